Background: an optimization exercise with open tools, aiming at small area, a short achievable clock period and few clock cycles. Do not read the settings as production practice. Where RTL was checked, it was by simulation tests only, not by an equivalence proof against the original. Order is by start time. A run may have started before the one above it ended, and the first run may already hold edits. Some runs may be left out. An edit can pass the tests and still lose a function that they never use. Only the layout flow was run in runs 4 to 8, 11 to 13, 17, 20, 21 and 26; the RTL was not checked for function there. Power figures rest on the tool's default switching activity, not on a simulated workload.

`design.v`:
```
module full_adder_1bit(
    input a,
    input b,
    input carry_in,
    output sum,
    output carry_out
);
assign sum = a ^ b ^ carry_in;
assign carry_out = ((a ^ b) & carry_in) | (a & b);
endmodule
module add_n_bit_signed #(parameter n = 4)(
    input signed [n - 1:0] a,
    input signed [n - 1:0] b,
    input enable,
    output reg valid,
    output signed [n:0] result
);
    wire [n - 1:0] carry_out;
    wire [n:0] pre_result;
    genvar i;
    generate
        for (i = 0; i <= n - 1; i = i +1) begin : FA_T1
            if (i == 0) begin
                full_adder_1bit u1(
                .a(a[i]),
                .b(b[i]),
                .carry_in(1'b0),
                .sum(pre_result[i]),
                .carry_out(carry_out[i])
            );
            end
            else begin
            full_adder_1bit u2(
                .a(a[i]),
                .b(b[i]),
                .carry_in(carry_out[i - 1]),
                .sum(pre_result[i]),
                .carry_out(carry_out[i])
            );
            end
        end
    endgenerate
    assign pre_result[n] = ((a[n-1] ^ b[n-1]) ? ~carry_out[n-1] : carry_out[n-1]);
    always @(*) begin
        if (enable) begin
            valid = 1'b1;
        end else begin
            valid = 1'b0;
        end
    end
    assign result = pre_result;
endmodule
module sub_n_bit_signed #(parameter n = 4)(
    input signed [n-1:0] a,
    input signed [n-1:0] b,
    input enable,
    output reg valid,
    output signed [n:0] result
);
    wire [n-1:0] b1;
    assign b1 = ~b + 1'b1;
    wire [n:0] pre_result;
    wire add_valid;
    add_n_bit_signed #(n) u1 (
        .a(a),
        .b(b1),
        .enable(enable),
        .valid(add_valid),
        .result(pre_result)
    );
    always @(*) begin
        if (enable && add_valid) begin
            valid = 1'b1;
        end else begin
            valid = 1'b0;
        end
    end
    assign result = (b1 == {1'b1, {(n-1){1'b0}}}) ? {~pre_result[n], pre_result[n-1:0]} : pre_result;
endmodule
module multiplier_n_bit_signed #(parameter n = 4)(
    input signed [n-1:0] a,    
    input signed [n-1:0] b,     
    input clk,                  
    input rst,
    input enable,                
    output reg valid,             
    output reg signed [2*n-1:0] result 
);
    reg signed [n:0] b_temp;      
    reg signed [2*n-1:0] A;  
    reg signed [2*n-1:0] a_temp;    
    reg internal_done;            
    integer i;                     
    always @(posedge clk or posedge rst) begin
        if (rst) begin  
            a_temp <= 0;
            b_temp <= 0;
            A <= 0;
            result <= 0;
            i <= 0;
            internal_done <= 1'b0;
            valid <= 1'b0;
        end 
        else if (enable) begin   
            if (i == 0) begin
                a_temp <= {{n{a[n-1]}}, a};   
                b_temp <= {b, 1'b0}; 
                A <= 0;
                i <= 1;
                valid <= 1'b0;
                internal_done <= 1'b0;
            end 
            else if (i < n) begin
                case ({b_temp[i+1], b_temp[i], b_temp[i-1]})
                    3'b001, 3'b010: A <= A + a_temp;
                    3'b011: A <= A + (a_temp << 1);
                    3'b100: A <= A - (a_temp << 1);
                    3'b101, 3'b110: A <= A - a_temp;
                    default: ;  
                endcase
                a_temp <= a_temp << 2;
                i <= i + 2;
            end 
            else begin
                result <= A;   
                i <= 0;
                valid <= 1'b1;
                internal_done <= 1'b1;
            end
        end
        else begin
            valid <= 1'b0;
            internal_done <= 1'b0;
        end
    end
endmodule
module divide_n_bit_signed #(parameter n = 4)(
    input signed [n - 1:0] f_num,    
    input signed [n - 1:0] s_num,    
    input clk,
    input rst,
    input enable,                
    output reg valid,             
    output reg signed [n : 0]  result,
    output reg signed [n - 1: 0] remainder
);
    reg [n  : 0] f_num1;
    reg [n  : 0] s_num1; 
    reg [n - 1 : 0] pre_result;
    reg [n  : 0] pre_remainder;
    reg [$clog2(n+2)-1:0] count;    
    always @(posedge clk or posedge rst) begin
        if (rst) begin 
            f_num1 <= 0;
            s_num1 <= 0;
            result <= 0;
            remainder <= 0;
            pre_result <= 0;
            pre_remainder <= 0;
            count <= 0;
            valid <= 1'b0;
        end
        else if (enable) begin
            if (count == 0) begin
                s_num1 <= (s_num[n-1] == 1) ? {1'b0, -s_num} : {1'b0, s_num};
                f_num1 <= (f_num[n-1] == 1) ? {1'b0, -f_num} : {1'b0, f_num};
                pre_result <= 0;
                pre_remainder <= 0;
                count <= n + 1;   
                valid <= 1'b0;
            end
            else begin 
                if (s_num == 0) begin
                    count <= 1;
                    valid <= 1'b0;
                end 
                else begin
                    if ({pre_remainder[n - 2 : 0], f_num1[n-1]} >= s_num1) begin
                        pre_remainder <= {pre_remainder[n - 2 : 0], f_num1[n-1]} - s_num1;
                        pre_result <= {pre_result[n - 2 : 0], 1'b1}; 
                    end 
                    else begin
                        pre_remainder <= {pre_remainder[n - 2 : 0], f_num1[n-1]};
                        pre_result <= {pre_result[n - 2 : 0], 1'b0};
                    end 
                    f_num1 <= f_num1 << 1;
                    count <= count - 1; 
                    if (count == 1) begin
                        result <= (f_num[n-1] ^ s_num[n-1]) ? -pre_result : pre_result;
                        remainder <= (f_num[n-1]) ? -pre_remainder[n-1:0] : pre_remainder[n-1:0];
                        valid <= 1'b1;
                    end
                end
            end
        end
        else begin
            valid <= 1'b0;
        end
    end
endmodule
module ALU_standard_calculator_n_bit #(parameter n = 32)(
    input clk,
    input rst,
    input [2:0] op,
    input signed [n-1:0] a,
    input signed [n-1:0] b,
    output reg signed [2*n-1:0] result,
    output reg valid_result
);
    reg enable_add, enable_sub, enable_mul, enable_div;
    wire valid_add, valid_sub, valid_mul, valid_div;
    wire signed [n:0] result_add;
    wire signed [n:0] result_sub;
    wire signed [2*n-1:0] result_mul;
    wire signed [n:0] result_div;
    wire signed [n-1:0] remainder;
    always @(*) begin
        enable_add = 1'b0;
        enable_sub = 1'b0;
        enable_mul = 1'b0;
        enable_div = 1'b0;
        case (op)
            3'b000: enable_add = 1'b1;
            3'b001: enable_sub = 1'b1;
            3'b010: enable_mul = 1'b1;
            3'b011: enable_div = 1'b1;
            3'b100: ;
            3'b101: ;
            3'b110: ;
            3'b111: ;
            default: ;
        endcase
    end
    add_n_bit_signed #(n) add(
        .a(a),
        .b(b),
        .enable(enable_add),
        .valid(valid_add),
        .result(result_add)
    );
    sub_n_bit_signed #(n) sub(
        .a(a),
        .b(b),
        .enable(enable_sub),
        .valid(valid_sub),
        .result(result_sub)
    );
    multiplier_n_bit_signed #(n) mul(
        .a(a),
        .b(b),
        .clk(clk),
        .rst(rst),
        .enable(enable_mul),
        .valid(valid_mul),
        .result(result_mul)
    );
    divide_n_bit_signed #(n) div(
        .f_num(a),
        .s_num(b),
        .clk(clk),
        .rst(rst),
        .enable(enable_div),
        .valid(valid_div),
        .result(result_div),
        .remainder(remainder)
    );
    always @(posedge clk or posedge rst) begin
        if (rst) begin
            result <= 0;
            valid_result <= 1'b0;
        end else begin
            case (op)
                3'b000: if (valid_add) begin result <= result_add; valid_result <= 1'b1; end
                3'b001: if (valid_sub) begin result <= result_sub; valid_result <= 1'b1; end
                3'b010: if (valid_mul) begin result <= result_mul; valid_result <= 1'b1; end
                3'b011: if (valid_div) begin result <= result_div; valid_result <= 1'b1; end
                3'b100: begin result <= a & b; valid_result <= 1'b1; end
                3'b101: begin result <= a | b; valid_result <= 1'b1; end
                3'b110: begin result <= a ^ b; valid_result <= 1'b1; end
                3'b111: begin result <= ~a; valid_result <= 1'b1; end
                default: begin result <= 0; valid_result <= 1'b1; end
            endcase
        end
    end
endmodule
```
`run.sh`:
```
#!/bin/bash
# synth_recipe.tcl (not shown) runs the flow's synth.tcl, then flattens the netlist and writes it again
# the make line also repeats each setting of config.mk as NAME=value (left out here)
make -C /OpenROAD-flow-scripts/flow DESIGN_CONFIG=/design/flow/config.mk WORK_HOME=/design/flow/orfs CLKGATE_MAP_FILE= SYNTH_SCRIPT=/design/flow/synth_recipe.tcl finish
```
`config.mk`:
```
export PLATFORM = sky130hd
export DESIGN_NAME = ALU_standard_calculator_n_bit
export DESIGN_NICKNAME = ALU_standard_calculator_n_bit
export VERILOG_FILES = /design/flow/design.v
export SDC_FILE = /design/flow/constraint.sdc
export NUM_CORES = 4
export LEC_CHECK = 0
export CAP_MARGIN = 20
export CORE_MARGIN = 2
export CORE_UTILIZATION = 40
export SLEW_MARGIN = 20
```
`constraint.sdc`:
```
create_clock -name core_clock -period 18.0 [get_ports {clk}]
set_input_delay 3.6000 -clock core_clock [delete_from_list [all_inputs] [get_ports {clk}]]
set_output_delay 3.6000 -clock core_clock [all_outputs]
set_load 0.01 [all_outputs]
```
==> metrics.md, run 1 <==
| Metric | Value |
|---|---|
| CTS tree | built |
| Max Root-Sink Buffers | 3 |
| Global Route Usage Sum | between 20 and 30% |
| # fillers | about 9400 |
| Maxcap violations | 0 |
| Nets@finish | between 4000 and 5000 |
| Cell taking the most area after synthesis | dfrtp_1 |
| Final min period | 17410 ps |
| Sequential area share after synthesis | approximately a third |
| Final-report hold violation count | 0 |
| CP max stage cell | clkdlybuf4s50_1 |
| Post-CTS Hold Buffers | 0 |
| Maximum vdd drop | roughly 0.00023 V |
| Worst min path class | reg -> reg |
| Crit path largest cell delay | between 600 and 700 ps |
| Area Overhead vs Synth | 11.39% |
| Drt total wl | 131300 µm |
| DIE AREA | approximately 100000 µm² |
| Worst skew pair latency | just under 700 ps |
| Site row count | roughly 110 |
| Critical path endpoint | result[45] |
| Top FF cell, synth | dfrtp_1 |
| Crit end category | register |
| Clk sinks | roughly 490 |
| Avg Inst Size Synth | 8.515 µm² |
| Part of the power in registers | roughly 18% |
| H-tree levels | 2 |
| Final Setup Violations | 0 |
| Critical Path Most Common Cell | fa_1 |
| Drt first pass iters | 6 |
| GR Overflow Total | 0 |
| CTS root buf | clkbuf_16 |
| DR vias | roughly 34000 |
| IO Port Bufs | 133 |
| Leak | ~20 nW |
| CP Max Fanout | 32 |
| DR vias/cell | ~5.8 |
| Critical Path RT | approximately 19000 ps |
| Most frequent cells in the layout | 574 x nand2_1, 489 x dfrtp_1, 433 x o21ai_0 |
| Crit. Startpoint | b[0] |
| Crit share post-route | 96.75% |
| Initial antenna violation count | 12 |
| Drt wl/cell | 22.45 µm |
| Net Sw Power | between 5 and 6 mW |
| Die Width | approximately 320 µm |
| Combinational power share | between 60% and 70% |
| Asr flop ratio synth | 100.0% |
| Top-area cell type share of the netlist area | approximately a third |
| Vias in the first global route | roughly 33000 |
| Global-route wire length before repair | ~200000 µm |
| Routability congestion estimate | 0.9606 |
| Initial core utilization | 40.31% |
| Synth Instances | roughly 4600 |
| Crit start category | input port |
| Worst R2R Path Depth | 25 |
| Max Freq | ~57 MHz |
| Post-Route Utilization | roughly 45% |
| Netlist cell types | 93 |
| Worst R2R End | mul.A[63] |
| Chip height | between 300 and 400 µm |
| Flop-to-flop setup slack | ~8700 ps |
| Yosys reg bits | 489 |
| Post-CTS sizing | 0 |
| Core area | slightly below 100000 µm² |
| Outcome | finished clean |
| PD cells | between 200 and 250 nW/µm² |
| Placed cells | approximately 5700 |
| Reg clk slew, reported paths | about 60 ps |
| Synth area leaders | dfrtp_1 31%, ha_1 7.6%, o21ai_0 5.6% |
| Commonest non-fill, non-tap cell in the layout | nand2_1 |
| I/O Pins | around 130 |
| Sw frac | roughly half |
| R2r startpoint | mul.i[0] |
| Area of the mapped netlist | between 30000 and 40000 µm² |
| Clock power share | 13.2% |
| RSZ-0062 raised after global routing | false |
| DRC | 0 |
| Share of cells above drive strength 1 | under 10% |
| Antenna viol nets, final | 0 |
| P_int | 4.923 mW |
| Slew Limit Headroom | around 25% |
| Worst Tran Pin Value | ~1100 ps |
| Setup bufs post-CTS | 0 |
| CP Data Arrival Time | roughly 18000 ps |
| Dpl ws | -43.17 ps |
| CTS Buf Count | 60 |
| HPWL after detailed placement | 96990 µm |
| Slew Viols, Final | 0 |
| Critical path type | in -> reg |
| Hold path startpoint | result[5] |
| WHS | 477.0 ps |
| Non-filler cells, final | ~5800 |
| Ys Warns | 5 |
| Post-synth EDFFs | 0 |
| Initial detailed-routing violation count | ~3500 |
| Largest net degree at the start of global routing | 157 |
| Total chip power | 10.03 mW |
| Worst Slack Setup Final | 585.3 ps |
| Clock Skew | between 20 and 30 ps |
==> flip-flops by register name (all words and copies together) (netlist names) <==
signal	cells
mul.result	64
mul.valid	1
div.count	6
div.valid	1
div.f_num1	32
mul.i	32
mul.A	64
result	64
div.s_num1	32
div.result	33
div.pre_result	32
div.pre_remainder	31
valid_result	1
mul.a_temp	64
mul.b_temp	32
==> Yosys cell counts, drive strengths merged (24+ instances only) <==
| cell | instances |
|---|---|
| nor2 | 357 |
| xnor2 | 206 |
| o31ai | 74 |
| mux2 | 102 |
| nand4 | 50 |
| a31oi | 35 |
| or3 | 49 |
| xor2 | 197 |
| ha | 235 |
| nor3 | 65 |
| mux2i | 48 |
| dfrtp | 489 |
| a221o | 25 |
| nand2 | 577 |
| o21ai | 439 |
| fa | 66 |
| nand2b | 34 |
| nor4 | 28 |
| a21o | 87 |
| inv | 184 |
| and3 | 38 |
| o21bai | 25 |
| nand3 | 68 |
| a22o | 33 |
| buf | 36 |
| a21oi | 382 |
| a211oi | 34 |
| nor2b | 25 |
| mux4 | 36 |
| or4 | 24 |
| clkbuf | 264 |
==> how the worst min path moves through the flow <==
| stage | endpoint | slack, ps | depth (start not counted) |
|---|---|---|---|
| after CTS | valid_result | 470 | 1 |
| after detailed placement | valid_result | 460 | 1 |
| after global routing | div.f_num1[14] | 510 | 2 |
| after global placement | valid_result | 450 | 1 |
| final | result[5] | 480 | 2 |
| after floorplan | div.s_num1[10] | 450 | 2 |
==> worst max-delay path: cells and delay by family <==
family,cells,cell delay [ps]
buffers and inverters,4,1100
adder cells (fa/ha/maj),32,12570
AO/OA/AOI/OAI,2,530
XOR/XNOR,1,100
==> stage by stage <==
| stage | cell area [µm²] | TNS (ps) |
|---|---|---|
| detailed placement | 41180 | -196.3 |
| global route | 43340 | 0 |
| global placement | 41180 | 0 |
| floorplan | 38920 | 0 |
| CTS | 43330 | 0 |
| finish | 43360 | 0 |
==> power by group through the flow <==
stage	sequential [mW]	clock, mW	combinational [mW]
6_report	1.81	1.32	6.90
5_1_grt	1.85	1.39	7.62
4_1_cts	1.80	1.35	6.81
3_5_place_dp	1.81	0	6.77
3_3_place_gp	1.81	0	6.73
2_1_floorplan	1.62	0	5.30
==> kinds of logic (layout without fill, tap and decap cells) <==
logic type | count (synthesis) | count (layout) | share of synthesized area [%]
other | 0 | 9 | 0
flip-flops | 489 | 489 | 31.44
adder cells (fa/ha/maj) | 301 | 301 | 10.95
AO/OA/AOI/OAI | 1332 | 1332 | 21.33
multiplexers | 186 | 186 | 6.269
XOR/XNOR | 403 | 403 | 9.107
AND/OR/NAND/NOR | 1375 | 1375 | 16.11
buffers and inverters | 485 | 478 | 4.790
==> layer usage <==
layer | vias up | track usage, % | part of all wire, %
li1 | 16086 | - | -
met1 | 16771 | 37.14 | 46
met2 | 1120 | 39.83 | 44
met3 | 221 | 4.113 | 6.8
met4 | 8 | 8.628 | 3.3
met5 | - | 0 | 0.036
==> layout make-up <==
cell class	count	area (µm²)	area share, %
clock buffer	77	1655	3.818
inverter	185	701.9	1.619
multi-input combinational	3597	24940	57.53
tap	1276	1597	3.682
sequential	489	12240	28.22
timing repair buffer	182	1713	3.951
antenna	9	22.52	0.05195
clock inverter	34	486.7	1.123
Testbench counts, summed over its fixed seeds: cycles 41,086.
==> inputs of run 2 (changes only) <==
==> design.v (replaced) <==
module ALU_standard_calculator_n_bit #(parameter n = 32)(
    input clk,
    input rst,
    input [2:0] op,
    input signed [n-1:0] a,
    input signed [n-1:0] b,
    output signed [2*n-1:0] result,
    output reg valid_result
);
    localparam W = 36;                
    reg [31:0] H, L;                  
    reg [31:0] A;                     
    reg        busy;                  
    reg        mmul, mdiv;            
    reg        bc;                    
    reg        sq;                    
    reg        dz;                    
    reg        dfirst;                
    reg        dneg;                  
    reg [4:0]  cnt;
    reg [7:0]  msel;                  
    assign result = {H, L};
    wire op_add = (op == 3'b000);
    wire op_sub = (op == 3'b001);
    wire op_mul = (op == 3'b010);
    wire op_div = (op == 3'b011);
    wire op_log = op[2];
    wire sa = a[31];
    wire sb = b[31];
    wire [31:0] xa = a ^ {32{sa}};
    wire [31:0] xb = b ^ {32{sb}};
    function [5:0] bitlen;            
        input [31:0] x;
        reg [4:0] z;
        reg [31:0] v;
        begin
            v = x;
            z[4] = (v[31:16] == 0); v = z[4] ? {v[15:0], 16'b0} : v;
            z[3] = (v[31:24] == 0); v = z[3] ? {v[23:0],  8'b0} : v;
            z[2] = (v[31:28] == 0); v = z[2] ? {v[27:0],  4'b0} : v;
            z[1] = (v[31:30] == 0); v = z[1] ? {v[29:0],  2'b0} : v;
            z[0] = (v[31] == 0);
            bitlen = (x == 0) ? 6'd0 : 6'd32 - {1'b0, z};
        end
    endfunction
    wire [5:0] lenA = bitlen(xa) + {5'b0, sa};    
    wire [5:0] lenB = bitlen(xb);                 
    wire [6:0] mq   = {1'b0, lenA} - {1'b0, lenB} + 7'd1;   
    wire early = mq[6] || (mq == 0);              
    wire [7:0] msel_n;
    assign msel_n[0] = (mq == 1);
    assign msel_n[1] = (mq == 2);
    assign msel_n[2] = (mq == 3);
    assign msel_n[3] = (mq == 4);
    assign msel_n[4] = (mq == 5) || (mq == 6);
    assign msel_n[5] = (mq >= 7) && (mq <= 9);
    assign msel_n[6] = (mq >= 10) && (mq <= 12);
    assign msel_n[7] = (mq >= 13);
    wire [4:0] dcnt = msel_n[0] ? 5'd0 : msel_n[1] ? 5'd1 : msel_n[2] ? 5'd2 :
                      msel_n[3] ? 5'd3 : msel_n[4] ? 5'd5 : msel_n[5] ? 5'd8 :
                      msel_n[6] ? 5'd11 : 5'd31;
    wire [31:0] lg = op[1] ? (op[0] ? ~a : a ^ b) : (op[0] ? a | b : a & b);
    function [33:0] bpp;              
        input [2:0] x;
        input [31:0] m;
        reg one, two, neg;
        reg [33:0] mag;
        begin
            one = x[1] ^ x[0];
            two = (x[2] & ~x[1] & ~x[0]) | (~x[2] & x[1] & x[0]);
            neg = x[2] & ~(x[1] & x[0]);
            mag = one ? {m[31], m[31], m} : two ? {m[31], m, 1'b0} : 34'b0;
            bpp = mag ^ {34{neg}};
        end
    endfunction
    wire [2:0] dg0 = {L[1], L[0], bc};
    wire [2:0] dg1 = {L[3], L[2], L[1]};
    wire neg0 = dg0[2] & ~(dg0[1] & dg0[0]);
    wire neg1 = dg1[2] & ~(dg1[1] & dg1[0]);
    wire [33:0] pp0 = bpp(dg0, A);
    wire [33:0] pp1 = bpp(dg1, A);
    wire [W-1:0] r0 = {{4{H[31]}}, H};
    wire [W-1:0] r1 = {{2{pp0[33]}}, pp0};
    wire [W-1:0] r2 = {pp1, neg1, neg0};
    wire [W-1:0] cs_s = r0 ^ r1 ^ r2;
    wire [W-1:0] cs_c = {((r0 & r1) | (r0 & r2) | (r1 & r2)), neg1} ;
    wire [31:0] rinit = msel[0] ? {1'b0,  L[31:1]} :
                        msel[1] ? {2'b0,  L[31:2]} :
                        msel[2] ? {3'b0,  L[31:3]} :
                        msel[3] ? {4'b0,  L[31:4]} :
                        msel[4] ? {6'b0,  L[31:6]} :
                        msel[5] ? {9'b0,  L[31:9]} :
                        msel[6] ? {12'b0, L[31:12]} : 32'b0;
    wire dbit = |(msel & {L[31], L[11], L[8], L[5], L[3], L[2], L[1], L[0]});
    wire [31:0] mask = {{20{msel[7]}}, {3{msel[7] | msel[6]}}, {3{|msel[7:5]}},
                        {2{|msel[7:4]}}, |msel[7:3], |msel[7:2], |msel[7:1], 1'b1};
    wire [31:0] rsrc = dfirst ? rinit : H;
    wire [31:0] dx = {rsrc[30:0], dbit};
    reg [W-1:0] ax, ay;
    reg         acin;
    always @(*) begin
        if (!busy) begin
            ax   = {{4{a[31] & ~op_div}}, a ^ {32{op_div & sa}}};
            ay   = op_div ? {W{1'b0}} : {{4{b[31] ^ op_sub}}, b ^ {32{op_sub}}};
            acin = op_sub | (op_div & sa);
        end else if (mmul) begin
            ax   = cs_s;
            ay   = cs_c;
            acin = neg1;
        end else if (dneg) begin
            ax   = {W{1'b0}};
            ay   = {4'b1111, ~L};
            acin = 1'b1;
        end else begin
            ax   = {4'b0, dx};
            ay   = {4'b1111, A ^ {32{~A[31]}}};
            acin = ~A[31];
        end
    end
    wire [W-1:0] sum = ax + ay + {{(W-1){1'b0}}, acin};
    wire ge = ~sum[W-1];
    always @(posedge clk) begin
        A <= b;
        if (!busy) begin
            mmul <= op_mul;
            mdiv <= op_div;
            bc <= 1'b0;
            sq <= sa ^ sb;
            dz <= (b == 0);
            dfirst <= 1'b1;
            msel <= msel_n;
            cnt <= op_mul ? 5'd7 : dcnt;
            if (op_log) begin
                H <= {32{lg[31]}};
                L <= lg;
            end else if (op_mul) begin
                H <= 32'b0;
                L <= a;
            end else if (op_div) begin
                H <= 32'b0;
                L <= early ? 32'b0 : sum[31:0];
            end else begin
                H <= {32{sum[32]}};
                L <= sum[31:0];
            end
        end else if (!valid_result) begin
            if (mmul) begin
                H <= sum[W-1:4];
                L <= {sum[3:0], L[31:4]};
                bc <= L[3];
                cnt <= cnt - 5'd1;
            end else if (dneg) begin
                H <= {32{sum[W-1]}};
                L <= sum[31:0];
            end else begin
                dfirst <= 1'b0;
                H <= (cnt == 0) ? 32'b0 : (ge ? sum[31:0] : dx);
                L <= {L[30:0], ge} & mask;
                cnt <= cnt - 5'd1;
            end
        end
    end
    always @(posedge clk or posedge rst) begin
        if (rst) begin
            busy <= 1'b0;
            valid_result <= 1'b0;
            dneg <= 1'b0;
        end else begin
            busy <= 1'b1;
            if (!busy) begin
                valid_result <= !(op_mul || (op_div && !early));
            end else if (!valid_result) begin
                if (mmul) begin
                    if (cnt == 0) valid_result <= 1'b1;
                end else if (dneg) begin
                    valid_result <= 1'b1;
                end else if (cnt == 0 && !dz) begin
                    if (sq) dneg <= 1'b1;
                    else valid_result <= 1'b1;
                end
            end
        end
    end
endmodule
==> metrics.md, run 2 <==
| Metric | Value |
|---|---|
| Drt total wl | 87530 µm (-33%) |
| Post-synth EDFFs | 80 (+80) |
| Area Overhead vs Synth | 11.84% |
| Worst Slack Setup Final | 6994 ps (+6408 ps) |
| CTS root buf | clkbuf_16 |
| Worst min path class | reg -> reg |
| Most frequent cells in the layout | 232 x a21oi_1, 196 x nand2_1, 186 x nor2_1 |
| Critical Path Most Common Cell | ha_1 |
| Core area | 46560 µm² (-52%) |
| Largest net degree at the start of global routing | 67 (-57%) |
| End of the worst hold path | bc |
| Drt wl/cell | 28.94 µm (+29%) |
| Final min period | 11010 ps (-6408 ps) |
| RSZ-0062 raised after global routing | false |
| Slew Viols, Final | 0 (unchanged) |
| Slew Limit Headroom | 18.22% (-7.0 points) |
| Final-report hold violation count | 0 (unchanged) |
| DRC | 0 (unchanged) |
| Crit start category | input port |
| CTS Buf Count | 17 (-72%) |
| Top-area cell type share of the netlist area | 12.74% (-19 points) |
| Initial core utilization | 40.51% (+0.20 points) |
| Final Setup Violations | 0 (unchanged) |
| # fillers | 4649 (-51%) |
| Dpl ws | 6736 ps (+6779 ps) |
| PD cells | 106.8 nW/µm² (-54%) |
| Crit end category | register |
| H-tree levels | 4 (+2) |
| Chip height | 221.1 µm (-30%) |
| Commonest cells in the netlist | 232 x a21oi_1, 198 x nand2_1, 187 x nor2_1 |
| DIE AREA | 48900 µm² (-51%) |
| Area of the mapped netlist | 18860 µm² (-52%) |
| Cell depth of the worst hold path | 2 (unchanged) |
| Global-route wire length before repair | 128200 µm (-36%) |
| Post-CTS sizing | 0 (unchanged) |
| Initial detailed-routing violation count | 2615 (-24%) |
| CTS tree | built |
| Ys Warns | 1 (-4) |
| CP Data Arrival Time | 11180 ps (-6780 ps) |
| Worst R2R Path Depth | 19 (-24%) |
| Top FF cell, synth | edfxtp_1 |
| Vias in the first global route | 18925 (-42%) |
| Yosys reg bits | 117 (-76%) |
| WP buf/inv | 5 (+1) |
| Worst R2R End | H[26] |
| Maxcap violations | 0 (unchanged) |
| Synth Instances | 2427 (-47%) |
| DR vias | 20167 (-41%) |
| Cell taking the most area after synthesis | edfxtp_1 |
| Leak | 8.275 nW (-58%) |
| Avg Inst Size Synth | 7.770 µm² (-8.7%) |
| Top Registers | A x32, H x32, L x32 |
| Global Route Usage Sum | 34.58% (+8.6 points) |
| Nets@finish | 2625 (-46%) |
| Max Root-Sink Buffers | 2 (-1) |
| Crit path max-delay family | compound AO/OA/AOI/OAI gates |
| Netlist cell types | 91 (-2.2%) |
| Crit path largest cell delay | 860 ps (+240 ps) |
| GR Overflow Total | 0 (unchanged) |
| Asr flop ratio synth | 2.564% (-97 points) |
| Critical path type | in -> reg |
| Sequential area share after synthesis | 16.75% (-15 points) |
| Setup bufs post-CTS | 0 (unchanged) |
| DR vias/cell | 6.667 (+14%) |
| Total chip power | 2.252 mW (-78%) |
| Worst Tran Pin Value | 1208 ps (+97.70 ps) |
| Max Freq | 90.86 MHz (+58%) |
| Drt first pass iters | 6 (unchanged) |
| Worst skew pair latency | 460 ps (-230 ps) |
| Synth area leaders | edfxtp_1 13%, ha_1 7.6%, mux2i_1 6.6% |
| Site row count | 79 (-31%) |
| IO Port Bufs | 133 (unchanged) |
| Clock Skew | 12.56 ps (-15.12 ps) |
| Critical Path RT | 18180 ps (-360 ps) |
| Setup TNS | 0 ps (unchanged) |
| Outcome | finished clean |
| CP max stage cell | o41ai_1 |
| Hold path startpoint | bc |
| HPWL after detailed placement | 66570 µm (-31%) |
| Antenna viol nets, final | 0 (unchanged) |
| Commonest non-fill, non-tap cell in the layout | a21oi_1 |
| Most instantiated library cell after synthesis | a21oi_1 |
| I/O Pins | 134 (unchanged) |
| R2r startpoint | L[1] |
| Die Width | 221.1 µm (-30%) |
| CP Max Fanout | 35 (+9.4%) |
| Initial antenna violation count | 0 (-12) |
| Flop-to-flop setup slack | 10240 ps (+1520 ps) |
| Clk sinks | 117 (-76%) |
| Maximum vdd drop | 0.00008156 V (-65%) |
| Routability congestion estimate | 1.001 (+4.2%) |
| Crit share post-route | 61.15% (-36 points) |
| Post-CTS Hold Buffers | 0 (unchanged) |
| Share of cells above drive strength 1 | 7.944% (-0.47 points) |
| Reg clk slew, reported paths | 70 ps (about the same) |
[run 2: changes by cell type in the layout (fill, tap and decap cells not counted), moves of 74 or more]
cell,delta
edfxtp_1,+80
dfrtp_1,-488
mux2i_1,+75
nor2_1,-165
xnor2_1,-80
a21oi_1,-118
mux2_2,-74
xor2_1,-141
ha_1,-122
nand2_1,-378
o21ai_0,-264
[run 2: cell type report]
cell class	count	area (µm²)	area share, %
Timing Repair Buffer	181	1688	8.003
Sequential cell	117	3166	15.01
Tap cell	607	759.5	3.601
Antenna cell	1	2.502	0.01187
Inverter	129	484.2	2.296
Clock buffer	17	425.4	2.017
Multi-Input combinational cell	1958	14400	68.30
Clock inverter	15	161.4	0.7653
[run 2: per-stage QoR]
step | cell area (µm²) | utilization (%) | hold slack [ps] | std cells
2_1_floorplan | 18860 | - | 484.0 | 2428
3_3_place_gp | 20490 | 44.01 | 502.1 | 2991
3_5_place_dp | 20500 | 44.04 | 507.7 | 2992
4_1_cts | 21090 | 45.30 | 518.7 | 3024
5_1_grt | 21090 | 45.30 | 550.7 | 3024
6_report | 21090 | 45.30 | 512.8 | 3025
[run 2: cell families after synthesis]
kind of cell	count (synthesis)	synth area share (%)
other	1	0.01989
and+or+nand+nor	611	14.97
adders and majority gates	152	11.56
muxes	184	12.08
buffers and inverters	353	7.292
DFF	117	16.75
AOI/OAI and AO/OA	828	28.93
xor gates and xnor gates	181	8.406
[run 2: report_power, final]
group	total, mW	leakage (nW)	switching [mW]	internal, mW
clock	0.356	0.287	0.160	0.196
sequential	0.485	1.16	0.131	0.353
combinational	1.41	6.82	0.870	0.541
total	2.25	8.28	1.16	1.09
[run 2: how the worst max path moves through the flow]
stage | slack, ps | end | from | cells after the start
CTS | 7210 | L[22] | b[31] | 25
global route | 6410 | L[6] | b[31] | 25
finish | 6990 | L[23] | b[31] | 25
detailed placement | 6740 | L[22] | b[31] | 25
global placement | 6780 | L[31] | b[31] | 24
floorplan | 8700 | L[18] | b[31] | 25
[run 2: routing by layer]
layer | vias to the layer above | share of wire [%] | global-route usage, %
li1 | 8896 | - | -
met1 | 9798 | 42 | 48.24
met2 | 1279 | 43 | 52.14
met3 | 194 | 11 | 6.653
met4 | 0 | 4.2 | 14.38
met5 | - | 0 | 0
[run 2: worst min-delay path: cells and delay by family, from the launching register on]
family / cells / cell delay (ps)
flops: 1 / 330
compound gates: 2 / 130
Testbench counts for the RTL of run 2, summed over its fixed seeds: cycles 15,928.
==> inputs of run 3 (changes only) <==
==> flow/run.sh (new file) <==
#!/bin/bash
set -euo pipefail
bash standard.sh SETUP_SLACK_MARGIN=12 finish > standard_flow.log 2>&1
==> standard.sh (new file) <==
#!/bin/bash
# synth_recipe.tcl (not shown) runs the flow's synth.tcl, then flattens the netlist and writes it again
# the make line also repeats each setting of config.mk as NAME=value (left out here)
make -C /OpenROAD-flow-scripts/flow DESIGN_CONFIG=/design/flow/config.mk WORK_HOME=/design/flow/orfs CLKGATE_MAP_FILE= SYNTH_SCRIPT=/design/flow/synth_recipe.tcl "${@:-finish}"
removed: run.sh
==> metrics.md, run 3 <==
| Metric | Value |
|---|---|
| Worst Tran Pin Value | 1020 ps (-188.0 ps) |
| Ys Warns | 1 (unchanged) |
| CP Max Fanout | 7 (-80%) |
| Worst skew pair latency | 460 ps (about the same) |
| Crit. Startpoint | a[31] |
| Global-route wire length before repair | 138900 µm (+8.3%) |
| Sequential area share after synthesis | 16.75% (unchanged) |
| Core area | 46560 µm² (unchanged) |
| Maxcap violations | 0 (unchanged) |
| Critical Path RT | 18210 ps (+30 ps) |
| DR vias | 21723 (+7.7%) |
| H-tree levels | 4 (unchanged) |
| Routability congestion estimate | 1.005 (+0.42%) |
| Netlist cell types | 91 (unchanged) |
| Max Freq | 114.7 MHz (+26%) |
| Crit share post-route | 48.45% (-13 points) |
| I/O Pins | 134 (unchanged) |
| Crit path max-delay family | compound AO/OA/AOI/OAI gates |
| Post-synth EDFFs | 80 (unchanged) |
| Site row count | 79 (unchanged) |
| Drt total wl | 96300 µm (+10%) |
| Nets@finish | 2774 (+5.7%) |
| HPWL after detailed placement | 67220 µm (+0.98%) |
| Clock Skew | 9.888 ps (-2.673 ps) |
| Drt wl/cell | 30.34 µm (+4.9%) |
| Dpl ws | 7598 ps (+862.0 ps) |
| CP Data Arrival Time | 8930 ps (-2250 ps) |
| Share of cells above drive strength 1 | 24.71% (+17 points) |
| Largest net degree at the start of global routing | 66 (-1.5%) |
| DIE AREA | 48900 µm² (unchanged) |
| Final instance area | 24590 µm² (+17%) |
| DR vias/cell | 6.844 (+2.7%) |
| Most frequent cells in the layout | 188 x nand2_1, 187 x a21oi_1, 176 x nor2_1 |
| Area of the mapped netlist | 18860 µm² (unchanged) |
| Hold path startpoint | bc |
| Crit end category | register |
| Vias in the first global route | 20648 (+9.1%) |
| Area Overhead vs Synth | 30.39% |
| Initial core utilization | 40.51% (unchanged) |
| Maximum vdd drop | 0.00007999 V (-1.9%) |
| CTS root buf | clkbuf_16 |
| Crit path largest cell delay | 550 ps (-310 ps) |
| Final Setup Violations | 0 (unchanged) |
| Top Registers | A x32, H x32, L x32 |
| Global Route Usage Sum | 37.87% (+3.3 points) |
| CP max stage cell | or4_4 |
| Outcome | finished clean |
| Placed cells | 2990 (-0.067%) |
| Crit start category | input port |
| Initial detailed-routing violation count | 3274 (+25%) |
| Drt first pass iters | 6 (unchanged) |
| Antenna viol nets, final | 0 (unchanged) |
| Most instantiated library cell after synthesis | a21oi_1 |
| Synth area leaders | edfxtp_1 13%, ha_1 7.6%, mux2i_1 6.6% |
| Asr flop ratio synth | 2.564% (unchanged) |
| Die Width | 221.1 µm (unchanged) |
| Slew Viols, Final | 0 (unchanged) |
| Max Root-Sink Buffers | 2 (unchanged) |
| IO Port Bufs | 133 (unchanged) |
| Post-CTS Hold Buffers | 0 (unchanged) |
| Final min period | 8722 ps (-2284 ps) |
| Initial antenna violation count | 1 (+1) |
| Non-filler cells, final | 3174 (+4.9%) |
| Reg clk slew, reported paths | 60 ps (about the same) |
| Commonest cells in the netlist | 232 x a21oi_1, 198 x nand2_1, 187 x nor2_1 |
| Synth Instances | 2427 (unchanged) |
| Cell taking the most area after synthesis | edfxtp_1 |
| Chip height | 221.1 µm (unchanged) |
| Critical path type | in -> reg |
| Yosys reg bits | 117 (unchanged) |
| Avg Inst Size Synth | 7.770 µm² (unchanged) |
| Worst Slack Setup Final | 9278 ps (+2284 ps) |
| WP buf/inv | 5 (unchanged) |
| Top FF cell, synth | edfxtp_1 |
| R2r startpoint | L[3] |
| Worst min path class | reg -> reg |
| Top-area cell type share of the netlist area | 12.74% (unchanged) |
| Setup TNS | 0 ps (unchanged) |
| Leak | 9.754 nW (+18%) |
| GR Overflow Total | 0 (unchanged) |
| CTS Buf Count | 17 (unchanged) |
| # fillers | 4394 (-5.5%) |
| Slew Limit Headroom | 32.02% (+14 points) |
| Placed Instance Area | 20840 µm² (+1.7%) |
| CTS tree | built |
| DRC | 0 (unchanged) |
| Final-report hold violation count | 0 (unchanged) |
| PD cells | 106.4 nW/µm² (-0.34%) |
| Commonest non-fill, non-tap cell in the layout | nand2_1 |
| Clk sinks | 117 (unchanged) |
| RSZ-0062 raised after global routing | true |
run 3: cell counts after synthesis:
No cell type changed its count.
run 3: final cells by class:
type                    count  area, µm²  share of cell area (%)
diodes                      1      2.502                 0.01018
clock buffers              17      425.4                   1.730
clock inverters            15      195.2                  0.7938
inverters                 129      496.7                   2.020
multi-input cells        1961      16070                   65.36
flip-flops and latches    117       3166                   12.87
well taps                 607      759.5                   3.089
repair buffers            327       3472                   14.12
run 3: repair_timing:
item / in CTS / in global routing
endpoints found under the setup margin: 78 / 78
cloned: 19 / 1
buffers inserted: 109 / 22
pin swaps: 79 / 65
resized for setup: 417 / 95
hold endpoints to repair: 0 / 0
run 3: cells by family (layout without fill, tap and decap cells):
group,Yosys count,count (layout),synth area share (%)
xor+xnor,181,181,8.406
compound gates,828,828,28.93
fa+ha+maj,152,152,11.56
flops,117,117,16.75
mux,184,185,12.08
buf+inv,353,488,7.292
other cells,1,3,0.01989
simple gates,611,613,14.97
run 3: worst paths after layout:
| check | end | slack (ps) | cells after the start |
|---|---|---|---|
| max reg2reg | H[27] | 11030 | 23 |
| min reg2reg | bc | 530 | 2 |
| max in group asynchronous | busy | 14510 | 2 |
| min in group asynchronous | busy | 3330 | 2 |
| min | bc | 530 | 2 |
| max | L[9] | 9280 | 26 |
run 3: report_power, final:
| group | internal (mW) | switching, mW |
|---|---|---|
| clock network | 0.221 | 0.157 |
| logic | 0.734 | 1.02 |
| registers | 0.353 | 0.131 |
| total | 1.31 | 1.31 |
run 3: worst register-to-register path, stage by stage (launching register included):
cell	delay, ps
edfxtp_1	810
nor2b_1	860
clkinv_1	260
buf_4	370
xnor2_1	310
fa_1	440
a221oi_1	710
a21oi_1	180
ha_4	330
buf_6	130
buf_4	160
nand2_1	90
a21oi_1	70
a21o_1	200
a221o_1	330
a41oi_4	220
buf_6	150
buf_4	110
mux2i_4	290
buf_12	150
buf_6	90
nor3_1	40
a311oi_1	230
o221ai_1	170
run 3: per-stage QoR:
step / total power, mW / hold slack [ps] / util, %
after CTS: 2.481 / 534.8 / 51.66
after global placement: 1.870 / 500.7 / 44.75
after floorplan: 1.368 / 484.0 / -
after global routing: 2.716 / 558.7 / 52.82
after detailed placement: 1.880 / 526.3 / 44.77
final: 2.616 / 534.0 / 52.82
run 3: layer usage:
layer  GRT usage, %  vias to the layer above  part of all wire (%)
met5              0                        -                     0
met4          22.08                        0                   6.6
met3          9.335                      365                    13
met2          56.13                     1644                    42
met1          49.95                    10502                    38
li1               -                     9212                     -
==> inputs of run 4 (changes only) <==
--- a/design.v
+++ b/design.v
@@ -19,5 +19,4 @@
     reg        dneg;                  
     reg [4:0]  cnt;
-    reg [7:0]  msel;                  
     assign result = {H, L};
     wire op_add = (op == 3'b000);
@@ -30,34 +29,52 @@
     wire [31:0] xa = a ^ {32{sa}};
     wire [31:0] xb = b ^ {32{sb}};
-    function [5:0] bitlen;            
+    function [31:0] smear;
         input [31:0] x;
-        reg [4:0] z;
         reg [31:0] v;
         begin
             v = x;
-            z[4] = (v[31:16] == 0); v = z[4] ? {v[15:0], 16'b0} : v;
-            z[3] = (v[31:24] == 0); v = z[3] ? {v[23:0],  8'b0} : v;
-            z[2] = (v[31:28] == 0); v = z[2] ? {v[27:0],  4'b0} : v;
-            z[1] = (v[31:30] == 0); v = z[1] ? {v[29:0],  2'b0} : v;
-            z[0] = (v[31] == 0);
-            bitlen = (x == 0) ? 6'd0 : 6'd32 - {1'b0, z};
+            v = v | {1'b0, v[31:1]};
+            v = v | {2'b0, v[31:2]};
+            v = v | {4'b0, v[31:4]};
+            v = v | {8'b0, v[31:8]};
+            v = v | {16'b0, v[31:16]};
+            smear = v;
         end
     endfunction
-    wire [5:0] lenA = bitlen(xa) + {5'b0, sa};    
-    wire [5:0] lenB = bitlen(xb);                 
-    wire [6:0] mq   = {1'b0, lenA} - {1'b0, lenB} + 7'd1;   
-    wire early = mq[6] || (mq == 0);              
-    wire [7:0] msel_n;
-    assign msel_n[0] = (mq == 1);
-    assign msel_n[1] = (mq == 2);
-    assign msel_n[2] = (mq == 3);
-    assign msel_n[3] = (mq == 4);
-    assign msel_n[4] = (mq == 5) || (mq == 6);
-    assign msel_n[5] = (mq >= 7) && (mq <= 9);
-    assign msel_n[6] = (mq >= 10) && (mq <= 12);
-    assign msel_n[7] = (mq >= 13);
-    wire [4:0] dcnt = msel_n[0] ? 5'd0 : msel_n[1] ? 5'd1 : msel_n[2] ? 5'd2 :
-                      msel_n[3] ? 5'd3 : msel_n[4] ? 5'd5 : msel_n[5] ? 5'd8 :
-                      msel_n[6] ? 5'd11 : 5'd31;
+    function [5:0] smlen;
+        input [31:0] m;
+        reg [31:0] h;
+        reg [4:0] k;
+        integer i;
+        begin
+            h = m & ~{1'b0, m[31:1]};
+            k = 5'd0;
+            for (i = 0; i < 32; i = i + 1)
+                k = k | (h[i] ? i[4:0] : 5'd0);
+            smlen = m[0] ? {1'b0, k} + 6'd1 : 6'd0;
+        end
+    endfunction
+    wire [31:0] smA = smear(xa);
+    wire [31:0] smB = smear(xb);
+    wire [31:0] smA1 = sa ? {smA[30:0], 1'b1} : smA;    
+    wire early = |(smB & ~smA1);                        
+    wire [5:0] lenA_n = smlen(smA1);                    
+    wire [5:0] lenB_n = smlen(smB);                     
+    reg  [5:0] lenA, lenB;
+    wire [6:0] mq   = {1'b0, lenA} - {1'b0, lenB} + 7'd1;
+    wire [7:0] mone;
+    assign mone[0] = (mq == 1);
+    assign mone[1] = (mq == 2);
+    assign mone[2] = (mq == 3);
+    assign mone[3] = (mq == 4);
+    assign mone[4] = (mq == 5) || (mq == 6);
+    assign mone[5] = (mq >= 7) && (mq <= 9);
+    assign mone[6] = (mq >= 10) && (mq <= 12);
+    assign mone[7] = (mq >= 13);
+    wire [4:0] dcnt = mone[0] ? 5'd0 : mone[1] ? 5'd1 : mone[2] ? 5'd2 :
+                      mone[3] ? 5'd3 : mone[4] ? 5'd5 : mone[5] ? 5'd8 :
+                      mone[6] ? 5'd11 : 5'd31;
+    reg  [7:0] mlast;
+    wire [7:0] msel = dfirst ? mone : mlast;
     wire [31:0] lg = op[1] ? (op[0] ? ~a : a ^ b) : (op[0] ? a | b : a & b);
     function [33:0] bpp;              
@@ -102,5 +119,5 @@
         if (!busy) begin
             ax   = {{4{a[31] & ~op_div}}, a ^ {32{op_div & sa}}};
-            ay   = op_div ? {W{1'b0}} : {{4{b[31] ^ op_sub}}, b ^ {32{op_sub}}};
+            ay   = op[1] ? {W{1'b0}} : {{4{b[31] ^ op_sub}}, b ^ {32{op_sub}}};
             acin = op_sub | (op_div & sa);
         end else if (mmul) begin
@@ -118,6 +135,8 @@
         end
     end
-    wire [W-1:0] sum = ax + ay + {{(W-1){1'b0}}, acin};
+    wire [W:0] sum1 = {ax, acin} + {ay, acin};    
+    wire [W-1:0] sum = sum1[W:1];
     wire ge = ~sum[W-1];
+    wire dlast = dfirst ? mone[0] : (cnt == 0);    
     always @(posedge clk) begin
         A <= b;
@@ -129,19 +148,9 @@
             dz <= (b == 0);
             dfirst <= 1'b1;
-            msel <= msel_n;
-            cnt <= op_mul ? 5'd7 : dcnt;
-            if (op_log) begin
-                H <= {32{lg[31]}};
-                L <= lg;
-            end else if (op_mul) begin
-                H <= 32'b0;
-                L <= a;
-            end else if (op_div) begin
-                H <= 32'b0;
-                L <= early ? 32'b0 : sum[31:0];
-            end else begin
-                H <= {32{sum[32]}};
-                L <= sum[31:0];
-            end
+            lenA <= lenA_n;
+            lenB <= lenB_n;
+            cnt <= 5'd7;
+            H <= {32{op_log ? lg[31] : sum[32] & ~op[1]}};
+            L <= op_log ? lg : sum[31:0] & {32{~(op_div & early)}};
         end else if (!valid_result) begin
             if (mmul) begin
@@ -155,7 +164,8 @@
             end else begin
                 dfirst <= 1'b0;
-                H <= (cnt == 0) ? 32'b0 : (ge ? sum[31:0] : dx);
+                mlast <= mone;
+                H <= dlast ? 32'b0 : (ge ? sum[31:0] : dx);
                 L <= {L[30:0], ge} & mask;
-                cnt <= cnt - 5'd1;
+                cnt <= (dfirst ? dcnt : cnt) - 5'd1;
             end
         end
@@ -175,5 +185,5 @@
                 end else if (dneg) begin
                     valid_result <= 1'b1;
-                end else if (cnt == 0 && !dz) begin
+                end else if (dlast && !dz) begin
                     if (sq) dneg <= 1'b1;
                     else valid_result <= 1'b1;
==> metrics.md, run 4 <==
| Metric | Value |
|---|---|
| Outcome | finished clean |
| Final instance area | 27090 µm² (+10%) |
| Global-route wire length before repair | 148000 µm (+6.6%) |
| Worst min path class | reg -> reg |
| Final Setup Violations | 0 (unchanged) |
| Share of cells above drive strength 1 | 26.34% (+1.6 points) |
| Most instantiated library cell after synthesis | nand2_1 |
| Maxcap violations | 0 (unchanged) |
| Cell taking the most area after synthesis | edfxtp_1 |
| Core area | 49970 µm² (+7.3%) |
| Antenna viol nets, final | 0 (unchanged) |
| Largest net degree at the start of global routing | 71 (+7.6%) |
| GR Overflow Total | 0 (unchanged) |
| Flop-to-flop setup slack | 10760 ps (-270 ps) |
| Top-area cell type share of the netlist area | 12.96% (+0.22 points) |
| Vias in the first global route | 22124 (+7.1%) |
| PD cells | 108.4 nW/µm² (+1.9%) |
| WP buf/inv | 6 (+1) |
| DIE AREA | 52210 µm² (+6.8%) |
| Setup TNS | 0 ps (unchanged) |
| Drt wl/cell | 29.46 µm (-2.9%) |
| Top Registers | A x32, H x32, L x32 |
| Crit path largest cell delay | 420 ps (-130 ps) |
| R2r startpoint | lenB[1] |
| Post-Route Utilization | 54.22% (+1.4 points) |
| Global Route Usage Sum | 37.50% (-0.37 points) |
| Final min period | 7352 ps (-1369 ps) |
| Sequential area share after synthesis | 17.21% (+0.46 points) |
| CTS Buf Count | 17 (unchanged) |
| Avg Inst Size Synth | 7.673 µm² (-1.2%) |
| Clock Skew | 11.68 ps (+1.791 ps) |
| CP Data Arrival Time | 7630 ps (-1300 ps) |
| Max Root-Sink Buffers | 2 (unchanged) |
| DR vias/cell | 6.852 (+0.12%) |
| Non-filler cells, final | 3489 (+9.9%) |
| CP max stage cell | ha_2 |
| Placed Instance Area | 22210 µm² (+6.6%) |
| Post-synth EDFFs | 87 (+8.8%) |
| End of the worst hold path | cnt[2] |
| Chip height | 228.5 µm (+3.3%) |
| H-tree levels | 4 (unchanged) |
| Leak | 10.60 nW (+8.7%) |
| Hold path startpoint | cnt[2] |
| I/O Pins | 134 (unchanged) |
| Critical Path RT | 18280 ps (+70 ps) |
| Number of antenna repair diodes | 0 (-1) |
| Initial detailed-routing violation count | 3788 (+16%) |
| Ys Warns | 1 (unchanged) |
| Max Freq | 136.0 MHz (+19%) |
| Placed cells | 3248 (+8.6%) |
| Commonest non-fill, non-tap cell in the layout | nor2_1 |
| Initial antenna violation count | 1 (unchanged) |
| Cell depth of the worst hold path | 2 (unchanged) |
| DR vias | 23908 (+10%) |
| Commonest cells in the netlist | 228 x nand2_1, 227 x nor2_1, 196 x clkbuf_1 |
| Die Width | 228.5 µm (+3.3%) |
| HPWL after detailed placement | 68740 µm (+2.3%) |
| DRC | 0 (unchanged) |
| Crit end category | register |
| Worst R2R Path Depth | 29 (+26%) |
| IO Port Bufs | 133 (unchanged) |
| Synth area leaders | edfxtp_1 13%, ha_1 7.3%, xnor2_1 6.7% |
| Site row count | 82 (+3.8%) |
| Slew Viols, Final | 0 (unchanged) |
| Drt total wl | 102800 µm (+6.7%) |
| Worst R2R End | H[10] |
| Area of the mapped netlist | 20160 µm² (+6.9%) |
| Worst skew pair latency | 470 ps (about the same) |
| Cells along the critical path | buf_12, buf_12, nand3b_1, buf_6, or2_4, xnor2_1, nand2_1, o21ai_0, ha_2, o21ai_0, o21ai_0, a211oi_1, o31ai_2, a21oi_4, o31ai_4, buf_6, xor2_4, buf_12, buf_4, a21oi_1, o221a_2, nor4_2 |
| Nets@finish | 3026 (+9.1%) |
| Yosys reg bits | 129 (+10%) |
| Area Overhead vs Synth | 34.39% |
| Worst Tran Pin Value | 1394 ps (+373.9 ps) |
| Crit share post-route | 40.85% (-7.6 points) |
| Routability congestion estimate | 1.018 (+1.2%) |
| RSZ-0062 raised after global routing | true |
| Initial core utilization | 40.34% (-0.16 points) |
| Maximum vdd drop | 0.00008823 V (+10%) |
| CTS root buf | clkbuf_16 |
| Drt first pass iters | 8 (+2) |
| CTS tree | built |
| Top FF cell, synth | edfxtp_1 |
| Reg clk slew, reported paths | 60 ps (about the same) |
| Synth Instances | 2627 (+8.2%) |
| Critical path type | in -> reg |
| Crit path max-delay family | compound AO/OA/AOI/OAI gates |
| Clk sinks | 129 (+10%) |
| Asr flop ratio synth | 2.326% (-0.24 points) |
| Most frequent cells in the layout | 215 x nor2_1, 212 x nand2_1, 169 x buf_4 |
| Slew Limit Headroom | 6.427% (-26 points) |
| Crit start category | input port |
| Final-report hold violation count | 0 (unchanged) |
| CP Max Fanout | 8 (+1) |
| Netlist cell types | 96 (+5.5%) |
| Post-CTS Hold Buffers | 0 (unchanged) |
## run 4: worst reg2reg max path, delay by kind of cell, from the launching register on
kind                     cells  cell delay, ps
AO/OA/AOI/OAI               11            2070
XOR/XNOR                     1             220
adder cells (fa/ha/maj)      4            1500
buffers and inverters        5             770
flip-flops                   1             370
AND/OR/NAND/NOR              8            2120
## run 4: layout make-up
class | instances | area [µm²]
Sequential cell | 129 | 3475
Fill cell | 4659 | 22870
Clock inverter | 15 | 191.4
Timing Repair Buffer | 385 | 3935
Multi-Input combinational cell | 2137 | 17700
Clock buffer | 17 | 425.4
Inverter | 134 | 523.0
Tap cell | 672 | 840.8
## run 4: logic make-up after synthesis
kind of cell | synth area share [%]
compound gates | 29.72
fa+ha+maj | 10.84
mux | 7.740
buf+inv | 7.088
xor+xnor | 8.994
other cells | 0.03726
simple gates | 18.38
flops | 17.21
## run 4: worst max path at each step
stage | slack (ps) | depth (start not counted) | to | start
detailed placement | 8690 | 19 | H[25] | op[2]
finish | 10650 | 22 | H[10] | op[2]
CTS | 10760 | 22 | H[25] | op[2]
global route | 10460 | 21 | H[10] | op[2]
global placement | 8540 | 19 | H[20] | op[2]
floorplan | 10420 | 24 | H[25] | a[31]
## run 4: layer usage
metal | track usage (%) | part of all wire [%] | up-vias
met5 | 0 | 0.011 | -
met3 | 9.581 | 13 | 385
li1 | - | - | 10119
met1 | 50.21 | 39 | 11540
met4 | 18.16 | 5.9 | 2
met2 | 56.10 | 43 | 1862
## run 4: per-stage QoR
stage          total power, mW  setup WS [ps]  hold slack [ps]
2_1_floorplan            1.497          10420            476.6
3_5_place_dp             2.019           8687            508.1
5_1_grt                  3.053          10460            531.3
3_3_place_gp             2.004           8539            498.4
4_1_cts                  2.679          10760            519.9
6_report                 2.937          10650            512.8
## run 4: what timing repair did
| item | 4_1_cts | 5_1_grt |
|---|---|---|
| pin swaps | 97 | 75 |
| gates cloned | 24 | 3 |
| gates resized for setup | 454 | 186 |
| setup endpoints to repair | 76 | 75 |
| setup buffers | 136 | 46 |
## run 4: power breakdown
group          switching, mW  internal, mW
Sequential             0.160         0.392
Combinational           1.14         0.868
Clock                  0.152         0.230
==> inputs of run 5 (changes only) <==
==> run.sh (new file) <==
#!/bin/bash
# synth_recipe.tcl (not shown) runs the flow's synth.tcl, then flattens the netlist and writes it again
# the make line also repeats each setting of config.mk as NAME=value (left out here)
make -C /OpenROAD-flow-scripts/flow DESIGN_CONFIG=/design/flow/config.mk WORK_HOME=/design/flow/orfs CLKGATE_MAP_FILE= SYNTH_SCRIPT=/design/flow/synth_recipe.tcl finish
removed: flow/run.sh
removed: standard.sh
==> metrics.md, run 5 <==
| Metric | Value |
|---|---|
| Worst R2R Path Depth | 28 (-3.4%) |
| Post-synth EDFFs | 87 (unchanged) |
| CTS tree | built |
| Cells along the critical path | clkdlybuf4s50_1, buf_4, nand3b_1, or2_2, buf_4, xnor2_1, nor2_1, a21oi_1, fa_1, nand2b_1, a21oi_1, o311ai_1, a21oi_1, a21oi_1, o31ai_1, xor2_2, buf_4, o221ai_1, o21bai_1, o21ai_0 |
| Worst skew pair latency | 470 ps (about the same) |
| Nets@finish | 2818 (-6.9%) |
| WHS | 509.4 ps (-3.321 ps) |
| Final min period | 9526 ps (+2174 ps) |
| WP buf/inv | 4 (-2) |
| Crit share post-route | 52.92% (+12 points) |
| Clock Skew | 10.22 ps (-1.458 ps) |
| I/O Pins | 134 (unchanged) |
| Leak | 8.635 nW (-19%) |
| DIE AREA | 52210 µm² (unchanged) |
| Drt wl/cell | 27.76 µm (-5.8%) |
| DR vias/cell | 6.671 (-2.6%) |
| Global Route Usage Sum | 33.87% (-3.6 points) |
| RSZ-0062 raised after global routing | false |
| End of the worst hold path | cnt[1] |
| Global-route wire length before repair | 135700 µm (-8.3%) |
| GRT busiest layer | met2 |
| Maximum vdd drop | 0.00007630 V (-14%) |
| Avg Inst Size Synth | 7.673 µm² (unchanged) |
| Crit end category | register |
| CP Max Fanout | 41 (+33) |
| Hold path startpoint | cnt[1] |
| Slew Limit Headroom | 22.70% (+16 points) |
| Critical path type | in -> reg |
| Critical Path Most Common Cell | a21oi_1 |
| Number of antenna repair diodes | 0 (unchanged) |
| Top-area cell type share of the netlist area | 12.96% (unchanged) |
| Share of cells above drive strength 1 | 7.896% (-18 points) |
| Met1 usage | 47.49% (-2.7 points) |
| Max Freq | 105.0 MHz (-23%) |
| Synth Instances | 2627 (unchanged) |
| Most frequent cells in the layout | 227 x nand2_1, 226 x nor2_1, 190 x o21ai_0 |
| Flop-to-flop setup slack | 8510 ps (-2250 ps) |
| GR Layer Usage met3 | 7.947% (-1.6 points) |
| Asr flop ratio synth | 2.326% (unchanged) |
| Crit start category | input port |
| Worst min path class | reg -> reg |
| Outcome | finished clean |
| Setup bufs post-CTS | 0 (-100%) |
| Vias in the first global route | 20573 (-7.0%) |
| Slew Viols, Final | 0 (unchanged) |
| CTS root buf | clkbuf_16 |
| Sequential area share after synthesis | 17.21% (unchanged) |
| Setup TNS | 0 ps (unchanged) |
| Routability congestion estimate | 0.9905 (-2.7%) |
| Post-CTS sizing | 0 (-100%) |
| Initial detailed-routing violation count | 3520 (-7.1%) |
| Max Root-Sink Buffers | 2 (unchanged) |
| Non-filler cells, final | 3281 (-6.0%) |
| Antenna viol nets, final | 0 (unchanged) |
| Cell taking the most area after synthesis | edfxtp_1 |
| Placed cells | 3249 (+0.031%) |
| Commonest cells in the netlist | 228 x nand2_1, 227 x nor2_1, 196 x clkbuf_1 |
| Drt first pass iters | 8 (unchanged) |
| PD cells | 107.1 nW/µm² (-1.2%) |
| Clk sinks | 129 (unchanged) |
| CP max stage cell | o221ai_1 |
| Yosys reg bits | 129 (unchanged) |
| Netlist cell types | 96 (unchanged) |
| HPWL after detailed placement | 67720 µm (-1.5%) |
| Drt total wl | 91100 µm (-11%) |
| Maxcap violations | 0 (unchanged) |
| Core area | 49970 µm² (unchanged) |
| H-tree levels | 4 (unchanged) |
| DRC | 0 (unchanged) |
| Top Registers | A x32, H x32, L x32 |
| Crit path max-delay family | compound AO/OA/AOI/OAI gates |
| R2r startpoint | lenB[1] |
| Post-CTS Hold Buffers | 0 (unchanged) |
| Chip height | 228.5 µm (unchanged) |
| Critical Path RT | 18160 ps (-120 ps) |
| Cell depth of the worst hold path | 2 (unchanged) |
| Worst R2R End | H[6] |
| GR Overflow Total | 0 (unchanged) |
| Initial core utilization | 40.34% (unchanged) |
| Initial antenna violation count | 0 (-1) |
| CP Data Arrival Time | 9690 ps (+2060 ps) |
| Area Overhead vs Synth | 11.48% |
| Ys Warns | 1 (unchanged) |
| CTS Buf Count | 17 (unchanged) |
| Synth area leaders | edfxtp_1 13%, ha_1 7.3%, xnor2_1 6.7% |
| Crit path largest cell delay | 860 ps (+440 ps) |
| Reg clk slew, reported paths | 60 ps (about the same) |
| Area of the mapped netlist | 20160 µm² (unchanged) |
| Largest net degree at the start of global routing | 71 (unchanged) |
| Site row count | 82 (unchanged) |
| Final Setup Violations | 0 (unchanged) |
| Commonest non-fill, non-tap cell in the layout | nand2_1 |
| Top FF cell, synth | edfxtp_1 |
| Worst Tran Pin Value | 1145 ps (-248.5 ps) |
| IO Port Bufs | 133 (unchanged) |
| Die Width | 228.5 µm (unchanged) |
| DR vias | 21889 (-8.4%) |
| Final-report hold violation count | 0 (unchanged) |
| Most instantiated library cell after synthesis | nand2_1 |
| Met2 usage | 50.39% (-5.7 points) |
[run 5: cell counts after synthesis]
No cell type changed its count.
[run 5: cell families after synthesis]
group	Yosys count	synth area share [%]
other	2	0.03726
flip-flops	129	17.21
AND/OR/NAND/NOR	786	18.38
adder cells (fa/ha/maj)	153	10.84
buffers and inverters	371	7.088
XOR/XNOR	207	8.994
AO/OA/AOI/OAI	864	29.72
multiplexers	115	7.740
[run 5: worst max-delay path by stage]
stage,from,cells after the start,slack [ps],end
6_report,op[2],20,8470,H[6]
3_3_place_gp,op[2],20,7990,H[18]
5_1_grt,op[2],20,8140,H[6]
3_5_place_dp,op[2],20,8080,H[6]
4_1_cts,op[2],20,8580,H[6]
2_1_floorplan,a[31],24,9350,H[22]
[run 5: per-stage QoR]
| stage | setup WS (ps) | total power [mW] | utilization [%] | cell area, µm² |
|---|---|---|---|---|
| detailed placement | 8075 | 1.989 | 43.82 | 21900 |
| floorplan | 9348 | 1.443 | - | 20160 |
| global placement | 7993 | 1.974 | 43.81 | 21890 |
| finish | 8474 | 2.406 | 44.97 | 22470 |
| global route | 8135 | 2.527 | 44.97 | 22470 |
| CTS | 8580 | 2.350 | 44.96 | 22460 |
[run 5: power breakdown]
part           total, mW  switching (mW)  internal (mW)
Clock              0.358           0.156          0.202
Combinational       1.50           0.922          0.577
Sequential         0.549           0.156          0.392
Total               2.41            1.23           1.17
[run 5: layout make-up]
cell class	count	area, µm²
Fill cell	5063	27490
Multi-Input combinational cell	2127	15370
Sequential cell	129	3475
Timing Repair Buffer	187	1717
Tap cell	672	840.8
Inverter	134	503.0
Clock buffer	17	425.4
Clock inverter	15	142.6
[run 5: layer usage]
| metal | wire length, µm | share of wire (%) | up-vias |
|---|---|---|---|
| met2 | 38430 | 42 | 1461 |
| met3 | 11480 | 13 | 190 |
| li1 | - | - | 9657 |
| met4 | 3453 | 3.8 | 0 |
| met1 | 37730 | 41 | 10581 |
| met5 | 0 | 0 | - |
[run 5: worst min-delay path: stages (launching register included)]
cell and delay (ps):
dfxtp_1 320, nand2_1 60, o211ai_1 70
==> inputs of run 6 (changes only) <==
==> design.v (replaced) <==
module ALU_standard_calculator_n_bit #(parameter n = 32)(
    input clk,
    input rst,
    input [2:0] op,
    input signed [n-1:0] a,
    input signed [n-1:0] b,
    output signed [2*n-1:0] result,
    output reg valid_result
);
    localparam W = 40;                
    reg [31:0] H, L;                  
    reg [31:0] A;                     
    reg        busy;                  
    reg        mmul;                  
    reg        bc;                    
    reg        sq;                    
    reg        dz;                    
    reg        dfirst;                
    reg        dneg;                  
    reg [4:0]  cnt;
    reg [6:0]  mq;                    
    reg [7:0]  mlast;
    assign result = {H, L};
    wire op_sub = (op == 3'b001);
    wire op_mul = (op == 3'b010);
    wire op_div = (op == 3'b011);
    wire op_and = (op == 3'b100);
    wire op_not = (op == 3'b111);
    wire op_log = op[2];
    wire sa = a[31];
    wire sb = b[31];
    wire [31:0] xa = a ^ {32{sa}};
    wire [31:0] xb = b ^ {32{sb}};
    wire [31:0] x1 = a ^ {32{op_div & sa}};
    wire [31:0] y1 = (op_mul | op_div) ? 32'b0 : op_not ? 32'hffffffff : b ^ {32{op_sub}};
    wire        c1 = op_sub | (op_div & sa);
    wire [31:0] pg = x1 ^ y1;
    wire [31:0] gg = x1 & y1;
    wire [31:0] lg = (pg & {32{~op_and}}) | (gg & {32{~op[1]}});
    function [31:0] smear;
        input [31:0] x;
        reg [31:0] v;
        begin
            v = x;
            v = v | {1'b0, v[31:1]};
            v = v | {2'b0, v[31:2]};
            v = v | {4'b0, v[31:4]};
            v = v | {8'b0, v[31:8]};
            v = v | {16'b0, v[31:16]};
            smear = v;
        end
    endfunction
    function [5:0] smlen;
        input [31:0] m;
        reg [31:0] h;
        reg [4:0] k;
        integer i;
        begin
            h = m & ~{1'b0, m[31:1]};
            k = 5'd0;
            for (i = 0; i < 32; i = i + 1)
                k = k | (h[i] ? i[4:0] : 5'd0);
            smlen = m[0] ? {1'b0, k} + 6'd1 : 6'd0;
        end
    endfunction
    wire [31:0] smA = smear(xa);
    wire [31:0] smB = smear(xb);
    wire [31:0] smA1 = sa ? {smA[30:0], 1'b1} : smA;    
    wire early = |(smB & ~smA1);                        
    wire [6:0] mq_n = {1'b0, smlen(smA1)} - {1'b0, smlen(smB)} + 7'd1;
    wire [7:0] mone;
    assign mone[0] = (mq == 1);
    assign mone[1] = (mq == 2);
    assign mone[2] = (mq == 3);
    assign mone[3] = (mq == 4);
    assign mone[4] = (mq == 5) || (mq == 6);
    assign mone[5] = (mq >= 7) && (mq <= 9);
    assign mone[6] = (mq >= 10) && (mq <= 12);
    assign mone[7] = (mq >= 13);
    wire [4:0] dcnt = {mone[7], mone[5] | mone[6] | mone[7], mone[4] | mone[7],      
                       mone[2] | mone[3] | mone[6] | mone[7],
                       mone[1] | mone[3] | mone[4] | mone[6] | mone[7]};
    wire [7:0] msel = dfirst ? mone : mlast;
    wire dlast = dfirst ? mone[0] : (cnt == 0);         
    wire [31:0] rinit = msel[0] ? {1'b0,  L[31:1]} :
                        msel[1] ? {2'b0,  L[31:2]} :
                        msel[2] ? {3'b0,  L[31:3]} :
                        msel[3] ? {4'b0,  L[31:4]} :
                        msel[4] ? {6'b0,  L[31:6]} :
                        msel[5] ? {9'b0,  L[31:9]} :
                        msel[6] ? {12'b0, L[31:12]} : 32'b0;
    wire dbit = |(msel & {L[31], L[11], L[8], L[5], L[3], L[2], L[1], L[0]});
    wire [31:0] mask = {{20{msel[7]}}, {3{msel[7] | msel[6]}}, {3{|msel[7:5]}},
                        {2{|msel[7:4]}}, |msel[7:3], |msel[7:2], |msel[7:1], 1'b1};
    wire [31:0] rsrc = dfirst ? rinit : H;
    wire [31:0] dx = {rsrc[30:0], dbit};                
    wire dstep = ~mmul & ~dneg;
    wire [8:0] mb = {L[7:0], bc};
    reg  [3:0] rone, rtwo, rneg;
    integer j;
    always @(*) begin
        for (j = 0; j < 4; j = j + 1) begin
            rone[j] = mmul & (mb[2*j+1] ^ mb[2*j]);
            rtwo[j] = mmul & ((mb[2*j+2] & ~mb[2*j+1] & ~mb[2*j]) | (~mb[2*j+2] & mb[2*j+1] & mb[2*j]));
            rneg[j] = mmul & mb[2*j+2] & ~(mb[2*j+1] & mb[2*j]);
        end
        rone[0] = rone[0] | dstep;
        rneg[0] = rneg[0] | (dstep & ~A[31]);
    end
    function [33:0] bpp;              
        input one, two, neg;
        input [31:0] m;
        begin
            bpp = (one ? {m[31], m[31], m} : two ? {m[31], m, 1'b0} : 34'b0) ^ {34{neg}};
        end
    endfunction
    wire [33:0] pp0 = bpp(rone[0], rtwo[0], rneg[0], A);
    wire [33:0] pp1 = bpp(rone[1], rtwo[1], rneg[1], A);
    wire [33:0] pp2 = bpp(rone[2], rtwo[2], rneg[2], A);
    wire [33:0] pp3 = bpp(rone[3], rtwo[3], rneg[3], A);
    wire n3 = rneg[3];
    wire [33:0] hrow = dstep ? {2'b10, dx} : {~H[31], H[31], H};
    wire [W-1:0] hr = {6'b0, hrow};
    wire [W-1:0] r0 = {6'b010101, ~pp0[33], pp0[32:0]};
    wire [W-1:0] r1 = {4'b0, ~pp1[33], pp1[32:0], n3, rneg[0]};
    wire [W-1:0] r2 = {2'b0, ~pp2[33], pp2[32:0], n3, rneg[1], n3, n3};
    wire [W-1:0] r3 = {~pp3[33], pp3[32:0], n3, rneg[2], n3, n3, n3, n3};
    wire [W-1:0] s1 = hr ^ r0 ^ r1;
    wire [W-1:0] k1 = {((hr & r0) | (hr & r1) | (r0 & r1)), n3};
    wire [W-1:0] s2 = s1 ^ k1 ^ r2;
    wire [W-1:0] k2 = {((s1 & k1) | (s1 & r2) | (k1 & r2)), n3};
    wire [W-1:0] s3 = s2 ^ k2 ^ r3;
    wire [W-1:0] k3 = {((s2 & k2) | (s2 & r3) | (k2 & r3)), n3};
    wire [W-1:0] ax = busy ? s3 : {{8{x1[31] & ~op_div}}, x1};
    wire [W-1:0] ay = busy ? k3 : {{8{y1[31]}}, y1};
    wire         ac = busy ? (n3 | dneg) : c1;
    wire [W:0] sum1 = {ax, ac} + {ay, ac};              
    wire [W-1:0] sum = sum1[W:1];
    wire ge = ~sum[W-1];
    wire [31:0] qn = {L[30:0], ge} & mask;              
    always @(posedge clk) begin
        A <= b;
        if (!busy) begin
            mmul <= op_mul;
            bc <= 1'b0;
            sq <= sa ^ sb;
            dz <= (b == 0);
            dfirst <= 1'b1;
            mq <= mq_n;
            cnt <= 5'd3;
            H <= {32{op_log ? lg[31] : sum[32] & ~op[1]}};
            L <= op_log ? lg : sum[31:0] & {32{~(op_div & early)}};
        end else if (!valid_result) begin
            if (mmul) begin
                H <= sum[W-1:8];
                L <= {sum[7:0], L[31:8]};
                bc <= L[7];
                cnt <= cnt - 5'd1;
            end else if (dneg) begin
                H <= {32{sum[31]}};
                L <= sum[31:0];
            end else begin
                dfirst <= 1'b0;
                mlast <= mone;
                H <= dlast ? (sq ? ~qn : 32'b0) : (ge ? sum[31:0] : dx);
                L <= qn;
                cnt <= (dfirst ? dcnt : cnt) - 5'd1;
            end
        end
    end
    always @(posedge clk or posedge rst) begin
        if (rst) begin
            busy <= 1'b0;
            valid_result <= 1'b0;
            dneg <= 1'b0;
        end else begin
            busy <= 1'b1;
            if (!busy) begin
                valid_result <= !(op_mul || (op_div && !early));
            end else if (!valid_result) begin
                if (mmul) begin
                    if (cnt == 0) valid_result <= 1'b1;
                end else if (dneg) begin
                    valid_result <= 1'b1;
                end else if (dlast && !dz) begin
                    if (sq) dneg <= 1'b1;
                    else valid_result <= 1'b1;
                end
            end
        end
    end
endmodule
==> flow/run.sh (new file) <==
#!/bin/bash
set -euo pipefail
bash standard.sh SETUP_SLACK_MARGIN=12 TNS_END_PERCENT=10 finish > standard_flow.log 2>&1
==> standard.sh (new file) <==
#!/bin/bash
# synth_recipe.tcl (not shown) runs the flow's synth.tcl, then flattens the netlist and writes it again
# the make line also repeats each setting of config.mk as NAME=value (left out here)
make -C /OpenROAD-flow-scripts/flow DESIGN_CONFIG=/design/flow/config.mk WORK_HOME=/design/flow/orfs CLKGATE_MAP_FILE= SYNTH_SCRIPT=/design/flow/synth_recipe.tcl "${@:-finish}"
removed: run.sh
==> metrics.md, run 6 <==
| Metric | Value |
|---|---|
| HPWL after detailed placement | 72400 µm (+6.9%) |
| Commonest cells in the netlist | 255 x nand2_1, 249 x a21oi_1, 237 x clkbuf_1 |
| PD cells | 152.5 nW/µm² (+42%) |
| Slew Limit Headroom | 31.14% (+8.4 points) |
| DR vias/cell | 6.831 (+2.4%) |
| H-tree levels | 4 (unchanged) |
| Most frequent cells in the layout | 250 x nand2_1, 240 x a21oi_1, 207 x nor2_1 |
| Post-CTS Hold Buffers | 0 (unchanged) |
| M1 WL | 40190 µm (+6.5%) |
| Final min period | 7933 ps (-1593 ps) |
| DIE AREA | 55660 µm² (+6.6%) |
| Chip height | 235.9 µm (+3.3%) |
| CP Data Arrival Time | 8180 ps (-1510 ps) |
| Slew Viols, Final | 0 (unchanged) |
| Most instantiated library cell after synthesis | nand2_1 |
| IO Port Bufs | 133 (unchanged) |
| # fillers | 5270 (+4.1%) |
| Ys Warns | 1 (unchanged) |
| Initial detailed-routing violation count | 3552 (+0.91%) |
| Leak | 9.993 nW (+16%) |
| Crit end category | register |
| Maximum vdd drop | 0.00009068 V (+19%) |
| Worst R2R Path Depth | 26 (-7.1%) |
| GR Overflow Total | 0 (unchanged) |
| Critical Path RT | 18240 ps (+80 ps) |
| Antenna viol nets, final | 0 (unchanged) |
| DR vias | 24388 (+11%) |
| Global Route Usage Sum | 35.24% (+1.4 points) |
| DRC | 0 (unchanged) |
| Area Overhead vs Synth | 19.17% |
| CP Max Fanout | 8 (-80%) |
| Global-route wire length before repair | 148500 µm (+9.5%) |
| Max Freq | 126.1 MHz (+20%) |
| Max Root-Sink Buffers | 2 (unchanged) |
| Asr flop ratio synth | 2.419% (+0.094 points) |
| Area of the mapped netlist | 21510 µm² (+6.7%) |
| Crit start category | input port |
| CTS root buf | clkbuf_16 |
| Largest net degree at the start of global routing | 98 (+38%) |
| Site row count | 85 (+3.7%) |
| Highest routed metal layer | met4 |
| I/O Pins | 134 (unchanged) |
| Dpl ws | 8371 ps (+296.4 ps) |
| Critical path type | in -> reg |
| Synth Instances | 2854 (+8.6%) |
| Post-Route Utilization | 47.93% (+3.0 points) |
| Final-report hold violation count | 0 (unchanged) |
| Post-synth EDFFs | 82 (-5.7%) |
| Top Registers | A x32, H x32, L x32 |
| Yosys reg bits | 124 (-3.9%) |
| CTS Buf Count | 17 (unchanged) |
| Reg clk slew, reported paths | 60 ps (about the same) |
| Initial antenna violation count | 1 (+1) |
| Die Width | 235.9 µm (+3.3%) |
| Maxcap violations | 0 (unchanged) |
| DR WL met3 | 11720 µm (+2.1%) |
| Final instance area | 25640 µm² (+14%) |
| Setup TNS | 0 ps (unchanged) |
| Worst Slack Setup Final | 10070 ps (+1593 ps) |
| Outcome | finished clean |
| Avg Inst Size Synth | 7.538 µm² (-1.8%) |
| Placed Instance Area | 23150 µm² (+5.7%) |
| CTS tree | built |
| Netlist cell types | 96 (unchanged) |
| Cell depth of the worst hold path | 2 (unchanged) |
| Commonest non-fill, non-tap cell in the layout | nand2_1 |
| RSZ-0062 raised after global routing | true |
| Clk sinks | 124 (-3.9%) |
| Worst Tran Pin Value | 1033 ps (-112.1 ps) |
| Share of cells above drive strength 1 | 13.51% (+5.6 points) |
| Initial core utilization | 40.22% (-0.13 points) |
| Worst min path class | reg -> reg |
| Vias in the first global route | 22730 (+10%) |
| Worst skew pair latency | 500 ps (+30 ps) |
| Top-area cell type share of the netlist area | 11.45% (-1.5 points) |
| Clock Skew | 9.523 ps (-0.6983 ps) |
| Met2 WL | 42730 µm (+11%) |
| Drt first pass iters | 6 (-2) |
| Final Setup Violations | 0 (unchanged) |
| Crit share post-route | 44.07% (-8.9 points) |
| Synth area leaders | edfxtp_1 11%, fa_1 9.5%, xnor2_1 7.0% |
| Drt total wl | 101000 µm (+11%) |
| Cell taking the most area after synthesis | edfxtp_1 |
| Core area | 53500 µm² (+7.1%) |
| Sequential area share after synthesis | 15.42% (-1.8 points) |
| Routability congestion estimate | 1.043 (+5.3%) |
| Top FF cell, synth | edfxtp_1 |
| Drt wl/cell | 28.28 µm (+1.9%) |
| Nets@finish | 3123 (+11%) |
run 6: critical path, cell delays in order:
cell and delay (ps):
buf_2 210, inv_1 110, ha_4 260, buf_4 140, buf_4 130, nand3_2 200, o21ai_0 130, a2111oi_0 820
nand4_1 390, nor4b_4 370, inv_1 130, buf_4 150, buf_4 130, a31oi_1 150, nor3_1 80, ha_1 310
ha_1 340, a21oi_2 190, o21bai_1 80, a21oi_1 160, xor2_1 100
run 6: kinds of logic (layout without fill, tap and decap cells):
kind of cell | count (synthesis) | in the layout | synth area share [%]
fa+ha+maj | 195 | 195 | 14.90
simple gates | 808 | 810 | 17.93
other cells | 1 | 4 | 0.01743
mux | 64 | 64 | 3.111
buf+inv | 449 | 464 | 8.119
flops | 124 | 124 | 15.42
xor+xnor | 218 | 218 | 8.875
compound gates | 995 | 995 | 31.63
run 6: power by group:
group / total [mW] / internal [mW] / leakage, nW / switching (mW)
Clock: 0.363 / 0.194 / 0.284 / 0.169
Sequential: 0.703 / 0.433 / 1.20 / 0.270
Combinational: 2.84 / 1.12 / 8.51 / 1.72
Total: 3.91 / 1.75 / 9.99 / 2.16
run 6: timing repair:
item                       CTS  global route
buffers inserted            55            19
setup endpoints to repair   72            72
pin swaps                   33            22
gates cloned                12             2
resized for setup          191            64
run 6: final timing paths:
kind / slack [ps] / endpoint / start
setup / recovery: 10070 / mq[6] / a[30]
hold / removal: 510 / cnt[0] / cnt[0]
setup reg to reg: 10380 / H[23] / dneg
hold reg to reg: 510 / cnt[0] / cnt[0]
max in group asynchronous: 14520 / busy / rst
min in group asynchronous: 3290 / dneg / rst
run 6: routing by layer:
layer | vias to the layer above | track usage [%]
met2 | 1728 | 51.92
met4 | 0 | 20.71
met5 | - | 0
li1 | 10515 | -
met3 | 333 | 7.607
met1 | 11812 | 47.32
run 6: layout make-up:
class	count	area [µm²]	share of cell area [%]
Clock buffer	17	425.4	1.659
Tap cell	696	870.8	3.397
Antenna cell	2	5.005	0.01952
Multi-Input combinational cell	2284	17430	67.99
Sequential cell	124	3326	12.97
Clock inverter	15	155.1	0.6051
Timing Repair Buffer	270	2799	10.92
Timing Repair inverter	1	7.507	0.02928
Inverter	161	619.3	2.416
run 6: stage by stage:
stage	total power [mW]	instances	hold WS, ps
6_report	3.909	3570	511.7
2_1_floorplan	2.228	2855	437.5
3_3_place_gp	3.191	3448	500.3
3_5_place_dp	3.215	3448	500.7
4_1_cts	3.734	3547	511.3
5_1_grt	4.092	3568	517.8
==> inputs of run 7 (changes only) <==
==> flow/run.sh (replaced) <==
#!/bin/bash
set -euo pipefail
bash standard.sh SETUP_SLACK_MARGIN=11 TNS_END_PERCENT=10 finish > standard_flow.log 2>&1
==> metrics.md, run 7 <==
| Metric | Value |
|---|---|
| Yosys reg bits | 124 (unchanged) |
| Final-report hold violation count | 0 (unchanged) |
| Site row count | 85 (unchanged) |
| Crit start category | input port |
| # fillers | 5270 (unchanged) |
| Sequential area share after synthesis | 15.42% (unchanged) |
| Top FF cell, synth | edfxtp_1 |
| Core area | 53500 µm² (unchanged) |
| Final min period | 7933 ps (unchanged) |
| Crit path max-delay family | compound AO/OA/AOI/OAI gates |
| Final Setup Violations | 0 (unchanged) |
| Drt total wl | 101000 µm (unchanged) |
| Chip height | 235.9 µm (unchanged) |
| RSZ-0062 raised after global routing | true |
| Leak | 9.993 nW (unchanged) |
| Final instance area | 25640 µm² (unchanged) |
| Netlist cell types | 96 (unchanged) |
| Maxcap violations | 0 (unchanged) |
| Area of the multi-input gates | 17430 µm² (unchanged) |
| Top Registers | A x32, H x32, L x32 |
| Drt wl/cell | 28.28 µm (unchanged) |
| Cells along the critical path | buf_2, inv_1, ha_4, buf_4, buf_4, nand3_2, o21ai_0, a2111oi_0, nand4_1, nor4b_4, inv_1, buf_4, buf_4, a31oi_1, nor3_1, ha_1, ha_1, a21oi_2, o21bai_1, a21oi_1, xor2_1 |
| Ys Warns | 1 (unchanged) |
| Share of cells above drive strength 1 | 13.51% (unchanged) |
| Die Width | 235.9 µm (unchanged) |
| Cell taking the most area after synthesis | edfxtp_1 |
| Initial detailed-routing violation count | 3552 (unchanged) |
| Global Route Usage Sum | 35.24% (unchanged) |
| Largest net degree at the start of global routing | 98 (unchanged) |
| Placed Instance Area | 23150 µm² (unchanged) |
| Synth area leaders | edfxtp_1 11%, fa_1 9.5%, xnor2_1 7.0% |
| Max Root-Sink Buffers | 2 (unchanged) |
| Area Overhead vs Synth | 19.17% (unchanged) |
| DRC | 0 (unchanged) |
| Crit end category | register |
| PD cells | 152.5 nW/µm² (unchanged) |
| Asr flop ratio synth | 2.419% (unchanged) |
| Routability congestion estimate | 1.043 (unchanged) |
| CTS root buf | clkbuf_16 |
| Synth Instances | 2854 (unchanged) |
| Max Freq | 126.1 MHz (unchanged) |
| GR Overflow Total | 0 (unchanged) |
| CTS Buf Count | 17 (unchanged) |
| Commonest non-fill, non-tap cell in the layout | nand2_1 |
| Crit path largest cell delay | 820 ps (about the same) |
| Antenna viol nets, final | 0 (unchanged) |
| Reg clk slew, reported paths | 60 ps (about the same) |
| Crit share post-route | 44.07% (unchanged) |
| DIE AREA | 55660 µm² (unchanged) |
| Most frequent cells in the layout | 250 x nand2_1, 240 x a21oi_1, 207 x nor2_1 |
| DR vias | 24388 (unchanged) |
| Maximum vdd drop | 0.00009068 V (unchanged) |
| Slew Limit Headroom | 31.14% (unchanged) |
| WP buf/inv | 7 (unchanged) |
| Setup TNS | 0 ps (unchanged) |
| Global-route wire length before repair | 148500 µm (unchanged) |
| Initial core utilization | 40.22% (unchanged) |
| I/O Pins | 134 (unchanged) |
| Initial antenna violation count | 1 (unchanged) |
| Drt first pass iters | 6 (unchanged) |
| IO Port Bufs | 133 (unchanged) |
| Clock Skew | 9.523 ps (unchanged) |
| Worst skew pair latency | 500 ps (about the same) |
| Worst min path class | reg -> reg |
| Sequential standard cell area | 3326 µm² (unchanged) |
| Area of the mapped netlist | 21510 µm² (unchanged) |
| Commonest cells in the netlist | 255 x nand2_1, 249 x a21oi_1, 237 x clkbuf_1 |
| Critical Path Most Common Cell | buf_4 |
| Worst Tran Pin Value | 1033 ps (unchanged) |
| CP Data Arrival Time | 8180 ps (about the same) |
| Most instantiated library cell after synthesis | nand2_1 |
| Slew Viols, Final | 0 (unchanged) |
| Post-synth EDFFs | 82 (unchanged) |
| H-tree levels | 4 (unchanged) |
| CP max stage cell | a2111oi_0 |
| CTS tree | built |
| Avg Inst Size Synth | 7.538 µm² (unchanged) |
| DR vias/cell | 6.831 (unchanged) |
| Top-area cell type share of the netlist area | 11.45% (unchanged) |
| Outcome | finished clean |
| HPWL after detailed placement | 72400 µm (unchanged) |
| Critical Path RT | 18240 ps (about the same) |
| Nets@finish | 3123 (unchanged) |
| CP Max Fanout | 8 (unchanged) |
| Critical path type | in -> reg |
| Clk sinks | 124 (unchanged) |
| Vias in the first global route | 22730 (unchanged) |
-- run 7: area by class of cell --
type | instances | area share (%)
Clock buffer | 17 | 1.659
Sequential cell | 124 | 12.97
Antenna cell | 2 | 0.01952
Timing Repair inverter | 1 | 0.02928
Clock inverter | 15 | 0.6051
Multi-Input combinational cell | 2284 | 67.99
Tap cell | 696 | 3.397
Timing Repair Buffer | 270 | 10.92
Inverter | 161 | 2.416
-- run 7: through the flow --
stage	total power, mW	hold slack, ps	setup slack [ps]	cells	util [%]
floorplan	2.228	437.5	9911	2855	-
global placement	3.191	500.3	8432	3448	43.28
detailed placement	3.215	500.7	8371	3448	43.28
CTS	3.734	511.3	10200	3547	47.02
global route	4.092	517.8	9956	3568	47.92
finish	3.909	511.7	10070	3570	47.93
-- run 7: final timing paths --
kind	from	end	slack, ps	cells after the start
worst max register to register	dneg	H[23]	10380	26
min in group asynchronous	rst	dneg	3290	2
worst min register to register	cnt[0]	cnt[0]	510	2
max in group asynchronous	rst	busy	14520	2
worst max-delay path	a[30]	mq[6]	10070	21
worst min-delay path	cnt[0]	cnt[0]	510	2
-- run 7: kinds of logic (layout without fill, tap and decap cells) --
family	count (synthesis)	in the layout	share of synthesized area, %
buffers and inverters	449	464	8.119
other	1	4	0.01743
AND/OR/NAND/NOR	808	810	17.93
flip-flops	124	124	15.42
multiplexers	64	64	3.111
AO/OA/AOI/OAI	995	995	31.63
adder cells (fa/ha/maj)	195	195	14.90
XOR/XNOR	218	218	8.875
-- run 7: worst reg2reg max path, stage by stage (launching register included) --
cell and delay (ps):
dfrtp_1 730, clkinvlp_4 460, nand2_1 240, buf_4 430, o21a_2 200, buf_6 360, xnor2_1 290, inv_1 100
fa_1 430, inv_1 100, fa_1 440, fa_1 510, mux2_2 290, ha_1 350, o211ai_1 250, o211ai_1 140
buf_4 180, a211oi_4 260, a211oi_2 100, buf_4 160, o31ai_4 250, xnor2_4 140, bufbuf_16 320, nand2_1 60
o21ai_0 110, a211oi_1 300, o21ai_0 150
-- run 7: report_power, final --
| group | switching (mW) | leakage (nW) | internal (mW) | total [mW] |
|---|---|---|---|---|
| clock | 0.169 | 0.284 | 0.194 | 0.363 |
| combinational | 1.72 | 8.51 | 1.12 | 2.84 |
| sequential | 0.270 | 1.20 | 0.433 | 0.703 |
| total | 2.16 | 9.99 | 1.75 | 3.91 |
-- run 7: routing by layer --
metal  share of wire [%]  global-route usage, %  vias to the layer above
met5                   0                      0                        -
met4                 6.3                  20.71                        0
met3                  12                  7.607                      333
met2                  42                  51.92                     1728
met1                  40                  47.32                    11812
li1                    -                      -                    10515
-- run 7: what timing repair did --
action                                  CTS  global route
setup buffers                            55            19
endpoints found under the setup margin   72            70
resized for setup                       191            64
hold buffers                              0             0
pin swaps                                33            22
cloned                                   12             2
==> inputs of run 8 (changes only) <==
--- a/design.v
+++ b/design.v
@@ -10,4 +10,5 @@
     localparam W = 40;                
     reg [31:0] H, L;                  
+    reg        hs;                    
     reg [31:0] A;                     
     reg        busy;                  
@@ -21,5 +22,5 @@
     reg [6:0]  mq;                    
     reg [7:0]  mlast;
-    assign result = {H, L};
+    assign result = {H | {32{hs}}, L};
     wire op_sub = (op == 3'b001);
     wire op_mul = (op == 3'b010);
@@ -93,6 +94,6 @@
     wire [31:0] mask = {{20{msel[7]}}, {3{msel[7] | msel[6]}}, {3{|msel[7:5]}},
                         {2{|msel[7:4]}}, |msel[7:3], |msel[7:2], |msel[7:1], 1'b1};
-    wire [31:0] rsrc = dfirst ? rinit : H;
-    wire [31:0] dx = {rsrc[30:0], dbit};                
+    wire [31:0] rsrc = dfirst ? rinit : H;             
+    wire        rneg_ = rsrc[31];                        
     wire dstep = ~mmul & ~dneg;
     wire [8:0] mb = {L[7:0], bc};
@@ -106,5 +107,5 @@
         end
         rone[0] = rone[0] | dstep;
-        rneg[0] = rneg[0] | (dstep & ~A[31]);
+        rneg[0] = rneg[0] | (dstep & (~A[31] ^ rneg_));
     end
     function [33:0] bpp;              
@@ -120,5 +121,5 @@
     wire [33:0] pp3 = bpp(rone[3], rtwo[3], rneg[3], A);
     wire n3 = rneg[3];
-    wire [33:0] hrow = dstep ? {2'b10, dx} : {~H[31], H[31], H};
+    wire [33:0] hrow = dstep ? {~rsrc[31], rsrc, dbit} : {~H[31], H[31], H};
     wire [W-1:0] hr = {6'b0, hrow};
     wire [W-1:0] r0 = {6'b010101, ~pp0[33], pp0[32:0]};
@@ -126,10 +127,10 @@
     wire [W-1:0] r2 = {2'b0, ~pp2[33], pp2[32:0], n3, rneg[1], n3, n3};
     wire [W-1:0] r3 = {~pp3[33], pp3[32:0], n3, rneg[2], n3, n3, n3, n3};
-    wire [W-1:0] s1 = hr ^ r0 ^ r1;
-    wire [W-1:0] k1 = {((hr & r0) | (hr & r1) | (r0 & r1)), n3};
-    wire [W-1:0] s2 = s1 ^ k1 ^ r2;
-    wire [W-1:0] k2 = {((s1 & k1) | (s1 & r2) | (k1 & r2)), n3};
-    wire [W-1:0] s3 = s2 ^ k2 ^ r3;
-    wire [W-1:0] k3 = {((s2 & k2) | (s2 & r3) | (k2 & r3)), n3};
+    wire [W-1:0] s1 = r1 ^ r2 ^ r3;
+    wire [W-1:0] k1 = {((r1 & r2) | (r1 & r3) | (r2 & r3)), n3};
+    wire [W-1:0] s2 = s1 ^ k1 ^ r0;
+    wire [W-1:0] k2 = {((s1 & k1) | (s1 & r0) | (k1 & r0)), n3};
+    wire [W-1:0] s3 = s2 ^ k2 ^ hr;
+    wire [W-1:0] k3 = {((s2 & k2) | (s2 & hr) | (k2 & hr)), n3};
     wire [W-1:0] ax = busy ? s3 : {{8{x1[31] & ~op_div}}, x1};
     wire [W-1:0] ay = busy ? k3 : {{8{y1[31]}}, y1};
@@ -149,5 +150,6 @@
             mq <= mq_n;
             cnt <= 5'd3;
-            H <= {32{op_log ? lg[31] : sum[32] & ~op[1]}};
+            H <= 32'b0;
+            hs <= op_log ? lg[31] : sum[32] & ~op[1];
             L <= op_log ? lg : sum[31:0] & {32{~(op_div & early)}};
         end else if (!valid_result) begin
@@ -158,10 +160,11 @@
                 cnt <= cnt - 5'd1;
             end else if (dneg) begin
-                H <= {32{sum[31]}};
+                H <= 32'b0;
+                hs <= sum[31];
                 L <= sum[31:0];
             end else begin
                 dfirst <= 1'b0;
                 mlast <= mone;
-                H <= dlast ? (sq ? ~qn : 32'b0) : (ge ? sum[31:0] : dx);
+                H <= dlast ? (sq ? ~qn : 32'b0) : sum[31:0];
                 L <= qn;
                 cnt <= (dfirst ? dcnt : cnt) - 5'd1;
==> flow/run.sh (replaced) <==
#!/bin/bash
set -euo pipefail
bash standard.sh SETUP_SLACK_MARGIN=12 TNS_END_PERCENT=10 finish > standard_flow.log 2>&1
==> metrics.md, run 8 <==
| Metric | Value |
|---|---|
| Outcome | finished clean |
| Crit share post-route | 41.19% (-2.9 points) |
| Post-Synth Adder-Cell Area | 15.48% (+0.58 points) |
| Commonest cells in the netlist | 281 x a21oi_1, 249 x clkbuf_1, 199 x nand2_1 |
| CP Data Arrival Time | 7620 ps (-560 ps) |
| CTS tree | built |
| Crit end category | register |
| Area of the multi-input gates | 17750 µm² (+1.8%) |
| Global-route wire length before repair | 141800 µm (-4.5%) |
| Sequential standard cell area | 3032 µm² (-8.8%) |
| Drt first pass iters | 6 (unchanged) |
| Clock Skew | 22.78 ps (+13.25 ps) |
| Most instantiated library cell after synthesis | a21oi_1 |
| Initial core utilization | 40.28% (+0.063 points) |
| Post-Synth XOR/XNOR Area | 8.973% (+0.099 points) |
| Yosys reg bits | 125 (+0.81%) |
| Worst Slack Setup Final | 10590 ps (+519.2 ps) |
| Worst Tran Pin Value | 1029 ps (-4.177 ps) |
| Initial antenna violation count | 0 (-1) |
| Commonest non-fill, non-tap cell in the layout | a21oi_1 |
| Dpl ws | 8841 ps (+469.7 ps) |
| Leak | 10.23 nW (+2.4%) |
| Avg Inst Size Synth | 7.535 µm² (about the same) |
| CTS Buf Count | 17 (unchanged) |
| Top-area cell type share of the netlist area | 9.306% (-2.1 points) |
| Antenna viol nets, final | 0 (unchanged) |
| Synth Instances | 2798 (-2.0%) |
| Area of the mapped netlist | 21080 µm² (-2.0%) |
| Area Overhead vs Synth | 22.12% |
| Max Freq | 134.9 MHz (+7.0%) |
| Nets@finish | 3131 (+0.26%) |
| Top FF cell, synth | dfxtp_1 |
| Worst skew pair latency | 490 ps (about the same) |
| Number of antenna repair diodes | 0 (-2) |
| Final min period | 7414 ps (-519.2 ps) |
| Max Root-Sink Buffers | 2 (unchanged) |
| Share of cells above drive strength 1 | 18.83% (+5.3 points) |
| Drt total wl | 96730 µm (-4.2%) |
| H-tree levels | 4 (unchanged) |
| Crit start category | input port |
| Core area | 52340 µm² (-2.2%) |
| Site row count | 84 (-1.2%) |
| HPWL after detailed placement | 69780 µm (-3.6%) |
| Cell taking the most area after synthesis | fa_1 |
| I/O Pins | 134 (unchanged) |
| Top Registers | A x32, H x32, L x32 |
| Setup TNS | 0 ps (unchanged) |
| CP Max Fanout | 8 (unchanged) |
| Final-report hold violation count | 0 (unchanged) |
| Chip height | 233.6 µm (-0.99%) |
| Vias in the first global route | 21783 (-4.2%) |
| Netlist cell types | 97 (+1.0%) |
| DRC | 0 (unchanged) |
| Synth Area in Compound Gates | 31.37% (-0.25 points) |
| Die Width | 233.6 µm (-0.99%) |
| Drt wl/cell | 27.16 µm (-3.9%) |
| Asr flop ratio synth | 2.400% (-0.019 points) |
| Worst R2R Path Depth | 24 (-7.7%) |
| Worst min path class | reg -> reg |
| # fillers | 5103 (-3.2%) |
| DR vias | 23687 (-2.9%) |
| Slew Viols, Final | 0 (unchanged) |
| Sequential area share after synthesis | 14.36% (-1.1 points) |
| WHS | 510.8 ps (-0.9010 ps) |
| Global Route Usage Sum | 34.59% (-0.64 points) |
| Proportion of synthesized area in mux cells | 2.261% (-0.85 points) |
| Maximum vdd drop | 0.00008865 V (-2.2%) |
| Flop-to-flop setup slack | 10850 ps (+470 ps) |
| DR vias/cell | 6.652 (-2.6%) |
| DIE AREA | 54560 µm² (-2.0%) |
| CTS root buf | clkbuf_16 |
| RSZ-0062 raised after global routing | true |
| Maxcap violations | 0 (unchanged) |
| Clk sinks | 125 (+0.81%) |
| Slew Limit Headroom | 30.92% (-0.21 points) |
| Final Setup Violations | 0 (unchanged) |
| IO Port Bufs | 133 (unchanged) |
| Placed Instance Area | 22780 µm² (-1.6%) |
| PD cells | 161.8 nW/µm² (+6.1%) |
| GR Overflow Total | 0 (unchanged) |
| Most frequent cells in the layout | 257 x a21oi_1, 192 x nand2_1, 188 x nor2_1 |
| Critical Path RT | 18210 ps (-30 ps) |
| Largest family of logic cells by synthesized area | compound AO/OA/AOI/OAI gates |
| Routability congestion estimate | 0.9641 (-7.5%) |
| Reg clk slew, reported paths | 60 ps (about the same) |
| Critical path type | in -> reg |
| Largest net degree at the start of global routing | 87 (-11%) |
| Post-CTS Hold Buffers | 0 (unchanged) |
| Ys Warns | 1 (unchanged) |
| Final instance area | 25750 µm² (+0.42%) |
| Cell depth of the worst hold path | 2 (unchanged) |
| Initial detailed-routing violation count | 2838 (-20%) |
| Post-synth EDFFs | 51 (-38%) |
| Synth area leaders | fa_1 9.3%, edfxtp_1 7.3%, dfxtp_1 6.7% |
| Post-Synth Simple-Gate Area | 20.17% (+2.2 points) |
## run 8: final cells by class
class                      count  share of cell area [%]
timing repair buffer         333                   12.24
multi-input combinational   2282                   68.94
inverter                     100                   1.521
clock buffer                  19                   1.759
timing repair inverter         1                 0.01944
tap                          688                   3.343
clock inverter                13                  0.4033
sequential                   125                   11.77
## run 8: critical path, stage by stage
cell and delay [ps]:
clkdlybuf4s15_2 300, or4_4 500, o22ai_4 180, buf_12 150, nand4_4 100, a21oi_1 180, o22ai_1 160, a2111oi_2 360
nand3_1 230, ha_4 220, nand3_1 80, xor2_1 390, ha_1 330, ha_1 370, inv_1 60, o21bai_1 160
a21oi_1 110, xor2_1 150
## run 8: logic make-up after synthesis
logic type,after synthesis
buffers and inverters,393
AND/OR/NAND/NOR,842
adder cells (fa/ha/maj),202
other,1
multiplexers,44
XOR/XNOR,216
AO/OA/AOI/OAI,975
flip-flops,125
## run 8: where the power goes
group	internal, mW	leakage, nW	switching (mW)
clock	0.186	0.278	0.163
combinational	1.33	8.83	1.90
sequential	0.388	1.12	0.198
## run 8: worst paths after layout
kind	start	to
hold reg to reg	cnt[0]	cnt[0]
setup reg to reg	mq[3]	H[23]
setup / recovery	b[27]	mq[6]
hold / removal	cnt[0]	cnt[0]
min in group asynchronous	rst	dneg
max in group asynchronous	rst	busy
## run 8: metal layers
metal | part of all wire [%] | routed length, µm | track usage [%]
met4 | 5.5 | 5328 | 16.53
met2 | 43 | 41340 | 51.86
met3 | 10 | 9809 | 5.920
met1 | 42 | 40250 | 47.94
met5 | 0 | 0 | 0
## run 8: timing repair
| item | in CTS | in global routing |
|---|---|---|
| setup endpoints to repair | 73 | 73 |
| gates resized for setup | 323 | 59 |
| cloned | 11 | 0 |
| pin swaps | 85 | 59 |
| buffers inserted | 106 | 31 |
## run 8: through the flow
| step | power, mW | instances | utilization (%) |
|---|---|---|---|
| 3_5_place_dp | 3.272 | 3381 | 43.53 |
| 4_1_cts | 3.909 | 3530 | 48.24 |
| 2_1_floorplan | 2.257 | 2799 | - |
| 6_report | 4.167 | 3561 | 49.19 |
| 5_1_grt | 4.380 | 3561 | 49.19 |
| 3_3_place_gp | 3.251 | 3381 | 43.53 |
==> inputs of run 9 (changes only) <==
--- a/design.v
+++ b/design.v
@@ -20,5 +20,5 @@
     reg        dneg;                  
     reg [4:0]  cnt;
-    reg [6:0]  mq;                    
+    reg [5:0]  lenA, lenB;            
     reg [7:0]  mlast;
     assign result = {H | {32{hs}}, L};
@@ -69,5 +69,5 @@
     wire [31:0] smA1 = sa ? {smA[30:0], 1'b1} : smA;    
     wire early = |(smB & ~smA1);                        
-    wire [6:0] mq_n = {1'b0, smlen(smA1)} - {1'b0, smlen(smB)} + 7'd1;
+    wire [6:0] mq = {1'b0, lenA} - {1'b0, lenB} + 7'd1;
     wire [7:0] mone;
     assign mone[0] = (mq == 1);
@@ -148,5 +148,6 @@
             dz <= (b == 0);
             dfirst <= 1'b1;
-            mq <= mq_n;
+            lenA <= smlen(smA1);
+            lenB <= smlen(smB);
             cnt <= 5'd3;
             H <= 32'b0;
==> metrics.md, run 9 <==
| Metric | Value |
|---|---|
| Hold path startpoint | cnt[0] |
| WHS | 516.6 ps (+5.863 ps) |
| I/O Pins | 134 (unchanged) |
| Netlist cell types | 94 (-3.1%) |
| CTS tree | built |
| DIE AREA | 55730 µm² (+2.1%) |
| Drt total wl | 107400 µm (+11%) |
| Initial antenna violation count | 3 (+3) |
| # fillers | 5084 (-0.37%) |
| Sequential area share after synthesis | 14.75% (+0.39 points) |
| Global-route wire length before repair | 152600 µm (+7.6%) |
| Final-report hold violation count | 0 (unchanged) |
| R2r startpoint | lenB[2] |
| Antenna viol nets, final | 0 (unchanged) |
| Critical Path RT | 18210 ps (about the same) |
| Synth area leaders | fa_1 9.1%, edfxtp_1 7.8%, dfxtp_1 6.6% |
| GR Overflow Total | 0 (unchanged) |
| Max Freq | 142.8 MHz (+5.9%) |
| Area of the mapped netlist | 21540 µm² (+2.2%) |
| Part of the power in registers | 14.4% (+0.3 points) |
| Slew Limit Headroom | 23.70% (-7.2 points) |
| Core area | 53500 µm² (+2.2%) |
| Maxcap violations | 0 (unchanged) |
| CP Data Arrival Time | 7210 ps (-410 ps) |
| Worst min path class | reg -> reg |
| Yosys reg bits | 130 (+4.0%) |
| Combinational power share | 76.8% (-0.7 points) |
| Post-synth EDFFs | 56 (+9.8%) |
| Worst skew pair latency | 490 ps (about the same) |
| Cell depth of the worst hold path | 2 (unchanged) |
| Routability congestion estimate | 1.014 (+5.1%) |
| Drt first pass iters | 8 (+2) |
| Clk sinks | 130 (+4.0%) |
| Synth Instances | 2832 (+1.2%) |
| Chip height | 236.1 µm (+1.1%) |
| RSZ-0062 raised after global routing | true |
| PD cells | 158.2 nW/µm² (-2.2%) |
| P_int | 2.030 mW (+6.4%) |
| End of the worst hold path | cnt[0] |
| Critical Path Most Common Cell | buf_12 |
| CTS Buf Count | 17 (unchanged) |
| DR vias/cell | 6.797 (+2.2%) |
| Outcome | finished clean |
| Avg Inst Size Synth | 7.607 µm² (+0.95%) |
| Worst R2R End | hs |
| Worst R2R Path Depth | 29 (+21%) |
| Final min period | 7003 ps (-411.2 ps) |
| Setup TNS | 0 ps (unchanged) |
| Largest net degree at the start of global routing | 87 (unchanged) |
| Top-area cell type share of the netlist area | 9.107% (-0.20 points) |
| Commonest non-fill, non-tap cell in the layout | a21oi_1 |
| Drt wl/cell | 29.80 µm (+9.7%) |
| Critical path type | in -> reg |
| Global Route Usage Sum | 36.64% (+2.1 points) |
| Crit path largest cell delay | 510 ps (about the same) |
| Cells along the critical path | buf_12, buf_12, buf_6, nor2b_4, buf_12, nand3_4, buf_12, buf_8, xnor2_4, nor2_1, a21oi_1, ha_2, nand4_1, or4_4, o21ai_4, a31oi_4, o31ai_4, mux2i_4, a211oi_2 |
| Leak | 10.72 nW (+4.8%) |
| Maximum vdd drop | 0.00008429 V (-4.9%) |
| IO Port Bufs | 133 (unchanged) |
| Asr flop ratio synth | 2.308% (-0.092 points) |
| Top FF cell, synth | dfxtp_1 |
| Flop-to-flop setup slack | 11060 ps (+210 ps) |
| Ys Warns | 1 (unchanged) |
| Top Registers | A x32, H x32, L x32 |
| Crit share post-route | 38.90% (-2.3 points) |
| Clock Skew | 13.88 ps (-8.895 ps) |
| Vias in the first global route | 22431 (+3.0%) |
| Final Setup Violations | 0 (unchanged) |
| Sw frac | 52.68% (-1.5 points) |
| Initial core utilization | 40.27% (about the same) |
| Area Overhead vs Synth | 25.88% |
| Most instantiated library cell after synthesis | clkbuf_1 |
| Slew Viols, Final | 0 (unchanged) |
| Commonest cells in the netlist | 241 x clkbuf_1, 239 x a21oi_1, 205 x nand2_1 |
| Crit end category | register |
| Cell taking the most area after synthesis | fa_1 |
| Reg clk slew, reported paths | 70 ps (about the same) |
| DRC | 0 (unchanged) |
| HPWL after detailed placement | 76620 µm (+9.8%) |
| CP Max Fanout | 6 (-2) |
| Nets@finish | 3164 (+1.1%) |
| Net Sw Power | 2.260 mW (about the same) |
| Max Root-Sink Buffers | 2 (unchanged) |
| CTS root buf | clkbuf_16 |
| DR vias | 24502 (+3.4%) |
| Worst Tran Pin Value | 1138 ps (+109.5 ps) |
| Most frequent cells in the layout | 225 x a21oi_1, 197 x nand2_1, 179 x nor2_1 |
| Die Width | 236.1 µm (+1.1%) |
| Initial detailed-routing violation count | 2901 (+2.2%) |
| Post-Route Utilization | 50.69% (+1.5 points) |
| Site row count | 85 (+1.2%) |
| Crit start category | input port |
| Share of cells above drive strength 1 | 20.54% (+1.7 points) |
| CP max stage cell | or4_4 |
| Clock power share | 8.9% (+0.5 points) |
| H-tree levels | 4 (unchanged) |
-- run 9: changes by cell type after synthesis, moves of 16 or more --
cell,change
nand2b_1,-44
a21oi_1,-42
o221ai_1,+26
a211oi_1,+22
a31oi_1,+20
nor3b_1,+19
a211o_1,-16
-- run 9: power groups by stage --
stage	clock network [mW]	registers [mW]	logic, mW
6_report	0.380	0.616	3.29
5_1_grt	0.393	0.609	3.47
4_1_cts	0.384	0.604	3.01
3_5_place_dp	0	0.609	2.61
3_3_place_gp	0	0.608	2.59
2_1_floorplan	0	0.463	1.75
-- run 9: worst max path at each step --
| stage | startpoint | to | slack [ps] | cells past startpoint |
|---|---|---|---|---|
| floorplan | a[31] | hs | 10860 | 19 |
| global placement | op[2] | L[29] | 9140 | 19 |
| detailed placement | op[2] | L[0] | 9100 | 19 |
| CTS | b[18] | L[0] | 11070 | 14 |
| global route | lenB[2] | L[0] | 10910 | 28 |
| finish | op[2] | L[0] | 11000 | 19 |
-- run 9: through the flow --
| stage | setup slack (ps) | std cells | area [µm²] | total power [mW] |
|---|---|---|---|---|
| after CTS | 11070 | 3543 | 25970 | 4.000 |
| after global routing | 10910 | 3603 | 27110 | 4.476 |
| final | 11000 | 3605 | 27120 | 4.290 |
| after global placement | 9138 | 3436 | 23280 | 3.201 |
| after detailed placement | 9095 | 3436 | 23280 | 3.223 |
| after floorplan | 10860 | 2832 | 21750 | 2.213 |
-- run 9: kinds of logic (layout without fill, tap and decap cells) --
| logic type | count (synthesis) | count (layout) | share of synthesized area, % |
|---|---|---|---|
| simple gates | 836 | 837 | 19.56 |
| buf+inv | 403 | 475 | 7.208 |
| compound gates | 995 | 996 | 32.14 |
| xor+xnor | 223 | 223 | 9.067 |
| flops | 130 | 130 | 14.75 |
| other cells | 2 | 5 | 0.03486 |
| mux | 41 | 41 | 2.085 |
| fa+ha+maj | 202 | 202 | 15.15 |
-- run 9: worst max-delay path: cells and delay by family --
kind,cells,cell delay (ps)
adder cells (fa/ha/maj),1,460
buffers and inverters,6,770
AO/OA/AOI/OAI,5,790
multiplexers,1,370
AND/OR/NAND/NOR,5,1060
XOR/XNOR,1,140
-- run 9: layout make-up --
cell class / instances / area (µm²) / share of cell area (%)
well taps: 696 / 870.8 / 3.212
clock inverters: 11 / 112.6 / 0.4153
repair buffers: 328 / 3326 / 12.26
flip-flops and latches: 130 / 3183 / 11.74
diodes: 3 / 7.507 / 0.02769
clock buffers: 21 / 504.2 / 1.860
inverters: 115 / 450.4 / 1.661
multi-input cells: 2301 / 18660 / 68.82
-- run 9: per-layer routing --
layer	share of wire (%)	global-route usage, %	vias to the layer above
met5	0	0	-
met3	10	8.508	302
met4	6.2	20.61	0
met2	43	54.69	1665
met1	40	48.60	11883
li1	-	-	10652
-- run 9: what timing repair did --
item                                    4_1_cts  5_1_grt
cloned                                       10        7
buffers inserted                             65       51
hold buffers                                  0        0
resized for setup                           309      152
endpoints found under the setup margin       77       77
pin swaps                                    58       75
Testbench counts for the RTL of run 9, summed over its fixed seeds: cycles 13,608.
==> inputs of run 10 (changes only) <==
--- a/config.mk
+++ b/config.mk
@@ -8,4 +8,5 @@
 export CAP_MARGIN = 20
 export CORE_MARGIN = 2
-export CORE_UTILIZATION = 40
+export CORE_UTILIZATION = 50
+export PLACE_DENSITY = 0.75
 export SLEW_MARGIN = 20
==> metrics.md, run 10 <==
| Metric | Value |
|---|---|
| Outcome | finished clean |
| Maxcap violations | 0 (unchanged) |
| Critical path type | reg -> reg |
| Core area | 42790 µm² (-20%) |
| Initial antenna violation count | 2 (-1) |
| Site row count | 76 (-11%) |
| Share of cells above drive strength 1 | 19.03% (-1.5 points) |
| Crit end category | register |
| Synth area leaders | fa_1 9.1%, edfxtp_1 7.8%, dfxtp_1 6.6% |
| Commonest non-fill, non-tap cell in the layout | a21oi_1 |
| Reg clk slew, reported paths | 70 ps (about the same) |
| Chip height | 211.6 µm (-10%) |
| Post-synth EDFFs | 56 (unchanged) |
| Setup TNS | 0 ps (unchanged) |
| Worst min path class | reg -> reg |
| Global-route wire length before repair | 150800 µm (-1.2%) |
| CTS Buf Count | 17 (unchanged) |
| Cell taking the most area after synthesis | fa_1 |
| Drt wl/cell | 30.47 µm (+2.3%) |
| IO Port Bufs | 133 (unchanged) |
| Max Freq | 137.7 MHz (-3.5%) |
| RSZ-0062 raised after global routing | true |
| Avg Inst Size Synth | 7.607 µm² (unchanged) |
| Drt total wl | 104700 µm (-2.5%) |
| Nets@finish | 3148 (-0.51%) |
| # fillers | 3713 (-27%) |
| Post-Route Utilization | 62.03% (+11 points) |
| Worst Tran Pin Value | 1191 ps (+52.23 ps) |
| Antenna viol nets, final | 0 (unchanged) |
| Worst skew pair latency | 490 ps (about the same) |
| DIE AREA | 44760 µm² (-20%) |
| Top FF cell, synth | dfxtp_1 |
| Asr flop ratio synth | 2.308% (unchanged) |
| Vias in the first global route | 22892 (+2.1%) |
| Routability congestion estimate | 1.029 (+1.5%) |
| Top Registers | A x32, H x32, L x32 |
| Slew Viols, Final | 0 (unchanged) |
| Drt first pass iters | 9 (+1) |
| Slew Limit Headroom | 20.38% (-3.3 points) |
| Max Root-Sink Buffers | 2 (unchanged) |
| Final min period | 7260 ps (+257.5 ps) |
| Clk sinks | 130 (unchanged) |
| Final Setup Violations | 0 (unchanged) |
| Die Width | 211.6 µm (-10%) |
| Netlist cell types | 94 (unchanged) |
| DRC | 0 (unchanged) |
| Top-area cell type share of the netlist area | 9.107% (unchanged) |
| Yosys reg bits | 130 (unchanged) |
| Ys Warns | 1 (unchanged) |
| Most instantiated library cell after synthesis | clkbuf_1 |
| GR Overflow Total | 0 (unchanged) |
| CP Data Arrival Time | 7620 ps (+410 ps) |
| Post-CTS Hold Buffers | 0 (unchanged) |
| Largest net degree at the start of global routing | 82 (-5.7%) |
| Crit start category | register |
| DR vias/cell | 7.256 (+6.8%) |
| Synth Instances | 2832 (unchanged) |
| CP Max Fanout | 12 (+6) |
| Commonest cells in the netlist | 241 x clkbuf_1, 239 x a21oi_1, 205 x nand2_1 |
| Dpl ws | 9234 ps (+138.4 ps) |
| Critical Path RT | 18360 ps (+150 ps) |
| Crit share post-route | 40.33% (+1.4 points) |
| Area Overhead vs Synth | 23.22% |
| Total chip power | 4.287 mW (about the same) |
| Maximum vdd drop | 0.0001028 V (+22%) |
| CTS tree | built |
| CTS root buf | clkbuf_16 |
| Final-report hold violation count | 0 (unchanged) |
| Sequential area share after synthesis | 14.75% (unchanged) |
| Final instance area | 26540 µm² (-2.1%) |
| Initial detailed-routing violation count | 3896 (+34%) |
| HPWL after detailed placement | 73380 µm (-4.2%) |
| Most frequent cells in the layout | 222 x a21oi_1, 199 x nand2_1, 182 x nor2_1 |
| PD cells | 161.5 nW/µm² (+2.1%) |
| WHS | 520.2 ps (+3.573 ps) |
| Area of the mapped netlist | 21540 µm² (unchanged) |
| Worst Slack Setup Final | 10740 ps (-257.5 ps) |
| Clock Skew | 17.51 ps (+3.626 ps) |
| Placed Instance Area | 23050 µm² (-0.98%) |
| Non-filler cells, final | 3436 (-4.7%) |
| Placed cells | 3279 (-4.6%) |
| DR vias | 24930 (+1.7%) |
| Leak | 10.39 nW (-3.1%) |
| Number of antenna repair diodes | 0 (-3) |
| H-tree levels | 4 (unchanged) |
| I/O Pins | 134 (unchanged) |
| Initial core utilization | 50.34% (+10 points) |
| Global Route Usage Sum | 45.66% (+9.0 points) |
-- run 10: cell counts after synthesis --
Identical to the previous run, type by type.
-- run 10: final timing paths --
path	start	endpoint	slack (ps)	cells past startpoint
max	lenA[2]	H[27]	10740	25
min	cnt[1]	cnt[1]	520	2
max reg2reg	lenA[2]	H[27]	10740	25
min reg2reg	cnt[1]	cnt[1]	520	2
max in group asynchronous	rst	busy	14520	2
min in group asynchronous	rst	dneg	3310	2
-- run 10: critical path, cell delays in order, from the launching register on --
cell and delay (ps):
edfxtp_1 430, ha_4 270, ha_1 280, a21o_1 240
a2111oi_4 400, a311oi_2 80, buf_4 190, buf_4 160
or2_2 320, o221ai_1 190, buf_4 230, o221ai_1 150
a211oi_2 740, o21ai_2 310, fa_1 620, a21oi_1 100
ha_1 450, o211a_1 220, nor2_2 80, or4_4 500
o21ai_4 250, buf_6 130, a21oi_1 80, a211oi_2 360
xnor2_1 200, o221ai_1 150
-- run 10: power breakdown --
part           total, mW  internal (mW)  switching [mW]  leakage (nW)
logic               3.27           1.40            1.88          8.93
registers          0.658          0.403           0.255          1.19
clock network      0.355          0.192           0.163         0.271
total               4.29           1.99            2.30          10.4
-- run 10: kinds of logic after synthesis --
| kind of cell | Yosys count | share of synthesized area [%] |
|---|---|---|
| buf+inv | 403 | 7.208 |
| compound gates | 995 | 32.14 |
| simple gates | 836 | 19.56 |
| mux | 41 | 2.085 |
| fa+ha+maj | 202 | 15.15 |
| xor+xnor | 223 | 9.067 |
| other cells | 2 | 0.03486 |
| flops | 130 | 14.75 |
-- run 10: repair_timing --
item	CTS	global route
endpoints found under the setup margin	77	77
gates resized for setup	325	88
pin swaps	54	51
gates cloned	14	1
setup buffers	78	31
-- run 10: final cells by class --
type                            instances  area, µm²  area share [%]
Multi-Input combinational cell       2303      18540           69.84
Inverter                              115      449.2           1.692
Tap cell                              546      683.2           2.574
Timing Repair Buffer                  310       3131           11.79
Clock buffer                           19      432.9           1.631
Clock inverter                         13      126.4          0.4761
Sequential cell                       130       3183           11.99
-- run 10: per-layer routing --
layer | global-route usage (%) | vias up | share of wire [%]
met5 | 0 | - | 0
met4 | 27.78 | 0 | 7.8
met3 | 14.11 | 439 | 14
met2 | 65.17 | 2026 | 40
met1 | 60.12 | 11835 | 38
li1 | - | 10630 | -
==> inputs of run 11 (changes only) <==
--- a/design.v
+++ b/design.v
@@ -142,12 +142,13 @@
     always @(posedge clk) begin
         A <= b;
+        mmul <= op_mul;
+        sq <= sa ^ sb;
+        dz <= (b == 0);
+        lenA <= smlen(smA1);
+        lenB <= smlen(smB);
+        mlast <= mone;
         if (!busy) begin
-            mmul <= op_mul;
             bc <= 1'b0;
-            sq <= sa ^ sb;
-            dz <= (b == 0);
             dfirst <= 1'b1;
-            lenA <= smlen(smA1);
-            lenB <= smlen(smB);
             cnt <= 5'd3;
             H <= 32'b0;
@@ -166,5 +167,4 @@
             end else begin
                 dfirst <= 1'b0;
-                mlast <= mone;
                 H <= dlast ? (sq ? ~qn : 32'b0) : sum[31:0];
                 L <= qn;
==> flow/run.sh (replaced) <==
#!/bin/bash
set -euo pipefail
bash standard.sh "BUFFER_PORTS_ARGS=-buffer_cell sky130_fd_sc_hd__buf_1" \
  SETUP_SLACK_MARGIN=12 TNS_END_PERCENT=10 finish > standard_flow.log 2>&1
--- a/config.mk
+++ b/config.mk
@@ -8,5 +8,4 @@
 export CAP_MARGIN = 20
 export CORE_MARGIN = 2
-export CORE_UTILIZATION = 50
-export PLACE_DENSITY = 0.75
+export CORE_UTILIZATION = 40
 export SLEW_MARGIN = 20
==> metrics.md, run 11 <==
| Metric | Value |
|---|---|
| IO Port Bufs | 133 (unchanged) |
| CTS tree | built |
| Crit start category | input port |
| Critical Path RT | 18340 ps (-20 ps) |
| Area of the multi-input gates | 19260 µm² (+3.9%) |
| Sw frac | 55.02% (+1.5 points) |
| Leak | 10.08 nW (-2.9%) |
| Cell taking the most area after synthesis | fa_1 |
| Max Root-Sink Buffers | 2 (unchanged) |
| DR vias/cell | 7.015 (-3.3%) |
| PD cells | 151.4 nW/µm² (-6.3%) |
| CTS Buf Count | 17 (unchanged) |
| Worst min path class | reg -> reg |
| Clk sinks | 130 (unchanged) |
| Chip height | 237.1 µm (+12%) |
| Synth Instances | 2933 (+3.6%) |
| CP Max Fanout | 7 (-5) |
| Ys Warns | 1 (unchanged) |
| Critical path type | in -> reg |
| Worst skew pair latency | 500 ps (about the same) |
| Top Registers | A x32, H x32, L x32 |
| Vias in the first global route | 24163 (+5.6%) |
| Most frequent cells in the layout | 234 x a21oi_1, 203 x nor2_1, 179 x nand2_1 |
| Slew Viols, Final | 0 (unchanged) |
| Sequential standard cell area | 2953 µm² (-7.2%) |
| RSZ-0062 raised after global routing | true |
| Drt wl/cell | 29.37 µm (-3.6%) |
| Net Sw Power | 2.237 mW (-2.5%) |
| Initial detailed-routing violation count | 3886 (-0.26%) |
| Sequential area share after synthesis | 13.56% (-1.2 points) |
| Commonest non-fill, non-tap cell in the layout | a21oi_1 |
| Post-synth EDFFs | 33 (-41%) |
| P_int | 1.828 mW (-8.2%) |
| WHS | 513.6 ps (-6.567 ps) |
| Most instantiated library cell after synthesis | a21oi_1 |
| Initial core utilization | 40.40% (-9.9 points) |
| Combinational power share | 76.1% (-0.3 points) |
| DIE AREA | 56230 µm² (+26%) |
| Largest net degree at the start of global routing | 82 (unchanged) |
| Global Route Usage Sum | 37.14% (-8.5 points) |
| Crit share post-route | 38.67% (-1.7 points) |
| Drt total wl | 108500 µm (+3.6%) |
| Final min period | 6961 ps (-299.1 ps) |
| DR vias | 25920 (+4.0%) |
| Clock power share | 9.3% (+1.0 points) |
| Crit path largest cell delay | 410 ps (-330 ps) |
| HPWL after detailed placement | 75430 µm (+2.8%) |
| Total chip power | 4.066 mW (-5.2%) |
| GR Overflow Total | 0 (unchanged) |
| Area of the mapped netlist | 21740 µm² (+0.92%) |
| Placed Instance Area | 22630 µm² (-1.8%) |
| Clock Skew | 11.71 ps (-5.798 ps) |
| Netlist cell types | 93 (-1.1%) |
| Top-area cell type share of the netlist area | 9.024% (-0.083 points) |
| Avg Inst Size Synth | 7.412 µm² (-2.6%) |
| Yosys reg bits | 130 (unchanged) |
| Final Setup Violations | 0 (unchanged) |
| # fillers | 5209 (+40%) |
| Nets@finish | 3255 (+3.4%) |
| Crit end category | register |
| Maxcap violations | 0 (unchanged) |
| DRC | 0 (unchanged) |
| H-tree levels | 4 (unchanged) |
| Outcome | finished clean |
| CP max stage cell | a2111oi_4 |
| Max Freq | 143.7 MHz (+4.3%) |
| Final-report hold violation count | 0 (unchanged) |
| Maximum vdd drop | 0.0001121 V (+9.1%) |
| Commonest cells in the netlist | 267 x a21oi_1, 253 x clkbuf_1, 217 x nor2_1 |
| Initial antenna violation count | 3 (+1) |
| Slew Limit Headroom | 24.82% (+4.4 points) |
| Post-CTS Hold Buffers | 0 (unchanged) |
| Site row count | 85 (+12%) |
| Worst Tran Pin Value | 1099 ps (-91.28 ps) |
| CTS root buf | clkbuf_16 |
| Global-route wire length before repair | 157800 µm (+4.6%) |
| Final instance area | 26860 µm² (+1.2%) |
| CP Data Arrival Time | 7310 ps (-310 ps) |
| I/O Pins | 134 (unchanged) |
| Asr flop ratio synth | 2.308% (unchanged) |
| Part of the power in registers | 14.6% (-0.8 points) |
| Antenna viol nets, final | 0 (unchanged) |
| Cells along the critical path | buf_8, buf_12, inv_12, nor2_4, nor2b_4, buf_12, o22a_1, a21o_1, ha_4, and3_4, and4_4, nand2_2, nor3_4, buf_4, o211ai_1, buf_4, a2111oi_4, or2_4, mux2i_2, o211ai_1, a21oi_1 |
| Core area | 53810 µm² (+26%) |
| Drt first pass iters | 7 (-2) |
| Reg clk slew, reported paths | 70 ps (about the same) |
| Setup TNS | 0 ps (unchanged) |
| Top FF cell, synth | dfxtp_1 |
| Share of cells above drive strength 1 | 20.72% (+1.7 points) |
| Routability congestion estimate | 0.9941 (-3.3%) |
| Area Overhead vs Synth | 23.56% |
| Synth area leaders | fa_1 9.0%, dfxtp_1 8.7%, a21oi_1 6.1% |
| Die Width | 237.1 µm (+12%) |
run 11: changes by cell type in the layout (fill, tap and decap cells not counted), moves of 21 or more:
cell / change
nor2_1: +21
dfxtp_1: +23
dlygate4sd2_1: -40
edfxtp_1: -23
o22ai_1: +25
nor3b_1: -23
buf_1: +115
clkdlybuf4s50_1: -80
run 11: kinds of logic after synthesis:
group           Yosys count  share of synthesized area, %
fa+ha+maj               202                         15.01
xor+xnor                220                         8.863
mux                      48                         2.377
other cells               2                       0.03455
simple gates            844                         19.30
flops                   130                         13.56
buf+inv                 440                         7.793
compound gates         1047                         33.06
run 11: area by class of cell:
cell class              instances  share of cell area, %
flip-flops and latches        130                  10.99
diodes                          2                0.01863
repair buffers                336                  9.880
inverters                     129                  1.910
clock buffers                  19                  1.686
multi-input cells            2369                  71.70
clock inverters                13                 0.5543
repair inverters                1                0.01863
well taps                     696                  3.242
run 11: final timing paths:
kind                              start    end  slack (ps)  cells past startpoint
worst max register to register  lenB[2]  H[29]       11090                     27
worst min-delay path                 bc     bc         510                      2
min in group asynchronous           rst   busy        3010                      2
worst min register to register       bc     bc         510                      2
worst max-delay path              op[2]   L[0]       11040                     21
max in group asynchronous           rst   busy       14730                      2
run 11: through the flow:
step | util (%) | instances | setup slack [ps]
after floorplan | - | 2933 | 10800
after global placement | 42.06 | 3509 | 9179
after detailed placement | 42.06 | 3509 | 9175
after CTS | 48.34 | 3664 | 11140
after global routing | 49.91 | 3694 | 10900
final | 49.91 | 3695 | 11040
run 11: critical path: cells and delay by family:
family	cells	cell delay [ps]
mux	1	240
simple gates	7	1210
fa+ha+maj	1	280
buf+inv	6	710
compound gates	6	1230
run 11: repair_timing:
action / in CTS / in global routing
setup endpoints to repair: 77 / 77
buffers inserted: 99 / 27
gates resized for setup: 324 / 115
pin swaps: 81 / 45
gates cloned: 24 / 2
run 11: per-layer routing:
layer / global-route usage, % / vias up / part of all wire, %
li1: - / 10994 / -
met1: 49.48 / 12368 / 38
met2: 55.59 / 2083 / 43
met3: 7.618 / 473 / 12
met4: 21.82 / 2 / 7.0
met5: 0 / - / 0.012
run 11: power groups by stage:
stage / Combinational [mW] / Clock, mW / Sequential [mW]
floorplan: 1.70 / 0 / 0.446
global placement: 2.37 / 0 / 0.574
detailed placement: 2.41 / 0 / 0.575
CTS: 2.80 / 0.378 / 0.570
global route: 3.26 / 0.385 / 0.586
finish: 3.10 / 0.376 / 0.594
==> inputs of run 12 (changes only) <==
--- a/design.v
+++ b/design.v
@@ -20,5 +20,6 @@
     reg        dneg;                  
     reg [4:0]  cnt;
-    reg [5:0]  lenA, lenB;            
+    reg [4:0]  kA, kB;                
+    reg        nzA, nzB, sar;         
     reg [7:0]  mlast;
     assign result = {H | {32{hs}}, L};
@@ -52,5 +53,5 @@
         end
     endfunction
-    function [5:0] smlen;
+    function [4:0] smidx;
         input [31:0] m;
         reg [31:0] h;
@@ -62,5 +63,5 @@
             for (i = 0; i < 32; i = i + 1)
                 k = k | (h[i] ? i[4:0] : 5'd0);
-            smlen = m[0] ? {1'b0, k} + 6'd1 : 6'd0;
+            smidx = k;
         end
     endfunction
@@ -69,4 +70,6 @@
     wire [31:0] smA1 = sa ? {smA[30:0], 1'b1} : smA;    
     wire early = |(smB & ~smA1);                        
+    wire [5:0] lenA = nzA ? {1'b0, kA} + 6'd1 + {5'b0, sar} : {5'b0, sar};
+    wire [5:0] lenB = nzB ? {1'b0, kB} + 6'd1 : 6'd0;
     wire [6:0] mq = {1'b0, lenA} - {1'b0, lenB} + 7'd1;
     wire [7:0] mone;
@@ -145,6 +148,9 @@
         sq <= sa ^ sb;
         dz <= (b == 0);
-        lenA <= smlen(smA1);
-        lenB <= smlen(smB);
+        kA <= smidx(smA);
+        kB <= smidx(smB);
+        nzA <= smA[0];
+        nzB <= smB[0];
+        sar <= sa;
         mlast <= mone;
         if (!busy) begin
==> metrics.md, run 12 <==
| Metric | Value |
|---|---|
| Initial core utilization | 40.33% (-0.065 points) |
| Maximum vdd drop | 0.0001119 V (-0.24%) |
| Top Registers | A x32, H x32, L x32 |
| Netlist cell types | 82 (-12%) |
| Ys Warns | 1 (unchanged) |
| Worst min path class | reg -> reg |
| Crit path max-delay family | simple AND/OR/NAND/NOR gates |
| Placed cells | 3432 (-2.2%) |
| Met2 WL | 43960 µm (-4.8%) |
| DIE AREA | 54740 µm² (-2.7%) |
| Crit end category | register |
| Site row count | 84 (-1.2%) |
| Cell depth of the worst hold path | 2 (unchanged) |
| DRC | 0 (unchanged) |
| Slew Limit Headroom | 18.72% (-6.1 points) |
| End of the worst hold path | cnt[1] |
| Non-filler cells, final | 3593 (-2.8%) |
| WHS | 522.7 ps (+9.112 ps) |
| Maxcap violations | 0 (unchanged) |
| CP Data Arrival Time | 7620 ps (+310 ps) |
| Largest net degree at the start of global routing | 74 (-9.8%) |
| Vias in the first global route | 23464 (-2.9%) |
| Commonest non-fill, non-tap cell in the layout | a21oi_1 |
| Post-CTS Hold Buffers | 0 (unchanged) |
| Yosys reg bits | 131 (+0.77%) |
| Setup TNS | 0 ps (unchanged) |
| Global-route wire length before repair | 158200 µm (+0.26%) |
| Max Freq | 136.5 MHz (-5.0%) |
| HPWL after detailed placement | 75230 µm (-0.27%) |
| Final-report hold violation count | 0 (unchanged) |
| Initial detailed-routing violation count | 3587 (-7.7%) |
| Reg clk slew, reported paths | 70 ps (about the same) |
| Avg Inst Size Synth | 7.448 µm² (+0.49%) |
| Nets@finish | 3163 (-2.8%) |
| Final instance area | 25670 µm² (-4.4%) |
| Clock Skew | 19.67 ps (+7.966 ps) |
| Post-Route Utilization | 48.94% (-0.98 points) |
| Number of antenna repair diodes | 0 (-2) |
| Worst Tran Pin Value | 1216 ps (+117.0 ps) |
| Hold path startpoint | cnt[1] |
| CP Max Fanout | 7 (unchanged) |
| Worst R2R Path Depth | 32 (+19%) |
| CTS Buf Count | 17 (unchanged) |
| Top FF cell, synth | dfxtp_1 |
| Core area | 52450 µm² (-2.5%) |
| Critical Path RT | 18290 ps (-50 ps) |
| Area of the mapped netlist | 21150 µm² (-2.7%) |
| Antenna viol nets, final | 0 (unchanged) |
| Commonest cells in the netlist | 277 x a21oi_1, 248 x clkbuf_1, 209 x nand2_1 |
| Final Setup Violations | 0 (unchanged) |
| Synth area leaders | fa_1 9.3%, dfxtp_1 9.0%, a21oi_1 6.6% |
| Top-area cell type share of the netlist area | 9.275% (+0.25 points) |
| CTS root buf | clkbuf_16 |
| Chip height | 234.0 µm (-1.3%) |
| Asr flop ratio synth | 2.290% (-0.018 points) |
| Drt total wl | 108600 µm (about the same) |
| Drt first pass iters | 7 (unchanged) |
| Highest routed metal layer | met5 |
| Slew Viols, Final | 0 (unchanged) |
| IO Port Bufs | 133 (unchanged) |
| CTS tree | built |
| Critical path type | in -> reg |
| CP max stage cell | or4_4 |
| Clk sinks | 131 (+0.77%) |
| DR vias/cell | 6.936 (-1.1%) |
| Leak | 9.889 nW (-1.9%) |
| Most instantiated library cell after synthesis | a21oi_1 |
| Cell taking the most area after synthesis | fa_1 |
| PD cells | 152.5 nW/µm² (+0.79%) |
| Drt wl/cell | 30.22 µm (+2.9%) |
| Crit share post-route | 40.69% (+2.0 points) |
| M1 WL | 41920 µm (+0.85%) |
| Max Root-Sink Buffers | 2 (unchanged) |
| Cells along the critical path | buf_1, buf_6, or4_4, mux2_4, or4_4, or4_4, a221o_1, a2111oi_4, a41oi_2, buf_6, a21o_4, buf_12, a221oi_2 |
| I/O Pins | 134 (unchanged) |
| RSZ-0062 raised after global routing | true |
| Post-synth EDFFs | 33 (unchanged) |
| GR Overflow Total | 0 (unchanged) |
| Worst R2R End | L[31] |
| Most frequent cells in the layout | 228 x a21oi_1, 205 x nand2_1, 179 x nor2_1 |
| H-tree levels | 4 (unchanged) |
| Sequential area share after synthesis | 14.03% (+0.47 points) |
| Die Width | 234.0 µm (-1.3%) |
| Crit path largest cell delay | 560 ps (+150 ps) |
| Crit start category | input port |
| DR WL met3 | 14770 µm (+12%) |
| Final min period | 7325 ps (+363.4 ps) |
| Share of cells above drive strength 1 | 19.14% (-1.6 points) |
| Area Overhead vs Synth | 21.34% |
| Global Route Usage Sum | 39.25% (+2.1 points) |
| R2r startpoint | sar |
| Flop-to-flop setup slack | 10750 ps (-340 ps) |
| Synth Instances | 2840 (-3.2%) |
| Worst skew pair latency | 490 ps (about the same) |
| Outcome | finished clean |
| Initial antenna violation count | 2 (-1) |
| Critical Path Most Common Cell | or4_4 |
| DR vias | 24922 (-3.9%) |
| WP buf/inv | 4 (-2) |
| Routability congestion estimate | 0.9938 (about the same) |
| Placed Instance Area | 22060 µm² (-2.5%) |
==> run 12: cell families (layout without fill, tap and decap cells) <==
kind of cell               Yosys count  after routing  synth area share, %
AOI/OAI and AO/OA                 1018           1018                32.78
and+or+nand+nor                    834            835                19.61
buffers and inverters              398            456                7.181
xor gates and xnor gates           221            221                9.151
adders and majority gates          202            202                15.43
DFF                                131            131                14.03
muxes                               35             41                1.804
other                                1              1              0.01773
==> run 12: worst max path at each step <==
stage / from / to / slack [ps] / depth (start not counted)
after floorplan: a[31] / L[31] / 10750 / 19
after global placement: sar / L[28] / 8800 / 33
after detailed placement: kA[0] / L[29] / 8720 / 33
after CTS: b[27] / L[13] / 10780 / 13
after global routing: sar / H[29] / 10530 / 33
final: b[22] / L[13] / 10680 / 13
==> run 12: metrics by stage <==
step           setup slack (ps)  total power [mW]
4_1_cts                   10780             3.666
2_1_floorplan             10750             2.078
3_5_place_dp               8718             2.891
6_report                  10680             3.915
3_3_place_gp               8801             2.874
5_1_grt                   10530             4.083
==> run 12: per-layer routing <==
metal	up-vias	track usage [%]
li1	10594	-
met1	11896	51.53
met2	1962	55.78
met3	468	12.77
met4	2	23.26
met5	-	0.6250
==> run 12: cell type report <==
cell class,count,area [µm²]
Timing Repair Buffer,315,2267
Multi-Input combinational cell,2318,18530
Sequential cell,131,2974
Clock inverter,8,126.4
Fill cell,5114,26780
Clock buffer,24,481.7
Tap cell,688,860.8
Inverter,109,427.9
==> run 12: report_power, final <==
group          switching (mW)  internal (mW)  leakage (nW)
sequential              0.242          0.385          1.15
clock                   0.157          0.229         0.299
combinational            1.75           1.15          8.44
==> run 12: worst min-delay path: stages (launching register included) <==
cell	delay (ps)
dfxtp_1	330
nand2_1	60
o211ai_1	80
==> run 12: what timing repair did <==
action / 4_1_cts / 5_1_grt
pin swaps: 105 / 49
gates resized for setup: 298 / 78
gates cloned: 15 / 0
hold endpoints to repair: 0 / 0
buffers inserted: 97 / 17
setup endpoints to repair: 75 / 74
==> inputs of run 13 (changes only) <==
--- a/config.mk
+++ b/config.mk
@@ -9,3 +9,4 @@
 export CORE_MARGIN = 2
 export CORE_UTILIZATION = 40
+export CTS_BUF_LIST = sky130_fd_sc_hd__clkbuf_4 sky130_fd_sc_hd__clkbuf_8
 export SLEW_MARGIN = 20
==> metrics.md, run 13 <==
| Metric | Value |
|---|---|
| Drt wl/cell | 30.46 µm (+0.78%) |
| P_int | 1.680 mW (-4.8%) |
| Clk sinks | 131 (unchanged) |
| Cell depth of the worst hold path | 2 (unchanged) |
| DR vias/cell | 6.987 (+0.74%) |
| DR vias | 25127 (+0.82%) |
| Crit end category | register |
| Share of cells above drive strength 1 | 18.36% (-0.78 points) |
| CTS tree | built |
| Max Freq | 133.8 MHz (-2.0%) |
| Placed Instance Area | 22060 µm² (unchanged) |
| Nets@finish | 3161 (-0.063%) |
| CTS root buf | clkbuf_8 |
| Vias in the first global route | 23079 (-1.6%) |
| CTS Buf Count | 17 (unchanged) |
| Routability congestion estimate | 0.9938 (unchanged) |
| Largest net degree at the start of global routing | 74 (unchanged) |
| Most instantiated library cell after synthesis | a21oi_1 |
| CP Max Fanout | 11 (+4) |
| Setup TNS | 0 ps (unchanged) |
| Global-route wire length before repair | 156300 µm (-1.2%) |
| Antenna viol nets, final | 0 (unchanged) |
| RSZ-0062 raised after global routing | true |
| Die Width | 234.0 µm (unchanged) |
| Final-report hold violation count | 0 (unchanged) |
| Most frequent cells in the layout | 239 x a21oi_1, 205 x nand2_1, 180 x nor2_1 |
| Critical Path RT | 18490 ps (+200 ps) |
| Core area | 52450 µm² (unchanged) |
| Global Route Usage Sum | 38.78% (-0.48 points) |
| R2r startpoint | sar |
| CP max stage cell | o21ai_0 |
| Commonest cells in the netlist | 277 x a21oi_1, 248 x clkbuf_1, 209 x nand2_1 |
| CP Depth | 32 (+19) |
| DRC | 0 (unchanged) |
| Maximum vdd drop | 0.00008204 V (-27%) |
| Leak | 9.704 nW (-1.9%) |
| Drt first pass iters | 11 (+4) |
| Worst min path class | reg -> reg |
| Crit share post-route | 41.52% (+0.82 points) |
| Final Setup Violations | 0 (unchanged) |
| Max Root-Sink Buffers | 2 (unchanged) |
| Chip height | 234.0 µm (unchanged) |
| Outcome | finished clean |
| Slew Viols, Final | 0 (unchanged) |
| Critical path endpoint | H[13] |
| Sequential area share after synthesis | 14.03% (unchanged) |
| WP buf/inv | 7 (+3) |
| Initial core utilization | 40.33% (unchanged) |
| H-tree levels | 4 (unchanged) |
| GR Overflow Total | 0 (unchanged) |
| Crit start category | register |
| Top FF cell, synth | dfxtp_1 |
| Initial antenna violation count | 2 (unchanged) |
| HPWL after detailed placement | 75230 µm (unchanged) |
| Initial detailed-routing violation count | 3617 (+0.84%) |
| Post-CTS Hold Buffers | 0 (unchanged) |
| Critical path type | reg -> reg |
| Yosys reg bits | 131 (unchanged) |
| Top Registers | A x32, H x32, L x32 |
| Crit path max-delay family | compound AO/OA/AOI/OAI gates |
| Area of the mapped netlist | 21150 µm² (unchanged) |
| Maxcap violations | 0 (unchanged) |
| Worst Tran Pin Value | 1142 ps (-74.25 ps) |
| Flop-to-flop setup slack | 10530 ps (-220 ps) |
| Crit path largest cell delay | 660 ps (+100 ps) |
| Ys Warns | 1 (unchanged) |
| I/O Pins | 134 (unchanged) |
| DIE AREA | 54740 µm² (unchanged) |
| Site row count | 84 (unchanged) |
| Part of the power in registers | 16.4% (+0.4 points) |
| Post-synth EDFFs | 33 (unchanged) |
| Net Sw Power | 2.129 mW (-1.0%) |
| Combinational power share | 75.7% (+1.6 points) |
| Worst R2R Path Depth | 32 (unchanged) |
| Critical Path Most Common Cell | ha_4 |
| Synth area leaders | fa_1 9.3%, dfxtp_1 9.0%, a21oi_1 6.6% |
| Crit. Startpoint | sar |
| Commonest non-fill, non-tap cell in the layout | a21oi_1 |
| Asr flop ratio synth | 2.290% (unchanged) |
| Area Overhead vs Synth | 19.69% |
| Synth Instances | 2840 (unchanged) |
| CP Data Arrival Time | 7960 ps (+340 ps) |
| Drt total wl | 109500 µm (+0.86%) |
| Top-area cell type share of the netlist area | 9.275% (unchanged) |
| Final min period | 7473 ps (+148.3 ps) |
| Sw frac | 55.89% (+0.95 points) |
| Cell taking the most area after synthesis | fa_1 |
| Clock power share | 7.9% (-2.0 points) |
| Final instance area | 25320 µm² (-1.4%) |
| PD cells | 150.5 nW/µm² (-1.4%) |
| Netlist cell types | 82 (unchanged) |
| Reg clk slew, reported paths | 100 ps (+30 ps) |
| Slew Limit Headroom | 23.68% (+5.0 points) |
| Avg Inst Size Synth | 7.448 µm² (unchanged) |
| IO Port Bufs | 133 (unchanged) |
| Clock Skew | 28.69 ps (+9.014 ps) |
| Worst R2R End | H[13] |
| Worst skew pair latency | 570 ps (+80 ps) |
run 13: cell families (layout without fill, tap and decap cells):
group	after synthesis	in the layout	synth area share (%)
AND/OR/NAND/NOR	834	835	19.61
adder cells (fa/ha/maj)	202	202	15.43
XOR/XNOR	221	221	9.151
flip-flops	131	131	14.03
multiplexers	35	40	1.804
buffers and inverters	398	455	7.181
other	1	6	0.01773
AO/OA/AOI/OAI	1018	1018	32.78
run 13: cell type report:
class,count,area [µm²]
Fill cell,5121,27130
Multi-Input combinational cell,2317,18380
Sequential cell,131,2974
Timing Repair Buffer,314,2235
Tap cell,688,860.8
Inverter,109,427.9
Clock buffer,24,305.3
Clock inverter,8,126.4
Antenna cell,5,12.51
run 13: worst reg2reg max path: cells and delay by family, from the launching register on:
| kind | cells | cell delay [ps] |
|---|---|---|
| DFF | 1 | 330 |
| and+or+nand+nor | 7 | 940 |
| buffers and inverters | 7 | 870 |
| xor gates and xnor gates | 1 | 160 |
| adders and majority gates | 7 | 1920 |
| muxes | 1 | 420 |
| AOI/OAI and AO/OA | 9 | 2760 |
run 13: power by group through the flow:
| stage | registers, mW | logic, mW | clock network, mW |
|---|---|---|---|
| global placement | 0.592 | 2.28 | 0 |
| detailed placement | 0.592 | 2.30 | 0 |
| floorplan | 0.442 | 1.64 | 0 |
| global route | 0.611 | 3.05 | 0.311 |
| finish | 0.623 | 2.88 | 0.302 |
| CTS | 0.588 | 2.55 | 0.303 |
run 13: layer usage:
layer	vias up	part of all wire, %	global-route usage, %
li1	10590	-	-
met2	2027	41	55.93
met5	-	0.010	0
met3	481	13	12.61
met4	2	6.9	21.28
met1	12027	39	50.92
run 13: worst min-delay path by stage:
stage | startpoint | endpoint | slack (ps)
2_1_floorplan | dz | dneg | 420
3_3_place_gp | cnt[1] | cnt[1] | 490
3_5_place_dp | cnt[2] | cnt[2] | 510
4_1_cts | cnt[2] | cnt[2] | 520
5_1_grt | cnt[3] | cnt[3] | 570
6_report | cnt[1] | cnt[1] | 520
run 13: repair_timing:
| item | in CTS | in global routing |
|---|---|---|
| setup buffers | 82 | 29 |
| pin swaps | 67 | 76 |
| cloned | 14 | 2 |
| resized for setup | 204 | 132 |
| setup endpoints to repair | 75 | 74 |
run 13: through the flow:
step | util [%] | std cells | total power [mW] | worst slack (ps) | hold WS (ps)
4_1_cts | 46.46 | 3560 | 3.437 | 10860 | 523.9
5_1_grt | 48.25 | 3591 | 3.975 | 10430 | 566.5
3_5_place_dp | 42.07 | 3432 | 2.891 | 8718 | 507.6
2_1_floorplan | - | 2840 | 2.078 | 10750 | 418.4
3_3_place_gp | 42.07 | 3432 | 2.874 | 8801 | 494.1
6_report | 48.28 | 3596 | 3.809 | 10530 | 519.5
==> inputs of run 14 (changes only) <==
--- a/design.v
+++ b/design.v
@@ -20,6 +20,5 @@
     reg        dneg;                  
     reg [4:0]  cnt;
-    reg [4:0]  kA, kB;                
-    reg        nzA, nzB, sar;         
+    reg [5:0]  lenA, lenB;            
     reg [7:0]  mlast;
     assign result = {H | {32{hs}}, L};
@@ -53,5 +52,5 @@
         end
     endfunction
-    function [4:0] smidx;
+    function [5:0] smlen;
         input [31:0] m;
         reg [31:0] h;
@@ -63,5 +62,5 @@
             for (i = 0; i < 32; i = i + 1)
                 k = k | (h[i] ? i[4:0] : 5'd0);
-            smidx = k;
+            smlen = m[0] ? {1'b0, k} + 6'd1 : 6'd0;
         end
     endfunction
@@ -70,6 +69,4 @@
     wire [31:0] smA1 = sa ? {smA[30:0], 1'b1} : smA;    
     wire early = |(smB & ~smA1);                        
-    wire [5:0] lenA = nzA ? {1'b0, kA} + 6'd1 + {5'b0, sar} : {5'b0, sar};
-    wire [5:0] lenB = nzB ? {1'b0, kB} + 6'd1 : 6'd0;
     wire [6:0] mq = {1'b0, lenA} - {1'b0, lenB} + 7'd1;
     wire [7:0] mone;
@@ -145,16 +142,12 @@
     always @(posedge clk) begin
         A <= b;
-        mmul <= op_mul;
-        sq <= sa ^ sb;
-        dz <= (b == 0);
-        kA <= smidx(smA);
-        kB <= smidx(smB);
-        nzA <= smA[0];
-        nzB <= smB[0];
-        sar <= sa;
-        mlast <= mone;
         if (!busy) begin
+            mmul <= op_mul;
             bc <= 1'b0;
+            sq <= sa ^ sb;
+            dz <= (b == 0);
             dfirst <= 1'b1;
+            lenA <= smlen(smA1);
+            lenB <= smlen(smB);
             cnt <= 5'd3;
             H <= 32'b0;
@@ -173,4 +166,5 @@
             end else begin
                 dfirst <= 1'b0;
+                mlast <= mone;
                 H <= dlast ? (sq ? ~qn : 32'b0) : sum[31:0];
                 L <= qn;
--- a/config.mk
+++ b/config.mk
@@ -9,4 +9,3 @@
 export CORE_MARGIN = 2
 export CORE_UTILIZATION = 40
-export CTS_BUF_LIST = sky130_fd_sc_hd__clkbuf_4 sky130_fd_sc_hd__clkbuf_8
 export SLEW_MARGIN = 20
==> metrics.md, run 14 <==
| Metric | Value |
|---|---|
| CTS tree | built |
| Slew Limit Headroom | 22.19% (-1.5 points) |
| Initial detailed-routing violation count | 3000 (-17%) |
| CP Data Arrival Time | 7270 ps (-690 ps) |
| Commonest cells in the netlist | 241 x clkbuf_1, 239 x a21oi_1, 205 x nand2_1 |
| Netlist cell types | 94 (+15%) |
| Crit path largest cell delay | 380 ps (-280 ps) |
| Ys Warns | 1 (unchanged) |
| Critical Path Most Common Cell | buf_12 |
| R2r startpoint | lenB[2] |
| Placed cells | 3436 (+0.12%) |
| Worst Tran Pin Value | 1167 ps (+25.23 ps) |
| Top FF cell, synth | dfxtp_1 |
| Sw frac | 54.05% (-1.8 points) |
| DR vias/cell | 6.773 (-3.1%) |
| Hold path startpoint | cnt[0] |
| Worst min path class | reg -> reg |
| Final Setup Violations | 0 (unchanged) |
| Part of the power in registers | 15.6% (-0.8 points) |
| Crit start category | input port |
| Post-Synth Adder-Cell Area | 15.15% (-0.28 points) |
| Non-filler cells, final | 3573 (-0.64%) |
| Max Root-Sink Buffers | 2 (unchanged) |
| Worst R2R Path Depth | 30 (-6.3%) |
| Slew Viols, Final | 0 (unchanged) |
| Cell depth of the worst hold path | 2 (unchanged) |
| Reg clk slew, reported paths | 70 ps (-30 ps) |
| Most frequent cells in the layout | 223 x a21oi_1, 198 x nand2_1, 180 x nor2_1 |
| Critical Path RT | 18230 ps (-260 ps) |
| Maximum vdd drop | 0.0001012 V (+23%) |
| Post-Synth XOR/XNOR Area | 9.067% (-0.084 points) |
| Global Route Usage Sum | 36.10% (-2.7 points) |
| Antenna viol nets, final | 0 (unchanged) |
| WP buf/inv | 5 (-2) |
| Setup TNS | 0 ps (unchanged) |
| Share of cells above drive strength 1 | 18.50% (+0.14 points) |
| Synth area leaders | fa_1 9.1%, edfxtp_1 7.8%, dfxtp_1 6.6% |
| Cells along the critical path | clkbuf_16, buf_12, nor2b_4, buf_12, nand3_4, buf_12, xnor2_4, mux2_4, ha_4, a21o_1, o21bai_4, or3_4, o21a_4, buf_4, a21oi_2, o31ai_1, xnor2_2, o21a_1, a221oi_2 |
| Worst R2R End | L[22] |
| End of the worst hold path | cnt[0] |
| Chip height | 236.1 µm (+0.90%) |
| Combinational power share | 75.0% (-0.7 points) |
| CTS root buf | clkbuf_16 |
| Crit. Startpoint | op[2] |
| Vias in the first global route | 22846 (-1.0%) |
| I/O Pins | 134 (unchanged) |
| CP Max Fanout | 6 (-5) |
| Final min period | 7034 ps (-438.9 ps) |
| Initial antenna violation count | 1 (-1) |
| Die Width | 236.1 µm (+0.90%) |
| Proportion of synthesized area in mux cells | 2.085% (+0.28 points) |
| DRC | 0 (unchanged) |
| Largest family of logic cells by synthesized area | compound AO/OA/AOI/OAI gates |
| Cell taking the most area after synthesis | fa_1 |
| CP max stage cell | xnor2_2 |
| Largest net degree at the start of global routing | 70 (-5.4%) |
| GR Overflow Total | 0 (unchanged) |
| DR vias | 24199 (-3.7%) |
| Routability congestion estimate | 1.006 (+1.2%) |
| Clock Skew | 17.35 ps (-11.34 ps) |
| Core area | 53500 µm² (+2.0%) |
| Post-Synth Simple-Gate Area | 19.56% (-0.046 points) |
| Sequential area share after synthesis | 14.75% (+0.72 points) |
| Yosys reg bits | 130 (-0.76%) |
| Drt wl/cell | 28.96 µm (-4.9%) |
| Avg Inst Size Synth | 7.607 µm² (+2.1%) |
| Outcome | finished clean |
| Drt total wl | 103500 µm (-5.5%) |
| Synth Instances | 2832 (-0.28%) |
| Critical path type | in -> reg |
| HPWL after detailed placement | 74200 µm (-1.4%) |
| Area Overhead vs Synth | 19.71% (about the same) |
| Top-area cell type share of the netlist area | 9.107% (-0.17 points) |
| CTS Buf Count | 17 (unchanged) |
| Drt first pass iters | 8 (-3) |
| PD cells | 163.1 nW/µm² (+8.4%) |
| Site row count | 85 (+1.2%) |
| H-tree levels | 4 (unchanged) |
| Clk sinks | 130 (-0.76%) |
| RSZ-0062 raised after global routing | true |
| Net Sw Power | 2.274 mW (+6.8%) |
| Most instantiated library cell after synthesis | clkbuf_1 |
| Flop-to-flop setup slack | 10990 ps (+460 ps) |
| Top Registers | A x32, H x32, L x32 |
| Maxcap violations | 0 (unchanged) |
| Global-route wire length before repair | 151700 µm (-2.9%) |
| Final-report hold violation count | 0 (unchanged) |
| P_int | 1.933 mW (+15%) |
| Commonest non-fill, non-tap cell in the layout | a21oi_1 |
| Leak | 9.889 nW (+1.9%) |
| DIE AREA | 55730 µm² (+1.8%) |
| Crit end category | register |
| IO Port Bufs | 133 (unchanged) |
| CP Depth | 19 (-41%) |
| Crit share post-route | 39.08% (-2.4 points) |
| Max Freq | 142.2 MHz (+6.2%) |
| Post-synth EDFFs | 56 (+70%) |
| Synth Area in Compound Gates | 32.14% (-0.64 points) |
| Crit path max-delay family | compound AO/OA/AOI/OAI gates |
| Post-Route Utilization | 48.21% (-0.068 points) |
| Nets@finish | 3133 (-0.89%) |
| Initial core utilization | 40.27% (-0.064 points) |
| Area of the mapped netlist | 21540 µm² (+1.8%) |
| Worst skew pair latency | 500 ps (-70 ps) |
| Asr flop ratio synth | 2.308% (+0.018 points) |
| Clock power share | 9.4% (+1.5 points) |
[run 14: cell count changes after synthesis, moves of 15 or more]
cell and change:
nor3b_1 +20, o221ai_1 +23, dfxtp_1 -24, o21ai_0 -16, edfxtp_1 +23, nand2b_1 -17, and3_1 -15, nor2b_1 +16
a21oi_1 -38
[run 14: layout make-up]
| class | instances | area, µm² |
|---|---|---|
| well taps | 696 | 870.8 |
| diodes | 2 | 5.005 |
| inverters | 115 | 447.9 |
| fillers | 5181 | 27710 |
| clock inverters | 14 | 187.7 |
| repair buffers | 293 | 2100 |
| multi-input cells | 2305 | 18570 |
| flip-flops and latches | 130 | 3183 |
| clock buffers | 18 | 429.2 |
[run 14: metal layers]
metal,track usage [%],part of all wire (%),vias to the layer above
met3,8.754,11,362
met4,17.91,6.3,0
li1,-,-,10590
met2,54.72,43,1599
met5,0,0,-
met1,47.87,40,11648
[run 14: worst reg2reg max path: cells and delay by family, from the launching register on]
kind,cells,cell delay (ps)
AO/OA/AOI/OAI,12,2250
adder cells (fa/ha/maj),4,1200
buffers and inverters,7,1090
multiplexers,2,660
AND/OR/NAND/NOR,4,640
flip-flops,1,500
XOR/XNOR,1,380
[run 14: worst max-delay path by stage]
stage / to / slack (ps)
floorplan: hs / 10860
global placement: L[27] / 9460
detailed placement: L[27] / 9380
CTS: L[31] / 11140
global route: L[0] / 10880
finish: L[22] / 10970
[run 14: power by group through the flow]
stage / logic, mW / clock network [mW] / registers [mW]
after global placement: 2.43 / 0 / 0.646
final: 3.15 / 0.396 / 0.656
after CTS: 2.92 / 0.396 / 0.633
after detailed placement: 2.46 / 0 / 0.647
after floorplan: 1.75 / 0 / 0.463
after global routing: 3.35 / 0.405 / 0.647
[run 14: per-stage QoR]
| step | cell area [µm²] | worst slack (ps) | hold WS (ps) | total power, mW |
|---|---|---|---|---|
| floorplan | 21750 | 10860 | 461.7 | 2.213 |
| global placement | 22460 | 9457 | 496.6 | 3.076 |
| detailed placement | 22460 | 9375 | 508.4 | 3.106 |
| CTS | 25140 | 11140 | 519.8 | 3.945 |
| global route | 25780 | 10880 | 548.7 | 4.400 |
| finish | 25790 | 10970 | 515.5 | 4.206 |
[run 14: logic make-up after synthesis]
family,after synthesis
AO/OA/AOI/OAI,995
AND/OR/NAND/NOR,836
buffers and inverters,403
XOR/XNOR,223
adder cells (fa/ha/maj),202
flip-flops,130
multiplexers,41
other,2
[run 14: repair_timing]
| action | 4_1_cts | 5_1_grt |
|---|---|---|
| hold endpoints to repair | 0 | 0 |
| gates resized for setup | 263 | 72 |
| buffers inserted | 64 | 27 |
| gates cloned | 10 | 2 |
| hold buffers | 0 | 0 |
| setup endpoints to repair | 77 | 77 |
| pin swaps | 71 | 55 |
Testbench counts for the RTL of run 14, summed over its fixed seeds: cycles 13,608.
==> inputs of run 15 (changes only) <==
--- a/design.v
+++ b/design.v
@@ -34,5 +34,5 @@
     wire [31:0] xb = b ^ {32{sb}};
     wire [31:0] x1 = a ^ {32{op_div & sa}};
-    wire [31:0] y1 = (op_mul | op_div) ? 32'b0 : op_not ? 32'hffffffff : b ^ {32{op_sub}};
+    wire [31:0] y1 = op[2] ? b | {32{op[1] & op[0]}} : (b ^ {32{op[0]}}) & {32{~op[1]}};
     wire        c1 = op_sub | (op_div & sa);
     wire [31:0] pg = x1 ^ y1;
@@ -138,5 +138,5 @@
     wire [W:0] sum1 = {ax, ac} + {ay, ac};              
     wire [W-1:0] sum = sum1[W:1];
-    wire ge = ~sum[W-1];
+    wire ge = ~sum[31];                                 
     wire [31:0] qn = {L[30:0], ge} & mask;              
     always @(posedge clk) begin
==> metrics.md, run 15 <==
| Metric | Value |
|---|---|
| PD cells | 171.0 nW/µm² (+4.9%) |
| Crit start category | input port |
| Crit end category | register |
| Number of antenna repair diodes | 0 (-2) |
| Post-Route Utilization | 50.55% (+2.3 points) |
| DIE AREA | 54370 µm² (-2.4%) |
| Yosys reg bits | 130 (unchanged) |
| Synth Instances | 2754 (-2.8%) |
| Max Root-Sink Buffers | 2 (unchanged) |
| Leak | 9.908 nW (+0.20%) |
| Sequential area share after synthesis | 15.13% (+0.38 points) |
| Drt first pass iters | 6 (-2) |
| Drt total wl | 99290 µm (-4.0%) |
| DR vias | 23926 (-1.1%) |
| HPWL after detailed placement | 68050 µm (-8.3%) |
| Synth area leaders | fa_1 9.3%, edfxtp_1 8.0%, dfxtp_1 6.8% |
| Post-CTS Hold Buffers | 0 (unchanged) |
| Routability congestion estimate | 0.9824 (-2.3%) |
| Most instantiated library cell after synthesis | clkbuf_1 |
| Worst skew pair latency | 500 ps (about the same) |
| Worst Tran Pin Value | 1126 ps (-41.32 ps) |
| Slew Limit Headroom | 24.79% (+2.6 points) |
| DR vias/cell | 6.791 (+0.28%) |
| Maxcap violations | 0 (unchanged) |
| RSZ-0062 raised after global routing | true |
| CP Max Fanout | 8 (+2) |
| Area Overhead vs Synth | 24.20% |
| Cell taking the most area after synthesis | fa_1 |
| Ys Warns | 1 (unchanged) |
| Share of cells above drive strength 1 | 20.61% (+2.1 points) |
| Area of the mapped netlist | 21010 µm² (-2.5%) |
| Global-route wire length before repair | 142500 µm (-6.0%) |
| Top-area cell type share of the netlist area | 9.339% (+0.23 points) |
| Final Setup Violations | 0 (unchanged) |
| Final min period | 6961 ps (-73.40 ps) |
| Asr flop ratio synth | 2.308% (unchanged) |
| IO Port Bufs | 133 (unchanged) |
| Critical Path RT | 18240 ps (about the same) |
| Core area | 51610 µm² (-3.5%) |
| Outcome | finished clean |
| # fillers | 4909 (-5.2%) |
| Largest net degree at the start of global routing | 76 (+8.6%) |
| Post-synth EDFFs | 56 (unchanged) |
| Clk sinks | 130 (unchanged) |
| Top Registers | A x32, H x32, L x32 |
| Critical path type | in -> reg |
| Drt wl/cell | 28.18 µm (-2.7%) |
| Non-filler cells, final | 3523 (-1.4%) |
| GR Overflow Total | 0 (unchanged) |
| Setup TNS | 0 ps (unchanged) |
| Chip height | 233.2 µm (-1.2%) |
| Crit share post-route | 38.67% (-0.41 points) |
| Global Route Usage Sum | 34.88% (-1.2 points) |
| Nets@finish | 3101 (-1.0%) |
| Vias in the first global route | 21652 (-5.2%) |
| Initial detailed-routing violation count | 3242 (+8.1%) |
| Slew Viols, Final | 0 (unchanged) |
| Max Freq | 143.7 MHz (+1.1%) |
| DRC | 0 (unchanged) |
| Reg clk slew, reported paths | 70 ps (about the same) |
| Die Width | 233.2 µm (-1.2%) |
| CTS Buf Count | 17 (unchanged) |
| H-tree levels | 4 (unchanged) |
| Commonest cells in the netlist | 242 x clkbuf_1, 227 x a21oi_1, 217 x nand2_1 |
| Clock Skew | 17.13 ps (-0.2213 ps) |
| Commonest non-fill, non-tap cell in the layout | nand2_1 |
| Top FF cell, synth | dfxtp_1 |
| Placed cells | 3335 (-2.9%) |
| I/O Pins | 134 (unchanged) |
| Site row count | 83 (-2.4%) |
| Avg Inst Size Synth | 7.628 µm² (+0.28%) |
| Netlist cell types | 93 (-1.1%) |
| CTS root buf | clkbuf_16 |
| Final-report hold violation count | 0 (unchanged) |
| Antenna viol nets, final | 0 (unchanged) |
| CP Data Arrival Time | 7200 ps (-70 ps) |
| CTS tree | built |
| Most frequent cells in the layout | 212 x nand2_1, 191 x a21oi_1, 160 x o21ai_0 |
| Initial core utilization | 40.70% (+0.43 points) |
| Initial antenna violation count | 0 (-1) |
| Maximum vdd drop | 0.0001053 V (+4.0%) |
| Worst min path class | reg -> reg |
## run 15: cell count changes after synthesis, moves of 8 or more
cell	change
a21oi_1	-12
a221oi_1	+34
a22oi_1	-14
a31oi_1	-18
and3_1	-10
inv_1	-17
nand2_1	+12
nand3_1	-12
nor2_1	-27
o211ai_1	-11
o21a_1	-8
o21ai_0	+50
o221ai_1	-21
## run 15: cell type report
| cell class | instances | area (µm²) | share of cell area (%) |
|---|---|---|---|
| clock buffers | 19 | 432.9 | 1.659 |
| clock inverters | 13 | 150.1 | 0.5755 |
| inverters | 97 | 390.4 | 1.496 |
| multi-input cells | 2249 | 18370 | 70.41 |
| flip-flops and latches | 130 | 3183 | 12.20 |
| well taps | 680 | 850.8 | 3.261 |
| repair buffers | 335 | 2714 | 10.40 |
## run 15: critical path: stages
cell and delay, ps:
clkbuf_16 130, clkinvlp_4 100, nor2_4 120, buf_12 110, nor2b_4 70, buf_12 150, o22a_1 240, mux2_4 300
fa_2 400, a211oi_4 270, o21bai_4 110, o211a_1 290, a21oi_4 200, o41a_1 240, o21bai_1 80, a21o_1 210
xnor2_4 250, o2111a_1 250, o32ai_2 70
## run 15: kinds of logic (layout without fill, tap and decap cells)
| logic type | after synthesis | in the layout | share of synthesized area [%] |
|---|---|---|---|
| AO/OA/AOI/OAI | 981 | 983 | 31.95 |
| AND/OR/NAND/NOR | 796 | 797 | 19.11 |
| buffers and inverters | 382 | 464 | 6.963 |
| XOR/XNOR | 221 | 221 | 9.214 |
| adder cells (fa/ha/maj) | 202 | 202 | 15.53 |
| flip-flops | 130 | 130 | 15.13 |
| multiplexers | 40 | 44 | 2.067 |
| other | 2 | 2 | 0.03575 |
## run 15: where the power goes
group | switching [mW] | internal [mW]
clock | 0.161 | 0.205
combinational | 1.97 | 1.46
sequential | 0.260 | 0.407
total | 2.39 | 2.07
## run 15: final timing paths
kind,from,endpoint,slack [ps],cells past startpoint
max,op[2],L[23],11040,19
min in group asynchronous,rst,busy,2930,2
max in group asynchronous,rst,busy,14900,2
min,cnt[1],cnt[1],530,2
max reg2reg,lenB[1],L[25],11070,28
min reg2reg,cnt[1],cnt[1],530,2
## run 15: through the flow
step	hold slack (ps)	worst slack, ps	area [µm²]	total power, mW
6_report	530.4	11040	26090	4.462
3_3_place_gp	501.7	9223	21920	3.181
3_5_place_dp	507.9	9172	21920	3.195
5_1_grt	551.7	10870	26090	4.673
2_1_floorplan	461.7	10510	21380	2.342
4_1_cts	523.7	11140	24520	3.968
## run 15: what timing repair did
action | in CTS | in global routing
gates cloned | 20 | 9
resized for setup | 230 | 182
pin swaps | 87 | 102
buffers inserted | 53 | 74
endpoints found under the setup margin | 77 | 77
## run 15: layer usage
metal | track usage, % | share of wire, %
met5 | 0 | 0.0081
met4 | 18.25 | 6.0
met3 | 9.863 | 12
met2 | 50.07 | 42
met1 | 47.16 | 40
Testbench counts for the RTL of run 15, summed over its fixed seeds: cycles 13,608.
==> inputs of run 16 (changes only) <==
==> flow/run.sh (replaced) <==
#!/bin/bash
set -euo pipefail
bash standard.sh "BUFFER_PORTS_ARGS=-buffer_cell sky130_fd_sc_hd__buf_1" \
  SETUP_SLACK_MARGIN=12 TNS_END_PERCENT=0 finish > standard_flow.log 2>&1
==> metrics.md, run 16 <==
| Metric | Value |
|---|---|
| CP Data Arrival Time | 7210 ps (about the same) |
| Nets@finish | 3070 (-1.0%) |
| CTS root buf | clkbuf_16 |
| Drt total wl | 98900 µm (-0.39%) |
| WHS | 536.7 ps (+6.338 ps) |
| Antenna viol nets, final | 0 (unchanged) |
| Crit start category | input port |
| Worst skew pair latency | 500 ps (about the same) |
| Sequential area share after synthesis | 15.13% (unchanged) |
| Worst R2R End | L[23] |
| Slew Limit Headroom | 31.80% (+7.0 points) |
| Commonest cells in the netlist | 242 x clkbuf_1, 227 x a21oi_1, 217 x nand2_1 |
| Area Overhead vs Synth | 21.79% |
| Crit path largest cell delay | 370 ps (-30 ps) |
| Proportion of synthesized area in mux cells | 2.067% (unchanged) |
| Yosys reg bits | 130 (unchanged) |
| CTS Buf Count | 17 (unchanged) |
| Top Registers | A x32, H x32, L x32 |
| Outcome | finished clean |
| Crit. Startpoint | op[2] |
| IO Port Bufs | 133 (unchanged) |
| Cell taking the most area after synthesis | fa_1 |
| Total chip power | 4.358 mW (-2.3%) |
| Synth Area in Compound Gates | 31.95% (unchanged) |
| Critical Path RT | 18250 ps (about the same) |
| Synth Instances | 2754 (unchanged) |
| Worst R2R Path Depth | 30 (+7.1%) |
| Drt wl/cell | 28.31 µm (+0.46%) |
| Initial antenna violation count | 3 (+3) |
| Top FF cell, synth | dfxtp_1 |
| DR vias | 23797 (-0.54%) |
| Reg clk slew, reported paths | 70 ps (about the same) |
| R2r startpoint | lenB[1] |
| Commonest non-fill, non-tap cell in the layout | nand2_1 |
| Initial core utilization | 40.70% (unchanged) |
| CP max stage cell | a221o_1 |
| Clock Skew | 17.64 ps (+0.5152 ps) |
| HPWL after detailed placement | 68360 µm (+0.45%) |
| Maxcap violations | 0 (unchanged) |
| Most instantiated library cell after synthesis | clkbuf_1 |
| Crit share post-route | 38.69% (about the same) |
| Worst min path class | reg -> reg |
| Chip height | 233.2 µm (unchanged) |
| Initial detailed-routing violation count | 3176 (-2.0%) |
| Worst Tran Pin Value | 1023 ps (-102.9 ps) |
| Vias in the first global route | 21533 (-0.55%) |
| Global Route Usage Sum | 34.61% (-0.27 points) |
| Critical path endpoint | L[23] |
| Setup TNS | 0 ps (unchanged) |
| Max Root-Sink Buffers | 2 (unchanged) |
| Largest net degree at the start of global routing | 76 (unchanged) |
| Largest family of logic cells by synthesized area | compound AO/OA/AOI/OAI gates |
| Core area | 51610 µm² (unchanged) |
| Crit end category | register |
| Leak | 9.691 nW (-2.2%) |
| Flop-to-flop setup slack | 11070 ps (about the same) |
| Die Width | 233.2 µm (unchanged) |
| Post-Synth Adder-Cell Area | 15.53% (unchanged) |
| Max Freq | 143.6 MHz (about the same) |
| Critical Path Most Common Cell | a21o_1 |
| Post-synth EDFFs | 56 (unchanged) |
| CTS tree | built |
| Most frequent cells in the layout | 210 x nand2_1, 193 x a21oi_1, 159 x o21ai_0 |
| Global-route wire length before repair | 142000 µm (-0.38%) |
| Post-Route Utilization | 49.57% (-0.98 points) |
| Critical path type | in -> reg |
| Site row count | 83 (unchanged) |
| Final Setup Violations | 0 (unchanged) |
| Share of cells above drive strength 1 | 19.38% (-1.2 points) |
| Cells along the critical path | buf_8, buf_12, clkinvlp_4, nor2_4, nor2b_4, bufbuf_16, o22a_1, a21o_1, ha_4, a221o_1, a211oi_4, nor2_2, a21oi_4, o41a_1, o21bai_1, a21o_1, xnor2_4, o2111a_1, o32ai_2 |
| Post-Synth Simple-Gate Area | 19.11% (unchanged) |
| Netlist cell types | 93 (unchanged) |
| Ys Warns | 1 (unchanged) |
| GR Overflow Total | 0 (unchanged) |
| Routability congestion estimate | 0.9600 (-2.3%) |
| Asr flop ratio synth | 2.308% (unchanged) |
| Post-CTS Hold Buffers | 0 (unchanged) |
| I/O Pins | 134 (unchanged) |
| RSZ-0062 raised after global routing | true |
| DR vias/cell | 6.813 (+0.32%) |
| Top-area cell type share of the netlist area | 9.339% (unchanged) |
| PD cells | 170.4 nW/µm² (-0.40%) |
| Clk sinks | 130 (unchanged) |
| Post-Synth XOR/XNOR Area | 9.214% (unchanged) |
| Final-report hold violation count | 0 (unchanged) |
| CP Max Fanout | 16 (+8) |
| Drt first pass iters | 6 (unchanged) |
| Slew Viols, Final | 0 (unchanged) |
| Avg Inst Size Synth | 7.628 µm² (unchanged) |
| DRC | 0 (unchanged) |
| DIE AREA | 54370 µm² (unchanged) |
| Maximum vdd drop | 0.00008629 V (-18%) |
| Area of the mapped netlist | 21010 µm² (unchanged) |
| H-tree levels | 4 (unchanged) |
| Final min period | 6963 ps (+2.800 ps) |
| Synth area leaders | fa_1 9.3%, edfxtp_1 8.0%, dfxtp_1 6.8% |
## run 16: report_power, final
part | internal [mW] | leakage [nW] | switching (mW)
logic | 1.37 | 8.22 | 1.93
clock network | 0.234 | 0.297 | 0.165
registers | 0.407 | 1.17 | 0.248
## run 16: timing repair
item / in CTS / in global routing
endpoints found under the setup margin: 77 / 77
pin swaps: 73 / 97
gates resized for setup: 269 / 108
cloned: 17 / 7
buffers inserted: 56 / 42
## run 16: worst min path at each step
stage	from	end	slack, ps	depth (start not counted)
2_1_floorplan	H[3]	H[3]	460	2
3_3_place_gp	cnt[3]	cnt[3]	510	2
3_5_place_dp	cnt[0]	cnt[0]	510	2
4_1_cts	bc	bc	530	2
5_1_grt	cnt[1]	cnt[1]	570	2
6_report	bc	bc	540	2
## run 16: logic make-up (layout without fill, tap and decap cells)
family	count (synthesis)	after routing
flops	130	130
fa+ha+maj	202	202
buf+inv	382	432
mux	40	45
simple gates	796	798
xor+xnor	221	221
other cells	2	3
compound gates	981	982
## run 16: area by class of cell
class                      instances  area, µm²
timing repair buffer             303       2349
multi-input combinational       2250      18200
clock inverter                    13      197.7
inverter                          97      372.9
clock buffer                      19      432.9
sequential                       130       3183
antenna                            1      2.502
tap                              680      850.8
fill                            4932      26030
## run 16: per-stage QoR
step	setup WS [ps]	instances	area, µm²
2_1_floorplan	10510	2754	21320
3_3_place_gp	9228	3338	21890
3_5_place_dp	9100	3338	21890
4_1_cts	11210	3443	24680
5_1_grt	10910	3493	25580
6_report	11040	3493	25580
## run 16: critical path: cells and delay by family
kind            cells  cell delay [ps]
compound gates     10             2210
xor+xnor            1              230
fa+ha+maj           1              280
buf+inv             4              580
simple gates        3              270
## run 16: layer usage
metal | vias up | track usage [%] | wire length [µm]
met5 | - | 0 | 9
met4 | 2 | 15.43 | 5508
met3 | 329 | 8.264 | 11760
met2 | 1728 | 51.36 | 41520
met1 | 11444 | 47.39 | 40100
li1 | 10294 | - | -
==> inputs of run 17 (changes only) <==
--- a/design.v
+++ b/design.v
@@ -21,5 +21,4 @@
     reg [4:0]  cnt;
     reg [5:0]  lenA, lenB;            
-    reg [7:0]  mlast;
     assign result = {H | {32{hs}}, L};
     wire op_sub = (op == 3'b001);
@@ -82,5 +81,5 @@
                        mone[2] | mone[3] | mone[6] | mone[7],
                        mone[1] | mone[3] | mone[4] | mone[6] | mone[7]};
-    wire [7:0] msel = dfirst ? mone : mlast;
+    wire [7:0] msel = mone;
     wire dlast = dfirst ? mone[0] : (cnt == 0);         
     wire [31:0] rinit = msel[0] ? {1'b0,  L[31:1]} :
@@ -166,5 +165,4 @@
             end else begin
                 dfirst <= 1'b0;
-                mlast <= mone;
                 H <= dlast ? (sq ? ~qn : 32'b0) : sum[31:0];
                 L <= qn;
==> metrics.md, run 17 <==
| Metric | Value |
|---|---|
| DR WL met3 | 13090 µm (+11%) |
| Ys Warns | 1 (unchanged) |
| PD cells | 148.7 nW/µm² (-13%) |
| Area Overhead vs Synth | 16.47% |
| Critical Path RT | 18380 ps (+130 ps) |
| DIE AREA | 55020 µm² (+1.2%) |
| IO Port Bufs | 133 (unchanged) |
| Critical path type | in -> reg |
| Worst R2R End | H[31] |
| Highest routed metal layer | met4 |
| Netlist cell types | 96 (+3.2%) |
| Maximum vdd drop | 0.00007792 V (-9.7%) |
| Crit path max-delay family | compound AO/OA/AOI/OAI gates |
| Reg clk slew, reported paths | 60 ps (about the same) |
| I/O Pins | 134 (unchanged) |
| RSZ-0062 raised after global routing | true |
| GR Overflow Total | 0 (unchanged) |
| Clock Skew | 19.32 ps (+1.681 ps) |
| Top-area cell type share of the netlist area | 9.226% (-0.11 points) |
| DRC | 0 (unchanged) |
| Outcome | finished clean |
| Yosys reg bits | 122 (-6.2%) |
| CP Max Fanout | 6 (-10) |
| Final instance area | 24770 µm² (-3.2%) |
| Worst Slack Setup Final | 10780 ps (-255.9 ps) |
| Nets@finish | 3079 (+0.29%) |
| Vias in the first global route | 22590 (+4.9%) |
| Global Route Usage Sum | 35.86% (+1.2 points) |
| CTS root buf | clkbuf_16 |
| Crit end category | register |
| Post-synth EDFFs | 48 (-14%) |
| Commonest non-fill, non-tap cell in the layout | nand2_1 |
| Antenna viol nets, final | 0 (unchanged) |
| Worst skew pair latency | 470 ps (-30 ps) |
| Hold path startpoint | cnt[1] |
| Synth area leaders | fa_1 9.2%, edfxtp_1 6.8%, dfxtp_1 6.7% |
| CTS Buf Count | 17 (unchanged) |
| CTS tree | built |
| Final Setup Violations | 0 (unchanged) |
| Most frequent cells in the layout | 230 x nand2_1, 211 x a21oi_1, 192 x nor2_1 |
| Met2 WL | 43450 µm (+4.7%) |
| Final-report hold violation count | 0 (unchanged) |
| Avg Inst Size Synth | 7.581 µm² (-0.61%) |
| Global-route wire length before repair | 147500 µm (+3.9%) |
| Chip height | 234.6 µm (+0.60%) |
| Maxcap violations | 0 (unchanged) |
| Cells along the critical path | buf_8, buf_12, nor2b_4, nand3_4, buf_12, xnor2_4, nor2_2, a21oi_2, ha_1, a21o_1, a21o_1, a2111oi_4, o32a_1, a21o_4, nand2_4, a311oi_4, o21ai_1, or4b_4, a41oi_2 |
| Area of the multi-input gates | 18040 µm² (-0.83%) |
| Top FF cell, synth | dfxtp_1 |
| Initial antenna violation count | 1 (-2) |
| Slew Viols, Final | 0 (unchanged) |
| Top Registers | A x32, H x32, L x32 |
| Dpl ws | 8571 ps (-528.3 ps) |
| Drt wl/cell | 29.12 µm (+2.9%) |
| Post-Route Utilization | 47.13% (-2.4 points) |
| Asr flop ratio synth | 2.459% (+0.15 points) |
| CP max stage cell | or4b_4 |
| Setup TNS | 0 ps (unchanged) |
| Crit start category | input port |
| Worst R2R Path Depth | 28 (-6.7%) |
| Total chip power | 3.683 mW (-15%) |
| Die Width | 234.6 µm (+0.60%) |
| Sequential area share after synthesis | 13.82% (-1.3 points) |
| HPWL after detailed placement | 72690 µm (+6.3%) |
| Routability congestion estimate | 1.021 (+6.3%) |
| Initial detailed-routing violation count | 3193 (+0.54%) |
| Final min period | 7219 ps (+255.9 ps) |
| Max Root-Sink Buffers | 2 (unchanged) |
| CP Data Arrival Time | 7600 ps (+390 ps) |
| Worst min path class | reg -> reg |
| Clk sinks | 122 (-6.2%) |
| Crit. Startpoint | op[2] |
| Crit share post-route | 40.11% (+1.4 points) |
| Non-filler cells, final | 3510 (+0.49%) |
| Most instantiated library cell after synthesis | clkbuf_1 |
| Leak | 9.468 nW (-2.3%) |
| Initial core utilization | 40.46% (-0.24 points) |
| Worst Tran Pin Value | 1101 ps (+77.98 ps) |
| Largest net degree at the start of global routing | 82 (+7.9%) |
| H-tree levels | 4 (unchanged) |
| Cell depth of the worst hold path | 2 (unchanged) |
| R2r startpoint | lenB[1] |
| DR vias | 24347 (+2.3%) |
| Drt total wl | 102200 µm (+3.4%) |
| M1 WL | 38990 µm (-2.8%) |
| Site row count | 84 (+1.2%) |
| WP buf/inv | 3 (-1) |
| Synth Instances | 2805 (+1.9%) |
| End of the worst hold path | cnt[1] |
| WHS | 532.4 ps (-4.316 ps) |
| Crit path largest cell delay | 540 ps (+170 ps) |
| Area of the mapped netlist | 21260 µm² (+1.2%) |
| Sequential standard cell area | 2943 µm² (-7.5%) |
| Max Freq | 138.5 MHz (-3.5%) |
| Commonest cells in the netlist | 245 x clkbuf_1, 244 x a21oi_1, 235 x nand2_1 |
| DR vias/cell | 6.936 (+1.8%) |
| # fillers | 5223 (+5.9%) |
| Drt first pass iters | 12 (+6) |
| Placed cells | 3380 (+1.3%) |
| Placed Instance Area | 21980 µm² (+0.38%) |
| Cell taking the most area after synthesis | fa_1 |
| Share of cells above drive strength 1 | 16.98% (-2.4 points) |
| Flop-to-flop setup slack | 10810 ps (-260 ps) |
| Slew Limit Headroom | 26.53% (-5.3 points) |
| Core area | 52550 µm² (+1.8%) |
run 17: cell count changes after synthesis, moves of 12 or more:
cell	change
a211oi_1	-23
nor2_1	+30
a222oi_1	+13
nand2_2	+15
a21oi_2	+24
a221oi_1	-21
nand2_1	+18
a32oi_1	+12
or3_1	-14
nor3b_1	-17
o21ai_0	-73
a21oi_1	+17
run 17: how the worst max path moves through the flow:
stage,depth (start not counted),to
after floorplan,22,hs
after global placement,19,H[0]
after detailed placement,19,H[0]
after CTS,19,L[25]
after global routing,29,H[31]
final,19,H[31]
run 17: kinds of logic (layout without fill, tap and decap cells):
group           Yosys count  in the layout  synth area share, %
compound gates          976            976                32.60
simple gates            840            846                19.74
buf+inv                 402            412                7.290
xor+xnor                215            215                8.856
fa+ha+maj               202            202                15.35
flops                   122            122                13.82
mux                      46             46                2.312
other cells               2              3              0.03532
run 17: area by class of cell:
type	instances	area share (%)
inverters	107	1.672
repair buffers	273	7.770
clock buffers	19	1.788
well taps	688	3.476
diodes	1	0.01010
flip-flops and latches	122	11.88
multi-input cells	2287	72.86
clock inverters	13	0.5406
run 17: report_power, final:
part           switching, mW  leakage, nW  total, mW  internal (mW)
combinational           1.72         8.09       2.76           1.04
clock                  0.160        0.280      0.358          0.198
sequential             0.205         1.10      0.569          0.364
run 17: worst min-delay path: stages, from the launching register on:
cell,delay [ps]
dfxtp_1,340
nand2_1,60
o211ai_1,70
run 17: per-layer routing:
layer,GRT usage [%],up-vias
met4,19.73,0
met2,53.91,1852
met5,0,-
met3,9.750,376
li1,-,10412
met1,46.44,11707
run 17: repair_timing:
item	4_1_cts	5_1_grt
hold buffers	0	0
setup buffers	59	25
pin swaps	67	31
cloned	9	4
setup endpoints to repair	77	77
gates resized for setup	193	53
hold endpoints to repair	0	0
==> inputs of run 18 (changes only) <==
--- a/design.v
+++ b/design.v
@@ -21,4 +21,5 @@
     reg [4:0]  cnt;
     reg [5:0]  lenA, lenB;            
+    reg [7:0]  mlast;
     assign result = {H | {32{hs}}, L};
     wire op_sub = (op == 3'b001);
@@ -81,5 +82,5 @@
                        mone[2] | mone[3] | mone[6] | mone[7],
                        mone[1] | mone[3] | mone[4] | mone[6] | mone[7]};
-    wire [7:0] msel = mone;
+    wire [7:0] msel = dfirst ? mone : mlast;
     wire dlast = dfirst ? mone[0] : (cnt == 0);         
     wire [31:0] rinit = msel[0] ? {1'b0,  L[31:1]} :
@@ -165,4 +166,5 @@
             end else begin
                 dfirst <= 1'b0;
+                mlast <= mone;
                 H <= dlast ? (sq ? ~qn : 32'b0) : sum[31:0];
                 L <= qn;
==> flow/run.sh (replaced) <==
#!/bin/bash
set -euo pipefail
bash standard.sh "BUFFER_PORTS_ARGS=-buffer_cell sky130_fd_sc_hd__buf_1" \
  SETUP_SLACK_MARGIN=10.5 TNS_END_PERCENT=0 finish > standard_flow.log 2>&1
==> metrics.md, run 18 <==
| Metric | Value |
|---|---|
| Most instantiated library cell after synthesis | clkbuf_1 |
| HPWL after detailed placement | 67760 µm (-6.8%) |
| Part of the power in registers | 16.6% (+1.1 points) |
| DRC | 0 (unchanged) |
| Slew Limit Headroom | 30.67% (+4.1 points) |
| Clock Skew | 13.65 ps (-5.679 ps) |
| Clk sinks | 130 (+6.6%) |
| Antenna viol nets, final | 0 (unchanged) |
| Clock power share | 9.6% (about the same) |
| Crit end category | register |
| Share of cells above drive strength 1 | 11.14% (-5.8 points) |
| Post-synth EDFFs | 56 (+17%) |
| Avg Inst Size Synth | 7.628 µm² (+0.62%) |
| Worst Tran Pin Value | 1038 ps (-63.15 ps) |
| Drt wl/cell | 26.96 µm (-7.4%) |
| Sw frac | 55.08% (-1.5 points) |
| CTS Buf Count | 17 (unchanged) |
| Commonest cells in the netlist | 242 x clkbuf_1, 227 x a21oi_1, 217 x nand2_1 |
| PD cells | 167.3 nW/µm² (+13%) |
| CP Data Arrival Time | 7710 ps (+110 ps) |
| Critical path type | in -> reg |
| Crit start category | input port |
| Max Root-Sink Buffers | 2 (unchanged) |
| Global Route Usage Sum | 33.01% (-2.8 points) |
| Top FF cell, synth | dfxtp_1 |
| Leak | 8.800 nW (-7.1%) |
| DR vias/cell | 6.679 (-3.7%) |
| Chip height | 233.2 µm (-0.60%) |
| Netlist cell types | 93 (-3.1%) |
| Combinational power share | 73.8% (-1.0 points) |
| Core area | 51610 µm² (-1.8%) |
| Most frequent cells in the layout | 221 x a21oi_1, 215 x nand2_1, 174 x o21ai_0 |
| Critical Path RT | 18230 ps (-150 ps) |
| IO Port Bufs | 133 (unchanged) |
| # fillers | 5142 (-1.6%) |
| Initial core utilization | 40.70% (+0.24 points) |
| Site row count | 83 (-1.2%) |
| I/O Pins | 134 (unchanged) |
| Largest net degree at the start of global routing | 73 (-11%) |
| Synth Instances | 2754 (-1.8%) |
| Area Overhead vs Synth | 11.81% |
| Sequential area share after synthesis | 15.13% (+1.3 points) |
| Commonest non-fill, non-tap cell in the layout | a21oi_1 |
| Area of the mapped netlist | 21010 µm² (-1.2%) |
| Max Freq | 133.8 MHz (-3.4%) |
| DR vias | 22647 (-7.0%) |
| Top Registers | A x32, H x32, L x32 |
| Cell taking the most area after synthesis | fa_1 |
| RSZ-0062 raised after global routing | true |
| CTS root buf | clkbuf_16 |
| Initial detailed-routing violation count | 2688 (-16%) |
| Slew Viols, Final | 0 (unchanged) |
| Worst skew pair latency | 490 ps (+20 ps) |
| Crit share post-route | 41.53% (+1.4 points) |
| Drt total wl | 91420 µm (-11%) |
| Ys Warns | 1 (unchanged) |
| Non-filler cells, final | 3391 (-3.4%) |
| Top-area cell type share of the netlist area | 9.339% (+0.11 points) |
| Flop-to-flop setup slack | 10700 ps (-110 ps) |
| GR Overflow Total | 0 (unchanged) |
| Routability congestion estimate | 0.9525 (-6.7%) |
| DIE AREA | 54370 µm² (-1.2%) |
| Setup TNS | 0 ps (unchanged) |
| Asr flop ratio synth | 2.308% (-0.15 points) |
| Yosys reg bits | 130 (+6.6%) |
| Nets@finish | 2968 (-3.6%) |
| Drt first pass iters | 9 (-3) |
| Initial antenna violation count | 2 (+1) |
| Net Sw Power | 2.165 mW (+3.9%) |
| Placed cells | 3335 (-1.3%) |
| Die Width | 233.2 µm (-0.60%) |
| H-tree levels | 4 (unchanged) |
| CP Max Fanout | 32 (+26) |
| Maximum vdd drop | 0.0001052 V (+35%) |
| Vias in the first global route | 20829 (-7.8%) |
| Final-report hold violation count | 0 (unchanged) |
| Maxcap violations | 0 (unchanged) |
| Reg clk slew, reported paths | 60 ps (about the same) |
| Synth area leaders | fa_1 9.3%, edfxtp_1 8.0%, dfxtp_1 6.8% |
| Outcome | finished clean |
| P_int | 1.765 mW (+10%) |
| Total chip power | 3.930 mW (+6.7%) |
| Final Setup Violations | 0 (unchanged) |
| CTS tree | built |
| Global-route wire length before repair | 135600 µm (-8.0%) |
| Final min period | 7476 ps (+256.8 ps) |
| Worst min path class | reg -> reg |
## run 18: timing repair
action / in CTS / in global routing
cloned: 3 / 2
hold buffers: 0 / 0
buffers inserted: 5 / 13
gates resized for setup: 64 / 84
endpoints found under the hold margin: 0 / 0
pin swaps: 6 / 19
endpoints found under the setup margin: 66 / 65
## run 18: cell type report
cell class                 count  area (µm²)  area share [%]
inverter                      97       371.6           1.582
clock inverter                14       161.4          0.6872
tap                          680       850.8           3.623
sequential                   130        3183           13.55
multi-input combinational   2244       17250           73.46
clock buffer                  18       429.2           1.827
timing repair buffer         207        1234           5.253
antenna                        1       2.502         0.01065
## run 18: worst max-delay path, stage by stage
cell      delay [ps]
buf_2            160
buf_12           180
inv_1            130
nor2_4           160
buf_12           180
nor2b_2           60
buf_6            190
o22a_1           300
mux2_2           310
ha_1             420
a211oi_4         300
o21bai_4         130
o211a_1          280
a21oi_4          190
o41a_1           220
o21bai_1          80
a21o_1           240
xnor2_4          240
o2111a_1         230
o32ai_2           80
## run 18: power by group through the flow
stage | Clock [mW] | Combinational [mW] | Sequential [mW]
finish | 0.375 | 2.90 | 0.653
global route | 0.386 | 3.12 | 0.648
CTS | 0.378 | 2.63 | 0.631
detailed placement | 0 | 2.54 | 0.634
global placement | 0 | 2.53 | 0.632
floorplan | 0 | 1.85 | 0.472
## run 18: cells by family after synthesis
logic type	after synthesis	synth area share, %
fa+ha+maj	202	15.53
simple gates	796	19.11
other cells	2	0.03575
flops	130	15.13
compound gates	981	31.95
xor+xnor	221	9.214
mux	40	2.067
buf+inv	382	6.963
## run 18: through the flow
| step | worst slack [ps] | area (µm²) | utilization, % | hold WS (ps) |
|---|---|---|---|---|
| 2_1_floorplan | 10490 | 21310 | - | 461.7 |
| 3_3_place_gp | 9178 | 21870 | 42.38 | 511.5 |
| 3_5_place_dp | 9117 | 21870 | 42.38 | 511.1 |
| 4_1_cts | 10400 | 22870 | 44.32 | 533.1 |
| 5_1_grt | 10400 | 23480 | 45.50 | 546.8 |
| 6_report | 10520 | 23490 | 45.50 | 532.9 |
## run 18: final timing paths
path                         start  endpoint  cells after the start
setup / recovery             op[2]     L[23]                     20
hold / removal              cnt[1]    cnt[1]                      2
setup reg to reg           lenB[1]      L[0]                     27
hold reg to reg             cnt[1]    cnt[1]                      2
max in group asynchronous      rst      busy                      2
min in group asynchronous      rst      busy                      2
## run 18: layer usage
layer	track usage (%)	wire [µm]
met5	0	13
met4	15.03	4649
met2	47.65	37700
met1	46.19	38640
met3	7.825	10420
Testbench counts for the RTL of run 18, summed over its fixed seeds: cycles 13,608.
==> inputs of run 19 (changes only) <==
==> flow/run.sh (replaced) <==
#!/bin/bash
set -euo pipefail
bash standard.sh "BUFFER_PORTS_ARGS=-buffer_cell sky130_fd_sc_hd__buf_1" \
  SETUP_SLACK_MARGIN=11 TNS_END_PERCENT=10 finish > standard_flow.log 2>&1
==> metrics.md, run 19 <==
| Metric | Value |
|---|---|
| Outcome | finished clean |
| Top Registers | A x32, H x32, L x32 |
| IO Port Bufs | 133 (unchanged) |
| DRC | 0 (unchanged) |
| CTS tree | built |
| Sequential area share after synthesis | 15.13% (unchanged) |
| Worst Tran Pin Value | 979.3 ps (-58.49 ps) |
| Most instantiated library cell after synthesis | clkbuf_1 |
| Number of antenna repair diodes | 0 (-1) |
| Initial antenna violation count | 2 (unchanged) |
| Vias in the first global route | 21250 (+2.0%) |
| Area of the mapped netlist | 21010 µm² (unchanged) |
| Routability congestion estimate | 0.9825 (+3.1%) |
| HPWL after detailed placement | 67970 µm (+0.30%) |
| I/O Pins | 134 (unchanged) |
| Final Setup Violations | 0 (unchanged) |
| Slew Limit Headroom | 34.71% (+4.0 points) |
| Clk sinks | 130 (unchanged) |
| Share of cells above drive strength 1 | 16.77% (+5.6 points) |
| Antenna viol nets, final | 0 (unchanged) |
| Global-route wire length before repair | 139300 µm (+2.7%) |
| Clock Skew | 18.42 ps (+4.775 ps) |
| Ys Warns | 1 (unchanged) |
| Largest net degree at the start of global routing | 70 (-4.1%) |
| CP Data Arrival Time | 7270 ps (-440 ps) |
| Synth Instances | 2754 (unchanged) |
| Worst skew pair latency | 500 ps (about the same) |
| Crit start category | input port |
| Top FF cell, synth | dfxtp_1 |
| Crit share post-route | 39.20% (-2.3 points) |
| Max Root-Sink Buffers | 2 (unchanged) |
| Initial detailed-routing violation count | 3342 (+24%) |
| WP buf/inv | 5 (unchanged) |
| Leak | 9.312 nW (+5.8%) |
| Slew Viols, Final | 0 (unchanged) |
| Netlist cell types | 93 (unchanged) |
| Nets@finish | 3037 (+2.3%) |
| DIE AREA | 54370 µm² (unchanged) |
| Sequential standard cell area | 3183 µm² (unchanged) |
| Die Width | 233.2 µm (unchanged) |
| Area Overhead vs Synth | 18.10% |
| PD cells | 167.7 nW/µm² (+0.24%) |
| CTS root buf | clkbuf_16 |
| Critical path type | in -> reg |
| Drt total wl | 95920 µm (+4.9%) |
| Reg clk slew, reported paths | 70 ps (about the same) |
| Cells along the critical path | clkbuf_16, clkinvlp_4, nor2_4, buf_12, nor2b_2, buf_8, o22a_1, mux2_2, ha_4, nand3_4, nor4_4, or4b_4, a41oi_4, a31oi_4, buf_6, xnor2_4, a31o_4, nand2b_4, o22ai_2 |
| Worst min path class | reg -> reg |
| DR vias | 23415 (+3.4%) |
| H-tree levels | 4 (unchanged) |
| Post-synth EDFFs | 56 (unchanged) |
| Crit end category | register |
| CP Max Fanout | 32 (unchanged) |
| Maxcap violations | 0 (unchanged) |
| Critical Path RT | 18210 ps (-20 ps) |
| Final-report hold violation count | 0 (unchanged) |
| Global Route Usage Sum | 33.97% (+0.96 points) |
| Core area | 51610 µm² (unchanged) |
| CP max stage cell | or4b_4 |
| Top-area cell type share of the netlist area | 9.339% (unchanged) |
| Asr flop ratio synth | 2.308% (unchanged) |
| Drt wl/cell | 27.73 µm (+2.9%) |
| CTS Buf Count | 17 (unchanged) |
| Non-filler cells, final | 3459 (+2.0%) |
| Avg Inst Size Synth | 7.628 µm² (unchanged) |
| Most frequent cells in the layout | 213 x nand2_1, 200 x a21oi_1, 168 x o21ai_0 |
| Cell taking the most area after synthesis | fa_1 |
| Crit path largest cell delay | 510 ps (+90 ps) |
| DR vias/cell | 6.769 (+1.4%) |
| RSZ-0062 raised after global routing | true |
| Worst Slack Setup Final | 10940 ps (+419.9 ps) |
| # fillers | 5064 (-1.5%) |
| Yosys reg bits | 130 (unchanged) |
| Chip height | 233.2 µm (unchanged) |
| Commonest non-fill, non-tap cell in the layout | nand2_1 |
| Placed cells | 3337 (+0.060%) |
| Maximum vdd drop | 0.0001036 V (-1.5%) |
| Setup TNS | 0 ps (unchanged) |
| Area of the multi-input gates | 17890 µm² (+3.7%) |
| Final min period | 7056 ps (-419.9 ps) |
| Initial core utilization | 40.70% (unchanged) |
| Site row count | 83 (unchanged) |
| Dpl ws | 9105 ps (-11.18 ps) |
| Drt first pass iters | 9 (unchanged) |
| Max Freq | 141.7 MHz (+6.0%) |
| Crit path max-delay family | simple AND/OR/NAND/NOR gates |
| Commonest cells in the netlist | 242 x clkbuf_1, 227 x a21oi_1, 217 x nand2_1 |
| Synth area leaders | fa_1 9.3%, edfxtp_1 8.0%, dfxtp_1 6.8% |
| GR Overflow Total | 0 (unchanged) |
-- run 19: cell counts after synthesis --
Identical to the previous run, type by type.
-- run 19: what timing repair did --
| action | in CTS | in global routing |
|---|---|---|
| hold buffers | 0 | 0 |
| pin swaps | 41 | 77 |
| cloned | 10 | 7 |
| resized for setup | 146 | 141 |
| setup endpoints to repair | 75 | 69 |
| buffers inserted | 22 | 51 |
-- run 19: cell families after synthesis --
family,share of synthesized area [%]
AOI/OAI and AO/OA,31.95
xor gates and xnor gates,9.214
adders and majority gates,15.53
buffers and inverters,6.963
DFF,15.13
muxes,2.067
other,0.03575
and+or+nand+nor,19.11
-- run 19: final timing paths --
kind                       slack [ps]     end     from  depth (start not counted)
setup / recovery                10940    L[0]    op[2]                         19
min in group asynchronous        2940    busy      rst                          2
hold / removal                    530  cnt[2]   cnt[2]                          2
setup reg to reg                11020    L[0]  lenB[1]                         30
hold reg to reg                   530  cnt[2]   cnt[2]                          2
max in group asynchronous       14910    busy      rst                          2
-- run 19: worst min-delay path, delay by kind of cell, from the launching register on --
kind | cells | cell delay [ps]
compound gates | 1 | 50
simple gates | 1 | 100
flops | 1 | 330
-- run 19: power breakdown --
part           internal [mW]  leakage (nW)  switching, mW  total (mW)
Sequential             0.407          1.17          0.253       0.660
Combinational           1.29          7.87           1.84        3.13
Clock                  0.204         0.276          0.163       0.367
Total                   1.90          9.31           2.26        4.16
-- run 19: area by class of cell --
type | count | share of cell area, %
clock buffers | 20 | 1.760
flip-flops and latches | 130 | 12.83
well taps | 680 | 3.429
clock inverters | 12 | 0.5447
repair buffers | 274 | 7.782
multi-input cells | 2246 | 72.12
inverters | 97 | 1.538
-- run 19: layer usage --
metal  track usage [%]  part of all wire [%]  up-vias
li1                  -                     -    10197
met1             47.01                    41    11235
met2             49.12                    42     1674
met3             8.289                    12      307
met4             16.28                   5.5        2
met5                 0                 0.011        -
-- run 19: metrics by stage --
| stage | cell area (µm²) | hold slack (ps) | util [%] | power [mW] |
|---|---|---|---|---|
| 6_report | 24810 | 534.8 | 48.07 | 4.161 |
| 3_5_place_dp | 21940 | 512.2 | 42.50 | 3.184 |
| 2_1_floorplan | 21380 | 461.7 | - | 2.342 |
| 5_1_grt | 24810 | 548.2 | 48.07 | 4.369 |
| 4_1_cts | 23620 | 525.9 | 45.76 | 3.770 |
| 3_3_place_gp | 21940 | 500.7 | 42.50 | 3.169 |
==> inputs of run 20 (changes only) <==
--- a/design.v
+++ b/design.v
@@ -21,5 +21,4 @@
     reg [4:0]  cnt;
     reg [5:0]  lenA, lenB;            
-    reg [7:0]  mlast;
     assign result = {H | {32{hs}}, L};
     wire op_sub = (op == 3'b001);
@@ -82,5 +81,5 @@
                        mone[2] | mone[3] | mone[6] | mone[7],
                        mone[1] | mone[3] | mone[4] | mone[6] | mone[7]};
-    wire [7:0] msel = dfirst ? mone : mlast;
+    wire [7:0] msel = mone;
     wire dlast = dfirst ? mone[0] : (cnt == 0);         
     wire [31:0] rinit = msel[0] ? {1'b0,  L[31:1]} :
@@ -166,5 +165,4 @@
             end else begin
                 dfirst <= 1'b0;
-                mlast <= mone;
                 H <= dlast ? (sq ? ~qn : 32'b0) : sum[31:0];
                 L <= qn;
==> flow/run.sh (replaced) <==
#!/bin/bash
set -euo pipefail
bash standard.sh "BUFFER_PORTS_ARGS=-buffer_cell sky130_fd_sc_hd__buf_1" \
  SETUP_SLACK_MARGIN=10.5 TNS_END_PERCENT=10 finish > standard_flow.log 2>&1
==> metrics.md, run 20 <==
| Metric | Value |
|---|---|
| Non-filler cells, final | 3471 (+0.35%) |
| Routability congestion estimate | 0.9982 (+1.6%) |
| Leak | 9.125 nW (-2.0%) |
| Chip height | 234.6 µm (+0.60%) |
| Worst Slack Setup Final | 10540 ps (-402.0 ps) |
| Synth area leaders | fa_1 9.2%, edfxtp_1 6.8%, dfxtp_1 6.7% |
| Maxcap violations | 0 (unchanged) |
| Final Setup Violations | 0 (unchanged) |
| RSZ-0062 raised after global routing | true |
| Initial antenna violation count | 3 (+1) |
| Placed cells | 3379 (+1.3%) |
| Area of the mapped netlist | 21260 µm² (+1.2%) |
| Critical Path RT | 18190 ps (-20 ps) |
| CTS root buf | clkbuf_16 |
| Dpl ws | 8573 ps (-532.3 ps) |
| Clock Skew | 13.10 ps (-5.326 ps) |
| Yosys reg bits | 122 (-6.2%) |
| Most instantiated library cell after synthesis | clkbuf_1 |
| Commonest cells in the netlist | 245 x clkbuf_1, 244 x a21oi_1, 235 x nand2_1 |
| Max Freq | 134.1 MHz (-5.4%) |
| Post-Route Utilization | 45.69% (-2.4 points) |
| Top Registers | A x32, H x32, L x32 |
| DR vias/cell | 6.852 (+1.2%) |
| Setup TNS | 0 ps (unchanged) |
| DRC | 0 (unchanged) |
| CP Data Arrival Time | 7640 ps (+370 ps) |
| Final-report hold violation count | 0 (unchanged) |
| Share of cells above drive strength 1 | 14.53% (-2.2 points) |
| Slew Viols, Final | 0 (unchanged) |
| GR Overflow Total | 0 (unchanged) |
| Top FF cell, synth | dfxtp_1 |
| Reg clk slew, reported paths | 60 ps (about the same) |
| Global-route wire length before repair | 146000 µm (+4.8%) |
| DIE AREA | 55020 µm² (+1.2%) |
| Drt first pass iters | 6 (-3) |
| Slew Limit Headroom | 29.21% (-5.5 points) |
| CP Max Fanout | 11 (-66%) |
| Antenna viol nets, final | 0 (unchanged) |
| IO Port Bufs | 133 (unchanged) |
| Worst min path class | reg -> reg |
| Final min period | 7458 ps (+402.0 ps) |
| CTS Buf Count | 17 (unchanged) |
| Synth Instances | 2805 (+1.9%) |
| Worst skew pair latency | 460 ps (-40 ps) |
| Avg Inst Size Synth | 7.581 µm² (-0.61%) |
| Initial core utilization | 40.46% (-0.24 points) |
| HPWL after detailed placement | 73570 µm (+8.2%) |
| Clk sinks | 122 (-6.2%) |
| Worst Tran Pin Value | 1062 ps (+82.47 ps) |
| Maximum vdd drop | 0.00007207 V (-30%) |
| Asr flop ratio synth | 2.459% (+0.15 points) |
| Crit end category | register |
| H-tree levels | 4 (unchanged) |
| Core area | 52550 µm² (+1.8%) |
| Sequential area share after synthesis | 13.82% (-1.3 points) |
| I/O Pins | 134 (unchanged) |
| Site row count | 84 (+1.2%) |
| Crit share post-route | 41.43% (+2.2 points) |
| Most frequent cells in the layout | 232 x nand2_1, 215 x a21oi_1, 193 x nor2_1 |
| Max Root-Sink Buffers | 2 (unchanged) |
| Drt total wl | 101300 µm (+5.7%) |
| CTS tree | built |
| Area Overhead vs Synth | 12.92% |
| Vias in the first global route | 21880 (+3.0%) |
| Netlist cell types | 96 (+3.2%) |
| Top-area cell type share of the netlist area | 9.226% (-0.11 points) |
| DR vias | 23783 (+1.6%) |
| Ys Warns | 1 (unchanged) |
| Initial detailed-routing violation count | 3107 (-7.0%) |
| Largest net degree at the start of global routing | 66 (-5.7%) |
| WHS | 524.3 ps (-10.45 ps) |
| Post-synth EDFFs | 48 (-14%) |
| Die Width | 234.6 µm (+0.60%) |
| Cell taking the most area after synthesis | fa_1 |
| Outcome | finished clean |
| Critical path type | in -> reg |
| Drt wl/cell | 29.20 µm (+5.3%) |
| PD cells | 146.1 nW/µm² (-13%) |
| Flop-to-flop setup slack | 10630 ps (-390 ps) |
| # fillers | 5275 (+4.2%) |
| Nets@finish | 3038 (+0.033%) |
| Global Route Usage Sum | 35.43% (+1.5 points) |
| Crit start category | input port |
| Commonest non-fill, non-tap cell in the layout | nand2_1 |
## run 20: changes by cell type after synthesis, sizes merged, moves of 10 or more
cell and delta:
a221oi -26, inv +10, nor3b -17, o22ai +10, o21bai -10, nand2 +33, or3 -14, nor4 +10
o21ai -77, nor2 +30, a222oi +13, a32oi +12, a211oi -22, a21oi +41
## run 20: path summary, 6_finish.rpt
path | startpoint | endpoint | depth (start not counted)
max in group asynchronous | rst | busy | 2
max reg2reg | lenB[1] | L[25] | 25
max | op[2] | L[25] | 19
min reg2reg | cnt[1] | cnt[1] | 2
min in group asynchronous | rst | dneg | 2
min | cnt[1] | cnt[1] | 2
## run 20: per-layer routing
layer	track usage, %	wire length (µm)	vias to the layer above
met5	0	20	-
met4	17.55	5413	4
met3	5.717	10990	320
met2	54.01	44180	1691
met1	48.45	40740	11441
li1	-	-	10327
## run 20: worst max-delay path, stage by stage
cell        delay (ps)
buf_2              170
buf_12             150
clkinvlp_4         100
nor2_4             160
nor2b_4             60
buf_4              180
o22a_1             240
mux2_2             280
ha_1               400
a21oi_2            110
o211ai_1           320
a21oi_2            130
or3_1              450
a21boi_2           230
o31a_1             240
a41oi_2            180
xnor2_2            230
a221oi_1           350
a21oi_2             40
## run 20: area by class of cell
type | instances | area [µm²] | area share, %
Antenna cell | 3 | 7.507 | 0.03126
Clock buffer | 22 | 465.4 | 1.938
Clock inverter | 10 | 91.34 | 0.3804
Inverter | 107 | 412.9 | 1.720
Multi-Input combinational cell | 2288 | 17740 | 73.87
Sequential cell | 122 | 2943 | 12.26
Tap cell | 688 | 860.8 | 3.585
Timing Repair Buffer | 231 | 1493 | 6.216
## run 20: cells by family (layout without fill, tap and decap cells)
group | count (synthesis) | after routing | share of synthesized area [%]
compound gates | 976 | 977 | 32.60
xor+xnor | 215 | 215 | 8.856
fa+ha+maj | 202 | 202 | 15.35
buf+inv | 402 | 370 | 7.290
flops | 122 | 122 | 13.82
mux | 46 | 46 | 2.312
other cells | 2 | 5 | 0.03532
simple gates | 840 | 846 | 19.74
## run 20: where the power goes
group | total [mW] | internal (mW) | switching (mW)
combinational | 2.60 | 0.944 | 1.66
clock | 0.340 | 0.198 | 0.142
sequential | 0.567 | 0.364 | 0.203
total | 3.51 | 1.51 | 2.00
## run 20: metrics by stage
step,power [mW],area [µm²]
2_1_floorplan,2.017,21390
3_3_place_gp,2.819,21920
3_5_place_dp,2.839,21920
4_1_cts,3.249,23130
5_1_grt,3.674,24000
6_report,3.508,24010
## run 20: what timing repair did
item                                    in CTS  in global routing
endpoints found under the setup margin      70                 64
buffers inserted                            21                 25
pin swaps                                    5                 29
gates resized for setup                     70                122
hold buffers                                 0                  0
gates cloned                                 6                  5
==> inputs of run 21 (changes only) <==
--- a/design.v
+++ b/design.v
@@ -132,8 +132,7 @@
     wire [W-1:0] s3 = s2 ^ k2 ^ hr;
     wire [W-1:0] k3 = {((s2 & k2) | (s2 & hr) | (k2 & hr)), n3};
-    wire [W-1:0] ax = busy ? s3 : {{8{x1[31] & ~op_div}}, x1};
-    wire [W-1:0] ay = busy ? k3 : {{8{y1[31]}}, y1};
-    wire         ac = busy ? (n3 | dneg) : c1;
-    wire [W:0] sum1 = {ax, ac} + {ay, ac};              
+    wire [33:0] f1 = {x1[31] & ~op_div, x1, c1} + {y1[31], y1, c1};    
+    wire [32:0] fsum = f1[33:1];
+    wire [W:0] sum1 = {s3, n3 | dneg} + {k3, n3 | dneg};
     wire [W-1:0] sum = sum1[W:1];
     wire ge = ~sum[31];                                 
@@ -151,6 +150,6 @@
             cnt <= 5'd3;
             H <= 32'b0;
-            hs <= op_log ? lg[31] : sum[32] & ~op[1];
-            L <= op_log ? lg : sum[31:0] & {32{~(op_div & early)}};
+            hs <= op_log ? lg[31] : fsum[32] & ~op[1];
+            L <= op_log ? lg : fsum[31:0] & {32{~(op_div & early)}};
         end else if (!valid_result) begin
             if (mmul) begin
==> metrics.md, run 21 <==
| Metric | Value |
|---|---|
| Most instantiated library cell after synthesis | a21oi_1 |
| Commonest non-fill, non-tap cell in the layout | a21oi_1 |
| Top Registers | A x32, H x32, L x32 |
| Largest net degree at the start of global routing | 66 (unchanged) |
| Sw frac | 58.53% (+1.5 points) |
| Final Setup Violations | 0 (unchanged) |
| Placed Instance Area | 22190 µm² (+1.2%) |
| Worst skew pair latency | 450 ps (about the same) |
| Yosys reg bits | 122 (unchanged) |
| CP Max Fanout | 10 (-1) |
| DR vias/cell | 6.614 (-3.5%) |
| Drt first pass iters | 16 (+10) |
| RSZ-0062 raised after global routing | true |
| Commonest cells in the netlist | 265 x a21oi_1, 232 x clkbuf_1, 220 x nand2_1 |
| Vias in the first global route | 21831 (-0.22%) |
| Antenna viol nets, final | 0 (unchanged) |
| Global-route wire length before repair | 141600 µm (-3.0%) |
| Crit share post-route | 41.78% (+0.35 points) |
| Outcome | finished clean |
| Chip height | 235.4 µm (+0.34%) |
| CTS root buf | clkbuf_16 |
| Hold path startpoint | bc |
| GR Overflow Total | 0 (unchanged) |
| Final min period | 7520 ps (+62.30 ps) |
| Drt total wl | 96870 µm (-4.4%) |
| Cell taking the most area after synthesis | fa_1 |
| Max Freq | 133.0 MHz (-0.83%) |
| Top-area cell type share of the netlist area | 9.349% (+0.12 points) |
| Final-report hold violation count | 0 (unchanged) |
| Worst Slack Setup Final | 10480 ps (-62.30 ps) |
| Maximum vdd drop | 0.0001512 V (+110%) |
| Net Sw Power | 2.153 mW (+7.6%) |
| Reg clk slew, reported paths | 70 ps (about the same) |
| Global Route Usage Sum | 33.45% (-2.0 points) |
| Top FF cell, synth | dfxtp_1 |
| Synth area leaders | fa_1 9.3%, edfxtp_1 6.7%, dfxtp_1 6.6% |
| Dpl ws | 9338 ps (+764.6 ps) |
| H-tree levels | 4 (unchanged) |
| CP Data Arrival Time | 7720 ps (+80 ps) |
| Post-Route Utilization | 44.46% (-1.2 points) |
| Worst Tran Pin Value | 1259 ps (+197.1 ps) |
| Share of cells above drive strength 1 | 9.866% (-4.7 points) |
| Critical path type | in -> reg |
| Leak | 9.063 nW (-0.67%) |
| Part of the power in registers | 13.8% (-2.4 points) |
| DIE AREA | 55400 µm² (+0.69%) |
| Number of antenna repair diodes | 0 (-3) |
| Routability congestion estimate | 1.004 (+0.56%) |
| CTS tree | built |
| Drt wl/cell | 27.47 µm (-5.9%) |
| I/O Pins | 134 (unchanged) |
| Crit end category | register |
| HPWL after detailed placement | 72180 µm (-1.9%) |
| Asr flop ratio synth | 2.459% (unchanged) |
| Clock Skew | 15.73 ps (+2.638 ps) |
| Critical Path RT | 18200 ps (about the same) |
| Area Overhead vs Synth | 9.542% |
| Initial core utilization | 40.59% (+0.12 points) |
| R2r startpoint | lenB[1] |
| Most frequent cells in the layout | 257 x a21oi_1, 219 x nand2_1, 190 x inv_1 |
| CTS Buf Count | 17 (unchanged) |
| Die Width | 235.4 µm (+0.34%) |
| Site row count | 84 (unchanged) |
| Crit. Startpoint | a[16] |
| Netlist cell types | 104 (+8.3%) |
| Post-synth EDFFs | 48 (unchanged) |
| P_int | 1.525 mW (+1.2%) |
| Clock power share | 9.2% (-0.5 points) |
| Synth Instances | 2876 (+2.5%) |
| Nets@finish | 3096 (+1.9%) |
| Setup TNS | 0 ps (unchanged) |
| Combinational power share | 77.0% (+2.9 points) |
| Max Root-Sink Buffers | 2 (unchanged) |
| PD cells | 156.8 nW/µm² (+7.3%) |
| Area of the mapped netlist | 21410 µm² (+0.70%) |
| IO Port Bufs | 133 (unchanged) |
| Crit start category | input port |
| Initial antenna violation count | 3 (unchanged) |
| Clk sinks | 122 (unchanged) |
| Sequential area share after synthesis | 13.72% (-0.096 points) |
| Ys Warns | 1 (unchanged) |
| Worst min path class | reg -> reg |
| Maxcap violations | 0 (unchanged) |
| Avg Inst Size Synth | 7.445 µm² (-1.8%) |
| Slew Limit Headroom | 16.03% (-13 points) |
| DRC | 0 (unchanged) |
| DR vias | 23321 (-1.9%) |
| Core area | 52760 µm² (+0.40%) |
| Initial detailed-routing violation count | 2899 (-6.7%) |
| Final instance area | 23460 µm² (-2.3%) |
| Slew Viols, Final | 0 (unchanged) |
[run 21: layout make-up]
cell class                 count  area (µm²)
inverter                     194       734.5
timing repair buffer         203        1129
clock inverter                15       141.4
multi-input combinational   2287       17230
clock buffer                  17       425.4
sequential                   122        2940
tap                          688       860.8
fill                        5422       29300
[run 21: worst max-delay path, cell delays in order]
cell and delay, ps:
buf_1 510, nand3_1 420, o22ai_2 570, nand4_1 420, nor3_1 600, a21oi_1 90
a32o_1 300, nor3_1 530, inv_1 130, ha_1 250, nand3b_1 100, xnor2_1 130
nor2_1 60
[run 21: stage by stage]
step / instances / total power [mW] / hold WS (ps)
after floorplan: 2876 / 2.148 / 436.8
after global placement: 3475 / 3.092 / 486.2
after detailed placement: 3476 / 3.104 / 499.4
after CTS: 3509 / 3.483 / 508.6
after global routing: 3526 / 3.872 / 542.2
final: 3526 / 3.678 / 514.3
[run 21: worst paths after layout]
check | endpoint | slack, ps | depth (start not counted)
setup / recovery | lenA[4] | 10480 | 13
hold / removal | bc | 510 | 2
hold reg to reg | bc | 510 | 2
setup reg to reg | L[22] | 10660 | 26
max in group asynchronous | busy | 14710 | 2
min in group asynchronous | dneg | 3040 | 2
[run 21: cell families (layout without fill, tap and decap cells)]
logic type | count (synthesis) | after routing | synth area share (%)
AOI/OAI and AO/OA | 1000 | 1000 | 32.01
and+or+nand+nor | 820 | 820 | 19.59
buffers and inverters | 467 | 429 | 8.327
xor gates and xnor gates | 232 | 232 | 9.489
adders and majority gates | 202 | 202 | 15.31
DFF | 122 | 122 | 13.72
muxes | 31 | 31 | 1.519
other | 2 | 2 | 0.03507
[run 21: power by group through the flow]
stage	logic (mW)	registers [mW]	clock network [mW]
finish	2.83	0.506	0.340
global route	3.01	0.505	0.353
CTS	2.65	0.494	0.341
detailed placement	2.60	0.499	0
global placement	2.59	0.498	0
floorplan	1.75	0.403	0
[run 21: per-layer routing]
metal	routed length, µm	up-vias	global-route usage, %
met5	32	-	0
met4	7549	6	23.01
met3	9239	321	5.898
met2	41560	1439	50.47
met1	38490	11152	43.48
li1	-	10403	-
[run 21: what timing repair did]
| item | in CTS | in global routing |
|---|---|---|
| hold buffers | 0 | 0 |
| setup endpoints to repair | 58 | 63 |
| pin swaps | 2 | 17 |
| resized for setup | 56 | 91 |
| setup buffers | 1 | 14 |
| gates cloned | 0 | 3 |
==> inputs of run 22 (changes only) <==
--- a/design.v
+++ b/design.v
@@ -21,4 +21,5 @@
     reg [4:0]  cnt;
     reg [5:0]  lenA, lenB;            
+    reg [7:0]  mlast;
     assign result = {H | {32{hs}}, L};
     wire op_sub = (op == 3'b001);
@@ -81,5 +82,5 @@
                        mone[2] | mone[3] | mone[6] | mone[7],
                        mone[1] | mone[3] | mone[4] | mone[6] | mone[7]};
-    wire [7:0] msel = mone;
+    wire [7:0] msel = dfirst ? mone : mlast;
     wire dlast = dfirst ? mone[0] : (cnt == 0);         
     wire [31:0] rinit = msel[0] ? {1'b0,  L[31:1]} :
@@ -132,7 +133,8 @@
     wire [W-1:0] s3 = s2 ^ k2 ^ hr;
     wire [W-1:0] k3 = {((s2 & k2) | (s2 & hr) | (k2 & hr)), n3};
-    wire [33:0] f1 = {x1[31] & ~op_div, x1, c1} + {y1[31], y1, c1};    
-    wire [32:0] fsum = f1[33:1];
-    wire [W:0] sum1 = {s3, n3 | dneg} + {k3, n3 | dneg};
+    wire [W-1:0] ax = busy ? s3 : {{8{x1[31] & ~op_div}}, x1};
+    wire [W-1:0] ay = busy ? k3 : {{8{y1[31]}}, y1};
+    wire         ac = busy ? (n3 | dneg) : c1;
+    wire [W:0] sum1 = {ax, ac} + {ay, ac};              
     wire [W-1:0] sum = sum1[W:1];
     wire ge = ~sum[31];                                 
@@ -150,6 +152,6 @@
             cnt <= 5'd3;
             H <= 32'b0;
-            hs <= op_log ? lg[31] : fsum[32] & ~op[1];
-            L <= op_log ? lg : fsum[31:0] & {32{~(op_div & early)}};
+            hs <= op_log ? lg[31] : sum[32] & ~op[1];
+            L <= op_log ? lg : sum[31:0] & {32{~(op_div & early)}};
         end else if (!valid_result) begin
             if (mmul) begin
@@ -164,4 +166,5 @@
             end else begin
                 dfirst <= 1'b0;
+                mlast <= mone;
                 H <= dlast ? (sq ? ~qn : 32'b0) : sum[31:0];
                 L <= qn;
==> metrics.md, run 22 <==
| Metric | Value |
|---|---|
| Crit path largest cell delay | 420 ps (-180 ps) |
| CP max stage cell | fa_2 |
| Global-route wire length before repair | 135600 µm (-4.3%) |
| Core area | 51610 µm² (-2.2%) |
| CP Max Fanout | 32 (+22) |
| Leak | 8.847 nW (-2.4%) |
| Proportion of synthesized area in mux cells | 2.067% (+0.55 points) |
| Largest net degree at the start of global routing | 73 (+11%) |
| Commonest non-fill, non-tap cell in the layout | a21oi_1 |
| Final-report hold violation count | 0 (unchanged) |
| H-tree levels | 4 (unchanged) |
| Initial detailed-routing violation count | 2587 (-11%) |
| PD cells | 166.4 nW/µm² (+6.2%) |
| Critical path type | in -> reg |
| RSZ-0062 raised after global routing | true |
| Critical Path Most Common Cell | buf_12 |
| Clock power share | 9.6% (+0.4 points) |
| Ys Warns | 1 (unchanged) |
| Sequential area share after synthesis | 15.13% (+1.4 points) |
| Worst skew pair latency | 490 ps (+40 ps) |
| Initial core utilization | 40.70% (+0.11 points) |
| Antenna viol nets, final | 0 (unchanged) |
| Net Sw Power | 2.156 mW (+0.17%) |
| Max Root-Sink Buffers | 2 (unchanged) |
| Synth area leaders | fa_1 9.3%, edfxtp_1 8.0%, dfxtp_1 6.8% |
| I/O Pins | 134 (unchanged) |
| Post-Synth Adder-Cell Area | 15.53% (+0.22 points) |
| Combinational power share | 73.8% (-3.2 points) |
| Worst min path class | reg -> reg |
| Chip height | 233.2 µm (-0.94%) |
| DIE AREA | 54370 µm² (-1.9%) |
| Final Setup Violations | 0 (unchanged) |
| Worst Tran Pin Value | 1027 ps (-231.5 ps) |
| Crit. Startpoint | op[2] |
| Slew Limit Headroom | 31.36% (+15 points) |
| DR vias/cell | 6.662 (+0.72%) |
| Slew Viols, Final | 0 (unchanged) |
| Top Registers | A x32, H x32, L x32 |
| Die Width | 233.2 µm (-0.94%) |
| GR Overflow Total | 0 (unchanged) |
| IO Port Bufs | 133 (unchanged) |
| Initial antenna violation count | 2 (-1) |
| Most frequent cells in the layout | 219 x a21oi_1, 215 x nand2_1, 173 x o21ai_0 |
| Top FF cell, synth | dfxtp_1 |
| Netlist cell types | 93 (-11%) |
| Largest family of logic cells by synthesized area | compound AO/OA/AOI/OAI gates |
| DR vias | 22657 (-2.8%) |
| Drt total wl | 91380 µm (-5.7%) |
| Routability congestion estimate | 0.9525 (-5.1%) |
| Crit share post-route | 40.82% (-0.96 points) |
| CTS root buf | clkbuf_16 |
| Post-Route Utilization | 45.69% (+1.2 points) |
| Post-Synth XOR/XNOR Area | 9.214% (-0.27 points) |
| Vias in the first global route | 20833 (-4.6%) |
| Global Route Usage Sum | 32.98% (-0.47 points) |
| CP Data Arrival Time | 7580 ps (-140 ps) |
| Clk sinks | 130 (+6.6%) |
| Reg clk slew, reported paths | 70 ps (about the same) |
| Top-area cell type share of the netlist area | 9.339% (-0.0096 points) |
| Crit end category | register |
| Post-synth EDFFs | 56 (+17%) |
| Nets@finish | 2978 (-3.8%) |
| Critical Path RT | 18230 ps (+30 ps) |
| Cell taking the most area after synthesis | fa_1 |
| R2r startpoint | lenB[1] |
| WHS | 534.5 ps (+20.22 ps) |
| Area Overhead vs Synth | 12.26% |
| Sw frac | 54.94% (-3.6 points) |
| Synth Area in Compound Gates | 31.95% (-0.059 points) |
| Non-filler cells, final | 3401 (-3.5%) |
| Crit start category | input port |
| Maxcap violations | 0 (unchanged) |
| CTS Buf Count | 17 (unchanged) |
| Critical path endpoint | L[23] |
| DRC | 0 (unchanged) |
| Area of the mapped netlist | 21010 µm² (-1.9%) |
| Synth Instances | 2754 (-4.2%) |
| Cells along the critical path | buf_2, buf_12, inv_1, nor2_4, buf_12, nor2b_2, buf_6, o22a_4, mux2_2, fa_2, a211oi_4, o21bai_4, o211a_1, a21oi_4, o41a_1, o21bai_1, a21o_1, xnor2_4, o2111a_1, o32ai_2 |
| Clock Skew | 14.12 ps (-1.614 ps) |
| Yosys reg bits | 130 (+6.6%) |
| Part of the power in registers | 16.6% (+2.8 points) |
| Placed cells | 3335 (-4.1%) |
| Max Freq | 136.1 MHz (+2.3%) |
| P_int | 1.769 mW (+16%) |
| Outcome | finished clean |
| Avg Inst Size Synth | 7.628 µm² (+2.4%) |
| Maximum vdd drop | 0.0001038 V (-31%) |
| Worst R2R Path Depth | 27 (+3.8%) |
| CTS tree | built |
| Share of cells above drive strength 1 | 11.65% (+1.8 points) |
| Drt first pass iters | 6 (-10) |
| Site row count | 83 (-1.2%) |
| Post-Synth Simple-Gate Area | 19.11% (-0.48 points) |
| Worst R2R End | L[0] |
| Setup TNS | 0 ps (unchanged) |
| Flop-to-flop setup slack | 10690 ps (+30 ps) |
| Drt wl/cell | 26.87 µm (-2.2%) |
| Post-CTS Hold Buffers | 0 (unchanged) |
| Most instantiated library cell after synthesis | clkbuf_1 |
| Commonest cells in the netlist | 242 x clkbuf_1, 227 x a21oi_1, 217 x nand2_1 |
| Total chip power | 3.925 mW (+6.7%) |
| Final min period | 7348 ps (-172.5 ps) |
| HPWL after detailed placement | 67760 µm (-6.1%) |
| Asr flop ratio synth | 2.308% (-0.15 points) |
-- run 22: changes by cell type after synthesis, sizes merged, moves of 16 or more --
cell,change
a211oi,+21
a21oi,-38
a221oi,+54
a222oi,-16
a22oi,-26
inv,-95
mux2,+18
nand3,-21
o21ai,+33
xnor2,-17
-- run 22: cell families (layout without fill, tap and decap cells) --
kind of cell / Yosys count / count (layout)
adder cells (fa/ha/maj): 202 / 202
AND/OR/NAND/NOR: 796 / 797
multiplexers: 40 / 41
other: 2 / 3
flip-flops: 130 / 130
buffers and inverters: 382 / 346
AO/OA/AOI/OAI: 981 / 981
XOR/XNOR: 221 / 221
-- run 22: worst max-delay path, delay by kind of cell --
kind,cells,cell delay [ps]
adder cells (fa/ha/maj),1,420
XOR/XNOR,1,250
buffers and inverters,5,710
multiplexers,1,310
AO/OA/AOI/OAI,10,2080
AND/OR/NAND/NOR,2,190
-- run 22: stage by stage --
step                      setup slack (ps)  cell area, µm²
after detailed placement              9117           21870
after floorplan                      10490           21310
after global routing                 10470           23580
after CTS                            10400           22920
final                                10650           23580
after global placement                9178           21870
-- run 22: cell type report --
cell class	count	area, µm²
fillers	5142	28030
multi-input cells	2244	17270
flip-flops and latches	130	3183
repair buffers	217	1315
well taps	680	850.8
clock buffers	18	429.2
inverters	97	371.6
clock inverters	14	161.4
diodes	1	2.502
-- run 22: how the worst min path moves through the flow --
stage          cells past startpoint   start     end  slack, ps
2_1_floorplan                      2    H[3]    H[3]        460
3_5_place_dp                       2  cnt[1]  cnt[1]        510
4_1_cts                            2  cnt[1]  cnt[1]        530
5_1_grt                            2  cnt[1]  cnt[1]        550
3_3_place_gp                       2  cnt[3]  cnt[3]        510
6_report                           2  cnt[2]  cnt[2]        530
-- run 22: repair_timing --
action,4_1_cts,5_1_grt
cloned,3,2
gates resized for setup,68,85
buffers inserted,8,20
setup endpoints to repair,66,62
pin swaps,8,25
-- run 22: power by group through the flow --
stage,sequential (mW),clock (mW),combinational [mW]
final,0.652,0.376,2.90
after global routing,0.649,0.386,3.12
after CTS,0.631,0.378,2.65
after detailed placement,0.634,0,2.54
after global placement,0.632,0,2.53
after floorplan,0.472,0,1.85
-- run 22: per-layer routing --
metal | GRT usage (%) | vias up | wire, µm
met5 | 0 | - | 13
met4 | 15.21 | 2 | 4682
met3 | 7.642 | 246 | 10360
met2 | 47.64 | 1448 | 37680
met1 | 46.16 | 10902 | 38640
li1 | - | 10059 | -
Testbench counts for the RTL of run 22, summed over its fixed seeds: cycles 13,608.
==> inputs of run 23 (changes only) <==
--- a/design.v
+++ b/design.v
@@ -21,5 +21,4 @@
     reg [4:0]  cnt;
     reg [5:0]  lenA, lenB;            
-    reg [7:0]  mlast;
     assign result = {H | {32{hs}}, L};
     wire op_sub = (op == 3'b001);
@@ -33,5 +32,5 @@
     wire [31:0] xa = a ^ {32{sa}};
     wire [31:0] xb = b ^ {32{sb}};
-    wire [31:0] x1 = a ^ {32{op_div & sa}};
+    wire [31:0] x1 = op_div ? xa : a;
     wire [31:0] y1 = op[2] ? b | {32{op[1] & op[0]}} : (b ^ {32{op[0]}}) & {32{~op[1]}};
     wire        c1 = op_sub | (op_div & sa);
@@ -82,5 +81,5 @@
                        mone[2] | mone[3] | mone[6] | mone[7],
                        mone[1] | mone[3] | mone[4] | mone[6] | mone[7]};
-    wire [7:0] msel = dfirst ? mone : mlast;
+    wire [7:0] msel = mone;
     wire dlast = dfirst ? mone[0] : (cnt == 0);         
     wire [31:0] rinit = msel[0] ? {1'b0,  L[31:1]} :
@@ -133,8 +132,7 @@
     wire [W-1:0] s3 = s2 ^ k2 ^ hr;
     wire [W-1:0] k3 = {((s2 & k2) | (s2 & hr) | (k2 & hr)), n3};
-    wire [W-1:0] ax = busy ? s3 : {{8{x1[31] & ~op_div}}, x1};
-    wire [W-1:0] ay = busy ? k3 : {{8{y1[31]}}, y1};
-    wire         ac = busy ? (n3 | dneg) : c1;
-    wire [W:0] sum1 = {ax, ac} + {ay, ac};              
+    wire [33:0] f1 = {x1[31] & ~op_div, x1, c1} + {y1[31], y1, c1};    
+    wire [32:0] fsum = f1[33:1];
+    wire [W:0] sum1 = {s3, n3 | dneg} + {k3, n3 | dneg};
     wire [W-1:0] sum = sum1[W:1];
     wire ge = ~sum[31];                                 
@@ -152,6 +150,6 @@
             cnt <= 5'd3;
             H <= 32'b0;
-            hs <= op_log ? lg[31] : sum[32] & ~op[1];
-            L <= op_log ? lg : sum[31:0] & {32{~(op_div & early)}};
+            hs <= op_log ? lg[31] : fsum[32] & ~op[1];
+            L <= op_log ? lg : fsum[31:0] & {32{~(op_div & early)}};
         end else if (!valid_result) begin
             if (mmul) begin
@@ -166,5 +164,4 @@
             end else begin
                 dfirst <= 1'b0;
-                mlast <= mone;
                 H <= dlast ? (sq ? ~qn : 32'b0) : sum[31:0];
                 L <= qn;
==> metrics.md, run 23 <==
| Metric | Value |
|---|---|
| Number of antenna repair diodes | 0 (-1) |
| Yosys reg bits | 122 (-6.2%) |
| Asr flop ratio synth | 2.459% (+0.15 points) |
| Synth Instances | 2783 (+1.1%) |
| Nets@finish | 3027 (+1.6%) |
| DR vias/cell | 6.451 (-3.2%) |
| Most frequent cells in the layout | 241 x nand2_1, 234 x a21oi_1, 204 x inv_1 |
| Area of the mapped netlist | 20780 µm² (-1.1%) |
| Setup TNS | 0 ps (unchanged) |
| CTS Buf Count | 17 (unchanged) |
| Commonest non-fill, non-tap cell in the layout | nand2_1 |
| Slew Limit Headroom | 25.09% (-6.3 points) |
| Share of cells above drive strength 1 | 8.198% (-3.5 points) |
| Commonest cells in the netlist | 243 x nand2_1, 241 x a21oi_1, 209 x clkbuf_1 |
| Post-synth EDFFs | 48 (-14%) |
| Sequential area share after synthesis | 14.14% (-0.99 points) |
| Worst min path class | reg -> reg |
| Drt first pass iters | 8 (+2) |
| Global Route Usage Sum | 33.24% (+0.26 points) |
| Crit end category | register |
| Maximum vdd drop | 0.00008521 V (-18%) |
| Most instantiated library cell after synthesis | nand2_1 |
| Max Root-Sink Buffers | 2 (unchanged) |
| Leak | 8.944 nW (+1.1%) |
| Top FF cell, synth | dfxtp_1 |
| Initial antenna violation count | 1 (-1) |
| DRC | 0 (unchanged) |
| Synth area leaders | fa_1 9.6%, edfxtp_1 6.9%, dfxtp_1 6.8% |
| Top-area cell type share of the netlist area | 9.632% (+0.29 points) |
| IO Port Bufs | 133 (unchanged) |
| Crit start category | input port |
| Worst skew pair latency | 450 ps (-40 ps) |
| Drt wl/cell | 26.55 µm (-1.2%) |
| Cell taking the most area after synthesis | fa_1 |
| Critical Path RT | 18180 ps (-50 ps) |
| Met1 usage | 43.63% (-2.5 points) |
| DR vias | 22248 (-1.8%) |
| Ys Warns | 1 (unchanged) |
| Global-route wire length before repair | 135500 µm (about the same) |
| Chip height | 231.9 µm (-0.52%) |
| Initial core utilization | 40.51% (-0.19 points) |
| Post-Route Utilization | 44.07% (-1.6 points) |
| GRT busiest layer | met2 |
| Dpl ws | 9220 ps (+103.7 ps) |
| Top Registers | A x32, H x32, L x32 |
| DIE AREA | 53800 µm² (-1.0%) |
| CTS root buf | clkbuf_16 |
| Post-CTS Hold Buffers | 0 (unchanged) |
| Clock Skew | 14.96 ps (+0.8418 ps) |
| Crit share post-route | 40.54% (-0.28 points) |
| CTS tree | built |
| Max Freq | 137.0 MHz (+0.70%) |
| Largest net degree at the start of global routing | 71 (-2.7%) |
| Crit path max-delay family | simple AND/OR/NAND/NOR gates |
| H-tree levels | 4 (unchanged) |
| GR Layer Usage met3 | 4.813% (-2.8 points) |
| Site row count | 83 (unchanged) |
| CP Data Arrival Time | 7470 ps (-110 ps) |
| Area Overhead vs Synth | 8.771% |
| Crit path largest cell delay | 590 ps (+170 ps) |
| Vias in the first global route | 20899 (+0.32%) |
| Clk sinks | 122 (-6.2%) |
| GR Overflow Total | 0 (unchanged) |
| Met2 usage | 52.36% (+4.7 points) |
| CP max stage cell | or4_1 |
| Outcome | finished clean |
| Drt total wl | 91580 µm (+0.22%) |
| Final min period | 7297 ps (-50.70 ps) |
| Core area | 51300 µm² (-0.60%) |
| PD cells | 133.0 nW/µm² (-20%) |
| Placed Instance Area | 21640 µm² (-1.0%) |
| Final-report hold violation count | 0 (unchanged) |
| I/O Pins | 134 (unchanged) |
| Worst Tran Pin Value | 1120 ps (+92.79 ps) |
| Critical path type | in -> reg |
| Die Width | 231.9 µm (-0.52%) |
| Flop-to-flop setup slack | 10720 ps (+30 ps) |
| CP Max Fanout | 41 (+28%) |
| HPWL after detailed placement | 70360 µm (+3.8%) |
| Worst Slack Setup Final | 10700 ps (+50.70 ps) |
| Final Setup Violations | 0 (unchanged) |
| Maxcap violations | 0 (unchanged) |
| Netlist cell types | 96 (+3.2%) |
| RSZ-0062 raised after global routing | true |
| Routability congestion estimate | 0.9879 (+3.7%) |
| Slew Viols, Final | 0 (unchanged) |
| WP buf/inv | 3 (-2) |
| Initial detailed-routing violation count | 3165 (+22%) |
| Antenna viol nets, final | 0 (unchanged) |
| Cells along the critical path | buf_1, buf_6, nor2b_4, nand3_4, buf_12, xnor2_1, ha_1, or4_1, o211ai_1, nor3_1, nor3_2, nor2b_1, a41oi_1, o21bai_1, a211o_1, a31oi_1, a21oi_1 |
| Final instance area | 22610 µm² (-4.1%) |
| Avg Inst Size Synth | 7.468 µm² (-2.1%) |
| Reg clk slew, reported paths | 60 ps (about the same) |
run 23: routing by layer:
metal | vias up | wire, µm
met5 | - | 0
met4 | 0 | 5578
met3 | 231 | 7526
met2 | 1234 | 40830
met1 | 10703 | 37650
li1 | 10080 | -
run 23: path summary, 6_finish.rpt:
check                        start      to  cells past startpoint
max in group asynchronous      rst    busy                      2
max                          op[0]   L[18]                     17
min reg2reg                 cnt[0]  cnt[0]                      2
min in group asynchronous      rst    dneg                      2
max reg2reg                lenA[2]    L[0]                     23
min                         cnt[0]  cnt[0]                      2
run 23: cell families after synthesis:
kind of cell / Yosys count / share of synthesized area (%)
compound gates: 961 / 31.69
xor+xnor: 243 / 10.24
fa+ha+maj: 202 / 15.77
buf+inv: 459 / 8.416
flops: 122 / 14.14
mux: 31 / 1.547
other cells: 2 / 0.03613
simple gates: 763 / 18.16
run 23: repair_timing:
action,4_1_cts,5_1_grt
endpoints found under the setup margin,62,63
endpoints found under the hold margin,0,0
pin swaps,2,2
gates resized for setup,34,40
buffers inserted,4,15
gates cloned,1,0
run 23: where the power goes:
| part | internal, mW | switching [mW] |
|---|---|---|
| Clock | 0.178 | 0.150 |
| Sequential | 0.349 | 0.125 |
| Combinational | 0.751 | 1.45 |
| Total | 1.28 | 1.73 |
run 23: layout make-up:
cell class | count | area (µm²)
clock buffers | 17 | 425.4
clock inverters | 15 | 118.9
fillers | 5355 | 28700
inverters | 208 | 780.7
multi-input cells | 2203 | 16390
flip-flops and latches | 122 | 2940
well taps | 680 | 850.8
repair buffers | 204 | 1100
run 23: metrics by stage:
| step | hold slack (ps) | instances | power [mW] |
|---|---|---|---|
| 2_1_floorplan | 456.5 | 2783 | 1.791 |
| 3_3_place_gp | 478.8 | 3395 | 2.537 |
| 3_5_place_dp | 484.4 | 3397 | 2.552 |
| 4_1_cts | 493.5 | 3434 | 2.906 |
| 5_1_grt | 519.0 | 3449 | 3.168 |
| 6_report | 498.4 | 3449 | 3.007 |
run 23: worst register-to-register path: stages (launching register included):
cell and delay, ps:
edfxtp_1 420, ha_1 340, ha_1 280, a21o_1 180, a21o_1 180, nor3_1 420
o221a_2 430, and2_2 450, nand2_1 160, o2111ai_1 350, o21ai_0 190, o21ai_1 410
fa_1 490, ha_1 370, a21o_1 200, a21o_1 180, a21oi_1 180, o21bai_1 110
a21o_1 170, a221o_1 470, or2_2 360, and3b_2 340, a21oi_2 260, a21oi_1 60
Testbench counts for the RTL of run 23, summed over its fixed seeds: cycles 13,608.
==> inputs of run 24 (changes only) <==
--- a/config.mk
+++ b/config.mk
@@ -6,6 +6,6 @@
 export NUM_CORES = 4
 export LEC_CHECK = 0
-export CAP_MARGIN = 20
+export CAP_MARGIN = 10
 export CORE_MARGIN = 2
 export CORE_UTILIZATION = 40
-export SLEW_MARGIN = 20
+export SLEW_MARGIN = 10
==> metrics.md, run 24 <==
| Metric | Value |
|---|---|
| Area of the mapped netlist | 20780 µm² (unchanged) |
| Area Overhead vs Synth | 8.699% (about the same) |
| Antenna viol nets, final | 0 (unchanged) |
| Clk sinks | 122 (unchanged) |
| Core area | 51300 µm² (unchanged) |
| CP Data Arrival Time | 7720 ps (+250 ps) |
| Placed Instance Area | 21630 µm² (about the same) |
| Non-filler cells, final | 3445 (-0.12%) |
| Avg Inst Size Synth | 7.468 µm² (unchanged) |
| I/O Pins | 134 (unchanged) |
| Largest net degree at the start of global routing | 71 (unchanged) |
| Outcome | finished clean |
| CTS root buf | clkbuf_16 |
| DR vias/cell | 6.522 (+1.1%) |
| Critical Path RT | 18290 ps (+110 ps) |
| Initial detailed-routing violation count | 2895 (-8.5%) |
| Crit path max-delay family | compound AO/OA/AOI/OAI gates |
| Max Freq | 134.6 MHz (-1.8%) |
| Crit share post-route | 41.27% (+0.73 points) |
| Initial antenna violation count | 1 (unchanged) |
| Placed cells | 3395 (-0.059%) |
| Synth area leaders | fa_1 9.6%, edfxtp_1 6.9%, dfxtp_1 6.8% |
| Synth Instances | 2783 (unchanged) |
| CP Depth | 23 (+6) |
| Most frequent cells in the layout | 241 x nand2_1, 234 x a21oi_1, 204 x inv_1 |
| Cell taking the most area after synthesis | fa_1 |
| Drt first pass iters | 9 (+1) |
| Site row count | 83 (unchanged) |
| Max Root-Sink Buffers | 2 (unchanged) |
| Top-area cell type share of the netlist area | 9.632% (unchanged) |
| Global Route Usage Sum | 33.13% (-0.11 points) |
| Area of the multi-input gates | 16380 µm² (about the same) |
| Worst R2R Path Depth | 23 (unchanged) |
| Global-route wire length before repair | 134800 µm (-0.49%) |
| DRC | 0 (unchanged) |
| Commonest non-fill, non-tap cell in the layout | nand2_1 |
| Final-report hold violation count | 0 (unchanged) |
| Netlist cell types | 96 (unchanged) |
| Initial core utilization | 40.51% (unchanged) |
| Crit start category | register |
| Clock Skew | 14.24 ps (-0.7217 ps) |
| Post-Route Utilization | 44.04% (about the same) |
| DIE AREA | 53800 µm² (unchanged) |
| Post-CTS Hold Buffers | 0 (unchanged) |
| Slew Viols, Final | 0 (unchanged) |
| Setup TNS | 0 ps (unchanged) |
| Maxcap violations | 0 (unchanged) |
| H-tree levels | 4 (unchanged) |
| Number of antenna repair diodes | 0 (unchanged) |
| Cells along the critical path | ha_1, ha_1, a21o_1, a21o_1, nor3_1, o221a_2, and2_4, a222oi_1, o2111ai_1, o21ai_0, o21ai_1, fa_1, ha_1, and3_1, o21ai_0, a31oi_1, a41oi_2, a21oi_2, a221o_1, or2_2, and3b_1, a21oi_2, a21oi_1 |
| Drt total wl | 91400 µm (-0.20%) |
| Worst min path class | reg -> reg |
| Share of cells above drive strength 1 | 7.920% (-0.28 points) |
| Leak | 8.935 nW (-0.11%) |
| Yosys reg bits | 122 (unchanged) |
| Critical Path Most Common Cell | ha_1 |
| DR vias | 22469 (+0.99%) |
| Final Setup Violations | 0 (unchanged) |
| Chip height | 231.9 µm (unchanged) |
| Crit end category | register |
| Routability congestion estimate | 0.9879 (unchanged) |
| Drt wl/cell | 26.53 µm (about the same) |
| Worst skew pair latency | 450 ps (about the same) |
| GR Overflow Total | 0 (unchanged) |
| Die Width | 231.9 µm (unchanged) |
| Maximum vdd drop | 0.00008149 V (-4.4%) |
| Vias in the first global route | 20814 (-0.41%) |
| Most instantiated library cell after synthesis | nand2_1 |
| RSZ-0062 raised after global routing | true |
| # fillers | 5308 (-0.88%) |
| Commonest cells in the netlist | 243 x nand2_1, 241 x a21oi_1, 209 x clkbuf_1 |
| Slew Limit Headroom | 15.97% (-9.1 points) |
| Final min period | 7428 ps (+131.1 ps) |
| Sequential area share after synthesis | 14.14% (unchanged) |
| Worst Tran Pin Value | 1257 ps (+136.5 ps) |
| CP max stage cell | fa_1 |
| IO Port Bufs | 133 (unchanged) |
| HPWL after detailed placement | 70260 µm (-0.14%) |
| PD cells | 134.0 nW/µm² (+0.72%) |
| Cell depth of the worst hold path | 2 (unchanged) |
| CP Max Fanout | 25 (-39%) |
| Top FF cell, synth | dfxtp_1 |
| Reg clk slew, reported paths | 60 ps (about the same) |
| Final instance area | 22590 µm² (about the same) |
| CTS tree | built |
| Critical path type | reg -> reg |
| Ys Warns | 1 (unchanged) |
| Sequential standard cell area | 2940 µm² (unchanged) |
| Top Registers | A x32, H x32, L x32 |
| Crit path largest cell delay | 490 ps (-100 ps) |
| CTS Buf Count | 17 (unchanged) |
| Asr flop ratio synth | 2.459% (unchanged) |
| WP buf/inv | 0 (-3) |
| Post-synth EDFFs | 48 (unchanged) |
| Nets@finish | 3023 (-0.13%) |
==> run 24: cell count changes in the layout (fill, tap and decap cells not counted), sizes merged <==
cell,change
buf,-3
clkinvlp,-2
bufinv,+2
clkinv,-1
==> run 24: path summary, 6_finish.rpt <==
kind                              start      to  slack [ps]
worst max-delay path            lenA[2]    L[0]       10570
worst min-delay path             cnt[0]  cnt[0]         500
worst max register to register  lenA[2]    L[0]       10570
worst min register to register   cnt[0]  cnt[0]         500
max in group asynchronous           rst    busy       14780
min in group asynchronous           rst    dneg        3020
==> run 24: area by class of cell <==
type | instances | share of cell area, %
clock inverter | 14 | 0.7255
clock buffer | 18 | 1.900
sequential | 122 | 13.02
inverter | 208 | 3.456
timing repair buffer | 200 | 4.652
tap | 680 | 3.766
multi-input combinational | 2203 | 72.49
==> run 24: repair_timing <==
item / CTS / global route
endpoints found under the setup margin: 65 / 63
setup buffers: 5 / 12
hold endpoints to repair: 0 / 0
gates resized for setup: 34 / 36
pin swaps: 1 / 2
gates cloned: 1 / 0
==> run 24: kinds of logic after synthesis <==
| logic type | synth area share [%] |
|---|---|
| buffers and inverters | 8.416 |
| and+or+nand+nor | 18.16 |
| other | 0.03613 |
| AOI/OAI and AO/OA | 31.69 |
| adders and majority gates | 15.77 |
| DFF | 14.14 |
| muxes | 1.547 |
| xor gates and xnor gates | 10.24 |
==> run 24: report_power, final <==
part | internal [mW] | leakage (nW) | switching, mW
registers | 0.349 | 1.10 | 0.125
clock network | 0.207 | 0.281 | 0.148
logic | 0.743 | 7.56 | 1.46
==> run 24: metrics by stage <==
stage,power (mW),worst slack (ps),hold slack (ps)
after CTS,2.924,10430,502.7
after global routing,3.182,10380,524.7
final,3.027,10570,500.5
after floorplan,1.791,10510,456.5
after global placement,2.537,9362,478.8
after detailed placement,2.550,9279,493.2
==> run 24: metal layers <==
layer / vias up / routed length (µm) / global-route usage, % / part of all wire, %
met3: 267 / 8176 / 5.194 / 8.9
met5: - / 0 / 0 / 0
li1: 10086 / - / - / -
met2: 1362 / 41020 / 52.91 / 45
met4: 0 / 5273 / 16.67 / 5.8
met1: 10754 / 36930 / 43.31 / 40
==> run 24: worst reg2reg max path, delay by kind of cell (launching register included) <==
kind | cells | cell delay, ps
flops | 1 | 400
simple gates | 5 | 1680
fa+ha+maj | 4 | 1500
compound gates | 14 | 3670
==> inputs of run 25 (changes only) <==
==> flow/run.sh (replaced) <==
#!/bin/bash
set -euo pipefail
bash standard.sh "BUFFER_PORTS_ARGS=-buffer_cell sky130_fd_sc_hd__buf_1" \
  SETUP_SLACK_MARGIN=11 TNS_END_PERCENT=10 finish > standard_flow.log 2>&1
--- a/config.mk
+++ b/config.mk
@@ -6,6 +6,6 @@
 export NUM_CORES = 4
 export LEC_CHECK = 0
-export CAP_MARGIN = 10
+export CAP_MARGIN = 20
 export CORE_MARGIN = 2
 export CORE_UTILIZATION = 40
-export SLEW_MARGIN = 10
+export SLEW_MARGIN = 20
==> metrics.md, run 25 <==
| Metric | Value |
|---|---|
| Largest net degree at the start of global routing | 70 (-1.4%) |
| Yosys reg bits | 122 (unchanged) |
| IO Port Bufs | 133 (unchanged) |
| Max Freq | 141.1 MHz (+4.8%) |
| Die Width | 231.9 µm (unchanged) |
| Avg Inst Size Synth | 7.468 µm² (unchanged) |
| CTS Buf Count | 17 (unchanged) |
| Cell taking the most area after synthesis | fa_1 |
| Global-route wire length before repair | 138100 µm (+2.5%) |
| Slew Limit Headroom | 35.89% (+20 points) |
| Crit start category | register |
| Critical path type | reg -> reg |
| RSZ-0062 raised after global routing | true |
| R2r startpoint | L[2] |
| DR vias | 22533 (+0.28%) |
| Area of the mapped netlist | 20780 µm² (unchanged) |
| Netlist cell types | 96 (unchanged) |
| Top Registers | A x32, H x32, L x32 |
| Outcome | finished clean |
| Hold path startpoint | cnt[0] |
| Crit share post-route | 39.38% (-1.9 points) |
| Post-CTS Hold Buffers | 0 (unchanged) |
| Worst min path class | reg -> reg |
| Area of the multi-input gates | 16870 µm² (+3.0%) |
| Number of antenna repair diodes | 0 (unchanged) |
| Drt wl/cell | 26.92 µm (+1.5%) |
| Crit end category | register |
| PD cells | 135.4 nW/µm² (+1.1%) |
| # fillers | 5258 (-0.94%) |
| Drt first pass iters | 11 (+2) |
| Synth area leaders | fa_1 9.6%, edfxtp_1 6.9%, dfxtp_1 6.8% |
| Flop-to-flop setup slack | 10910 ps (+340 ps) |
| Antenna viol nets, final | 0 (unchanged) |
| CP Data Arrival Time | 7400 ps (-320 ps) |
| I/O Pins | 134 (unchanged) |
| Worst skew pair latency | 460 ps (about the same) |
| Maxcap violations | 0 (unchanged) |
| Final Setup Violations | 0 (unchanged) |
| Non-filler cells, final | 3467 (+0.64%) |
| Worst R2R Path Depth | 21 (-8.7%) |
| Slew Viols, Final | 0 (unchanged) |
| Final-report hold violation count | 0 (unchanged) |
| Max Root-Sink Buffers | 2 (unchanged) |
| DRC | 0 (unchanged) |
| GR Overflow Total | 0 (unchanged) |
| Final min period | 7088 ps (-340.2 ps) |
| Global Route Usage Sum | 33.92% (+0.79 points) |
| Clock Skew | 19.88 ps (+5.641 ps) |
| Site row count | 83 (unchanged) |
| Routability congestion estimate | 1.025 (+3.8%) |
| Most instantiated library cell after synthesis | nand2_1 |
| Commonest cells in the netlist | 243 x nand2_1, 241 x a21oi_1, 209 x clkbuf_1 |
| Most frequent cells in the layout | 241 x nand2_1, 230 x a21oi_1, 204 x inv_1 |
| Reg clk slew, reported paths | 70 ps (about the same) |
| H-tree levels | 4 (unchanged) |
| Top-area cell type share of the netlist area | 9.632% (unchanged) |
| Area Overhead vs Synth | 12.09% |
| Worst R2R End | H[25] |
| Sequential standard cell area | 2940 µm² (unchanged) |
| Clk sinks | 122 (unchanged) |
| Top FF cell, synth | dfxtp_1 |
| Leak | 9.215 nW (+3.1%) |
| Cell depth of the worst hold path | 2 (unchanged) |
| CTS root buf | clkbuf_16 |
| Critical Path RT | 18310 ps (+20 ps) |
| Worst Tran Pin Value | 954.8 ps (-301.9 ps) |
| Maximum vdd drop | 0.0001143 V (+40%) |
| End of the worst hold path | cnt[0] |
| Commonest non-fill, non-tap cell in the layout | nand2_1 |
| Initial antenna violation count | 4 (+3) |
| Asr flop ratio synth | 2.459% (unchanged) |
| Core area | 51300 µm² (unchanged) |
| Share of cells above drive strength 1 | 10.73% (+2.8 points) |
| Synth Instances | 2783 (unchanged) |
| Ys Warns | 1 (unchanged) |
| Chip height | 231.9 µm (unchanged) |
| Setup TNS | 0 ps (unchanged) |
| Post-synth EDFFs | 48 (unchanged) |
| Placed cells | 3403 (+0.24%) |
| DR vias/cell | 6.499 (-0.35%) |
| DIE AREA | 53800 µm² (unchanged) |
| Nets@finish | 3045 (+0.73%) |
| Drt total wl | 93340 µm (+2.1%) |
| Vias in the first global route | 21404 (+2.8%) |
| CTS tree | built |
| Initial detailed-routing violation count | 3207 (+11%) |
| CP Max Fanout | 20 (-20%) |
| HPWL after detailed placement | 70660 µm (+0.57%) |
| Sequential area share after synthesis | 14.14% (unchanged) |
| Initial core utilization | 40.51% (unchanged) |
## run 25: cell counts after synthesis
No cell type changed its count.
## run 25: per-layer routing
metal / routed length, µm / vias to the layer above / global-route usage (%)
met2: 41760 / 1275 / 53.08
li1: - / 10104 / -
met4: 6241 / 4 / 20.41
met5: 28 / - / 0
met3: 7946 / 274 / 5.943
met1: 37360 / 10876 / 43.56
## run 25: layout make-up
class	instances	area share, %
clock inverters	14	0.5156
clock buffers	18	1.842
flip-flops and latches	122	12.62
well taps	680	3.652
inverters	208	3.362
repair buffers	220	5.580
multi-input cells	2205	72.43
## run 25: worst max path at each step
| stage | startpoint | end | slack, ps | depth (start not counted) |
|---|---|---|---|---|
| after floorplan | a[31] | L[31] | 10770 | 20 |
| after global placement | a[31] | L[11] | 9450 | 13 |
| after detailed placement | a[31] | L[11] | 9340 | 13 |
| after CTS | b[14] | lenB[4] | 10910 | 12 |
| after global routing | L[2] | L[0] | 10750 | 21 |
| final | L[2] | H[25] | 10910 | 21 |
## run 25: where the power goes
group | leakage, nW | switching (mW) | internal [mW]
Sequential | 1.10 | 0.117 | 0.349
Clock | 0.266 | 0.143 | 0.190
Combinational | 7.85 | 1.54 | 0.820
## run 25: logic make-up after synthesis
| kind of cell | synth area share, % |
|---|---|
| compound gates | 31.69 |
| simple gates | 18.16 |
| buf+inv | 8.416 |
| xor+xnor | 10.24 |
| fa+ha+maj | 15.77 |
| flops | 14.14 |
| mux | 1.547 |
| other cells | 0.03613 |
## run 25: metrics by stage
| step | worst slack [ps] | hold slack (ps) | total power, mW | cell area (µm²) | utilization, % |
|---|---|---|---|---|---|
| after floorplan | 10770 | 456.5 | 1.793 | 20900 | - |
| after global placement | 9454 | 478.5 | 2.538 | 21670 | 42.24 |
| after detailed placement | 9343 | 483.0 | 2.562 | 21690 | 42.29 |
| after CTS | 10910 | 492.8 | 2.962 | 22810 | 44.46 |
| after global routing | 10750 | 510.1 | 3.312 | 23300 | 45.41 |
| final | 10910 | 488.7 | 3.155 | 23300 | 45.41 |
## run 25: what timing repair did
| action | in CTS | in global routing |
|---|---|---|
| pin swaps | 7 | 24 |
| gates resized for setup | 94 | 69 |
| buffers inserted | 12 | 14 |
| gates cloned | 4 | 2 |
| setup endpoints to repair | 76 | 70 |
## run 25: critical path, stage by stage (launching register included)
cell and delay, ps:
edfxtp_1 660, ha_1 480, and2_1 750, buf_4 370, a22oi_1 130, xor2_1 180
fa_1 490, inv_1 50, fa_1 470, inv_1 60, fa_1 440, ha_1 390
a21o_1 200, a21o_1 180, a21oi_1 230, o21bai_1 110, a21o_1 170, a221o_1 430
a31o_2 310, a221oi_1 360, xor2_1 320, o221ai_1 170
==> inputs of run 26 (changes only) <==
--- a/design.v
+++ b/design.v
@@ -66,6 +66,5 @@
     wire [31:0] smA = smear(xa);
     wire [31:0] smB = smear(xb);
-    wire [31:0] smA1 = sa ? {smA[30:0], 1'b1} : smA;    
-    wire early = |(smB & ~smA1);                        
+    wire early = sa ? |(smB[31:1] & ~smA[30:0]) : |(smB & ~smA);
     wire [6:0] mq = {1'b0, lenA} - {1'b0, lenB} + 7'd1;
     wire [7:0] mone;
@@ -146,5 +145,5 @@
             dz <= (b == 0);
             dfirst <= 1'b1;
-            lenA <= smlen(smA1);
+            lenA <= smlen(smA) + {5'b0, sa};            
             lenB <= smlen(smB);
             cnt <= 5'd3;
==> flow/run.sh (replaced) <==
#!/bin/bash
set -euo pipefail
bash standard.sh "BUFFER_PORTS_ARGS=-buffer_cell sky130_fd_sc_hd__buf_1" \
  SETUP_SLACK_MARGIN=10.5 TNS_END_PERCENT=10 finish > standard_flow.log 2>&1
==> metrics.md, run 26 <==
| Metric | Value |
|---|---|
| Top-area cell type share of the netlist area | 9.326% (-0.31 points) |
| Avg Inst Size Synth | 7.399 µm² (-0.92%) |
| Drt wl/cell | 28.57 µm (+6.1%) |
| Chip height | 235.7 µm (+1.6%) |
| Commonest non-fill, non-tap cell in the layout | a21oi_1 |
| Area of the mapped netlist | 21470 µm² (+3.3%) |
| DR vias/cell | 6.715 (+3.3%) |
| Synth Instances | 2901 (+4.2%) |
| Maxcap violations | 0 (unchanged) |
| Nets@finish | 3132 (+2.9%) |
| Synth area leaders | fa_1 9.3%, edfxtp_1 6.7%, dfxtp_1 6.6% |
| Setup TNS | 0 ps (unchanged) |
| Final Setup Violations | 0 (unchanged) |
| Initial core utilization | 40.68% (+0.17 points) |
| Top FF cell, synth | dfxtp_1 |
| Final min period | 7489 ps (+400.5 ps) |
| Post-CTS Hold Buffers | 0 (unchanged) |
| Placed Instance Area | 22320 µm² (+2.9%) |
| CP max stage cell | o22ai_1 |
| Initial detailed-routing violation count | 3637 (+13%) |
| Ys Warns | 1 (unchanged) |
| CTS root buf | clkbuf_16 |
| Crit path largest cell delay | 550 ps (-200 ps) |
| Clock Skew | 13.26 ps (-6.617 ps) |
| Crit end category | register |
| Top Registers | A x32, H x32, L x32 |
| H-tree levels | 4 (unchanged) |
| DRC | 0 (unchanged) |
| Maximum vdd drop | 0.00007865 V (-31%) |
| WHS | 525.1 ps (+36.45 ps) |
| Most instantiated library cell after synthesis | a21oi_1 |
| Final-report hold violation count | 0 (unchanged) |
| Netlist cell types | 99 (+3.1%) |
| Crit share post-route | 41.60% (+2.2 points) |
| Leak | 9.118 nW (-1.1%) |
| Slew Viols, Final | 0 (unchanged) |
| Max Freq | 133.5 MHz (-5.3%) |
| Sequential area share after synthesis | 13.69% (-0.45 points) |
| Worst min path class | reg -> reg |
| Yosys reg bits | 122 (unchanged) |
| Cells along the critical path | clkbuf_2, buf_6, or4_1, o22ai_1, nand3_2, or3_1, a311oi_1, o2111ai_1, ha_1, nor2b_1, ha_1, nor4bb_1, xnor2_1 |
| Core area | 52760 µm² (+2.8%) |
| Drt first pass iters | 10 (-1) |
| Area Overhead vs Synth | 9.629% |
| GR Overflow Total | 0 (unchanged) |
| Global Route Usage Sum | 35.40% (+1.5 points) |
| Worst skew pair latency | 460 ps (about the same) |
| Non-filler cells, final | 3566 (+2.9%) |
| I/O Pins | 134 (unchanged) |
| Worst Tran Pin Value | 1205 ps (+249.9 ps) |
| Most frequent cells in the layout | 268 x a21oi_1, 209 x nand2_1, 205 x inv_1 |
| Critical Path Most Common Cell | ha_1 |
| Initial antenna violation count | 3 (-1) |
| Slew Limit Headroom | 19.60% (-16 points) |
| Outcome | finished clean |
| Critical Path RT | 18200 ps (-110 ps) |
| CTS Buf Count | 17 (unchanged) |
| PD cells | 144.2 nW/µm² (+6.5%) |
| Reg clk slew, reported paths | 70 ps (about the same) |
| Sequential standard cell area | 2939 µm² (about the same) |
| Share of cells above drive strength 1 | 9.398% (-1.3 points) |
| Placed cells | 3508 (+3.1%) |
| Global-route wire length before repair | 148100 µm (+7.2%) |
| CP Max Fanout | 55 (+180%) |
| Asr flop ratio synth | 2.459% (unchanged) |
| RSZ-0062 raised after global routing | true |
| IO Port Bufs | 133 (unchanged) |
| DIE AREA | 55530 µm² (+3.2%) |
| Vias in the first global route | 22138 (+3.4%) |
| Cell taking the most area after synthesis | fa_1 |
| Die Width | 235.7 µm (+1.6%) |
| DR vias | 23944 (+6.3%) |
| Routability congestion estimate | 1.031 (+0.50%) |
| Antenna viol nets, final | 0 (unchanged) |
| Largest net degree at the start of global routing | 64 (-8.6%) |
| Critical path type | in -> reg |
| Crit start category | input port |
| Final instance area | 23530 µm² (+1.0%) |
| HPWL after detailed placement | 76840 µm (+8.7%) |
| CP Data Arrival Time | 7690 ps (+290 ps) |
| # fillers | 5409 (+2.9%) |
| Clk sinks | 122 (unchanged) |
| Commonest cells in the netlist | 275 x a21oi_1, 233 x clkbuf_1, 210 x nand2_1 |
| Drt total wl | 101900 µm (+9.2%) |
| Site row count | 84 (+1.2%) |
| Post-synth EDFFs | 48 (unchanged) |
| CTS tree | built |
| Max Root-Sink Buffers | 2 (unchanged) |
| Area of the multi-input gates | 17140 µm² (+1.6%) |
-- run 26: worst paths after layout --
check / start / end / slack [ps] / cells past startpoint
worst max-delay path: a[31] / lenA[4] / 10510 / 13
max in group asynchronous: rst / busy / 14810 / 2
worst max register to register: lenB[1] / L[24] / 10640 / 25
worst min register to register: bc / bc / 530 / 2
worst min-delay path: bc / bc / 530 / 2
min in group asynchronous: rst / busy / 3010 / 2
-- run 26: critical path: cells and delay by family --
kind / cells / cell delay [ps]
adders and majority gates: 2 / 570
xor gates and xnor gates: 1 / 130
AOI/OAI and AO/OA: 3 / 1200
buffers and inverters: 2 / 310
and+or+nand+nor: 5 / 1860
-- run 26: what timing repair did --
action	4_1_cts	5_1_grt
pin swaps	6	11
setup buffers	11	8
gates resized for setup	52	50
endpoints found under the setup margin	73	58
gates cloned	1	1
-- run 26: per-stage QoR --
step	setup WS, ps	util [%]	power (mW)
floorplan	10500	-	1.924
global placement	8671	42.30	2.787
detailed placement	8549	42.30	2.786
CTS	10460	44.05	3.225
global route	10370	44.58	3.555
finish	10510	44.60	3.394
-- run 26: cell families (layout without fill, tap and decap cells) --
| family | count (synthesis) | in the layout | share of synthesized area, % |
|---|---|---|---|
| xor gates and xnor gates | 235 | 235 | 9.588 |
| muxes | 29 | 29 | 1.416 |
| and+or+nand+nor | 812 | 813 | 19.15 |
| adders and majority gates | 203 | 203 | 15.33 |
| other | 2 | 7 | 0.03499 |
| buffers and inverters | 484 | 455 | 8.586 |
| DFF | 122 | 122 | 13.69 |
| AOI/OAI and AO/OA | 1014 | 1014 | 32.21 |
-- run 26: cell type report --
type / instances / area share [%]
Antenna cell: 5 / 0.05317
Clock buffer: 19 / 1.856
Clock inverter: 13 / 0.5955
Inverter: 206 / 3.296
Multi-Input combinational cell: 2296 / 72.84
Sequential cell: 122 / 12.49
Tap cell: 688 / 3.658
Timing Repair Buffer: 217 / 5.216
-- run 26: where the power goes --
part / switching [mW] / internal, mW
clock network: 0.146 / 0.206
logic: 1.68 / 0.893
registers: 0.124 / 0.345
total: 1.95 / 1.44
-- run 26: layer usage --
layer / GRT usage (%) / wire length [µm] / vias up
met4: 20.59 / 6775 / 2
met5: 0 / 13 / -
li1: - / - / 10536
met3: 7.939 / 10240 / 329
met1: 45.95 / 40570 / 11494
met2: 53.92 / 44290 / 1583
==> inputs of run 27 (changes only) <==
--- a/design.v
+++ b/design.v
@@ -66,5 +66,6 @@
     wire [31:0] smA = smear(xa);
     wire [31:0] smB = smear(xb);
-    wire early = sa ? |(smB[31:1] & ~smA[30:0]) : |(smB & ~smA);
+    wire [31:0] smA1 = sa ? {smA[30:0], 1'b1} : smA;    
+    wire early = |(smB & ~smA1);                        
     wire [6:0] mq = {1'b0, lenA} - {1'b0, lenB} + 7'd1;
     wire [7:0] mone;
@@ -145,5 +146,5 @@
             dz <= (b == 0);
             dfirst <= 1'b1;
-            lenA <= smlen(smA) + {5'b0, sa};            
+            lenA <= smlen(smA1);
             lenB <= smlen(smB);
             cnt <= 5'd3;
==> flow/run.sh (replaced) <==
#!/bin/bash
set -euo pipefail
bash standard.sh "BUFFER_PORTS_ARGS=-buffer_cell sky130_fd_sc_hd__buf_1" \
  SETUP_SLACK_MARGIN=10.5 TNS_END_PERCENT=0 finish > standard_flow.log 2>&1
==> metrics.md, run 27 <==
| Metric | Value |
|---|---|
| Leak | 8.889 nW (-2.5%) |
| Maxcap violations | 0 (unchanged) |
| Worst skew pair latency | 450 ps (about the same) |
| Avg Inst Size Synth | 7.468 µm² (+0.93%) |
| H-tree levels | 4 (unchanged) |
| Crit path max-delay family | compound AO/OA/AOI/OAI gates |
| Initial antenna violation count | 1 (-2) |
| Crit share post-route | 40.96% (-0.64 points) |
| Initial core utilization | 40.51% (-0.17 points) |
| CTS tree | built |
| Ys Warns | 1 (unchanged) |
| Maximum vdd drop | 0.0001021 V (+30%) |
| Cells along the critical path | clkbuf_2, clkbuf_8, ha_1, nor2b_1, a22o_2, o2111ai_2, or4_1, o21ai_0, a221o_1, nand4bb_1, o21ai_1, buf_4, a221oi_1, nor2_1 |
| Top FF cell, synth | dfxtp_1 |
| DR vias | 22472 (-6.1%) |
| Post-synth EDFFs | 48 (unchanged) |
| Top Registers | A x32, H x32, L x32 |
| Core area | 51300 µm² (-2.8%) |
| Cell taking the most area after synthesis | fa_1 |
| Netlist cell types | 96 (-3.0%) |
| Final min period | 7373 ps (-115.7 ps) |
| Crit start category | input port |
| Asr flop ratio synth | 2.459% (unchanged) |
| Max Root-Sink Buffers | 2 (unchanged) |
| I/O Pins | 134 (unchanged) |
| Total chip power | 2.995 mW (-12%) |
| Sequential area share after synthesis | 14.14% (+0.45 points) |
| Final Setup Violations | 0 (unchanged) |
| DRC | 0 (unchanged) |
| Critical path type | in -> reg |
| Yosys reg bits | 122 (unchanged) |
| Most instantiated library cell after synthesis | nand2_1 |
| Site row count | 83 (-1.2%) |
| Reg clk slew, reported paths | 70 ps (about the same) |
| Outcome | finished clean |
| Clock Skew | 15.94 ps (+2.677 ps) |
| DIE AREA | 53800 µm² (-3.1%) |
| Final-report hold violation count | 0 (unchanged) |
| Critical Path RT | 18170 ps (-30 ps) |
| # fillers | 5231 (-3.3%) |
| Drt first pass iters | 9 (-1) |
| Vias in the first global route | 20794 (-6.1%) |
| Drt total wl | 90080 µm (-12%) |
| GR Overflow Total | 0 (unchanged) |
| Clk sinks | 122 (unchanged) |
| Global-route wire length before repair | 133000 µm (-10%) |
| Crit path largest cell delay | 540 ps (about the same) |
| IO Port Bufs | 133 (unchanged) |
| Synth area leaders | fa_1 9.6%, edfxtp_1 6.9%, dfxtp_1 6.8% |
| HPWL after detailed placement | 68600 µm (-11%) |
| Top-area cell type share of the netlist area | 9.632% (+0.31 points) |
| Setup TNS | 0 ps (unchanged) |
| Die Width | 231.9 µm (-1.6%) |
| Area Overhead vs Synth | 8.278% |
| Synth Instances | 2783 (-4.1%) |
| Worst Tran Pin Value | 998.5 ps (-206.1 ps) |
| PD cells | 133.1 nW/µm² (-7.7%) |
| Most frequent cells in the layout | 242 x nand2_1, 235 x a21oi_1, 204 x inv_1 |
| Initial detailed-routing violation count | 3010 (-17%) |
| WP buf/inv | 3 (+1) |
| CP Max Fanout | 60 (+9.1%) |
| CTS root buf | clkbuf_16 |
| Commonest non-fill, non-tap cell in the layout | nand2_1 |
| Number of antenna repair diodes | 0 (-5) |
| Share of cells above drive strength 1 | 7.589% (-1.8 points) |
| CTS Buf Count | 17 (unchanged) |
| CP max stage cell | or4_1 |
| Chip height | 231.9 µm (-1.6%) |
| Nets@finish | 3012 (-3.8%) |
| Area of the mapped netlist | 20780 µm² (-3.2%) |
| CP Data Arrival Time | 7540 ps (-150 ps) |
| Routability congestion estimate | 1.031 (about the same) |
| Slew Limit Headroom | 33.30% (+14 points) |
| Worst min path class | reg -> reg |
| Slew Viols, Final | 0 (unchanged) |
| DR vias/cell | 6.544 (-2.5%) |
| Post-CTS Hold Buffers | 0 (unchanged) |
| Commonest cells in the netlist | 243 x nand2_1, 241 x a21oi_1, 209 x clkbuf_1 |
| Max Freq | 135.6 MHz (+1.6%) |
| Largest net degree at the start of global routing | 71 (+11%) |
| Antenna viol nets, final | 0 (unchanged) |
| Drt wl/cell | 26.23 µm (-8.2%) |
| Global Route Usage Sum | 32.50% (-2.9 points) |
| Crit end category | register |
| RSZ-0062 raised after global routing | true |
run 27: kinds of logic (layout without fill, tap and decap cells):
group	Yosys count	count (layout)	synth area share, %
compound gates	961	961	31.69
buf+inv	459	429	8.416
flops	122	122	14.14
mux	31	31	1.547
simple gates	763	764	18.16
fa+ha+maj	202	202	15.77
xor+xnor	243	243	10.24
other cells	2	2	0.03613
run 27: repair_timing:
| item | CTS | global route |
|---|---|---|
| resized for setup | 32 | 38 |
| setup buffers | 6 | 5 |
| endpoints found under the hold margin | 0 | 0 |
| setup endpoints to repair | 65 | 56 |
| gates cloned | 1 | 0 |
| pin swaps | 2 | 0 |
run 27: final timing paths:
kind | start | end | slack [ps] | depth (start not counted)
worst min-delay path | cnt[0] | cnt[0] | 510 | 2
worst min register to register | cnt[0] | cnt[0] | 510 | 2
min in group asynchronous | rst | busy | 3040 | 2
max in group asynchronous | rst | busy | 14760 | 2
worst max-delay path | a[31] | L[25] | 10630 | 14
worst max register to register | L[6] | L[20] | 10640 | 21
run 27: layer usage:
metal | up-vias | wire, µm | global-route usage, %
met1 | 10793 | 36540 | 42.29
met5 | - | 0 | 0
met2 | 1361 | 39650 | 50.14
li1 | 10052 | - | -
met3 | 266 | 8393 | 6.164
met4 | 0 | 5491 | 18.83
run 27: area by class of cell:
class,instances,area [µm²],area share (%)
Inverter,208,785.8,3.492
Multi-Input combinational cell,2203,16380,72.77
Timing Repair Buffer,189,972.2,4.320
Clock inverter,15,152.6,0.6783
Clock buffer,17,425.4,1.890
Tap cell,680,850.8,3.781
Sequential cell,122,2940,13.07
run 27: worst reg2reg max path, delay by kind of cell, from the launching register on:
family	cells	cell delay, ps
compound gates	8	2120
flops	1	630
fa+ha+maj	5	2140
xor+xnor	2	550
buf+inv	3	670
simple gates	3	1000
run 27: power breakdown:
part	switching [mW]	leakage [nW]	internal, mW	total (mW)
combinational	1.42	7.51	0.737	2.16
clock	0.155	0.280	0.195	0.350
sequential	0.133	1.10	0.349	0.482
total	1.71	8.89	1.28	2.99
run 27: per-stage QoR:
step / utilization, % / instances / hold slack [ps] / instance area, µm² / setup slack, ps
finish: 43.87 / 3434 / 507.3 / 22500 / 10630
global route: 43.87 / 3434 / 545.3 / 22500 / 10440
CTS: 43.47 / 3429 / 508.7 / 22300 / 10450
detailed placement: 42.09 / 3390 / 498.0 / 21590 / 9258
global placement: 42.07 / 3390 / 481.1 / 21580 / 9445
floorplan: - / 2783 / 456.5 / 20850 / 10500
Testbench counts for the RTL of run 27, summed over its fixed seeds: cycles 13,608.
==> inputs of run 28 (changes only) <==
==> flow/run.sh (replaced) <==
#!/bin/bash
set -euo pipefail
bash standard.sh "BUFFER_PORTS_ARGS=-buffer_cell sky130_fd_sc_hd__buf_1" \
  SETUP_SLACK_MARGIN=10.5 TNS_END_PERCENT=10 finish > standard_flow.log 2>&1
--- a/config.mk
+++ b/config.mk
@@ -9,3 +9,4 @@
 export CORE_MARGIN = 2
 export CORE_UTILIZATION = 40
+export PLACE_DENSITY = 0.65
 export SLEW_MARGIN = 20
==> metrics.md, run 28 <==
| Metric | Value |
|---|---|
| Yosys reg bits | 122 (unchanged) |
| Most instantiated library cell after synthesis | nand2_1 |
| Leak | 8.888 nW (about the same) |
| Cell taking the most area after synthesis | fa_1 |
| PD cells | 136.2 nW/µm² (+2.4%) |
| Non-filler cells, final | 3430 (-0.12%) |
| Crit start category | input port |
| Ys Warns | 1 (unchanged) |
| Core area | 51300 µm² (unchanged) |
| CP Max Fanout | 60 (unchanged) |
| Placed cells | 3391 (+0.029%) |
| Max Freq | 135.2 MHz (-0.29%) |
| Post-CTS Hold Buffers | 0 (unchanged) |
| GR Overflow Total | 0 (unchanged) |
| CTS root buf | clkbuf_16 |
| Worst Slack Setup Final | 10610 ps (-21.70 ps) |
| CTS tree | built |
| Synth Instances | 2783 (unchanged) |
| Drt first pass iters | 8 (-1) |
| DRC | 0 (unchanged) |
| Worst min path class | reg -> reg |
| Final min period | 7395 ps (+21.70 ps) |
| IO Port Bufs | 133 (unchanged) |
| HPWL after detailed placement | 68340 µm (-0.37%) |
| Outcome | finished clean |
| Crit end category | register |
| Chip height | 231.9 µm (unchanged) |
| Critical Path RT | 18150 ps (-20 ps) |
| Maximum vdd drop | 0.00008902 V (-13%) |
| I/O Pins | 134 (unchanged) |
| Global-route wire length before repair | 132900 µm (about the same) |
| RSZ-0062 raised after global routing | true |
| Maxcap violations | 0 (unchanged) |
| Top-area cell type share of the netlist area | 9.632% (unchanged) |
| Placed Instance Area | 21590 µm² (about the same) |
| Slew Viols, Final | 0 (unchanged) |
| Drt wl/cell | 26.37 µm (+0.55%) |
| Global Route Usage Sum | 32.71% (+0.21 points) |
| Share of cells above drive strength 1 | 7.676% (+0.087 points) |
| Vias in the first global route | 20613 (-0.87%) |
| Final-report hold violation count | 0 (unchanged) |
| Asr flop ratio synth | 2.459% (unchanged) |
| Drt total wl | 90470 µm (+0.43%) |
| Synth area leaders | fa_1 9.6%, edfxtp_1 6.9%, dfxtp_1 6.8% |
| Final Setup Violations | 0 (unchanged) |
| Slew Limit Headroom | 35.97% (+2.7 points) |
| Worst Tran Pin Value | 953.6 ps (-44.88 ps) |
| DR vias | 22408 (-0.28%) |
| Die Width | 231.9 µm (unchanged) |
| Dpl ws | 9021 ps (-236.7 ps) |
| Largest net degree at the start of global routing | 71 (unchanged) |
| DR vias/cell | 6.533 (-0.17%) |
| Clk sinks | 122 (unchanged) |
| Routability congestion estimate | 0.9943 (-3.5%) |
| Commonest non-fill, non-tap cell in the layout | nand2_1 |
| CP Data Arrival Time | 7540 ps (about the same) |
| H-tree levels | 4 (unchanged) |
| Avg Inst Size Synth | 7.468 µm² (unchanged) |
| Top Registers | A x32, H x32, L x32 |
| Critical path type | in -> reg |
| Area Overhead vs Synth | 8.392% |
| Worst skew pair latency | 440 ps (about the same) |
| Sequential area share after synthesis | 14.14% (unchanged) |
| GR Layer Usage met3 | 4.801% (-1.4 points) |
| Most frequent cells in the layout | 241 x nand2_1, 236 x a21oi_1, 204 x inv_1 |
| Max Root-Sink Buffers | 2 (unchanged) |
| Post-synth EDFFs | 48 (unchanged) |
| DIE AREA | 53800 µm² (unchanged) |
| Initial antenna violation count | 0 (-1) |
| Setup TNS | 0 ps (unchanged) |
| Site row count | 83 (unchanged) |
| GRT busiest layer | met2 |
| Reg clk slew, reported paths | 70 ps (about the same) |
| CTS Buf Count | 17 (unchanged) |
| Netlist cell types | 96 (unchanged) |
| Area of the mapped netlist | 20780 µm² (unchanged) |
| Commonest cells in the netlist | 243 x nand2_1, 241 x a21oi_1, 209 x clkbuf_1 |
| Initial detailed-routing violation count | 3046 (+1.2%) |
| Antenna viol nets, final | 0 (unchanged) |
| Final instance area | 22530 µm² (+0.11%) |
| Met2 usage | 51.02% (+0.88 points) |
| Top FF cell, synth | dfxtp_1 |
| Initial core utilization | 40.51% (unchanged) |
| Crit share post-route | 41.08% (+0.12 points) |
| Total chip power | 3.069 mW (+2.5%) |
| Met1 usage | 43.79% (+1.5 points) |
| Nets@finish | 3007 (-0.17%) |
| Clock Skew | 14.76 ps (-1.183 ps) |
run 28: cell count changes in the layout (fill, tap and decap cells not counted), moves of 3 or more:
cell        previous run  this run
inv_6                  8         4
xnor2_1              143       140
o21ai_2                4         8
clkinvlp_4             1         4
xnor2_2                2         5
buf_4                 51        45
run 28: report_power, final:
group / total, mW / switching, mW / internal [mW] / leakage [nW]
clock: 0.346 / 0.153 / 0.193 / 0.266
combinational: 2.25 / 1.49 / 0.759 / 7.53
sequential: 0.473 / 0.124 / 0.349 / 1.10
run 28: per-layer routing:
| layer | up-vias | wire length (µm) |
|---|---|---|
| li1 | 10046 | - |
| met3 | 248 | 8467 |
| met4 | 0 | 5399 |
| met2 | 1367 | 39830 |
| met1 | 10747 | 36770 |
| met5 | - | 0 |
run 28: what timing repair did:
item / 4_1_cts / 5_1_grt
endpoints found under the setup margin: 65 / 66
gates cloned: 1 / 1
resized for setup: 36 / 52
pin swaps: 1 / 2
setup buffers: 3 / 1
run 28: path summary, 6_finish.rpt:
check                             from            to  depth (start not counted)  slack, ps
worst min-delay path            cnt[0]        cnt[0]                          2        490
min in group asynchronous          rst  valid_result                          2       3020
worst max register to register    L[5]          L[0]                         22      10650
max in group asynchronous          rst          busy                          2      14780
worst max-delay path             a[31]          L[3]                         13      10610
worst min register to register  cnt[0]        cnt[0]                          2        490
run 28: kinds of logic (layout without fill, tap and decap cells):
kind of cell | Yosys count | after routing | synth area share, %
AO/OA/AOI/OAI | 961 | 961 | 31.69
XOR/XNOR | 243 | 243 | 10.24
adder cells (fa/ha/maj) | 202 | 202 | 15.77
buffers and inverters | 459 | 423 | 8.416
flip-flops | 122 | 122 | 14.14
multiplexers | 31 | 31 | 1.547
other | 2 | 3 | 0.03613
AND/OR/NAND/NOR | 763 | 765 | 18.16
run 28: cell type report:
type                    instances  area [µm²]
diodes                          1       2.502
well taps                     680       850.8
clock inverters                15       142.6
inverters                     208       783.3
clock buffers                  17       425.4
fillers                      5241       28770
flip-flops and latches        122        2940
multi-input cells            2204       16440
repair buffers                183       938.4
run 28: through the flow:
stage	hold slack (ps)	util, %
6_report	489.5	43.91
2_1_floorplan	456.5	-
5_1_grt	523.1	43.91
3_3_place_gp	473.8	42.08
4_1_cts	489.0	43.48
3_5_place_dp	480.7	42.08
run 28: worst max-delay path, stage by stage:
cell and delay (ps):
clkbuf_2 80, buf_6 230, or4_1 630, o32ai_1 690
nand3_1 160, o32ai_1 690, o21ai_1 140, o2111ai_1 190
or3_1 170, o21ai_1 50, buf_4 220, a221oi_1 550
a21oi_1 80
==> inputs of run 29 (changes only) <==
==> flow/run.sh (replaced) <==
#!/bin/bash
set -euo pipefail
bash standard.sh "BUFFER_PORTS_ARGS=-buffer_cell sky130_fd_sc_hd__buf_1" \
  SETUP_SLACK_MARGIN=10.25 TNS_END_PERCENT=10 finish > standard_flow.log 2>&1
--- a/config.mk
+++ b/config.mk
@@ -9,4 +9,3 @@
 export CORE_MARGIN = 2
 export CORE_UTILIZATION = 40
-export PLACE_DENSITY = 0.65
 export SLEW_MARGIN = 20
==> metrics.md, run 29 <==
| Metric | Value |
|---|---|
| Outcome | finished clean |
| CTS root buf | clkbuf_16 |
| Most instantiated library cell after synthesis | nand2_1 |
| Initial detailed-routing violation count | 2986 (-2.0%) |
| Site row count | 83 (unchanged) |
| Worst Slack Setup Final | 10410 ps (-192.9 ps) |
| Placed cells | 3395 (+0.12%) |
| HPWL after detailed placement | 69450 µm (+1.6%) |
| P_int | 1.272 mW (-2.2%) |
| Maximum vdd drop | 0.00008999 V (+1.1%) |
| Reg clk slew, reported paths | 70 ps (about the same) |
| Core area | 51300 µm² (unchanged) |
| Cell taking the most area after synthesis | fa_1 |
| Clock Skew | 13.11 ps (-1.649 ps) |
| Net Sw Power | 1.717 mW (-2.9%) |
| Share of cells above drive strength 1 | 6.938% (-0.74 points) |
| Worst skew pair latency | 450 ps (about the same) |
| Largest net degree at the start of global routing | 70 (-1.4%) |
| Setup TNS | 0 ps (unchanged) |
| Initial core utilization | 40.51% (unchanged) |
| Critical path type | reg -> reg |
| Global-route wire length before repair | 134700 µm (+1.4%) |
| Area Overhead vs Synth | 7.597% |
| CP max stage cell | o21ai_1 |
| Final-report hold violation count | 0 (unchanged) |
| Worst Tran Pin Value | 1048 ps (+94.58 ps) |
| Critical Path RT | 18170 ps (+20 ps) |
| Crit start category | register |
| Dpl ws | 9210 ps (+188.2 ps) |
| Clock power share | 11.6% (+0.3 points) |
| Global Route Usage Sum | 33.03% (+0.32 points) |
| CTS Buf Count | 17 (unchanged) |
| H-tree levels | 4 (unchanged) |
| DIE AREA | 53800 µm² (unchanged) |
| Die Width | 231.9 µm (unchanged) |
| Max Freq | 131.8 MHz (-2.5%) |
| Most frequent cells in the layout | 241 x nand2_1, 237 x a21oi_1, 204 x inv_1 |
| Combinational power share | 72.5% (-0.8 points) |
| Sequential area share after synthesis | 14.14% (unchanged) |
| Commonest non-fill, non-tap cell in the layout | nand2_1 |
| CP Data Arrival Time | 7760 ps (+220 ps) |
| Post-Route Utilization | 43.59% (-0.32 points) |
| Part of the power in registers | 15.9% (+0.5 points) |
| Post-synth EDFFs | 48 (unchanged) |
| Top Registers | A x32, H x32, L x32 |
| Maxcap violations | 0 (unchanged) |
| GR Overflow Total | 0 (unchanged) |
| Avg Inst Size Synth | 7.468 µm² (unchanged) |
| Initial antenna violation count | 1 (+1) |
| Crit end category | register |
| Synth Instances | 2783 (unchanged) |
| Synth area leaders | fa_1 9.6%, edfxtp_1 6.9%, dfxtp_1 6.8% |
| Asr flop ratio synth | 2.459% (unchanged) |
| Drt total wl | 91660 µm (+1.3%) |
| Leak | 8.842 nW (-0.52%) |
| Netlist cell types | 96 (unchanged) |
| DR vias/cell | 6.573 (+0.61%) |
| Antenna viol nets, final | 0 (unchanged) |
| DR vias | 22572 (+0.73%) |
| Commonest cells in the netlist | 243 x nand2_1, 241 x a21oi_1, 209 x clkbuf_1 |
| CTS tree | built |
| Drt first pass iters | 9 (+1) |
| Nets@finish | 3011 (+0.13%) |
| Final Setup Violations | 0 (unchanged) |
| Top-area cell type share of the netlist area | 9.632% (unchanged) |
| Top FF cell, synth | dfxtp_1 |
| Worst min path class | reg -> reg |
| Chip height | 231.9 µm (unchanged) |
| CP Max Fanout | 28 (-53%) |
| Cells along the critical path | ha_1, ha_1, a21o_1, a21o_1, nor3_1, o221ai_2, nor3_2, buf_4, a22oi_1, nand3_1, o21ai_0, o21ai_1, fa_1, ha_1, a21oi_1, o21ai_0, a21oi_1, o21ai_0, a21o_1, a221o_1, a31o_2, xnor2_1, o2111a_1, a41oi_2 |
| IO Port Bufs | 133 (unchanged) |
| I/O Pins | 134 (unchanged) |
| Crit path largest cell delay | 630 ps (-60 ps) |
| DRC | 0 (unchanged) |
| Sw frac | 57.45% (-0.16 points) |
| Ys Warns | 1 (unchanged) |
| Yosys reg bits | 122 (unchanged) |
| Max Root-Sink Buffers | 2 (unchanged) |
| Vias in the first global route | 21008 (+1.9%) |
| Clk sinks | 122 (unchanged) |
| Non-filler cells, final | 3434 (+0.12%) |
| Post-CTS Hold Buffers | 0 (unchanged) |
| Area of the mapped netlist | 20780 µm² (unchanged) |
| Total chip power | 2.989 mW (-2.6%) |
| Crit share post-route | 42.15% (+1.1 points) |
| Routability congestion estimate | 1.046 (+5.2%) |
| RSZ-0062 raised after global routing | true |
| PD cells | 133.6 nW/µm² (-1.9%) |
| Slew Viols, Final | 0 (unchanged) |
| Slew Limit Headroom | 29.62% (-6.4 points) |
| Final min period | 7588 ps (+192.9 ps) |
| Drt wl/cell | 26.69 µm (+1.2%) |
[run 29: power groups by stage]
| stage | sequential [mW] | clock [mW] | combinational [mW] |
|---|---|---|---|
| finish | 0.474 | 0.348 | 2.17 |
| global route | 0.474 | 0.357 | 2.30 |
| CTS | 0.463 | 0.347 | 2.09 |
| detailed placement | 0.469 | 0 | 2.07 |
| floorplan | 0.395 | 0 | 1.40 |
| global placement | 0.469 | 0 | 2.05 |
[run 29: repair_timing]
action,CTS,global route
pin swaps,0,2
setup endpoints to repair,43,58
gates cloned,1,0
resized for setup,19,26
setup buffers,0,5
[run 29: final cells by class]
class | instances | area, µm²
sequential | 122 | 2940
inverter | 208 | 782.0
clock inverter | 14 | 138.9
fill | 5303 | 28940
multi-input combinational | 2203 | 16280
tap | 680 | 850.8
antenna | 1 | 2.502
timing repair buffer | 188 | 939.7
clock buffer | 18 | 429.2
[run 29: cell families (layout without fill, tap and decap cells)]
logic type | after synthesis | count (layout) | share of synthesized area [%]
compound gates | 961 | 961 | 31.69
buf+inv | 459 | 428 | 8.416
fa+ha+maj | 202 | 202 | 15.77
simple gates | 763 | 764 | 18.16
mux | 31 | 31 | 1.547
xor+xnor | 243 | 243 | 10.24
flops | 122 | 122 | 14.14
other cells | 2 | 3 | 0.03613
[run 29: metrics by stage]
stage / hold WS [ps] / area [µm²]
6_report: 489.4 / 22360
5_1_grt: 519.5 / 22360
4_1_cts: 494.7 / 22220
3_5_place_dp: 485.8 / 21610
3_3_place_gp: 474.9 / 21600
2_1_floorplan: 456.5 / 20800
[run 29: metal layers]
layer / vias up / share of wire, % / GRT usage [%]
li1: 10049 / - / -
met1: 10753 / 40 / 42.81
met2: 1472 / 44 / 51.36
met3: 298 / 9.5 / 5.943
met4: 0 / 6.6 / 19.25
met5: - / 0 / 0
[run 29: final timing paths]
| check | start | end | slack, ps | depth (start not counted) |
|---|---|---|---|---|
| hold reg to reg | cnt[0] | cnt[0] | 490 | 2 |
| setup / recovery | lenA[2] | L[29] | 10410 | 24 |
| setup reg to reg | lenA[2] | L[29] | 10410 | 24 |
| min in group asynchronous | rst | busy | 3010 | 2 |
| max in group asynchronous | rst | busy | 14800 | 2 |
| hold / removal | cnt[0] | cnt[0] | 490 | 2 |
[run 29: critical path, delay by kind of cell (launching register included)]
family / cells / cell delay, ps
DFF: 1 / 410
xor gates and xnor gates: 1 / 480
buffers and inverters: 1 / 340
AOI/OAI and AO/OA: 15 / 3600
adders and majority gates: 4 / 1580
and+or+nand+nor: 3 / 880
==> inputs of run 30 (changes only) <==
==> flow/run.sh (replaced) <==
#!/bin/bash
set -euo pipefail
bash standard.sh "BUFFER_PORTS_ARGS=-buffer_cell sky130_fd_sc_hd__buf_1" \
  SETUP_SLACK_MARGIN=10.75 TNS_END_PERCENT=10 finish > standard_flow.log 2>&1
==> metrics.md, run 30 <==
| Metric | Value |
|---|---|
| Final Setup Violations | 0 (unchanged) |
| Non-filler cells, final | 3455 (+0.61%) |
| P_int | 1.346 mW (+5.8%) |
| Maximum vdd drop | 0.0001007 V (+12%) |
| Total chip power | 3.093 mW (+3.5%) |
| CTS tree | built |
| Routability congestion estimate | 1.019 (-2.6%) |
| Commonest cells in the netlist | 243 x nand2_1, 241 x a21oi_1, 209 x clkbuf_1 |
| Number of antenna repair diodes | 0 (-1) |
| Critical path type | in -> reg |
| Core area | 51300 µm² (unchanged) |
| Initial detailed-routing violation count | 3211 (+7.5%) |
| Drt wl/cell | 27.17 µm (+1.8%) |
| Setup TNS | 0 ps (unchanged) |
| GR Overflow Total | 0 (unchanged) |
| Vias in the first global route | 20978 (-0.14%) |
| Synth Instances | 2783 (unchanged) |
| Final-report hold violation count | 0 (unchanged) |
| Outcome | finished clean |
| Top FF cell, synth | dfxtp_1 |
| Top-area cell type share of the netlist area | 9.632% (unchanged) |
| Area Overhead vs Synth | 10.61% |
| CTS root buf | clkbuf_16 |
| Clock power share | 12.0% (+0.4 points) |
| Site row count | 83 (unchanged) |
| Netlist cell types | 96 (unchanged) |
| Chip height | 231.9 µm (unchanged) |
| Combinational power share | 72.7% (+0.2 points) |
| Worst min path class | reg -> reg |
| Largest net degree at the start of global routing | 72 (+2.9%) |
| Max Freq | 139.4 MHz (+5.8%) |
| Part of the power in registers | 15.2% (-0.7 points) |
| Leak | 9.137 nW (+3.3%) |
| Crit end category | register |
| Clk sinks | 122 (unchanged) |
| CTS Buf Count | 17 (unchanged) |
| H-tree levels | 4 (unchanged) |
| Ys Warns | 1 (unchanged) |
| DR vias | 22519 (-0.23%) |
| Nets@finish | 3033 (+0.73%) |
| Worst skew pair latency | 460 ps (about the same) |
| Asr flop ratio synth | 2.459% (unchanged) |
| Post-synth EDFFs | 48 (unchanged) |
| Synth area leaders | fa_1 9.6%, edfxtp_1 6.9%, dfxtp_1 6.8% |
| Commonest non-fill, non-tap cell in the layout | nand2_1 |
| Global Route Usage Sum | 33.67% (+0.65 points) |
| Worst Tran Pin Value | 1082 ps (+34.03 ps) |
| Share of cells above drive strength 1 | 9.405% (+2.5 points) |
| RSZ-0062 raised after global routing | true |
| Max Root-Sink Buffers | 2 (unchanged) |
| DRC | 0 (unchanged) |
| Initial core utilization | 40.51% (unchanged) |
| IO Port Bufs | 133 (unchanged) |
| CP Data Arrival Time | 7460 ps (-300 ps) |
| Global-route wire length before repair | 136500 µm (+1.3%) |
| Sw frac | 56.50% (-0.95 points) |
| Drt total wl | 93870 µm (+2.4%) |
| CP Max Fanout | 25 (-11%) |
| Most frequent cells in the layout | 240 x nand2_1, 234 x a21oi_1, 204 x inv_1 |
| Sequential area share after synthesis | 14.14% (unchanged) |
| Slew Limit Headroom | 27.70% (-1.9 points) |
| DIE AREA | 53800 µm² (unchanged) |
| Initial antenna violation count | 0 (-1) |
| Maxcap violations | 0 (unchanged) |
| Placed cells | 3397 (+0.059%) |
| Net Sw Power | 1.748 mW (+1.8%) |
| Yosys reg bits | 122 (unchanged) |
| Worst Slack Setup Final | 10830 ps (+412.7 ps) |
| PD cells | 134.6 nW/µm² (+0.68%) |
| Die Width | 231.9 µm (unchanged) |
| Crit share post-route | 39.86% (-2.3 points) |
| Avg Inst Size Synth | 7.468 µm² (unchanged) |
| Area of the mapped netlist | 20780 µm² (unchanged) |
| Dpl ws | 9658 ps (+448.2 ps) |
| DR vias/cell | 6.518 (-0.84%) |
| I/O Pins | 134 (unchanged) |
| Drt first pass iters | 14 (+5) |
| Reg clk slew, reported paths | 60 ps (about the same) |
| Critical Path RT | 18290 ps (+120 ps) |
| Slew Viols, Final | 0 (unchanged) |
| Most instantiated library cell after synthesis | nand2_1 |
| HPWL after detailed placement | 71120 µm (+2.4%) |
| Final min period | 7175 ps (-412.7 ps) |
| Antenna viol nets, final | 0 (unchanged) |
| Clock Skew | 16.98 ps (+3.869 ps) |
| Crit start category | input port |
| Cell taking the most area after synthesis | fa_1 |
| Top Registers | A x32, H x32, L x32 |
==> run 30: cell counts after synthesis <==
No cell type changed its count.
==> run 30: worst max-delay path, cell delays in order <==
cell,delay [ps]
clkbuf_2,170
buf_12,210
inv_1,120
ha_2,370
nand2b_1,240
o32a_4,320
nor3_4,340
buf_4,220
buf_4,150
nand2_1,100
a221o_1,370
nand4bb_2,300
o31a_1,350
nor3_1,510
a21oi_1,90
==> run 30: metrics by stage <==
step / util, % / hold WS [ps] / instance area (µm²)
global placement: 42.17 / 476.4 / 21640
CTS: 43.89 / 488.7 / 22520
floorplan: - / 456.5 / 20890
detailed placement: 42.21 / 479.6 / 21650
global route: 44.81 / 523.3 / 22990
finish: 44.81 / 492.7 / 22990
==> run 30: area by class of cell <==
| cell class | instances | area [µm²] |
|---|---|---|
| flip-flops and latches | 122 | 2940 |
| clock inverters | 15 | 196.4 |
| well taps | 680 | 850.8 |
| inverters | 208 | 794.5 |
| multi-input cells | 2204 | 16590 |
| fillers | 5225 | 28310 |
| repair buffers | 209 | 1187 |
| clock buffers | 17 | 425.4 |
==> run 30: power by group through the flow <==
stage,Combinational (mW),Sequential [mW],Clock [mW]
finish,2.25,0.472,0.372
global route,2.41,0.472,0.385
global placement,2.08,0.466,0
CTS,2.13,0.461,0.373
detailed placement,2.09,0.467,0
floorplan,1.40,0.395,0
==> run 30: repair_timing <==
item	in CTS	in global routing
hold buffers	0	0
setup endpoints to repair	70	64
buffers inserted	5	16
pin swaps	1	9
resized for setup	59	63
cloned	1	4
endpoints found under the hold margin	0	0
==> run 30: final timing paths <==
path | slack (ps) | endpoint | start | cells after the start
min reg2reg | 490 | cnt[0] | cnt[0] | 2
min | 490 | cnt[0] | cnt[0] | 2
min in group asynchronous | 3020 | dneg | rst | 2
max reg2reg | 10930 | L[20] | lenA[1] | 28
max in group asynchronous | 14780 | busy | rst | 2
max | 10830 | valid_result | b[31] | 15
==> run 30: logic make-up (layout without fill, tap and decap cells) <==
group           count (synthesis)  count (layout)  share of synthesized area, %
flops                         122             122                         14.14
xor+xnor                      243             243                         10.24
fa+ha+maj                     202             202                         15.77
mux                            31              31                         1.547
buf+inv                       459             449                         8.416
compound gates                961             961                         31.69
simple gates                  763             765                         18.16
other cells                     2               2                       0.03613
==> run 30: per-layer routing <==
layer	vias to the layer above	global-route usage, %	wire (µm)
li1	10085	-	-
met1	10821	43.53	37200
met2	1360	52.75	41720
met3	253	5.747	8857
met4	0	19.63	6084
met5	-	0	0

[afterwards: timing with drivers on the ports]
The results above use ideal ports. As a check the final layouts listed here were re-extracted and re-timed, cells and wires unchanged.
Step 1 sets driving cells, clkbuf_16 on the clock port and buf_2 on the other inputs (assumed; they add their load-dependent delay and slew).
Step 2, shift: input delay + t, output delay - t, t = (earliest + latest rising clock arrival at the registers) / 2. This alone moves slack from input paths to output paths.
Three values: ideal, step 1, step 2; two values: the first two.
run	t, ns	slack for setup (ns)	worst register clock-pin slew, ns	pins driven straight from the clock port
run 1	0.755	0.585 / 0.457 / -0.298	0.07 / 0.07	1
run 2	0.508	6.994 / 7.027 / 6.518	0.07 / 0.07	1
run 3	0.508	9.278 / 9.291 / 8.783	0.07 / 0.07	1
run 4	0.516	10.648 / 10.650 / 10.134	0.07 / 0.07	1
run 5	0.524	8.474 / 8.508 / 7.990	0.07 / 0.07	1
run 6	0.556	10.067 / 10.103 / 9.547	0.07 / 0.07	1
run 7	0.556	10.067 / 10.103 / 9.547	0.07 / 0.07	1
run 8	0.529	10.586 / 10.613 / 10.084	0.08 / 0.08	1
run 9	0.546	10.997 / 11.009 / 10.463	0.07 / 0.07	1
run 10	0.540	10.740 / 10.740 / 10.540	0.07 / 0.07	1
run 11	0.550	11.039 / 10.992 / 10.442	0.07 / 0.07	1
run 12	0.546	10.676 / 10.716 / 10.170	0.07 / 0.07	1
run 13	0.613	10.527 / 10.527 / 10.134	0.10 / 0.10	1
run 14	0.555	10.966 / 10.954 / 10.399	0.08 / 0.08	1
run 15	0.552	11.039 / 10.934 / 10.382	0.07 / 0.07	1
run 16	0.546	11.037 / 10.968 / 10.422	0.08 / 0.08	1
run 17	0.518	10.781 / 10.762 / 10.244	0.08 / 0.08	1
run 18	0.545	10.524 / 10.550 / 10.005	0.07 / 0.07	1
run 19	0.545	10.944 / 10.852 / 10.307	0.08 / 0.08	1
run 20	0.504	10.542 / 10.549 / 10.045	0.06 / 0.06	1
run 21	0.502	10.480 / 10.514 / 10.011	0.07 / 0.07	1
run 22	0.542	10.652 / 10.676 / 10.134	0.07 / 0.07	1
run 23	0.504	10.703 / 10.722 / 10.230	0.07 / 0.07	1
run 24	0.501	10.572 / 10.572 / 10.203	0.07 / 0.07	1
run 25	0.504	10.912 / 10.912 / 10.483	0.07 / 0.07	1
run 26	0.514	10.511 / 10.548 / 10.033	0.07 / 0.07	1
run 27	0.502	10.627 / 10.642 / 10.166	0.07 / 0.07	1
run 28	0.491	10.605 / 10.642 / 10.151	0.07 / 0.07	1
run 29	0.502	10.412 / 10.412 / 9.964	0.07 / 0.07	1
run 30	0.510	10.825 / 10.862 / 10.352	0.07 / 0.07	1
Met with ideal ports but missed after step 2: setup timing in run 1. The setup slack of run 1, which loses most, moves by -0.128 ns with the drivers and by -0.883 ns with both steps.
